Context: an optimization exercise on an open-source flow, tuned for small area, a short achievable clock period and few clock cycles per item. The choices shown serve that exercise and are no tape-out recipe. RTL that was checked went through simulation tests only; none was proved equivalent to the original. The runs stand in the order in which they began. Some may have run side by side, so a run need not build on the results above it, and the first need not be the original design. Some runs may be left out. An edit can pass the tests and still lose a function that they never use. No functional check of the RTL was part of runs 2, 3, 7, 10 to 13, 17, 23, 24, 27 and 33. Power figures rest on the tool's default switching activity, not on a simulated workload.

### design.v
`timescale 1ns / 1ps
`timescale 1ns / 1ps
module mac (
    input  wire        clk,
    input  wire        rst,
    input  wire [31:0] x,
    input  wire [31:0] y,
    input  wire        start,
    output wire [31:0] z,
    output wire        busy
  );
  wire signed [7:0] a0 = x[ 7: 0], b0 = y[ 7: 0];
  wire signed [7:0] a1 = x[15: 8], b1 = y[15: 8];
  wire signed [7:0] a2 = x[23:16], b2 = y[23:16];
  wire signed [7:0] a3 = x[31:24], b3 = y[31:24];
  wire signed [15:0] p0 = a0 * b0;
  wire signed [15:0] p1 = a1 * b1;
  wire signed [15:0] p2 = a2 * b2;
  wire signed [15:0] p3 = a3 * b3;
  wire signed [17:0] dot = p0 + p1 + p2 + p3;
  reg [17:0] zr;
  always @(posedge clk)
  begin
    if (start)
      zr <= dot;
  end
  assign z    = {{14{zr[17]}}, zr};
  assign busy = 1'b0;
endmodule
### run.sh
#!/bin/bash
# synth_recipe.tcl (not shown) runs the flow's synth.tcl, then flattens the netlist and writes it again
# the make line also repeats each setting of config.mk as NAME=value (left out here)
make -C /OpenROAD-flow-scripts/flow DESIGN_CONFIG=/design/flow/config.mk WORK_HOME=/design/flow/orfs CLKGATE_MAP_FILE= SYNTH_SCRIPT=/design/flow/synth_recipe.tcl finish
### config.mk
export PLATFORM = sky130hd
export DESIGN_NAME = mac
export DESIGN_NICKNAME = mac
export VERILOG_FILES = /design/flow/design.v
export SDC_FILE = /design/flow/constraint.sdc
export NUM_CORES = 4
export LEC_CHECK = 0
export CAP_MARGIN = 20
export CORE_MARGIN = 2
export CORE_UTILIZATION = 40
export SLEW_MARGIN = 20
### constraint.sdc
create_clock -name core_clock -period 7.0 [get_ports {clk}]
set_input_delay 1.4000 -clock core_clock [delete_from_list [all_inputs] [get_ports {clk}]]
set_output_delay 1.4000 -clock core_clock [all_outputs]
set_load 0.01 [all_outputs]
==> results by group, run 1 <==
Floorplan
  • Die Wd: 174 um
  • Die area: 30400 um2
  • FP Rows: 62
  • Placeable core region: 28600 um2
  • Effective utilization at floorplan: 0.406
  • I/O pin count: 100
  • Die boundary height: 174 um

STA
  • Time the final worst path needs with I/O delays and setup: 7.22 ns
  • Max Transition Viols Final: 0
  • Final period utilization: 1.03
  • Max Clock Freq: 139 MHz
  • Measured slew at the worst slew-check pin: 0.849 ns
  • Slew headroom: 0.432
  • Setup repair after global routing missed its margin: yes
  • Hold violation total from the final report: 0
  • Final hold slack: 1.71 ns
  • Final setup violating endpoints: 7
  • Post-route worst setup slack: -0.219 ns

Yosys
  • Library cells used by synthesis: 37
  • Number of warnings printed during yosys synthesis: 1
  • Most common library cells after synthesis: 357 x sky130_fd_sc_hd__inv_1, 318 x sky130_fd_sc_hd__fa_1, 148 x sky130_fd_sc_hd__and2_1, 97 x sky130_fd_sc_hd__ha_1, 81 x sky130_fd_sc_hd__nand2_1
  • Area share of the largest cell type after synthesis: 0.548
  • Post-synthesis area per instance: 10.1 um2
  • Most used flip-flop cell after synthesis: sky130_fd_sc_hd__edfxtp_1
  • Number of flops mapped to enable cells by yosys: 18
  • Gate count after technology mapping: 1155
  • Flops & latches, synth: 18
  • Area leader, netlist: sky130_fd_sc_hd__fa_1
  • Synth Net Count: 1637
  • Part of the Yosys area used for sequential elements: 0.0465
  • Library cell with the highest instance count after synthesis: sky130_fd_sc_hd__inv_1
  • Async set or reset register ratio after synthesis: 0
  • Synth Cell Area: 11600 um2
  • Top cells by area in the synthesized netlist: sky130_fd_sc_hd__fa_1 55%, sky130_fd_sc_hd__inv_1 12%, sky130_fd_sc_hd__ha_1 10%

Finish
  • Largest registers: zr: 18 flops
  • Fraction of final layout cells sized beyond drive strength 1: 0.264
  • Inserted Diodes: 0
  • Number of flip-flops under the largest register name: 18
  • Sequential Area: 541 um2
  • Area of combinational cells with multiple inputs: 10200 um2
  • Most flops, register: zr
  • Total Nets Final: 1875
  • Fill cell total of the finished layout: 2596
  • P&R area growth vs syn: 28.1%

Clocking
  • Buffer cell driving the clock tree root: sky130_fd_sc_hd__clkbuf_16
  • Count of hold-fix buffers inserted at cts: 0
  • Max clock buf depth: 2
  • Inserted Clock Buffers: 3
  • Clock slew seen by the registers of the worst setup and hold paths: 0.06 ns
  • Max H-tree Level: 1
  • Clock sink count: 18
  • TritonCTS clock tree: yes

Detailed routing
  • Antenna-violating nets left: 0
  • Total length of routed met3 wires: 809 um
  • Overall routed net length: 26000 um
  • Length of routed met2 wiring: 13900 um
  • Total vias in the final route: 7920
  • Average wire per cell in the routed design: 14.6 um
  • Post-detailed-route via-to-cell ratio: 4.46
  • DRC Markers: 0
  • Number of DRC violations after detailed-routing iteration 0: 289
  • Routed met1 length: 11300 um
  • DRT Pass-1 Iters: 4
  • Highest routing layer actually used: met4

GRT
  • Global-route usage over all layers: 0.182
  • Largest net degree at the start of global routing: 19
  • First-pass GRT wire length: 44000 um
  • Number of antenna violations at the first check in global routing: 0
  • Vias in the first global route: 8836
  • GR Overflow Total: 0

Critical path
  • Critical Path Source Type: input port
  • Critical path arrival: 7.20 ns
  • CP required: 6.98 ns
  • Critical Setup Path Class: in -> reg
  • Largest fanout of any net on the critical path: 4
  • Capturing element type of the critical path: flop

Flow run
  • # Max-Cap Violations: 0

Outcome
  • Status: complete, but fails checks
  • Layout violations: negative setup slack

Placed design
  • HPWL after DPL: 23700 um
  • Worst setup slack before clock tree synthesis: -1.06 ns
  • Input/output buffers: 97
  • GPL Wtd Cong: 0.825

Worst hold path
  • Path category of the worst min-delay check: in -> reg
==> per-layer routing <==
metal	up-vias	track usage
met1	4033	0.253
met2	123	0.331
met5	-	0
met3	6	0.00941
met4	0	0.00945
li1	3758	-
==> through the flow <==
stage / setup TNS [ns] / cells / utilization / cell area, um2
finish: -0.976 / 1776 / 0.520 / 14900
global route: -2.48 / 1776 / 0.520 / 14900
CTS: -1.43 / 1772 / 0.511 / 14600
detailed placement: -10.94 / 1745 / 0.488 / 14000
global placement: -10.42 / 1745 / 0.488 / 14000
floorplan: -0.0484 / 1155 / - / 11600
==> kinds of logic after synthesis <==
logic type,Yosys count,synth area share
compound gates,40,0.0223
xor+xnor,27,0.0222
fa+ha+maj,415,0.653
buf+inv,375,0.126
flops,18,0.0465
mux,2,0.00183
other cells,1,0.000323
simple gates,277,0.128
==> path summary, 6_finish.rpt <==
path                  startpoint  cells after the start                to  slack, ns
worst max-delay path       y[20]                     21  zr[16]$_DFFE_PP_      -0.22
worst min-delay path        y[0]                      3   zr[0]$_DFFE_PP_       1.71
==> placed cells by master (no fill, tap or decap), types with 3 or more instances in the layout <==
master                            instances
sky130_fd_sc_hd__nor2_2                   4
sky130_fd_sc_hd__ha_1                    81
sky130_fd_sc_hd__inv_1                  319
sky130_fd_sc_hd__nand2b_1                 7
sky130_fd_sc_hd__buf_4                  118
sky130_fd_sc_hd__nor2_1                  10
sky130_fd_sc_hd__buf_12                   9
sky130_fd_sc_hd__and2_1                 114
sky130_fd_sc_hd__nand2_1                 69
sky130_fd_sc_hd__clkbuf_16                3
sky130_fd_sc_hd__o21ai_1                  4
sky130_fd_sc_hd__nand2_2                  8
sky130_fd_sc_hd__edfxtp_1                18
sky130_fd_sc_hd__ha_4                    14
sky130_fd_sc_hd__clkdlybuf4s50_1         33
sky130_fd_sc_hd__xor2_1                   5
sky130_fd_sc_hd__and2_4                  34
sky130_fd_sc_hd__inv_2                   38
sky130_fd_sc_hd__a21oi_2                  6
sky130_fd_sc_hd__o21ai_0                  5
sky130_fd_sc_hd__clkbuf_4                 5
sky130_fd_sc_hd__fa_2                    11
sky130_fd_sc_hd__nand2b_4                 6
sky130_fd_sc_hd__clkdlybuf4s15_2          3
sky130_fd_sc_hd__buf_6                   55
sky130_fd_sc_hd__xnor2_1                 19
sky130_fd_sc_hd__buf_2                   22
sky130_fd_sc_hd__a21o_1                   6
sky130_fd_sc_hd__nand2_4                  4
sky130_fd_sc_hd__fa_1                   307
sky130_fd_sc_hd__nor2b_1                  7
==> layout make-up <==
class	count	area share
inverter	357	0.0901
timing repair buffer	251	0.152
sequential	18	0.0363
multi-input combinational	762	0.684
tap	384	0.0323
clock inverter	1	0.000252
clock buffer	3	0.00505
==> critical path, stage by stage <==
cell	delay (ns)
sky130_fd_sc_hd__buf_4	0.13
sky130_fd_sc_hd__buf_4	0.15
sky130_fd_sc_hd__and2_4	0.14
sky130_fd_sc_hd__fa_1	0.53
sky130_fd_sc_hd__inv_1	0.05
sky130_fd_sc_hd__fa_1	0.47
sky130_fd_sc_hd__inv_1	0.05
sky130_fd_sc_hd__fa_1	0.50
sky130_fd_sc_hd__fa_1	0.53
sky130_fd_sc_hd__fa_1	0.62
sky130_fd_sc_hd__fa_1	0.45
sky130_fd_sc_hd__fa_1	0.53
sky130_fd_sc_hd__inv_2	0.04
sky130_fd_sc_hd__fa_1	0.54
sky130_fd_sc_hd__inv_2	0.06
sky130_fd_sc_hd__ha_4	0.27
sky130_fd_sc_hd__and3_4	0.19
sky130_fd_sc_hd__a32oi_4	0.12
sky130_fd_sc_hd__buf_6	0.14
sky130_fd_sc_hd__o2111ai_2	0.15
sky130_fd_sc_hd__nand4_1	0.12
==> what timing repair did <==
action	4_1_cts	5_1_grt
pin swaps	164	84
endpoints found under the setup margin	12	10
resized for setup	436	98
cloned	0	0
hold endpoints to repair	0	0
setup buffers	24	6
Testbench counts, summed over its fixed seeds: cycles 512, items 512.
Power of run 1 is left out: the tool's default activity adds up to more than one toggle a clock period on the data nets, which glitch-free logic cannot reach.
==> run 2: changes to the inputs <==
==> design.v (replaced) <==
`timescale 1ns / 1ps
`timescale 1ns / 1ps
module mac (
    input  wire        clk,
    input  wire        rst,
    input  wire [31:0] x,
    input  wire [31:0] y,
    input  wire        start,
    output wire [31:0] z,
    output wire        busy
  );
  wire pp1 = x[0] & y[0];
  wire pp2 = x[0] & y[1];
  wire pp3 = x[0] & y[2];
  wire pp4 = x[0] & y[3];
  wire pp5 = x[0] & y[4];
  wire pp6 = x[0] & y[5];
  wire pp7 = x[0] & y[6];
  wire pp8 = ~(x[0] & y[7]);
  wire pp9 = x[1] & y[0];
  wire pp10 = x[1] & y[1];
  wire pp11 = x[1] & y[2];
  wire pp12 = x[1] & y[3];
  wire pp13 = x[1] & y[4];
  wire pp14 = x[1] & y[5];
  wire pp15 = x[1] & y[6];
  wire pp16 = ~(x[1] & y[7]);
  wire pp17 = x[2] & y[0];
  wire pp18 = x[2] & y[1];
  wire pp19 = x[2] & y[2];
  wire pp20 = x[2] & y[3];
  wire pp21 = x[2] & y[4];
  wire pp22 = x[2] & y[5];
  wire pp23 = x[2] & y[6];
  wire pp24 = ~(x[2] & y[7]);
  wire pp25 = x[3] & y[0];
  wire pp26 = x[3] & y[1];
  wire pp27 = x[3] & y[2];
  wire pp28 = x[3] & y[3];
  wire pp29 = x[3] & y[4];
  wire pp30 = x[3] & y[5];
  wire pp31 = x[3] & y[6];
  wire pp32 = ~(x[3] & y[7]);
  wire pp33 = x[4] & y[0];
  wire pp34 = x[4] & y[1];
  wire pp35 = x[4] & y[2];
  wire pp36 = x[4] & y[3];
  wire pp37 = x[4] & y[4];
  wire pp38 = x[4] & y[5];
  wire pp39 = x[4] & y[6];
  wire pp40 = ~(x[4] & y[7]);
  wire pp41 = x[5] & y[0];
  wire pp42 = x[5] & y[1];
  wire pp43 = x[5] & y[2];
  wire pp44 = x[5] & y[3];
  wire pp45 = x[5] & y[4];
  wire pp46 = x[5] & y[5];
  wire pp47 = x[5] & y[6];
  wire pp48 = ~(x[5] & y[7]);
  wire pp49 = x[6] & y[0];
  wire pp50 = x[6] & y[1];
  wire pp51 = x[6] & y[2];
  wire pp52 = x[6] & y[3];
  wire pp53 = x[6] & y[4];
  wire pp54 = x[6] & y[5];
  wire pp55 = x[6] & y[6];
  wire pp56 = ~(x[6] & y[7]);
  wire pp57 = ~(x[7] & y[0]);
  wire pp58 = ~(x[7] & y[1]);
  wire pp59 = ~(x[7] & y[2]);
  wire pp60 = ~(x[7] & y[3]);
  wire pp61 = ~(x[7] & y[4]);
  wire pp62 = ~(x[7] & y[5]);
  wire pp63 = ~(x[7] & y[6]);
  wire pp64 = x[7] & y[7];
  wire pp65 = x[8] & y[8];
  wire pp66 = x[8] & y[9];
  wire pp67 = x[8] & y[10];
  wire pp68 = x[8] & y[11];
  wire pp69 = x[8] & y[12];
  wire pp70 = x[8] & y[13];
  wire pp71 = x[8] & y[14];
  wire pp72 = ~(x[8] & y[15]);
  wire pp73 = x[9] & y[8];
  wire pp74 = x[9] & y[9];
  wire pp75 = x[9] & y[10];
  wire pp76 = x[9] & y[11];
  wire pp77 = x[9] & y[12];
  wire pp78 = x[9] & y[13];
  wire pp79 = x[9] & y[14];
  wire pp80 = ~(x[9] & y[15]);
  wire pp81 = x[10] & y[8];
  wire pp82 = x[10] & y[9];
  wire pp83 = x[10] & y[10];
  wire pp84 = x[10] & y[11];
  wire pp85 = x[10] & y[12];
  wire pp86 = x[10] & y[13];
  wire pp87 = x[10] & y[14];
  wire pp88 = ~(x[10] & y[15]);
  wire pp89 = x[11] & y[8];
  wire pp90 = x[11] & y[9];
  wire pp91 = x[11] & y[10];
  wire pp92 = x[11] & y[11];
  wire pp93 = x[11] & y[12];
  wire pp94 = x[11] & y[13];
  wire pp95 = x[11] & y[14];
  wire pp96 = ~(x[11] & y[15]);
  wire pp97 = x[12] & y[8];
  wire pp98 = x[12] & y[9];
  wire pp99 = x[12] & y[10];
  wire pp100 = x[12] & y[11];
  wire pp101 = x[12] & y[12];
  wire pp102 = x[12] & y[13];
  wire pp103 = x[12] & y[14];
  wire pp104 = ~(x[12] & y[15]);
  wire pp105 = x[13] & y[8];
  wire pp106 = x[13] & y[9];
  wire pp107 = x[13] & y[10];
  wire pp108 = x[13] & y[11];
  wire pp109 = x[13] & y[12];
  wire pp110 = x[13] & y[13];
  wire pp111 = x[13] & y[14];
  wire pp112 = ~(x[13] & y[15]);
  wire pp113 = x[14] & y[8];
  wire pp114 = x[14] & y[9];
  wire pp115 = x[14] & y[10];
  wire pp116 = x[14] & y[11];
  wire pp117 = x[14] & y[12];
  wire pp118 = x[14] & y[13];
  wire pp119 = x[14] & y[14];
  wire pp120 = ~(x[14] & y[15]);
  wire pp121 = ~(x[15] & y[8]);
  wire pp122 = ~(x[15] & y[9]);
  wire pp123 = ~(x[15] & y[10]);
  wire pp124 = ~(x[15] & y[11]);
  wire pp125 = ~(x[15] & y[12]);
  wire pp126 = ~(x[15] & y[13]);
  wire pp127 = ~(x[15] & y[14]);
  wire pp128 = x[15] & y[15];
  wire pp129 = x[16] & y[16];
  wire pp130 = x[16] & y[17];
  wire pp131 = x[16] & y[18];
  wire pp132 = x[16] & y[19];
  wire pp133 = x[16] & y[20];
  wire pp134 = x[16] & y[21];
  wire pp135 = x[16] & y[22];
  wire pp136 = ~(x[16] & y[23]);
  wire pp137 = x[17] & y[16];
  wire pp138 = x[17] & y[17];
  wire pp139 = x[17] & y[18];
  wire pp140 = x[17] & y[19];
  wire pp141 = x[17] & y[20];
  wire pp142 = x[17] & y[21];
  wire pp143 = x[17] & y[22];
  wire pp144 = ~(x[17] & y[23]);
  wire pp145 = x[18] & y[16];
  wire pp146 = x[18] & y[17];
  wire pp147 = x[18] & y[18];
  wire pp148 = x[18] & y[19];
  wire pp149 = x[18] & y[20];
  wire pp150 = x[18] & y[21];
  wire pp151 = x[18] & y[22];
  wire pp152 = ~(x[18] & y[23]);
  wire pp153 = x[19] & y[16];
  wire pp154 = x[19] & y[17];
  wire pp155 = x[19] & y[18];
  wire pp156 = x[19] & y[19];
  wire pp157 = x[19] & y[20];
  wire pp158 = x[19] & y[21];
  wire pp159 = x[19] & y[22];
  wire pp160 = ~(x[19] & y[23]);
  wire pp161 = x[20] & y[16];
  wire pp162 = x[20] & y[17];
  wire pp163 = x[20] & y[18];
  wire pp164 = x[20] & y[19];
  wire pp165 = x[20] & y[20];
  wire pp166 = x[20] & y[21];
  wire pp167 = x[20] & y[22];
  wire pp168 = ~(x[20] & y[23]);
  wire pp169 = x[21] & y[16];
  wire pp170 = x[21] & y[17];
  wire pp171 = x[21] & y[18];
  wire pp172 = x[21] & y[19];
  wire pp173 = x[21] & y[20];
  wire pp174 = x[21] & y[21];
  wire pp175 = x[21] & y[22];
  wire pp176 = ~(x[21] & y[23]);
  wire pp177 = x[22] & y[16];
  wire pp178 = x[22] & y[17];
  wire pp179 = x[22] & y[18];
  wire pp180 = x[22] & y[19];
  wire pp181 = x[22] & y[20];
  wire pp182 = x[22] & y[21];
  wire pp183 = x[22] & y[22];
  wire pp184 = ~(x[22] & y[23]);
  wire pp185 = ~(x[23] & y[16]);
  wire pp186 = ~(x[23] & y[17]);
  wire pp187 = ~(x[23] & y[18]);
  wire pp188 = ~(x[23] & y[19]);
  wire pp189 = ~(x[23] & y[20]);
  wire pp190 = ~(x[23] & y[21]);
  wire pp191 = ~(x[23] & y[22]);
  wire pp192 = x[23] & y[23];
  wire pp193 = x[24] & y[24];
  wire pp194 = x[24] & y[25];
  wire pp195 = x[24] & y[26];
  wire pp196 = x[24] & y[27];
  wire pp197 = x[24] & y[28];
  wire pp198 = x[24] & y[29];
  wire pp199 = x[24] & y[30];
  wire pp200 = ~(x[24] & y[31]);
  wire pp201 = x[25] & y[24];
  wire pp202 = x[25] & y[25];
  wire pp203 = x[25] & y[26];
  wire pp204 = x[25] & y[27];
  wire pp205 = x[25] & y[28];
  wire pp206 = x[25] & y[29];
  wire pp207 = x[25] & y[30];
  wire pp208 = ~(x[25] & y[31]);
  wire pp209 = x[26] & y[24];
  wire pp210 = x[26] & y[25];
  wire pp211 = x[26] & y[26];
  wire pp212 = x[26] & y[27];
  wire pp213 = x[26] & y[28];
  wire pp214 = x[26] & y[29];
  wire pp215 = x[26] & y[30];
  wire pp216 = ~(x[26] & y[31]);
  wire pp217 = x[27] & y[24];
  wire pp218 = x[27] & y[25];
  wire pp219 = x[27] & y[26];
  wire pp220 = x[27] & y[27];
  wire pp221 = x[27] & y[28];
  wire pp222 = x[27] & y[29];
  wire pp223 = x[27] & y[30];
  wire pp224 = ~(x[27] & y[31]);
  wire pp225 = x[28] & y[24];
  wire pp226 = x[28] & y[25];
  wire pp227 = x[28] & y[26];
  wire pp228 = x[28] & y[27];
  wire pp229 = x[28] & y[28];
  wire pp230 = x[28] & y[29];
  wire pp231 = x[28] & y[30];
  wire pp232 = ~(x[28] & y[31]);
  wire pp233 = x[29] & y[24];
  wire pp234 = x[29] & y[25];
  wire pp235 = x[29] & y[26];
  wire pp236 = x[29] & y[27];
  wire pp237 = x[29] & y[28];
  wire pp238 = x[29] & y[29];
  wire pp239 = x[29] & y[30];
  wire pp240 = ~(x[29] & y[31]);
  wire pp241 = x[30] & y[24];
  wire pp242 = x[30] & y[25];
  wire pp243 = x[30] & y[26];
  wire pp244 = x[30] & y[27];
  wire pp245 = x[30] & y[28];
  wire pp246 = x[30] & y[29];
  wire pp247 = x[30] & y[30];
  wire pp248 = ~(x[30] & y[31]);
  wire pp249 = ~(x[31] & y[24]);
  wire pp250 = ~(x[31] & y[25]);
  wire pp251 = ~(x[31] & y[26]);
  wire pp252 = ~(x[31] & y[27]);
  wire pp253 = ~(x[31] & y[28]);
  wire pp254 = ~(x[31] & y[29]);
  wire pp255 = ~(x[31] & y[30]);
  wire pp256 = x[31] & y[31];
  wire s257 = pp1 ^ pp65 ^ pp129;
  wire c258 = (pp1 & pp65) | (pp1 & pp129) | (pp65 & pp129);
  wire s259 = pp2 ^ pp9 ^ pp66;
  wire c260 = (pp2 & pp9) | (pp2 & pp66) | (pp9 & pp66);
  wire s261 = pp73 ^ pp130 ^ pp137;
  wire c262 = (pp73 & pp130) | (pp73 & pp137) | (pp130 & pp137);
  wire s263 = pp194 ^ pp201 ^ c258;
  wire c264 = (pp194 & pp201) | (pp194 & c258) | (pp201 & c258);
  wire s265 = s259 ^ s261 ^ s263;
  wire c266 = (s259 & s261) | (s259 & s263) | (s261 & s263);
  wire s267 = pp3 ^ pp10 ^ pp17;
  wire c268 = (pp3 & pp10) | (pp3 & pp17) | (pp10 & pp17);
  wire s269 = pp67 ^ pp74 ^ pp81;
  wire c270 = (pp67 & pp74) | (pp67 & pp81) | (pp74 & pp81);
  wire s271 = pp131 ^ pp138 ^ pp145;
  wire c272 = (pp131 & pp138) | (pp131 & pp145) | (pp138 & pp145);
  wire s273 = pp195 ^ pp202 ^ pp209;
  wire c274 = (pp195 & pp202) | (pp195 & pp209) | (pp202 & pp209);
  wire s275 = c260 ^ c262 ^ s267;
  wire c276 = (c260 & c262) | (c260 & s267) | (c262 & s267);
  wire s277 = s269 ^ s271 ^ s273;
  wire c278 = (s269 & s271) | (s269 & s273) | (s271 & s273);
  wire s279 = c264 ^ s275 ^ s277;
  wire c280 = (c264 & s275) | (c264 & s277) | (s275 & s277);
  wire s281 = pp4 ^ pp11 ^ pp18;
  wire c282 = (pp4 & pp11) | (pp4 & pp18) | (pp11 & pp18);
  wire s283 = pp25 ^ pp68 ^ pp75;
  wire c284 = (pp25 & pp68) | (pp25 & pp75) | (pp68 & pp75);
  wire s285 = pp82 ^ pp89 ^ pp132;
  wire c286 = (pp82 & pp89) | (pp82 & pp132) | (pp89 & pp132);
  wire s287 = pp139 ^ pp146 ^ pp153;
  wire c288 = (pp139 & pp146) | (pp139 & pp153) | (pp146 & pp153);
  wire s289 = pp196 ^ pp203 ^ pp210;
  wire c290 = (pp196 & pp203) | (pp196 & pp210) | (pp203 & pp210);
  wire s291 = pp217 ^ c268 ^ c270;
  wire c292 = (pp217 & c268) | (pp217 & c270) | (c268 & c270);
  wire s293 = c272 ^ c274 ^ s281;
  wire c294 = (c272 & c274) | (c272 & s281) | (c274 & s281);
  wire s295 = s283 ^ s285 ^ s287;
  wire c296 = (s283 & s285) | (s283 & s287) | (s285 & s287);
  wire s297 = s289 ^ c276 ^ c278;
  wire c298 = (s289 & c276) | (s289 & c278) | (c276 & c278);
  wire s299 = s291 ^ s293 ^ s295;
  wire c300 = (s291 & s293) | (s291 & s295) | (s293 & s295);
  wire s301 = c280 ^ s297 ^ s299;
  wire c302 = (c280 & s297) | (c280 & s299) | (s297 & s299);
  wire s303 = pp5 ^ pp12 ^ pp19;
  wire c304 = (pp5 & pp12) | (pp5 & pp19) | (pp12 & pp19);
  wire s305 = pp26 ^ pp33 ^ pp69;
  wire c306 = (pp26 & pp33) | (pp26 & pp69) | (pp33 & pp69);
  wire s307 = pp76 ^ pp83 ^ pp90;
  wire c308 = (pp76 & pp83) | (pp76 & pp90) | (pp83 & pp90);
  wire s309 = pp97 ^ pp133 ^ pp140;
  wire c310 = (pp97 & pp133) | (pp97 & pp140) | (pp133 & pp140);
  wire s311 = pp147 ^ pp154 ^ pp161;
  wire c312 = (pp147 & pp154) | (pp147 & pp161) | (pp154 & pp161);
  wire s313 = pp197 ^ pp204 ^ pp211;
  wire c314 = (pp197 & pp204) | (pp197 & pp211) | (pp204 & pp211);
  wire s315 = pp218 ^ pp225 ^ c282;
  wire c316 = (pp218 & pp225) | (pp218 & c282) | (pp225 & c282);
  wire s317 = c284 ^ c286 ^ c288;
  wire c318 = (c284 & c286) | (c284 & c288) | (c286 & c288);
  wire s319 = c290 ^ s303 ^ s305;
  wire c320 = (c290 & s303) | (c290 & s305) | (s303 & s305);
  wire s321 = s307 ^ s309 ^ s311;
  wire c322 = (s307 & s309) | (s307 & s311) | (s309 & s311);
  wire s323 = s313 ^ c292 ^ c294;
  wire c324 = (s313 & c292) | (s313 & c294) | (c292 & c294);
  wire s325 = c296 ^ s315 ^ s317;
  wire c326 = (c296 & s315) | (c296 & s317) | (s315 & s317);
  wire s327 = s319 ^ s321 ^ c298;
  wire c328 = (s319 & s321) | (s319 & c298) | (s321 & c298);
  wire s329 = c300 ^ s323 ^ s325;
  wire c330 = (c300 & s323) | (c300 & s325) | (s323 & s325);
  wire s331 = s327 ^ c302 ^ s329;
  wire c332 = (s327 & c302) | (s327 & s329) | (c302 & s329);
  wire s333 = pp6 ^ pp13 ^ pp20;
  wire c334 = (pp6 & pp13) | (pp6 & pp20) | (pp13 & pp20);
  wire s335 = pp27 ^ pp34 ^ pp41;
  wire c336 = (pp27 & pp34) | (pp27 & pp41) | (pp34 & pp41);
  wire s337 = pp70 ^ pp77 ^ pp84;
  wire c338 = (pp70 & pp77) | (pp70 & pp84) | (pp77 & pp84);
  wire s339 = pp91 ^ pp98 ^ pp105;
  wire c340 = (pp91 & pp98) | (pp91 & pp105) | (pp98 & pp105);
  wire s341 = pp134 ^ pp141 ^ pp148;
  wire c342 = (pp134 & pp141) | (pp134 & pp148) | (pp141 & pp148);
  wire s343 = pp155 ^ pp162 ^ pp169;
  wire c344 = (pp155 & pp162) | (pp155 & pp169) | (pp162 & pp169);
  wire s345 = pp198 ^ pp205 ^ pp212;
  wire c346 = (pp198 & pp205) | (pp198 & pp212) | (pp205 & pp212);
  wire s347 = pp219 ^ pp226 ^ pp233;
  wire c348 = (pp219 & pp226) | (pp219 & pp233) | (pp226 & pp233);
  wire s349 = c304 ^ c306 ^ c308;
  wire c350 = (c304 & c306) | (c304 & c308) | (c306 & c308);
  wire s351 = c310 ^ c312 ^ c314;
  wire c352 = (c310 & c312) | (c310 & c314) | (c312 & c314);
  wire s353 = s333 ^ s335 ^ s337;
  wire c354 = (s333 & s335) | (s333 & s337) | (s335 & s337);
  wire s355 = s339 ^ s341 ^ s343;
  wire c356 = (s339 & s341) | (s339 & s343) | (s341 & s343);
  wire s357 = s345 ^ s347 ^ c316;
  wire c358 = (s345 & s347) | (s345 & c316) | (s347 & c316);
  wire s359 = c318 ^ c320 ^ c322;
  wire c360 = (c318 & c320) | (c318 & c322) | (c320 & c322);
  wire s361 = s349 ^ s351 ^ s353;
  wire c362 = (s349 & s351) | (s349 & s353) | (s351 & s353);
  wire s363 = s355 ^ c324 ^ c326;
  wire c364 = (s355 & c324) | (s355 & c326) | (c324 & c326);
  wire s365 = s357 ^ s359 ^ s361;
  wire c366 = (s357 & s359) | (s357 & s361) | (s359 & s361);
  wire s367 = c328 ^ c330 ^ s363;
  wire c368 = (c328 & c330) | (c328 & s363) | (c330 & s363);
  wire s369 = s365 ^ c332 ^ s367;
  wire c370 = (s365 & c332) | (s365 & s367) | (c332 & s367);
  wire s371 = pp7 ^ pp14 ^ pp21;
  wire c372 = (pp7 & pp14) | (pp7 & pp21) | (pp14 & pp21);
  wire s373 = pp28 ^ pp35 ^ pp42;
  wire c374 = (pp28 & pp35) | (pp28 & pp42) | (pp35 & pp42);
  wire s375 = pp49 ^ pp71 ^ pp78;
  wire c376 = (pp49 & pp71) | (pp49 & pp78) | (pp71 & pp78);
  wire s377 = pp85 ^ pp92 ^ pp99;
  wire c378 = (pp85 & pp92) | (pp85 & pp99) | (pp92 & pp99);
  wire s379 = pp106 ^ pp113 ^ pp135;
  wire c380 = (pp106 & pp113) | (pp106 & pp135) | (pp113 & pp135);
  wire s381 = pp142 ^ pp149 ^ pp156;
  wire c382 = (pp142 & pp149) | (pp142 & pp156) | (pp149 & pp156);
  wire s383 = pp163 ^ pp170 ^ pp177;
  wire c384 = (pp163 & pp170) | (pp163 & pp177) | (pp170 & pp177);
  wire s385 = pp199 ^ pp206 ^ pp213;
  wire c386 = (pp199 & pp206) | (pp199 & pp213) | (pp206 & pp213);
  wire s387 = pp220 ^ pp227 ^ pp234;
  wire c388 = (pp220 & pp227) | (pp220 & pp234) | (pp227 & pp234);
  wire s389 = pp241 ^ c334 ^ c336;
  wire c390 = (pp241 & c334) | (pp241 & c336) | (c334 & c336);
  wire s391 = c338 ^ c340 ^ c342;
  wire c392 = (c338 & c340) | (c338 & c342) | (c340 & c342);
  wire s393 = c344 ^ c346 ^ c348;
  wire c394 = (c344 & c346) | (c344 & c348) | (c346 & c348);
  wire s395 = s371 ^ s373 ^ s375;
  wire c396 = (s371 & s373) | (s371 & s375) | (s373 & s375);
  wire s397 = s377 ^ s379 ^ s381;
  wire c398 = (s377 & s379) | (s377 & s381) | (s379 & s381);
  wire s399 = s383 ^ s385 ^ s387;
  wire c400 = (s383 & s385) | (s383 & s387) | (s385 & s387);
  wire s401 = c350 ^ c352 ^ c354;
  wire c402 = (c350 & c352) | (c350 & c354) | (c352 & c354);
  wire s403 = c356 ^ s389 ^ s391;
  wire c404 = (c356 & s389) | (c356 & s391) | (s389 & s391);
  wire s405 = s393 ^ s395 ^ s397;
  wire c406 = (s393 & s395) | (s393 & s397) | (s395 & s397);
  wire s407 = s399 ^ c358 ^ c360;
  wire c408 = (s399 & c358) | (s399 & c360) | (c358 & c360);
  wire s409 = c362 ^ s401 ^ s403;
  wire c410 = (c362 & s401) | (c362 & s403) | (s401 & s403);
  wire s411 = s405 ^ c364 ^ s407;
  wire c412 = (s405 & c364) | (s405 & s407) | (c364 & s407);
  wire s413 = c366 ^ s409 ^ c368;
  wire c414 = (c366 & s409) | (c366 & c368) | (s409 & c368);
  wire s415 = s411 ^ c370 ^ s413;
  wire c416 = (s411 & c370) | (s411 & s413) | (c370 & s413);
  wire s417 = pp8 ^ pp15 ^ pp22;
  wire c418 = (pp8 & pp15) | (pp8 & pp22) | (pp15 & pp22);
  wire s419 = pp29 ^ pp36 ^ pp43;
  wire c420 = (pp29 & pp36) | (pp29 & pp43) | (pp36 & pp43);
  wire s421 = pp50 ^ pp57 ^ pp72;
  wire c422 = (pp50 & pp57) | (pp50 & pp72) | (pp57 & pp72);
  wire s423 = pp79 ^ pp86 ^ pp93;
  wire c424 = (pp79 & pp86) | (pp79 & pp93) | (pp86 & pp93);
  wire s425 = pp100 ^ pp107 ^ pp114;
  wire c426 = (pp100 & pp107) | (pp100 & pp114) | (pp107 & pp114);
  wire s427 = pp121 ^ pp136 ^ pp143;
  wire c428 = (pp121 & pp136) | (pp121 & pp143) | (pp136 & pp143);
  wire s429 = pp150 ^ pp157 ^ pp164;
  wire c430 = (pp150 & pp157) | (pp150 & pp164) | (pp157 & pp164);
  wire s431 = pp171 ^ pp178 ^ pp185;
  wire c432 = (pp171 & pp178) | (pp171 & pp185) | (pp178 & pp185);
  wire s433 = pp200 ^ pp207 ^ pp214;
  wire c434 = (pp200 & pp207) | (pp200 & pp214) | (pp207 & pp214);
  wire s435 = pp221 ^ pp228 ^ pp235;
  wire c436 = (pp221 & pp228) | (pp221 & pp235) | (pp228 & pp235);
  wire s437 = pp242 ^ pp249 ^ c372;
  wire c438 = (pp242 & pp249) | (pp242 & c372) | (pp249 & c372);
  wire s439 = c374 ^ c376 ^ c378;
  wire c440 = (c374 & c376) | (c374 & c378) | (c376 & c378);
  wire s441 = c380 ^ c382 ^ c384;
  wire c442 = (c380 & c382) | (c380 & c384) | (c382 & c384);
  wire s443 = c386 ^ c388 ^ s417;
  wire c444 = (c386 & c388) | (c386 & s417) | (c388 & s417);
  wire s445 = s419 ^ s421 ^ s423;
  wire c446 = (s419 & s421) | (s419 & s423) | (s421 & s423);
  wire s447 = s425 ^ s427 ^ s429;
  wire c448 = (s425 & s427) | (s425 & s429) | (s427 & s429);
  wire s449 = s431 ^ s433 ^ s435;
  wire c450 = (s431 & s433) | (s431 & s435) | (s433 & s435);
  wire s451 = c390 ^ c392 ^ c394;
  wire c452 = (c390 & c392) | (c390 & c394) | (c392 & c394);
  wire s453 = c396 ^ c398 ^ c400;
  wire c454 = (c396 & c398) | (c396 & c400) | (c398 & c400);
  wire s455 = s437 ^ s439 ^ s441;
  wire c456 = (s437 & s439) | (s437 & s441) | (s439 & s441);
  wire s457 = s443 ^ s445 ^ s447;
  wire c458 = (s443 & s445) | (s443 & s447) | (s445 & s447);
  wire s459 = s449 ^ c402 ^ c404;
  wire c460 = (s449 & c402) | (s449 & c404) | (c402 & c404);
  wire s461 = s451 ^ c406 ^ s453;
  wire c462 = (s451 & c406) | (s451 & s453) | (c406 & s453);
  wire s463 = s455 ^ s457 ^ c408;
  wire c464 = (s455 & s457) | (s455 & c408) | (s457 & c408);
  wire s465 = c410 ^ s459 ^ s461;
  wire c466 = (c410 & s459) | (c410 & s461) | (s459 & s461);
  wire s467 = c412 ^ s463 ^ s465;
  wire c468 = (c412 & s463) | (c412 & s465) | (s463 & s465);
  wire s469 = c414 ^ s467 ^ c416;
  wire c470 = (c414 & s467) | (c414 & c416) | (s467 & c416);
  wire s471 = pp16 ^ pp23 ^ pp30;
  wire c472 = (pp16 & pp23) | (pp16 & pp30) | (pp23 & pp30);
  wire s473 = pp37 ^ pp44 ^ pp51;
  wire c474 = (pp37 & pp44) | (pp37 & pp51) | (pp44 & pp51);
  wire s475 = pp58 ^ pp80 ^ pp87;
  wire c476 = (pp58 & pp80) | (pp58 & pp87) | (pp80 & pp87);
  wire s477 = pp94 ^ pp101 ^ pp108;
  wire c478 = (pp94 & pp101) | (pp94 & pp108) | (pp101 & pp108);
  wire s479 = pp115 ^ pp122 ^ pp144;
  wire c480 = (pp115 & pp122) | (pp115 & pp144) | (pp122 & pp144);
  wire s481 = pp151 ^ pp158 ^ pp165;
  wire c482 = (pp151 & pp158) | (pp151 & pp165) | (pp158 & pp165);
  wire s483 = pp172 ^ pp179 ^ pp186;
  wire c484 = (pp172 & pp179) | (pp172 & pp186) | (pp179 & pp186);
  wire s485 = pp208 ^ pp215 ^ pp222;
  wire c486 = (pp208 & pp215) | (pp208 & pp222) | (pp215 & pp222);
  wire s487 = pp229 ^ pp236 ^ pp243;
  wire c488 = (pp229 & pp236) | (pp229 & pp243) | (pp236 & pp243);
  wire s489 = pp250 ^ c418 ^ c420;
  wire c490 = (pp250 & c418) | (pp250 & c420) | (c418 & c420);
  wire s491 = c422 ^ c424 ^ c426;
  wire c492 = (c422 & c424) | (c422 & c426) | (c424 & c426);
  wire s493 = c428 ^ c430 ^ c432;
  wire c494 = (c428 & c430) | (c428 & c432) | (c430 & c432);
  wire s495 = c434 ^ c436 ^ s471;
  wire c496 = (c434 & c436) | (c434 & s471) | (c436 & s471);
  wire s497 = s473 ^ s475 ^ s477;
  wire c498 = (s473 & s475) | (s473 & s477) | (s475 & s477);
  wire s499 = s479 ^ s481 ^ s483;
  wire c500 = (s479 & s481) | (s479 & s483) | (s481 & s483);
  wire s501 = s485 ^ s487 ^ c438;
  wire c502 = (s485 & s487) | (s485 & c438) | (s487 & c438);
  wire s503 = c440 ^ c442 ^ c444;
  wire c504 = (c440 & c442) | (c440 & c444) | (c442 & c444);
  wire s505 = c446 ^ c448 ^ c450;
  wire c506 = (c446 & c448) | (c446 & c450) | (c448 & c450);
  wire s507 = s489 ^ s491 ^ s493;
  wire c508 = (s489 & s491) | (s489 & s493) | (s491 & s493);
  wire s509 = s495 ^ s497 ^ s499;
  wire c510 = (s495 & s497) | (s495 & s499) | (s497 & s499);
  wire s511 = c452 ^ c454 ^ c456;
  wire c512 = (c452 & c454) | (c452 & c456) | (c454 & c456);
  wire s513 = s501 ^ c458 ^ s503;
  wire c514 = (s501 & c458) | (s501 & s503) | (c458 & s503);
  wire s515 = s505 ^ s507 ^ s509;
  wire c516 = (s505 & s507) | (s505 & s509) | (s507 & s509);
  wire s517 = c460 ^ c462 ^ s511;
  wire c518 = (c460 & c462) | (c460 & s511) | (c462 & s511);
  wire s519 = s513 ^ s515 ^ c464;
  wire c520 = (s513 & s515) | (s513 & c464) | (s515 & c464);
  wire s521 = c466 ^ s517 ^ s519;
  wire c522 = (c466 & s517) | (c466 & s519) | (s517 & s519);
  wire s523 = c468 ^ s521 ^ c470;
  wire c524 = (c468 & s521) | (c468 & c470) | (s521 & c470);
  wire s525 = pp24 ^ pp31 ^ pp38;
  wire c526 = (pp24 & pp31) | (pp24 & pp38) | (pp31 & pp38);
  wire s527 = pp45 ^ pp52 ^ pp59;
  wire c528 = (pp45 & pp52) | (pp45 & pp59) | (pp52 & pp59);
  wire s529 = pp88 ^ pp95 ^ pp102;
  wire c530 = (pp88 & pp95) | (pp88 & pp102) | (pp95 & pp102);
  wire s531 = pp109 ^ pp116 ^ pp123;
  wire c532 = (pp109 & pp116) | (pp109 & pp123) | (pp116 & pp123);
  wire s533 = pp152 ^ pp159 ^ pp166;
  wire c534 = (pp152 & pp159) | (pp152 & pp166) | (pp159 & pp166);
  wire s535 = pp173 ^ pp180 ^ pp187;
  wire c536 = (pp173 & pp180) | (pp173 & pp187) | (pp180 & pp187);
  wire s537 = pp216 ^ pp223 ^ pp230;
  wire c538 = (pp216 & pp223) | (pp216 & pp230) | (pp223 & pp230);
  wire s539 = pp237 ^ pp244 ^ pp251;
  wire c540 = (pp237 & pp244) | (pp237 & pp251) | (pp244 & pp251);
  wire s541 = c472 ^ c474 ^ c476;
  wire c542 = (c472 & c474) | (c472 & c476) | (c474 & c476);
  wire s543 = c478 ^ c480 ^ c482;
  wire c544 = (c478 & c480) | (c478 & c482) | (c480 & c482);
  wire s545 = c484 ^ c486 ^ c488;
  wire c546 = (c484 & c486) | (c484 & c488) | (c486 & c488);
  wire s547 = s525 ^ s527 ^ s529;
  wire c548 = (s525 & s527) | (s525 & s529) | (s527 & s529);
  wire s549 = s531 ^ s533 ^ s535;
  wire c550 = (s531 & s533) | (s531 & s535) | (s533 & s535);
  wire s551 = s537 ^ s539 ^ c490;
  wire c552 = (s537 & s539) | (s537 & c490) | (s539 & c490);
  wire s553 = c492 ^ c494 ^ c496;
  wire c554 = (c492 & c494) | (c492 & c496) | (c494 & c496);
  wire s555 = c498 ^ c500 ^ s541;
  wire c556 = (c498 & c500) | (c498 & s541) | (c500 & s541);
  wire s557 = s543 ^ s545 ^ s547;
  wire c558 = (s543 & s545) | (s543 & s547) | (s545 & s547);
  wire s559 = s549 ^ c502 ^ c504;
  wire c560 = (s549 & c502) | (s549 & c504) | (c502 & c504);
  wire s561 = c506 ^ c508 ^ s551;
  wire c562 = (c506 & c508) | (c506 & s551) | (c508 & s551);
  wire s563 = c510 ^ s553 ^ s555;
  wire c564 = (c510 & s553) | (c510 & s555) | (s553 & s555);
  wire s565 = s557 ^ c512 ^ c514;
  wire c566 = (s557 & c512) | (s557 & c514) | (c512 & c514);
  wire s567 = s559 ^ s561 ^ c516;
  wire c568 = (s559 & s561) | (s559 & c516) | (s561 & c516);
  wire s569 = s563 ^ c518 ^ s565;
  wire c570 = (s563 & c518) | (s563 & s565) | (c518 & s565);
  wire s571 = s567 ^ c520 ^ s569;
  wire c572 = (s567 & c520) | (s567 & s569) | (c520 & s569);
  wire s573 = c522 ^ s571 ^ c524;
  wire c574 = (c522 & s571) | (c522 & c524) | (s571 & c524);
  wire s575 = 1'b1 ^ pp32 ^ pp39;
  wire c576 = (1'b1 & pp32) | (1'b1 & pp39) | (pp32 & pp39);
  wire s577 = pp46 ^ pp53 ^ pp60;
  wire c578 = (pp46 & pp53) | (pp46 & pp60) | (pp53 & pp60);
  wire s579 = pp96 ^ pp103 ^ pp110;
  wire c580 = (pp96 & pp103) | (pp96 & pp110) | (pp103 & pp110);
  wire s581 = pp117 ^ pp124 ^ pp160;
  wire c582 = (pp117 & pp124) | (pp117 & pp160) | (pp124 & pp160);
  wire s583 = pp167 ^ pp174 ^ pp181;
  wire c584 = (pp167 & pp174) | (pp167 & pp181) | (pp174 & pp181);
  wire s585 = pp188 ^ pp224 ^ pp231;
  wire c586 = (pp188 & pp224) | (pp188 & pp231) | (pp224 & pp231);
  wire s587 = pp238 ^ pp245 ^ pp252;
  wire c588 = (pp238 & pp245) | (pp238 & pp252) | (pp245 & pp252);
  wire s589 = c526 ^ c528 ^ c530;
  wire c590 = (c526 & c528) | (c526 & c530) | (c528 & c530);
  wire s591 = c532 ^ c534 ^ c536;
  wire c592 = (c532 & c534) | (c532 & c536) | (c534 & c536);
  wire s593 = c538 ^ c540 ^ s575;
  wire c594 = (c538 & c540) | (c538 & s575) | (c540 & s575);
  wire s595 = s577 ^ s579 ^ s581;
  wire c596 = (s577 & s579) | (s577 & s581) | (s579 & s581);
  wire s597 = s583 ^ s585 ^ s587;
  wire c598 = (s583 & s585) | (s583 & s587) | (s585 & s587);
  wire s599 = c542 ^ c544 ^ c546;
  wire c600 = (c542 & c544) | (c542 & c546) | (c544 & c546);
  wire s601 = c548 ^ c550 ^ s589;
  wire c602 = (c548 & c550) | (c548 & s589) | (c550 & s589);
  wire s603 = s591 ^ s593 ^ s595;
  wire c604 = (s591 & s593) | (s591 & s595) | (s593 & s595);
  wire s605 = s597 ^ c552 ^ c554;
  wire c606 = (s597 & c552) | (s597 & c554) | (c552 & c554);
  wire s607 = c556 ^ s599 ^ c558;
  wire c608 = (c556 & s599) | (c556 & c558) | (s599 & c558);
  wire s609 = s601 ^ s603 ^ c560;
  wire c610 = (s601 & s603) | (s601 & c560) | (s603 & c560);
  wire s611 = c562 ^ c564 ^ s605;
  wire c612 = (c562 & c564) | (c562 & s605) | (c564 & s605);
  wire s613 = s607 ^ c566 ^ s609;
  wire c614 = (s607 & c566) | (s607 & s609) | (c566 & s609);
  wire s615 = c568 ^ s611 ^ c570;
  wire c616 = (c568 & s611) | (c568 & c570) | (s611 & c570);
  wire s617 = s613 ^ c572 ^ s615;
  wire c618 = (s613 & c572) | (s613 & s615) | (c572 & s615);
  wire s619 = pp40 ^ pp47 ^ pp54;
  wire c620 = (pp40 & pp47) | (pp40 & pp54) | (pp47 & pp54);
  wire s621 = pp61 ^ pp104 ^ pp111;
  wire c622 = (pp61 & pp104) | (pp61 & pp111) | (pp104 & pp111);
  wire s623 = pp118 ^ pp125 ^ pp168;
  wire c624 = (pp118 & pp125) | (pp118 & pp168) | (pp125 & pp168);
  wire s625 = pp175 ^ pp182 ^ pp189;
  wire c626 = (pp175 & pp182) | (pp175 & pp189) | (pp182 & pp189);
  wire s627 = pp232 ^ pp239 ^ pp246;
  wire c628 = (pp232 & pp239) | (pp232 & pp246) | (pp239 & pp246);
  wire s629 = pp253 ^ c576 ^ c578;
  wire c630 = (pp253 & c576) | (pp253 & c578) | (c576 & c578);
  wire s631 = c580 ^ c582 ^ c584;
  wire c632 = (c580 & c582) | (c580 & c584) | (c582 & c584);
  wire s633 = c586 ^ c588 ^ s619;
  wire c634 = (c586 & c588) | (c586 & s619) | (c588 & s619);
  wire s635 = s621 ^ s623 ^ s625;
  wire c636 = (s621 & s623) | (s621 & s625) | (s623 & s625);
  wire s637 = s627 ^ c590 ^ c592;
  wire c638 = (s627 & c590) | (s627 & c592) | (c590 & c592);
  wire s639 = c594 ^ c596 ^ c598;
  wire c640 = (c594 & c596) | (c594 & c598) | (c596 & c598);
  wire s641 = s629 ^ s631 ^ s633;
  wire c642 = (s629 & s631) | (s629 & s633) | (s631 & s633);
  wire s643 = s635 ^ c600 ^ c602;
  wire c644 = (s635 & c600) | (s635 & c602) | (c600 & c602);
  wire s645 = s637 ^ c604 ^ s639;
  wire c646 = (s637 & c604) | (s637 & s639) | (c604 & s639);
  wire s647 = s641 ^ c606 ^ c608;
  wire c648 = (s641 & c606) | (s641 & c608) | (c606 & c608);
  wire s649 = s643 ^ s645 ^ c610;
  wire c650 = (s643 & s645) | (s643 & c610) | (s645 & c610);
  wire s651 = c612 ^ s647 ^ c614;
  wire c652 = (c612 & s647) | (c612 & c614) | (s647 & c614);
  wire s653 = s649 ^ c616 ^ s651;
  wire c654 = (s649 & c616) | (s649 & s651) | (c616 & s651);
  wire s655 = pp48 ^ pp55 ^ pp62;
  wire c656 = (pp48 & pp55) | (pp48 & pp62) | (pp55 & pp62);
  wire s657 = pp112 ^ pp119 ^ pp126;
  wire c658 = (pp112 & pp119) | (pp112 & pp126) | (pp119 & pp126);
  wire s659 = pp176 ^ pp183 ^ pp190;
  wire c660 = (pp176 & pp183) | (pp176 & pp190) | (pp183 & pp190);
  wire s661 = pp240 ^ pp247 ^ pp254;
  wire c662 = (pp240 & pp247) | (pp240 & pp254) | (pp247 & pp254);
  wire s663 = c620 ^ c622 ^ c624;
  wire c664 = (c620 & c622) | (c620 & c624) | (c622 & c624);
  wire s665 = c626 ^ c628 ^ s655;
  wire c666 = (c626 & c628) | (c626 & s655) | (c628 & s655);
  wire s667 = s657 ^ s659 ^ s661;
  wire c668 = (s657 & s659) | (s657 & s661) | (s659 & s661);
  wire s669 = c630 ^ c632 ^ c634;
  wire c670 = (c630 & c632) | (c630 & c634) | (c632 & c634);
  wire s671 = c636 ^ s663 ^ s665;
  wire c672 = (c636 & s663) | (c636 & s665) | (s663 & s665);
  wire s673 = s667 ^ c638 ^ c640;
  wire c674 = (s667 & c638) | (s667 & c640) | (c638 & c640);
  wire s675 = c642 ^ s669 ^ s671;
  wire c676 = (c642 & s669) | (c642 & s671) | (s669 & s671);
  wire s677 = c644 ^ c646 ^ s673;
  wire c678 = (c644 & c646) | (c644 & s673) | (c646 & s673);
  wire s679 = s675 ^ c648 ^ s677;
  wire c680 = (s675 & c648) | (s675 & s677) | (c648 & s677);
  wire s681 = c650 ^ s679 ^ c652;
  wire c682 = (c650 & s679) | (c650 & c652) | (s679 & c652);
  wire s683 = pp56 ^ pp63 ^ pp120;
  wire c684 = (pp56 & pp63) | (pp56 & pp120) | (pp63 & pp120);
  wire s685 = pp127 ^ pp184 ^ pp191;
  wire c686 = (pp127 & pp184) | (pp127 & pp191) | (pp184 & pp191);
  wire s687 = pp248 ^ pp255 ^ c656;
  wire c688 = (pp248 & pp255) | (pp248 & c656) | (pp255 & c656);
  wire s689 = c658 ^ c660 ^ c662;
  wire c690 = (c658 & c660) | (c658 & c662) | (c660 & c662);
  wire s691 = s683 ^ s685 ^ c664;
  wire c692 = (s683 & s685) | (s683 & c664) | (s685 & c664);
  wire s693 = c666 ^ c668 ^ s687;
  wire c694 = (c666 & c668) | (c666 & s687) | (c668 & s687);
  wire s695 = s689 ^ c670 ^ s691;
  wire c696 = (s689 & c670) | (s689 & s691) | (c670 & s691);
  wire s697 = c672 ^ s693 ^ c674;
  wire c698 = (c672 & s693) | (c672 & c674) | (s693 & c674);
  wire s699 = s695 ^ c676 ^ c678;
  wire c700 = (s695 & c676) | (s695 & c678) | (c676 & c678);
  wire s701 = s697 ^ c680 ^ s699;
  wire c702 = (s697 & c680) | (s697 & s699) | (c680 & s699);
  wire s703 = pp64 ^ pp128 ^ pp192;
  wire c704 = (pp64 & pp128) | (pp64 & pp192) | (pp128 & pp192);
  wire s705 = pp256 ^ c684 ^ c686;
  wire c706 = (pp256 & c684) | (pp256 & c686) | (c684 & c686);
  wire s707 = s703 ^ c688 ^ c690;
  wire c708 = (s703 & c688) | (s703 & c690) | (c688 & c690);
  wire s709 = s705 ^ c692 ^ c694;
  wire c710 = (s705 & c692) | (s705 & c694) | (c692 & c694);
  wire s711 = s707 ^ c696 ^ s709;
  wire c712 = (s707 & c696) | (s707 & s709) | (c696 & s709);
  wire s713 = c698 ^ s711 ^ c700;
  wire c714 = (c698 & s711) | (c698 & c700) | (s711 & c700);
  wire s715 = c704 ^ c706 ^ c708;
  wire c716 = (c704 & c706) | (c704 & c708) | (c706 & c708);
  wire s717 = c710 ^ s715 ^ c712;
  wire c718 = (c710 & s715) | (c710 & c712) | (s715 & c712);
  reg  [16:0] ra;
  reg  [8:0] rb;
  always @(posedge clk)
  begin
    if (start)
    begin
      ra <= {c716, s717, c702, s701, c654, c618, s617, s573, s523, s469, s415, s369, s331, s301, c266, s265, pp193};
      rb <= {c718, c714, s713, c682, s681, s653, c574, s279, s257};
    end
  end
  wire [17:0] sum = {1'b1, ra[16], ra[15], ra[14], ra[13], ra[12], ra[11], ra[10], ra[9], ra[8], ra[7], ra[6], ra[5], ra[4], ra[3], ra[2], ra[1], ra[0]} + {1'b0, rb[8], rb[7], rb[6], rb[5], rb[4], rb[3], rb[2], 1'b0, 1'b0, 1'b0, 1'b0, 1'b0, 1'b0, 1'b0, rb[1], 1'b0, rb[0]};
  assign z    = {{14{sum[17]}}, sum};
  assign busy = 1'b0;
endmodule
==> results by group, run 2 <==
Outcome
  • Status: finished clean

Floorplan
  • FP Rows: 52 (-16%)
  • Placeable core region: 20200 um2 (-29%)
  • I/O pin count: 100 (unchanged)
  • Die Wd: 148 um (-15%)
  • Effective utilization at floorplan: 0.408 (+0.00275)
  • Die area: 21800 um2 (-28%)
  • Die boundary height: 148 um (-15%)

Critical path
  • CP required: 7.00 ns (+0.02 ns)
  • Largest fanout of any net on the critical path: 2 (-2)
  • Slowest cell on the critical path: sky130_fd_sc_hd__fa_1
  • Capturing element type of the critical path: flop
  • Critical Setup Path Class: in -> reg
  • Kind of cell adding the most delay to the critical path: adder cells
  • Critical Path Source Type: input port
  • Most common cell on crit path: sky130_fd_sc_hd__fa_1
  • Longest individual stage delay on the worst path: 0.54 ns (-0.08 ns)
  • Count of buffering cells on the critical path with inverters included: 5 (-2)
  • Critical path arrival: 6.75 ns (-0.45 ns)
  • CP cell instances: clkdlybuf4s50_1 > and2_1 > fa_1 > fa_1 > inv_1 > fa_1 > inv_1 > fa_1 > fa_1 > fa_1 > fa_1 > inv_1 > fa_1 > inv_1 > fa_1 > fa_1

Finish
  • Fill cell total of the finished layout: 1938 (-25%)
  • Area of combinational cells with multiple inputs: 6580 um2 (-35%)
  • Most flops, register: ra
  • Most frequent cells in the layout: 230 x sky130_fd_sc_hd__fa_1, 209 x sky130_fd_sc_hd__inv_1, 159 x sky130_fd_sc_hd__and2_1
  • Number of flip-flops under the largest register name: 17 (-1)
  • Total Nets Final: 1265 (-33%)
  • Sequential Area: 781 um2 (+44%)
  • Fraction of final layout cells sized beyond drive strength 1: 0.0732 (-0.191)
  • Commonest non-fill, non-tap cell in the layout: sky130_fd_sc_hd__fa_1
  • Number of standard cells in the layout, taps in and fillers out: 1226 (-31%)
  • P&R area growth vs syn: 21.0%
  • Largest registers: ra: 17 flops, rb: 9 flops
  • Inserted Diodes: 0 (unchanged)

GRT
  • First-pass GRT wire length: 35200 um (-20%)
  • Largest net degree at the start of global routing: 27 (+8)
  • Number of antenna violations at the first check in global routing: 1 (+1)
  • GR Overflow Total: 0 (unchanged)
  • Vias in the first global route: 6330 (-28%)
  • Global-route usage over all layers: 0.216 (+0.0342)

STA
  • Hold violation total from the final report: 0 (unchanged)
  • Final period utilization: 0.964 (-0.0676)
  • Measured slew at the worst slew-check pin: 0.591 ns (-0.259 ns)
  • Max Clock Freq: 148 MHz (+7.0%)
  • Final hold slack: 1.67 ns (-0.0374 ns)
  • Setup repair after global routing missed its margin: no
  • Slew headroom: 0.606 (+0.174)
  • Time the final worst path needs with I/O delays and setup: 6.75 ns (-0.473 ns)
  • Final setup violating endpoints: 0 (-7)
  • Max Transition Viols Final: 0 (unchanged)

Pwr
  • Maximum vdd ir drop: 0.296 mV
  • Power density of the placed cells: 430 nW/um2
  • Leak Pwr: 0.00464 uW

Detailed routing
  • Number of DRC violations after detailed-routing iteration 0: 280 (-3.1%)
  • DRC Markers: 0 (unchanged)
  • Overall routed net length: 21900 um (-16%)
  • Post-detailed-route via-to-cell ratio: 4.62 (+3.6%)
  • DRT Pass-1 Iters: 5 (+1)
  • Antenna-violating nets left: 0 (unchanged)
  • Average wire per cell in the routed design: 17.9 um (+22%)
  • Total vias in the final route: 5662 (-29%)

Placed design
  • Instance count after placement with tap cells included: 1222 (-30%)
  • HPWL after DPL: 20300 um (-14%)
  • GPL Wtd Cong: 0.891 (+7.9%)
  • Input/output buffers: 97 (unchanged)

Yosys
  • Library cell with the highest instance count after synthesis: sky130_fd_sc_hd__fa_1
  • Synth Cell Area: 8260 um2 (-29%)
  • Area leader, netlist: sky130_fd_sc_hd__fa_1
  • Post-synthesis area per instance: 10.2 um2 (+1.2%)
  • Flops & latches, synth: 26 (+8)
  • Gate count after technology mapping: 812 (-30%)
  • Library cells used by synthesis: 37 (unchanged)
  • Number of warnings printed during yosys synthesis: 1 (unchanged)
  • Top cells by area in the synthesized netlist: sky130_fd_sc_hd__fa_1 56%, sky130_fd_sc_hd__and2_1 12%, sky130_fd_sc_hd__inv_1 9.5%
  • Async set or reset register ratio after synthesis: 0 (unchanged)
  • Area share of the largest cell type after synthesis: 0.557 (+0.00894)
  • Most used flip-flop cell after synthesis: sky130_fd_sc_hd__edfxtp_1
  • Synth Net Count: 1120 (-32%)
  • Most common library cells after synthesis: 230 x sky130_fd_sc_hd__fa_1, 209 x sky130_fd_sc_hd__inv_1, 159 x sky130_fd_sc_hd__and2_1, 104 x sky130_fd_sc_hd__nand2_1, 26 x sky130_fd_sc_hd__edfxtp_1
  • Number of flops mapped to enable cells by yosys: 26 (+8)
  • Part of the Yosys area used for sequential elements: 0.0945 (+0.0479)

Clocking
  • Post-CTS setup buffer count: 0 (-100%)
  • Buffer cell driving the clock tree root: sky130_fd_sc_hd__clkbuf_16
  • TritonCTS clock tree: yes
  • Clock sink count: 26 (+8)
  • Inserted Clock Buffers: 3 (unchanged)
  • Max clock buf depth: 2 (unchanged)
  • Clock slew seen by the registers of the worst setup and hold paths: 0.06 ns (about the same)
  • Max H-tree Level: 1 (unchanged)
  • Count of hold-fix buffers inserted at cts: 0 (unchanged)
  • Number of resized instances in the post-cts repair step: 0 (-100%)

Flow run
  • # Max-Cap Violations: 0 (unchanged)

Worst hold path
  • Path category of the worst min-delay check: in -> reg
==> run 2: cell count changes after synthesis, sizes merged, moves of 5 or more <==
| cell | previous run | this run |
|---|---|---|
| a21o | 7 | 2 |
| inv | 357 | 209 |
| fa | 318 | 230 |
| a21oi | 9 | 4 |
| nor2b | 9 | 2 |
| o21ai | 11 | 2 |
| nand2b | 13 | 2 |
| ha | 97 | 11 |
| edfxtp | 18 | 26 |
| and2 | 148 | 159 |
| nand2 | 81 | 104 |
| xnor2 | 20 | 8 |
| nor2 | 16 | 5 |
==> run 2: final timing paths <==
path	startpoint	end	slack (ns)	cells after the start
max	x[11]	ra[9]$_DFFE_PP_	0.25	16
min	start	ra[2]$_DFFE_PP_	1.67	1
==> run 2: per-stage QoR <==
step / cell area, um2 / power, uW / util / TNS, ns / setup WS, ns
final: 10000 / 4300 / 0.494 / 0 / 0.254
after global routing: 10000 / 4970 / 0.494 / 0 / 0.0582
after CTS: 10000 / 4430 / 0.494 / 0 / 0.229
after detailed placement: 9900 / 4230 / 0.489 / -0.0493 / -0.0493
after global placement: 9900 / 4130 / 0.489 / -0.0215 / -0.0215
after floorplan: 8260 / 3000 / - / 0 / 0.666
==> run 2: area by class of cell <==
cell class	instances	share of cell area
multi-input cells	561	0.658
well taps	270	0.0338
inverters	209	0.0785
repair buffers	156	0.141
clock buffers	3	0.00751
clock inverters	1	0.00300
flip-flops and latches	26	0.0781
==> run 2: cell families (layout without fill, tap and decap cells) <==
| logic type | after synthesis | in the layout | synth area share |
|---|---|---|---|
| and+or+nand+nor | 288 | 288 | 0.188 |
| adders and majority gates | 241 | 241 | 0.574 |
| buffers and inverters | 225 | 369 | 0.109 |
| DFF | 26 | 26 | 0.0945 |
| AOI/OAI and AO/OA | 18 | 18 | 0.0201 |
| xor gates and xnor gates | 13 | 13 | 0.0138 |
| other | 1 | 1 | 0.000454 |
==> run 2: power breakdown <==
part           internal (uW)  switching [uW]
sequential               523            41.4
combinational           1660            1910
clock                    114            50.2
total                   2300            2000
==> run 2: layer usage <==
metal,up-vias,share of wire,track usage,routed length [um]
li1,2597,-,-,-
met1,2893,0.44,0.308,9640
met2,160,0.49,0.366,10700
met3,12,0.062,0.0293,1350
met4,0,0.011,0.0288,244
met5,-,0,0,0
==> run 3: changes to the inputs <==
==> design.v (replaced) <==
`timescale 1ns / 1ps
`timescale 1ns / 1ps
module mac (
    input  wire        clk,
    input  wire        rst,
    input  wire [31:0] x,
    input  wire [31:0] y,
    input  wire        start,
    output wire [31:0] z,
    output wire        busy
  );
  wire one1 = y[0] ^ 1'b0;
  wire two2 = (y[1] & ~y[0] & ~1'b0) | (~y[1] & y[0] & 1'b0);
  wire pp3 = ((one1 & x[0]) ^ y[1]);
  wire pp4 = (((one1 & x[1]) | (two2 & x[0])) ^ y[1]);
  wire pp5 = (((one1 & x[2]) | (two2 & x[1])) ^ y[1]);
  wire pp6 = (((one1 & x[3]) | (two2 & x[2])) ^ y[1]);
  wire pp7 = (((one1 & x[4]) | (two2 & x[3])) ^ y[1]);
  wire pp8 = (((one1 & x[5]) | (two2 & x[4])) ^ y[1]);
  wire pp9 = (((one1 & x[6]) | (two2 & x[5])) ^ y[1]);
  wire pp10 = (((one1 & x[7]) | (two2 & x[6])) ^ y[1]);
  wire pp11 = ~(((one1 & x[7]) | (two2 & x[7])) ^ y[1]);
  wire one12 = y[2] ^ y[1];
  wire two13 = (y[3] & ~y[2] & ~y[1]) | (~y[3] & y[2] & y[1]);
  wire pp14 = ((one12 & x[0]) ^ y[3]);
  wire pp15 = (((one12 & x[1]) | (two13 & x[0])) ^ y[3]);
  wire pp16 = (((one12 & x[2]) | (two13 & x[1])) ^ y[3]);
  wire pp17 = (((one12 & x[3]) | (two13 & x[2])) ^ y[3]);
  wire pp18 = (((one12 & x[4]) | (two13 & x[3])) ^ y[3]);
  wire pp19 = (((one12 & x[5]) | (two13 & x[4])) ^ y[3]);
  wire pp20 = (((one12 & x[6]) | (two13 & x[5])) ^ y[3]);
  wire pp21 = (((one12 & x[7]) | (two13 & x[6])) ^ y[3]);
  wire pp22 = ~(((one12 & x[7]) | (two13 & x[7])) ^ y[3]);
  wire one23 = y[4] ^ y[3];
  wire two24 = (y[5] & ~y[4] & ~y[3]) | (~y[5] & y[4] & y[3]);
  wire pp25 = ((one23 & x[0]) ^ y[5]);
  wire pp26 = (((one23 & x[1]) | (two24 & x[0])) ^ y[5]);
  wire pp27 = (((one23 & x[2]) | (two24 & x[1])) ^ y[5]);
  wire pp28 = (((one23 & x[3]) | (two24 & x[2])) ^ y[5]);
  wire pp29 = (((one23 & x[4]) | (two24 & x[3])) ^ y[5]);
  wire pp30 = (((one23 & x[5]) | (two24 & x[4])) ^ y[5]);
  wire pp31 = (((one23 & x[6]) | (two24 & x[5])) ^ y[5]);
  wire pp32 = (((one23 & x[7]) | (two24 & x[6])) ^ y[5]);
  wire pp33 = ~(((one23 & x[7]) | (two24 & x[7])) ^ y[5]);
  wire one34 = y[6] ^ y[5];
  wire two35 = (y[7] & ~y[6] & ~y[5]) | (~y[7] & y[6] & y[5]);
  wire pp36 = ((one34 & x[0]) ^ y[7]);
  wire pp37 = (((one34 & x[1]) | (two35 & x[0])) ^ y[7]);
  wire pp38 = (((one34 & x[2]) | (two35 & x[1])) ^ y[7]);
  wire pp39 = (((one34 & x[3]) | (two35 & x[2])) ^ y[7]);
  wire pp40 = (((one34 & x[4]) | (two35 & x[3])) ^ y[7]);
  wire pp41 = (((one34 & x[5]) | (two35 & x[4])) ^ y[7]);
  wire pp42 = (((one34 & x[6]) | (two35 & x[5])) ^ y[7]);
  wire pp43 = (((one34 & x[7]) | (two35 & x[6])) ^ y[7]);
  wire pp44 = ~(((one34 & x[7]) | (two35 & x[7])) ^ y[7]);
  wire one45 = y[8] ^ 1'b0;
  wire two46 = (y[9] & ~y[8] & ~1'b0) | (~y[9] & y[8] & 1'b0);
  wire pp47 = ((one45 & x[8]) ^ y[9]);
  wire pp48 = (((one45 & x[9]) | (two46 & x[8])) ^ y[9]);
  wire pp49 = (((one45 & x[10]) | (two46 & x[9])) ^ y[9]);
  wire pp50 = (((one45 & x[11]) | (two46 & x[10])) ^ y[9]);
  wire pp51 = (((one45 & x[12]) | (two46 & x[11])) ^ y[9]);
  wire pp52 = (((one45 & x[13]) | (two46 & x[12])) ^ y[9]);
  wire pp53 = (((one45 & x[14]) | (two46 & x[13])) ^ y[9]);
  wire pp54 = (((one45 & x[15]) | (two46 & x[14])) ^ y[9]);
  wire pp55 = ~(((one45 & x[15]) | (two46 & x[15])) ^ y[9]);
  wire one56 = y[10] ^ y[9];
  wire two57 = (y[11] & ~y[10] & ~y[9]) | (~y[11] & y[10] & y[9]);
  wire pp58 = ((one56 & x[8]) ^ y[11]);
  wire pp59 = (((one56 & x[9]) | (two57 & x[8])) ^ y[11]);
  wire pp60 = (((one56 & x[10]) | (two57 & x[9])) ^ y[11]);
  wire pp61 = (((one56 & x[11]) | (two57 & x[10])) ^ y[11]);
  wire pp62 = (((one56 & x[12]) | (two57 & x[11])) ^ y[11]);
  wire pp63 = (((one56 & x[13]) | (two57 & x[12])) ^ y[11]);
  wire pp64 = (((one56 & x[14]) | (two57 & x[13])) ^ y[11]);
  wire pp65 = (((one56 & x[15]) | (two57 & x[14])) ^ y[11]);
  wire pp66 = ~(((one56 & x[15]) | (two57 & x[15])) ^ y[11]);
  wire one67 = y[12] ^ y[11];
  wire two68 = (y[13] & ~y[12] & ~y[11]) | (~y[13] & y[12] & y[11]);
  wire pp69 = ((one67 & x[8]) ^ y[13]);
  wire pp70 = (((one67 & x[9]) | (two68 & x[8])) ^ y[13]);
  wire pp71 = (((one67 & x[10]) | (two68 & x[9])) ^ y[13]);
  wire pp72 = (((one67 & x[11]) | (two68 & x[10])) ^ y[13]);
  wire pp73 = (((one67 & x[12]) | (two68 & x[11])) ^ y[13]);
  wire pp74 = (((one67 & x[13]) | (two68 & x[12])) ^ y[13]);
  wire pp75 = (((one67 & x[14]) | (two68 & x[13])) ^ y[13]);
  wire pp76 = (((one67 & x[15]) | (two68 & x[14])) ^ y[13]);
  wire pp77 = ~(((one67 & x[15]) | (two68 & x[15])) ^ y[13]);
  wire one78 = y[14] ^ y[13];
  wire two79 = (y[15] & ~y[14] & ~y[13]) | (~y[15] & y[14] & y[13]);
  wire pp80 = ((one78 & x[8]) ^ y[15]);
  wire pp81 = (((one78 & x[9]) | (two79 & x[8])) ^ y[15]);
  wire pp82 = (((one78 & x[10]) | (two79 & x[9])) ^ y[15]);
  wire pp83 = (((one78 & x[11]) | (two79 & x[10])) ^ y[15]);
  wire pp84 = (((one78 & x[12]) | (two79 & x[11])) ^ y[15]);
  wire pp85 = (((one78 & x[13]) | (two79 & x[12])) ^ y[15]);
  wire pp86 = (((one78 & x[14]) | (two79 & x[13])) ^ y[15]);
  wire pp87 = (((one78 & x[15]) | (two79 & x[14])) ^ y[15]);
  wire pp88 = ~(((one78 & x[15]) | (two79 & x[15])) ^ y[15]);
  wire one89 = y[16] ^ 1'b0;
  wire two90 = (y[17] & ~y[16] & ~1'b0) | (~y[17] & y[16] & 1'b0);
  wire pp91 = ((one89 & x[16]) ^ y[17]);
  wire pp92 = (((one89 & x[17]) | (two90 & x[16])) ^ y[17]);
  wire pp93 = (((one89 & x[18]) | (two90 & x[17])) ^ y[17]);
  wire pp94 = (((one89 & x[19]) | (two90 & x[18])) ^ y[17]);
  wire pp95 = (((one89 & x[20]) | (two90 & x[19])) ^ y[17]);
  wire pp96 = (((one89 & x[21]) | (two90 & x[20])) ^ y[17]);
  wire pp97 = (((one89 & x[22]) | (two90 & x[21])) ^ y[17]);
  wire pp98 = (((one89 & x[23]) | (two90 & x[22])) ^ y[17]);
  wire pp99 = ~(((one89 & x[23]) | (two90 & x[23])) ^ y[17]);
  wire one100 = y[18] ^ y[17];
  wire two101 = (y[19] & ~y[18] & ~y[17]) | (~y[19] & y[18] & y[17]);
  wire pp102 = ((one100 & x[16]) ^ y[19]);
  wire pp103 = (((one100 & x[17]) | (two101 & x[16])) ^ y[19]);
  wire pp104 = (((one100 & x[18]) | (two101 & x[17])) ^ y[19]);
  wire pp105 = (((one100 & x[19]) | (two101 & x[18])) ^ y[19]);
  wire pp106 = (((one100 & x[20]) | (two101 & x[19])) ^ y[19]);
  wire pp107 = (((one100 & x[21]) | (two101 & x[20])) ^ y[19]);
  wire pp108 = (((one100 & x[22]) | (two101 & x[21])) ^ y[19]);
  wire pp109 = (((one100 & x[23]) | (two101 & x[22])) ^ y[19]);
  wire pp110 = ~(((one100 & x[23]) | (two101 & x[23])) ^ y[19]);
  wire one111 = y[20] ^ y[19];
  wire two112 = (y[21] & ~y[20] & ~y[19]) | (~y[21] & y[20] & y[19]);
  wire pp113 = ((one111 & x[16]) ^ y[21]);
  wire pp114 = (((one111 & x[17]) | (two112 & x[16])) ^ y[21]);
  wire pp115 = (((one111 & x[18]) | (two112 & x[17])) ^ y[21]);
  wire pp116 = (((one111 & x[19]) | (two112 & x[18])) ^ y[21]);
  wire pp117 = (((one111 & x[20]) | (two112 & x[19])) ^ y[21]);
  wire pp118 = (((one111 & x[21]) | (two112 & x[20])) ^ y[21]);
  wire pp119 = (((one111 & x[22]) | (two112 & x[21])) ^ y[21]);
  wire pp120 = (((one111 & x[23]) | (two112 & x[22])) ^ y[21]);
  wire pp121 = ~(((one111 & x[23]) | (two112 & x[23])) ^ y[21]);
  wire one122 = y[22] ^ y[21];
  wire two123 = (y[23] & ~y[22] & ~y[21]) | (~y[23] & y[22] & y[21]);
  wire pp124 = ((one122 & x[16]) ^ y[23]);
  wire pp125 = (((one122 & x[17]) | (two123 & x[16])) ^ y[23]);
  wire pp126 = (((one122 & x[18]) | (two123 & x[17])) ^ y[23]);
  wire pp127 = (((one122 & x[19]) | (two123 & x[18])) ^ y[23]);
  wire pp128 = (((one122 & x[20]) | (two123 & x[19])) ^ y[23]);
  wire pp129 = (((one122 & x[21]) | (two123 & x[20])) ^ y[23]);
  wire pp130 = (((one122 & x[22]) | (two123 & x[21])) ^ y[23]);
  wire pp131 = (((one122 & x[23]) | (two123 & x[22])) ^ y[23]);
  wire pp132 = ~(((one122 & x[23]) | (two123 & x[23])) ^ y[23]);
  wire one133 = y[24] ^ 1'b0;
  wire two134 = (y[25] & ~y[24] & ~1'b0) | (~y[25] & y[24] & 1'b0);
  wire pp135 = ((one133 & x[24]) ^ y[25]);
  wire pp136 = (((one133 & x[25]) | (two134 & x[24])) ^ y[25]);
  wire pp137 = (((one133 & x[26]) | (two134 & x[25])) ^ y[25]);
  wire pp138 = (((one133 & x[27]) | (two134 & x[26])) ^ y[25]);
  wire pp139 = (((one133 & x[28]) | (two134 & x[27])) ^ y[25]);
  wire pp140 = (((one133 & x[29]) | (two134 & x[28])) ^ y[25]);
  wire pp141 = (((one133 & x[30]) | (two134 & x[29])) ^ y[25]);
  wire pp142 = (((one133 & x[31]) | (two134 & x[30])) ^ y[25]);
  wire pp143 = ~(((one133 & x[31]) | (two134 & x[31])) ^ y[25]);
  wire one144 = y[26] ^ y[25];
  wire two145 = (y[27] & ~y[26] & ~y[25]) | (~y[27] & y[26] & y[25]);
  wire pp146 = ((one144 & x[24]) ^ y[27]);
  wire pp147 = (((one144 & x[25]) | (two145 & x[24])) ^ y[27]);
  wire pp148 = (((one144 & x[26]) | (two145 & x[25])) ^ y[27]);
  wire pp149 = (((one144 & x[27]) | (two145 & x[26])) ^ y[27]);
  wire pp150 = (((one144 & x[28]) | (two145 & x[27])) ^ y[27]);
  wire pp151 = (((one144 & x[29]) | (two145 & x[28])) ^ y[27]);
  wire pp152 = (((one144 & x[30]) | (two145 & x[29])) ^ y[27]);
  wire pp153 = (((one144 & x[31]) | (two145 & x[30])) ^ y[27]);
  wire pp154 = ~(((one144 & x[31]) | (two145 & x[31])) ^ y[27]);
  wire one155 = y[28] ^ y[27];
  wire two156 = (y[29] & ~y[28] & ~y[27]) | (~y[29] & y[28] & y[27]);
  wire pp157 = ((one155 & x[24]) ^ y[29]);
  wire pp158 = (((one155 & x[25]) | (two156 & x[24])) ^ y[29]);
  wire pp159 = (((one155 & x[26]) | (two156 & x[25])) ^ y[29]);
  wire pp160 = (((one155 & x[27]) | (two156 & x[26])) ^ y[29]);
  wire pp161 = (((one155 & x[28]) | (two156 & x[27])) ^ y[29]);
  wire pp162 = (((one155 & x[29]) | (two156 & x[28])) ^ y[29]);
  wire pp163 = (((one155 & x[30]) | (two156 & x[29])) ^ y[29]);
  wire pp164 = (((one155 & x[31]) | (two156 & x[30])) ^ y[29]);
  wire pp165 = ~(((one155 & x[31]) | (two156 & x[31])) ^ y[29]);
  wire one166 = y[30] ^ y[29];
  wire two167 = (y[31] & ~y[30] & ~y[29]) | (~y[31] & y[30] & y[29]);
  wire pp168 = ((one166 & x[24]) ^ y[31]);
  wire pp169 = (((one166 & x[25]) | (two167 & x[24])) ^ y[31]);
  wire pp170 = (((one166 & x[26]) | (two167 & x[25])) ^ y[31]);
  wire pp171 = (((one166 & x[27]) | (two167 & x[26])) ^ y[31]);
  wire pp172 = (((one166 & x[28]) | (two167 & x[27])) ^ y[31]);
  wire pp173 = (((one166 & x[29]) | (two167 & x[28])) ^ y[31]);
  wire pp174 = (((one166 & x[30]) | (two167 & x[29])) ^ y[31]);
  wire pp175 = (((one166 & x[31]) | (two167 & x[30])) ^ y[31]);
  wire pp176 = ~(((one166 & x[31]) | (two167 & x[31])) ^ y[31]);
  wire s177 = y[1] ^ y[9] ^ y[17];
  wire c178 = (y[1] & y[9]) | (y[1] & y[17]) | (y[9] & y[17]);
  wire s179 = y[25] ^ pp3 ^ pp47;
  wire c180 = (y[25] & pp3) | (y[25] & pp47) | (pp3 & pp47);
  wire s181 = pp91 ^ pp135 ^ s177;
  wire c182 = (pp91 & pp135) | (pp91 & s177) | (pp135 & s177);
  wire s183 = pp4 ^ pp48 ^ pp92;
  wire c184 = (pp4 & pp48) | (pp4 & pp92) | (pp48 & pp92);
  wire s185 = pp136 ^ c178 ^ c180;
  wire c186 = (pp136 & c178) | (pp136 & c180) | (c178 & c180);
  wire s187 = s183 ^ c182 ^ s185;
  wire c188 = (s183 & c182) | (s183 & s185) | (c182 & s185);
  wire s189 = y[3] ^ y[11] ^ y[19];
  wire c190 = (y[3] & y[11]) | (y[3] & y[19]) | (y[11] & y[19]);
  wire s191 = y[27] ^ pp5 ^ pp14;
  wire c192 = (y[27] & pp5) | (y[27] & pp14) | (pp5 & pp14);
  wire s193 = pp49 ^ pp58 ^ pp93;
  wire c194 = (pp49 & pp58) | (pp49 & pp93) | (pp58 & pp93);
  wire s195 = pp102 ^ pp137 ^ pp146;
  wire c196 = (pp102 & pp137) | (pp102 & pp146) | (pp137 & pp146);
  wire s197 = s189 ^ c184 ^ s191;
  wire c198 = (s189 & c184) | (s189 & s191) | (c184 & s191);
  wire s199 = s193 ^ s195 ^ c186;
  wire c200 = (s193 & s195) | (s193 & c186) | (s195 & c186);
  wire s201 = s197 ^ c188 ^ s199;
  wire c202 = (s197 & c188) | (s197 & s199) | (c188 & s199);
  wire s203 = pp6 ^ pp15 ^ pp50;
  wire c204 = (pp6 & pp15) | (pp6 & pp50) | (pp15 & pp50);
  wire s205 = pp59 ^ pp94 ^ pp103;
  wire c206 = (pp59 & pp94) | (pp59 & pp103) | (pp94 & pp103);
  wire s207 = pp138 ^ pp147 ^ c190;
  wire c208 = (pp138 & pp147) | (pp138 & c190) | (pp147 & c190);
  wire s209 = c192 ^ c194 ^ c196;
  wire c210 = (c192 & c194) | (c192 & c196) | (c194 & c196);
  wire s211 = s203 ^ s205 ^ s207;
  wire c212 = (s203 & s205) | (s203 & s207) | (s205 & s207);
  wire s213 = c198 ^ s209 ^ s211;
  wire c214 = (c198 & s209) | (c198 & s211) | (s209 & s211);
  wire s215 = c200 ^ s213 ^ c202;
  wire c216 = (c200 & s213) | (c200 & c202) | (s213 & c202);
  wire s217 = y[5] ^ y[13] ^ y[21];
  wire c218 = (y[5] & y[13]) | (y[5] & y[21]) | (y[13] & y[21]);
  wire s219 = y[29] ^ pp7 ^ pp16;
  wire c220 = (y[29] & pp7) | (y[29] & pp16) | (pp7 & pp16);
  wire s221 = pp25 ^ pp51 ^ pp60;
  wire c222 = (pp25 & pp51) | (pp25 & pp60) | (pp51 & pp60);
  wire s223 = pp69 ^ pp95 ^ pp104;
  wire c224 = (pp69 & pp95) | (pp69 & pp104) | (pp95 & pp104);
  wire s225 = pp113 ^ pp139 ^ pp148;
  wire c226 = (pp113 & pp139) | (pp113 & pp148) | (pp139 & pp148);
  wire s227 = pp157 ^ s217 ^ c204;
  wire c228 = (pp157 & s217) | (pp157 & c204) | (s217 & c204);
  wire s229 = c206 ^ s219 ^ s221;
  wire c230 = (c206 & s219) | (c206 & s221) | (s219 & s221);
  wire s231 = s223 ^ s225 ^ c208;
  wire c232 = (s223 & s225) | (s223 & c208) | (s225 & c208);
  wire s233 = c210 ^ s227 ^ s229;
  wire c234 = (c210 & s227) | (c210 & s229) | (s227 & s229);
  wire s235 = c212 ^ s231 ^ s233;
  wire c236 = (c212 & s231) | (c212 & s233) | (s231 & s233);
  wire s237 = c214 ^ s235 ^ c216;
  wire c238 = (c214 & s235) | (c214 & c216) | (s235 & c216);
  wire s239 = pp8 ^ pp17 ^ pp26;
  wire c240 = (pp8 & pp17) | (pp8 & pp26) | (pp17 & pp26);
  wire s241 = pp52 ^ pp61 ^ pp70;
  wire c242 = (pp52 & pp61) | (pp52 & pp70) | (pp61 & pp70);
  wire s243 = pp96 ^ pp105 ^ pp114;
  wire c244 = (pp96 & pp105) | (pp96 & pp114) | (pp105 & pp114);
  wire s245 = pp140 ^ pp149 ^ pp158;
  wire c246 = (pp140 & pp149) | (pp140 & pp158) | (pp149 & pp158);
  wire s247 = c218 ^ c220 ^ c222;
  wire c248 = (c218 & c220) | (c218 & c222) | (c220 & c222);
  wire s249 = c224 ^ c226 ^ s239;
  wire c250 = (c224 & c226) | (c224 & s239) | (c226 & s239);
  wire s251 = s241 ^ s243 ^ s245;
  wire c252 = (s241 & s243) | (s241 & s245) | (s243 & s245);
  wire s253 = c228 ^ c230 ^ s247;
  wire c254 = (c228 & c230) | (c228 & s247) | (c230 & s247);
  wire s255 = c232 ^ s249 ^ s251;
  wire c256 = (c232 & s249) | (c232 & s251) | (s249 & s251);
  wire s257 = c234 ^ s253 ^ s255;
  wire c258 = (c234 & s253) | (c234 & s255) | (s253 & s255);
  wire s259 = c236 ^ s257 ^ c238;
  wire c260 = (c236 & s257) | (c236 & c238) | (s257 & c238);
  wire s261 = y[7] ^ y[15] ^ y[23];
  wire c262 = (y[7] & y[15]) | (y[7] & y[23]) | (y[15] & y[23]);
  wire s263 = y[31] ^ pp9 ^ pp18;
  wire c264 = (y[31] & pp9) | (y[31] & pp18) | (pp9 & pp18);
  wire s265 = pp27 ^ pp36 ^ pp53;
  wire c266 = (pp27 & pp36) | (pp27 & pp53) | (pp36 & pp53);
  wire s267 = pp62 ^ pp71 ^ pp80;
  wire c268 = (pp62 & pp71) | (pp62 & pp80) | (pp71 & pp80);
  wire s269 = pp97 ^ pp106 ^ pp115;
  wire c270 = (pp97 & pp106) | (pp97 & pp115) | (pp106 & pp115);
  wire s271 = pp124 ^ pp141 ^ pp150;
  wire c272 = (pp124 & pp141) | (pp124 & pp150) | (pp141 & pp150);
  wire s273 = pp159 ^ pp168 ^ s261;
  wire c274 = (pp159 & pp168) | (pp159 & s261) | (pp168 & s261);
  wire s275 = c240 ^ c242 ^ c244;
  wire c276 = (c240 & c242) | (c240 & c244) | (c242 & c244);
  wire s277 = c246 ^ s263 ^ s265;
  wire c278 = (c246 & s263) | (c246 & s265) | (s263 & s265);
  wire s279 = s267 ^ s269 ^ s271;
  wire c280 = (s267 & s269) | (s267 & s271) | (s269 & s271);
  wire s281 = s273 ^ c248 ^ c250;
  wire c282 = (s273 & c248) | (s273 & c250) | (c248 & c250);
  wire s283 = c252 ^ s275 ^ s277;
  wire c284 = (c252 & s275) | (c252 & s277) | (s275 & s277);
  wire s285 = s279 ^ c254 ^ c256;
  wire c286 = (s279 & c254) | (s279 & c256) | (c254 & c256);
  wire s287 = s281 ^ s283 ^ c258;
  wire c288 = (s281 & s283) | (s281 & c258) | (s283 & c258);
  wire s289 = s285 ^ s287 ^ c260;
  wire c290 = (s285 & s287) | (s285 & c260) | (s287 & c260);
  wire s291 = pp10 ^ pp19 ^ pp28;
  wire c292 = (pp10 & pp19) | (pp10 & pp28) | (pp19 & pp28);
  wire s293 = pp37 ^ pp54 ^ pp63;
  wire c294 = (pp37 & pp54) | (pp37 & pp63) | (pp54 & pp63);
  wire s295 = pp72 ^ pp81 ^ pp98;
  wire c296 = (pp72 & pp81) | (pp72 & pp98) | (pp81 & pp98);
  wire s297 = pp107 ^ pp116 ^ pp125;
  wire c298 = (pp107 & pp116) | (pp107 & pp125) | (pp116 & pp125);
  wire s299 = pp142 ^ pp151 ^ pp160;
  wire c300 = (pp142 & pp151) | (pp142 & pp160) | (pp151 & pp160);
  wire s301 = pp169 ^ c262 ^ c264;
  wire c302 = (pp169 & c262) | (pp169 & c264) | (c262 & c264);
  wire s303 = c266 ^ c268 ^ c270;
  wire c304 = (c266 & c268) | (c266 & c270) | (c268 & c270);
  wire s305 = c272 ^ s291 ^ s293;
  wire c306 = (c272 & s291) | (c272 & s293) | (s291 & s293);
  wire s307 = s295 ^ s297 ^ s299;
  wire c308 = (s295 & s297) | (s295 & s299) | (s297 & s299);
  wire s309 = c274 ^ c276 ^ c278;
  wire c310 = (c274 & c276) | (c274 & c278) | (c276 & c278);
  wire s311 = c280 ^ s301 ^ s303;
  wire c312 = (c280 & s301) | (c280 & s303) | (s301 & s303);
  wire s313 = s305 ^ s307 ^ c282;
  wire c314 = (s305 & s307) | (s305 & c282) | (s307 & c282);
  wire s315 = c284 ^ s309 ^ s311;
  wire c316 = (c284 & s309) | (c284 & s311) | (s309 & s311);
  wire s317 = c286 ^ s313 ^ s315;
  wire c318 = (c286 & s313) | (c286 & s315) | (s313 & s315);
  wire s319 = c288 ^ s317 ^ c290;
  wire c320 = (c288 & s317) | (c288 & c290) | (s317 & c290);
  wire s321 = pp11 ^ pp20 ^ pp29;
  wire c322 = (pp11 & pp20) | (pp11 & pp29) | (pp20 & pp29);
  wire s323 = pp38 ^ pp55 ^ pp64;
  wire c324 = (pp38 & pp55) | (pp38 & pp64) | (pp55 & pp64);
  wire s325 = pp73 ^ pp82 ^ pp99;
  wire c326 = (pp73 & pp82) | (pp73 & pp99) | (pp82 & pp99);
  wire s327 = pp108 ^ pp117 ^ pp126;
  wire c328 = (pp108 & pp117) | (pp108 & pp126) | (pp117 & pp126);
  wire s329 = pp143 ^ pp152 ^ pp161;
  wire c330 = (pp143 & pp152) | (pp143 & pp161) | (pp152 & pp161);
  wire s331 = pp170 ^ c292 ^ c294;
  wire c332 = (pp170 & c292) | (pp170 & c294) | (c292 & c294);
  wire s333 = c296 ^ c298 ^ c300;
  wire c334 = (c296 & c298) | (c296 & c300) | (c298 & c300);
  wire s335 = s321 ^ s323 ^ s325;
  wire c336 = (s321 & s323) | (s321 & s325) | (s323 & s325);
  wire s337 = s327 ^ s329 ^ c302;
  wire c338 = (s327 & s329) | (s327 & c302) | (s329 & c302);
  wire s339 = c304 ^ c306 ^ c308;
  wire c340 = (c304 & c306) | (c304 & c308) | (c306 & c308);
  wire s341 = s331 ^ s333 ^ s335;
  wire c342 = (s331 & s333) | (s331 & s335) | (s333 & s335);
  wire s343 = c310 ^ c312 ^ s337;
  wire c344 = (c310 & c312) | (c310 & s337) | (c312 & s337);
  wire s345 = s339 ^ s341 ^ c314;
  wire c346 = (s339 & s341) | (s339 & c314) | (s341 & c314);
  wire s347 = c316 ^ s343 ^ s345;
  wire c348 = (c316 & s343) | (c316 & s345) | (s343 & s345);
  wire s349 = c318 ^ s347 ^ c320;
  wire c350 = (c318 & s347) | (c318 & c320) | (s347 & c320);
  wire s351 = pp21 ^ pp30 ^ pp39;
  wire c352 = (pp21 & pp30) | (pp21 & pp39) | (pp30 & pp39);
  wire s353 = pp65 ^ pp74 ^ pp83;
  wire c354 = (pp65 & pp74) | (pp65 & pp83) | (pp74 & pp83);
  wire s355 = pp109 ^ pp118 ^ pp127;
  wire c356 = (pp109 & pp118) | (pp109 & pp127) | (pp118 & pp127);
  wire s357 = pp153 ^ pp162 ^ pp171;
  wire c358 = (pp153 & pp162) | (pp153 & pp171) | (pp162 & pp171);
  wire s359 = c322 ^ c324 ^ c326;
  wire c360 = (c322 & c324) | (c322 & c326) | (c324 & c326);
  wire s361 = c328 ^ c330 ^ s351;
  wire c362 = (c328 & c330) | (c328 & s351) | (c330 & s351);
  wire s363 = s353 ^ s355 ^ s357;
  wire c364 = (s353 & s355) | (s353 & s357) | (s355 & s357);
  wire s365 = c332 ^ c334 ^ c336;
  wire c366 = (c332 & c334) | (c332 & c336) | (c334 & c336);
  wire s367 = s359 ^ s361 ^ s363;
  wire c368 = (s359 & s361) | (s359 & s363) | (s361 & s363);
  wire s369 = c338 ^ c340 ^ c342;
  wire c370 = (c338 & c340) | (c338 & c342) | (c340 & c342);
  wire s371 = s365 ^ s367 ^ c344;
  wire c372 = (s365 & s367) | (s365 & c344) | (s367 & c344);
  wire s373 = s369 ^ c346 ^ s371;
  wire c374 = (s369 & c346) | (s369 & s371) | (c346 & s371);
  wire s375 = c348 ^ s373 ^ c350;
  wire c376 = (c348 & s373) | (c348 & c350) | (s373 & c350);
  wire s377 = 1'b1 ^ pp22 ^ pp31;
  wire c378 = (1'b1 & pp22) | (1'b1 & pp31) | (pp22 & pp31);
  wire s379 = pp40 ^ pp66 ^ pp75;
  wire c380 = (pp40 & pp66) | (pp40 & pp75) | (pp66 & pp75);
  wire s381 = pp84 ^ pp110 ^ pp119;
  wire c382 = (pp84 & pp110) | (pp84 & pp119) | (pp110 & pp119);
  wire s383 = pp128 ^ pp154 ^ pp163;
  wire c384 = (pp128 & pp154) | (pp128 & pp163) | (pp154 & pp163);
  wire s385 = pp172 ^ c352 ^ c354;
  wire c386 = (pp172 & c352) | (pp172 & c354) | (c352 & c354);
  wire s387 = c356 ^ c358 ^ s377;
  wire c388 = (c356 & c358) | (c356 & s377) | (c358 & s377);
  wire s389 = s379 ^ s381 ^ s383;
  wire c390 = (s379 & s381) | (s379 & s383) | (s381 & s383);
  wire s391 = c360 ^ c362 ^ c364;
  wire c392 = (c360 & c362) | (c360 & c364) | (c362 & c364);
  wire s393 = s385 ^ s387 ^ s389;
  wire c394 = (s385 & s387) | (s385 & s389) | (s387 & s389);
  wire s395 = c366 ^ c368 ^ s391;
  wire c396 = (c366 & c368) | (c366 & s391) | (c368 & s391);
  wire s397 = s393 ^ c370 ^ s395;
  wire c398 = (s393 & c370) | (s393 & s395) | (c370 & s395);
  wire s399 = c372 ^ s397 ^ c374;
  wire c400 = (c372 & s397) | (c372 & c374) | (s397 & c374);
  wire s401 = 1'b1 ^ pp32 ^ pp41;
  wire c402 = (1'b1 & pp32) | (1'b1 & pp41) | (pp32 & pp41);
  wire s403 = pp76 ^ pp85 ^ pp120;
  wire c404 = (pp76 & pp85) | (pp76 & pp120) | (pp85 & pp120);
  wire s405 = pp129 ^ pp164 ^ pp173;
  wire c406 = (pp129 & pp164) | (pp129 & pp173) | (pp164 & pp173);
  wire s407 = c378 ^ c380 ^ c382;
  wire c408 = (c378 & c380) | (c378 & c382) | (c380 & c382);
  wire s409 = c384 ^ s401 ^ s403;
  wire c410 = (c384 & s401) | (c384 & s403) | (s401 & s403);
  wire s411 = s405 ^ c386 ^ c388;
  wire c412 = (s405 & c386) | (s405 & c388) | (c386 & c388);
  wire s413 = c390 ^ s407 ^ s409;
  wire c414 = (c390 & s407) | (c390 & s409) | (s407 & s409);
  wire s415 = c392 ^ c394 ^ s411;
  wire c416 = (c392 & c394) | (c392 & s411) | (c394 & s411);
  wire s417 = s413 ^ c396 ^ s415;
  wire c418 = (s413 & c396) | (s413 & s415) | (c396 & s415);
  wire s419 = c398 ^ s417 ^ c400;
  wire c420 = (c398 & s417) | (c398 & c400) | (s417 & c400);
  wire s421 = pp33 ^ pp42 ^ pp77;
  wire c422 = (pp33 & pp42) | (pp33 & pp77) | (pp42 & pp77);
  wire s423 = pp86 ^ pp121 ^ pp130;
  wire c424 = (pp86 & pp121) | (pp86 & pp130) | (pp121 & pp130);
  wire s425 = pp165 ^ pp174 ^ c402;
  wire c426 = (pp165 & pp174) | (pp165 & c402) | (pp174 & c402);
  wire s427 = c404 ^ c406 ^ s421;
  wire c428 = (c404 & c406) | (c404 & s421) | (c406 & s421);
  wire s429 = s423 ^ c408 ^ c410;
  wire c430 = (s423 & c408) | (s423 & c410) | (c408 & c410);
  wire s431 = s425 ^ s427 ^ c412;
  wire c432 = (s425 & s427) | (s425 & c412) | (s427 & c412);
  wire s433 = c414 ^ s429 ^ c416;
  wire c434 = (c414 & s429) | (c414 & c416) | (s429 & c416);
  wire s435 = s431 ^ c418 ^ s433;
  wire c436 = (s431 & c418) | (s431 & s433) | (c418 & s433);
  wire s437 = 1'b1 ^ pp43 ^ pp87;
  wire c438 = (1'b1 & pp43) | (1'b1 & pp87) | (pp43 & pp87);
  wire s439 = pp131 ^ pp175 ^ c422;
  wire c440 = (pp131 & pp175) | (pp131 & c422) | (pp175 & c422);
  wire s441 = c424 ^ s437 ^ c426;
  wire c442 = (c424 & s437) | (c424 & c426) | (s437 & c426);
  wire s443 = c428 ^ s439 ^ c430;
  wire c444 = (c428 & s439) | (c428 & c430) | (s439 & c430);
  wire s445 = s441 ^ c432 ^ s443;
  wire c446 = (s441 & c432) | (s441 & s443) | (c432 & s443);
  wire s447 = c434 ^ s445 ^ c436;
  wire c448 = (c434 & s445) | (c434 & c436) | (s445 & c436);
  wire s449 = pp44 ^ pp88 ^ pp132;
  wire c450 = (pp44 & pp88) | (pp44 & pp132) | (pp88 & pp132);
  wire s451 = pp176 ^ c438 ^ s449;
  wire c452 = (pp176 & c438) | (pp176 & s449) | (c438 & s449);
  wire s453 = c440 ^ s451 ^ c442;
  wire c454 = (c440 & s451) | (c440 & c442) | (s451 & c442);
  wire s455 = c444 ^ s453 ^ c446;
  wire c456 = (c444 & s453) | (c444 & c446) | (s453 & c446);
  wire s457 = 1'b1 ^ c450 ^ c452;
  wire c458 = (1'b1 & c450) | (1'b1 & c452) | (c450 & c452);
  wire s459 = s457 ^ c454 ^ c456;
  wire c460 = (s457 & c454) | (s457 & c456) | (c454 & c456);
  reg  [16:0] ra;
  reg  [4:0] rb;
  always @(posedge clk)
  begin
    if (start)
    begin
      ra <= {c458, s459, s455, s447, s435, s419, s399, s375, s349, s319, s289, s259, s237, s215, s201, s187, s179};
      rb <= {c460, c448, c420, c376, s181};
    end
  end
  wire [17:0] sum = {1'b1, ra[16], ra[15], ra[14], ra[13], ra[12], ra[11], ra[10], ra[9], ra[8], ra[7], ra[6], ra[5], ra[4], ra[3], ra[2], ra[1], ra[0]} + {1'b0, rb[4], 1'b0, rb[3], 1'b0, rb[2], 1'b0, rb[1], 1'b0, 1'b0, 1'b0, 1'b0, 1'b0, 1'b0, 1'b0, 1'b0, 1'b0, rb[0]};
  assign z    = {{14{sum[17]}}, sum};
  assign busy = 1'b0;
endmodule
==> results by group, run 3 <==
Yosys
  • Top cells by area in the synthesized netlist: sky130_fd_sc_hd__fa_1 29%, sky130_fd_sc_hd__edfxtp_1 7.0%, sky130_fd_sc_hd__a21oi_1 6.3%
  • Part of the Yosys area used for sequential elements: 0.0699 (-0.0245)
  • Synthesized-area fraction occupied by ao, oa, aoi and oai cells: 0.258 (+0.238)
  • Synth Net Count: 1411 (+26%)
  • Combinational family with the most area after synthesis: adder cells
  • Most common library cells after synthesis: 156 x sky130_fd_sc_hd__inv_1, 138 x sky130_fd_sc_hd__fa_1, 119 x sky130_fd_sc_hd__a21oi_1, 89 x sky130_fd_sc_hd__nand2_1, 64 x sky130_fd_sc_hd__o21ai_0
  • Area fraction in and, or, nand and nor cells after synthesis: 0.124 (-0.0645)
  • Synth Cell Area: 9450 um2 (+14%)
  • Share of the synthesized netlist area taken by xor and xnor gates: 0.0519 (+0.0381)
  • Mux cell area share after synthesis: 0.0201 (+0.0201)
  • Post-Synth Adder-Cell Area: 0.347 (-0.227)
  • Area share of the largest cell type after synthesis: 0.292 (-0.265)
  • Gate count after technology mapping: 1196 (+47%)
  • Library cell with the highest instance count after synthesis: sky130_fd_sc_hd__inv_1
  • Area leader, netlist: sky130_fd_sc_hd__fa_1
  • Library cells used by synthesis: 54 (+46%)
  • Number of flops mapped to enable cells by yosys: 22 (-15%)
  • Most used flip-flop cell after synthesis: sky130_fd_sc_hd__edfxtp_1
  • Flops & latches, synth: 22 (-15%)
  • Post-synthesis area per instance: 7.90 um2 (-22%)
  • Number of warnings printed during yosys synthesis: 1 (unchanged)
  • Async set or reset register ratio after synthesis: 0 (unchanged)

Finish
  • Fraction of final layout cells sized beyond drive strength 1: 0.160 (+0.0865)
  • Number of standard cells in the layout, taps in and fillers out: 1671 (+36%)
  • Most frequent cells in the layout: 178 x sky130_fd_sc_hd__buf_4, 156 x sky130_fd_sc_hd__inv_1, 132 x sky130_fd_sc_hd__fa_1
  • Largest registers: ra: 17 flops, rb: 5 flops
  • P&R area growth vs syn: 24.4%
  • Sequential Area: 661 um2 (-15%)
  • Total Nets Final: 1568 (+24%)
  • Commonest non-fill, non-tap cell in the layout: sky130_fd_sc_hd__buf_4
  • Final core utilization: 0.504 (+0.00968)
  • Post-route design area: 11800 um2 (+18%)
  • Area of combinational cells with multiple inputs: 7620 um2 (+16%)
  • Number of flip-flops under the largest register name: 17 (unchanged)
  • Fill cell total of the finished layout: 2249 (+16%)
  • Inserted Diodes: 0 (unchanged)
  • Most flops, register: ra

Critical path
  • Most common cell on crit path: sky130_fd_sc_hd__fa_1
  • Critical path arrival: 6.82 ns (+0.07 ns)
  • Critical Path Source Type: input port
  • Beginning of the critical path: x[1]
  • Largest fanout of any net on the critical path: 4 (+2)
  • Slowest cell on the critical path: sky130_fd_sc_hd__fa_1
  • Count of buffering cells on the critical path with inverters included: 6 (+1)
  • CP required: 7.00 ns (about the same)
  • Longest individual stage delay on the worst path: 0.53 ns (about the same)
  • Critical Setup Path Class: in -> reg
  • Capturing element type of the critical path: flop
  • Kind of cell adding the most delay to the critical path: adder cells
  • CP cell instances: clkdlybuf4s50_1 > maj3_1 > o22ai_1 > a21oi_1 > buf_4 > fa_1 > inv_1 > fa_1 > inv_1 > fa_1 > fa_2 > fa_2 > fa_2 > fa_1 > inv_1 > fa_1 > inv_1 > fa_2 > fa_1

Clocking
  • Buffer cell driving the clock tree root: sky130_fd_sc_hd__clkbuf_16
  • Post-CTS setup buffer count: 0 (unchanged)
  • Count of hold-fix buffers inserted at cts: 0 (unchanged)
  • TritonCTS clock tree: yes
  • Clock slew seen by the registers of the worst setup and hold paths: 0.05 ns (about the same)
  • Inserted Clock Buffers: 3 (unchanged)
  • Clock sink count: 22 (-15%)
  • Max H-tree Level: 1 (unchanged)
  • Max clock buf depth: 2 (unchanged)

STA
  • Slew headroom: 0.349 (-0.257)
  • Final period utilization: 0.975 (+0.0115)
  • Max Clock Freq: 146 MHz (-1.2%)
  • Final setup violating endpoints: 0 (unchanged)
  • Hold violation total from the final report: 0 (unchanged)
  • Post-route worst setup slack: 0.173 ns (-0.0806 ns)
  • Measured slew at the worst slew-check pin: 0.972 ns (+0.381 ns)
  • Max Transition Viols Final: 0 (unchanged)
  • Time the final worst path needs with I/O delays and setup: 6.83 ns (+0.0806 ns)

Floorplan
  • Die boundary height: 158 um (+6.7%)
  • FP Rows: 56 (+7.7%)
  • Placeable core region: 23300 um2 (+15%)
  • Die Wd: 158 um (+6.7%)
  • Die area: 24900 um2 (+14%)
  • I/O pin count: 100 (unchanged)
  • Effective utilization at floorplan: 0.405 (-0.00355)

Flow run
  • # Max-Cap Violations: 0 (unchanged)

Pwr
  • Total design power: 4190 uW (-2.6%)
  • Maximum vdd ir drop: 0.434 mV (+47%)
  • Power density of the placed cells: 356 nW/um2 (-17%)
  • Leak Pwr: 0.00504 uW (+8.6%)

Worst hold path
  • Number of cells on the worst hold path: 7 (+6)
  • Worst hold path endpoint: ra[0]$_DFFE_PP_
  • Critical hold path startpoint: y[1]
  • Path category of the worst min-delay check: in -> reg

GRT
  • Global-route usage over all layers: 0.231 (+0.0150)
  • Largest net degree at the start of global routing: 34 (+26%)
  • GR Overflow Total: 0 (unchanged)
  • First-pass GRT wire length: 45100 um (+28%)
  • Vias in the first global route: 8321 (+31%)
  • Number of antenna violations at the first check in global routing: 0 (-1)

Detailed routing
  • DRT Pass-1 Iters: 6 (+1)
  • Post-detailed-route via-to-cell ratio: 5.40 (+17%)
  • Total vias in the final route: 9019 (+59%)
  • DRC Markers: 0 (unchanged)
  • Overall routed net length: 28600 um (+30%)
  • Number of DRC violations after detailed-routing iteration 0: 750 (+170%)
  • Average wire per cell in the routed design: 17.1 um (-4.3%)
  • Antenna-violating nets left: 0 (unchanged)

Placed design
  • Worst setup slack before clock tree synthesis: -0.330 ns (-0.281 ns)
  • HPWL after DPL: 24000 um (+18%)
  • Instance count after placement with tap cells included: 1667 (+36%)
  • GPL Wtd Cong: 0.943 (+5.9%)
  • Input/output buffers: 97 (unchanged)
  • Total placed instance area: 11600 um2 (+17%)

Outcome
  • Status: finished clean
-- run 3: worst max path at each step --
stage          slack (ns)              end  cells after the start
3_3_place_gp        -0.27  ra[9]$_DFFE_PP_                     19
5_1_grt             -0.01  ra[9]$_DFFE_PP_                     19
4_1_cts              0.02  ra[9]$_DFFE_PP_                     19
3_5_place_dp        -0.33  ra[9]$_DFFE_PP_                     19
6_report             0.17  ra[9]$_DFFE_PP_                     19
2_1_floorplan        0.27  ra[9]$_DFFE_PP_                     19
-- run 3: what timing repair did --
action / 4_1_cts / 5_1_grt
pin swaps: 1 / 2
setup endpoints to repair: 2 / 2
gates cloned: 0 / 0
resized for setup: 10 / 15
-- run 3: tightest hold or removal path: cells and delay by family --
kind / cells / cell delay, ns
xor+xnor: 1 / 0.17
fa+ha+maj: 1 / 0.17
buf+inv: 5 / 0.53
-- run 3: per-stage QoR --
| stage | TNS, ns | hold WS [ns] |
|---|---|---|
| after detailed placement | -0.626 | 2.28 |
| after floorplan | 0 | 1.51 |
| after global placement | -0.494 | 2.27 |
| after CTS | 0 | 2.21 |
| after global routing | -0.0108 | 2.22 |
| final | 0 | 2.18 |
-- run 3: kinds of logic after synthesis --
| group | count (synthesis) |
|---|---|
| compound gates | 383 |
| buf+inv | 290 |
| simple gates | 239 |
| fa+ha+maj | 187 |
| xor+xnor | 56 |
| flops | 22 |
| mux | 18 |
| other cells | 1 |
-- run 3: cell type report --
| class | instances | area share |
|---|---|---|
| timing repair buffer | 279 | 0.201 |
| tap | 319 | 0.0340 |
| clock buffer | 3 | 0.00639 |
| sequential | 22 | 0.0562 |
| inverter | 163 | 0.0520 |
| multi-input combinational | 884 | 0.648 |
| clock inverter | 1 | 0.00255 |
-- run 3: where the power goes --
group	switching (uW)	internal, uW	total [uW]
Clock	41.6	113	155
Sequential	45.8	486	532
Combinational	1890	1610	3500
-- run 3: layer usage --
| layer | wire [um] | share of wire | up-vias | global-route usage |
|---|---|---|---|---|
| met2 | 13500 | 0.47 | 326 | 0.391 |
| met4 | 638 | 0.022 | 0 | 0.0506 |
| met3 | 1860 | 0.065 | 26 | 0.0104 |
| met1 | 12600 | 0.44 | 4280 | 0.329 |
| met5 | 0 | 0 | - | 0 |
| li1 | - | - | 4387 | - |
==> run 4: changes to the inputs <==
==> design.v (replaced) <==
`timescale 1ns / 1ps
`timescale 1ns / 1ps
module mac (
    input  wire        clk,
    input  wire        rst,
    input  wire [31:0] x,
    input  wire [31:0] y,
    input  wire        start,
    output wire [31:0] z,
    output wire        busy
  );
  wire pp1 = ~(x[0] & y[0]);
  wire pp2 = ~(x[0] & y[1]);
  wire pp3 = ~(x[0] & y[2]);
  wire pp4 = ~(x[0] & y[3]);
  wire pp5 = ~(x[0] & y[4]);
  wire pp6 = ~(x[0] & y[5]);
  wire pp7 = ~(x[0] & y[6]);
  wire pp8 = x[0] & y[7];
  wire pp9 = ~(x[1] & y[0]);
  wire pp10 = ~(x[1] & y[1]);
  wire pp11 = ~(x[1] & y[2]);
  wire pp12 = ~(x[1] & y[3]);
  wire pp13 = ~(x[1] & y[4]);
  wire pp14 = ~(x[1] & y[5]);
  wire pp15 = ~(x[1] & y[6]);
  wire pp16 = x[1] & y[7];
  wire pp17 = ~(x[2] & y[0]);
  wire pp18 = ~(x[2] & y[1]);
  wire pp19 = ~(x[2] & y[2]);
  wire pp20 = ~(x[2] & y[3]);
  wire pp21 = ~(x[2] & y[4]);
  wire pp22 = ~(x[2] & y[5]);
  wire pp23 = ~(x[2] & y[6]);
  wire pp24 = x[2] & y[7];
  wire pp25 = ~(x[3] & y[0]);
  wire pp26 = ~(x[3] & y[1]);
  wire pp27 = ~(x[3] & y[2]);
  wire pp28 = ~(x[3] & y[3]);
  wire pp29 = ~(x[3] & y[4]);
  wire pp30 = ~(x[3] & y[5]);
  wire pp31 = ~(x[3] & y[6]);
  wire pp32 = x[3] & y[7];
  wire pp33 = ~(x[4] & y[0]);
  wire pp34 = ~(x[4] & y[1]);
  wire pp35 = ~(x[4] & y[2]);
  wire pp36 = ~(x[4] & y[3]);
  wire pp37 = ~(x[4] & y[4]);
  wire pp38 = ~(x[4] & y[5]);
  wire pp39 = ~(x[4] & y[6]);
  wire pp40 = x[4] & y[7];
  wire pp41 = ~(x[5] & y[0]);
  wire pp42 = ~(x[5] & y[1]);
  wire pp43 = ~(x[5] & y[2]);
  wire pp44 = ~(x[5] & y[3]);
  wire pp45 = ~(x[5] & y[4]);
  wire pp46 = ~(x[5] & y[5]);
  wire pp47 = ~(x[5] & y[6]);
  wire pp48 = x[5] & y[7];
  wire pp49 = ~(x[6] & y[0]);
  wire pp50 = ~(x[6] & y[1]);
  wire pp51 = ~(x[6] & y[2]);
  wire pp52 = ~(x[6] & y[3]);
  wire pp53 = ~(x[6] & y[4]);
  wire pp54 = ~(x[6] & y[5]);
  wire pp55 = ~(x[6] & y[6]);
  wire pp56 = x[6] & y[7];
  wire pp57 = x[7] & y[0];
  wire pp58 = x[7] & y[1];
  wire pp59 = x[7] & y[2];
  wire pp60 = x[7] & y[3];
  wire pp61 = x[7] & y[4];
  wire pp62 = x[7] & y[5];
  wire pp63 = x[7] & y[6];
  wire pp64 = ~(x[7] & y[7]);
  wire pp65 = ~(x[8] & y[8]);
  wire pp66 = ~(x[8] & y[9]);
  wire pp67 = ~(x[8] & y[10]);
  wire pp68 = ~(x[8] & y[11]);
  wire pp69 = ~(x[8] & y[12]);
  wire pp70 = ~(x[8] & y[13]);
  wire pp71 = ~(x[8] & y[14]);
  wire pp72 = x[8] & y[15];
  wire pp73 = ~(x[9] & y[8]);
  wire pp74 = ~(x[9] & y[9]);
  wire pp75 = ~(x[9] & y[10]);
  wire pp76 = ~(x[9] & y[11]);
  wire pp77 = ~(x[9] & y[12]);
  wire pp78 = ~(x[9] & y[13]);
  wire pp79 = ~(x[9] & y[14]);
  wire pp80 = x[9] & y[15];
  wire pp81 = ~(x[10] & y[8]);
  wire pp82 = ~(x[10] & y[9]);
  wire pp83 = ~(x[10] & y[10]);
  wire pp84 = ~(x[10] & y[11]);
  wire pp85 = ~(x[10] & y[12]);
  wire pp86 = ~(x[10] & y[13]);
  wire pp87 = ~(x[10] & y[14]);
  wire pp88 = x[10] & y[15];
  wire pp89 = ~(x[11] & y[8]);
  wire pp90 = ~(x[11] & y[9]);
  wire pp91 = ~(x[11] & y[10]);
  wire pp92 = ~(x[11] & y[11]);
  wire pp93 = ~(x[11] & y[12]);
  wire pp94 = ~(x[11] & y[13]);
  wire pp95 = ~(x[11] & y[14]);
  wire pp96 = x[11] & y[15];
  wire pp97 = ~(x[12] & y[8]);
  wire pp98 = ~(x[12] & y[9]);
  wire pp99 = ~(x[12] & y[10]);
  wire pp100 = ~(x[12] & y[11]);
  wire pp101 = ~(x[12] & y[12]);
  wire pp102 = ~(x[12] & y[13]);
  wire pp103 = ~(x[12] & y[14]);
  wire pp104 = x[12] & y[15];
  wire pp105 = ~(x[13] & y[8]);
  wire pp106 = ~(x[13] & y[9]);
  wire pp107 = ~(x[13] & y[10]);
  wire pp108 = ~(x[13] & y[11]);
  wire pp109 = ~(x[13] & y[12]);
  wire pp110 = ~(x[13] & y[13]);
  wire pp111 = ~(x[13] & y[14]);
  wire pp112 = x[13] & y[15];
  wire pp113 = ~(x[14] & y[8]);
  wire pp114 = ~(x[14] & y[9]);
  wire pp115 = ~(x[14] & y[10]);
  wire pp116 = ~(x[14] & y[11]);
  wire pp117 = ~(x[14] & y[12]);
  wire pp118 = ~(x[14] & y[13]);
  wire pp119 = ~(x[14] & y[14]);
  wire pp120 = x[14] & y[15];
  wire pp121 = x[15] & y[8];
  wire pp122 = x[15] & y[9];
  wire pp123 = x[15] & y[10];
  wire pp124 = x[15] & y[11];
  wire pp125 = x[15] & y[12];
  wire pp126 = x[15] & y[13];
  wire pp127 = x[15] & y[14];
  wire pp128 = ~(x[15] & y[15]);
  wire pp129 = ~(x[16] & y[16]);
  wire pp130 = ~(x[16] & y[17]);
  wire pp131 = ~(x[16] & y[18]);
  wire pp132 = ~(x[16] & y[19]);
  wire pp133 = ~(x[16] & y[20]);
  wire pp134 = ~(x[16] & y[21]);
  wire pp135 = ~(x[16] & y[22]);
  wire pp136 = x[16] & y[23];
  wire pp137 = ~(x[17] & y[16]);
  wire pp138 = ~(x[17] & y[17]);
  wire pp139 = ~(x[17] & y[18]);
  wire pp140 = ~(x[17] & y[19]);
  wire pp141 = ~(x[17] & y[20]);
  wire pp142 = ~(x[17] & y[21]);
  wire pp143 = ~(x[17] & y[22]);
  wire pp144 = x[17] & y[23];
  wire pp145 = ~(x[18] & y[16]);
  wire pp146 = ~(x[18] & y[17]);
  wire pp147 = ~(x[18] & y[18]);
  wire pp148 = ~(x[18] & y[19]);
  wire pp149 = ~(x[18] & y[20]);
  wire pp150 = ~(x[18] & y[21]);
  wire pp151 = ~(x[18] & y[22]);
  wire pp152 = x[18] & y[23];
  wire pp153 = ~(x[19] & y[16]);
  wire pp154 = ~(x[19] & y[17]);
  wire pp155 = ~(x[19] & y[18]);
  wire pp156 = ~(x[19] & y[19]);
  wire pp157 = ~(x[19] & y[20]);
  wire pp158 = ~(x[19] & y[21]);
  wire pp159 = ~(x[19] & y[22]);
  wire pp160 = x[19] & y[23];
  wire pp161 = ~(x[20] & y[16]);
  wire pp162 = ~(x[20] & y[17]);
  wire pp163 = ~(x[20] & y[18]);
  wire pp164 = ~(x[20] & y[19]);
  wire pp165 = ~(x[20] & y[20]);
  wire pp166 = ~(x[20] & y[21]);
  wire pp167 = ~(x[20] & y[22]);
  wire pp168 = x[20] & y[23];
  wire pp169 = ~(x[21] & y[16]);
  wire pp170 = ~(x[21] & y[17]);
  wire pp171 = ~(x[21] & y[18]);
  wire pp172 = ~(x[21] & y[19]);
  wire pp173 = ~(x[21] & y[20]);
  wire pp174 = ~(x[21] & y[21]);
  wire pp175 = ~(x[21] & y[22]);
  wire pp176 = x[21] & y[23];
  wire pp177 = ~(x[22] & y[16]);
  wire pp178 = ~(x[22] & y[17]);
  wire pp179 = ~(x[22] & y[18]);
  wire pp180 = ~(x[22] & y[19]);
  wire pp181 = ~(x[22] & y[20]);
  wire pp182 = ~(x[22] & y[21]);
  wire pp183 = ~(x[22] & y[22]);
  wire pp184 = x[22] & y[23];
  wire pp185 = x[23] & y[16];
  wire pp186 = x[23] & y[17];
  wire pp187 = x[23] & y[18];
  wire pp188 = x[23] & y[19];
  wire pp189 = x[23] & y[20];
  wire pp190 = x[23] & y[21];
  wire pp191 = x[23] & y[22];
  wire pp192 = ~(x[23] & y[23]);
  wire pp193 = ~(x[24] & y[24]);
  wire pp194 = ~(x[24] & y[25]);
  wire pp195 = ~(x[24] & y[26]);
  wire pp196 = ~(x[24] & y[27]);
  wire pp197 = ~(x[24] & y[28]);
  wire pp198 = ~(x[24] & y[29]);
  wire pp199 = ~(x[24] & y[30]);
  wire pp200 = x[24] & y[31];
  wire pp201 = ~(x[25] & y[24]);
  wire pp202 = ~(x[25] & y[25]);
  wire pp203 = ~(x[25] & y[26]);
  wire pp204 = ~(x[25] & y[27]);
  wire pp205 = ~(x[25] & y[28]);
  wire pp206 = ~(x[25] & y[29]);
  wire pp207 = ~(x[25] & y[30]);
  wire pp208 = x[25] & y[31];
  wire pp209 = ~(x[26] & y[24]);
  wire pp210 = ~(x[26] & y[25]);
  wire pp211 = ~(x[26] & y[26]);
  wire pp212 = ~(x[26] & y[27]);
  wire pp213 = ~(x[26] & y[28]);
  wire pp214 = ~(x[26] & y[29]);
  wire pp215 = ~(x[26] & y[30]);
  wire pp216 = x[26] & y[31];
  wire pp217 = ~(x[27] & y[24]);
  wire pp218 = ~(x[27] & y[25]);
  wire pp219 = ~(x[27] & y[26]);
  wire pp220 = ~(x[27] & y[27]);
  wire pp221 = ~(x[27] & y[28]);
  wire pp222 = ~(x[27] & y[29]);
  wire pp223 = ~(x[27] & y[30]);
  wire pp224 = x[27] & y[31];
  wire pp225 = ~(x[28] & y[24]);
  wire pp226 = ~(x[28] & y[25]);
  wire pp227 = ~(x[28] & y[26]);
  wire pp228 = ~(x[28] & y[27]);
  wire pp229 = ~(x[28] & y[28]);
  wire pp230 = ~(x[28] & y[29]);
  wire pp231 = ~(x[28] & y[30]);
  wire pp232 = x[28] & y[31];
  wire pp233 = ~(x[29] & y[24]);
  wire pp234 = ~(x[29] & y[25]);
  wire pp235 = ~(x[29] & y[26]);
  wire pp236 = ~(x[29] & y[27]);
  wire pp237 = ~(x[29] & y[28]);
  wire pp238 = ~(x[29] & y[29]);
  wire pp239 = ~(x[29] & y[30]);
  wire pp240 = x[29] & y[31];
  wire pp241 = ~(x[30] & y[24]);
  wire pp242 = ~(x[30] & y[25]);
  wire pp243 = ~(x[30] & y[26]);
  wire pp244 = ~(x[30] & y[27]);
  wire pp245 = ~(x[30] & y[28]);
  wire pp246 = ~(x[30] & y[29]);
  wire pp247 = ~(x[30] & y[30]);
  wire pp248 = x[30] & y[31];
  wire pp249 = x[31] & y[24];
  wire pp250 = x[31] & y[25];
  wire pp251 = x[31] & y[26];
  wire pp252 = x[31] & y[27];
  wire pp253 = x[31] & y[28];
  wire pp254 = x[31] & y[29];
  wire pp255 = x[31] & y[30];
  wire pp256 = ~(x[31] & y[31]);
  wire s257 = ~(pp1 ^ pp65);
  wire c258 = pp1 | pp65;
  wire s259, c259;
  mac_fa u259 (.a(pp129), .b(pp193), .ci(s257), .s(s259), .co(c259));
  wire s260 = ~(pp2 ^ pp9);
  wire c261 = pp2 | pp9;
  wire s262, c262;
  mac_fa u262 (.a(pp66), .b(pp73), .ci(pp130), .s(s262), .co(c262));
  wire s263, c263;
  mac_fa u263 (.a(pp137), .b(pp194), .ci(pp201), .s(s263), .co(c263));
  wire s264, c264;
  mac_fa u264 (.a(c258), .b(s260), .ci(s262), .s(s264), .co(c264));
  wire s265, c265;
  mac_fa u265 (.a(s263), .b(c259), .ci(s264), .s(s265), .co(c265));
  wire s266, c266;
  mac_fa u266 (.a(pp3), .b(pp10), .ci(pp17), .s(s266), .co(c266));
  wire s267, c267;
  mac_fa u267 (.a(pp67), .b(pp74), .ci(pp81), .s(s267), .co(c267));
  wire s268, c268;
  mac_fa u268 (.a(pp131), .b(pp138), .ci(pp145), .s(s268), .co(c268));
  wire s269, c269;
  mac_fa u269 (.a(pp195), .b(pp202), .ci(pp209), .s(s269), .co(c269));
  wire s270, c270;
  mac_fa u270 (.a(c261), .b(c262), .ci(c263), .s(s270), .co(c270));
  wire s271, c271;
  mac_fa u271 (.a(s266), .b(s267), .ci(s268), .s(s271), .co(c271));
  wire s272, c272;
  mac_fa u272 (.a(s269), .b(c264), .ci(s270), .s(s272), .co(c272));
  wire s273, c273;
  mac_fa u273 (.a(s271), .b(c265), .ci(s272), .s(s273), .co(c273));
  wire s274 = ~(pp4 ^ pp11);
  wire c275 = pp4 | pp11;
  wire s276, c276;
  mac_fa u276 (.a(pp18), .b(pp25), .ci(pp68), .s(s276), .co(c276));
  wire s277, c277;
  mac_fa u277 (.a(pp75), .b(pp82), .ci(pp89), .s(s277), .co(c277));
  wire s278, c278;
  mac_fa u278 (.a(pp132), .b(pp139), .ci(pp146), .s(s278), .co(c278));
  wire s279, c279;
  mac_fa u279 (.a(pp153), .b(pp196), .ci(pp203), .s(s279), .co(c279));
  wire s280, c280;
  mac_fa u280 (.a(pp210), .b(pp217), .ci(s274), .s(s280), .co(c280));
  wire s281, c281;
  mac_fa u281 (.a(c266), .b(c267), .ci(c268), .s(s281), .co(c281));
  wire s282, c282;
  mac_fa u282 (.a(c269), .b(s276), .ci(s277), .s(s282), .co(c282));
  wire s283, c283;
  mac_fa u283 (.a(s278), .b(s279), .ci(s280), .s(s283), .co(c283));
  wire s284, c284;
  mac_fa u284 (.a(c270), .b(c271), .ci(s281), .s(s284), .co(c284));
  wire s285, c285;
  mac_fa u285 (.a(s282), .b(s283), .ci(c272), .s(s285), .co(c285));
  wire s286, c286;
  mac_fa u286 (.a(s284), .b(c273), .ci(s285), .s(s286), .co(c286));
  wire s287 = ~(pp5 ^ pp12);
  wire c288 = pp5 | pp12;
  wire s289, c289;
  mac_fa u289 (.a(pp19), .b(pp26), .ci(pp33), .s(s289), .co(c289));
  wire s290, c290;
  mac_fa u290 (.a(pp69), .b(pp76), .ci(pp83), .s(s290), .co(c290));
  wire s291, c291;
  mac_fa u291 (.a(pp90), .b(pp97), .ci(pp133), .s(s291), .co(c291));
  wire s292, c292;
  mac_fa u292 (.a(pp140), .b(pp147), .ci(pp154), .s(s292), .co(c292));
  wire s293, c293;
  mac_fa u293 (.a(pp161), .b(pp197), .ci(pp204), .s(s293), .co(c293));
  wire s294, c294;
  mac_fa u294 (.a(pp211), .b(pp218), .ci(pp225), .s(s294), .co(c294));
  wire s295, c295;
  mac_fa u295 (.a(c275), .b(s287), .ci(c276), .s(s295), .co(c295));
  wire s296, c296;
  mac_fa u296 (.a(c277), .b(c278), .ci(c279), .s(s296), .co(c296));
  wire s297, c297;
  mac_fa u297 (.a(s289), .b(s290), .ci(s291), .s(s297), .co(c297));
  wire s298, c298;
  mac_fa u298 (.a(s292), .b(s293), .ci(s294), .s(s298), .co(c298));
  wire s299, c299;
  mac_fa u299 (.a(c280), .b(c281), .ci(c282), .s(s299), .co(c299));
  wire s300, c300;
  mac_fa u300 (.a(s295), .b(s296), .ci(s297), .s(s300), .co(c300));
  wire s301, c301;
  mac_fa u301 (.a(s298), .b(c283), .ci(c284), .s(s301), .co(c301));
  wire s302, c302;
  mac_fa u302 (.a(s299), .b(s300), .ci(c285), .s(s302), .co(c302));
  wire s303, c303;
  mac_fa u303 (.a(s301), .b(c286), .ci(s302), .s(s303), .co(c303));
  wire s304 = ~(pp6 ^ pp13);
  wire c305 = pp6 | pp13;
  wire s306, c306;
  mac_fa u306 (.a(pp20), .b(pp27), .ci(pp34), .s(s306), .co(c306));
  wire s307, c307;
  mac_fa u307 (.a(pp41), .b(pp70), .ci(pp77), .s(s307), .co(c307));
  wire s308, c308;
  mac_fa u308 (.a(pp84), .b(pp91), .ci(pp98), .s(s308), .co(c308));
  wire s309, c309;
  mac_fa u309 (.a(pp105), .b(pp134), .ci(pp141), .s(s309), .co(c309));
  wire s310, c310;
  mac_fa u310 (.a(pp148), .b(pp155), .ci(pp162), .s(s310), .co(c310));
  wire s311, c311;
  mac_fa u311 (.a(pp169), .b(pp198), .ci(pp205), .s(s311), .co(c311));
  wire s312, c312;
  mac_fa u312 (.a(pp212), .b(pp219), .ci(pp226), .s(s312), .co(c312));
  wire s313, c313;
  mac_fa u313 (.a(pp233), .b(c288), .ci(s304), .s(s313), .co(c313));
  wire s314, c314;
  mac_fa u314 (.a(c289), .b(c290), .ci(c291), .s(s314), .co(c314));
  wire s315, c315;
  mac_fa u315 (.a(c292), .b(c293), .ci(c294), .s(s315), .co(c315));
  wire s316, c316;
  mac_fa u316 (.a(s306), .b(s307), .ci(s308), .s(s316), .co(c316));
  wire s317, c317;
  mac_fa u317 (.a(s309), .b(s310), .ci(s311), .s(s317), .co(c317));
  wire s318, c318;
  mac_fa u318 (.a(s312), .b(s313), .ci(c295), .s(s318), .co(c318));
  wire s319, c319;
  mac_fa u319 (.a(c296), .b(c297), .ci(c298), .s(s319), .co(c319));
  wire s320, c320;
  mac_fa u320 (.a(s314), .b(s315), .ci(s316), .s(s320), .co(c320));
  wire s321, c321;
  mac_fa u321 (.a(s317), .b(c299), .ci(c300), .s(s321), .co(c321));
  wire s322, c322;
  mac_fa u322 (.a(s318), .b(s319), .ci(s320), .s(s322), .co(c322));
  wire s323, c323;
  mac_fa u323 (.a(c301), .b(s321), .ci(s322), .s(s323), .co(c323));
  wire s324, c324;
  mac_fa u324 (.a(c302), .b(s323), .ci(c303), .s(s324), .co(c324));
  wire s325 = ~(pp7 ^ pp14);
  wire c326 = pp7 | pp14;
  wire s327, c327;
  mac_fa u327 (.a(pp21), .b(pp28), .ci(pp35), .s(s327), .co(c327));
  wire s328, c328;
  mac_fa u328 (.a(pp42), .b(pp49), .ci(pp71), .s(s328), .co(c328));
  wire s329, c329;
  mac_fa u329 (.a(pp78), .b(pp85), .ci(pp92), .s(s329), .co(c329));
  wire s330, c330;
  mac_fa u330 (.a(pp99), .b(pp106), .ci(pp113), .s(s330), .co(c330));
  wire s331, c331;
  mac_fa u331 (.a(pp135), .b(pp142), .ci(pp149), .s(s331), .co(c331));
  wire s332, c332;
  mac_fa u332 (.a(pp156), .b(pp163), .ci(pp170), .s(s332), .co(c332));
  wire s333, c333;
  mac_fa u333 (.a(pp177), .b(pp199), .ci(pp206), .s(s333), .co(c333));
  wire s334, c334;
  mac_fa u334 (.a(pp213), .b(pp220), .ci(pp227), .s(s334), .co(c334));
  wire s335, c335;
  mac_fa u335 (.a(pp234), .b(pp241), .ci(c305), .s(s335), .co(c335));
  wire s336, c336;
  mac_fa u336 (.a(s325), .b(c306), .ci(c307), .s(s336), .co(c336));
  wire s337, c337;
  mac_fa u337 (.a(c308), .b(c309), .ci(c310), .s(s337), .co(c337));
  wire s338, c338;
  mac_fa u338 (.a(c311), .b(c312), .ci(s327), .s(s338), .co(c338));
  wire s339, c339;
  mac_fa u339 (.a(s328), .b(s329), .ci(s330), .s(s339), .co(c339));
  wire s340, c340;
  mac_fa u340 (.a(s331), .b(s332), .ci(s333), .s(s340), .co(c340));
  wire s341, c341;
  mac_fa u341 (.a(s334), .b(s335), .ci(c313), .s(s341), .co(c341));
  wire s342, c342;
  mac_fa u342 (.a(c314), .b(c315), .ci(c316), .s(s342), .co(c342));
  wire s343, c343;
  mac_fa u343 (.a(c317), .b(s336), .ci(s337), .s(s343), .co(c343));
  wire s344, c344;
  mac_fa u344 (.a(s338), .b(s339), .ci(s340), .s(s344), .co(c344));
  wire s345, c345;
  mac_fa u345 (.a(s341), .b(c318), .ci(c319), .s(s345), .co(c345));
  wire s346, c346;
  mac_fa u346 (.a(c320), .b(s342), .ci(s343), .s(s346), .co(c346));
  wire s347, c347;
  mac_fa u347 (.a(s344), .b(c321), .ci(c322), .s(s347), .co(c347));
  wire s348, c348;
  mac_fa u348 (.a(s345), .b(s346), .ci(c323), .s(s348), .co(c348));
  wire s349, c349;
  mac_fa u349 (.a(s347), .b(s348), .ci(c324), .s(s349), .co(c349));
  wire s350 = ~(pp8 ^ pp15);
  wire c351 = pp8 | pp15;
  wire s352, c352;
  mac_fa u352 (.a(pp22), .b(pp29), .ci(pp36), .s(s352), .co(c352));
  wire s353, c353;
  mac_fa u353 (.a(pp43), .b(pp50), .ci(pp57), .s(s353), .co(c353));
  wire s354, c354;
  mac_fa u354 (.a(pp72), .b(pp79), .ci(pp86), .s(s354), .co(c354));
  wire s355, c355;
  mac_fa u355 (.a(pp93), .b(pp100), .ci(pp107), .s(s355), .co(c355));
  wire s356, c356;
  mac_fa u356 (.a(pp114), .b(pp121), .ci(pp136), .s(s356), .co(c356));
  wire s357, c357;
  mac_fa u357 (.a(pp143), .b(pp150), .ci(pp157), .s(s357), .co(c357));
  wire s358, c358;
  mac_fa u358 (.a(pp164), .b(pp171), .ci(pp178), .s(s358), .co(c358));
  wire s359, c359;
  mac_fa u359 (.a(pp185), .b(pp200), .ci(pp207), .s(s359), .co(c359));
  wire s360, c360;
  mac_fa u360 (.a(pp214), .b(pp221), .ci(pp228), .s(s360), .co(c360));
  wire s361, c361;
  mac_fa u361 (.a(pp235), .b(pp242), .ci(pp249), .s(s361), .co(c361));
  wire s362, c362;
  mac_fa u362 (.a(c326), .b(s350), .ci(c327), .s(s362), .co(c362));
  wire s363, c363;
  mac_fa u363 (.a(c328), .b(c329), .ci(c330), .s(s363), .co(c363));
  wire s364, c364;
  mac_fa u364 (.a(c331), .b(c332), .ci(c333), .s(s364), .co(c364));
  wire s365, c365;
  mac_fa u365 (.a(c334), .b(s352), .ci(s353), .s(s365), .co(c365));
  wire s366, c366;
  mac_fa u366 (.a(s354), .b(s355), .ci(s356), .s(s366), .co(c366));
  wire s367, c367;
  mac_fa u367 (.a(s357), .b(s358), .ci(s359), .s(s367), .co(c367));
  wire s368, c368;
  mac_fa u368 (.a(s360), .b(s361), .ci(c335), .s(s368), .co(c368));
  wire s369, c369;
  mac_fa u369 (.a(c336), .b(c337), .ci(c338), .s(s369), .co(c369));
  wire s370, c370;
  mac_fa u370 (.a(c339), .b(c340), .ci(s362), .s(s370), .co(c370));
  wire s371, c371;
  mac_fa u371 (.a(s363), .b(s364), .ci(s365), .s(s371), .co(c371));
  wire s372, c372;
  mac_fa u372 (.a(s366), .b(s367), .ci(s368), .s(s372), .co(c372));
  wire s373, c373;
  mac_fa u373 (.a(c341), .b(c342), .ci(c343), .s(s373), .co(c373));
  wire s374, c374;
  mac_fa u374 (.a(c344), .b(s369), .ci(s370), .s(s374), .co(c374));
  wire s375, c375;
  mac_fa u375 (.a(s371), .b(s372), .ci(c345), .s(s375), .co(c375));
  wire s376, c376;
  mac_fa u376 (.a(c346), .b(s373), .ci(s374), .s(s376), .co(c376));
  wire s377, c377;
  mac_fa u377 (.a(c347), .b(s375), .ci(s376), .s(s377), .co(c377));
  wire s378 = c348 ^ s377;
  wire c379 = c348 & s377;
  wire s380 = ~(pp16 ^ pp23);
  wire c381 = pp16 | pp23;
  wire s382, c382;
  mac_fa u382 (.a(pp30), .b(pp37), .ci(pp44), .s(s382), .co(c382));
  wire s383, c383;
  mac_fa u383 (.a(pp51), .b(pp58), .ci(pp80), .s(s383), .co(c383));
  wire s384, c384;
  mac_fa u384 (.a(pp87), .b(pp94), .ci(pp101), .s(s384), .co(c384));
  wire s385, c385;
  mac_fa u385 (.a(pp108), .b(pp115), .ci(pp122), .s(s385), .co(c385));
  wire s386, c386;
  mac_fa u386 (.a(pp144), .b(pp151), .ci(pp158), .s(s386), .co(c386));
  wire s387, c387;
  mac_fa u387 (.a(pp165), .b(pp172), .ci(pp179), .s(s387), .co(c387));
  wire s388, c388;
  mac_fa u388 (.a(pp186), .b(pp208), .ci(pp215), .s(s388), .co(c388));
  wire s389, c389;
  mac_fa u389 (.a(pp222), .b(pp229), .ci(pp236), .s(s389), .co(c389));
  wire s390, c390;
  mac_fa u390 (.a(pp243), .b(pp250), .ci(c351), .s(s390), .co(c390));
  wire s391, c391;
  mac_fa u391 (.a(s380), .b(c352), .ci(c353), .s(s391), .co(c391));
  wire s392, c392;
  mac_fa u392 (.a(c354), .b(c355), .ci(c356), .s(s392), .co(c392));
  wire s393, c393;
  mac_fa u393 (.a(c357), .b(c358), .ci(c359), .s(s393), .co(c393));
  wire s394, c394;
  mac_fa u394 (.a(c360), .b(c361), .ci(s382), .s(s394), .co(c394));
  wire s395, c395;
  mac_fa u395 (.a(s383), .b(s384), .ci(s385), .s(s395), .co(c395));
  wire s396, c396;
  mac_fa u396 (.a(s386), .b(s387), .ci(s388), .s(s396), .co(c396));
  wire s397, c397;
  mac_fa u397 (.a(s389), .b(s390), .ci(c362), .s(s397), .co(c397));
  wire s398, c398;
  mac_fa u398 (.a(c363), .b(c364), .ci(c365), .s(s398), .co(c398));
  wire s399, c399;
  mac_fa u399 (.a(c366), .b(c367), .ci(s391), .s(s399), .co(c399));
  wire s400, c400;
  mac_fa u400 (.a(s392), .b(s393), .ci(s394), .s(s400), .co(c400));
  wire s401, c401;
  mac_fa u401 (.a(s395), .b(s396), .ci(c368), .s(s401), .co(c401));
  wire s402, c402;
  mac_fa u402 (.a(c369), .b(c370), .ci(c371), .s(s402), .co(c402));
  wire s403, c403;
  mac_fa u403 (.a(s397), .b(s398), .ci(s399), .s(s403), .co(c403));
  wire s404, c404;
  mac_fa u404 (.a(s400), .b(c372), .ci(s401), .s(s404), .co(c404));
  wire s405, c405;
  mac_fa u405 (.a(c373), .b(c374), .ci(s402), .s(s405), .co(c405));
  wire s406, c406;
  mac_fa u406 (.a(s403), .b(s404), .ci(c375), .s(s406), .co(c406));
  wire s407, c407;
  mac_fa u407 (.a(c376), .b(s405), .ci(c377), .s(s407), .co(c407));
  wire s408, c408;
  mac_fa u408 (.a(s406), .b(c379), .ci(s407), .s(s408), .co(c408));
  wire s409 = ~(pp24 ^ pp31);
  wire c410 = pp24 | pp31;
  wire s411, c411;
  mac_fa u411 (.a(pp38), .b(pp45), .ci(pp52), .s(s411), .co(c411));
  wire s412, c412;
  mac_fa u412 (.a(pp59), .b(pp88), .ci(pp95), .s(s412), .co(c412));
  wire s413, c413;
  mac_fa u413 (.a(pp102), .b(pp109), .ci(pp116), .s(s413), .co(c413));
  wire s414, c414;
  mac_fa u414 (.a(pp123), .b(pp152), .ci(pp159), .s(s414), .co(c414));
  wire s415, c415;
  mac_fa u415 (.a(pp166), .b(pp173), .ci(pp180), .s(s415), .co(c415));
  wire s416, c416;
  mac_fa u416 (.a(pp187), .b(pp216), .ci(pp223), .s(s416), .co(c416));
  wire s417, c417;
  mac_fa u417 (.a(pp230), .b(pp237), .ci(pp244), .s(s417), .co(c417));
  wire s418, c418;
  mac_fa u418 (.a(pp251), .b(c381), .ci(s409), .s(s418), .co(c418));
  wire s419, c419;
  mac_fa u419 (.a(c382), .b(c383), .ci(c384), .s(s419), .co(c419));
  wire s420, c420;
  mac_fa u420 (.a(c385), .b(c386), .ci(c387), .s(s420), .co(c420));
  wire s421, c421;
  mac_fa u421 (.a(c388), .b(c389), .ci(s411), .s(s421), .co(c421));
  wire s422, c422;
  mac_fa u422 (.a(s412), .b(s413), .ci(s414), .s(s422), .co(c422));
  wire s423, c423;
  mac_fa u423 (.a(s415), .b(s416), .ci(s417), .s(s423), .co(c423));
  wire s424, c424;
  mac_fa u424 (.a(c390), .b(s418), .ci(c391), .s(s424), .co(c424));
  wire s425, c425;
  mac_fa u425 (.a(c392), .b(c393), .ci(c394), .s(s425), .co(c425));
  wire s426, c426;
  mac_fa u426 (.a(c395), .b(c396), .ci(s419), .s(s426), .co(c426));
  wire s427, c427;
  mac_fa u427 (.a(s420), .b(s421), .ci(s422), .s(s427), .co(c427));
  wire s428, c428;
  mac_fa u428 (.a(s423), .b(c397), .ci(c398), .s(s428), .co(c428));
  wire s429, c429;
  mac_fa u429 (.a(c399), .b(c400), .ci(s424), .s(s429), .co(c429));
  wire s430, c430;
  mac_fa u430 (.a(s425), .b(s426), .ci(s427), .s(s430), .co(c430));
  wire s431, c431;
  mac_fa u431 (.a(c401), .b(c402), .ci(c403), .s(s431), .co(c431));
  wire s432, c432;
  mac_fa u432 (.a(s428), .b(s429), .ci(s430), .s(s432), .co(c432));
  wire s433, c433;
  mac_fa u433 (.a(c404), .b(c405), .ci(s431), .s(s433), .co(c433));
  wire s434, c434;
  mac_fa u434 (.a(s432), .b(c406), .ci(s433), .s(s434), .co(c434));
  wire s435 = c407 ^ s434;
  wire c436 = c407 & s434;
  wire s437, c437;
  mac_fa u437 (.a(pp32), .b(pp39), .ci(pp46), .s(s437), .co(c437));
  wire s438, c438;
  mac_fa u438 (.a(pp53), .b(pp60), .ci(pp96), .s(s438), .co(c438));
  wire s439, c439;
  mac_fa u439 (.a(pp103), .b(pp110), .ci(pp117), .s(s439), .co(c439));
  wire s440, c440;
  mac_fa u440 (.a(pp124), .b(pp160), .ci(pp167), .s(s440), .co(c440));
  wire s441, c441;
  mac_fa u441 (.a(pp174), .b(pp181), .ci(pp188), .s(s441), .co(c441));
  wire s442, c442;
  mac_fa u442 (.a(pp224), .b(pp231), .ci(pp238), .s(s442), .co(c442));
  wire s443, c443;
  mac_fa u443 (.a(pp245), .b(pp252), .ci(c410), .s(s443), .co(c443));
  wire s444, c444;
  mac_fa u444 (.a(c411), .b(c412), .ci(c413), .s(s444), .co(c444));
  wire s445, c445;
  mac_fa u445 (.a(c414), .b(c415), .ci(c416), .s(s445), .co(c445));
  wire s446, c446;
  mac_fa u446 (.a(c417), .b(s437), .ci(s438), .s(s446), .co(c446));
  wire s447, c447;
  mac_fa u447 (.a(s439), .b(s440), .ci(s441), .s(s447), .co(c447));
  wire s448, c448;
  mac_fa u448 (.a(s442), .b(s443), .ci(c418), .s(s448), .co(c448));
  wire s449, c449;
  mac_fa u449 (.a(c419), .b(c420), .ci(c421), .s(s449), .co(c449));
  wire s450, c450;
  mac_fa u450 (.a(c422), .b(c423), .ci(s444), .s(s450), .co(c450));
  wire s451, c451;
  mac_fa u451 (.a(s445), .b(s446), .ci(s447), .s(s451), .co(c451));
  wire s452, c452;
  mac_fa u452 (.a(s448), .b(c424), .ci(c425), .s(s452), .co(c452));
  wire s453, c453;
  mac_fa u453 (.a(c426), .b(c427), .ci(s449), .s(s453), .co(c453));
  wire s454, c454;
  mac_fa u454 (.a(s450), .b(s451), .ci(c428), .s(s454), .co(c454));
  wire s455, c455;
  mac_fa u455 (.a(c429), .b(c430), .ci(s452), .s(s455), .co(c455));
  wire s456, c456;
  mac_fa u456 (.a(s453), .b(c431), .ci(c432), .s(s456), .co(c456));
  wire s457, c457;
  mac_fa u457 (.a(s454), .b(s455), .ci(c433), .s(s457), .co(c457));
  wire s458, c458;
  mac_fa u458 (.a(s456), .b(c434), .ci(s457), .s(s458), .co(c458));
  wire s459, c459;
  mac_fa u459 (.a(pp40), .b(pp47), .ci(pp54), .s(s459), .co(c459));
  wire s460, c460;
  mac_fa u460 (.a(pp61), .b(pp104), .ci(pp111), .s(s460), .co(c460));
  wire s461, c461;
  mac_fa u461 (.a(pp118), .b(pp125), .ci(pp168), .s(s461), .co(c461));
  wire s462, c462;
  mac_fa u462 (.a(pp175), .b(pp182), .ci(pp189), .s(s462), .co(c462));
  wire s463, c463;
  mac_fa u463 (.a(pp232), .b(pp239), .ci(pp246), .s(s463), .co(c463));
  wire s464, c464;
  mac_fa u464 (.a(pp253), .b(c437), .ci(c438), .s(s464), .co(c464));
  wire s465, c465;
  mac_fa u465 (.a(c439), .b(c440), .ci(c441), .s(s465), .co(c465));
  wire s466, c466;
  mac_fa u466 (.a(c442), .b(s459), .ci(s460), .s(s466), .co(c466));
  wire s467, c467;
  mac_fa u467 (.a(s461), .b(s462), .ci(s463), .s(s467), .co(c467));
  wire s468, c468;
  mac_fa u468 (.a(c443), .b(c444), .ci(c445), .s(s468), .co(c468));
  wire s469, c469;
  mac_fa u469 (.a(c446), .b(c447), .ci(s464), .s(s469), .co(c469));
  wire s470, c470;
  mac_fa u470 (.a(s465), .b(s466), .ci(s467), .s(s470), .co(c470));
  wire s471, c471;
  mac_fa u471 (.a(c448), .b(c449), .ci(c450), .s(s471), .co(c471));
  wire s472, c472;
  mac_fa u472 (.a(c451), .b(s468), .ci(s469), .s(s472), .co(c472));
  wire s473, c473;
  mac_fa u473 (.a(s470), .b(c452), .ci(c453), .s(s473), .co(c473));
  wire s474, c474;
  mac_fa u474 (.a(s471), .b(s472), .ci(c454), .s(s474), .co(c474));
  wire s475, c475;
  mac_fa u475 (.a(c455), .b(s473), .ci(c456), .s(s475), .co(c475));
  wire s476, c476;
  mac_fa u476 (.a(s474), .b(c457), .ci(s475), .s(s476), .co(c476));
  wire s477, c477;
  mac_fa u477 (.a(pp48), .b(pp55), .ci(pp62), .s(s477), .co(c477));
  wire s478, c478;
  mac_fa u478 (.a(pp112), .b(pp119), .ci(pp126), .s(s478), .co(c478));
  wire s479, c479;
  mac_fa u479 (.a(pp176), .b(pp183), .ci(pp190), .s(s479), .co(c479));
  wire s480, c480;
  mac_fa u480 (.a(pp240), .b(pp247), .ci(pp254), .s(s480), .co(c480));
  wire s481, c481;
  mac_fa u481 (.a(c459), .b(c460), .ci(c461), .s(s481), .co(c481));
  wire s482, c482;
  mac_fa u482 (.a(c462), .b(c463), .ci(s477), .s(s482), .co(c482));
  wire s483, c483;
  mac_fa u483 (.a(s478), .b(s479), .ci(s480), .s(s483), .co(c483));
  wire s484, c484;
  mac_fa u484 (.a(c464), .b(c465), .ci(c466), .s(s484), .co(c484));
  wire s485, c485;
  mac_fa u485 (.a(c467), .b(s481), .ci(s482), .s(s485), .co(c485));
  wire s486, c486;
  mac_fa u486 (.a(s483), .b(c468), .ci(c469), .s(s486), .co(c486));
  wire s487, c487;
  mac_fa u487 (.a(c470), .b(s484), .ci(s485), .s(s487), .co(c487));
  wire s488, c488;
  mac_fa u488 (.a(c471), .b(c472), .ci(s486), .s(s488), .co(c488));
  wire s489, c489;
  mac_fa u489 (.a(s487), .b(c473), .ci(s488), .s(s489), .co(c489));
  wire s490, c490;
  mac_fa u490 (.a(c474), .b(s489), .ci(c475), .s(s490), .co(c490));
  wire s491, c491;
  mac_fa u491 (.a(pp56), .b(pp63), .ci(pp120), .s(s491), .co(c491));
  wire s492, c492;
  mac_fa u492 (.a(pp127), .b(pp184), .ci(pp191), .s(s492), .co(c492));
  wire s493, c493;
  mac_fa u493 (.a(pp248), .b(pp255), .ci(c477), .s(s493), .co(c493));
  wire s494, c494;
  mac_fa u494 (.a(c478), .b(c479), .ci(c480), .s(s494), .co(c494));
  wire s495, c495;
  mac_fa u495 (.a(s491), .b(s492), .ci(c481), .s(s495), .co(c495));
  wire s496, c496;
  mac_fa u496 (.a(c482), .b(c483), .ci(s493), .s(s496), .co(c496));
  wire s497, c497;
  mac_fa u497 (.a(s494), .b(c484), .ci(c485), .s(s497), .co(c497));
  wire s498, c498;
  mac_fa u498 (.a(s495), .b(s496), .ci(c486), .s(s498), .co(c498));
  wire s499, c499;
  mac_fa u499 (.a(c487), .b(s497), .ci(c488), .s(s499), .co(c499));
  wire s500, c500;
  mac_fa u500 (.a(s498), .b(c489), .ci(s499), .s(s500), .co(c500));
  wire s501, c501;
  mac_fa u501 (.a(pp64), .b(pp128), .ci(pp192), .s(s501), .co(c501));
  wire s502, c502;
  mac_fa u502 (.a(pp256), .b(c491), .ci(c492), .s(s502), .co(c502));
  wire s503, c503;
  mac_fa u503 (.a(s501), .b(c493), .ci(c494), .s(s503), .co(c503));
  wire s504, c504;
  mac_fa u504 (.a(s502), .b(c495), .ci(c496), .s(s504), .co(c504));
  wire s505, c505;
  mac_fa u505 (.a(s503), .b(c497), .ci(s504), .s(s505), .co(c505));
  wire s506, c506;
  mac_fa u506 (.a(c498), .b(s505), .ci(c499), .s(s506), .co(c506));
  wire s507, c507;
  mac_fa u507 (.a(c501), .b(c502), .ci(c503), .s(s507), .co(c507));
  wire s508, c508;
  mac_fa u508 (.a(c504), .b(s507), .ci(c505), .s(s508), .co(c508));
  reg  [16:0] ra;
  reg  [8:0] rb;
  always @(posedge clk)
  begin
    if (start)
    begin
      ra <= {c507, s508, c500, s500, c476, c458, c436, s435, s408, s378, s349, s324, s303, s286, s273, s265, s259};
      rb <= {c508, c506, s506, c490, s490, s476, s458, c408, c349};
    end
  end
  wire [17:0] va = {1'b1, ra[16], ra[15], ra[14], ra[13], ra[12], ra[11], ra[10], ra[9], ra[8], ra[7], ra[6], ra[5], ra[4], ra[3], ra[2], ra[1], ra[0]};
  wire [17:0] vb = {1'b0, rb[8], rb[7], rb[6], rb[5], rb[4], rb[3], rb[2], rb[1], 1'b0, rb[0], 1'b0, 1'b0, 1'b0, 1'b0, 1'b0, 1'b0, 1'b0};
  wire [17:0] sum = ~(va + vb);
  assign z    = {{14{sum[17]}}, sum};
  assign busy = 1'b0;
endmodule
module mac_fa (
    input  wire a,
    input  wire b,
    input  wire ci,
    output wire s,
    output wire co
  );
  assign s  = a ^ b ^ ci;
  assign co = (a & b) | (a & ci) | (b & ci);
endmodule
--- a/config.mk
+++ b/config.mk
@@ -9,3 +9,5 @@
 export CORE_MARGIN = 2
 export CORE_UTILIZATION = 40
 export SLEW_MARGIN = 20
+export SYNTH_HIERARCHICAL = 1
+export SYNTH_MINIMUM_KEEP_SIZE = 0
==> results by group, run 4 <==
Yosys
  • Part of the Yosys area used for sequential elements: 0.106 (+0.0359)
  • Area fraction in and, or, nand and nor cells after synthesis: 0.164 (+0.0408)
  • Number of warnings printed during yosys synthesis: 7 (+6)
  • Post-Synth Adder-Cell Area: 0.660 (+0.313)
  • Post-synthesis area per instance: 11.6 um2 (+46%)
  • Gate count after technology mapping: 638 (-47%)
  • Library cells used by synthesis: 34 (-37%)
  • Library cell with the highest instance count after synthesis: sky130_fd_sc_hd__fa_1
  • Most common library cells after synthesis: 230 x sky130_fd_sc_hd__fa_1, 189 x sky130_fd_sc_hd__nand2_1, 68 x sky130_fd_sc_hd__and2_1, 32 x sky130_fd_sc_hd__inv_1, 26 x sky130_fd_sc_hd__edfxtp_1
  • Synthesized-area fraction occupied by ao, oa, aoi and oai cells: 0.0210 (-0.237)
  • Mux cell area share after synthesis: 0 (-0.0201)
  • Most used flip-flop cell after synthesis: sky130_fd_sc_hd__edfxtp_1
  • Async set or reset register ratio after synthesis: 0 (unchanged)
  • Synth Cell Area: 7380 um2 (-22%)
  • Synth Net Count: 956 (-32%)
  • Flops & latches, synth: 26 (+18%)
  • Area leader, netlist: sky130_fd_sc_hd__fa_1
  • Combinational family with the most area after synthesis: adder cells
  • Share of the synthesized netlist area taken by xor and xnor gates: 0.00831 (-0.0436)
  • Top cells by area in the synthesized netlist: sky130_fd_sc_hd__fa_1 62%, sky130_fd_sc_hd__edfxtp_1 11%, sky130_fd_sc_hd__nand2_1 9.6%
  • Number of flops mapped to enable cells by yosys: 26 (+18%)
  • Area share of the largest cell type after synthesis: 0.624 (+0.332)

Placed design
  • GPL Wtd Cong: 0.926 (-1.8%)
  • Total placed instance area: 8470 um2 (-27%)
  • Worst setup slack before clock tree synthesis: 0.609 ns (+0.940 ns)
  • Instance count after placement with tap cells included: 934 (-44%)
  • Input/output buffers: 97 (unchanged)
  • HPWL after DPL: 17700 um (-26%)

Pwr
  • Register share of total power: 0.140 (+0.013)
  • Internal power component: 2200 uW (-0.28%)
  • Net switching share of the total power: 0.435 (-0.0374)
  • Switching Power: 1700 uW (-14%)
  • Combinational Power Share: 0.825 (-0.011)
  • Leak Pwr: 0.00312 uW (-38%)
  • Maximum vdd ir drop: 0.255 mV (-41%)
  • Power density of the placed cells: 456 nW/um2 (+28%)
  • Portion of total power attributed to the clock network: 0.035 (-0.002)

Clocking
  • Post-CTS setup buffer count: 0 (unchanged)
  • Clock slew seen by the registers of the worst setup and hold paths: 0.08 ns (+0.03 ns)
  • Inserted Clock Buffers: 3 (unchanged)
  • Count of hold-fix buffers inserted at cts: 0 (unchanged)
  • TritonCTS clock tree: yes
  • Clock sink count: 26 (+18%)
  • Max H-tree Level: 1 (unchanged)
  • Number of resized instances in the post-cts repair step: 0 (-10)
  • Buffer cell driving the clock tree root: sky130_fd_sc_hd__clkbuf_16
  • Max clock buf depth: 2 (unchanged)

GRT
  • GR Overflow Total: 0 (unchanged)
  • First-pass GRT wire length: 32700 um (-28%)
  • Largest net degree at the start of global routing: 27 (-21%)
  • Number of antenna violations at the first check in global routing: 0 (unchanged)
  • Global-route usage over all layers: 0.220 (-0.0115)
  • Vias in the first global route: 5832 (-30%)

Detailed routing
  • Overall routed net length: 20200 um (-29%)
  • DRT Pass-1 Iters: 5 (-1)
  • Total vias in the final route: 4993 (-45%)
  • Post-detailed-route via-to-cell ratio: 5.32 (-1.4%)
  • DRC Markers: 0 (unchanged)
  • Antenna-violating nets left: 0 (unchanged)
  • Average wire per cell in the routed design: 21.6 um (+26%)
  • Number of DRC violations after detailed-routing iteration 0: 311 (-59%)

Flow run
  • # Max-Cap Violations: 0 (unchanged)

STA
  • Final hold slack: 1.97 ns (-0.210 ns)
  • Max Clock Freq: 164 MHz (+12%)
  • Time the final worst path needs with I/O delays and setup: 6.09 ns (-0.734 ns)
  • Hold violation total from the final report: 0 (unchanged)
  • Slew headroom: 0.486 (+0.136)
  • Measured slew at the worst slew-check pin: 0.769 ns (-0.203 ns)
  • Final period utilization: 0.870 (-0.105)
  • Setup repair after global routing missed its margin: no
  • Final setup TNS: 0 ns (unchanged)
  • Max Transition Viols Final: 0 (unchanged)
  • Post-route worst setup slack: 0.907 ns (+0.734 ns)
  • Final setup violating endpoints: 0 (unchanged)

Floorplan
  • FP Rows: 49 (-13%)
  • Effective utilization at floorplan: 0.409 (+0.00447)
  • Die Wd: 140 um (-11%)
  • I/O pin count: 100 (unchanged)
  • Die area: 19500 um2 (-21%)
  • Die boundary height: 140 um (-11%)
  • Placeable core region: 18000 um2 (-23%)

Finish
  • Number of standard cells in the layout, taps in and fillers out: 938 (-44%)
  • Inserted Diodes: 0 (unchanged)
  • Most frequent cells in the layout: 230 x sky130_fd_sc_hd__fa_1, 189 x sky130_fd_sc_hd__nand2_1, 97 x sky130_fd_sc_hd__clkdlybuf4s50_1
  • Fraction of final layout cells sized beyond drive strength 1: 0.0155 (-0.144)
  • Number of flip-flops under the largest register name: 17 (unchanged)
  • Total Nets Final: 1028 (-34%)
  • Post-route design area: 8550 um2 (-27%)
  • Largest registers: ra: 17 flops, rb: 9 flops
  • P&R area growth vs syn: 15.9%
  • Commonest non-fill, non-tap cell in the layout: sky130_fd_sc_hd__fa_1
  • Most flops, register: ra

Outcome
  • Status: finished clean

Critical path
  • Critical path arrival: 6.11 ns (-0.71 ns)
  • Largest fanout of any net on the critical path: 8 (+4)
  • Capturing element type of the critical path: flop
  • Critical Setup Path Class: in -> reg
  • Critical Path Source Type: input port
  • CP required: 7.02 ns (+0.02 ns)

Worst hold path
  • Path category of the worst min-delay check: in -> reg
run 4: logic make-up (layout without fill, tap and decap cells):
family | Yosys count | in the layout
flops | 26 | 26
other cells | 1 | 1
fa+ha+maj | 251 | 251
compound gates | 19 | 19
buf+inv | 64 | 135
simple gates | 270 | 270
xor+xnor | 7 | 7
run 4: layer usage:
layer	global-route usage	part of all wire
met1	0.289	0.39
met2	0.387	0.53
met3	0.0275	0.045
met4	0.0595	0.031
met5	0	0
run 4: path summary, 6_finish.rpt:
| path | end | slack, ns | startpoint | cells after the start |
|---|---|---|---|---|
| worst max-delay path | ra[8]$_DFFE_PP_ | 0.91 | x[26] | 10 |
| worst min-delay path | ra[2]$_DFFE_PP_ | 1.97 | start | 2 |
run 4: power groups by stage:
stage,Clock (uW),Sequential (uW),Combinational (uW)
3_3_place_gp,0,553,3210
3_5_place_dp,0,552,3330
2_1_floorplan,0,544,2260
4_1_cts,140,549,3340
6_report,136,548,3220
5_1_grt,146,555,3680
run 4: area by class of cell:
type	instances	area, um2
clock buffer	3	75.1
clock inverter	1	3.75
fill	1658	9470
inverter	32	120
multi-input combinational	548	6300
sequential	26	781
tap	229	287
timing repair buffer	99	986
run 4: worst max-delay path, cell delays in order:
cell	delay, ns
sky130_fd_sc_hd__clkdlybuf4s50_1	0.75
sky130_fd_sc_hd__nand2_1	0.15
sky130_fd_sc_hd__fa_1	0.50
sky130_fd_sc_hd__fa_1	0.51
sky130_fd_sc_hd__fa_1	0.48
sky130_fd_sc_hd__fa_1	0.57
sky130_fd_sc_hd__fa_1	0.43
sky130_fd_sc_hd__fa_1	0.39
sky130_fd_sc_hd__fa_1	0.51
sky130_fd_sc_hd__fa_1	0.41
run 4: through the flow:
stage / util / total power (uW)
6_report: 0.475 / 3900
5_1_grt: 0.475 / 4380
4_1_cts: 0.475 / 4030
3_5_place_dp: 0.470 / 3880
3_3_place_gp: 0.470 / 3760
2_1_floorplan: - / 2800
run 4: Yosys stat by module, one instance, submodules excluded:
module  cells  times used
mac_fa      1         230
mac       408           1
Testbench counts for the RTL of run 4, summed over its fixed seeds: cycles 512, items 512.
==> run 5: changes to the inputs <==
==> flow/run.sh (new file) <==
#!/bin/bash
# Standard layout, with port buffers of a smaller cell than buffer_ports picks by default.
set -euo pipefail
export BUFFER_PORTS_ARGS="-buffer_cell sky130_fd_sc_hd__buf_2"
bash standard.sh > standard.log 2>&1
==> standard.sh (new file) <==
#!/bin/bash
# synth_recipe.tcl (not shown) runs the flow's synth.tcl, then flattens the netlist and writes it again
# the make line also repeats each setting of config.mk as NAME=value (left out here)
make -C /OpenROAD-flow-scripts/flow DESIGN_CONFIG=/design/flow/config.mk WORK_HOME=/design/flow/orfs CLKGATE_MAP_FILE= SYNTH_SCRIPT=/design/flow/synth_recipe.tcl "${@:-finish}"
removed: run.sh
==> results by group, run 5 <==
Yosys
  • Number of warnings printed during yosys synthesis: 7 (unchanged)
  • Synth Net Count: 956 (unchanged)
  • Part of the Yosys area used for sequential elements: 0.106 (unchanged)
  • Post-synthesis area per instance: 11.6 um2 (unchanged)
  • Async set or reset register ratio after synthesis: 0 (unchanged)
  • Flops & latches, synth: 26 (unchanged)
  • Most used flip-flop cell after synthesis: sky130_fd_sc_hd__edfxtp_1
  • Area leader, netlist: sky130_fd_sc_hd__fa_1
  • Combinational family with the most area after synthesis: adder cells
  • Synth Cell Area: 7380 um2 (unchanged)
  • Most common library cells after synthesis: 230 x sky130_fd_sc_hd__fa_1, 189 x sky130_fd_sc_hd__nand2_1, 68 x sky130_fd_sc_hd__and2_1, 32 x sky130_fd_sc_hd__inv_1, 26 x sky130_fd_sc_hd__edfxtp_1
  • Number of flops mapped to enable cells by yosys: 26 (unchanged)
  • Gate count after technology mapping: 638 (unchanged)
  • Library cell with the highest instance count after synthesis: sky130_fd_sc_hd__fa_1
  • Library cells used by synthesis: 34 (unchanged)
  • Area share of the largest cell type after synthesis: 0.624 (unchanged)
  • Top cells by area in the synthesized netlist: sky130_fd_sc_hd__fa_1 62%, sky130_fd_sc_hd__edfxtp_1 11%, sky130_fd_sc_hd__nand2_1 9.6%
  • Synthesized-area fraction occupied by ao, oa, aoi and oai cells: 0.0210 (unchanged)
  • Mux cell area share after synthesis: 0 (unchanged)
  • Post-Synth Adder-Cell Area: 0.660 (unchanged)
  • Share of the synthesized netlist area taken by xor and xnor gates: 0.00831 (unchanged)
  • Area fraction in and, or, nand and nor cells after synthesis: 0.164 (unchanged)

Critical path
  • Most common cell on crit path: sky130_fd_sc_hd__fa_1
  • Beginning of the critical path: y[19]
  • Critical Path Source Type: input port
  • Kind of cell adding the most delay to the critical path: adder cells
  • Count of buffering cells on the critical path with inverters included: 1 (unchanged)
  • Slowest cell on the critical path: sky130_fd_sc_hd__fa_1
  • Critical Setup Path Class: in -> reg
  • Longest individual stage delay on the worst path: 0.54 ns (-0.21 ns)
  • Capturing element type of the critical path: flop
  • Largest fanout of any net on the critical path: 8 (unchanged)
  • Critical path arrival: 5.52 ns (-0.59 ns)
  • CP required: 7.02 ns (about the same)
  • CP cell instances: buf_2 > nand2_1 > fa_1 > fa_1 > fa_1 > fa_1 > fa_1 > fa_1 > fa_1 > fa_1

Detailed routing
  • Routed met1 length: 7420 um (-6.7%)
  • Average wire per cell in the routed design: 20.9 um (-3.2%)
  • Post-detailed-route via-to-cell ratio: 5.31 (-0.17%)
  • Total length of routed met3 wires: 1170 um (+29%)
  • Length of routed met2 wiring: 9760 um (-9.4%)
  • Number of DRC violations after detailed-routing iteration 0: 317 (+1.9%)
  • DRT Pass-1 Iters: 7 (+2)
  • Antenna-violating nets left: 0 (unchanged)
  • Highest routing layer actually used: met4
  • Total vias in the final route: 4974 (-0.38%)
  • DRC Markers: 0 (unchanged)
  • Overall routed net length: 19600 um (-3.4%)

GRT
  • First-pass GRT wire length: 31500 um (-3.7%)
  • Global-route usage over all layers: 0.211 (-0.00837)
  • GR Overflow Total: 0 (unchanged)
  • Vias in the first global route: 5848 (+0.27%)
  • Number of antenna violations at the first check in global routing: 0 (unchanged)
  • Largest net degree at the start of global routing: 27 (unchanged)

Finish
  • Most flops, register: ra
  • P&R area growth vs syn: 9.50%
  • Total Nets Final: 1026 (-0.19%)
  • Fraction of final layout cells sized beyond drive strength 1: 0.151 (+0.136)
  • Inserted Diodes: 0 (unchanged)
  • Final core utilization: 0.448 (-0.0263)
  • Most frequent cells in the layout: 230 x sky130_fd_sc_hd__fa_1, 189 x sky130_fd_sc_hd__nand2_1, 97 x sky130_fd_sc_hd__buf_2
  • Number of flip-flops under the largest register name: 17 (unchanged)
  • Commonest non-fill, non-tap cell in the layout: sky130_fd_sc_hd__fa_1
  • Number of standard cells in the layout, taps in and fillers out: 936 (-0.21%)
  • Largest registers: ra: 17 flops, rb: 9 flops

Flow run
  • # Max-Cap Violations: 0 (unchanged)

STA
  • Final period utilization: 0.787 (-0.0836)
  • Hold violation total from the final report: 0 (unchanged)
  • Max Transition Viols Final: 0 (unchanged)
  • Post-route worst setup slack: 1.49 ns (+0.585 ns)
  • Final setup TNS: 0 ns (unchanged)
  • Slew headroom: 0.582 (+0.0962)
  • Setup repair after global routing missed its margin: no
  • Measured slew at the worst slew-check pin: 0.625 ns (-0.144 ns)
  • Max Clock Freq: 182 MHz (+11%)
  • Final setup violating endpoints: 0 (unchanged)
  • Time the final worst path needs with I/O delays and setup: 5.51 ns (-0.585 ns)

Clocking
  • Post-CTS setup buffer count: 0 (unchanged)
  • TritonCTS clock tree: yes
  • Number of resized instances in the post-cts repair step: 0 (unchanged)
  • Count of hold-fix buffers inserted at cts: 0 (unchanged)
  • Buffer cell driving the clock tree root: sky130_fd_sc_hd__clkbuf_16
  • Clock slew seen by the registers of the worst setup and hold paths: 0.07 ns (about the same)
  • Clock sink count: 26 (unchanged)
  • Inserted Clock Buffers: 3 (unchanged)
  • Max H-tree Level: 1 (unchanged)
  • Max clock buf depth: 2 (unchanged)

Worst hold path
  • Critical hold path startpoint: y[24]
  • Path category of the worst min-delay check: in -> reg

Floorplan
  • Die Wd: 140 um (unchanged)
  • Placeable core region: 18000 um2 (unchanged)
  • Die area: 19500 um2 (unchanged)
  • FP Rows: 49 (unchanged)
  • Effective utilization at floorplan: 0.409 (unchanged)
  • Die boundary height: 140 um (unchanged)
  • I/O pin count: 100 (unchanged)

Placed design
  • Instance count after placement with tap cells included: 932 (-0.21%)
  • GPL Wtd Cong: 0.912 (-1.5%)
  • Worst setup slack before clock tree synthesis: 1.19 ns (+0.581 ns)
  • HPWL after DPL: 17300 um (-2.2%)
  • Input/output buffers: 97 (unchanged)

Pwr
  • Power density of the placed cells: 460 nW/um2 (+0.79%)
  • Maximum vdd ir drop: 0.325 mV (+28%)
  • Total design power: 3710 uW (-4.8%)
  • Leak Pwr: 0.00314 uW (+0.66%)

Outcome
  • Status: finished clean
[run 5: cell count changes in the layout (fill, tap and decap cells not counted), sizes merged]
| cell | before | now |
|---|---|---|
| clkinv | 1 | 0 |
| bufinv | 0 | 1 |
| clkdlybuf4s50 | 97 | 0 |
| buf | 2 | 97 |
[run 5: worst paths after layout]
path | cells after the start | endpoint
hold / removal | 3 | ra[0]$_DFFE_PP_
setup / recovery | 10 | ra[8]$_DFFE_PP_
[run 5: through the flow]
step                instance area [um2]  hold slack, ns
floorplan                          7380            1.51
global placement                   7970            1.86
detailed placement                 7970            1.86
CTS                                8080            1.67
global route                       8080            1.69
finish                             8080            1.66
[run 5: per-layer routing]
layer | track usage | vias up
met5 | 0 | -
met4 | 0.112 | 0
li1 | - | 2076
met3 | 0.0313 | 61
met1 | 0.267 | 2604
met2 | 0.353 | 233
[run 5: cells by family after synthesis]
kind of cell	Yosys count
simple gates	270
xor+xnor	7
compound gates	19
buf+inv	64
flops	26
fa+ha+maj	251
other cells	1
[run 5: power by group]
part           internal, uW  switching, uW  total [uW]
combinational          1380           1610        2990
clock                   114           59.9         174
sequential              524           24.4         548
total                  2020           1690        3710
[run 5: final cells by class]
type / count / area [um2]
Fill cell: 1709 / 9950
Multi-Input combinational cell: 548 / 6300
Sequential cell: 26 / 781
Timing Repair Buffer: 97 / 485
Tap cell: 229 / 287
Inverter: 32 / 120
Clock buffer: 3 / 75.1
Clock inverter: 1 / 30.0
[run 5: Yosys stat by module, one instance, submodules excluded]
module / times used / flip-flops and latches
mac: 1 / 26
mac_fa: 230 / 0
==> run 6: changes to the inputs <==
==> flow/run.sh (replaced) <==
#!/bin/bash
# Standard layout, with port buffers of a smaller cell than buffer_ports picks by default.
set -euo pipefail
export BUFFER_PORTS_ARGS="-buffer_cell sky130_fd_sc_hd__buf_1"
bash standard.sh > standard.log 2>&1
==> results by group, run 6 <==
Pwr
  • Total design power: 3660 uW (-1.4%)
  • Leak Pwr: 0.00287 uW (-8.6%)
  • Power density of the placed cells: 459 nW/um2 (about the same)
  • Maximum vdd ir drop: 0.298 mV (-8.5%)

Finish
  • Number of flip-flops under the largest register name: 17 (unchanged)
  • P&R area growth vs syn: 8.05%
  • Fraction of final layout cells sized beyond drive strength 1: 0.0169 (-0.134)
  • Final core utilization: 0.442 (-0.00590)
  • Inserted Diodes: 0 (unchanged)
  • Total Nets Final: 1028 (+0.19%)
  • Most frequent cells in the layout: 230 x sky130_fd_sc_hd__fa_1, 189 x sky130_fd_sc_hd__nand2_1, 97 x sky130_fd_sc_hd__buf_1
  • Commonest non-fill, non-tap cell in the layout: sky130_fd_sc_hd__fa_1
  • Largest registers: ra: 17 flops, rb: 9 flops
  • Most flops, register: ra

Yosys
  • Top cells by area in the synthesized netlist: sky130_fd_sc_hd__fa_1 62%, sky130_fd_sc_hd__edfxtp_1 11%, sky130_fd_sc_hd__nand2_1 9.6%
  • Gate count after technology mapping: 638 (unchanged)
  • Area fraction in and, or, nand and nor cells after synthesis: 0.164 (unchanged)
  • Library cells used by synthesis: 34 (unchanged)
  • Synthesized-area fraction occupied by ao, oa, aoi and oai cells: 0.0210 (unchanged)
  • Share of the synthesized netlist area taken by xor and xnor gates: 0.00831 (unchanged)
  • Area share of the largest cell type after synthesis: 0.624 (unchanged)
  • Async set or reset register ratio after synthesis: 0 (unchanged)
  • Library cell with the highest instance count after synthesis: sky130_fd_sc_hd__fa_1
  • Number of warnings printed during yosys synthesis: 7 (unchanged)
  • Area leader, netlist: sky130_fd_sc_hd__fa_1
  • Flops & latches, synth: 26 (unchanged)
  • Synth Net Count: 956 (unchanged)
  • Mux cell area share after synthesis: 0 (unchanged)
  • Combinational family with the most area after synthesis: adder cells
  • Synth Cell Area: 7380 um2 (unchanged)
  • Part of the Yosys area used for sequential elements: 0.106 (unchanged)
  • Most common library cells after synthesis: 230 x sky130_fd_sc_hd__fa_1, 189 x sky130_fd_sc_hd__nand2_1, 68 x sky130_fd_sc_hd__and2_1, 32 x sky130_fd_sc_hd__inv_1, 26 x sky130_fd_sc_hd__edfxtp_1
  • Post-synthesis area per instance: 11.6 um2 (unchanged)
  • Most used flip-flop cell after synthesis: sky130_fd_sc_hd__edfxtp_1
  • Post-Synth Adder-Cell Area: 0.660 (unchanged)
  • Number of flops mapped to enable cells by yosys: 26 (unchanged)

Outcome
  • Status: finished clean

Critical path
  • Most common cell on crit path: sky130_fd_sc_hd__fa_1
  • Critical path arrival: 5.76 ns (+0.24 ns)
  • Critical Path Source Type: input port
  • Slowest cell on the critical path: sky130_fd_sc_hd__fa_1
  • CP required: 7.01 ns (about the same)
  • Critical Setup Path Class: in -> reg
  • Longest individual stage delay on the worst path: 0.58 ns (+0.04 ns)
  • Capturing element type of the critical path: flop
  • Largest fanout of any net on the critical path: 8 (unchanged)
  • CP cell instances: buf_1 > nand2_1 > fa_1 > fa_1 > fa_1 > fa_1 > fa_1 > fa_1 > fa_1 > fa_1

Floorplan
  • Die area: 19500 um2 (unchanged)
  • FP Rows: 49 (unchanged)
  • I/O pin count: 100 (unchanged)
  • Placeable core region: 18000 um2 (unchanged)
  • Effective utilization at floorplan: 0.409 (unchanged)
  • Die boundary height: 140 um (unchanged)
  • Die Wd: 140 um (unchanged)

STA
  • Final setup TNS: 0 ns (unchanged)
  • Final hold slack: 1.64 ns (-0.0221 ns)
  • Hold violation total from the final report: 0 (unchanged)
  • Max Transition Viols Final: 0 (unchanged)
  • Time the final worst path needs with I/O delays and setup: 5.75 ns (+0.243 ns)
  • Max Clock Freq: 174 MHz (-4.2%)
  • Setup repair after global routing missed its margin: no
  • Slew headroom: 0.544 (-0.0373)
  • Final period utilization: 0.821 (+0.0347)
  • Measured slew at the worst slew-check pin: 0.681 ns (+0.0557 ns)
  • Final setup violating endpoints: 0 (unchanged)

Detailed routing
  • Average wire per cell in the routed design: 20.9 um (-0.10%)
  • Total vias in the final route: 4977 (+0.060%)
  • DRT Pass-1 Iters: 4 (-3)
  • DRC Markers: 0 (unchanged)
  • Overall routed net length: 19600 um (+0.11%)
  • Antenna-violating nets left: 0 (unchanged)
  • Number of DRC violations after detailed-routing iteration 0: 334 (+5.4%)
  • Post-detailed-route via-to-cell ratio: 5.31 (-0.15%)

Clocking
  • Clock slew seen by the registers of the worst setup and hold paths: 0.07 ns (about the same)
  • Buffer cell driving the clock tree root: sky130_fd_sc_hd__clkbuf_16
  • Max H-tree Level: 1 (unchanged)
  • Count of hold-fix buffers inserted at cts: 0 (unchanged)
  • Inserted Clock Buffers: 3 (unchanged)
  • Number of resized instances in the post-cts repair step: 0 (unchanged)
  • Clock sink count: 26 (unchanged)
  • Max clock buf depth: 2 (unchanged)
  • Post-CTS setup buffer count: 0 (unchanged)
  • TritonCTS clock tree: yes

GRT
  • Largest net degree at the start of global routing: 27 (unchanged)
  • GR Overflow Total: 0 (unchanged)
  • Vias in the first global route: 5847 (-0.017%)
  • First-pass GRT wire length: 31500 um (about the same)
  • Global-route usage over all layers: 0.211 (-0.000705)
  • Number of antenna violations at the first check in global routing: 0 (unchanged)

Placed design
  • GPL Wtd Cong: 0.898 (-1.6%)
  • HPWL after DPL: 17300 um (about the same)
  • Input/output buffers: 97 (unchanged)

Worst hold path
  • Worst hold path endpoint: ra[2]$_DFFE_PP_
  • Path category of the worst min-delay check: in -> reg
  • Critical hold path startpoint: start
  • Number of cells on the worst hold path: 2 (-1)

Flow run
  • # Max-Cap Violations: 0 (unchanged)
run 6: cell counts after synthesis:
Identical to the previous run, type by type.
run 6: stage by stage:
stage          std cells  area [um2]  setup WS, ns
2_1_floorplan        638        7380          1.34
3_3_place_gp         934        7870         0.993
3_5_place_dp         934        7870         0.966
4_1_cts              938        7970          1.26
5_1_grt              938        7970          1.12
6_report             938        7970          1.25
run 6: report_power, final:
part           internal (uW)  switching, uW  total (uW)
Sequential               524           23.1         547
Clock                    114           59.8         174
Combinational           1320           1620        2940
run 6: how the worst max path moves through the flow:
stage          startpoint  slack [ns]         endpoint  cells past startpoint
3_3_place_gp        x[26]        0.99  ra[8]$_DFFE_PP_                     10
5_1_grt              x[6]        1.12  rb[3]$_DFFE_PP_                     10
2_1_floorplan        x[2]        1.34  ra[8]$_DFFE_PP_                     10
4_1_cts              x[6]        1.26  rb[3]$_DFFE_PP_                     10
6_report             x[6]        1.25  rb[3]$_DFFE_PP_                     10
3_5_place_dp         x[6]        0.97  rb[3]$_DFFE_PP_                     10
run 6: cells by family (layout without fill, tap and decap cells):
| kind of cell | Yosys count | count (layout) |
|---|---|---|
| AOI/OAI and AO/OA | 19 | 19 |
| xor gates and xnor gates | 7 | 7 |
| adders and majority gates | 251 | 251 |
| buffers and inverters | 64 | 135 |
| DFF | 26 | 26 |
| other | 1 | 1 |
| and+or+nand+nor | 270 | 270 |
run 6: metal layers:
layer	global-route usage	share of wire	up-vias
li1	-	-	2084
met1	0.277	0.39	2621
met2	0.347	0.50	220
met3	0.0303	0.055	52
met4	0.0995	0.054	0
met5	0	0	-
run 6: cell type report:
class / instances / area [um2]
clock buffer: 3 / 75.1
clock inverter: 1 / 30.0
fill: 1728 / 10100
inverter: 32 / 120
multi-input combinational: 548 / 6300
sequential: 26 / 781
tap: 229 / 287
timing repair buffer: 99 / 379
run 6: Yosys stat by module (local to each module, per instance):
module	area [um2]	cells	flops+latches
mac_fa	20.0	1	0
mac	2770	408	26
run 6: critical path, delay by kind of cell:
| family | cells | cell delay, ns |
|---|---|---|
| and+or+nand+nor | 1 | 0.16 |
| buffers and inverters | 1 | 0.40 |
| adders and majority gates | 8 | 3.78 |
==> run 7: changes to the inputs <==
--- a/design.v
+++ b/design.v
@@ -437,329 +437,323 @@
   mac_fa u347 (.a(s344), .b(c321), .ci(c322), .s(s347), .co(c347));
   wire s348, c348;
   mac_fa u348 (.a(s345), .b(s346), .ci(c323), .s(s348), .co(c348));
-  wire s349, c349;
-  mac_fa u349 (.a(s347), .b(s348), .ci(c324), .s(s349), .co(c349));
-  wire s350 = ~(pp8 ^ pp15);
-  wire c351 = pp8 | pp15;
+  wire s349 = ~(pp8 ^ pp15);
+  wire c350 = pp8 | pp15;
+  wire s351, c351;
+  mac_fa u351 (.a(pp22), .b(pp29), .ci(pp36), .s(s351), .co(c351));
   wire s352, c352;
-  mac_fa u352 (.a(pp22), .b(pp29), .ci(pp36), .s(s352), .co(c352));
+  mac_fa u352 (.a(pp43), .b(pp50), .ci(pp57), .s(s352), .co(c352));
   wire s353, c353;
-  mac_fa u353 (.a(pp43), .b(pp50), .ci(pp57), .s(s353), .co(c353));
+  mac_fa u353 (.a(pp72), .b(pp79), .ci(pp86), .s(s353), .co(c353));
   wire s354, c354;
-  mac_fa u354 (.a(pp72), .b(pp79), .ci(pp86), .s(s354), .co(c354));
+  mac_fa u354 (.a(pp93), .b(pp100), .ci(pp107), .s(s354), .co(c354));
   wire s355, c355;
-  mac_fa u355 (.a(pp93), .b(pp100), .ci(pp107), .s(s355), .co(c355));
+  mac_fa u355 (.a(pp114), .b(pp121), .ci(pp136), .s(s355), .co(c355));
   wire s356, c356;
-  mac_fa u356 (.a(pp114), .b(pp121), .ci(pp136), .s(s356), .co(c356));
+  mac_fa u356 (.a(pp143), .b(pp150), .ci(pp157), .s(s356), .co(c356));
   wire s357, c357;
-  mac_fa u357 (.a(pp143), .b(pp150), .ci(pp157), .s(s357), .co(c357));
+  mac_fa u357 (.a(pp164), .b(pp171), .ci(pp178), .s(s357), .co(c357));
   wire s358, c358;
-  mac_fa u358 (.a(pp164), .b(pp171), .ci(pp178), .s(s358), .co(c358));
+  mac_fa u358 (.a(pp185), .b(pp200), .ci(pp207), .s(s358), .co(c358));
   wire s359, c359;
-  mac_fa u359 (.a(pp185), .b(pp200), .ci(pp207), .s(s359), .co(c359));
+  mac_fa u359 (.a(pp214), .b(pp221), .ci(pp228), .s(s359), .co(c359));
   wire s360, c360;
-  mac_fa u360 (.a(pp214), .b(pp221), .ci(pp228), .s(s360), .co(c360));
+  mac_fa u360 (.a(pp235), .b(pp242), .ci(pp249), .s(s360), .co(c360));
   wire s361, c361;
-  mac_fa u361 (.a(pp235), .b(pp242), .ci(pp249), .s(s361), .co(c361));
+  mac_fa u361 (.a(c326), .b(s349), .ci(c327), .s(s361), .co(c361));
   wire s362, c362;
-  mac_fa u362 (.a(c326), .b(s350), .ci(c327), .s(s362), .co(c362));
+  mac_fa u362 (.a(c328), .b(c329), .ci(c330), .s(s362), .co(c362));
   wire s363, c363;
-  mac_fa u363 (.a(c328), .b(c329), .ci(c330), .s(s363), .co(c363));
+  mac_fa u363 (.a(c331), .b(c332), .ci(c333), .s(s363), .co(c363));
   wire s364, c364;
-  mac_fa u364 (.a(c331), .b(c332), .ci(c333), .s(s364), .co(c364));
+  mac_fa u364 (.a(c334), .b(s351), .ci(s352), .s(s364), .co(c364));
   wire s365, c365;
-  mac_fa u365 (.a(c334), .b(s352), .ci(s353), .s(s365), .co(c365));
+  mac_fa u365 (.a(s353), .b(s354), .ci(s355), .s(s365), .co(c365));
   wire s366, c366;
-  mac_fa u366 (.a(s354), .b(s355), .ci(s356), .s(s366), .co(c366));
+  mac_fa u366 (.a(s356), .b(s357), .ci(s358), .s(s366), .co(c366));
   wire s367, c367;
-  mac_fa u367 (.a(s357), .b(s358), .ci(s359), .s(s367), .co(c367));
+  mac_fa u367 (.a(s359), .b(s360), .ci(c335), .s(s367), .co(c367));
   wire s368, c368;
-  mac_fa u368 (.a(s360), .b(s361), .ci(c335), .s(s368), .co(c368));
+  mac_fa u368 (.a(c336), .b(c337), .ci(c338), .s(s368), .co(c368));
   wire s369, c369;
-  mac_fa u369 (.a(c336), .b(c337), .ci(c338), .s(s369), .co(c369));
+  mac_fa u369 (.a(c339), .b(c340), .ci(s361), .s(s369), .co(c369));
   wire s370, c370;
-  mac_fa u370 (.a(c339), .b(c340), .ci(s362), .s(s370), .co(c370));
+  mac_fa u370 (.a(s362), .b(s363), .ci(s364), .s(s370), .co(c370));
   wire s371, c371;
-  mac_fa u371 (.a(s363), .b(s364), .ci(s365), .s(s371), .co(c371));
+  mac_fa u371 (.a(s365), .b(s366), .ci(s367), .s(s371), .co(c371));
   wire s372, c372;
-  mac_fa u372 (.a(s366), .b(s367), .ci(s368), .s(s372), .co(c372));
+  mac_fa u372 (.a(c341), .b(c342), .ci(c343), .s(s372), .co(c372));
   wire s373, c373;
-  mac_fa u373 (.a(c341), .b(c342), .ci(c343), .s(s373), .co(c373));
+  mac_fa u373 (.a(c344), .b(s368), .ci(s369), .s(s373), .co(c373));
   wire s374, c374;
-  mac_fa u374 (.a(c344), .b(s369), .ci(s370), .s(s374), .co(c374));
+  mac_fa u374 (.a(s370), .b(s371), .ci(c345), .s(s374), .co(c374));
   wire s375, c375;
-  mac_fa u375 (.a(s371), .b(s372), .ci(c345), .s(s375), .co(c375));
+  mac_fa u375 (.a(c346), .b(s372), .ci(s373), .s(s375), .co(c375));
   wire s376, c376;
-  mac_fa u376 (.a(c346), .b(s373), .ci(s374), .s(s376), .co(c376));
-  wire s377, c377;
-  mac_fa u377 (.a(c347), .b(s375), .ci(s376), .s(s377), .co(c377));
-  wire s378 = c348 ^ s377;
-  wire c379 = c348 & s377;
-  wire s380 = ~(pp16 ^ pp23);
-  wire c381 = pp16 | pp23;
+  mac_fa u376 (.a(c347), .b(s374), .ci(s375), .s(s376), .co(c376));
+  wire s377 = ~(pp16 ^ pp23);
+  wire c378 = pp16 | pp23;
+  wire s379, c379;
+  mac_fa u379 (.a(pp30), .b(pp37), .ci(pp44), .s(s379), .co(c379));
+  wire s380, c380;
+  mac_fa u380 (.a(pp51), .b(pp58), .ci(pp80), .s(s380), .co(c380));
+  wire s381, c381;
+  mac_fa u381 (.a(pp87), .b(pp94), .ci(pp101), .s(s381), .co(c381));
   wire s382, c382;
-  mac_fa u382 (.a(pp30), .b(pp37), .ci(pp44), .s(s382), .co(c382));
+  mac_fa u382 (.a(pp108), .b(pp115), .ci(pp122), .s(s382), .co(c382));
   wire s383, c383;
-  mac_fa u383 (.a(pp51), .b(pp58), .ci(pp80), .s(s383), .co(c383));
+  mac_fa u383 (.a(pp144), .b(pp151), .ci(pp158), .s(s383), .co(c383));
   wire s384, c384;
-  mac_fa u384 (.a(pp87), .b(pp94), .ci(pp101), .s(s384), .co(c384));
+  mac_fa u384 (.a(pp165), .b(pp172), .ci(pp179), .s(s384), .co(c384));
   wire s385, c385;
-  mac_fa u385 (.a(pp108), .b(pp115), .ci(pp122), .s(s385), .co(c385));
+  mac_fa u385 (.a(pp186), .b(pp208), .ci(pp215), .s(s385), .co(c385));
   wire s386, c386;
-  mac_fa u386 (.a(pp144), .b(pp151), .ci(pp158), .s(s386), .co(c386));
+  mac_fa u386 (.a(pp222), .b(pp229), .ci(pp236), .s(s386), .co(c386));
   wire s387, c387;
-  mac_fa u387 (.a(pp165), .b(pp172), .ci(pp179), .s(s387), .co(c387));
+  mac_fa u387 (.a(pp243), .b(pp250), .ci(c350), .s(s387), .co(c387));
   wire s388, c388;
-  mac_fa u388 (.a(pp186), .b(pp208), .ci(pp215), .s(s388), .co(c388));
+  mac_fa u388 (.a(s377), .b(c351), .ci(c352), .s(s388), .co(c388));
   wire s389, c389;
-  mac_fa u389 (.a(pp222), .b(pp229), .ci(pp236), .s(s389), .co(c389));
+  mac_fa u389 (.a(c353), .b(c354), .ci(c355), .s(s389), .co(c389));
   wire s390, c390;
-  mac_fa u390 (.a(pp243), .b(pp250), .ci(c351), .s(s390), .co(c390));
+  mac_fa u390 (.a(c356), .b(c357), .ci(c358), .s(s390), .co(c390));
   wire s391, c391;
-  mac_fa u391 (.a(s380), .b(c352), .ci(c353), .s(s391), .co(c391));
+  mac_fa u391 (.a(c359), .b(c360), .ci(s379), .s(s391), .co(c391));
   wire s392, c392;
-  mac_fa u392 (.a(c354), .b(c355), .ci(c356), .s(s392), .co(c392));
+  mac_fa u392 (.a(s380), .b(s381), .ci(s382), .s(s392), .co(c392));
   wire s393, c393;
-  mac_fa u393 (.a(c357), .b(c358), .ci(c359), .s(s393), .co(c393));
+  mac_fa u393 (.a(s383), .b(s384), .ci(s385), .s(s393), .co(c393));
   wire s394, c394;
-  mac_fa u394 (.a(c360), .b(c361), .ci(s382), .s(s394), .co(c394));
+  mac_fa u394 (.a(s386), .b(s387), .ci(c361), .s(s394), .co(c394));
   wire s395, c395;
-  mac_fa u395 (.a(s383), .b(s384), .ci(s385), .s(s395), .co(c395));
+  mac_fa u395 (.a(c362), .b(c363), .ci(c364), .s(s395), .co(c395));
   wire s396, c396;
-  mac_fa u396 (.a(s386), .b(s387), .ci(s388), .s(s396), .co(c396));
+  mac_fa u396 (.a(c365), .b(c366), .ci(s388), .s(s396), .co(c396));
   wire s397, c397;
-  mac_fa u397 (.a(s389), .b(s390), .ci(c362), .s(s397), .co(c397));
+  mac_fa u397 (.a(s389), .b(s390), .ci(s391), .s(s397), .co(c397));
   wire s398, c398;
-  mac_fa u398 (.a(c363), .b(c364), .ci(c365), .s(s398), .co(c398));
+  mac_fa u398 (.a(s392), .b(s393), .ci(c367), .s(s398), .co(c398));
   wire s399, c399;
-  mac_fa u399 (.a(c366), .b(c367), .ci(s391), .s(s399), .co(c399));
+  mac_fa u399 (.a(c368), .b(c369), .ci(c370), .s(s399), .co(c399));
   wire s400, c400;
-  mac_fa u400 (.a(s392), .b(s393), .ci(s394), .s(s400), .co(c400));
+  mac_fa u400 (.a(s394), .b(s395), .ci(s396), .s(s400), .co(c400));
   wire s401, c401;
-  mac_fa u401 (.a(s395), .b(s396), .ci(c368), .s(s401), .co(c401));
+  mac_fa u401 (.a(s397), .b(c371), .ci(s398), .s(s401), .co(c401));
   wire s402, c402;
-  mac_fa u402 (.a(c369), .b(c370), .ci(c371), .s(s402), .co(c402));
+  mac_fa u402 (.a(c372), .b(c373), .ci(s399), .s(s402), .co(c402));
   wire s403, c403;
-  mac_fa u403 (.a(s397), .b(s398), .ci(s399), .s(s403), .co(c403));
+  mac_fa u403 (.a(s400), .b(s401), .ci(c374), .s(s403), .co(c403));
   wire s404, c404;
-  mac_fa u404 (.a(s400), .b(c372), .ci(s401), .s(s404), .co(c404));
-  wire s405, c405;
-  mac_fa u405 (.a(c373), .b(c374), .ci(s402), .s(s405), .co(c405));
-  wire s406, c406;
-  mac_fa u406 (.a(s403), .b(s404), .ci(c375), .s(s406), .co(c406));
+  mac_fa u404 (.a(c375), .b(s402), .ci(c376), .s(s404), .co(c404));
+  wire s405 = ~(pp24 ^ pp31);
+  wire c406 = pp24 | pp31;
   wire s407, c407;
-  mac_fa u407 (.a(c376), .b(s405), .ci(c377), .s(s407), .co(c407));
+  mac_fa u407 (.a(pp38), .b(pp45), .ci(pp52), .s(s407), .co(c407));
   wire s408, c408;
-  mac_fa u408 (.a(s406), .b(c379), .ci(s407), .s(s408), .co(c408));
-  wire s409 = ~(pp24 ^ pp31);
-  wire c410 = pp24 | pp31;
+  mac_fa u408 (.a(pp59), .b(pp88), .ci(pp95), .s(s408), .co(c408));
+  wire s409, c409;
+  mac_fa u409 (.a(pp102), .b(pp109), .ci(pp116), .s(s409), .co(c409));
+  wire s410, c410;
+  mac_fa u410 (.a(pp123), .b(pp152), .ci(pp159), .s(s410), .co(c410));
   wire s411, c411;
-  mac_fa u411 (.a(pp38), .b(pp45), .ci(pp52), .s(s411), .co(c411));
+  mac_fa u411 (.a(pp166), .b(pp173), .ci(pp180), .s(s411), .co(c411));
   wire s412, c412;
-  mac_fa u412 (.a(pp59), .b(pp88), .ci(pp95), .s(s412), .co(c412));
+  mac_fa u412 (.a(pp187), .b(pp216), .ci(pp223), .s(s412), .co(c412));
   wire s413, c413;
-  mac_fa u413 (.a(pp102), .b(pp109), .ci(pp116), .s(s413), .co(c413));
+  mac_fa u413 (.a(pp230), .b(pp237), .ci(pp244), .s(s413), .co(c413));
   wire s414, c414;
-  mac_fa u414 (.a(pp123), .b(pp152), .ci(pp159), .s(s414), .co(c414));
+  mac_fa u414 (.a(pp251), .b(c378), .ci(s405), .s(s414), .co(c414));
   wire s415, c415;
-  mac_fa u415 (.a(pp166), .b(pp173), .ci(pp180), .s(s415), .co(c415));
+  mac_fa u415 (.a(c379), .b(c380), .ci(c381), .s(s415), .co(c415));
   wire s416, c416;
-  mac_fa u416 (.a(pp187), .b(pp216), .ci(pp223), .s(s416), .co(c416));
+  mac_fa u416 (.a(c382), .b(c383), .ci(c384), .s(s416), .co(c416));
   wire s417, c417;
-  mac_fa u417 (.a(pp230), .b(pp237), .ci(pp244), .s(s417), .co(c417));
+  mac_fa u417 (.a(c385), .b(c386), .ci(s407), .s(s417), .co(c417));
   wire s418, c418;
-  mac_fa u418 (.a(pp251), .b(c381), .ci(s409), .s(s418), .co(c418));
+  mac_fa u418 (.a(s408), .b(s409), .ci(s410), .s(s418), .co(c418));
   wire s419, c419;
-  mac_fa u419 (.a(c382), .b(c383), .ci(c384), .s(s419), .co(c419));
+  mac_fa u419 (.a(s411), .b(s412), .ci(s413), .s(s419), .co(c419));
   wire s420, c420;
-  mac_fa u420 (.a(c385), .b(c386), .ci(c387), .s(s420), .co(c420));
+  mac_fa u420 (.a(c387), .b(s414), .ci(c388), .s(s420), .co(c420));
   wire s421, c421;
-  mac_fa u421 (.a(c388), .b(c389), .ci(s411), .s(s421), .co(c421));
+  mac_fa u421 (.a(c389), .b(c390), .ci(c391), .s(s421), .co(c421));
   wire s422, c422;
-  mac_fa u422 (.a(s412), .b(s413), .ci(s414), .s(s422), .co(c422));
+  mac_fa u422 (.a(c392), .b(c393), .ci(s415), .s(s422), .co(c422));
   wire s423, c423;
-  mac_fa u423 (.a(s415), .b(s416), .ci(s417), .s(s423), .co(c423));
+  mac_fa u423 (.a(s416), .b(s417), .ci(s418), .s(s423), .co(c423));
   wire s424, c424;
-  mac_fa u424 (.a(c390), .b(s418), .ci(c391), .s(s424), .co(c424));
+  mac_fa u424 (.a(s419), .b(c394), .ci(c395), .s(s424), .co(c424));
   wire s425, c425;
-  mac_fa u425 (.a(c392), .b(c393), .ci(c394), .s(s425), .co(c425));
+  mac_fa u425 (.a(c396), .b(c397), .ci(s420), .s(s425), .co(c425));
   wire s426, c426;
-  mac_fa u426 (.a(c395), .b(c396), .ci(s419), .s(s426), .co(c426));
+  mac_fa u426 (.a(s421), .b(s422), .ci(s423), .s(s426), .co(c426));
   wire s427, c427;
-  mac_fa u427 (.a(s420), .b(s421), .ci(s422), .s(s427), .co(c427));
+  mac_fa u427 (.a(c398), .b(c399), .ci(c400), .s(s427), .co(c427));
   wire s428, c428;
-  mac_fa u428 (.a(s423), .b(c397), .ci(c398), .s(s428), .co(c428));
+  mac_fa u428 (.a(s424), .b(s425), .ci(s426), .s(s428), .co(c428));
   wire s429, c429;
-  mac_fa u429 (.a(c399), .b(c400), .ci(s424), .s(s429), .co(c429));
+  mac_fa u429 (.a(c401), .b(c402), .ci(s427), .s(s429), .co(c429));
   wire s430, c430;
-  mac_fa u430 (.a(s425), .b(s426), .ci(s427), .s(s430), .co(c430));
+  mac_fa u430 (.a(s428), .b(c403), .ci(s429), .s(s430), .co(c430));
   wire s431, c431;
-  mac_fa u431 (.a(c401), .b(c402), .ci(c403), .s(s431), .co(c431));
+  mac_fa u431 (.a(pp32), .b(pp39), .ci(pp46), .s(s431), .co(c431));
   wire s432, c432;
-  mac_fa u432 (.a(s428), .b(s429), .ci(s430), .s(s432), .co(c432));
+  mac_fa u432 (.a(pp53), .b(pp60), .ci(pp96), .s(s432), .co(c432));
   wire s433, c433;
-  mac_fa u433 (.a(c404), .b(c405), .ci(s431), .s(s433), .co(c433));
+  mac_fa u433 (.a(pp103), .b(pp110), .ci(pp117), .s(s433), .co(c433));
   wire s434, c434;
-  mac_fa u434 (.a(s432), .b(c406), .ci(s433), .s(s434), .co(c434));
-  wire s435 = c407 ^ s434;
-  wire c436 = c407 & s434;
+  mac_fa u434 (.a(pp124), .b(pp160), .ci(pp167), .s(s434), .co(c434));
+  wire s435, c435;
+  mac_fa u435 (.a(pp174), .b(pp181), .ci(pp188), .s(s435), .co(c435));
+  wire s436, c436;
+  mac_fa u436 (.a(pp224), .b(pp231), .ci(pp238), .s(s436), .co(c436));
   wire s437, c437;
-  mac_fa u437 (.a(pp32), .b(pp39), .ci(pp46), .s(s437), .co(c437));
+  mac_fa u437 (.a(pp245), .b(pp252), .ci(c406), .s(s437), .co(c437));
   wire s438, c438;
-  mac_fa u438 (.a(pp53), .b(pp60), .ci(pp96), .s(s438), .co(c438));
+  mac_fa u438 (.a(c407), .b(c408), .ci(c409), .s(s438), .co(c438));
   wire s439, c439;
-  mac_fa u439 (.a(pp103), .b(pp110), .ci(pp117), .s(s439), .co(c439));
+  mac_fa u439 (.a(c410), .b(c411), .ci(c412), .s(s439), .co(c439));
   wire s440, c440;
-  mac_fa u440 (.a(pp124), .b(pp160), .ci(pp167), .s(s440), .co(c440));
+  mac_fa u440 (.a(c413), .b(s431), .ci(s432), .s(s440), .co(c440));
   wire s441, c441;
-  mac_fa u441 (.a(pp174), .b(pp181), .ci(pp188), .s(s441), .co(c441));
+  mac_fa u441 (.a(s433), .b(s434), .ci(s435), .s(s441), .co(c441));
   wire s442, c442;
-  mac_fa u442 (.a(pp224), .b(pp231), .ci(pp238), .s(s442), .co(c442));
+  mac_fa u442 (.a(s436), .b(s437), .ci(c414), .s(s442), .co(c442));
   wire s443, c443;
-  mac_fa u443 (.a(pp245), .b(pp252), .ci(c410), .s(s443), .co(c443));
+  mac_fa u443 (.a(c415), .b(c416), .ci(c417), .s(s443), .co(c443));
   wire s444, c444;
-  mac_fa u444 (.a(c411), .b(c412), .ci(c413), .s(s444), .co(c444));
+  mac_fa u444 (.a(c418), .b(c419), .ci(s438), .s(s444), .co(c444));
   wire s445, c445;
-  mac_fa u445 (.a(c414), .b(c415), .ci(c416), .s(s445), .co(c445));
+  mac_fa u445 (.a(s439), .b(s440), .ci(s441), .s(s445), .co(c445));
   wire s446, c446;
-  mac_fa u446 (.a(c417), .b(s437), .ci(s438), .s(s446), .co(c446));
+  mac_fa u446 (.a(s442), .b(c420), .ci(c421), .s(s446), .co(c446));
   wire s447, c447;
-  mac_fa u447 (.a(s439), .b(s440), .ci(s441), .s(s447), .co(c447));
+  mac_fa u447 (.a(c422), .b(c423), .ci(s443), .s(s447), .co(c447));
   wire s448, c448;
-  mac_fa u448 (.a(s442), .b(s443), .ci(c418), .s(s448), .co(c448));
+  mac_fa u448 (.a(s444), .b(s445), .ci(c424), .s(s448), .co(c448));
   wire s449, c449;
-  mac_fa u449 (.a(c419), .b(c420), .ci(c421), .s(s449), .co(c449));
+  mac_fa u449 (.a(c425), .b(c426), .ci(s446), .s(s449), .co(c449));
   wire s450, c450;
-  mac_fa u450 (.a(c422), .b(c423), .ci(s444), .s(s450), .co(c450));
+  mac_fa u450 (.a(s447), .b(c427), .ci(c428), .s(s450), .co(c450));
   wire s451, c451;
-  mac_fa u451 (.a(s445), .b(s446), .ci(s447), .s(s451), .co(c451));
+  mac_fa u451 (.a(s448), .b(s449), .ci(c429), .s(s451), .co(c451));
   wire s452, c452;
-  mac_fa u452 (.a(s448), .b(c424), .ci(c425), .s(s452), .co(c452));
+  mac_fa u452 (.a(pp40), .b(pp47), .ci(pp54), .s(s452), .co(c452));
   wire s453, c453;
-  mac_fa u453 (.a(c426), .b(c427), .ci(s449), .s(s453), .co(c453));
+  mac_fa u453 (.a(pp61), .b(pp104), .ci(pp111), .s(s453), .co(c453));
   wire s454, c454;
-  mac_fa u454 (.a(s450), .b(s451), .ci(c428), .s(s454), .co(c454));
+  mac_fa u454 (.a(pp118), .b(pp125), .ci(pp168), .s(s454), .co(c454));
   wire s455, c455;
-  mac_fa u455 (.a(c429), .b(c430), .ci(s452), .s(s455), .co(c455));
+  mac_fa u455 (.a(pp175), .b(pp182), .ci(pp189), .s(s455), .co(c455));
   wire s456, c456;
-  mac_fa u456 (.a(s453), .b(c431), .ci(c432), .s(s456), .co(c456));
+  mac_fa u456 (.a(pp232), .b(pp239), .ci(pp246), .s(s456), .co(c456));
   wire s457, c457;
-  mac_fa u457 (.a(s454), .b(s455), .ci(c433), .s(s457), .co(c457));
+  mac_fa u457 (.a(pp253), .b(c431), .ci(c432), .s(s457), .co(c457));
   wire s458, c458;
-  mac_fa u458 (.a(s456), .b(c434), .ci(s457), .s(s458), .co(c458));
+  mac_fa u458 (.a(c433), .b(c434), .ci(c435), .s(s458), .co(c458));
   wire s459, c459;
-  mac_fa u459 (.a(pp40), .b(pp47), .ci(pp54), .s(s459), .co(c459));
+  mac_fa u459 (.a(c436), .b(s452), .ci(s453), .s(s459), .co(c459));
   wire s460, c460;
-  mac_fa u460 (.a(pp61), .b(pp104), .ci(pp111), .s(s460), .co(c460));
+  mac_fa u460 (.a(s454), .b(s455), .ci(s456), .s(s460), .co(c460));
   wire s461, c461;
-  mac_fa u461 (.a(pp118), .b(pp125), .ci(pp168), .s(s461), .co(c461));
+  mac_fa u461 (.a(c437), .b(c438), .ci(c439), .s(s461), .co(c461));
   wire s462, c462;
-  mac_fa u462 (.a(pp175), .b(pp182), .ci(pp189), .s(s462), .co(c462));
+  mac_fa u462 (.a(c440), .b(c441), .ci(s457), .s(s462), .co(c462));
   wire s463, c463;
-  mac_fa u463 (.a(pp232), .b(pp239), .ci(pp246), .s(s463), .co(c463));
+  mac_fa u463 (.a(s458), .b(s459), .ci(s460), .s(s463), .co(c463));
   wire s464, c464;
-  mac_fa u464 (.a(pp253), .b(c437), .ci(c438), .s(s464), .co(c464));
+  mac_fa u464 (.a(c442), .b(c443), .ci(c444), .s(s464), .co(c464));
   wire s465, c465;
-  mac_fa u465 (.a(c439), .b(c440), .ci(c441), .s(s465), .co(c465));
+  mac_fa u465 (.a(c445), .b(s461), .ci(s462), .s(s465), .co(c465));
   wire s466, c466;
-  mac_fa u466 (.a(c442), .b(s459), .ci(s460), .s(s466), .co(c466));
+  mac_fa u466 (.a(s463), .b(c446), .ci(c447), .s(s466), .co(c466));
   wire s467, c467;
-  mac_fa u467 (.a(s461), .b(s462), .ci(s463), .s(s467), .co(c467));
+  mac_fa u467 (.a(s464), .b(s465), .ci(c448), .s(s467), .co(c467));
   wire s468, c468;
-  mac_fa u468 (.a(c443), .b(c444), .ci(c445), .s(s468), .co(c468));
+  mac_fa u468 (.a(c449), .b(s466), .ci(c450), .s(s468), .co(c468));
   wire s469, c469;
-  mac_fa u469 (.a(c446), .b(c447), .ci(s464), .s(s469), .co(c469));
+  mac_fa u469 (.a(pp48), .b(pp55), .ci(pp62), .s(s469), .co(c469));
   wire s470, c470;
-  mac_fa u470 (.a(s465), .b(s466), .ci(s467), .s(s470), .co(c470));
+  mac_fa u470 (.a(pp112), .b(pp119), .ci(pp126), .s(s470), .co(c470));
   wire s471, c471;
-  mac_fa u471 (.a(c448), .b(c449), .ci(c450), .s(s471), .co(c471));
+  mac_fa u471 (.a(pp176), .b(pp183), .ci(pp190), .s(s471), .co(c471));
   wire s472, c472;
-  mac_fa u472 (.a(c451), .b(s468), .ci(s469), .s(s472), .co(c472));
+  mac_fa u472 (.a(pp240), .b(pp247), .ci(pp254), .s(s472), .co(c472));
   wire s473, c473;
-  mac_fa u473 (.a(s470), .b(c452), .ci(c453), .s(s473), .co(c473));
+  mac_fa u473 (.a(c452), .b(c453), .ci(c454), .s(s473), .co(c473));
   wire s474, c474;
-  mac_fa u474 (.a(s471), .b(s472), .ci(c454), .s(s474), .co(c474));
+  mac_fa u474 (.a(c455), .b(c456), .ci(s469), .s(s474), .co(c474));
   wire s475, c475;
-  mac_fa u475 (.a(c455), .b(s473), .ci(c456), .s(s475), .co(c475));
+  mac_fa u475 (.a(s470), .b(s471), .ci(s472), .s(s475), .co(c475));
   wire s476, c476;
-  mac_fa u476 (.a(s474), .b(c457), .ci(s475), .s(s476), .co(c476));
+  mac_fa u476 (.a(c457), .b(c458), .ci(c459), .s(s476), .co(c476));
   wire s477, c477;
-  mac_fa u477 (.a(pp48), .b(pp55), .ci(pp62), .s(s477), .co(c477));
+  mac_fa u477 (.a(c460), .b(s473), .ci(s474), .s(s477), .co(c477));
   wire s478, c478;
-  mac_fa u478 (.a(pp112), .b(pp119), .ci(pp126), .s(s478), .co(c478));
+  mac_fa u478 (.a(s475), .b(c461), .ci(c462), .s(s478), .co(c478));
   wire s479, c479;
-  mac_fa u479 (.a(pp176), .b(pp183), .ci(pp190), .s(s479), .co(c479));
+  mac_fa u479 (.a(c463), .b(s476), .ci(s477), .s(s479), .co(c479));
   wire s480, c480;
-  mac_fa u480 (.a(pp240), .b(pp247), .ci(pp254), .s(s480), .co(c480));
+  mac_fa u480 (.a(c464), .b(c465), .ci(s478), .s(s480), .co(c480));
   wire s481, c481;
-  mac_fa u481 (.a(c459), .b(c460), .ci(c461), .s(s481), .co(c481));
+  mac_fa u481 (.a(s479), .b(c466), .ci(s480), .s(s481), .co(c481));
   wire s482, c482;
-  mac_fa u482 (.a(c462), .b(c463), .ci(s477), .s(s482), .co(c482));
+  mac_fa u482 (.a(pp56), .b(pp63), .ci(pp120), .s(s482), .co(c482));
   wire s483, c483;
-  mac_fa u483 (.a(s478), .b(s479), .ci(s480), .s(s483), .co(c483));
+  mac_fa u483 (.a(pp127), .b(pp184), .ci(pp191), .s(s483), .co(c483));
   wire s484, c484;
-  mac_fa u484 (.a(c464), .b(c465), .ci(c466), .s(s484), .co(c484));
+  mac_fa u484 (.a(pp248), .b(pp255), .ci(c469), .s(s484), .co(c484));
   wire s485, c485;
-  mac_fa u485 (.a(c467), .b(s481), .ci(s482), .s(s485), .co(c485));
+  mac_fa u485 (.a(c470), .b(c471), .ci(c472), .s(s485), .co(c485));
   wire s486, c486;
-  mac_fa u486 (.a(s483), .b(c468), .ci(c469), .s(s486), .co(c486));
+  mac_fa u486 (.a(s482), .b(s483), .ci(c473), .s(s486), .co(c486));
   wire s487, c487;
-  mac_fa u487 (.a(c470), .b(s484), .ci(s485), .s(s487), .co(c487));
+  mac_fa u487 (.a(c474), .b(c475), .ci(s484), .s(s487), .co(c487));
   wire s488, c488;
-  mac_fa u488 (.a(c471), .b(c472), .ci(s486), .s(s488), .co(c488));
+  mac_fa u488 (.a(s485), .b(c476), .ci(c477), .s(s488), .co(c488));
   wire s489, c489;
-  mac_fa u489 (.a(s487), .b(c473), .ci(s488), .s(s489), .co(c489));
+  mac_fa u489 (.a(s486), .b(s487), .ci(c478), .s(s489), .co(c489));
   wire s490, c490;
-  mac_fa u490 (.a(c474), .b(s489), .ci(c475), .s(s490), .co(c490));
+  mac_fa u490 (.a(c479), .b(s488), .ci(c480), .s(s490), .co(c490));
   wire s491, c491;
-  mac_fa u491 (.a(pp56), .b(pp63), .ci(pp120), .s(s491), .co(c491));
+  mac_fa u491 (.a(s489), .b(c481), .ci(s490), .s(s491), .co(c491));
   wire s492, c492;
-  mac_fa u492 (.a(pp127), .b(pp184), .ci(pp191), .s(s492), .co(c492));
+  mac_fa u492 (.a(pp64), .b(pp128), .ci(pp192), .s(s492), .co(c492));
   wire s493, c493;
-  mac_fa u493 (.a(pp248), .b(pp255), .ci(c477), .s(s493), .co(c493));
+  mac_fa u493 (.a(pp256), .b(c482), .ci(c483), .s(s493), .co(c493));
   wire s494, c494;
-  mac_fa u494 (.a(c478), .b(c479), .ci(c480), .s(s494), .co(c494));
+  mac_fa u494 (.a(s492), .b(c484), .ci(c485), .s(s494), .co(c494));
   wire s495, c495;
-  mac_fa u495 (.a(s491), .b(s492), .ci(c481), .s(s495), .co(c495));
+  mac_fa u495 (.a(s493), .b(c486), .ci(c487), .s(s495), .co(c495));
   wire s496, c496;
-  mac_fa u496 (.a(c482), .b(c483), .ci(s493), .s(s496), .co(c496));
+  mac_fa u496 (.a(s494), .b(c488), .ci(s495), .s(s496), .co(c496));
   wire s497, c497;
-  mac_fa u497 (.a(s494), .b(c484), .ci(c485), .s(s497), .co(c497));
+  mac_fa u497 (.a(c489), .b(s496), .ci(c490), .s(s497), .co(c497));
   wire s498, c498;
-  mac_fa u498 (.a(s495), .b(s496), .ci(c486), .s(s498), .co(c498));
+  mac_fa u498 (.a(c492), .b(c493), .ci(c494), .s(s498), .co(c498));
   wire s499, c499;
-  mac_fa u499 (.a(c487), .b(s497), .ci(c488), .s(s499), .co(c499));
+  mac_fa u499 (.a(c495), .b(s498), .ci(c496), .s(s499), .co(c499));
+  reg  [30:0] r;
+  always @(posedge clk)
+  begin
+    if (start)
+      r <= {c499, c498, c497, s499, s497, c491, s491, c468, s481, c467, s468, c451, s467, s451, c430, s450, s430, c404, s404, s403, s376, c348, c324, s348, s347, s324, s303, s286, s273, s265, s259};
+  end
   wire s500, c500;
-  mac_fa u500 (.a(s498), .b(c489), .ci(s499), .s(s500), .co(c500));
+  mac_fa u500 (.a(r[6]), .b(r[7]), .ci(r[8]), .s(s500), .co(c500));
   wire s501, c501;
-  mac_fa u501 (.a(pp64), .b(pp128), .ci(pp192), .s(s501), .co(c501));
-  wire s502, c502;
-  mac_fa u502 (.a(pp256), .b(c491), .ci(c492), .s(s502), .co(c502));
-  wire s503, c503;
-  mac_fa u503 (.a(s501), .b(c493), .ci(c494), .s(s503), .co(c503));
+  mac_fa u501 (.a(r[9]), .b(r[10]), .ci(c500), .s(s501), .co(c501));
+  wire s502 = r[11] ^ r[12];
+  wire c503 = r[11] & r[12];
   wire s504, c504;
-  mac_fa u504 (.a(s502), .b(c495), .ci(c496), .s(s504), .co(c504));
+  mac_fa u504 (.a(r[13]), .b(r[14]), .ci(c503), .s(s504), .co(c504));
   wire s505, c505;
-  mac_fa u505 (.a(s503), .b(c497), .ci(s504), .s(s505), .co(c505));
+  mac_fa u505 (.a(r[15]), .b(r[16]), .ci(r[17]), .s(s505), .co(c505));
   wire s506, c506;
-  mac_fa u506 (.a(c498), .b(s505), .ci(c499), .s(s506), .co(c506));
+  mac_fa u506 (.a(r[18]), .b(r[19]), .ci(r[20]), .s(s506), .co(c506));
   wire s507, c507;
-  mac_fa u507 (.a(c501), .b(c502), .ci(c503), .s(s507), .co(c507));
-  wire s508, c508;
-  mac_fa u508 (.a(c504), .b(s507), .ci(c505), .s(s508), .co(c508));
-  reg  [16:0] ra;
-  reg  [8:0] rb;
-  always @(posedge clk)
-  begin
-    if (start)
-    begin
-      ra <= {c507, s508, c500, s500, c476, c458, c436, s435, s408, s378, s349, s324, s303, s286, s273, s265, s259};
-      rb <= {c508, c506, s506, c490, s490, s476, s458, c408, c349};
-    end
-  end
-  wire [17:0] va = {1'b1, ra[16], ra[15], ra[14], ra[13], ra[12], ra[11], ra[10], ra[9], ra[8], ra[7], ra[6], ra[5], ra[4], ra[3], ra[2], ra[1], ra[0]};
-  wire [17:0] vb = {1'b0, rb[8], rb[7], rb[6], rb[5], rb[4], rb[3], rb[2], rb[1], 1'b0, rb[0], 1'b0, 1'b0, 1'b0, 1'b0, 1'b0, 1'b0, 1'b0};
-  wire [17:0] sum = ~(va + vb);
+  mac_fa u507 (.a(r[21]), .b(r[22]), .ci(r[23]), .s(s507), .co(c507));
+  wire [17:0] sum = ~({1'b1, r[29], r[27], r[25], r[24], c506, c505, s505, s504, s502, s501, s500, r[5], r[4], r[3], r[2], r[1], r[0]} + {1'b0, r[30], r[28], r[26], c507, s507, s506, c504, 1'b0, c501, 1'b0, 1'b0, 1'b0, 1'b0, 1'b0, 1'b0, 1'b0, 1'b0});
   assign z    = {{14{sum[17]}}, sum};
   assign busy = 1'b0;
 endmodule
==> flow/run.sh (replaced) <==
#!/bin/bash
# The standard layout (standard.sh), with port buffers of the given cell instead
# of the one buffer_ports picks by default.  make's output goes to standard.log;
# ORFS keeps each step's log under orfs/logs.
set -euo pipefail
export BUFFER_PORTS_ARGS="-buffer_cell sky130_fd_sc_hd__buf_2"
bash standard.sh > standard.log 2>&1
==> results by group, run 7 <==
Outcome
  • Status: finished clean

GRT
  • Global-route track usage on met1: 0.304 (+0.0267)
  • First-pass GRT wire length: 31500 um (about the same)
  • Global routing's busiest layer: met2
  • Number of antenna violations at the first check in global routing: 0 (unchanged)
  • Met2 track demand over resource in global routing: 0.342 (-0.00527)
  • Vias in the first global route: 5436 (-7.0%)
  • GR Overflow Total: 0 (unchanged)
  • Global-route usage over all layers: 0.211 (about the same)
  • GR met3 Demand/Resource: 0.0335 (+0.00322)
  • Largest net degree at the start of global routing: 32 (+19%)

Finish
  • Most flops, register: r
  • Fraction of final layout cells sized beyond drive strength 1: 0.154 (+0.137)
  • Total Nets Final: 1023 (-0.49%)
  • Number of flip-flops under the largest register name: 31 (+14)
  • Inserted Diodes: 0 (unchanged)
  • Number of standard cells in the layout, taps in and fillers out: 936 (-0.21%)
  • Most frequent cells in the layout: 231 x sky130_fd_sc_hd__fa_1, 190 x sky130_fd_sc_hd__nand2_1, 97 x sky130_fd_sc_hd__buf_2
  • Fill cell total of the finished layout: 1697 (-1.8%)
  • P&R area growth vs syn: 9.94%
  • Commonest non-fill, non-tap cell in the layout: sky130_fd_sc_hd__fa_1
  • Largest registers: r: 31 flops

Yosys
  • Area leader, netlist: sky130_fd_sc_hd__fa_1
  • Most common library cells after synthesis: 231 x sky130_fd_sc_hd__fa_1, 190 x sky130_fd_sc_hd__nand2_1, 68 x sky130_fd_sc_hd__and2_1, 31 x sky130_fd_sc_hd__edfxtp_1, 29 x sky130_fd_sc_hd__inv_1
  • Number of flops mapped to enable cells by yosys: 31 (+19%)
  • Synth Cell Area: 7450 um2 (+1.0%)
  • Part of the Yosys area used for sequential elements: 0.125 (+0.0191)
  • Area share of the largest cell type after synthesis: 0.621 (-0.00350)
  • Post-synthesis area per instance: 11.8 um2 (+1.6%)
  • Top cells by area in the synthesized netlist: sky130_fd_sc_hd__fa_1 62%, sky130_fd_sc_hd__edfxtp_1 12%, sky130_fd_sc_hd__nand2_1 9.6%
  • Number of warnings printed during yosys synthesis: 7 (unchanged)
  • Gate count after technology mapping: 634 (-0.63%)
  • Library cells used by synthesis: 25 (-26%)
  • Synth Net Count: 951 (-0.52%)
  • Flops & latches, synth: 31 (+19%)
  • Most used flip-flop cell after synthesis: sky130_fd_sc_hd__edfxtp_1
  • Library cell with the highest instance count after synthesis: sky130_fd_sc_hd__fa_1
  • Async set or reset register ratio after synthesis: 0 (unchanged)

Flow run
  • # Max-Cap Violations: 0 (unchanged)

Detailed routing
  • Overall routed net length: 19900 um (+1.4%)
  • Antenna-violating nets left: 0 (unchanged)
  • Total vias in the final route: 4937 (-0.80%)
  • Average wire per cell in the routed design: 21.2 um (+1.6%)
  • Post-detailed-route via-to-cell ratio: 5.27 (-0.59%)
  • DRC Markers: 0 (unchanged)
  • DRT Pass-1 Iters: 4 (unchanged)
  • Number of DRC violations after detailed-routing iteration 0: 325 (-2.7%)

STA
  • Slew headroom: 0.564 (+0.0196)
  • Final period utilization: 0.725 (-0.0960)
  • Max Clock Freq: 197 MHz (+13%)
  • Time the final worst path needs with I/O delays and setup: 5.08 ns (-0.672 ns)
  • Hold violation total from the final report: 0 (unchanged)
  • Max Transition Viols Final: 0 (unchanged)
  • Setup repair after global routing missed its margin: no
  • Final setup violating endpoints: 0 (unchanged)
  • Measured slew at the worst slew-check pin: 0.654 ns (-0.0268 ns)
  • Final setup TNS: 0 ns (unchanged)

Clocking
  • Inserted Clock Buffers: 5 (+2)
  • TritonCTS clock tree: yes
  • Max clock buf depth: 2 (unchanged)
  • Max H-tree Level: 2 (+1)
  • Post-CTS setup buffer count: 0 (unchanged)
  • Clock sink count: 31 (+19%)
  • Number of resized instances in the post-cts repair step: 0 (unchanged)
  • Count of hold-fix buffers inserted at cts: 0 (unchanged)
  • Clock slew seen by the registers of the worst setup and hold paths: 0.05 ns (-0.02 ns)
  • Buffer cell driving the clock tree root: sky130_fd_sc_hd__clkbuf_16

Critical path
  • CP required: 7.01 ns (about the same)
  • Critical path arrival: 5.09 ns (-0.67 ns)
  • Critical Path Source Type: input port
  • Capturing element type of the critical path: flop
  • Largest fanout of any net on the critical path: 8 (unchanged)
  • Critical Setup Path Class: in -> reg

Pwr
  • Maximum vdd ir drop: 0.164 mV (-45%)
  • Leak Pwr: 0.00315 uW (+9.9%)
  • Power density of the placed cells: 421 nW/um2 (-8.3%)
  • Total design power: 3450 uW (-5.8%)

Placed design
  • GPL Wtd Cong: 0.965 (+7.4%)
  • Instance count after placement with tap cells included: 928 (-0.64%)
  • HPWL after DPL: 17300 um (-0.39%)
  • Input/output buffers: 97 (unchanged)

Floorplan
  • Effective utilization at floorplan: 0.411 (+0.00130)
  • Die area: 19700 um2 (+0.98%)
  • FP Rows: 49 (unchanged)
  • Die boundary height: 140 um (+0.49%)
  • I/O pin count: 100 (unchanged)
  • Die Wd: 140 um (+0.49%)
  • Placeable core region: 18100 um2 (+0.68%)

Worst hold path
  • Number of cells on the worst hold path: 3 (+1)
  • Path category of the worst min-delay check: in -> reg
[run 7: cell types whose count changed in the layout (fill, tap and decap cells not counted), moves of 3 or more]
cell / change
sky130_fd_sc_hd__edfxtp_1: +5
sky130_fd_sc_hd__buf_1: -97
sky130_fd_sc_hd__inv_1: -3
sky130_fd_sc_hd__a21oi_1: +3
sky130_fd_sc_hd__buf_2: +97
[run 7: cell type report]
cell class,count,area [um2],area share
sequential,31,931,0.114
inverter,29,109,0.0133
timing repair buffer,97,485,0.0593
clock buffer,5,125,0.0153
tap,229,287,0.0350
clock inverter,3,20.0,0.00244
multi-input combinational,542,6240,0.761
[run 7: final timing paths]
| check | startpoint | end |
|---|---|---|
| setup / recovery | x[5] | r[14]$_DFFE_PP_ |
| hold / removal | y[24] | r[0]$_DFFE_PP_ |
[run 7: power by group]
group / internal, uW / switching, uW
Combinational: 1230 / 1480
Clock: 131 / 76.5
Sequential: 496 / 36.6
[run 7: Yosys stat by module (local to each module, per instance)]
module / cell area (um2) / flip-flops and latches / times used / cells inside
mac: 2830 / 31 / 1 / 403
mac_fa: 20.0 / 0 / 231 / 1
[run 7: worst max-delay path: stages]
cell and delay [ns]:
sky130_fd_sc_hd__buf_2 0.17, sky130_fd_sc_hd__nand2_1 0.10, sky130_fd_sc_hd__fa_1 0.53, sky130_fd_sc_hd__fa_1 0.58, sky130_fd_sc_hd__fa_1 0.45, sky130_fd_sc_hd__fa_1 0.45
sky130_fd_sc_hd__fa_1 0.46, sky130_fd_sc_hd__fa_1 0.54, sky130_fd_sc_hd__fa_1 0.40
[run 7: through the flow]
stage                     setup WS (ns)  hold WS [ns]  instance area, um2  utilization
after floorplan                    1.80          1.51                7450            -
after global placement             1.66          1.86                8050        0.443
after detailed placement           1.62          1.86                8050        0.443
after CTS                          1.92          1.65                8190        0.451
after global routing               1.81          1.68                8190        0.451
final                              1.92          1.66                8190        0.451
[run 7: cell families (layout without fill, tap and decap cells)]
group / count (synthesis) / count (layout) / share of synthesized area
simple gates: 269 / 269 / 0.161
fa+ha+maj: 250 / 250 / 0.652
buf+inv: 61 / 134 / 0.0383
flops: 31 / 31 / 0.125
compound gates: 16 / 16 / 0.0163
xor+xnor: 6 / 6 / 0.00705
other cells: 1 / 1 / 0.000503
[run 7: layer usage]
layer	part of all wire	routed length, um
met5	0	0
met2	0.48	9530
met4	0.012	231
met3	0.080	1590
met1	0.43	8510
==> run 8: changes to the inputs <==
--- a/design.v
+++ b/design.v
@@ -389,371 +389,371 @@
   mac_fa u322 (.a(s318), .b(s319), .ci(s320), .s(s322), .co(c322));
   wire s323, c323;
   mac_fa u323 (.a(c301), .b(s321), .ci(s322), .s(s323), .co(c323));
-  wire s324, c324;
-  mac_fa u324 (.a(c302), .b(s323), .ci(c303), .s(s324), .co(c324));
-  wire s325 = ~(pp7 ^ pp14);
-  wire c326 = pp7 | pp14;
+  wire s324 = ~(pp7 ^ pp14);
+  wire c325 = pp7 | pp14;
+  wire s326, c326;
+  mac_fa u326 (.a(pp21), .b(pp28), .ci(pp35), .s(s326), .co(c326));
   wire s327, c327;
-  mac_fa u327 (.a(pp21), .b(pp28), .ci(pp35), .s(s327), .co(c327));
+  mac_fa u327 (.a(pp42), .b(pp49), .ci(pp71), .s(s327), .co(c327));
   wire s328, c328;
-  mac_fa u328 (.a(pp42), .b(pp49), .ci(pp71), .s(s328), .co(c328));
+  mac_fa u328 (.a(pp78), .b(pp85), .ci(pp92), .s(s328), .co(c328));
   wire s329, c329;
-  mac_fa u329 (.a(pp78), .b(pp85), .ci(pp92), .s(s329), .co(c329));
+  mac_fa u329 (.a(pp99), .b(pp106), .ci(pp113), .s(s329), .co(c329));
   wire s330, c330;
-  mac_fa u330 (.a(pp99), .b(pp106), .ci(pp113), .s(s330), .co(c330));
+  mac_fa u330 (.a(pp135), .b(pp142), .ci(pp149), .s(s330), .co(c330));
   wire s331, c331;
-  mac_fa u331 (.a(pp135), .b(pp142), .ci(pp149), .s(s331), .co(c331));
+  mac_fa u331 (.a(pp156), .b(pp163), .ci(pp170), .s(s331), .co(c331));
   wire s332, c332;
-  mac_fa u332 (.a(pp156), .b(pp163), .ci(pp170), .s(s332), .co(c332));
+  mac_fa u332 (.a(pp177), .b(pp199), .ci(pp206), .s(s332), .co(c332));
   wire s333, c333;
-  mac_fa u333 (.a(pp177), .b(pp199), .ci(pp206), .s(s333), .co(c333));
+  mac_fa u333 (.a(pp213), .b(pp220), .ci(pp227), .s(s333), .co(c333));
   wire s334, c334;
-  mac_fa u334 (.a(pp213), .b(pp220), .ci(pp227), .s(s334), .co(c334));
+  mac_fa u334 (.a(pp234), .b(pp241), .ci(c305), .s(s334), .co(c334));
   wire s335, c335;
-  mac_fa u335 (.a(pp234), .b(pp241), .ci(c305), .s(s335), .co(c335));
+  mac_fa u335 (.a(s324), .b(c306), .ci(c307), .s(s335), .co(c335));
   wire s336, c336;
-  mac_fa u336 (.a(s325), .b(c306), .ci(c307), .s(s336), .co(c336));
+  mac_fa u336 (.a(c308), .b(c309), .ci(c310), .s(s336), .co(c336));
   wire s337, c337;
-  mac_fa u337 (.a(c308), .b(c309), .ci(c310), .s(s337), .co(c337));
+  mac_fa u337 (.a(c311), .b(c312), .ci(s326), .s(s337), .co(c337));
   wire s338, c338;
-  mac_fa u338 (.a(c311), .b(c312), .ci(s327), .s(s338), .co(c338));
+  mac_fa u338 (.a(s327), .b(s328), .ci(s329), .s(s338), .co(c338));
   wire s339, c339;
-  mac_fa u339 (.a(s328), .b(s329), .ci(s330), .s(s339), .co(c339));
+  mac_fa u339 (.a(s330), .b(s331), .ci(s332), .s(s339), .co(c339));
   wire s340, c340;
-  mac_fa u340 (.a(s331), .b(s332), .ci(s333), .s(s340), .co(c340));
+  mac_fa u340 (.a(s333), .b(s334), .ci(c313), .s(s340), .co(c340));
   wire s341, c341;
-  mac_fa u341 (.a(s334), .b(s335), .ci(c313), .s(s341), .co(c341));
+  mac_fa u341 (.a(c314), .b(c315), .ci(c316), .s(s341), .co(c341));
   wire s342, c342;
-  mac_fa u342 (.a(c314), .b(c315), .ci(c316), .s(s342), .co(c342));
+  mac_fa u342 (.a(c317), .b(s335), .ci(s336), .s(s342), .co(c342));
   wire s343, c343;
-  mac_fa u343 (.a(c317), .b(s336), .ci(s337), .s(s343), .co(c343));
+  mac_fa u343 (.a(s337), .b(s338), .ci(s339), .s(s343), .co(c343));
   wire s344, c344;
-  mac_fa u344 (.a(s338), .b(s339), .ci(s340), .s(s344), .co(c344));
+  mac_fa u344 (.a(s340), .b(c318), .ci(c319), .s(s344), .co(c344));
   wire s345, c345;
-  mac_fa u345 (.a(s341), .b(c318), .ci(c319), .s(s345), .co(c345));
+  mac_fa u345 (.a(c320), .b(s341), .ci(s342), .s(s345), .co(c345));
   wire s346, c346;
-  mac_fa u346 (.a(c320), .b(s342), .ci(s343), .s(s346), .co(c346));
+  mac_fa u346 (.a(s343), .b(c321), .ci(c322), .s(s346), .co(c346));
   wire s347, c347;
-  mac_fa u347 (.a(s344), .b(c321), .ci(c322), .s(s347), .co(c347));
-  wire s348, c348;
-  mac_fa u348 (.a(s345), .b(s346), .ci(c323), .s(s348), .co(c348));
-  wire s349 = ~(pp8 ^ pp15);
-  wire c350 = pp8 | pp15;
+  mac_fa u347 (.a(s344), .b(s345), .ci(c323), .s(s347), .co(c347));
+  wire s348 = ~(pp8 ^ pp15);
+  wire c349 = pp8 | pp15;
+  wire s350, c350;
+  mac_fa u350 (.a(pp22), .b(pp29), .ci(pp36), .s(s350), .co(c350));
   wire s351, c351;
-  mac_fa u351 (.a(pp22), .b(pp29), .ci(pp36), .s(s351), .co(c351));
+  mac_fa u351 (.a(pp43), .b(pp50), .ci(pp57), .s(s351), .co(c351));
   wire s352, c352;
-  mac_fa u352 (.a(pp43), .b(pp50), .ci(pp57), .s(s352), .co(c352));
+  mac_fa u352 (.a(pp72), .b(pp79), .ci(pp86), .s(s352), .co(c352));
   wire s353, c353;
-  mac_fa u353 (.a(pp72), .b(pp79), .ci(pp86), .s(s353), .co(c353));
+  mac_fa u353 (.a(pp93), .b(pp100), .ci(pp107), .s(s353), .co(c353));
   wire s354, c354;
-  mac_fa u354 (.a(pp93), .b(pp100), .ci(pp107), .s(s354), .co(c354));
+  mac_fa u354 (.a(pp114), .b(pp121), .ci(pp136), .s(s354), .co(c354));
   wire s355, c355;
-  mac_fa u355 (.a(pp114), .b(pp121), .ci(pp136), .s(s355), .co(c355));
+  mac_fa u355 (.a(pp143), .b(pp150), .ci(pp157), .s(s355), .co(c355));
   wire s356, c356;
-  mac_fa u356 (.a(pp143), .b(pp150), .ci(pp157), .s(s356), .co(c356));
+  mac_fa u356 (.a(pp164), .b(pp171), .ci(pp178), .s(s356), .co(c356));
   wire s357, c357;
-  mac_fa u357 (.a(pp164), .b(pp171), .ci(pp178), .s(s357), .co(c357));
+  mac_fa u357 (.a(pp185), .b(pp200), .ci(pp207), .s(s357), .co(c357));
   wire s358, c358;
-  mac_fa u358 (.a(pp185), .b(pp200), .ci(pp207), .s(s358), .co(c358));
+  mac_fa u358 (.a(pp214), .b(pp221), .ci(pp228), .s(s358), .co(c358));
   wire s359, c359;
-  mac_fa u359 (.a(pp214), .b(pp221), .ci(pp228), .s(s359), .co(c359));
+  mac_fa u359 (.a(pp235), .b(pp242), .ci(pp249), .s(s359), .co(c359));
   wire s360, c360;
-  mac_fa u360 (.a(pp235), .b(pp242), .ci(pp249), .s(s360), .co(c360));
+  mac_fa u360 (.a(c325), .b(s348), .ci(c326), .s(s360), .co(c360));
   wire s361, c361;
-  mac_fa u361 (.a(c326), .b(s349), .ci(c327), .s(s361), .co(c361));
+  mac_fa u361 (.a(c327), .b(c328), .ci(c329), .s(s361), .co(c361));
   wire s362, c362;
-  mac_fa u362 (.a(c328), .b(c329), .ci(c330), .s(s362), .co(c362));
+  mac_fa u362 (.a(c330), .b(c331), .ci(c332), .s(s362), .co(c362));
   wire s363, c363;
-  mac_fa u363 (.a(c331), .b(c332), .ci(c333), .s(s363), .co(c363));
+  mac_fa u363 (.a(c333), .b(s350), .ci(s351), .s(s363), .co(c363));
   wire s364, c364;
-  mac_fa u364 (.a(c334), .b(s351), .ci(s352), .s(s364), .co(c364));
+  mac_fa u364 (.a(s352), .b(s353), .ci(s354), .s(s364), .co(c364));
   wire s365, c365;
-  mac_fa u365 (.a(s353), .b(s354), .ci(s355), .s(s365), .co(c365));
+  mac_fa u365 (.a(s355), .b(s356), .ci(s357), .s(s365), .co(c365));
   wire s366, c366;
-  mac_fa u366 (.a(s356), .b(s357), .ci(s358), .s(s366), .co(c366));
+  mac_fa u366 (.a(s358), .b(s359), .ci(c334), .s(s366), .co(c366));
   wire s367, c367;
-  mac_fa u367 (.a(s359), .b(s360), .ci(c335), .s(s367), .co(c367));
+  mac_fa u367 (.a(c335), .b(c336), .ci(c337), .s(s367), .co(c367));
   wire s368, c368;
-  mac_fa u368 (.a(c336), .b(c337), .ci(c338), .s(s368), .co(c368));
+  mac_fa u368 (.a(c338), .b(c339), .ci(s360), .s(s368), .co(c368));
   wire s369, c369;
-  mac_fa u369 (.a(c339), .b(c340), .ci(s361), .s(s369), .co(c369));
+  mac_fa u369 (.a(s361), .b(s362), .ci(s363), .s(s369), .co(c369));
   wire s370, c370;
-  mac_fa u370 (.a(s362), .b(s363), .ci(s364), .s(s370), .co(c370));
+  mac_fa u370 (.a(s364), .b(s365), .ci(s366), .s(s370), .co(c370));
   wire s371, c371;
-  mac_fa u371 (.a(s365), .b(s366), .ci(s367), .s(s371), .co(c371));
+  mac_fa u371 (.a(c340), .b(c341), .ci(c342), .s(s371), .co(c371));
   wire s372, c372;
-  mac_fa u372 (.a(c341), .b(c342), .ci(c343), .s(s372), .co(c372));
+  mac_fa u372 (.a(c343), .b(s367), .ci(s368), .s(s372), .co(c372));
   wire s373, c373;
-  mac_fa u373 (.a(c344), .b(s368), .ci(s369), .s(s373), .co(c373));
+  mac_fa u373 (.a(s369), .b(s370), .ci(c344), .s(s373), .co(c373));
   wire s374, c374;
-  mac_fa u374 (.a(s370), .b(s371), .ci(c345), .s(s374), .co(c374));
+  mac_fa u374 (.a(c345), .b(s371), .ci(s372), .s(s374), .co(c374));
   wire s375, c375;
-  mac_fa u375 (.a(c346), .b(s372), .ci(s373), .s(s375), .co(c375));
-  wire s376, c376;
-  mac_fa u376 (.a(c347), .b(s374), .ci(s375), .s(s376), .co(c376));
-  wire s377 = ~(pp16 ^ pp23);
-  wire c378 = pp16 | pp23;
+  mac_fa u375 (.a(c346), .b(s373), .ci(s374), .s(s375), .co(c375));
+  wire s376 = ~(pp16 ^ pp23);
+  wire c377 = pp16 | pp23;
+  wire s378, c378;
+  mac_fa u378 (.a(pp30), .b(pp37), .ci(pp44), .s(s378), .co(c378));
   wire s379, c379;
-  mac_fa u379 (.a(pp30), .b(pp37), .ci(pp44), .s(s379), .co(c379));
+  mac_fa u379 (.a(pp51), .b(pp58), .ci(pp80), .s(s379), .co(c379));
   wire s380, c380;
-  mac_fa u380 (.a(pp51), .b(pp58), .ci(pp80), .s(s380), .co(c380));
+  mac_fa u380 (.a(pp87), .b(pp94), .ci(pp101), .s(s380), .co(c380));
   wire s381, c381;
-  mac_fa u381 (.a(pp87), .b(pp94), .ci(pp101), .s(s381), .co(c381));
+  mac_fa u381 (.a(pp108), .b(pp115), .ci(pp122), .s(s381), .co(c381));
   wire s382, c382;
-  mac_fa u382 (.a(pp108), .b(pp115), .ci(pp122), .s(s382), .co(c382));
+  mac_fa u382 (.a(pp144), .b(pp151), .ci(pp158), .s(s382), .co(c382));
   wire s383, c383;
-  mac_fa u383 (.a(pp144), .b(pp151), .ci(pp158), .s(s383), .co(c383));
+  mac_fa u383 (.a(pp165), .b(pp172), .ci(pp179), .s(s383), .co(c383));
   wire s384, c384;
-  mac_fa u384 (.a(pp165), .b(pp172), .ci(pp179), .s(s384), .co(c384));
+  mac_fa u384 (.a(pp186), .b(pp208), .ci(pp215), .s(s384), .co(c384));
   wire s385, c385;
-  mac_fa u385 (.a(pp186), .b(pp208), .ci(pp215), .s(s385), .co(c385));
+  mac_fa u385 (.a(pp222), .b(pp229), .ci(pp236), .s(s385), .co(c385));
   wire s386, c386;
-  mac_fa u386 (.a(pp222), .b(pp229), .ci(pp236), .s(s386), .co(c386));
+  mac_fa u386 (.a(pp243), .b(pp250), .ci(c349), .s(s386), .co(c386));
   wire s387, c387;
-  mac_fa u387 (.a(pp243), .b(pp250), .ci(c350), .s(s387), .co(c387));
+  mac_fa u387 (.a(s376), .b(c350), .ci(c351), .s(s387), .co(c387));
   wire s388, c388;
-  mac_fa u388 (.a(s377), .b(c351), .ci(c352), .s(s388), .co(c388));
+  mac_fa u388 (.a(c352), .b(c353), .ci(c354), .s(s388), .co(c388));
   wire s389, c389;
-  mac_fa u389 (.a(c353), .b(c354), .ci(c355), .s(s389), .co(c389));
+  mac_fa u389 (.a(c355), .b(c356), .ci(c357), .s(s389), .co(c389));
   wire s390, c390;
-  mac_fa u390 (.a(c356), .b(c357), .ci(c358), .s(s390), .co(c390));
+  mac_fa u390 (.a(c358), .b(c359), .ci(s378), .s(s390), .co(c390));
   wire s391, c391;
-  mac_fa u391 (.a(c359), .b(c360), .ci(s379), .s(s391), .co(c391));
+  mac_fa u391 (.a(s379), .b(s380), .ci(s381), .s(s391), .co(c391));
   wire s392, c392;
-  mac_fa u392 (.a(s380), .b(s381), .ci(s382), .s(s392), .co(c392));
+  mac_fa u392 (.a(s382), .b(s383), .ci(s384), .s(s392), .co(c392));
   wire s393, c393;
-  mac_fa u393 (.a(s383), .b(s384), .ci(s385), .s(s393), .co(c393));
+  mac_fa u393 (.a(s385), .b(s386), .ci(c360), .s(s393), .co(c393));
   wire s394, c394;
-  mac_fa u394 (.a(s386), .b(s387), .ci(c361), .s(s394), .co(c394));
+  mac_fa u394 (.a(c361), .b(c362), .ci(c363), .s(s394), .co(c394));
   wire s395, c395;
-  mac_fa u395 (.a(c362), .b(c363), .ci(c364), .s(s395), .co(c395));
+  mac_fa u395 (.a(c364), .b(c365), .ci(s387), .s(s395), .co(c395));
   wire s396, c396;
-  mac_fa u396 (.a(c365), .b(c366), .ci(s388), .s(s396), .co(c396));
+  mac_fa u396 (.a(s388), .b(s389), .ci(s390), .s(s396), .co(c396));
   wire s397, c397;
-  mac_fa u397 (.a(s389), .b(s390), .ci(s391), .s(s397), .co(c397));
+  mac_fa u397 (.a(s391), .b(s392), .ci(c366), .s(s397), .co(c397));
   wire s398, c398;
-  mac_fa u398 (.a(s392), .b(s393), .ci(c367), .s(s398), .co(c398));
+  mac_fa u398 (.a(c367), .b(c368), .ci(c369), .s(s398), .co(c398));
   wire s399, c399;
-  mac_fa u399 (.a(c368), .b(c369), .ci(c370), .s(s399), .co(c399));
+  mac_fa u399 (.a(s393), .b(s394), .ci(s395), .s(s399), .co(c399));
   wire s400, c400;
-  mac_fa u400 (.a(s394), .b(s395), .ci(s396), .s(s400), .co(c400));
+  mac_fa u400 (.a(s396), .b(c370), .ci(s397), .s(s400), .co(c400));
   wire s401, c401;
-  mac_fa u401 (.a(s397), .b(c371), .ci(s398), .s(s401), .co(c401));
+  mac_fa u401 (.a(c371), .b(c372), .ci(s398), .s(s401), .co(c401));
   wire s402, c402;
-  mac_fa u402 (.a(c372), .b(c373), .ci(s399), .s(s402), .co(c402));
-  wire s403, c403;
-  mac_fa u403 (.a(s400), .b(s401), .ci(c374), .s(s403), .co(c403));
-  wire s404, c404;
-  mac_fa u404 (.a(c375), .b(s402), .ci(c376), .s(s404), .co(c404));
-  wire s405 = ~(pp24 ^ pp31);
-  wire c406 = pp24 | pp31;
+  mac_fa u402 (.a(s399), .b(s400), .ci(c373), .s(s402), .co(c402));
+  wire s403 = ~(pp24 ^ pp31);
+  wire c404 = pp24 | pp31;
+  wire s405, c405;
+  mac_fa u405 (.a(pp38), .b(pp45), .ci(pp52), .s(s405), .co(c405));
+  wire s406, c406;
+  mac_fa u406 (.a(pp59), .b(pp88), .ci(pp95), .s(s406), .co(c406));
   wire s407, c407;
-  mac_fa u407 (.a(pp38), .b(pp45), .ci(pp52), .s(s407), .co(c407));
+  mac_fa u407 (.a(pp102), .b(pp109), .ci(pp116), .s(s407), .co(c407));
   wire s408, c408;
-  mac_fa u408 (.a(pp59), .b(pp88), .ci(pp95), .s(s408), .co(c408));
+  mac_fa u408 (.a(pp123), .b(pp152), .ci(pp159), .s(s408), .co(c408));
   wire s409, c409;
-  mac_fa u409 (.a(pp102), .b(pp109), .ci(pp116), .s(s409), .co(c409));
+  mac_fa u409 (.a(pp166), .b(pp173), .ci(pp180), .s(s409), .co(c409));
   wire s410, c410;
-  mac_fa u410 (.a(pp123), .b(pp152), .ci(pp159), .s(s410), .co(c410));
+  mac_fa u410 (.a(pp187), .b(pp216), .ci(pp223), .s(s410), .co(c410));
   wire s411, c411;
-  mac_fa u411 (.a(pp166), .b(pp173), .ci(pp180), .s(s411), .co(c411));
+  mac_fa u411 (.a(pp230), .b(pp237), .ci(pp244), .s(s411), .co(c411));
   wire s412, c412;
-  mac_fa u412 (.a(pp187), .b(pp216), .ci(pp223), .s(s412), .co(c412));
+  mac_fa u412 (.a(pp251), .b(c377), .ci(s403), .s(s412), .co(c412));
   wire s413, c413;
-  mac_fa u413 (.a(pp230), .b(pp237), .ci(pp244), .s(s413), .co(c413));
+  mac_fa u413 (.a(c378), .b(c379), .ci(c380), .s(s413), .co(c413));
   wire s414, c414;
-  mac_fa u414 (.a(pp251), .b(c378), .ci(s405), .s(s414), .co(c414));
+  mac_fa u414 (.a(c381), .b(c382), .ci(c383), .s(s414), .co(c414));
   wire s415, c415;
-  mac_fa u415 (.a(c379), .b(c380), .ci(c381), .s(s415), .co(c415));
+  mac_fa u415 (.a(c384), .b(c385), .ci(s405), .s(s415), .co(c415));
   wire s416, c416;
-  mac_fa u416 (.a(c382), .b(c383), .ci(c384), .s(s416), .co(c416));
+  mac_fa u416 (.a(s406), .b(s407), .ci(s408), .s(s416), .co(c416));
   wire s417, c417;
-  mac_fa u417 (.a(c385), .b(c386), .ci(s407), .s(s417), .co(c417));
+  mac_fa u417 (.a(s409), .b(s410), .ci(s411), .s(s417), .co(c417));
   wire s418, c418;
-  mac_fa u418 (.a(s408), .b(s409), .ci(s410), .s(s418), .co(c418));
+  mac_fa u418 (.a(c386), .b(s412), .ci(c387), .s(s418), .co(c418));
   wire s419, c419;
-  mac_fa u419 (.a(s411), .b(s412), .ci(s413), .s(s419), .co(c419));
+  mac_fa u419 (.a(c388), .b(c389), .ci(c390), .s(s419), .co(c419));
   wire s420, c420;
-  mac_fa u420 (.a(c387), .b(s414), .ci(c388), .s(s420), .co(c420));
+  mac_fa u420 (.a(c391), .b(c392), .ci(s413), .s(s420), .co(c420));
   wire s421, c421;
-  mac_fa u421 (.a(c389), .b(c390), .ci(c391), .s(s421), .co(c421));
+  mac_fa u421 (.a(s414), .b(s415), .ci(s416), .s(s421), .co(c421));
   wire s422, c422;
-  mac_fa u422 (.a(c392), .b(c393), .ci(s415), .s(s422), .co(c422));
+  mac_fa u422 (.a(s417), .b(c393), .ci(c394), .s(s422), .co(c422));
   wire s423, c423;
-  mac_fa u423 (.a(s416), .b(s417), .ci(s418), .s(s423), .co(c423));
+  mac_fa u423 (.a(c395), .b(c396), .ci(s418), .s(s423), .co(c423));
   wire s424, c424;
-  mac_fa u424 (.a(s419), .b(c394), .ci(c395), .s(s424), .co(c424));
+  mac_fa u424 (.a(s419), .b(s420), .ci(s421), .s(s424), .co(c424));
   wire s425, c425;
-  mac_fa u425 (.a(c396), .b(c397), .ci(s420), .s(s425), .co(c425));
+  mac_fa u425 (.a(c397), .b(c398), .ci(c399), .s(s425), .co(c425));
   wire s426, c426;
-  mac_fa u426 (.a(s421), .b(s422), .ci(s423), .s(s426), .co(c426));
+  mac_fa u426 (.a(s422), .b(s423), .ci(s424), .s(s426), .co(c426));
   wire s427, c427;
-  mac_fa u427 (.a(c398), .b(c399), .ci(c400), .s(s427), .co(c427));
+  mac_fa u427 (.a(c400), .b(c401), .ci(s425), .s(s427), .co(c427));
   wire s428, c428;
-  mac_fa u428 (.a(s424), .b(s425), .ci(s426), .s(s428), .co(c428));
+  mac_fa u428 (.a(pp32), .b(pp39), .ci(pp46), .s(s428), .co(c428));
   wire s429, c429;
-  mac_fa u429 (.a(c401), .b(c402), .ci(s427), .s(s429), .co(c429));
+  mac_fa u429 (.a(pp53), .b(pp60), .ci(pp96), .s(s429), .co(c429));
   wire s430, c430;
-  mac_fa u430 (.a(s428), .b(c403), .ci(s429), .s(s430), .co(c430));
+  mac_fa u430 (.a(pp103), .b(pp110), .ci(pp117), .s(s430), .co(c430));
   wire s431, c431;
-  mac_fa u431 (.a(pp32), .b(pp39), .ci(pp46), .s(s431), .co(c431));
+  mac_fa u431 (.a(pp124), .b(pp160), .ci(pp167), .s(s431), .co(c431));
   wire s432, c432;
-  mac_fa u432 (.a(pp53), .b(pp60), .ci(pp96), .s(s432), .co(c432));
+  mac_fa u432 (.a(pp174), .b(pp181), .ci(pp188), .s(s432), .co(c432));
   wire s433, c433;
-  mac_fa u433 (.a(pp103), .b(pp110), .ci(pp117), .s(s433), .co(c433));
+  mac_fa u433 (.a(pp224), .b(pp231), .ci(pp238), .s(s433), .co(c433));
   wire s434, c434;
-  mac_fa u434 (.a(pp124), .b(pp160), .ci(pp167), .s(s434), .co(c434));
+  mac_fa u434 (.a(pp245), .b(pp252), .ci(c404), .s(s434), .co(c434));
   wire s435, c435;
-  mac_fa u435 (.a(pp174), .b(pp181), .ci(pp188), .s(s435), .co(c435));
+  mac_fa u435 (.a(c405), .b(c406), .ci(c407), .s(s435), .co(c435));
   wire s436, c436;
-  mac_fa u436 (.a(pp224), .b(pp231), .ci(pp238), .s(s436), .co(c436));
+  mac_fa u436 (.a(c408), .b(c409), .ci(c410), .s(s436), .co(c436));
   wire s437, c437;
-  mac_fa u437 (.a(pp245), .b(pp252), .ci(c406), .s(s437), .co(c437));
+  mac_fa u437 (.a(c411), .b(s428), .ci(s429), .s(s437), .co(c437));
   wire s438, c438;
-  mac_fa u438 (.a(c407), .b(c408), .ci(c409), .s(s438), .co(c438));
+  mac_fa u438 (.a(s430), .b(s431), .ci(s432), .s(s438), .co(c438));
   wire s439, c439;
-  mac_fa u439 (.a(c410), .b(c411), .ci(c412), .s(s439), .co(c439));
+  mac_fa u439 (.a(s433), .b(s434), .ci(c412), .s(s439), .co(c439));
   wire s440, c440;
-  mac_fa u440 (.a(c413), .b(s431), .ci(s432), .s(s440), .co(c440));
+  mac_fa u440 (.a(c413), .b(c414), .ci(c415), .s(s440), .co(c440));
   wire s441, c441;
-  mac_fa u441 (.a(s433), .b(s434), .ci(s435), .s(s441), .co(c441));
+  mac_fa u441 (.a(c416), .b(c417), .ci(s435), .s(s441), .co(c441));
   wire s442, c442;
-  mac_fa u442 (.a(s436), .b(s437), .ci(c414), .s(s442), .co(c442));
+  mac_fa u442 (.a(s436), .b(s437), .ci(s438), .s(s442), .co(c442));
   wire s443, c443;
-  mac_fa u443 (.a(c415), .b(c416), .ci(c417), .s(s443), .co(c443));
+  mac_fa u443 (.a(s439), .b(c418), .ci(c419), .s(s443), .co(c443));
   wire s444, c444;
-  mac_fa u444 (.a(c418), .b(c419), .ci(s438), .s(s444), .co(c444));
+  mac_fa u444 (.a(c420), .b(c421), .ci(s440), .s(s444), .co(c444));
   wire s445, c445;
-  mac_fa u445 (.a(s439), .b(s440), .ci(s441), .s(s445), .co(c445));
+  mac_fa u445 (.a(s441), .b(s442), .ci(c422), .s(s445), .co(c445));
   wire s446, c446;
-  mac_fa u446 (.a(s442), .b(c420), .ci(c421), .s(s446), .co(c446));
+  mac_fa u446 (.a(c423), .b(c424), .ci(s443), .s(s446), .co(c446));
   wire s447, c447;
-  mac_fa u447 (.a(c422), .b(c423), .ci(s443), .s(s447), .co(c447));
+  mac_fa u447 (.a(s444), .b(c425), .ci(c426), .s(s447), .co(c447));
   wire s448, c448;
-  mac_fa u448 (.a(s444), .b(s445), .ci(c424), .s(s448), .co(c448));
+  mac_fa u448 (.a(pp40), .b(pp47), .ci(pp54), .s(s448), .co(c448));
   wire s449, c449;
-  mac_fa u449 (.a(c425), .b(c426), .ci(s446), .s(s449), .co(c449));
+  mac_fa u449 (.a(pp61), .b(pp104), .ci(pp111), .s(s449), .co(c449));
   wire s450, c450;
-  mac_fa u450 (.a(s447), .b(c427), .ci(c428), .s(s450), .co(c450));
+  mac_fa u450 (.a(pp118), .b(pp125), .ci(pp168), .s(s450), .co(c450));
   wire s451, c451;
-  mac_fa u451 (.a(s448), .b(s449), .ci(c429), .s(s451), .co(c451));
+  mac_fa u451 (.a(pp175), .b(pp182), .ci(pp189), .s(s451), .co(c451));
   wire s452, c452;
-  mac_fa u452 (.a(pp40), .b(pp47), .ci(pp54), .s(s452), .co(c452));
+  mac_fa u452 (.a(pp232), .b(pp239), .ci(pp246), .s(s452), .co(c452));
   wire s453, c453;
-  mac_fa u453 (.a(pp61), .b(pp104), .ci(pp111), .s(s453), .co(c453));
+  mac_fa u453 (.a(pp253), .b(c428), .ci(c429), .s(s453), .co(c453));
   wire s454, c454;
-  mac_fa u454 (.a(pp118), .b(pp125), .ci(pp168), .s(s454), .co(c454));
+  mac_fa u454 (.a(c430), .b(c431), .ci(c432), .s(s454), .co(c454));
   wire s455, c455;
-  mac_fa u455 (.a(pp175), .b(pp182), .ci(pp189), .s(s455), .co(c455));
+  mac_fa u455 (.a(c433), .b(s448), .ci(s449), .s(s455), .co(c455));
   wire s456, c456;
-  mac_fa u456 (.a(pp232), .b(pp239), .ci(pp246), .s(s456), .co(c456));
+  mac_fa u456 (.a(s450), .b(s451), .ci(s452), .s(s456), .co(c456));
   wire s457, c457;
-  mac_fa u457 (.a(pp253), .b(c431), .ci(c432), .s(s457), .co(c457));
+  mac_fa u457 (.a(c434), .b(c435), .ci(c436), .s(s457), .co(c457));
   wire s458, c458;
-  mac_fa u458 (.a(c433), .b(c434), .ci(c435), .s(s458), .co(c458));
+  mac_fa u458 (.a(c437), .b(c438), .ci(s453), .s(s458), .co(c458));
   wire s459, c459;
-  mac_fa u459 (.a(c436), .b(s452), .ci(s453), .s(s459), .co(c459));
+  mac_fa u459 (.a(s454), .b(s455), .ci(s456), .s(s459), .co(c459));
   wire s460, c460;
-  mac_fa u460 (.a(s454), .b(s455), .ci(s456), .s(s460), .co(c460));
+  mac_fa u460 (.a(c439), .b(c440), .ci(c441), .s(s460), .co(c460));
   wire s461, c461;
-  mac_fa u461 (.a(c437), .b(c438), .ci(c439), .s(s461), .co(c461));
+  mac_fa u461 (.a(c442), .b(s457), .ci(s458), .s(s461), .co(c461));
   wire s462, c462;
-  mac_fa u462 (.a(c440), .b(c441), .ci(s457), .s(s462), .co(c462));
+  mac_fa u462 (.a(s459), .b(c443), .ci(c444), .s(s462), .co(c462));
   wire s463, c463;
-  mac_fa u463 (.a(s458), .b(s459), .ci(s460), .s(s463), .co(c463));
+  mac_fa u463 (.a(s460), .b(s461), .ci(c445), .s(s463), .co(c463));
   wire s464, c464;
-  mac_fa u464 (.a(c442), .b(c443), .ci(c444), .s(s464), .co(c464));
+  mac_fa u464 (.a(pp48), .b(pp55), .ci(pp62), .s(s464), .co(c464));
   wire s465, c465;
-  mac_fa u465 (.a(c445), .b(s461), .ci(s462), .s(s465), .co(c465));
+  mac_fa u465 (.a(pp112), .b(pp119), .ci(pp126), .s(s465), .co(c465));
   wire s466, c466;
-  mac_fa u466 (.a(s463), .b(c446), .ci(c447), .s(s466), .co(c466));
+  mac_fa u466 (.a(pp176), .b(pp183), .ci(pp190), .s(s466), .co(c466));
   wire s467, c467;
-  mac_fa u467 (.a(s464), .b(s465), .ci(c448), .s(s467), .co(c467));
+  mac_fa u467 (.a(pp240), .b(pp247), .ci(pp254), .s(s467), .co(c467));
   wire s468, c468;
-  mac_fa u468 (.a(c449), .b(s466), .ci(c450), .s(s468), .co(c468));
+  mac_fa u468 (.a(c448), .b(c449), .ci(c450), .s(s468), .co(c468));
   wire s469, c469;
-  mac_fa u469 (.a(pp48), .b(pp55), .ci(pp62), .s(s469), .co(c469));
+  mac_fa u469 (.a(c451), .b(c452), .ci(s464), .s(s469), .co(c469));
   wire s470, c470;
-  mac_fa u470 (.a(pp112), .b(pp119), .ci(pp126), .s(s470), .co(c470));
+  mac_fa u470 (.a(s465), .b(s466), .ci(s467), .s(s470), .co(c470));
   wire s471, c471;
-  mac_fa u471 (.a(pp176), .b(pp183), .ci(pp190), .s(s471), .co(c471));
+  mac_fa u471 (.a(c453), .b(c454), .ci(c455), .s(s471), .co(c471));
   wire s472, c472;
-  mac_fa u472 (.a(pp240), .b(pp247), .ci(pp254), .s(s472), .co(c472));
+  mac_fa u472 (.a(c456), .b(s468), .ci(s469), .s(s472), .co(c472));
   wire s473, c473;
-  mac_fa u473 (.a(c452), .b(c453), .ci(c454), .s(s473), .co(c473));
+  mac_fa u473 (.a(s470), .b(c457), .ci(c458), .s(s473), .co(c473));
   wire s474, c474;
-  mac_fa u474 (.a(c455), .b(c456), .ci(s469), .s(s474), .co(c474));
+  mac_fa u474 (.a(c459), .b(s471), .ci(s472), .s(s474), .co(c474));
   wire s475, c475;
-  mac_fa u475 (.a(s470), .b(s471), .ci(s472), .s(s475), .co(c475));
+  mac_fa u475 (.a(c460), .b(c461), .ci(s473), .s(s475), .co(c475));
   wire s476, c476;
-  mac_fa u476 (.a(c457), .b(c458), .ci(c459), .s(s476), .co(c476));
+  mac_fa u476 (.a(s474), .b(c462), .ci(s475), .s(s476), .co(c476));
   wire s477, c477;
-  mac_fa u477 (.a(c460), .b(s473), .ci(s474), .s(s477), .co(c477));
+  mac_fa u477 (.a(pp56), .b(pp63), .ci(pp120), .s(s477), .co(c477));
   wire s478, c478;
-  mac_fa u478 (.a(s475), .b(c461), .ci(c462), .s(s478), .co(c478));
+  mac_fa u478 (.a(pp127), .b(pp184), .ci(pp191), .s(s478), .co(c478));
   wire s479, c479;
-  mac_fa u479 (.a(c463), .b(s476), .ci(s477), .s(s479), .co(c479));
+  mac_fa u479 (.a(pp248), .b(pp255), .ci(c464), .s(s479), .co(c479));
   wire s480, c480;
-  mac_fa u480 (.a(c464), .b(c465), .ci(s478), .s(s480), .co(c480));
+  mac_fa u480 (.a(c465), .b(c466), .ci(c467), .s(s480), .co(c480));
   wire s481, c481;
-  mac_fa u481 (.a(s479), .b(c466), .ci(s480), .s(s481), .co(c481));
+  mac_fa u481 (.a(s477), .b(s478), .ci(c468), .s(s481), .co(c481));
   wire s482, c482;
-  mac_fa u482 (.a(pp56), .b(pp63), .ci(pp120), .s(s482), .co(c482));
+  mac_fa u482 (.a(c469), .b(c470), .ci(s479), .s(s482), .co(c482));
   wire s483, c483;
-  mac_fa u483 (.a(pp127), .b(pp184), .ci(pp191), .s(s483), .co(c483));
+  mac_fa u483 (.a(s480), .b(c471), .ci(c472), .s(s483), .co(c483));
   wire s484, c484;
-  mac_fa u484 (.a(pp248), .b(pp255), .ci(c469), .s(s484), .co(c484));
+  mac_fa u484 (.a(s481), .b(s482), .ci(c473), .s(s484), .co(c484));
   wire s485, c485;
-  mac_fa u485 (.a(c470), .b(c471), .ci(c472), .s(s485), .co(c485));
+  mac_fa u485 (.a(c474), .b(s483), .ci(c475), .s(s485), .co(c485));
   wire s486, c486;
-  mac_fa u486 (.a(s482), .b(s483), .ci(c473), .s(s486), .co(c486));
+  mac_fa u486 (.a(pp64), .b(pp128), .ci(pp192), .s(s486), .co(c486));
   wire s487, c487;
-  mac_fa u487 (.a(c474), .b(c475), .ci(s484), .s(s487), .co(c487));
+  mac_fa u487 (.a(pp256), .b(c477), .ci(c478), .s(s487), .co(c487));
   wire s488, c488;
-  mac_fa u488 (.a(s485), .b(c476), .ci(c477), .s(s488), .co(c488));
+  mac_fa u488 (.a(s486), .b(c479), .ci(c480), .s(s488), .co(c488));
   wire s489, c489;
-  mac_fa u489 (.a(s486), .b(s487), .ci(c478), .s(s489), .co(c489));
+  mac_fa u489 (.a(s487), .b(c481), .ci(c482), .s(s489), .co(c489));
   wire s490, c490;
-  mac_fa u490 (.a(c479), .b(s488), .ci(c480), .s(s490), .co(c490));
+  mac_fa u490 (.a(s488), .b(c483), .ci(s489), .s(s490), .co(c490));
   wire s491, c491;
-  mac_fa u491 (.a(s489), .b(c481), .ci(s490), .s(s491), .co(c491));
+  mac_fa u491 (.a(c486), .b(c487), .ci(c488), .s(s491), .co(c491));
   wire s492, c492;
-  mac_fa u492 (.a(pp64), .b(pp128), .ci(pp192), .s(s492), .co(c492));
+  mac_fa u492 (.a(c489), .b(s491), .ci(c490), .s(s492), .co(c492));
+  reg  [37:0] r;
+  always @(posedge clk)
+  begin
+    if (start)
+      r <= {c492, c491, s492, c485, s490, c484, s485, c476, s484, s476, c463, s463, c447, s462, c446, s447, c427, s446, s445, s427, c402, s426, s402, c375, s401, c374, s375, c347, s347, s346, c303, s323, c302, s303, s286, s273, s265, s259};
+  end
   wire s493, c493;
-  mac_fa u493 (.a(pp256), .b(c482), .ci(c483), .s(s493), .co(c493));
+  mac_fa u493 (.a(r[5]), .b(r[6]), .ci(r[7]), .s(s493), .co(c493));
   wire s494, c494;
-  mac_fa u494 (.a(s492), .b(c484), .ci(c485), .s(s494), .co(c494));
-  wire s495, c495;
-  mac_fa u495 (.a(s493), .b(c486), .ci(c487), .s(s495), .co(c495));
-  wire s496, c496;
-  mac_fa u496 (.a(s494), .b(c488), .ci(s495), .s(s496), .co(c496));
+  mac_fa u494 (.a(r[8]), .b(r[9]), .ci(c493), .s(s494), .co(c494));
+  wire s495 = r[10] ^ r[11];
+  wire c496 = r[10] & r[11];
   wire s497, c497;
-  mac_fa u497 (.a(c489), .b(s496), .ci(c490), .s(s497), .co(c497));
+  mac_fa u497 (.a(r[12]), .b(r[13]), .ci(r[14]), .s(s497), .co(c497));
   wire s498, c498;
-  mac_fa u498 (.a(c492), .b(c493), .ci(c494), .s(s498), .co(c498));
+  mac_fa u498 (.a(r[15]), .b(c496), .ci(s497), .s(s498), .co(c498));
   wire s499, c499;
-  mac_fa u499 (.a(c495), .b(s498), .ci(c496), .s(s499), .co(c499));
-  reg  [30:0] r;
-  always @(posedge clk)
-  begin
-    if (start)
-      r <= {c499, c498, c497, s499, s497, c491, s491, c468, s481, c467, s468, c451, s467, s451, c430, s450, s430, c404, s404, s403, s376, c348, c324, s348, s347, s324, s303, s286, s273, s265, s259};
-  end
-  wire s500, c500;
-  mac_fa u500 (.a(r[6]), .b(r[7]), .ci(r[8]), .s(s500), .co(c500));
-  wire s501, c501;
-  mac_fa u501 (.a(r[9]), .b(r[10]), .ci(c500), .s(s501), .co(c501));
-  wire s502 = r[11] ^ r[12];
-  wire c503 = r[11] & r[12];
+  mac_fa u499 (.a(r[16]), .b(r[17]), .ci(r[18]), .s(s499), .co(c499));
+  wire s500 = c497 ^ s499;
+  wire c501 = c497 & s499;
+  wire s502, c502;
+  mac_fa u502 (.a(r[19]), .b(r[20]), .ci(r[21]), .s(s502), .co(c502));
+  wire s503, c503;
+  mac_fa u503 (.a(r[22]), .b(c499), .ci(s502), .s(s503), .co(c503));
   wire s504, c504;
-  mac_fa u504 (.a(r[13]), .b(r[14]), .ci(c503), .s(s504), .co(c504));
+  mac_fa u504 (.a(r[23]), .b(r[24]), .ci(r[25]), .s(s504), .co(c504));
   wire s505, c505;
-  mac_fa u505 (.a(r[15]), .b(r[16]), .ci(r[17]), .s(s505), .co(c505));
+  mac_fa u505 (.a(r[26]), .b(c502), .ci(s504), .s(s505), .co(c505));
   wire s506, c506;
-  mac_fa u506 (.a(r[18]), .b(r[19]), .ci(r[20]), .s(s506), .co(c506));
+  mac_fa u506 (.a(r[27]), .b(r[28]), .ci(c504), .s(s506), .co(c506));
   wire s507, c507;
-  mac_fa u507 (.a(r[21]), .b(r[22]), .ci(r[23]), .s(s507), .co(c507));
-  wire [17:0] sum = ~({1'b1, r[29], r[27], r[25], r[24], c506, c505, s505, s504, s502, s501, s500, r[5], r[4], r[3], r[2], r[1], r[0]} + {1'b0, r[30], r[28], r[26], c507, s507, s506, c504, 1'b0, c501, 1'b0, 1'b0, 1'b0, 1'b0, 1'b0, 1'b0, 1'b0, 1'b0});
+  mac_fa u507 (.a(r[29]), .b(r[30]), .ci(r[31]), .s(s507), .co(c507));
+  wire s508, c508;
+  mac_fa u508 (.a(r[32]), .b(r[33]), .ci(r[34]), .s(s508), .co(c508));
+  wire [17:0] sum = ~({1'b1, r[36], r[35], c507, s507, c505, c503, c501, s500, s498, s495, s494, s493, r[4], r[3], r[2], r[1], r[0]} + {1'b0, r[37], c508, s508, c506, s506, s505, s503, c498, 1'b0, c494, 1'b0, 1'b0, 1'b0, 1'b0, 1'b0, 1'b0, 1'b0});
   assign z    = {{14{sum[17]}}, sum};
   assign busy = 1'b0;
 endmodule
==> results by group, run 8 <==
Placed design
  • Instance count after placement with tap cells included: 978 (+5.4%)
  • Input/output buffers: 97 (unchanged)
  • GPL Wtd Cong: 0.884 (-8.4%)
  • HPWL after DPL: 17600 um (+1.8%)
  • Total placed instance area: 8390 um2 (+4.3%)

Finish
  • Post-route design area: 8590 um2 (+4.9%)
  • Most flops, register: r
  • Most frequent cells in the layout: 230 x sky130_fd_sc_hd__fa_1, 188 x sky130_fd_sc_hd__nand2_1, 97 x sky130_fd_sc_hd__buf_2
  • Fill cell total of the finished layout: 1862 (+9.7%)
  • Commonest non-fill, non-tap cell in the layout: sky130_fd_sc_hd__fa_1
  • P&R area growth vs syn: 9.19%
  • Fraction of final layout cells sized beyond drive strength 1: 0.164 (+0.00949)
  • Largest registers: r: 38 flops
  • Inserted Diodes: 0 (unchanged)
  • Number of flip-flops under the largest register name: 38 (+23%)
  • Number of standard cells in the layout, taps in and fillers out: 986 (+5.3%)
  • Total Nets Final: 1038 (+1.5%)
  • Final core utilization: 0.443 (-0.00861)

Yosys
  • Area leader, netlist: sky130_fd_sc_hd__fa_1
  • Flops & latches, synth: 38 (+23%)
  • Library cell with the highest instance count after synthesis: sky130_fd_sc_hd__fa_1
  • Synth Cell Area: 7870 um2 (+5.6%)
  • Part of the Yosys area used for sequential elements: 0.145 (+0.0201)
  • Post-synthesis area per instance: 11.6 um2 (-0.99%)
  • Top cells by area in the synthesized netlist: sky130_fd_sc_hd__fa_1 59%, sky130_fd_sc_hd__edfxtp_1 15%, sky130_fd_sc_hd__nand2_1 9.0%
  • Number of warnings printed during yosys synthesis: 7 (unchanged)
  • Area share of the largest cell type after synthesis: 0.585 (-0.0353)
  • Most common library cells after synthesis: 230 x sky130_fd_sc_hd__fa_1, 188 x sky130_fd_sc_hd__nand2_1, 68 x sky130_fd_sc_hd__and2_1, 44 x sky130_fd_sc_hd__clkbuf_1, 38 x sky130_fd_sc_hd__edfxtp_1
  • Most used flip-flop cell after synthesis: sky130_fd_sc_hd__edfxtp_1
  • Library cells used by synthesis: 37 (+48%)
  • Async set or reset register ratio after synthesis: 0 (unchanged)
  • Synth Net Count: 994 (+4.5%)
  • Number of flops mapped to enable cells by yosys: 38 (+23%)
  • Gate count after technology mapping: 676 (+6.6%)

Floorplan
  • Die area: 20800 um2 (+5.4%)
  • Die Wd: 144 um (+2.7%)
  • Effective utilization at floorplan: 0.406 (-0.00507)
  • Placeable core region: 19400 um2 (+6.9%)
  • I/O pin count: 100 (unchanged)
  • FP Rows: 51 (+4.1%)
  • Die boundary height: 144 um (+2.7%)

Clocking
  • Number of resized instances in the post-cts repair step: 0 (unchanged)
  • Clock slew seen by the registers of the worst setup and hold paths: 0.06 ns (about the same)
  • Inserted Clock Buffers: 5 (unchanged)
  • Buffer cell driving the clock tree root: sky130_fd_sc_hd__clkbuf_16
  • TritonCTS clock tree: yes
  • Post-CTS setup buffer count: 0 (unchanged)
  • Count of hold-fix buffers inserted at cts: 0 (unchanged)
  • Max H-tree Level: 2 (unchanged)
  • Max clock buf depth: 2 (unchanged)
  • Clock sink count: 38 (+23%)

GRT
  • First-pass GRT wire length: 31700 um (+0.76%)
  • Global-route usage over all layers: 0.208 (-0.00213)
  • Number of antenna violations at the first check in global routing: 0 (unchanged)
  • Largest net degree at the start of global routing: 39 (+22%)
  • Vias in the first global route: 5494 (+1.1%)
  • GR Overflow Total: 0 (unchanged)

Critical path
  • Longest individual stage delay on the worst path: 0.56 ns (-0.02 ns)
  • Largest fanout of any net on the critical path: 15 (+7)
  • Beginning of the critical path: r[23]$_DFFE_PP_
  • Critical path arrival: 3.33 ns (-1.76 ns)
  • CP cell instances: fa_1 > fa_1 > ha_1 > nand2_2 > o21ai_2 > a2111oi_2 > nor3_2 > buf_2
  • Slowest cell on the critical path: sky130_fd_sc_hd__fa_1
  • Critical Path Source Type: flop
  • Capturing element type of the critical path: primary output
  • Most common cell on crit path: sky130_fd_sc_hd__fa_1
  • CP required: 5.60 ns (-1.41 ns)
  • Critical Setup Path Class: reg -> out

Detailed routing
  • Overall routed net length: 20200 um (+1.9%)
  • Post-detailed-route via-to-cell ratio: 5.13 (-2.7%)
  • Total vias in the final route: 5061 (+2.5%)
  • Antenna-violating nets left: 0 (unchanged)
  • Number of DRC violations after detailed-routing iteration 0: 289 (-11%)
  • DRT Pass-1 Iters: 5 (+1)
  • Average wire per cell in the routed design: 20.5 um (-3.3%)
  • DRC Markers: 0 (unchanged)

Flow run
  • # Max-Cap Violations: 0 (unchanged)

STA
  • Setup repair after global routing missed its margin: no
  • Measured slew at the worst slew-check pin: 0.847 ns (+0.194 ns)
  • Final setup violating endpoints: 0 (unchanged)
  • Max Clock Freq: 211 MHz (+7.4%)
  • Time the final worst path needs with I/O delays and setup: 4.73 ns (-0.349 ns)
  • Max Transition Viols Final: 0 (unchanged)
  • Slew headroom: 0.435 (-0.129)
  • Final setup TNS: 0 ns (unchanged)
  • Final period utilization: 0.676 (-0.0498)
  • Hold violation total from the final report: 0 (unchanged)

Outcome
  • Status: finished clean

Worst hold path
  • Critical hold path startpoint: x[24]
  • Path category of the worst min-delay check: in -> reg
==> run 8: cell type report <==
class / instances / area [um2] / area share
clock inverters: 3 / 68.8 / 0.00801
repair buffers: 97 / 485 / 0.0565
flip-flops and latches: 38 / 1140 / 0.133
multi-input cells: 547 / 6320 / 0.736
well taps: 265 / 332 / 0.0386
inverters: 31 / 116 / 0.0135
clock buffers: 5 / 125 / 0.0146
==> run 8: critical path: cells and delay by family, from the launching register on <==
| family | cells | cell delay, ns |
|---|---|---|
| fa+ha+maj | 3 | 1.40 |
| simple gates | 2 | 0.62 |
| compound gates | 2 | 0.37 |
| buf+inv | 1 | 0.24 |
| flops | 1 | 0.39 |
==> run 8: per-layer routing <==
metal / GRT usage / vias up / wire [um]
li1: - / 2137 / -
met1: 0.297 / 2708 / 8510
met2: 0.335 / 191 / 9950
met3: 0.0377 / 25 / 1390
met4: 0.0521 / 0 / 379
met5: 0 / - / 0
==> run 8: stage by stage <==
stage | setup WS [ns] | hold WS, ns
floorplan | 2.20 | 1.51
global placement | 2.04 | 1.85
detailed placement | 2.00 | 1.86
CTS | 1.81 | 1.64
global route | 1.98 | 1.67
finish | 2.27 | 1.63
==> run 8: worst paths after layout <==
kind | depth (start not counted) | to
min | 3 | r[0]$_DFFE_PP_
max | 8 | z[24]
==> run 8: logic make-up after synthesis <==
group / count (synthesis) / synth area share
adders and majority gates: 251 / 0.619
buffers and inverters: 91 / 0.0520
DFF: 38 / 0.145
AOI/OAI and AO/OA: 19 / 0.0219
other: 1 / 0.000477
xor gates and xnor gates: 7 / 0.00779
and+or+nand+nor: 269 / 0.154
==> run 8: Yosys stat by module (local to each module, per instance) <==
module	flip-flops and latches	cells inside	copies in the design	cell area [um2]
mac	38	446	1	3260
mac_fa	0	1	230	20.0
Testbench counts for the RTL of run 8, summed over its fixed seeds: cycles 512, items 512.
Power of run 8 is not shown: the default activity estimate is doubtful for this run.
==> run 9: changes to the inputs <==
--- a/config.mk
+++ b/config.mk
@@ -8,6 +8,7 @@
 export CAP_MARGIN = 20
 export CORE_MARGIN = 2
 export CORE_UTILIZATION = 40
+export SETUP_SLACK_MARGIN = 2.6
 export SLEW_MARGIN = 20
 export SYNTH_HIERARCHICAL = 1
 export SYNTH_MINIMUM_KEEP_SIZE = 0
==> results by group, run 9 <==
STA
  • Setup repair after global routing missed its margin: yes
  • Measured slew at the worst slew-check pin: 0.795 ns (-0.0521 ns)
  • Time the final worst path needs with I/O delays and setup: 4.48 ns (-0.245 ns)
  • Final hold slack: 1.65 ns (+0.0179 ns)
  • Slew headroom: 0.470 (+0.0347)
  • Max Transition Viols Final: 0 (unchanged)
  • Final period utilization: 0.641 (-0.0350)
  • Max Clock Freq: 223 MHz (+5.5%)
  • Final setup TNS: 0 ns (unchanged)
  • Final setup violating endpoints: 0 (unchanged)
  • Post-route worst setup slack: 2.52 ns (+0.245 ns)
  • Hold violation total from the final report: 0 (unchanged)

GRT
  • Number of antenna violations at the first check in global routing: 0 (unchanged)
  • Vias in the first global route: 5843 (+6.4%)
  • Global-route usage over all layers: 0.207 (-0.00120)
  • Largest net degree at the start of global routing: 39 (unchanged)
  • First-pass GRT wire length: 32000 um (+0.91%)
  • GR Overflow Total: 0 (unchanged)

Detailed routing
  • Number of DRC violations after detailed-routing iteration 0: 251 (-13%)
  • Routed met1 length: 8790 um (+3.3%)
  • Overall routed net length: 20600 um (+1.6%)
  • DRC Markers: 0 (unchanged)
  • Total length of routed met3 wires: 1280 um (-7.4%)
  • Highest routing layer actually used: met4
  • Total vias in the final route: 5052 (-0.18%)
  • Length of routed met2 wiring: 10200 um (+2.1%)
  • DRT Pass-1 Iters: 4 (-1)
  • Average wire per cell in the routed design: 20.7 um (+0.98%)
  • Post-detailed-route via-to-cell ratio: 5.09 (-0.78%)
  • Antenna-violating nets left: 0 (unchanged)

Placed design
  • Worst setup slack before clock tree synthesis: 2.06 ns (+0.0630 ns)
  • GPL Wtd Cong: 0.876 (-0.83%)
  • Input/output buffers: 97 (unchanged)
  • HPWL after DPL: 18000 um (+2.7%)

Yosys
  • Part of the Yosys area used for sequential elements: 0.145 (unchanged)
  • Most common library cells after synthesis: 230 x sky130_fd_sc_hd__fa_1, 188 x sky130_fd_sc_hd__nand2_1, 68 x sky130_fd_sc_hd__and2_1, 44 x sky130_fd_sc_hd__clkbuf_1, 38 x sky130_fd_sc_hd__edfxtp_1
  • Async set or reset register ratio after synthesis: 0 (unchanged)
  • Most used flip-flop cell after synthesis: sky130_fd_sc_hd__edfxtp_1
  • Synth Cell Area: 7870 um2 (unchanged)
  • Top cells by area in the synthesized netlist: sky130_fd_sc_hd__fa_1 59%, sky130_fd_sc_hd__edfxtp_1 15%, sky130_fd_sc_hd__nand2_1 9.0%
  • Flops & latches, synth: 38 (unchanged)
  • Number of flops mapped to enable cells by yosys: 38 (unchanged)
  • Area leader, netlist: sky130_fd_sc_hd__fa_1
  • Library cells used by synthesis: 37 (unchanged)
  • Synth Net Count: 994 (unchanged)
  • Post-synthesis area per instance: 11.6 um2 (unchanged)
  • Gate count after technology mapping: 676 (unchanged)
  • Area share of the largest cell type after synthesis: 0.585 (unchanged)
  • Number of warnings printed during yosys synthesis: 7 (unchanged)
  • Library cell with the highest instance count after synthesis: sky130_fd_sc_hd__fa_1

Clocking
  • Max H-tree Level: 2 (unchanged)
  • TritonCTS clock tree: yes
  • Inserted Clock Buffers: 5 (unchanged)
  • Buffer cell driving the clock tree root: sky130_fd_sc_hd__clkbuf_16
  • Count of hold-fix buffers inserted at cts: 0 (unchanged)
  • Max clock buf depth: 2 (unchanged)
  • Clock slew seen by the registers of the worst setup and hold paths: 0.05 ns (about the same)
  • Clock sink count: 38 (unchanged)

Finish
  • Largest registers: r: 38 flops
  • Most frequent cells in the layout: 171 x sky130_fd_sc_hd__nand2_1, 145 x sky130_fd_sc_hd__fa_1, 85 x sky130_fd_sc_hd__fa_2
  • Most flops, register: r
  • Number of flip-flops under the largest register name: 38 (unchanged)
  • Fraction of final layout cells sized beyond drive strength 1: 0.331 (+0.168)
  • Commonest non-fill, non-tap cell in the layout: sky130_fd_sc_hd__nand2_1
  • P&R area growth vs syn: 19.6%
  • Inserted Diodes: 0 (unchanged)
  • Total Nets Final: 1044 (+0.58%)

Worst hold path
  • Critical hold path startpoint: y[16]
  • Path category of the worst min-delay check: in -> reg
  • Number of cells on the worst hold path: 3 (unchanged)
  • Worst hold path endpoint: r[0]$_DFFE_PP_

Critical path
  • Capturing element type of the critical path: flop
  • Critical path arrival: 4.50 ns (+1.17 ns)
  • Critical Setup Path Class: in -> reg
  • Largest fanout of any net on the critical path: 8 (-7)
  • Critical Path Source Type: input port
  • CP required: 7.02 ns (+1.42 ns)

Floorplan
  • Placeable core region: 19400 um2 (unchanged)
  • Die boundary height: 144 um (unchanged)
  • Die Wd: 144 um (unchanged)
  • Die area: 20800 um2 (unchanged)
  • FP Rows: 51 (unchanged)
  • I/O pin count: 100 (unchanged)
  • Effective utilization at floorplan: 0.406 (unchanged)

Outcome
  • Status: finished clean

Flow run
  • # Max-Cap Violations: 0 (unchanged)
==> run 9: cell counts after synthesis <==
No cell type changed its count.
==> run 9: cell families after synthesis <==
family,after synthesis,synth area share
and+or+nand+nor,269,0.154
other,1,0.000477
DFF,38,0.145
buffers and inverters,91,0.0520
adders and majority gates,251,0.619
AOI/OAI and AO/OA,19,0.0219
xor gates and xnor gates,7,0.00779
==> run 9: final cells by class <==
cell class	instances	area, um2
inverter	31	116
multi-input combinational	547	6700
sequential	38	1140
clock inverter	3	63.8
clock buffer	5	125
timing repair buffer	103	930
tap	265	332
fill	1765	9990
==> run 9: metrics by stage <==
stage | area (um2) | instances | util
finish | 9410 | 992 | 0.485
global placement | 8570 | 978 | 0.442
floorplan | 8340 | 676 | -
global route | 9410 | 992 | 0.485
detailed placement | 8570 | 978 | 0.442
CTS | 9130 | 988 | 0.471
==> run 9: worst max path at each step <==
stage                                from         endpoint  slack (ns)
final                               y[10]  r[11]$_DFFE_PP_        2.52
after CTS                            x[1]  r[11]$_DFFE_PP_        2.52
after detailed placement            y[29]  r[11]$_DFFE_PP_        2.06
after global placement               x[4]  r[11]$_DFFE_PP_        2.08
after global routing      r[23]$_DFFE_PP_            z[20]        2.47
after floorplan                     x[21]  r[11]$_DFFE_PP_        2.33
==> run 9: repair_timing <==
item | in CTS | in global routing
pin swaps | 35 | 17
hold endpoints to repair | 0 | 0
buffers inserted | 2 | 4
setup endpoints to repair | 28 | 27
gates resized for setup | 104 | 70
gates cloned | 0 | 0
==> run 9: per-module statistics from Yosys (local to each module, per instance) <==
module,flops+latches,cells,times used,cell area (um2)
mac_fa,0,1,230,20.0
mac,38,446,1,3260
==> run 9: layer usage <==
metal  global-route usage  up-vias
met2                0.344      193
met4               0.0664        0
met5                    0        -
met3               0.0305       22
met1                0.284     2695
li1                     -     2142
==> run 9: critical path: stages <==
cell and delay [ns]:
sky130_fd_sc_hd__buf_6 0.12, sky130_fd_sc_hd__nand2_1 0.09, sky130_fd_sc_hd__fa_1 0.48, sky130_fd_sc_hd__fa_2 0.43
sky130_fd_sc_hd__fa_1 0.55, sky130_fd_sc_hd__fa_2 0.45, sky130_fd_sc_hd__fa_1 0.54, sky130_fd_sc_hd__fa_2 0.43
Power of run 9 is not shown: the default activity estimate is doubtful for this run.
--- run 10: outline of the changes from run 9 ---
design.v: 769 -> 769 lines; modules unchanged: 1
  mac: edited, 757 -> 757 lines, not shown
--- a/config.mk
+++ b/config.mk
@@ -8,7 +8,6 @@
 export CAP_MARGIN = 20
 export CORE_MARGIN = 2
 export CORE_UTILIZATION = 40
-export SETUP_SLACK_MARGIN = 2.6
 export SLEW_MARGIN = 20
 export SYNTH_HIERARCHICAL = 1
 export SYNTH_MINIMUM_KEEP_SIZE = 0
==> results by group, run 10 <==
Finish
  • Final core utilization: 0.440 (-0.0450)
  • Most frequent cells in the layout: 230 x sky130_fd_sc_hd__fa_1, 188 x sky130_fd_sc_hd__nand2_1, 97 x sky130_fd_sc_hd__buf_2
  • Fraction of final layout cells sized beyond drive strength 1: 0.159 (-0.173)
  • Inserted Diodes: 0 (unchanged)
  • Total Nets Final: 1048 (+0.38%)
  • Number of flip-flops under the largest register name: 48 (+26%)
  • Post-route design area: 8840 um2 (-6.0%)
  • Commonest non-fill, non-tap cell in the layout: sky130_fd_sc_hd__fa_1
  • P&R area growth vs syn: 8.27%
  • Most flops, register: r
  • Largest registers: r: 48 flops

GRT
  • Global-route usage over all layers: 0.195 (-0.0119)
  • Vias in the first global route: 5514 (-5.6%)
  • GR Overflow Total: 0 (unchanged)
  • First-pass GRT wire length: 31800 um (-0.67%)
  • Number of antenna violations at the first check in global routing: 0 (unchanged)
  • Largest net degree at the start of global routing: 49 (+26%)

Yosys
  • Mux cell area share after synthesis: 0 (unchanged)
  • Synthesized-area fraction occupied by ao, oa, aoi and oai cells: 0.0211 (-0.000807)
  • Synth Net Count: 1004 (+1.0%)
  • Part of the Yosys area used for sequential elements: 0.176 (+0.0314)
  • Top cells by area in the synthesized netlist: sky130_fd_sc_hd__fa_1 56%, sky130_fd_sc_hd__edfxtp_1 18%, sky130_fd_sc_hd__nand2_1 8.6%
  • Synth Cell Area: 8170 um2 (+3.8%)
  • Area leader, netlist: sky130_fd_sc_hd__fa_1
  • Post-Synth Adder-Cell Area: 0.596 (-0.0227)
  • Combinational family with the most area after synthesis: adder cells
  • Async set or reset register ratio after synthesis: 0 (unchanged)
  • Flops & latches, synth: 48 (+26%)
  • Share of the synthesized netlist area taken by xor and xnor gates: 0.00751 (-0.000286)
  • Gate count after technology mapping: 686 (+1.5%)
  • Number of flops mapped to enable cells by yosys: 48 (+26%)
  • Area share of the largest cell type after synthesis: 0.564 (-0.0215)
  • Most common library cells after synthesis: 230 x sky130_fd_sc_hd__fa_1, 188 x sky130_fd_sc_hd__nand2_1, 68 x sky130_fd_sc_hd__and2_1, 48 x sky130_fd_sc_hd__edfxtp_1, 44 x sky130_fd_sc_hd__clkbuf_1
  • Library cells used by synthesis: 37 (unchanged)
  • Area fraction in and, or, nand and nor cells after synthesis: 0.148 (-0.00567)
  • Most used flip-flop cell after synthesis: sky130_fd_sc_hd__edfxtp_1
  • Number of warnings printed during yosys synthesis: 7 (unchanged)
  • Library cell with the highest instance count after synthesis: sky130_fd_sc_hd__fa_1
  • Post-synthesis area per instance: 11.9 um2 (+2.3%)

Clocking
  • Max H-tree Level: 2 (unchanged)
  • Number of resized instances in the post-cts repair step: 0 (-100%)
  • Count of hold-fix buffers inserted at cts: 0 (unchanged)
  • Post-CTS setup buffer count: 0 (-2)
  • Buffer cell driving the clock tree root: sky130_fd_sc_hd__clkbuf_16
  • TritonCTS clock tree: yes
  • Clock sink count: 48 (+26%)
  • Max clock buf depth: 2 (unchanged)
  • Inserted Clock Buffers: 5 (unchanged)
  • Clock slew seen by the registers of the worst setup and hold paths: 0.06 ns (about the same)

STA
  • Slew headroom: 0.311 (-0.159)
  • Final setup violating endpoints: 0 (unchanged)
  • Hold violation total from the final report: 0 (unchanged)
  • Time the final worst path needs with I/O delays and setup: 5.01 ns (+0.526 ns)
  • Final hold slack: 1.64 ns (-0.0109 ns)
  • Setup repair after global routing missed its margin: no
  • Final period utilization: 0.716 (+0.0751)
  • Max Clock Freq: 200 MHz (-10%)
  • Measured slew at the worst slew-check pin: 1.03 ns (+0.238 ns)
  • Final setup TNS: 0 ns (unchanged)
  • Max Transition Viols Final: 0 (unchanged)

Worst hold path
  • Path category of the worst min-delay check: in -> reg
  • Number of cells on the worst hold path: 3 (unchanged)

Critical path
  • CP required: 5.60 ns (-1.42 ns)
  • Critical Path Source Type: flop
  • Largest fanout of any net on the critical path: 15 (+7)
  • Critical Setup Path Class: reg -> out
  • Capturing element type of the critical path: primary output
  • Critical path arrival: 3.61 ns (-0.89 ns)

Placed design
  • Input/output buffers: 97 (unchanged)
  • HPWL after DPL: 17600 um (-2.5%)
  • Total placed instance area: 8700 um2 (+1.4%)
  • GPL Wtd Cong: 0.944 (+7.7%)

Floorplan
  • Die boundary height: 147 um (+1.8%)
  • Effective utilization at floorplan: 0.406 (+0.000701)
  • Die area: 21600 um2 (+3.7%)
  • Die Wd: 147 um (+1.8%)
  • Placeable core region: 20100 um2 (+3.6%)
  • FP Rows: 52 (+2.0%)
  • I/O pin count: 100 (unchanged)

Detailed routing
  • Average wire per cell in the routed design: 20.1 um (-3.0%)
  • Post-detailed-route via-to-cell ratio: 5.03 (-1.3%)
  • Total vias in the final route: 5032 (-0.40%)
  • Overall routed net length: 20100 um (-2.1%)
  • Number of DRC violations after detailed-routing iteration 0: 259 (+3.2%)
  • Antenna-violating nets left: 0 (unchanged)
  • DRC Markers: 0 (unchanged)
  • DRT Pass-1 Iters: 5 (+1)

Outcome
  • Status: finished clean

Flow run
  • # Max-Cap Violations: 0 (unchanged)
## run 10: changes by cell type after synthesis, sizes merged
cell,previous run,this run
edfxtp,38,48
## run 10: routing by layer
layer / wire (um) / global-route usage
met1: 9070 / 0.286
met2: 9430 / 0.314
met3: 1480 / 0.0357
met4: 146 / 0.0337
met5: 0 / 0
## run 10: layout make-up
class	instances	area, um2
clock buffer	6	129
sequential	48	1440
inverter	31	116
timing repair buffer	97	485
fill	1860	11300
clock inverter	2	11.3
multi-input combinational	547	6320
tap	270	338
## run 10: per-module statistics from Yosys, one instance, submodules excluded
module | flip-flops and latches | copies in the design | cells | cell area, um2
mac | 48 | 1 | 456 | 3560
mac_fa | 0 | 230 | 1 | 20.0
## run 10: stage by stage
stage	setup WS, ns	cells
after floorplan	1.90	686
after global placement	1.96	993
after detailed placement	1.86	993
after CTS	1.54	1001
after global routing	1.70	1001
final	1.99	1001
## run 10: cell families (layout without fill, tap and decap cells)
kind of cell	count (synthesis)	in the layout
AOI/OAI and AO/OA	19	19
other	1	1
buffers and inverters	91	136
DFF	48	48
and+or+nand+nor	269	269
adders and majority gates	251	251
xor gates and xnor gates	7	7
## run 10: final timing paths
path | endpoint | from | slack, ns
worst max-delay path | z[28] | r[25]$_DFFE_PP_ | 1.99
worst min-delay path | r[0]$_DFFE_PP_ | y[24] | 1.64
## run 10: worst max-delay path: stages (launching register included)
cell	delay [ns]
sky130_fd_sc_hd__edfxtp_1	0.39
sky130_fd_sc_hd__fa_1	0.45
sky130_fd_sc_hd__fa_1	0.51
sky130_fd_sc_hd__fa_1	0.42
sky130_fd_sc_hd__ha_1	0.40
sky130_fd_sc_hd__nand2_2	0.11
sky130_fd_sc_hd__o21ai_2	0.21
sky130_fd_sc_hd__a2111oi_2	0.11
sky130_fd_sc_hd__nor3_2	0.50
sky130_fd_sc_hd__buf_2	0.24
Power of run 10 is not shown: the default activity estimate is doubtful for this run.
==> run 11: changes to the inputs <==
--- a/design.v
+++ b/design.v
@@ -711,49 +711,49 @@
   mac_fa u484 (.a(r[7]), .b(r[8]), .ci(c483), .s(s484), .co(c484));
   wire s485, c485;
   mac_fa u485 (.a(r[9]), .b(r[10]), .ci(r[11]), .s(s485), .co(c485));
-  wire s486, c486;
-  mac_fa u486 (.a(r[12]), .b(s485), .ci(c484), .s(s486), .co(c486));
-  wire s487, c487;
-  mac_fa u487 (.a(r[13]), .b(r[14]), .ci(r[15]), .s(s487), .co(c487));
-  wire s488 = c485 ^ s487;
-  wire c489 = c485 & s487;
-  wire s490, c490;
-  mac_fa u490 (.a(r[16]), .b(r[17]), .ci(r[18]), .s(s490), .co(c490));
+  wire s486 = r[12] ^ s485;
+  wire c487 = r[12] & s485;
+  wire s488, c488;
+  mac_fa u488 (.a(r[13]), .b(r[14]), .ci(r[15]), .s(s488), .co(c488));
+  wire s489 = c485 ^ s488;
+  wire c490 = c485 & s488;
   wire s491, c491;
-  mac_fa u491 (.a(r[19]), .b(r[20]), .ci(c487), .s(s491), .co(c491));
+  mac_fa u491 (.a(r[16]), .b(r[17]), .ci(r[18]), .s(s491), .co(c491));
   wire s492, c492;
-  mac_fa u492 (.a(s490), .b(c489), .ci(s491), .s(s492), .co(c492));
-  wire s493, c493;
-  mac_fa u493 (.a(r[21]), .b(r[22]), .ci(r[23]), .s(s493), .co(c493));
-  wire s494, c494;
-  mac_fa u494 (.a(r[24]), .b(c490), .ci(s493), .s(s494), .co(c494));
-  wire s495 = c491 ^ s494;
-  wire c496 = c491 & s494;
-  wire s497, c497;
-  mac_fa u497 (.a(r[25]), .b(r[26]), .ci(r[27]), .s(s497), .co(c497));
-  wire s498, c498;
-  mac_fa u498 (.a(r[28]), .b(r[29]), .ci(c493), .s(s498), .co(c498));
+  mac_fa u492 (.a(r[19]), .b(r[20]), .ci(c488), .s(s492), .co(c492));
+  wire s493 = s491 ^ c490;
+  wire c494 = s491 & c490;
+  wire s495, c495;
+  mac_fa u495 (.a(r[21]), .b(r[22]), .ci(r[23]), .s(s495), .co(c495));
+  wire s496, c496;
+  mac_fa u496 (.a(r[24]), .b(c491), .ci(s495), .s(s496), .co(c496));
+  wire s497 = c492 ^ c494;
+  wire c498 = c492 & c494;
   wire s499, c499;
-  mac_fa u499 (.a(s497), .b(c494), .ci(s498), .s(s499), .co(c499));
+  mac_fa u499 (.a(r[25]), .b(r[26]), .ci(r[27]), .s(s499), .co(c499));
   wire s500, c500;
-  mac_fa u500 (.a(r[30]), .b(r[31]), .ci(r[32]), .s(s500), .co(c500));
+  mac_fa u500 (.a(r[28]), .b(r[29]), .ci(c495), .s(s500), .co(c500));
   wire s501, c501;
-  mac_fa u501 (.a(r[33]), .b(r[34]), .ci(c497), .s(s501), .co(c501));
+  mac_fa u501 (.a(s499), .b(c496), .ci(s500), .s(s501), .co(c501));
   wire s502, c502;
-  mac_fa u502 (.a(s500), .b(c498), .ci(s501), .s(s502), .co(c502));
+  mac_fa u502 (.a(r[30]), .b(r[31]), .ci(r[32]), .s(s502), .co(c502));
   wire s503, c503;
-  mac_fa u503 (.a(r[35]), .b(r[36]), .ci(r[37]), .s(s503), .co(c503));
+  mac_fa u503 (.a(r[33]), .b(r[34]), .ci(c499), .s(s503), .co(c503));
   wire s504, c504;
-  mac_fa u504 (.a(c500), .b(s503), .ci(c501), .s(s504), .co(c504));
+  mac_fa u504 (.a(s502), .b(c500), .ci(s503), .s(s504), .co(c504));
   wire s505, c505;
-  mac_fa u505 (.a(r[38]), .b(r[39]), .ci(r[40]), .s(s505), .co(c505));
+  mac_fa u505 (.a(r[35]), .b(r[36]), .ci(r[37]), .s(s505), .co(c505));
   wire s506, c506;
-  mac_fa u506 (.a(r[41]), .b(c503), .ci(s505), .s(s506), .co(c506));
+  mac_fa u506 (.a(c502), .b(s505), .ci(c503), .s(s506), .co(c506));
   wire s507, c507;
-  mac_fa u507 (.a(r[42]), .b(r[43]), .ci(c505), .s(s507), .co(c507));
+  mac_fa u507 (.a(r[38]), .b(r[39]), .ci(r[40]), .s(s507), .co(c507));
   wire s508, c508;
-  mac_fa u508 (.a(r[44]), .b(r[45]), .ci(r[46]), .s(s508), .co(c508));
-  wire [17:0] sum = ~({1'b1, r[47], s508, c506, s506, c502, c499, c496, s495, s492, s488, s486, s484, s483, r[3], r[2], r[1], r[0]} + {1'b0, c508, c507, s507, c504, s504, s502, s499, c492, 1'b0, c486, 1'b0, 1'b0, 1'b0, 1'b0, 1'b0, 1'b0, 1'b0});
+  mac_fa u508 (.a(r[41]), .b(c505), .ci(s507), .s(s508), .co(c508));
+  wire s509, c509;
+  mac_fa u509 (.a(r[42]), .b(r[43]), .ci(c507), .s(s509), .co(c509));
+  wire s510, c510;
+  mac_fa u510 (.a(r[44]), .b(r[45]), .ci(r[46]), .s(s510), .co(c510));
+  wire [17:0] sum = ~({1'b1, r[47], s510, c508, s508, c504, c501, c498, s496, s492, c487, s486, s484, s483, r[3], r[2], r[1], r[0]} + {1'b0, c510, c509, s509, c506, s506, s504, s501, s497, s493, s489, c484, 1'b0, 1'b0, 1'b0, 1'b0, 1'b0, 1'b0});
   assign z    = {{14{sum[17]}}, sum};
   assign busy = 1'b0;
 endmodule
==> results by group, run 11 <==
Clocking
  • Post-CTS setup buffer count: 0 (unchanged)
  • Clock sink count: 48 (unchanged)
  • Inserted Clock Buffers: 5 (unchanged)
  • Buffer cell driving the clock tree root: sky130_fd_sc_hd__clkbuf_16
  • Count of hold-fix buffers inserted at cts: 0 (unchanged)
  • Max H-tree Level: 2 (unchanged)
  • Number of resized instances in the post-cts repair step: 0 (unchanged)
  • Max clock buf depth: 2 (unchanged)
  • Clock slew seen by the registers of the worst setup and hold paths: 0.06 ns (about the same)
  • TritonCTS clock tree: yes

Worst hold path
  • Path category of the worst min-delay check: in -> reg
  • Number of cells on the worst hold path: 3 (unchanged)

Detailed routing
  • Average wire per cell in the routed design: 20.5 um (+2.0%)
  • DRC Markers: 0 (unchanged)
  • Antenna-violating nets left: 0 (unchanged)
  • Number of DRC violations after detailed-routing iteration 0: 282 (+8.9%)
  • Overall routed net length: 20600 um (+2.4%)
  • DRT Pass-1 Iters: 5 (unchanged)
  • Post-detailed-route via-to-cell ratio: 5.09 (+1.2%)
  • Total vias in the final route: 5113 (+1.6%)

Critical path
  • Critical Setup Path Class: reg -> out
  • Critical path arrival: 3.66 ns (+0.05 ns)
  • Largest fanout of any net on the critical path: 15 (unchanged)
  • CP required: 5.60 ns (about the same)
  • Capturing element type of the critical path: primary output
  • Critical Path Source Type: flop

Placed design
  • HPWL after DPL: 17700 um (+0.79%)
  • Input/output buffers: 97 (unchanged)
  • GPL Wtd Cong: 0.928 (-1.7%)

GRT
  • Vias in the first global route: 5789 (+5.0%)
  • Number of antenna violations at the first check in global routing: 0 (unchanged)
  • Global-route usage over all layers: 0.202 (+0.00701)
  • First-pass GRT wire length: 32900 um (+3.3%)
  • Largest net degree at the start of global routing: 49 (unchanged)
  • GR Overflow Total: 0 (unchanged)

STA
  • Final setup TNS: 0 ns (unchanged)
  • Max Transition Viols Final: 0 (unchanged)
  • Final setup violating endpoints: 0 (unchanged)
  • Time the final worst path needs with I/O delays and setup: 5.06 ns (+0.0530 ns)
  • Setup repair after global routing missed its margin: no
  • Slew headroom: 0.335 (+0.0244)
  • Final period utilization: 0.723 (+0.00757)
  • Hold violation total from the final report: 0 (unchanged)
  • Measured slew at the worst slew-check pin: 0.997 ns (-0.0366 ns)
  • Final hold slack: 1.65 ns (+0.00685 ns)
  • Max Clock Freq: 198 MHz (-1.0%)

Floorplan
  • Die Wd: 146 um (-0.54%)
  • I/O pin count: 100 (unchanged)
  • FP Rows: 51 (-1.9%)
  • Die boundary height: 146 um (-0.54%)
  • Placeable core region: 19700 um2 (-2.2%)
  • Effective utilization at floorplan: 0.411 (+0.00473)
  • Die area: 21300 um2 (-1.1%)

Yosys
  • Async set or reset register ratio after synthesis: 0 (unchanged)
  • Most common library cells after synthesis: 229 x sky130_fd_sc_hd__fa_1, 192 x sky130_fd_sc_hd__nand2_1, 68 x sky130_fd_sc_hd__and2_1, 48 x sky130_fd_sc_hd__edfxtp_1, 29 x sky130_fd_sc_hd__inv_1
  • Synth Cell Area: 8080 um2 (-1.1%)
  • Library cells used by synthesis: 30 (-19%)
  • Post-synthesis area per instance: 12.1 um2 (+1.4%)
  • Area share of the largest cell type after synthesis: 0.568 (+0.00381)
  • Area leader, netlist: sky130_fd_sc_hd__fa_1
  • Top cells by area in the synthesized netlist: sky130_fd_sc_hd__fa_1 57%, sky130_fd_sc_hd__edfxtp_1 18%, sky130_fd_sc_hd__nand2_1 8.9%
  • Gate count after technology mapping: 669 (-2.5%)
  • Number of warnings printed during yosys synthesis: 7 (unchanged)
  • Synth Net Count: 989 (-1.5%)
  • Number of flops mapped to enable cells by yosys: 48 (unchanged)
  • Flops & latches, synth: 48 (unchanged)
  • Most used flip-flop cell after synthesis: sky130_fd_sc_hd__edfxtp_1
  • Library cell with the highest instance count after synthesis: sky130_fd_sc_hd__fa_1
  • Part of the Yosys area used for sequential elements: 0.178 (+0.00197)

Finish
  • Largest registers: r: 48 flops
  • Commonest non-fill, non-tap cell in the layout: sky130_fd_sc_hd__fa_1
  • Inserted Diodes: 0 (unchanged)
  • Most flops, register: r
  • Total Nets Final: 1059 (+1.0%)
  • Fill cell total of the finished layout: 1872 (+0.65%)
  • Fraction of final layout cells sized beyond drive strength 1: 0.147 (-0.0114)
  • P&R area growth vs syn: 9.93%
  • Number of flip-flops under the largest register name: 48 (unchanged)
  • Most frequent cells in the layout: 229 x sky130_fd_sc_hd__fa_1, 192 x sky130_fd_sc_hd__nand2_1, 97 x sky130_fd_sc_hd__buf_2

Outcome
  • Status: finished clean

Flow run
  • # Max-Cap Violations: 0 (unchanged)
==> run 11: cell types whose count changed after synthesis, sizes merged, moves of 3 or more <==
cell | before | now
a21oi | 4 | 10
clkbuf | 44 | 17
ha | 21 | 24
nand2b | 0 | 3
xor2 | 3 | 6
==> run 11: stage by stage <==
step	instances	util	cell area [um2]	worst slack, ns
final	1005	0.452	8880	1.94
after floorplan	669	-	8080	2.42
after global routing	1005	0.452	8880	1.68
after CTS	1005	0.452	8880	1.92
after global placement	997	0.443	8710	2.29
after detailed placement	997	0.443	8710	2.24
==> run 11: final cells by class <==
cell class	instances	area [um2]	area share
clock buffer	5	125	0.0141
clock inverter	3	46.3	0.00521
inverter	29	109	0.0123
multi-input combinational	558	6340	0.714
sequential	48	1440	0.162
tap	265	332	0.0373
timing repair buffer	97	485	0.0547
==> run 11: path summary, 6_finish.rpt <==
path	from	to
min	y[24]	r[0]$_DFFE_PP_
max	r[16]$_DFFE_PP_	z[26]
==> run 11: critical path, stage by stage, from the launching register on <==
cell                       delay [ns]
sky130_fd_sc_hd__edfxtp_1        0.40
sky130_fd_sc_hd__fa_1            0.47
sky130_fd_sc_hd__fa_1            0.43
sky130_fd_sc_hd__fa_1            0.47
sky130_fd_sc_hd__ha_1            0.36
sky130_fd_sc_hd__a21oi_1         0.18
sky130_fd_sc_hd__o21ai_1         0.13
sky130_fd_sc_hd__a31oi_1         0.34
sky130_fd_sc_hd__o21ai_1         0.13
sky130_fd_sc_hd__a21o_1          0.29
sky130_fd_sc_hd__buf_2           0.18
==> run 11: cell families (layout without fill, tap and decap cells) <==
family / count (synthesis) / after routing / share of synthesized area
simple gates: 270 / 270 / 0.149
fa+ha+maj: 253 / 253 / 0.605
buf+inv: 63 / 134 / 0.0366
flops: 48 / 48 / 0.178
compound gates: 25 / 25 / 0.0208
xor+xnor: 9 / 9 / 0.00976
other cells: 1 / 1 / 0.000464
==> run 11: metal layers <==
layer,GRT usage,vias to the layer above,wire length (um),share of wire
met5,0,-,0,0
met4,0.0393,0,214,0.010
met3,0.0341,17,1530,0.074
met2,0.339,196,9970,0.48
met1,0.283,2699,8880,0.43
li1,-,2201,-,-
==> run 11: Yosys stat by module, one instance, submodules excluded <==
module	area [um2]	times used
mac	3510	1
mac_fa	20.0	228
Power of run 11 is not shown: the default activity estimate is doubtful for this run.
--- run 12: outline of the changes from run 11 ---
design.v: 769 -> 895 lines; modules unchanged: 1
  mac: edited, 757 -> 858 lines, not shown
  mac_sgn: new, 9 lines, not shown
  mac_sgn0: new, 8 lines
  mac_sgn1: new, 8 lines
==> module mac_sgn0 as of run 12 <==
module mac_sgn0 (
    input  wire g,
    input  wire p,
    input  wire c,
    output wire s
  );
  assign s = ~(g | (p & c));
endmodule
==> module mac_sgn1 as of run 12 <==
module mac_sgn1 (
    input  wire g,
    input  wire p,
    input  wire c,
    output wire s
  );
  assign s = g | (p & c);
endmodule
==> results by group, run 12 <==
Outcome
  • Status: finished clean

Clocking
  • Clock slew seen by the registers of the worst setup and hold paths: 0.06 ns (about the same)
  • Number of resized instances in the post-cts repair step: 0 (unchanged)
  • Inserted Clock Buffers: 5 (unchanged)
  • Max clock buf depth: 2 (unchanged)
  • Buffer cell driving the clock tree root: sky130_fd_sc_hd__clkbuf_16
  • Count of hold-fix buffers inserted at cts: 0 (unchanged)
  • Post-CTS setup buffer count: 0 (unchanged)
  • Max H-tree Level: 2 (unchanged)
  • TritonCTS clock tree: yes
  • Clock sink count: 38 (-21%)

Floorplan
  • Die boundary height: 144 um (-1.5%)
  • I/O pin count: 100 (unchanged)
  • FP Rows: 51 (unchanged)
  • Placeable core region: 19300 um2 (-1.6%)
  • Die area: 20700 um2 (-3.0%)
  • Effective utilization at floorplan: 0.405 (-0.00622)
  • Die Wd: 144 um (-1.5%)

STA
  • Setup repair after global routing missed its margin: no
  • Slew headroom: 0.407 (+0.0712)
  • Final setup violating endpoints: 0 (unchanged)
  • Final hold slack: 1.46 ns (-0.191 ns)
  • Max Clock Freq: 202 MHz (+2.4%)
  • Final period utilization: 0.707 (-0.0167)
  • Max Transition Viols Final: 0 (unchanged)
  • Final setup TNS: 0 ns (unchanged)
  • Time the final worst path needs with I/O delays and setup: 4.95 ns (-0.117 ns)
  • Measured slew at the worst slew-check pin: 0.890 ns (-0.107 ns)
  • Post-route worst setup slack: 2.05 ns (+0.117 ns)
  • Hold violation total from the final report: 0 (unchanged)

Critical path
  • End point of the critical path: z[28]
  • Largest fanout of any net on the critical path: 5 (-10)
  • Critical Setup Path Class: reg -> out
  • Kind of cell adding the most delay to the critical path: adder cells
  • CP cell instances: fa_1 > inv_1 > ha_1 > inv_1 > fa_1 > ha_1 > and4_1 > a21oi_1 > a21boi_1 > a21oi_1 > o21bai_1 > a21o_1 > buf_2
  • Beginning of the critical path: r[13]$_DFFE_PP_
  • Count of buffering cells on the critical path with inverters included: 3 (+2)
  • Slowest cell on the critical path: sky130_fd_sc_hd__fa_1
  • CP required: 5.60 ns (about the same)
  • Capturing element type of the critical path: primary output
  • CP Depth: 13 (+3)
  • Longest individual stage delay on the worst path: 0.43 ns (-0.04 ns)
  • Critical path arrival: 3.55 ns (-0.11 ns)
  • Critical Path Source Type: flop

Yosys
  • Area share of the largest cell type after synthesis: 0.588 (+0.0208)
  • Most common library cells after synthesis: 230 x sky130_fd_sc_hd__fa_1, 205 x sky130_fd_sc_hd__nand2_1, 56 x sky130_fd_sc_hd__and2_1, 38 x sky130_fd_sc_hd__edfxtp_1, 26 x sky130_fd_sc_hd__inv_1
  • Part of the Yosys area used for sequential elements: 0.146 (-0.0326)
  • Area leader, netlist: sky130_fd_sc_hd__fa_1
  • Top cells by area in the synthesized netlist: sky130_fd_sc_hd__fa_1 59%, sky130_fd_sc_hd__edfxtp_1 15%, sky130_fd_sc_hd__nand2_1 9.8%
  • Number of warnings printed during yosys synthesis: 7 (unchanged)
  • Post-synthesis area per instance: 11.7 um2 (-2.8%)
  • Synth Net Count: 987 (-0.20%)
  • Library cell with the highest instance count after synthesis: sky130_fd_sc_hd__fa_1
  • Library cells used by synthesis: 37 (+23%)
  • Gate count after technology mapping: 667 (-0.30%)
  • Flops & latches, synth: 38 (-21%)
  • Most used flip-flop cell after synthesis: sky130_fd_sc_hd__edfxtp_1
  • Number of flops mapped to enable cells by yosys: 38 (-21%)
  • Synth Cell Area: 7830 um2 (-3.1%)
  • Async set or reset register ratio after synthesis: 0 (unchanged)

Finish
  • Fill cell total of the finished layout: 1806 (-3.5%)
  • Commonest non-fill, non-tap cell in the layout: sky130_fd_sc_hd__fa_1
  • Inserted Diodes: 0 (unchanged)
  • Largest registers: r: 38 flops
  • Number of flip-flops under the largest register name: 38 (-21%)
  • Sequential Area: 1140 um2 (-21%)
  • Most flops, register: r
  • Area of combinational cells with multiple inputs: 6400 um2 (+0.87%)
  • P&R area growth vs syn: 9.64%
  • Total Nets Final: 1053 (-0.57%)
  • Fraction of final layout cells sized beyond drive strength 1: 0.149 (+0.00161)
  • Most frequent cells in the layout: 230 x sky130_fd_sc_hd__fa_1, 205 x sky130_fd_sc_hd__nand2_1, 97 x sky130_fd_sc_hd__buf_2

GRT
  • GR Overflow Total: 0 (unchanged)
  • Largest net degree at the start of global routing: 39 (-20%)
  • Number of antenna violations at the first check in global routing: 0 (unchanged)
  • First-pass GRT wire length: 32200 um (-1.9%)
  • Global-route usage over all layers: 0.211 (+0.00812)
  • Vias in the first global route: 5781 (-0.14%)

Placed design
  • GPL Wtd Cong: 0.894 (-3.7%)
  • Worst setup slack before clock tree synthesis: 2.02 ns (-0.224 ns)
  • HPWL after DPL: 17600 um (-0.77%)
  • Input/output buffers: 97 (unchanged)

Detailed routing
  • Number of DRC violations after detailed-routing iteration 0: 284 (+0.71%)
  • Average wire per cell in the routed design: 19.9 um (-2.9%)
  • Total vias in the final route: 5092 (-0.41%)
  • DRC Markers: 0 (unchanged)
  • Post-detailed-route via-to-cell ratio: 5.11 (+0.39%)
  • DRT Pass-1 Iters: 4 (-1)
  • Overall routed net length: 19800 um (-3.6%)
  • Antenna-violating nets left: 0 (unchanged)

Flow run
  • # Max-Cap Violations: 0 (unchanged)

Worst hold path
  • Path category of the worst min-delay check: in -> reg
## run 12: stage by stage
| step | cell area [um2] | cells | util |
|---|---|---|---|
| finish | 8580 | 997 | 0.444 |
| global route | 8580 | 997 | 0.444 |
| CTS | 8580 | 997 | 0.444 |
| detailed placement | 8450 | 991 | 0.437 |
| global placement | 8450 | 991 | 0.437 |
| floorplan | 7830 | 667 | - |
## run 12: how the worst min path moves through the flow
stage                     slack [ns]  startpoint  depth (start not counted)              to
final                           1.46       x[24]                          2  r[0]$_DFFE_PP_
after global routing            1.47       x[24]                          2  r[0]$_DFFE_PP_
after CTS                       1.46       x[24]                          2  r[0]$_DFFE_PP_
after detailed placement        1.75       x[24]                          2  r[0]$_DFFE_PP_
after global placement          1.75       x[24]                          2  r[0]$_DFFE_PP_
after floorplan                 1.51       start                          0  r[0]$_DFFE_PP_
## run 12: cell families after synthesis
group	share of synthesized area
AO/OA/AOI/OAI	0.0185
XOR/XNOR	0.00895
adder cells (fa/ha/maj)	0.625
buffers and inverters	0.0369
flip-flops	0.146
multiplexers	0.00128
other	0.000479
AND/OR/NAND/NOR	0.163
## run 12: per-module statistics from Yosys, one instance, submodules excluded
module | cell area [um2] | flip-flops and latches | cells inside | copies in the design
mac | 3220 | 38 | 435 | 1
mac_fa | 20.0 | 0 | 1 | 229
mac_sgn1 | 7.51 | 0 | 1 | 3
## run 12: cell type report
cell class              count  area share
repair buffers             97      0.0566
inverters                  26      0.0114
flip-flops and latches     38       0.133
multi-input cells         565       0.745
well taps                 265      0.0386
clock inverters             1    0.000437
clock buffers               5      0.0146
## run 12: layer usage
| layer | vias to the layer above | part of all wire | global-route usage |
|---|---|---|---|
| li1 | 2178 | - | - |
| met1 | 2715 | 0.43 | 0.288 |
| met2 | 173 | 0.48 | 0.341 |
| met3 | 26 | 0.071 | 0.0470 |
| met4 | 0 | 0.020 | 0.0583 |
| met5 | - | 0 | 0 |
Power of run 12 is not shown: the default activity estimate is doubtful for this run.
## Run 13: large edit since run 12, in outline
design.v: 895 -> 895 lines; modules unchanged: 4
  mac: edited, 858 -> 858 lines, shown in part
==> module mac, changes in run 13, first 16 of 668 lines <==
@@ -376,414 +376,414 @@
   wire s312, c312;
   mac_fa u312 (.a(c292), .b(c293), .ci(s310), .s(s312), .co(c312));
   wire s313, c313;
-  mac_fa u313 (.a(s311), .b(c294), .ci(s312), .s(s313), .co(c313));
+  mac_fa u313 (.a(pp7), .b(pp14), .ci(pp21), .s(s313), .co(c313));
   wire s314, c314;
-  mac_fa u314 (.a(pp7), .b(pp14), .ci(pp21), .s(s314), .co(c314));
+  mac_fa u314 (.a(pp28), .b(pp35), .ci(pp42), .s(s314), .co(c314));
   wire s315, c315;
-  mac_fa u315 (.a(pp28), .b(pp35), .ci(pp42), .s(s315), .co(c315));
+  mac_fa u315 (.a(pp49), .b(pp71), .ci(pp78), .s(s315), .co(c315));
   wire s316, c316;
-  mac_fa u316 (.a(pp49), .b(pp71), .ci(pp78), .s(s316), .co(c316));
+  mac_fa u316 (.a(pp85), .b(pp92), .ci(pp99), .s(s316), .co(c316));
   wire s317, c317;
==> results by group, run 13 <==
Outcome
  • Status: finished clean

Yosys
  • Flops & latches, synth: 48 (+26%)
  • Area leader, netlist: sky130_fd_sc_hd__fa_1
  • Most used flip-flop cell after synthesis: sky130_fd_sc_hd__edfxtp_1
  • Area share of the largest cell type after synthesis: 0.573 (-0.0157)
  • Number of flops mapped to enable cells by yosys: 48 (+26%)
  • Synth Cell Area: 8040 um2 (+2.7%)
  • Synth Net Count: 987 (unchanged)
  • Library cells used by synthesis: 28 (-24%)
  • Most common library cells after synthesis: 230 x sky130_fd_sc_hd__fa_1, 203 x sky130_fd_sc_hd__nand2_1, 56 x sky130_fd_sc_hd__and2_1, 48 x sky130_fd_sc_hd__edfxtp_1, 32 x sky130_fd_sc_hd__inv_1
  • Async set or reset register ratio after synthesis: 0 (unchanged)
  • Post-synthesis area per instance: 12.1 um2 (+2.9%)
  • Top cells by area in the synthesized netlist: sky130_fd_sc_hd__fa_1 57%, sky130_fd_sc_hd__edfxtp_1 18%, sky130_fd_sc_hd__nand2_1 9.5%
  • Gate count after technology mapping: 666 (-0.15%)
  • Library cell with the highest instance count after synthesis: sky130_fd_sc_hd__fa_1
  • Number of warnings printed during yosys synthesis: 7 (unchanged)
  • Part of the Yosys area used for sequential elements: 0.179 (+0.0334)

Finish
  • Number of flip-flops under the largest register name: 48 (+26%)
  • Commonest non-fill, non-tap cell in the layout: sky130_fd_sc_hd__fa_1
  • Number of standard cells in the layout, taps in and fillers out: 998 (+0.10%)
  • Most flops, register: r
  • Most frequent cells in the layout: 230 x sky130_fd_sc_hd__fa_1, 203 x sky130_fd_sc_hd__nand2_1, 96 x sky130_fd_sc_hd__buf_2
  • Largest registers: r: 48 flops
  • P&R area growth vs syn: 9.94%
  • Inserted Diodes: 0 (unchanged)
  • Sequential Area: 1440 um2 (+26%)
  • Fraction of final layout cells sized beyond drive strength 1: 0.151 (+0.00253)
  • Total Nets Final: 1053 (unchanged)
  • Area of combinational cells with multiple inputs: 6290 um2 (-1.7%)
  • Fill cell total of the finished layout: 1823 (+0.94%)

Detailed routing
  • DRC Markers: 0 (unchanged)
  • Number of DRC violations after detailed-routing iteration 0: 293 (+3.2%)
  • Antenna-violating nets left: 0 (unchanged)
  • Post-detailed-route via-to-cell ratio: 4.97 (-2.7%)
  • Total vias in the final route: 4958 (-2.6%)
  • DRT Pass-1 Iters: 5 (+1)
  • Overall routed net length: 19500 um (-1.6%)
  • Average wire per cell in the routed design: 19.6 um (-1.7%)

Worst hold path
  • Path category of the worst min-delay check: in -> reg
  • Number of cells on the worst hold path: 2 (unchanged)
  • Critical hold path startpoint: x[24]
  • Worst hold path endpoint: r[0]$_DFFE_PP_

Clocking
  • TritonCTS clock tree: yes
  • Post-CTS setup buffer count: 0 (unchanged)
  • Clock slew seen by the registers of the worst setup and hold paths: 0.07 ns (about the same)
  • Buffer cell driving the clock tree root: sky130_fd_sc_hd__clkbuf_16
  • Inserted Clock Buffers: 5 (unchanged)
  • Number of resized instances in the post-cts repair step: 0 (unchanged)
  • Count of hold-fix buffers inserted at cts: 0 (unchanged)
  • Max clock buf depth: 2 (unchanged)
  • Clock sink count: 48 (+26%)
  • Max H-tree Level: 2 (unchanged)

Critical path
  • Largest fanout of any net on the critical path: 5 (unchanged)
  • Critical Path Source Type: flop
  • Critical path arrival: 3.77 ns (+0.22 ns)
  • Capturing element type of the critical path: primary output
  • CP required: 5.60 ns (about the same)
  • Critical Setup Path Class: reg -> out

GRT
  • GR Overflow Total: 0 (unchanged)
  • Number of antenna violations at the first check in global routing: 0 (unchanged)
  • Vias in the first global route: 5764 (-0.29%)
  • Global-route usage over all layers: 0.192 (-0.0181)
  • Largest net degree at the start of global routing: 49 (+26%)
  • First-pass GRT wire length: 31600 um (-2.1%)

STA
  • Post-route worst setup slack: 1.83 ns (-0.228 ns)
  • Final period utilization: 0.739 (+0.0326)
  • Max Clock Freq: 193 MHz (-4.4%)
  • Setup repair after global routing missed its margin: no
  • Hold violation total from the final report: 0 (unchanged)
  • Measured slew at the worst slew-check pin: 0.635 ns (-0.255 ns)
  • Max Transition Viols Final: 0 (unchanged)
  • Final setup TNS: 0 ns (unchanged)
  • Time the final worst path needs with I/O delays and setup: 5.17 ns (+0.228 ns)
  • Final setup violating endpoints: 0 (unchanged)
  • Slew headroom: 0.577 (+0.170)

Floorplan
  • Die area: 21300 um2 (+2.7%)
  • Die boundary height: 146 um (+1.3%)
  • Die Wd: 146 um (+1.3%)
  • FP Rows: 51 (unchanged)
  • I/O pin count: 100 (unchanged)
  • Effective utilization at floorplan: 0.410 (+0.00571)
  • Placeable core region: 19600 um2 (+1.3%)

Placed design
  • HPWL after DPL: 17400 um (-1.1%)
  • Worst setup slack before clock tree synthesis: 2.03 ns (+0.00708 ns)
  • Instance count after placement with tap cells included: 990 (-0.10%)
  • GPL Wtd Cong: 0.879 (-1.6%)
  • Input/output buffers: 97 (unchanged)

Flow run
  • # Max-Cap Violations: 0 (unchanged)
==> run 13: cell types whose count changed in the layout (fill, tap and decap cells not counted), sizes merged, moves of 2 or more <==
cell,delta
edfxtp,+10
inv,+7
nand2,-2
nor3,-5
a21oi,-3
and3,-2
==> run 13: worst max path at each step <==
stage          depth (start not counted)     to            start
6_report                              11  z[21]  r[22]$_DFFE_PP_
5_1_grt                               11  z[20]  r[22]$_DFFE_PP_
2_1_floorplan                         10  z[18]  r[26]$_DFFE_PP_
3_3_place_gp                          11  z[21]  r[22]$_DFFE_PP_
3_5_place_dp                          11  z[21]  r[22]$_DFFE_PP_
4_1_cts                               11  z[21]  r[22]$_DFFE_PP_
==> run 13: layout make-up <==
cell class | count | area share
tap | 265 | 0.0375
clock inverter | 3 | 0.00524
timing repair buffer | 97 | 0.0552
clock buffer | 5 | 0.0142
inverter | 32 | 0.0136
multi-input combinational | 548 | 0.711
sequential | 48 | 0.163
==> run 13: cell families (layout without fill, tap and decap cells) <==
group / Yosys count / in the layout / share of synthesized area
and+or+nand+nor: 269 / 269 / 0.148
xor gates and xnor gates: 8 / 8 / 0.00871
buffers and inverters: 70 / 137 / 0.0387
DFF: 48 / 48 / 0.179
other: 1 / 1 / 0.000466
muxes: 1 / 1 / 0.00124
AOI/OAI and AO/OA: 15 / 15 / 0.0135
adders and majority gates: 254 / 254 / 0.610
==> run 13: per-module statistics from Yosys (local to each module, per instance) <==
module | cell area [um2] | copies in the design | cells inside
mac | 3430 | 1 | 434
mac_fa | 20.0 | 229 | 1
mac_sgn1 | 7.51 | 3 | 1
==> run 13: critical path, cell delays in order (launching register included) <==
cell	delay (ns)
sky130_fd_sc_hd__edfxtp_1	0.39
sky130_fd_sc_hd__fa_1	0.51
sky130_fd_sc_hd__fa_1	0.45
sky130_fd_sc_hd__fa_1	0.48
sky130_fd_sc_hd__ha_1	0.34
sky130_fd_sc_hd__nand2_1	0.07
sky130_fd_sc_hd__a221oi_2	0.31
sky130_fd_sc_hd__o2111ai_1	0.26
sky130_fd_sc_hd__nand2_1	0.18
sky130_fd_sc_hd__a21o_1	0.16
sky130_fd_sc_hd__a21o_1	0.17
sky130_fd_sc_hd__buf_2	0.15
==> run 13: stage by stage <==
| stage | hold WS, ns | instance area, um2 | util |
|---|---|---|---|
| floorplan | 1.51 | 8040 | - |
| global placement | 1.74 | 8670 | 0.442 |
| detailed placement | 1.75 | 8670 | 0.442 |
| CTS | 1.44 | 8840 | 0.451 |
| global route | 1.45 | 8840 | 0.451 |
| finish | 1.45 | 8840 | 0.451 |
==> run 13: layer usage <==
| metal | global-route usage | part of all wire |
|---|---|---|
| met1 | 0.271 | 0.45 |
| met2 | 0.313 | 0.48 |
| met3 | 0.0414 | 0.069 |
| met4 | 0.0353 | 0.0066 |
| met5 | 0 | 0 |
Power of run 13 is not shown: the default activity estimate is doubtful for this run.
==> run 14: changes to the inputs <==
==> design.v: back to that of run 8 <==
--- a/config.mk
+++ b/config.mk
@@ -8,6 +8,7 @@
 export CAP_MARGIN = 20
 export CORE_MARGIN = 2
 export CORE_UTILIZATION = 40
+export SETUP_SLACK_MARGIN = 2.35
 export SLEW_MARGIN = 20
 export SYNTH_HIERARCHICAL = 1
 export SYNTH_MINIMUM_KEEP_SIZE = 0
==> results by group, run 14 <==
Outcome
  • Status: finished clean

Yosys
  • Top cells by area in the synthesized netlist: sky130_fd_sc_hd__fa_1 59%, sky130_fd_sc_hd__edfxtp_1 15%, sky130_fd_sc_hd__nand2_1 9.0%
  • Flops & latches, synth: 38 (-21%)
  • Library cells used by synthesis: 37 (+32%)
  • Number of warnings printed during yosys synthesis: 7 (unchanged)
  • Area leader, netlist: sky130_fd_sc_hd__fa_1
  • Synth Cell Area: 7870 um2 (-2.2%)
  • Most used flip-flop cell after synthesis: sky130_fd_sc_hd__edfxtp_1
  • Most common library cells after synthesis: 230 x sky130_fd_sc_hd__fa_1, 188 x sky130_fd_sc_hd__nand2_1, 68 x sky130_fd_sc_hd__and2_1, 44 x sky130_fd_sc_hd__clkbuf_1, 38 x sky130_fd_sc_hd__edfxtp_1
  • Synth Net Count: 994 (+0.71%)
  • Gate count after technology mapping: 676 (+1.5%)
  • Async set or reset register ratio after synthesis: 0 (unchanged)
  • Part of the Yosys area used for sequential elements: 0.145 (-0.0342)
  • Library cell with the highest instance count after synthesis: sky130_fd_sc_hd__fa_1
  • Area share of the largest cell type after synthesis: 0.585 (+0.0127)
  • Number of flops mapped to enable cells by yosys: 38 (-21%)
  • Post-synthesis area per instance: 11.6 um2 (-3.6%)

Finish
  • Inserted Diodes: 0 (unchanged)
  • Most frequent cells in the layout: 218 x sky130_fd_sc_hd__fa_1, 188 x sky130_fd_sc_hd__nand2_1, 76 x sky130_fd_sc_hd__buf_2
  • Number of flip-flops under the largest register name: 38 (-21%)
  • Most flops, register: r
  • Commonest non-fill, non-tap cell in the layout: sky130_fd_sc_hd__fa_1
  • Total Nets Final: 1039 (-1.3%)
  • P&R area growth vs syn: 11.1%
  • Largest registers: r: 38 flops
  • Fraction of final layout cells sized beyond drive strength 1: 0.187 (+0.0355)

Detailed routing
  • DRC Markers: 0 (unchanged)
  • Total vias in the final route: 5135 (+3.6%)
  • Average wire per cell in the routed design: 20.7 um (+6.0%)
  • Post-detailed-route via-to-cell ratio: 5.20 (+4.7%)
  • Overall routed net length: 20500 um (+4.8%)
  • Antenna-violating nets left: 0 (unchanged)
  • DRT Pass-1 Iters: 5 (unchanged)
  • Number of DRC violations after detailed-routing iteration 0: 384 (+31%)

Clocking
  • Count of hold-fix buffers inserted at cts: 0 (unchanged)
  • Max clock buf depth: 2 (unchanged)
  • Buffer cell driving the clock tree root: sky130_fd_sc_hd__clkbuf_16
  • Clock sink count: 38 (-21%)
  • Inserted Clock Buffers: 5 (unchanged)
  • TritonCTS clock tree: yes
  • Clock slew seen by the registers of the worst setup and hold paths: 0.06 ns (about the same)
  • Max H-tree Level: 2 (unchanged)

STA
  • Measured slew at the worst slew-check pin: 0.852 ns (+0.217 ns)
  • Final setup violating endpoints: 0 (unchanged)
  • Hold violation total from the final report: 0 (unchanged)
  • Setup repair after global routing missed its margin: no
  • Time the final worst path needs with I/O delays and setup: 4.57 ns (-0.601 ns)
  • Final period utilization: 0.653 (-0.0858)
  • Slew headroom: 0.432 (-0.144)
  • Final setup TNS: 0 ns (unchanged)
  • Max Clock Freq: 219 MHz (+13%)
  • Max Transition Viols Final: 0 (unchanged)

GRT
  • Largest net degree at the start of global routing: 39 (-20%)
  • Vias in the first global route: 5698 (-1.1%)
  • First-pass GRT wire length: 31700 um (+0.46%)
  • GR Overflow Total: 0 (unchanged)
  • Number of antenna violations at the first check in global routing: 0 (unchanged)
  • Global-route usage over all layers: 0.208 (+0.0157)

Critical path
  • CP required: 7.03 ns (+1.43 ns)
  • Longest individual stage delay on the worst path: 0.64 ns (+0.13 ns)
  • Slowest cell on the critical path: sky130_fd_sc_hd__fa_2
  • Most common cell on crit path: sky130_fd_sc_hd__fa_1
  • Capturing element type of the critical path: flop
  • Critical path arrival: 4.60 ns (+0.83 ns)
  • Critical Path Source Type: input port
  • Largest fanout of any net on the critical path: 8 (+3)
  • Critical Setup Path Class: in -> reg
  • CP cell instances: buf_4 > nand2_1 > fa_2 > fa_1 > fa_2 > fa_1 > fa_1 > fa_1

Floorplan
  • Die area: 20800 um2 (-2.1%)
  • Placeable core region: 19400 um2 (-0.98%)
  • Die boundary height: 144 um (-1.1%)
  • FP Rows: 51 (unchanged)
  • I/O pin count: 100 (unchanged)
  • Effective utilization at floorplan: 0.406 (-0.00491)
  • Die Wd: 144 um (-1.1%)

Flow run
  • # Max-Cap Violations: 0 (unchanged)

Placed design
  • Input/output buffers: 97 (unchanged)
  • GPL Wtd Cong: 0.912 (+3.7%)
  • HPWL after DPL: 18000 um (+3.4%)

Worst hold path
  • Path category of the worst min-delay check: in -> reg
run 14: cell count changes in the layout (fill, tap and decap cells not counted), moves of 4 or more:
cell,delta
sky130_fd_sc_hd__buf_2,-20
sky130_fd_sc_hd__and2_1,+11
sky130_fd_sc_hd__fa_1,-12
sky130_fd_sc_hd__fa_2,+12
sky130_fd_sc_hd__ha_1,-5
sky130_fd_sc_hd__a21o_1,-4
sky130_fd_sc_hd__edfxtp_1,-10
sky130_fd_sc_hd__nand2_1,-15
sky130_fd_sc_hd__clkbuf_4,+19
run 14: metrics by stage:
stage / setup WS [ns] / hold WS, ns / instance area [um2] / std cells / util
after floorplan: 2.28 / 1.51 / 7940 / 676 / -
after global placement: 2.04 / 1.86 / 8410 / 978 / 0.434
after detailed placement: 1.99 / 1.85 / 8410 / 978 / 0.434
after CTS: 2.36 / 1.65 / 8670 / 987 / 0.447
after global routing: 2.35 / 1.66 / 8740 / 987 / 0.450
final: 2.43 / 1.65 / 8740 / 987 / 0.450
run 14: area by class of cell:
cell class | count | area (um2)
clock buffer | 5 | 125
clock inverter | 3 | 68.8
fill | 1834 | 10700
inverter | 31 | 116
multi-input combinational | 547 | 6400
sequential | 38 | 1140
tap | 265 | 332
timing repair buffer | 98 | 558
run 14: kinds of logic (layout without fill, tap and decap cells):
kind of cell | count (synthesis) | count (layout) | share of synthesized area
fa+ha+maj | 251 | 251 | 0.619
buf+inv | 91 | 137 | 0.0520
simple gates | 269 | 269 | 0.154
compound gates | 19 | 19 | 0.0219
other cells | 1 | 1 | 0.000477
xor+xnor | 7 | 7 | 0.00779
flops | 38 | 38 | 0.145
run 14: path summary, 6_finish.rpt:
kind                  startpoint         endpoint  slack [ns]  depth (start not counted)
worst min-delay path       x[24]   r[0]$_DFFE_PP_        1.65                          3
worst max-delay path        x[4]  r[11]$_DFFE_PP_        2.43                          8
run 14: modules after synthesis (local to each module, per instance):
module / cells inside / times used
mac: 446 / 1
mac_fa: 1 / 230
run 14: worst max-delay path, delay by kind of cell:
family,cells,cell delay [ns]
AND/OR/NAND/NOR,1,0.10
adder cells (fa/ha/maj),6,2.95
buffers and inverters,1,0.14
run 14: what timing repair did:
action	in CTS	in global routing
buffers inserted	1	0
setup endpoints to repair	17	20
gates resized for setup	7	27
pin swaps	4	5
run 14: routing by layer:
metal  vias to the layer above  track usage  share of wire
li1                       2134            -              -
met3                        24       0.0414          0.072
met1                      2741        0.281           0.40
met4                         0       0.0603          0.022
met2                       236        0.346           0.51
met5                         -            0              0
Testbench counts for the RTL of run 14, summed over its fixed seeds: cycles 512, items 512.
Power of run 14 is not shown: the default activity estimate is doubtful for this run.
==> run 15: changes to the inputs <==
--- a/config.mk
+++ b/config.mk
@@ -8,7 +8,7 @@
 export CAP_MARGIN = 20
 export CORE_MARGIN = 2
 export CORE_UTILIZATION = 40
-export SETUP_SLACK_MARGIN = 2.35
+export SETUP_SLACK_MARGIN = 2.45
 export SLEW_MARGIN = 20
 export SYNTH_HIERARCHICAL = 1
 export SYNTH_MINIMUM_KEEP_SIZE = 0
==> results by group, run 15 <==
Outcome
  • Status: finished clean

Detailed routing
  • Post-detailed-route via-to-cell ratio: 5.23 (+0.45%)
  • Antenna-violating nets left: 0 (unchanged)
  • DRC Markers: 0 (unchanged)
  • Average wire per cell in the routed design: 21.1 um (+1.8%)
  • Overall routed net length: 20900 um (+2.1%)
  • DRT Pass-1 Iters: 5 (unchanged)
  • Number of DRC violations after detailed-routing iteration 0: 428 (+11%)
  • Total vias in the final route: 5174 (+0.76%)

Clocking
  • Clock sink count: 38 (unchanged)
  • Max clock buf depth: 2 (unchanged)
  • Clock slew seen by the registers of the worst setup and hold paths: 0.06 ns (about the same)
  • Inserted Clock Buffers: 5 (unchanged)
  • TritonCTS clock tree: yes
  • Max H-tree Level: 2 (unchanged)
  • Count of hold-fix buffers inserted at cts: 0 (unchanged)
  • Buffer cell driving the clock tree root: sky130_fd_sc_hd__clkbuf_16

Critical path
  • CP required: 7.03 ns (about the same)
  • Critical Setup Path Class: in -> reg
  • Largest fanout of any net on the critical path: 8 (unchanged)
  • Capturing element type of the critical path: flop
  • Critical path arrival: 4.53 ns (-0.07 ns)
  • Critical Path Source Type: input port

Yosys
  • Area leader, netlist: sky130_fd_sc_hd__fa_1
  • Async set or reset register ratio after synthesis: 0 (unchanged)
  • Synth Net Count: 994 (unchanged)
  • Library cell with the highest instance count after synthesis: sky130_fd_sc_hd__fa_1
  • Number of flops mapped to enable cells by yosys: 38 (unchanged)
  • Most common library cells after synthesis: 230 x sky130_fd_sc_hd__fa_1, 188 x sky130_fd_sc_hd__nand2_1, 68 x sky130_fd_sc_hd__and2_1, 44 x sky130_fd_sc_hd__clkbuf_1, 38 x sky130_fd_sc_hd__edfxtp_1
  • Synth Cell Area: 7870 um2 (unchanged)
  • Gate count after technology mapping: 676 (unchanged)
  • Area share of the largest cell type after synthesis: 0.585 (unchanged)
  • Most used flip-flop cell after synthesis: sky130_fd_sc_hd__edfxtp_1
  • Part of the Yosys area used for sequential elements: 0.145 (unchanged)
  • Top cells by area in the synthesized netlist: sky130_fd_sc_hd__fa_1 59%, sky130_fd_sc_hd__edfxtp_1 15%, sky130_fd_sc_hd__nand2_1 9.0%
  • Library cells used by synthesis: 37 (unchanged)
  • Number of warnings printed during yosys synthesis: 7 (unchanged)
  • Post-synthesis area per instance: 11.6 um2 (unchanged)
  • Flops & latches, synth: 38 (unchanged)

Finish
  • Most flops, register: r
  • Fraction of final layout cells sized beyond drive strength 1: 0.269 (+0.0820)
  • Number of flip-flops under the largest register name: 38 (unchanged)
  • Commonest non-fill, non-tap cell in the layout: sky130_fd_sc_hd__fa_1
  • Fill cell total of the finished layout: 1806 (-1.5%)
  • Final core utilization: 0.463 (+0.0128)
  • P&R area growth vs syn: 14.2%
  • Most frequent cells in the layout: 179 x sky130_fd_sc_hd__fa_1, 178 x sky130_fd_sc_hd__nand2_1, 61 x sky130_fd_sc_hd__and2_1
  • Largest registers: r: 38 flops
  • Total Nets Final: 1042 (+0.29%)
  • Inserted Diodes: 0 (unchanged)

GRT
  • Global-route usage over all layers: 0.211 (+0.00229)
  • Largest net degree at the start of global routing: 39 (unchanged)
  • GR Overflow Total: 0 (unchanged)
  • First-pass GRT wire length: 32100 um (+1.1%)
  • Number of antenna violations at the first check in global routing: 0 (unchanged)
  • Vias in the first global route: 5810 (+2.0%)

Floorplan
  • I/O pin count: 100 (unchanged)
  • Placeable core region: 19400 um2 (unchanged)
  • Die boundary height: 144 um (unchanged)
  • FP Rows: 51 (unchanged)
  • Die area: 20800 um2 (unchanged)
  • Effective utilization at floorplan: 0.406 (unchanged)
  • Die Wd: 144 um (unchanged)

Placed design
  • Worst setup slack before clock tree synthesis: 2.06 ns (+0.0709 ns)
  • HPWL after DPL: 17900 um (-0.48%)
  • GPL Wtd Cong: 0.895 (-1.8%)
  • Input/output buffers: 97 (unchanged)

STA
  • Time the final worst path needs with I/O delays and setup: 4.50 ns (-0.0698 ns)
  • Final setup violating endpoints: 0 (unchanged)
  • Final period utilization: 0.643 (-0.00997)
  • Max Clock Freq: 222 MHz (+1.5%)
  • Slew headroom: 0.430 (-0.00201)
  • Setup repair after global routing missed its margin: yes
  • Hold violation total from the final report: 0 (unchanged)
  • Final hold slack: 1.62 ns (-0.0307 ns)
  • Final setup TNS: 0 ns (unchanged)
  • Max Transition Viols Final: 0 (unchanged)
  • Measured slew at the worst slew-check pin: 0.855 ns (+0.00301 ns)
  • Post-route worst setup slack: 2.50 ns (+0.0698 ns)

Worst hold path
  • Path category of the worst min-delay check: in -> reg
  • Number of cells on the worst hold path: 3 (unchanged)

Flow run
  • # Max-Cap Violations: 0 (unchanged)
run 15: cell types whose count changed in the layout (fill, tap and decap cells not counted), sizes merged:
cell      delta
buf          +4
bufinv       -2
clkbuf       -1
clkinv       +1
clkinvlp     +1
run 15: layout make-up:
| type | count | area (um2) | area share |
|---|---|---|---|
| clock inverter | 3 | 16.3 | 0.00181 |
| sequential | 38 | 1140 | 0.127 |
| clock buffer | 5 | 125 | 0.0139 |
| multi-input combinational | 547 | 6570 | 0.731 |
| tap | 265 | 332 | 0.0369 |
| timing repair buffer | 101 | 688 | 0.0766 |
| inverter | 31 | 116 | 0.0129 |
run 15: final timing paths:
path	start	end	slack (ns)
setup / recovery	x[5]	r[35]$_DFFE_PP_	2.50
hold / removal	x[16]	r[0]$_DFFE_PP_	1.62
run 15: repair_timing:
item / in CTS / in global routing
pin swaps: 5 / 25
resized for setup: 22 / 79
buffers inserted: 2 / 2
setup endpoints to repair: 17 / 20
run 15: critical path: stages:
cell,delay [ns]
sky130_fd_sc_hd__clkbuf_4,0.16
sky130_fd_sc_hd__and2_1,0.19
sky130_fd_sc_hd__fa_1,0.61
sky130_fd_sc_hd__fa_1,0.47
sky130_fd_sc_hd__fa_1,0.43
sky130_fd_sc_hd__fa_1,0.41
sky130_fd_sc_hd__fa_1,0.42
sky130_fd_sc_hd__fa_1,0.45
run 15: logic make-up after synthesis:
kind of cell | synth area share
other cells | 0.000477
buf+inv | 0.0520
simple gates | 0.154
xor+xnor | 0.00779
flops | 0.145
fa+ha+maj | 0.619
compound gates | 0.0219
run 15: modules after synthesis, one instance, submodules excluded:
module,flops+latches,cells,cell area (um2)
mac,38,446,3260
mac_fa,0,1,20.0
run 15: layer usage:
layer	vias up	GRT usage	share of wire
li1	2140	-	-
met1	2743	0.293	0.40
met2	248	0.341	0.50
met3	43	0.0371	0.075
met4	0	0.0629	0.024
met5	-	0	0
run 15: through the flow:
stage | instances | cell area [um2]
2_1_floorplan | 676 | 8200
3_3_place_gp | 978 | 8510
3_5_place_dp | 978 | 8510
4_1_cts | 988 | 8760
5_1_grt | 990 | 8990
6_report | 990 | 8990
Power of run 15 is not shown: the default activity estimate is doubtful for this run.
==> run 16: changes to the inputs <==
--- a/design.v
+++ b/design.v
@@ -753,8 +753,110 @@
   mac_fa u507 (.a(r[29]), .b(r[30]), .ci(r[31]), .s(s507), .co(c507));
   wire s508, c508;
   mac_fa u508 (.a(r[32]), .b(r[33]), .ci(r[34]), .s(s508), .co(c508));
-  wire [17:0] sum = ~({1'b1, r[36], r[35], c507, s507, c505, c503, c501, s500, s498, s495, s494, s493, r[4], r[3], r[2], r[1], r[0]} + {1'b0, r[37], c508, s508, c506, s506, s505, s503, c498, 1'b0, c494, 1'b0, 1'b0, 1'b0, 1'b0, 1'b0, 1'b0, 1'b0});
-  assign z    = {{14{sum[17]}}, sum};
+  wire g0 = r[0] & 1'b0;
+  wire p0 = r[0] ^ 1'b0;
+  wire g1 = r[1] & 1'b0;
+  wire p1 = r[1] ^ 1'b0;
+  wire g2 = r[2] & 1'b0;
+  wire p2 = r[2] ^ 1'b0;
+  wire g3 = r[3] & 1'b0;
+  wire p3 = r[3] ^ 1'b0;
+  wire g4 = r[4] & 1'b0;
+  wire p4 = r[4] ^ 1'b0;
+  wire g5 = s493 & 1'b0;
+  wire p5 = s493 ^ 1'b0;
+  wire g6 = s494 & 1'b0;
+  wire p6 = s494 ^ 1'b0;
+  wire g7 = s495 & c494;
+  wire p7 = s495 ^ c494;
+  wire g8 = s498 & 1'b0;
+  wire p8 = s498 ^ 1'b0;
+  wire g9 = s500 & c498;
+  wire p9 = s500 ^ c498;
+  wire g10 = c501 & s503;
+  wire p10 = c501 ^ s503;
+  wire g11 = c503 & s505;
+  wire p11 = c503 ^ s505;
+  wire g12 = c505 & s506;
+  wire p12 = c505 ^ s506;
+  wire g13 = s507 & c506;
+  wire p13 = s507 ^ c506;
+  wire g14 = c507 & s508;
+  wire p14 = c507 ^ s508;
+  wire g15 = r[35] & c508;
+  wire p15 = r[35] ^ c508;
+  wire g16 = r[36] & r[37];
+  wire p16 = r[36] ^ r[37];
+  wire G1_1 = g1 | (p1 & g0);
+  wire P1_1 = p1 & p0;
+  wire G1_3 = g3 | (p3 & g2);
+  wire P1_3 = p3 & p2;
+  wire G1_5 = g5 | (p5 & g4);
+  wire P1_5 = p5 & p4;
+  wire G1_7 = g7 | (p7 & g6);
+  wire P1_7 = p7 & p6;
+  wire G1_9 = g9 | (p9 & g8);
+  wire P1_9 = p9 & p8;
+  wire G1_11 = g11 | (p11 & g10);
+  wire P1_11 = p11 & p10;
+  wire G1_13 = g13 | (p13 & g12);
+  wire P1_13 = p13 & p12;
+  wire G1_15 = g15 | (p15 & g14);
+  wire P1_15 = p15 & p14;
+  wire G2_2 = g2 | (p2 & G1_1);
+  wire P2_2 = p2 & P1_1;
+  wire G2_3 = G1_3 | (P1_3 & G1_1);
+  wire P2_3 = P1_3 & P1_1;
+  wire G2_6 = g6 | (p6 & G1_5);
+  wire P2_6 = p6 & P1_5;
+  wire G2_7 = G1_7 | (P1_7 & G1_5);
+  wire P2_7 = P1_7 & P1_5;
+  wire G2_10 = g10 | (p10 & G1_9);
+  wire P2_10 = p10 & P1_9;
+  wire G2_11 = G1_11 | (P1_11 & G1_9);
+  wire P2_11 = P1_11 & P1_9;
+  wire G2_14 = g14 | (p14 & G1_13);
+  wire P2_14 = p14 & P1_13;
+  wire G2_15 = G1_15 | (P1_15 & G1_13);
+  wire P2_15 = P1_15 & P1_13;
+  wire G4_4 = g4 | (p4 & G2_3);
+  wire P4_4 = p4 & P2_3;
+  wire G4_5 = G1_5 | (P1_5 & G2_3);
+  wire P4_5 = P1_5 & P2_3;
+  wire G4_6 = G2_6 | (P2_6 & G2_3);
+  wire P4_6 = P2_6 & P2_3;
+  wire G4_7 = G2_7 | (P2_7 & G2_3);
+  wire P4_7 = P2_7 & P2_3;
+  wire G4_12 = g12 | (p12 & G2_11);
+  wire P4_12 = p12 & P2_11;
+  wire G4_13 = G1_13 | (P1_13 & G2_11);
+  wire P4_13 = P1_13 & P2_11;
+  wire G4_14 = G2_14 | (P2_14 & G2_11);
+  wire P4_14 = P2_14 & P2_11;
+  wire G4_15 = G2_15 | (P2_15 & G2_11);
+  wire P4_15 = P2_15 & P2_11;
+  wire G8_8 = g8 | (p8 & G4_7);
+  wire P8_8 = p8 & P4_7;
+  wire G8_9 = G1_9 | (P1_9 & G4_7);
+  wire P8_9 = P1_9 & P4_7;
+  wire G8_10 = G2_10 | (P2_10 & G4_7);
+  wire P8_10 = P2_10 & P4_7;
+  wire G8_11 = G2_11 | (P2_11 & G4_7);
+  wire P8_11 = P2_11 & P4_7;
+  wire G8_12 = G4_12 | (P4_12 & G4_7);
+  wire P8_12 = P4_12 & P4_7;
+  wire G8_13 = G4_13 | (P4_13 & G4_7);
+  wire P8_13 = P4_13 & P4_7;
+  wire G8_14 = G4_14 | (P4_14 & G4_7);
+  wire P8_14 = P4_14 & P4_7;
+  wire G8_15 = G4_15 | (P4_15 & G4_7);
+  wire P8_15 = P4_15 & P4_7;
+  wire [2:0] sgn;
+  mac_sgn1 usgn0 (.g(g16), .p(p16), .c(G8_15), .s(sgn[0]));
+  mac_sgn1 usgn1 (.g(g16), .p(p16), .c(G8_15), .s(sgn[1]));
+  mac_sgn1 usgn2 (.g(g16), .p(p16), .c(G8_15), .s(sgn[2]));
+  assign z    = {sgn[2], sgn[2], sgn[2], sgn[2], sgn[2], sgn[1], sgn[1], sgn[1], sgn[1], sgn[1], sgn[0], sgn[0], sgn[0], sgn[0], sgn[0],
+                 ~(p16 ^ G8_15), ~(p15 ^ G8_14), ~(p14 ^ G8_13), ~(p13 ^ G8_12), ~(p12 ^ G8_11), ~(p11 ^ G8_10), ~(p10 ^ G8_9), ~(p9 ^ G8_8), ~(p8 ^ G4_7), ~(p7 ^ G4_6), ~(p6 ^ G4_5), ~(p5 ^ G4_4), ~(p4 ^ G2_3), ~(p3 ^ G2_2), ~(p2 ^ G1_1), ~(p1 ^ g0), ~p0};
   assign busy = 1'b0;
 endmodule
 module mac_fa (
@@ -767,3 +869,28 @@
   assign s  = a ^ b ^ ci;
   assign co = (a & b) | (a & ci) | (b & ci);
 endmodule
+module mac_sgn (
+    input  wire t,
+    input  wire g,
+    input  wire p,
+    input  wire c,
+    output wire s
+  );
+  assign s = ~(t ^ (g | (p & c)));
+endmodule
+module mac_sgn0 (
+    input  wire g,
+    input  wire p,
+    input  wire c,
+    output wire s
+  );
+  assign s = ~(g | (p & c));
+endmodule
+module mac_sgn1 (
+    input  wire g,
+    input  wire p,
+    input  wire c,
+    output wire s
+  );
+  assign s = g | (p & c);
+endmodule
--- a/config.mk
+++ b/config.mk
@@ -8,7 +8,6 @@
 export CAP_MARGIN = 20
 export CORE_MARGIN = 2
 export CORE_UTILIZATION = 40
-export SETUP_SLACK_MARGIN = 2.45
 export SLEW_MARGIN = 20
 export SYNTH_HIERARCHICAL = 1
 export SYNTH_MINIMUM_KEEP_SIZE = 0
==> results by group, run 16 <==
Outcome
  • Status: finished clean

Clocking
  • TritonCTS clock tree: yes
  • Inserted Clock Buffers: 5 (unchanged)
  • Max H-tree Level: 2 (unchanged)
  • Buffer cell driving the clock tree root: sky130_fd_sc_hd__clkbuf_16
  • Number of resized instances in the post-cts repair step: 0 (-100%)
  • Max clock buf depth: 2 (unchanged)
  • Clock slew seen by the registers of the worst setup and hold paths: 0.06 ns (about the same)
  • Post-CTS setup buffer count: 0 (-2)
  • Clock sink count: 38 (unchanged)
  • Count of hold-fix buffers inserted at cts: 0 (unchanged)

Yosys
  • Mux cell area share after synthesis: 0 (unchanged)
  • Async set or reset register ratio after synthesis: 0 (unchanged)
  • Part of the Yosys area used for sequential elements: 0.149 (+0.00354)
  • Share of the synthesized netlist area taken by xor and xnor gates: 0.0101 (+0.00231)
  • Area leader, netlist: sky130_fd_sc_hd__fa_1
  • Post-Synth Adder-Cell Area: 0.634 (+0.0151)
  • Post-synthesis area per instance: 12.1 um2 (+4.1%)
  • Area share of the largest cell type after synthesis: 0.600 (+0.0143)
  • Synth Cell Area: 7680 um2 (-2.4%)
  • Area fraction in and, or, nand and nor cells after synthesis: 0.155 (+0.00116)
  • Library cells used by synthesis: 26 (-30%)
  • Library cell with the highest instance count after synthesis: sky130_fd_sc_hd__fa_1
  • Most used flip-flop cell after synthesis: sky130_fd_sc_hd__edfxtp_1
  • Synthesized-area fraction occupied by ao, oa, aoi and oai cells: 0.0161 (-0.00582)
  • Synth Net Count: 952 (-4.2%)
  • Number of flops mapped to enable cells by yosys: 38 (unchanged)
  • Most common library cells after synthesis: 230 x sky130_fd_sc_hd__fa_1, 188 x sky130_fd_sc_hd__nand2_1, 69 x sky130_fd_sc_hd__and2_1, 38 x sky130_fd_sc_hd__edfxtp_1, 29 x sky130_fd_sc_hd__inv_1
  • Number of warnings printed during yosys synthesis: 7 (unchanged)
  • Gate count after technology mapping: 634 (-6.2%)
  • Combinational family with the most area after synthesis: adder cells
  • Top cells by area in the synthesized netlist: sky130_fd_sc_hd__fa_1 60%, sky130_fd_sc_hd__edfxtp_1 15%, sky130_fd_sc_hd__nand2_1 9.2%
  • Flops & latches, synth: 38 (unchanged)

Critical path
  • Critical Setup Path Class: in -> reg
  • CP required: 7.02 ns (about the same)
  • Largest fanout of any net on the critical path: 8 (unchanged)
  • Critical Path Source Type: input port
  • Capturing element type of the critical path: flop
  • Critical path arrival: 4.72 ns (+0.19 ns)

GRT
  • Largest net degree at the start of global routing: 39 (unchanged)
  • Vias in the first global route: 5676 (-2.3%)
  • Number of antenna violations at the first check in global routing: 0 (unchanged)
  • First-pass GRT wire length: 32600 um (+1.5%)
  • Global-route usage over all layers: 0.217 (+0.00608)
  • GR Overflow Total: 0 (unchanged)

Finish
  • Sequential Area: 1140 um2 (unchanged)
  • Most frequent cells in the layout: 230 x sky130_fd_sc_hd__fa_1, 188 x sky130_fd_sc_hd__nand2_1, 97 x sky130_fd_sc_hd__buf_2
  • Fill cell total of the finished layout: 1783 (-1.3%)
  • Area of combinational cells with multiple inputs: 6260 um2 (-4.6%)
  • Fraction of final layout cells sized beyond drive strength 1: 0.158 (-0.111)
  • P&R area growth vs syn: 9.82%
  • Final core utilization: 0.449 (-0.0138)
  • Commonest non-fill, non-tap cell in the layout: sky130_fd_sc_hd__fa_1
  • Most flops, register: r
  • Number of standard cells in the layout, taps in and fillers out: 942 (-4.8%)
  • Number of flip-flops under the largest register name: 38 (unchanged)
  • Largest registers: r: 38 flops
  • Total Nets Final: 1025 (-1.6%)
  • Inserted Diodes: 0 (unchanged)

Floorplan
  • Die Wd: 143 um (-1.2%)
  • Die boundary height: 143 um (-1.2%)
  • Die area: 20300 um2 (-2.3%)
  • I/O pin count: 100 (unchanged)
  • Effective utilization at floorplan: 0.409 (+0.00363)
  • FP Rows: 50 (-2.0%)
  • Placeable core region: 18800 um2 (-3.3%)

Detailed routing
  • Highest routing layer actually used: met4
  • Total length of routed met3 wires: 1390 um (-11%)
  • Overall routed net length: 20700 um (-0.82%)
  • Total vias in the final route: 4975 (-3.8%)
  • Length of routed met2 wiring: 10400 um (+0.42%)
  • Antenna-violating nets left: 0 (unchanged)
  • DRC Markers: 0 (unchanged)
  • DRT Pass-1 Iters: 5 (unchanged)
  • Number of DRC violations after detailed-routing iteration 0: 324 (-24%)
  • Routed met1 length: 8740 um (+3.4%)
  • Post-detailed-route via-to-cell ratio: 5.28 (+1.1%)
  • Average wire per cell in the routed design: 22.0 um (+4.2%)

Pwr
  • Power density of the placed cells: 476 nW/um2
  • Combinational Power Share: 0.802
  • Maximum vdd ir drop: 0.277 mV
  • Internal power component: 2110 uW
  • Leak Pwr: 0.00326 uW
  • Switching Power: 1910 uW
  • Portion of total power attributed to the clock network: 0.054
  • Register share of total power: 0.143
  • Net switching share of the total power: 0.475

Placed design
  • Input/output buffers: 97 (unchanged)
  • HPWL after DPL: 17900 um (about the same)
  • GPL Wtd Cong: 0.970 (+8.3%)
  • Instance count after placement with tap cells included: 934 (-4.5%)

STA
  • Final period utilization: 0.671 (+0.0273)
  • Final setup TNS: 0 ns (unchanged)
  • Final hold slack: 1.68 ns (+0.0628 ns)
  • Final setup violating endpoints: 0 (unchanged)
  • Max Transition Viols Final: 0 (unchanged)
  • Hold violation total from the final report: 0 (unchanged)
  • Measured slew at the worst slew-check pin: 0.881 ns (+0.0259 ns)
  • Setup repair after global routing missed its margin: no
  • Time the final worst path needs with I/O delays and setup: 4.70 ns (+0.191 ns)
  • Slew headroom: 0.413 (-0.0173)
  • Max Clock Freq: 213 MHz (-4.1%)

Worst hold path
  • Path category of the worst min-delay check: in -> reg

Flow run
  • # Max-Cap Violations: 0 (unchanged)
## run 16: cell count changes after synthesis, moves of 2 or more
cell                        change
sky130_fd_sc_hd__nor3_1         -2
sky130_fd_sc_hd__clkbuf_1      -26
sky130_fd_sc_hd__buf_4          -2
sky130_fd_sc_hd__a2111oi_2      -2
sky130_fd_sc_hd__nand2_2        -2
sky130_fd_sc_hd__o21ai_0        -2
sky130_fd_sc_hd__a21oi_1        -2
sky130_fd_sc_hd__a21o_1         +2
## run 16: layout make-up
type | instances | share of cell area
multi-input combinational | 536 | 0.743
sequential | 38 | 0.135
timing repair buffer | 97 | 0.0576
tap | 234 | 0.0347
clock buffer | 5 | 0.0148
inverter | 29 | 0.0129
clock inverter | 3 | 0.00193
## run 16: layer usage
| metal | up-vias | GRT usage |
|---|---|---|
| li1 | 2076 | - |
| met2 | 216 | 0.371 |
| met1 | 2668 | 0.304 |
| met3 | 15 | 0.0259 |
| met5 | - | 0 |
| met4 | 0 | 0.0380 |
## run 16: cells by family after synthesis
| logic type | Yosys count |
|---|---|
| AO/OA/AOI/OAI | 11 |
| AND/OR/NAND/NOR | 265 |
| other | 1 |
| adder cells (fa/ha/maj) | 251 |
| XOR/XNOR | 8 |
| buffers and inverters | 60 |
| flip-flops | 38 |
## run 16: per-stage QoR
| stage | worst slack, ns | area (um2) | total power [uW] |
|---|---|---|---|
| 2_1_floorplan | 2.20 | 7680 | 2880 |
| 3_3_place_gp | 2.07 | 8290 | 3760 |
| 3_5_place_dp | 2.04 | 8290 | 3850 |
| 4_1_cts | 2.34 | 8430 | 4070 |
| 5_1_grt | 2.23 | 8430 | 4450 |
| 6_report | 2.30 | 8430 | 4010 |
## run 16: path summary, 6_finish.rpt
kind	startpoint	slack (ns)	cells after the start	end
worst min-delay path	y[24]	1.68	3	r[0]$_DFFE_PP_
worst max-delay path	y[4]	2.30	8	r[11]$_DFFE_PP_
## run 16: power groups by stage
stage / Sequential, uW / Combinational (uW) / Clock (uW)
6_report: 575 / 3220 / 219
5_1_grt: 591 / 3630 / 231
4_1_cts: 578 / 3270 / 223
3_5_place_dp: 583 / 3260 / 0
3_3_place_gp: 578 / 3180 / 0
2_1_floorplan: 570 / 2310 / 0
## run 16: critical path, stage by stage
cell and delay, ns:
sky130_fd_sc_hd__buf_2 0.19, sky130_fd_sc_hd__nand2_1 0.10, sky130_fd_sc_hd__fa_1 0.60, sky130_fd_sc_hd__fa_1 0.47, sky130_fd_sc_hd__fa_1 0.47, sky130_fd_sc_hd__fa_1 0.61, sky130_fd_sc_hd__fa_1 0.45, sky130_fd_sc_hd__fa_1 0.43
## run 16: per-module statistics from Yosys, one instance, submodules excluded
module / cell area (um2) / cells inside
mac_sgn1: 7.51 / 1
mac_fa: 20.0 / 1
mac: 3050 / 401
Testbench counts for the RTL of run 16, summed over its fixed seeds: cycles 512, items 512.
--- run 17: outline of the changes from run 16 ---
design.v: 896 -> 896 lines; modules unchanged: 4
  mac: edited, 859 -> 859 lines, shown in part
==> module mac, changes in run 17, first 19 of 698 lines <==
@@ -347,410 +347,410 @@
   mac_fa u301 (.a(s298), .b(c283), .ci(c284), .s(s301), .co(c301));
   wire s302, c302;
   mac_fa u302 (.a(s299), .b(s300), .ci(c285), .s(s302), .co(c302));
-  wire s303, c303;
-  mac_fa u303 (.a(s301), .b(c286), .ci(s302), .s(s303), .co(c303));
-  wire s304 = ~(pp6 ^ pp13);
-  wire c305 = pp6 | pp13;
+  wire s303 = ~(pp6 ^ pp13);
+  wire c304 = pp6 | pp13;
+  wire s305, c305;
+  mac_fa u305 (.a(pp20), .b(pp27), .ci(pp34), .s(s305), .co(c305));
   wire s306, c306;
-  mac_fa u306 (.a(pp20), .b(pp27), .ci(pp34), .s(s306), .co(c306));
+  mac_fa u306 (.a(pp41), .b(pp70), .ci(pp77), .s(s306), .co(c306));
   wire s307, c307;
-  mac_fa u307 (.a(pp41), .b(pp70), .ci(pp77), .s(s307), .co(c307));
+  mac_fa u307 (.a(pp84), .b(pp91), .ci(pp98), .s(s307), .co(c307));
   wire s308, c308;
==> results by group, run 17 <==
Clocking
  • Buffer cell driving the clock tree root: sky130_fd_sc_hd__clkbuf_16
  • Max H-tree Level: 2 (unchanged)
  • Clock sink count: 48 (+26%)
  • Clock slew seen by the registers of the worst setup and hold paths: 0.06 ns (about the same)
  • TritonCTS clock tree: yes
  • Number of resized instances in the post-cts repair step: 0 (unchanged)
  • Inserted Clock Buffers: 5 (unchanged)
  • Max clock buf depth: 2 (unchanged)
  • Count of hold-fix buffers inserted at cts: 0 (unchanged)
  • Post-CTS setup buffer count: 0 (unchanged)

Detailed routing
  • Antenna-violating nets left: 0 (unchanged)
  • DRC Markers: 0 (unchanged)
  • Overall routed net length: 20200 um (-2.5%)
  • Post-detailed-route via-to-cell ratio: 5.12 (-3.0%)
  • Total vias in the final route: 5105 (+2.6%)
  • DRT Pass-1 Iters: 5 (unchanged)
  • Average wire per cell in the routed design: 20.3 um (-7.8%)
  • Number of DRC violations after detailed-routing iteration 0: 306 (-5.6%)

Finish
  • Fraction of final layout cells sized beyond drive strength 1: 0.146 (-0.0120)
  • Commonest non-fill, non-tap cell in the layout: sky130_fd_sc_hd__fa_1
  • Most frequent cells in the layout: 230 x sky130_fd_sc_hd__fa_1, 191 x sky130_fd_sc_hd__nand2_1, 97 x sky130_fd_sc_hd__buf_2
  • Post-route design area: 8810 um2 (+4.5%)
  • Most flops, register: r
  • P&R area growth vs syn: 10.3%
  • Total Nets Final: 1051 (+2.5%)
  • Final core utilization: 0.451 (+0.00177)
  • Inserted Diodes: 0 (unchanged)
  • Largest registers: r: 48 flops
  • Number of flip-flops under the largest register name: 48 (+26%)

Floorplan
  • Effective utilization at floorplan: 0.409 (about the same)
  • Placeable core region: 19500 um2 (+4.0%)
  • FP Rows: 51 (+2.0%)
  • Die boundary height: 145 um (+1.9%)
  • Die Wd: 145 um (+1.9%)
  • Die area: 21100 um2 (+3.9%)
  • I/O pin count: 100 (unchanged)

GRT
  • Vias in the first global route: 5858 (+3.2%)
  • First-pass GRT wire length: 32500 um (-0.17%)
  • Global-route usage over all layers: 0.198 (-0.0181)
  • Number of antenna violations at the first check in global routing: 0 (unchanged)
  • Largest net degree at the start of global routing: 49 (+26%)
  • GR Overflow Total: 0 (unchanged)

Yosys
  • Number of warnings printed during yosys synthesis: 7 (unchanged)
  • Synth Net Count: 978 (+2.7%)
  • Flops & latches, synth: 48 (+26%)
  • Most used flip-flop cell after synthesis: sky130_fd_sc_hd__edfxtp_1
  • Async set or reset register ratio after synthesis: 0 (unchanged)
  • Area leader, netlist: sky130_fd_sc_hd__fa_1
  • Gate count after technology mapping: 658 (+3.8%)
  • Part of the Yosys area used for sequential elements: 0.180 (+0.0318)
  • Synth Cell Area: 7990 um2 (+4.0%)
  • Library cells used by synthesis: 23 (-12%)
  • Area share of the largest cell type after synthesis: 0.576 (-0.0233)
  • Most common library cells after synthesis: 230 x sky130_fd_sc_hd__fa_1, 191 x sky130_fd_sc_hd__nand2_1, 68 x sky130_fd_sc_hd__and2_1, 48 x sky130_fd_sc_hd__edfxtp_1, 31 x sky130_fd_sc_hd__inv_1
  • Post-synthesis area per instance: 12.1 um2 (+0.25%)
  • Top cells by area in the synthesized netlist: sky130_fd_sc_hd__fa_1 58%, sky130_fd_sc_hd__edfxtp_1 18%, sky130_fd_sc_hd__nand2_1 9.0%
  • Number of flops mapped to enable cells by yosys: 48 (+26%)
  • Library cell with the highest instance count after synthesis: sky130_fd_sc_hd__fa_1

STA
  • Max Transition Viols Final: 0 (unchanged)
  • Final setup TNS: 0 ns (unchanged)
  • Slew headroom: 0.346 (-0.0667)
  • Final period utilization: 0.701 (+0.0303)
  • Max Clock Freq: 204 MHz (-4.3%)
  • Hold violation total from the final report: 0 (unchanged)
  • Measured slew at the worst slew-check pin: 0.981 ns (+0.100 ns)
  • Setup repair after global routing missed its margin: no
  • Final setup violating endpoints: 0 (unchanged)
  • Time the final worst path needs with I/O delays and setup: 4.91 ns (+0.212 ns)

Placed design
  • Total placed instance area: 8640 um2 (+4.2%)
  • Input/output buffers: 97 (unchanged)
  • GPL Wtd Cong: 0.897 (-7.5%)
  • HPWL after DPL: 18000 um (+0.71%)

Flow run
  • # Max-Cap Violations: 0 (unchanged)

Worst hold path
  • Path category of the worst min-delay check: in -> reg

Critical path
  • Capturing element type of the critical path: primary output
  • Largest fanout of any net on the critical path: 5 (-3)
  • Critical Setup Path Class: reg -> out
  • Critical path arrival: 3.51 ns (-1.21 ns)
  • Critical Path Source Type: flop
  • CP required: 5.60 ns (-1.42 ns)

Outcome
  • Status: finished clean
-- run 17: worst paths after layout --
kind | start | to | slack [ns] | cells after the start
setup / recovery | r[21]$_DFFE_PP_ | z[21] | 2.09 | 10
hold / removal | x[24] | r[0]$_DFFE_PP_ | 1.66 | 3
-- run 17: worst max-delay path, stage by stage (launching register included) --
cell and delay, ns:
sky130_fd_sc_hd__edfxtp_1 0.40, sky130_fd_sc_hd__fa_1 0.51, sky130_fd_sc_hd__fa_1 0.41, sky130_fd_sc_hd__fa_1 0.48
sky130_fd_sc_hd__ha_1 0.32, sky130_fd_sc_hd__o21ai_0 0.11, sky130_fd_sc_hd__a211oi_1 0.43, sky130_fd_sc_hd__o31ai_2 0.14
sky130_fd_sc_hd__nand2b_2 0.12, sky130_fd_sc_hd__a21o_1 0.18, sky130_fd_sc_hd__buf_2 0.15
-- run 17: per-module statistics from Yosys, one instance, submodules excluded --
| module | area [um2] | times used |
|---|---|---|
| mac | 3400 | 1 |
| mac_sgn1 | 7.51 | 3 |
| mac_fa | 20.0 | 228 |
-- run 17: metrics by stage --
step / std cells / hold WS, ns / worst slack (ns)
6_report: 997 / 1.66 / 2.09
5_1_grt: 997 / 1.69 / 1.83
4_1_cts: 997 / 1.65 / 2.03
3_5_place_dp: 989 / 1.85 / 2.35
3_3_place_gp: 989 / 1.85 / 2.38
2_1_floorplan: 658 / 1.51 / 2.54
-- run 17: cell type report --
| cell class | count | area, um2 |
|---|---|---|
| Fill cell | 1836 | 10700 |
| Multi-Input combinational cell | 548 | 6270 |
| Sequential cell | 48 | 1440 |
| Timing Repair Buffer | 97 | 485 |
| Tap cell | 265 | 332 |
| Clock buffer | 5 | 125 |
| Inverter | 31 | 116 |
| Clock inverter | 3 | 42.5 |
-- run 17: cells by family (layout without fill, tap and decap cells) --
family	after synthesis	after routing	synth area share
buf+inv	62	136	0.0352
other cells	1	1	0.000469
xor+xnor	6	6	0.00658
fa+ha+maj	253	253	0.612
compound gates	15	15	0.0122
flops	48	48	0.180
simple gates	273	273	0.153
-- run 17: layer usage --
layer	routed length, um	global-route usage	vias up
met3	1360	0.0279	29
li1	-	-	2156
met2	9550	0.322	205
met4	320	0.0456	0
met1	8980	0.288	2715
met5	0	0	-
Power of run 17 is not shown: the default activity estimate is doubtful for this run.
==> run 18: changes to the inputs <==
==> design.v: back to that of run 16 <==
--- a/config.mk
+++ b/config.mk
@@ -8,6 +8,7 @@
 export CAP_MARGIN = 20
 export CORE_MARGIN = 2
 export CORE_UTILIZATION = 40
+export SETUP_SLACK_MARGIN = 2.5
 export SLEW_MARGIN = 20
 export SYNTH_HIERARCHICAL = 1
 export SYNTH_MINIMUM_KEEP_SIZE = 0
==> results by group, run 18 <==
Critical path
  • Critical path arrival: 4.53 ns (+1.02 ns)
  • Beginning of the critical path: y[29]
  • Critical Setup Path Class: in -> reg
  • Capturing element type of the critical path: flop
  • End point of the critical path: r[11]$_DFFE_PP_
  • CP required: 7.03 ns (+1.43 ns)
  • CP cell instances: buf_4 > nand2_1 > fa_1 > fa_2 > fa_2 > fa_1 > fa_1 > fa_1
  • Largest fanout of any net on the critical path: 8 (+3)
  • Slowest cell on the critical path: sky130_fd_sc_hd__fa_1
  • CP Depth: 8 (-2)
  • Most common cell on crit path: sky130_fd_sc_hd__fa_1
  • Count of buffering cells on the critical path with inverters included: 1 (unchanged)
  • Critical Path Source Type: input port
  • Longest individual stage delay on the worst path: 0.57 ns (+0.06 ns)
  • Kind of cell adding the most delay to the critical path: adder cells

Finish
  • Fill cell total of the finished layout: 1720 (-6.3%)
  • Largest registers: r: 38 flops
  • Most flops, register: r
  • Post-route design area: 9040 um2 (+2.6%)
  • Most frequent cells in the layout: 179 x sky130_fd_sc_hd__fa_1, 171 x sky130_fd_sc_hd__nand2_1, 66 x sky130_fd_sc_hd__and2_1
  • Total Nets Final: 1032 (-1.8%)
  • Area of combinational cells with multiple inputs: 6550 um2 (+4.4%)
  • Sequential Area: 1140 um2 (-21%)
  • Commonest non-fill, non-tap cell in the layout: sky130_fd_sc_hd__fa_1
  • P&R area growth vs syn: 17.7%
  • Number of flip-flops under the largest register name: 38 (-21%)
  • Fraction of final layout cells sized beyond drive strength 1: 0.277 (+0.131)
  • Inserted Diodes: 0 (unchanged)

STA
  • Final setup violating endpoints: 0 (unchanged)
  • Setup repair after global routing missed its margin: yes
  • Max Clock Freq: 222 MHz (+9.0%)
  • Slew headroom: 0.415 (+0.0692)
  • Time the final worst path needs with I/O delays and setup: 4.50 ns (-0.404 ns)
  • Measured slew at the worst slew-check pin: 0.877 ns (-0.104 ns)
  • Final hold slack: 1.65 ns (-0.00700 ns)
  • Hold violation total from the final report: 0 (unchanged)
  • Final setup TNS: 0 ns (unchanged)
  • Max Transition Viols Final: 0 (unchanged)
  • Final period utilization: 0.643 (-0.0577)

Placed design
  • Input/output buffers: 97 (unchanged)
  • GPL Wtd Cong: 0.973 (+8.5%)
  • HPWL after DPL: 17800 um (-1.0%)
  • Total placed instance area: 8370 um2 (-3.2%)

Outcome
  • Status: finished clean

Yosys
  • Part of the Yosys area used for sequential elements: 0.149 (-0.0318)
  • Top cells by area in the synthesized netlist: sky130_fd_sc_hd__fa_1 60%, sky130_fd_sc_hd__edfxtp_1 15%, sky130_fd_sc_hd__nand2_1 9.2%
  • Flops & latches, synth: 38 (-21%)
  • Gate count after technology mapping: 634 (-3.6%)
  • Library cell with the highest instance count after synthesis: sky130_fd_sc_hd__fa_1
  • Async set or reset register ratio after synthesis: 0 (unchanged)
  • Synth Net Count: 952 (-2.7%)
  • Most used flip-flop cell after synthesis: sky130_fd_sc_hd__edfxtp_1
  • Area leader, netlist: sky130_fd_sc_hd__fa_1
  • Number of flops mapped to enable cells by yosys: 38 (-21%)
  • Synth Cell Area: 7680 um2 (-3.9%)
  • Number of warnings printed during yosys synthesis: 7 (unchanged)
  • Library cells used by synthesis: 26 (+13%)
  • Post-synthesis area per instance: 12.1 um2 (-0.25%)
  • Area share of the largest cell type after synthesis: 0.600 (+0.0233)
  • Most common library cells after synthesis: 230 x sky130_fd_sc_hd__fa_1, 188 x sky130_fd_sc_hd__nand2_1, 69 x sky130_fd_sc_hd__and2_1, 38 x sky130_fd_sc_hd__edfxtp_1, 29 x sky130_fd_sc_hd__inv_1

Worst hold path
  • Path category of the worst min-delay check: in -> reg

Detailed routing
  • Routed met1 length: 8450 um (-5.9%)
  • Number of DRC violations after detailed-routing iteration 0: 226 (-26%)
  • Average wire per cell in the routed design: 21.7 um (+7.0%)
  • Overall routed net length: 20600 um (+1.8%)
  • Antenna-violating nets left: 0 (unchanged)
  • Post-detailed-route via-to-cell ratio: 5.18 (+1.2%)
  • Total length of routed met3 wires: 1740 um (+28%)
  • Highest routing layer actually used: met4
  • Length of routed met2 wiring: 10000 um (+5.2%)
  • DRT Pass-1 Iters: 5 (unchanged)
  • DRC Markers: 0 (unchanged)
  • Total vias in the final route: 4919 (-3.6%)

Pwr
  • Power density of the placed cells: 495 nW/um2
  • Switching Power: 2020 uW
  • Combinational Power Share: 0.823
  • Maximum vdd ir drop: 0.292 mV
  • Leak Pwr: 0.00338 uW
  • Register share of total power: 0.129
  • Portion of total power attributed to the clock network: 0.049
  • Internal power component: 2460 uW
  • Net switching share of the total power: 0.451

Clocking
  • Clock slew seen by the registers of the worst setup and hold paths: 0.06 ns (about the same)
  • Max H-tree Level: 2 (unchanged)
  • Count of hold-fix buffers inserted at cts: 0 (unchanged)
  • Clock sink count: 38 (-21%)
  • TritonCTS clock tree: yes
  • Inserted Clock Buffers: 5 (unchanged)
  • Buffer cell driving the clock tree root: sky130_fd_sc_hd__clkbuf_16
  • Max clock buf depth: 2 (unchanged)

GRT
  • Number of antenna violations at the first check in global routing: 0 (unchanged)
  • First-pass GRT wire length: 32800 um (+0.83%)
  • Vias in the first global route: 5818 (-0.68%)
  • GR Overflow Total: 0 (unchanged)
  • Largest net degree at the start of global routing: 39 (-20%)
  • Global-route usage over all layers: 0.217 (+0.0184)

Floorplan
  • Die Wd: 143 um (-1.9%)
  • Die boundary height: 143 um (-1.9%)
  • Die area: 20300 um2 (-3.8%)
  • I/O pin count: 100 (unchanged)
  • Effective utilization at floorplan: 0.409 (about the same)
  • FP Rows: 50 (-2.0%)
  • Placeable core region: 18800 um2 (-3.9%)

Flow run
  • # Max-Cap Violations: 0 (unchanged)
## run 18: logic make-up after synthesis
logic type,Yosys count,synth area share
AO/OA/AOI/OAI,11,0.0161
XOR/XNOR,8,0.0101
adder cells (fa/ha/maj),251,0.634
buffers and inverters,60,0.0357
flip-flops,38,0.149
other,1,0.000488
AND/OR/NAND/NOR,265,0.155
## run 18: how the worst min path moves through the flow
stage                              start              to  slack, ns  cells past startpoint
final                              x[24]  r[0]$_DFFE_PP_       1.65                      3
after global routing               x[24]  r[0]$_DFFE_PP_       1.70                      3
after detailed placement  r[3]$_DFFE_PP_            z[3]       1.86                      2
after floorplan                    start  r[0]$_DFFE_PP_       1.51                      0
after global placement    r[1]$_DFFE_PP_            z[1]       1.85                      2
after CTS                          y[24]  r[0]$_DFFE_PP_       1.68                      3
## run 18: routing by layer
metal  GRT usage  vias to the layer above
li1            -                     2086
met1       0.295                     2599
met2       0.360                      207
met3      0.0444                       27
met4      0.0526                        0
met5           0                        -
## run 18: through the flow
step	instances	total power, uW	worst slack, ns	util
floorplan	634	2920	2.37	-
global placement	934	3790	2.11	0.446
detailed placement	934	3860	2.09	0.446
CTS	944	4330	2.46	0.459
global route	949	4990	2.42	0.482
finish	949	4480	2.50	0.482
## run 18: cell type report
type | instances | share of cell area
Clock buffer | 5 | 0.0138
Multi-Input combinational cell | 536 | 0.724
Inverter | 29 | 0.0120
Sequential cell | 38 | 0.126
Timing Repair Buffer | 104 | 0.0899
Tap cell | 234 | 0.0324
Clock inverter | 3 | 0.00180
## run 18: repair_timing
item | 4_1_cts | 5_1_grt
setup endpoints to repair | 25 | 30
buffers inserted | 2 | 5
pin swaps | 8 | 35
gates resized for setup | 28 | 138
## run 18: worst min-delay path, delay by kind of cell
| kind | cells | cell delay [ns] |
|---|---|---|
| AND/OR/NAND/NOR | 1 | 0.09 |
| buffers and inverters | 1 | 0.15 |
| adder cells (fa/ha/maj) | 1 | 0.18 |
## run 18: per-module statistics from Yosys, one instance, submodules excluded
module | flip-flops and latches | area (um2) | cells
mac | 38 | 3050 | 401
mac_fa | 0 | 20.0 | 1
mac_sgn1 | 0 | 7.51 | 1
## run 18: power groups by stage
stage / Clock (uW) / Sequential (uW) / Combinational, uW
global placement: 0 / 578 / 3210
global route: 233 / 589 / 4160
finish: 218 / 576 / 3690
CTS: 223 / 579 / 3520
floorplan: 0 / 570 / 2350
detailed placement: 0 / 583 / 3280
Testbench counts for the RTL of run 18, summed over its fixed seeds: cycles 512, items 512.
==> run 19: changes to the inputs <==
--- a/config.mk
+++ b/config.mk
@@ -7,8 +7,8 @@
 export LEC_CHECK = 0
 export CAP_MARGIN = 20
 export CORE_MARGIN = 2
-export CORE_UTILIZATION = 40
-export SETUP_SLACK_MARGIN = 2.5
+export CORE_UTILIZATION = 60
+export SETUP_SLACK_MARGIN = 2.35
 export SLEW_MARGIN = 20
 export SYNTH_HIERARCHICAL = 1
 export SYNTH_MINIMUM_KEEP_SIZE = 0
==> results by group, run 19 <==
STA
  • Time the final worst path needs with I/O delays and setup: 4.65 ns (+0.147 ns)
  • Final period utilization: 0.664 (+0.0210)
  • Hold violation total from the final report: 0 (unchanged)
  • Measured slew at the worst slew-check pin: 0.902 ns (+0.0247 ns)
  • Setup repair after global routing missed its margin: yes
  • Final hold slack: 1.64 ns (-0.0120 ns)
  • Slew headroom: 0.399 (-0.0165)
  • Max Transition Viols Final: 0 (unchanged)
  • Final setup TNS: 0 ns (unchanged)
  • Final setup violating endpoints: 0 (unchanged)
  • Max Clock Freq: 215 MHz (-3.2%)

Pwr
  • Power density of the placed cells: 485 nW/um2 (-2.1%)
  • Maximum vdd ir drop: 0.327 mV (+12%)
  • Total design power: 4090 uW (-8.8%)
  • Leak Pwr: 0.00326 uW (-3.5%)

GRT
  • Largest net degree at the start of global routing: 39 (unchanged)
  • Number of antenna violations at the first check in global routing: 0 (unchanged)
  • Global-route usage over all layers: 0.313 (+0.0959)
  • GR Overflow Total: 0 (unchanged)
  • Vias in the first global route: 5592 (-3.9%)
  • First-pass GRT wire length: 30400 um (-7.3%)

Yosys
  • Share of the synthesized netlist area taken by xor and xnor gates: 0.0101 (unchanged)
  • Post-Synth Adder-Cell Area: 0.634 (unchanged)
  • Area fraction in and, or, nand and nor cells after synthesis: 0.155 (unchanged)
  • Synth Net Count: 952 (unchanged)
  • Top cells by area in the synthesized netlist: sky130_fd_sc_hd__fa_1 60%, sky130_fd_sc_hd__edfxtp_1 15%, sky130_fd_sc_hd__nand2_1 9.2%
  • Library cell with the highest instance count after synthesis: sky130_fd_sc_hd__fa_1
  • Flops & latches, synth: 38 (unchanged)
  • Part of the Yosys area used for sequential elements: 0.149 (unchanged)
  • Mux cell area share after synthesis: 0 (unchanged)
  • Most used flip-flop cell after synthesis: sky130_fd_sc_hd__edfxtp_1
  • Synthesized-area fraction occupied by ao, oa, aoi and oai cells: 0.0161 (unchanged)
  • Number of flops mapped to enable cells by yosys: 38 (unchanged)
  • Combinational family with the most area after synthesis: adder cells
  • Synth Cell Area: 7680 um2 (unchanged)
  • Most common library cells after synthesis: 230 x sky130_fd_sc_hd__fa_1, 188 x sky130_fd_sc_hd__nand2_1, 69 x sky130_fd_sc_hd__and2_1, 38 x sky130_fd_sc_hd__edfxtp_1, 29 x sky130_fd_sc_hd__inv_1
  • Area share of the largest cell type after synthesis: 0.600 (unchanged)
  • Gate count after technology mapping: 634 (unchanged)
  • Post-synthesis area per instance: 12.1 um2 (unchanged)
  • Number of warnings printed during yosys synthesis: 7 (unchanged)
  • Area leader, netlist: sky130_fd_sc_hd__fa_1
  • Async set or reset register ratio after synthesis: 0 (unchanged)
  • Library cells used by synthesis: 26 (unchanged)

Detailed routing
  • DRT Pass-1 Iters: 5 (unchanged)
  • Post-detailed-route via-to-cell ratio: 5.73 (+11%)
  • Total vias in the final route: 5038 (+2.4%)
  • Antenna-violating nets left: 0 (unchanged)
  • Average wire per cell in the routed design: 22.3 um (+2.8%)
  • Overall routed net length: 19600 um (-4.8%)
  • DRC Markers: 0 (unchanged)
  • Number of DRC violations after detailed-routing iteration 0: 306 (+35%)

Worst hold path
  • Path category of the worst min-delay check: in -> reg

Floorplan
  • Die area: 13700 um2 (-32%)
  • I/O pin count: 100 (unchanged)
  • Die Wd: 117 um (-18%)
  • Placeable core region: 12600 um2 (-33%)
  • Effective utilization at floorplan: 0.611 (+0.202)
  • FP Rows: 41 (-18%)
  • Die boundary height: 117 um (-18%)

Clocking
  • TritonCTS clock tree: yes
  • Clock sink count: 38 (unchanged)
  • Number of resized instances in the post-cts repair step: 0 (-100%)
  • Count of hold-fix buffers inserted at cts: 0 (unchanged)
  • Clock slew seen by the registers of the worst setup and hold paths: 0.05 ns (about the same)
  • Max H-tree Level: 2 (unchanged)
  • Buffer cell driving the clock tree root: sky130_fd_sc_hd__clkbuf_16
  • Inserted Clock Buffers: 5 (unchanged)
  • Post-CTS setup buffer count: 0 (-2)
  • Max clock buf depth: 2 (unchanged)

Finish
  • Number of flip-flops under the largest register name: 38 (unchanged)
  • Final core utilization: 0.670 (+0.189)
  • Largest registers: r: 38 flops
  • Most frequent cells in the layout: 217 x sky130_fd_sc_hd__fa_1, 187 x sky130_fd_sc_hd__nand2_1, 88 x sky130_fd_sc_hd__buf_2
  • Inserted Diodes: 0 (unchanged)
  • Commonest non-fill, non-tap cell in the layout: sky130_fd_sc_hd__fa_1
  • Total Nets Final: 1025 (-0.68%)
  • Most flops, register: r
  • Number of standard cells in the layout, taps in and fillers out: 879 (-7.4%)
  • Fraction of final layout cells sized beyond drive strength 1: 0.181 (-0.0959)
  • P&R area growth vs syn: 9.71%

Critical path
  • Critical path arrival: 4.67 ns (+0.14 ns)
  • Critical Path Source Type: input port
  • CP required: 7.02 ns (about the same)
  • Capturing element type of the critical path: flop
  • Largest fanout of any net on the critical path: 8 (unchanged)
  • CP cell instances: buf_2 > nand2_1 > fa_1 > fa_1 > fa_2 > fa_1 > fa_1 > fa_1
  • Longest individual stage delay on the worst path: 0.63 ns (+0.06 ns)
  • Slowest cell on the critical path: sky130_fd_sc_hd__fa_1
  • Most common cell on crit path: sky130_fd_sc_hd__fa_1
  • Kind of cell adding the most delay to the critical path: adder cells
  • Count of buffering cells on the critical path with inverters included: 1 (unchanged)
  • Critical Setup Path Class: in -> reg

Placed design
  • Instance count after placement with tap cells included: 872 (-6.6%)
  • Input/output buffers: 97 (unchanged)
  • HPWL after DPL: 17100 um (-4.4%)
  • GPL Wtd Cong: 1.02 (+4.7%)

Outcome
  • Status: finished clean

Flow run
  • # Max-Cap Violations: 0 (unchanged)
==> run 19: worst paths after layout <==
check             startpoint              end  cells past startpoint
setup / recovery        x[2]  r[11]$_DFFE_PP_                      8
hold / removal         x[24]   r[0]$_DFFE_PP_                      3
==> run 19: modules after synthesis (local to each module, per instance) <==
module / flops+latches / copies in the design
mac: 38 / 1
mac_fa: 0 / 230
mac_sgn1: 0 / 3
==> run 19: area by class of cell <==
| class | count | area, um2 |
|---|---|---|
| clock inverters | 2 | 10.0 |
| flip-flops and latches | 38 | 1140 |
| fillers | 998 | 4140 |
| inverters | 29 | 109 |
| repair buffers | 97 | 508 |
| clock buffers | 5 | 125 |
| multi-input cells | 536 | 6320 |
| well taps | 172 | 215 |
==> run 19: cell families (layout without fill, tap and decap cells) <==
logic type               count (synthesis)  count (layout)
XOR/XNOR                                 8               8
adder cells (fa/ha/maj)                251             251
AND/OR/NAND/NOR                        265             265
AO/OA/AOI/OAI                           11              11
flip-flops                              38              38
other                                    1               1
buffers and inverters                   60             133
==> run 19: through the flow <==
stage | area, um2 | setup slack [ns]
after floorplan | 7710 | 2.32
after global placement | 8230 | 2.12
after detailed placement | 8230 | 2.06
after CTS | 8360 | 2.36
after global routing | 8430 | 2.32
final | 8430 | 2.35
==> run 19: where the power goes <==
part	internal [uW]	switching, uW
clock network	129	86.8
logic	1520	1770
registers	524	56.3
==> run 19: per-layer routing <==
layer,GRT usage,part of all wire
met1,0.444,0.41
met2,0.489,0.46
met3,0.0989,0.11
met4,0.0620,0.016
met5,0,0
==> run 20: changes to the inputs <==
--- a/config.mk
+++ b/config.mk
@@ -7,7 +7,7 @@
 export LEC_CHECK = 0
 export CAP_MARGIN = 20
 export CORE_MARGIN = 2
-export CORE_UTILIZATION = 60
+export CORE_UTILIZATION = 75
 export SETUP_SLACK_MARGIN = 2.35
 export SLEW_MARGIN = 20
 export SYNTH_HIERARCHICAL = 1
==> results by group, run 20 <==
Outcome
  • Status: finished clean

Floorplan
  • Placeable core region: 9860 um2 (-22%)
  • I/O pin count: 100 (unchanged)
  • Die Wd: 105 um (-10%)
  • Effective utilization at floorplan: 0.779 (+0.167)
  • Die boundary height: 105 um (-10%)
  • Die area: 11100 um2 (-19%)
  • FP Rows: 36 (-12%)

Yosys
  • Number of flops mapped to enable cells by yosys: 38 (unchanged)
  • Post-Synth Adder-Cell Area: 0.634 (unchanged)
  • Number of warnings printed during yosys synthesis: 7 (unchanged)
  • Async set or reset register ratio after synthesis: 0 (unchanged)
  • Area share of the largest cell type after synthesis: 0.600 (unchanged)
  • Area leader, netlist: sky130_fd_sc_hd__fa_1
  • Most used flip-flop cell after synthesis: sky130_fd_sc_hd__edfxtp_1
  • Share of the synthesized netlist area taken by xor and xnor gates: 0.0101 (unchanged)
  • Library cell with the highest instance count after synthesis: sky130_fd_sc_hd__fa_1
  • Gate count after technology mapping: 634 (unchanged)
  • Top cells by area in the synthesized netlist: sky130_fd_sc_hd__fa_1 60%, sky130_fd_sc_hd__edfxtp_1 15%, sky130_fd_sc_hd__nand2_1 9.2%
  • Mux cell area share after synthesis: 0 (unchanged)
  • Synthesized-area fraction occupied by ao, oa, aoi and oai cells: 0.0161 (unchanged)
  • Part of the Yosys area used for sequential elements: 0.149 (unchanged)
  • Combinational family with the most area after synthesis: adder cells
  • Most common library cells after synthesis: 230 x sky130_fd_sc_hd__fa_1, 188 x sky130_fd_sc_hd__nand2_1, 69 x sky130_fd_sc_hd__and2_1, 38 x sky130_fd_sc_hd__edfxtp_1, 29 x sky130_fd_sc_hd__inv_1
  • Post-synthesis area per instance: 12.1 um2 (unchanged)
  • Flops & latches, synth: 38 (unchanged)
  • Area fraction in and, or, nand and nor cells after synthesis: 0.155 (unchanged)
  • Synth Net Count: 952 (unchanged)
  • Synth Cell Area: 7680 um2 (unchanged)
  • Library cells used by synthesis: 26 (unchanged)

Finish
  • Number of flip-flops under the largest register name: 38 (unchanged)
  • Most flops, register: r
  • Total Nets Final: 1027 (+0.20%)
  • Inserted Diodes: 0 (unchanged)
  • Fraction of final layout cells sized beyond drive strength 1: 0.187 (+0.00628)
  • P&R area growth vs syn: 9.47%
  • Commonest non-fill, non-tap cell in the layout: sky130_fd_sc_hd__fa_1
  • Number of standard cells in the layout, taps in and fillers out: 843 (-4.1%)
  • Largest registers: r: 38 flops
  • Fill cell total of the finished layout: 527 (-47%)
  • Most frequent cells in the layout: 216 x sky130_fd_sc_hd__fa_1, 187 x sky130_fd_sc_hd__nand2_1, 88 x sky130_fd_sc_hd__buf_2

Critical path
  • CP Depth: 8 (unchanged)
  • End point of the critical path: r[11]$_DFFE_PP_
  • Longest individual stage delay on the worst path: 0.60 ns (-0.03 ns)
  • CP required: 7.02 ns (about the same)
  • CP cell instances: buf_2 > nand2_1 > fa_1 > fa_2 > fa_2 > fa_1 > fa_1 > fa_1
  • Beginning of the critical path: y[3]
  • Most common cell on crit path: sky130_fd_sc_hd__fa_1
  • Critical Path Source Type: input port
  • Count of buffering cells on the critical path with inverters included: 1 (unchanged)
  • Critical path arrival: 4.70 ns (+0.03 ns)
  • Capturing element type of the critical path: flop
  • Slowest cell on the critical path: sky130_fd_sc_hd__fa_1
  • Kind of cell adding the most delay to the critical path: adder cells
  • Critical Setup Path Class: in -> reg
  • Largest fanout of any net on the critical path: 8 (unchanged)

Detailed routing
  • Antenna-violating nets left: 0 (unchanged)
  • Total vias in the final route: 5267 (+4.5%)
  • Post-detailed-route via-to-cell ratio: 6.25 (+9.0%)
  • DRT Pass-1 Iters: 5 (unchanged)
  • Number of DRC violations after detailed-routing iteration 0: 480 (+57%)
  • Overall routed net length: 20800 um (+6.0%)
  • DRC Markers: 0 (unchanged)
  • Average wire per cell in the routed design: 24.6 um (+10%)

Flow run
  • # Max-Cap Violations: 0 (unchanged)

STA
  • Slew headroom: 0.460 (+0.0614)
  • Setup repair after global routing missed its margin: yes
  • Time the final worst path needs with I/O delays and setup: 4.67 ns (+0.0242 ns)
  • Final hold slack: 1.64 ns (-0.00311 ns)
  • Final period utilization: 0.668 (+0.00346)
  • Final setup violating endpoints: 0 (unchanged)
  • Max Transition Viols Final: 0 (unchanged)
  • Hold violation total from the final report: 0 (unchanged)
  • Max Clock Freq: 214 MHz (-0.52%)
  • Final setup TNS: 0 ns (unchanged)
  • Measured slew at the worst slew-check pin: 0.810 ns (-0.0920 ns)

GRT
  • Number of antenna violations at the first check in global routing: 0 (unchanged)
  • First-pass GRT wire length: 32400 um (+6.7%)
  • GR Overflow Total: 0 (unchanged)
  • Global-route usage over all layers: 0.406 (+0.0933)
  • Largest net degree at the start of global routing: 39 (unchanged)
  • Vias in the first global route: 6070 (+8.5%)

Placed design
  • HPWL after DPL: 17400 um (+2.1%)
  • Instance count after placement with tap cells included: 833 (-4.5%)
  • GPL Wtd Cong: 0.981 (-3.7%)
  • Input/output buffers: 97 (unchanged)

Clocking
  • Max clock buf depth: 2 (unchanged)
  • Max H-tree Level: 2 (unchanged)
  • Inserted Clock Buffers: 5 (unchanged)
  • TritonCTS clock tree: yes
  • Clock sink count: 38 (unchanged)
  • Clock slew seen by the registers of the worst setup and hold paths: 0.07 ns (+0.02 ns)
  • Buffer cell driving the clock tree root: sky130_fd_sc_hd__clkbuf_8
  • Count of hold-fix buffers inserted at cts: 0 (unchanged)

Worst hold path
  • Critical hold path startpoint: x[24]
  • Path category of the worst min-delay check: in -> reg
## run 20: cell families (layout without fill, tap and decap cells)
group           after synthesis  in the layout
other cells                   1              1
fa+ha+maj                   251            251
simple gates                265            265
flops                        38             38
xor+xnor                      8              8
compound gates               11             11
buf+inv                      60            136
## run 20: tightest hold or removal path: cells and delay by family
| kind | cells | cell delay, ns |
|---|---|---|
| simple gates | 1 | 0.09 |
| fa+ha+maj | 1 | 0.17 |
| buf+inv | 1 | 0.15 |
## run 20: final cells by class
| type | instances | area [um2] | share of cell area |
|---|---|---|---|
| Inverter | 29 | 109 | 0.0129 |
| Clock inverter | 3 | 63.8 | 0.00759 |
| Clock buffer | 5 | 68.8 | 0.00819 |
| Multi-Input combinational cell | 536 | 6330 | 0.754 |
| Tap cell | 133 | 166 | 0.0198 |
| Timing Repair Buffer | 99 | 523 | 0.0622 |
| Sequential cell | 38 | 1140 | 0.136 |
## run 20: worst min path at each step
stage                endpoint  slack, ns  cells after the start
2_1_floorplan  r[0]$_DFFE_PP_       1.51                      0
4_1_cts        r[0]$_DFFE_PP_       1.62                      3
6_report       r[0]$_DFFE_PP_       1.64                      3
3_3_place_gp             z[0]       1.85                      2
5_1_grt        r[0]$_DFFE_PP_       1.67                      3
3_5_place_dp             z[1]       1.86                      2
## run 20: modules after synthesis, one instance, submodules excluded
module / copies in the design / area (um2) / cells inside / flops+latches
mac_sgn1: 3 / 7.51 / 1 / 0
mac_fa: 230 / 20.0 / 1 / 0
mac: 1 / 3050 / 401 / 38
## run 20: per-layer routing
metal / vias to the layer above / GRT usage / share of wire
met5: - / 0 / 0
met4: 0 / 0.123 / 0.039
met3: 85 / 0.140 / 0.13
met2: 445 / 0.674 / 0.49
met1: 2661 / 0.511 / 0.34
li1: 2076 / - / -
## run 20: what timing repair did
action                     CTS  global route
setup endpoints to repair    2            18
buffers inserted             0             2
gates resized for setup      5            19
pin swaps                    0            11
## run 20: through the flow
step | worst slack, ns | util | area (um2)
2_1_floorplan | 2.32 | - | 7710
3_3_place_gp | 2.14 | 0.829 | 8180
3_5_place_dp | 2.01 | 0.829 | 8180
4_1_cts | 2.35 | 0.844 | 8320
5_1_grt | 2.28 | 0.852 | 8410
6_report | 2.33 | 0.852 | 8410
Power of run 20 is not shown: the default activity estimate is doubtful for this run.
==> run 21: changes to the inputs <==
--- a/config.mk
+++ b/config.mk
@@ -7,7 +7,7 @@
 export LEC_CHECK = 0
 export CAP_MARGIN = 20
 export CORE_MARGIN = 2
-export CORE_UTILIZATION = 75
+export CORE_UTILIZATION = 40
 export SETUP_SLACK_MARGIN = 2.35
 export SLEW_MARGIN = 20
 export SYNTH_HIERARCHICAL = 1
==> results by group, run 21 <==
Pwr
  • Net switching share of the total power: 0.468
  • Internal power component: 2210 uW
  • Portion of total power attributed to the clock network: 0.052
  • Combinational Power Share: 0.809
  • Switching Power: 1940 uW
  • Maximum vdd ir drop: 0.262 mV
  • Power density of the placed cells: 486 nW/um2
  • Leak Pwr: 0.00326 uW
  • Register share of total power: 0.139

Clocking
  • Clock sink count: 38 (unchanged)
  • TritonCTS clock tree: yes
  • Inserted Clock Buffers: 5 (unchanged)
  • Max clock buf depth: 2 (unchanged)
  • Clock slew seen by the registers of the worst setup and hold paths: 0.06 ns (about the same)
  • Buffer cell driving the clock tree root: sky130_fd_sc_hd__clkbuf_16
  • Max H-tree Level: 2 (unchanged)

Placed design
  • Input/output buffers: 97 (unchanged)
  • Total placed instance area: 8310 um2 (+1.5%)
  • Worst setup slack before clock tree synthesis: 2.04 ns (+0.0268 ns)
  • GPL Wtd Cong: 0.937 (-4.5%)
  • HPWL after DPL: 17800 um (+2.3%)

Detailed routing
  • DRT Pass-1 Iters: 5 (unchanged)
  • Total vias in the final route: 4967 (-5.7%)
  • Number of DRC violations after detailed-routing iteration 0: 289 (-40%)
  • Antenna-violating nets left: 0 (unchanged)
  • DRC Markers: 0 (unchanged)
  • Average wire per cell in the routed design: 22.0 um (-11%)
  • Overall routed net length: 20700 um (-0.13%)
  • Post-detailed-route via-to-cell ratio: 5.27 (-16%)

GRT
  • Vias in the first global route: 5749 (-5.3%)
  • Global-route usage over all layers: 0.215 (-0.191)
  • First-pass GRT wire length: 32200 um (-0.75%)
  • Number of antenna violations at the first check in global routing: 0 (unchanged)
  • Largest net degree at the start of global routing: 39 (unchanged)
  • GR Overflow Total: 0 (unchanged)

Finish
  • Most flops, register: r
  • P&R area growth vs syn: 11.3%
  • Number of flip-flops under the largest register name: 38 (unchanged)
  • Post-route design area: 8550 um2 (+1.7%)
  • Largest registers: r: 38 flops
  • Total Nets Final: 1025 (-0.19%)
  • Inserted Diodes: 0 (unchanged)
  • Commonest non-fill, non-tap cell in the layout: sky130_fd_sc_hd__fa_1
  • Most frequent cells in the layout: 216 x sky130_fd_sc_hd__fa_1, 188 x sky130_fd_sc_hd__nand2_1, 77 x sky130_fd_sc_hd__buf_2
  • Fraction of final layout cells sized beyond drive strength 1: 0.182 (-0.00512)

STA
  • Final period utilization: 0.658 (-0.00971)
  • Time the final worst path needs with I/O delays and setup: 4.61 ns (-0.0680 ns)
  • Max Transition Viols Final: 0 (unchanged)
  • Final setup violating endpoints: 0 (unchanged)
  • Final setup TNS: 0 ns (unchanged)
  • Hold violation total from the final report: 0 (unchanged)
  • Post-route worst setup slack: 2.39 ns (+0.0680 ns)
  • Slew headroom: 0.411 (-0.0488)
  • Max Clock Freq: 217 MHz (+1.5%)
  • Setup repair after global routing missed its margin: no
  • Measured slew at the worst slew-check pin: 0.883 ns (+0.0732 ns)

Yosys
  • Number of warnings printed during yosys synthesis: 7 (unchanged)
  • Flops & latches, synth: 38 (unchanged)
  • Synth Cell Area: 7680 um2 (unchanged)
  • Most used flip-flop cell after synthesis: sky130_fd_sc_hd__edfxtp_1
  • Post-synthesis area per instance: 12.1 um2 (unchanged)
  • Part of the Yosys area used for sequential elements: 0.149 (unchanged)
  • Library cells used by synthesis: 26 (unchanged)
  • Area leader, netlist: sky130_fd_sc_hd__fa_1
  • Most common library cells after synthesis: 230 x sky130_fd_sc_hd__fa_1, 188 x sky130_fd_sc_hd__nand2_1, 69 x sky130_fd_sc_hd__and2_1, 38 x sky130_fd_sc_hd__edfxtp_1, 29 x sky130_fd_sc_hd__inv_1
  • Library cell with the highest instance count after synthesis: sky130_fd_sc_hd__fa_1
  • Area share of the largest cell type after synthesis: 0.600 (unchanged)
  • Async set or reset register ratio after synthesis: 0 (unchanged)
  • Number of flops mapped to enable cells by yosys: 38 (unchanged)
  • Top cells by area in the synthesized netlist: sky130_fd_sc_hd__fa_1 60%, sky130_fd_sc_hd__edfxtp_1 15%, sky130_fd_sc_hd__nand2_1 9.2%
  • Synth Net Count: 952 (unchanged)
  • Gate count after technology mapping: 634 (unchanged)

Floorplan
  • Die area: 20300 um2 (+84%)
  • Effective utilization at floorplan: 0.409 (-0.369)
  • Die Wd: 143 um (+36%)
  • I/O pin count: 100 (unchanged)
  • Die boundary height: 143 um (+36%)
  • FP Rows: 50 (+39%)
  • Placeable core region: 18800 um2 (+90%)

Worst hold path
  • Path category of the worst min-delay check: in -> reg

Critical path
  • Largest fanout of any net on the critical path: 8 (unchanged)
  • Critical Setup Path Class: in -> reg
  • CP required: 7.02 ns (about the same)
  • Capturing element type of the critical path: flop
  • Critical path arrival: 4.63 ns (-0.07 ns)
  • Critical Path Source Type: input port

Flow run
  • # Max-Cap Violations: 0 (unchanged)

Outcome
  • Status: finished clean
## run 21: cell types whose count changed in the layout (fill, tap and decap cells not counted)
cell,change
sky130_fd_sc_hd__bufinv_16,-2
sky130_fd_sc_hd__ha_1,+1
sky130_fd_sc_hd__buf_2,-11
sky130_fd_sc_hd__clkinvlp_4,+1
sky130_fd_sc_hd__clkbuf_16,+5
sky130_fd_sc_hd__nand2_2,-1
sky130_fd_sc_hd__clkinv_2,+1
sky130_fd_sc_hd__clkbuf_8,-5
sky130_fd_sc_hd__clkbuf_4,+9
sky130_fd_sc_hd__nand2_1,+1
sky130_fd_sc_hd__ha_2,-1
## run 21: modules after synthesis (local to each module, per instance)
module / cells inside / cell area [um2] / copies in the design
mac: 401 / 3050 / 1
mac_fa: 1 / 20.0 / 230
mac_sgn1: 1 / 7.51 / 3
## run 21: cells by family after synthesis
family                   share of synthesized area
AO/OA/AOI/OAI                               0.0161
XOR/XNOR                                    0.0101
adder cells (fa/ha/maj)                      0.634
buffers and inverters                       0.0357
flip-flops                                   0.149
other                                     0.000488
AND/OR/NAND/NOR                              0.155
## run 21: power groups by stage
stage / clock network (uW) / logic [uW] / registers (uW)
finish: 218 / 3360 / 576
global route: 231 / 3790 / 591
CTS: 222 / 3300 / 579
detailed placement: 0 / 3300 / 583
global placement: 0 / 3210 / 578
floorplan: 0 / 2320 / 570
## run 21: path summary, 6_finish.rpt
| kind | depth (start not counted) | endpoint | start | slack, ns |
|---|---|---|---|---|
| max | 8 | r[11]$_DFFE_PP_ | y[11] | 2.39 |
| min | 3 | r[0]$_DFFE_PP_ | y[24] | 1.69 |
## run 21: stage by stage
stage | hold WS [ns] | utilization | power [uW] | std cells
after floorplan | 1.51 | - | 2890 | 634
after global placement | 1.86 | 0.443 | 3790 | 934
after detailed placement | 1.86 | 0.443 | 3880 | 934
after CTS | 1.68 | 0.450 | 4100 | 942
after global routing | 1.69 | 0.456 | 4610 | 942
final | 1.69 | 0.456 | 4160 | 942
## run 21: what timing repair did
action,4_1_cts,5_1_grt
buffers inserted,0,0
gates resized for setup,2,30
hold buffers,0,0
pin swaps,0,5
setup endpoints to repair,1,23
## run 21: cell type report
type	count	area, um2
well taps	234	293
multi-input cells	536	6330
flip-flops and latches	38	1140
clock buffers	5	125
fillers	1731	10200
repair buffers	97	536
inverters	29	109
clock inverters	3	16.3
## run 21: metal layers
layer	GRT usage	routed length (um)	share of wire
met2	0.376	10500	0.51
met5	0	0	0
met4	0.0578	393	0.019
met3	0.0273	1480	0.071
met1	0.285	8350	0.40
## run 21: critical path: stages
cell	delay, ns
sky130_fd_sc_hd__buf_2	0.20
sky130_fd_sc_hd__nand2_1	0.11
sky130_fd_sc_hd__fa_1	0.47
sky130_fd_sc_hd__fa_1	0.57
sky130_fd_sc_hd__fa_1	0.46
sky130_fd_sc_hd__fa_1	0.42
sky130_fd_sc_hd__fa_1	0.59
sky130_fd_sc_hd__fa_1	0.41
==> run 22: changes to the inputs <==
==> flow/run.sh (replaced) <==
#!/bin/bash
# The standard layout (standard.sh), with port buffers of the given cell instead
# of the one buffer_ports picks by default.  make's output goes to standard.log;
# ORFS keeps each step's log under orfs/logs.
set -euo pipefail
export BUFFER_PORTS_ARGS="-buffer_cell sky130_fd_sc_hd__buf_1"
bash standard.sh > standard.log 2>&1
==> results by group, run 22 <==
Yosys
  • Part of the Yosys area used for sequential elements: 0.149 (unchanged)
  • Most used flip-flop cell after synthesis: sky130_fd_sc_hd__edfxtp_1
  • Synth Cell Area: 7680 um2 (unchanged)
  • Area leader, netlist: sky130_fd_sc_hd__fa_1
  • Most common library cells after synthesis: 230 x sky130_fd_sc_hd__fa_1, 188 x sky130_fd_sc_hd__nand2_1, 69 x sky130_fd_sc_hd__and2_1, 38 x sky130_fd_sc_hd__edfxtp_1, 29 x sky130_fd_sc_hd__inv_1
  • Number of warnings printed during yosys synthesis: 7 (unchanged)
  • Flops & latches, synth: 38 (unchanged)
  • Top cells by area in the synthesized netlist: sky130_fd_sc_hd__fa_1 60%, sky130_fd_sc_hd__edfxtp_1 15%, sky130_fd_sc_hd__nand2_1 9.2%
  • Area share of the largest cell type after synthesis: 0.600 (unchanged)
  • Library cells used by synthesis: 26 (unchanged)
  • Library cell with the highest instance count after synthesis: sky130_fd_sc_hd__fa_1
  • Synth Net Count: 952 (unchanged)
  • Gate count after technology mapping: 634 (unchanged)
  • Async set or reset register ratio after synthesis: 0 (unchanged)
  • Number of flops mapped to enable cells by yosys: 38 (unchanged)
  • Post-synthesis area per instance: 12.1 um2 (unchanged)

Clocking
  • TritonCTS clock tree: yes
  • Post-CTS setup buffer count: 0 (unchanged)
  • Inserted Clock Buffers: 5 (unchanged)
  • Clock sink count: 38 (unchanged)
  • Count of hold-fix buffers inserted at cts: 0 (unchanged)
  • Max clock buf depth: 2 (unchanged)
  • Clock slew seen by the registers of the worst setup and hold paths: 0.06 ns (about the same)
  • Max H-tree Level: 2 (unchanged)
  • Buffer cell driving the clock tree root: sky130_fd_sc_hd__clkbuf_16

Placed design
  • Input/output buffers: 97 (unchanged)
  • GPL Wtd Cong: 0.956 (+2.1%)
  • Instance count after placement with tap cells included: 934 (unchanged)
  • HPWL after DPL: 18100 um (+1.8%)

Pwr
  • Maximum vdd ir drop: 0.217 mV (-17%)
  • Register share of total power: 0.143 (+0.004)
  • Portion of total power attributed to the clock network: 0.054 (+0.002)
  • Power density of the placed cells: 472 nW/um2 (-2.9%)
  • Internal power component: 2080 uW (-5.9%)
  • Combinational Power Share: 0.803 (-0.006)
  • Switching Power: 1940 uW (-0.33%)
  • Leak Pwr: 0.00321 uW (-1.5%)
  • Net switching share of the total power: 0.482 (+0.0144)

STA
  • Max Transition Viols Final: 0 (unchanged)
  • Max Clock Freq: 217 MHz (-0.12%)
  • Hold violation total from the final report: 0 (unchanged)
  • Final setup TNS: 0 ns (unchanged)
  • Final setup violating endpoints: 0 (unchanged)
  • Time the final worst path needs with I/O delays and setup: 4.61 ns (+0.00557 ns)
  • Measured slew at the worst slew-check pin: 0.979 ns (+0.0958 ns)
  • Setup repair after global routing missed its margin: yes
  • Final period utilization: 0.659 (+0.000796)
  • Slew headroom: 0.348 (-0.0639)

Floorplan
  • Placeable core region: 18800 um2 (unchanged)
  • Die boundary height: 143 um (unchanged)
  • I/O pin count: 100 (unchanged)
  • FP Rows: 50 (unchanged)
  • Effective utilization at floorplan: 0.409 (unchanged)
  • Die Wd: 143 um (unchanged)
  • Die area: 20300 um2 (unchanged)

Detailed routing
  • Average wire per cell in the routed design: 22.5 um (+2.2%)
  • Overall routed net length: 21200 um (+2.2%)
  • Antenna-violating nets left: 0 (unchanged)
  • DRT Pass-1 Iters: 5 (unchanged)
  • DRC Markers: 0 (unchanged)
  • Post-detailed-route via-to-cell ratio: 5.30 (+0.60%)
  • Total vias in the final route: 4997 (+0.60%)
  • Number of DRC violations after detailed-routing iteration 0: 287 (-0.69%)

GRT
  • Largest net degree at the start of global routing: 39 (unchanged)
  • Number of antenna violations at the first check in global routing: 0 (unchanged)
  • Global-route usage over all layers: 0.222 (+0.00728)
  • First-pass GRT wire length: 33500 um (+4.1%)
  • GR Overflow Total: 0 (unchanged)
  • Vias in the first global route: 5949 (+3.5%)

Finish
  • Inserted Diodes: 0 (unchanged)
  • Number of flip-flops under the largest register name: 38 (unchanged)
  • Most flops, register: r
  • Fraction of final layout cells sized beyond drive strength 1: 0.157 (-0.0254)
  • P&R area growth vs syn: 10.8%
  • Commonest non-fill, non-tap cell in the layout: sky130_fd_sc_hd__fa_1
  • Largest registers: r: 38 flops
  • Most frequent cells in the layout: 215 x sky130_fd_sc_hd__fa_1, 187 x sky130_fd_sc_hd__nand2_1, 69 x sky130_fd_sc_hd__and2_1
  • Fill cell total of the finished layout: 1757 (+1.5%)
  • Total Nets Final: 1025 (unchanged)
  • Number of standard cells in the layout, taps in and fillers out: 942 (unchanged)

Critical path
  • Critical Path Source Type: input port
  • Beginning of the critical path: x[5]
  • Kind of cell adding the most delay to the critical path: adder cells
  • CP cell instances: buf_2 > nand2_1 > fa_1 > fa_2 > fa_1 > fa_1 > fa_1 > fa_1
  • End point of the critical path: r[11]$_DFFE_PP_
  • Longest individual stage delay on the worst path: 0.62 ns (+0.03 ns)
  • Critical path arrival: 4.64 ns (about the same)
  • CP Depth: 8 (unchanged)
  • Count of buffering cells on the critical path with inverters included: 1 (unchanged)
  • Capturing element type of the critical path: flop
  • Slowest cell on the critical path: sky130_fd_sc_hd__fa_1
  • CP required: 7.03 ns (about the same)
  • Most common cell on crit path: sky130_fd_sc_hd__fa_1
  • Critical Setup Path Class: in -> reg
  • Largest fanout of any net on the critical path: 8 (unchanged)

Flow run
  • # Max-Cap Violations: 0 (unchanged)

Outcome
  • Status: finished clean

Worst hold path
  • Path category of the worst min-delay check: in -> reg
## run 22: cell counts after synthesis
No cell type changed its count.
## run 22: how the worst min path moves through the flow
stage,from,depth (start not counted),slack [ns],endpoint
detailed placement,r[4]$_DFFE_PP_,2,1.85,z[4]
global placement,r[0]$_DFFE_PP_,2,1.85,z[0]
global route,y[16],3,1.70,r[0]$_DFFE_PP_
CTS,x[24],3,1.65,r[0]$_DFFE_PP_
floorplan,start,0,1.51,r[0]$_DFFE_PP_
finish,x[24],3,1.66,r[0]$_DFFE_PP_
## run 22: routing by layer
metal / up-vias / track usage / routed length (um)
li1: 2079 / - / -
met1: 2670 / 0.299 / 8630
met2: 230 / 0.387 / 10700
met3: 18 / 0.0340 / 1680
met4: 0 / 0.0427 / 237
met5: - / 0 / 0
## run 22: through the flow
step           setup WS, ns  hold slack, ns  cell area [um2]   util  power (uW)
5_1_grt                2.33            1.70             8510  0.453        4500
3_5_place_dp           1.77            1.85             8190  0.436        3760
6_report               2.39            1.66             8510  0.453        4020
4_1_cts                2.35            1.65             8390  0.447        3990
2_1_floorplan          2.32            1.51             7710      -        2890
3_3_place_gp           1.79            1.85             8190  0.436        3680
## run 22: area by class of cell
cell class              count  area [um2]  area share
clock inverters             2        8.76     0.00103
well taps                 234         293      0.0344
multi-input cells         536        6320       0.743
flip-flops and latches     38        1140       0.134
repair buffers             97         507      0.0596
inverters                  29         109      0.0128
clock buffers               6         129      0.0151
## run 22: timing repair
action / CTS / global route
pin swaps: 0 / 8
setup endpoints to repair: 19 / 27
resized for setup: 54 / 56
## run 22: Yosys stat by module, one instance, submodules excluded
module	cells inside	area, um2
mac_sgn1	1	7.51
mac_fa	1	20.0
mac	401	3050
## run 22: logic make-up after synthesis
family                     after synthesis  synth area share
adders and majority gates              251             0.634
DFF                                     38             0.149
xor gates and xnor gates                 8            0.0101
buffers and inverters                   60            0.0357
and+or+nand+nor                        265             0.155
other                                    1          0.000488
AOI/OAI and AO/OA                       11            0.0161
## run 22: power groups by stage
stage          Sequential, uW  Combinational [uW]  Clock [uW]
5_1_grt                   591                3680         229
3_5_place_dp              584                3180           0
3_3_place_gp              577                3100           0
2_1_floorplan             570                2320           0
4_1_cts                   580                3190         223
6_report                  576                3230         217
==> run 23: changes to the inputs <==
==> design.v: back to that of run 17 <==
==> flow/run.sh (replaced) <==
#!/bin/bash
# The standard layout (standard.sh), with port buffers of the given cell instead
# of the one buffer_ports picks by default.  make's output goes to standard.log;
# ORFS keeps each step's log under orfs/logs.
set -euo pipefail
export BUFFER_PORTS_ARGS="-buffer_cell sky130_fd_sc_hd__buf_2"
bash standard.sh > standard.log 2>&1
--- a/config.mk
+++ b/config.mk
@@ -8,7 +8,7 @@
 export CAP_MARGIN = 20
 export CORE_MARGIN = 2
 export CORE_UTILIZATION = 40
-export SETUP_SLACK_MARGIN = 2.35
+export SETUP_SLACK_MARGIN = 2.6
 export SLEW_MARGIN = 20
 export SYNTH_HIERARCHICAL = 1
 export SYNTH_MINIMUM_KEEP_SIZE = 0
==> results by group, run 23 <==
Yosys
  • Area share of the largest cell type after synthesis: 0.576 (-0.0233)
  • Number of warnings printed during yosys synthesis: 7 (unchanged)
  • Most used flip-flop cell after synthesis: sky130_fd_sc_hd__edfxtp_1
  • Area leader, netlist: sky130_fd_sc_hd__fa_1
  • Async set or reset register ratio after synthesis: 0 (unchanged)
  • Post-synthesis area per instance: 12.1 um2 (+0.25%)
  • Flops & latches, synth: 48 (+26%)
  • Part of the Yosys area used for sequential elements: 0.180 (+0.0318)
  • Library cell with the highest instance count after synthesis: sky130_fd_sc_hd__fa_1
  • Synth Cell Area: 7990 um2 (+4.0%)
  • Library cells used by synthesis: 23 (-12%)
  • Synth Net Count: 978 (+2.7%)
  • Most common library cells after synthesis: 230 x sky130_fd_sc_hd__fa_1, 191 x sky130_fd_sc_hd__nand2_1, 68 x sky130_fd_sc_hd__and2_1, 48 x sky130_fd_sc_hd__edfxtp_1, 31 x sky130_fd_sc_hd__inv_1
  • Top cells by area in the synthesized netlist: sky130_fd_sc_hd__fa_1 58%, sky130_fd_sc_hd__edfxtp_1 18%, sky130_fd_sc_hd__nand2_1 9.0%
  • Number of flops mapped to enable cells by yosys: 48 (+26%)
  • Gate count after technology mapping: 658 (+3.8%)

GRT
  • First-pass GRT wire length: 33600 um (+0.45%)
  • Largest net degree at the start of global routing: 49 (+26%)
  • Vias in the first global route: 5911 (-0.64%)
  • GR Overflow Total: 0 (unchanged)
  • Number of antenna violations at the first check in global routing: 0 (unchanged)
  • Global-route usage over all layers: 0.209 (-0.0134)

STA
  • Measured slew at the worst slew-check pin: 1.04 ns (+0.0635 ns)
  • Setup repair after global routing missed its margin: yes
  • Max Transition Viols Final: 0 (unchanged)
  • Max Clock Freq: 211 MHz (-2.7%)
  • Slew headroom: 0.305 (-0.0423)
  • Final setup TNS: 0 ns (unchanged)
  • Final period utilization: 0.677 (+0.0181)
  • Final setup violating endpoints: 0 (unchanged)
  • Hold violation total from the final report: 0 (unchanged)
  • Time the final worst path needs with I/O delays and setup: 4.74 ns (+0.127 ns)

Floorplan
  • Die Wd: 145 um (+1.9%)
  • Effective utilization at floorplan: 0.409 (about the same)
  • Placeable core region: 19500 um2 (+4.0%)
  • Die area: 21100 um2 (+3.9%)
  • I/O pin count: 100 (unchanged)
  • Die boundary height: 145 um (+1.9%)
  • FP Rows: 51 (+2.0%)

Worst hold path
  • Critical hold path startpoint: y[24]
  • Path category of the worst min-delay check: in -> reg

Critical path
  • Critical Path Source Type: flop
  • CP cell instances: fa_2 > fa_1 > fa_1 > ha_4 > nand4_1 > a211oi_4 > o31ai_4 > nand2b_4 > a21o_1 > buf_2
  • Largest fanout of any net on the critical path: 5 (-3)
  • CP required: 5.60 ns (-1.43 ns)
  • Kind of cell adding the most delay to the critical path: adder cells
  • Critical path arrival: 3.34 ns (-1.30 ns)
  • Beginning of the critical path: r[25]$_DFFE_PP_
  • Count of buffering cells on the critical path with inverters included: 1 (unchanged)
  • Most common cell on crit path: sky130_fd_sc_hd__fa_1
  • Slowest cell on the critical path: sky130_fd_sc_hd__fa_1
  • Longest individual stage delay on the worst path: 0.50 ns (-0.12 ns)
  • Capturing element type of the critical path: primary output
  • Critical Setup Path Class: reg -> out

Clocking
  • Count of hold-fix buffers inserted at cts: 0 (unchanged)
  • Clock slew seen by the registers of the worst setup and hold paths: 0.07 ns (about the same)
  • Clock sink count: 48 (+26%)
  • Max clock buf depth: 2 (unchanged)
  • Inserted Clock Buffers: 5 (unchanged)
  • Buffer cell driving the clock tree root: sky130_fd_sc_hd__clkbuf_16
  • TritonCTS clock tree: yes
  • Max H-tree Level: 2 (unchanged)

Finish
  • Fraction of final layout cells sized beyond drive strength 1: 0.172 (+0.0149)
  • Inserted Diodes: 0 (unchanged)
  • Most frequent cells in the layout: 225 x sky130_fd_sc_hd__fa_1, 191 x sky130_fd_sc_hd__nand2_1, 97 x sky130_fd_sc_hd__buf_2
  • Most flops, register: r
  • Commonest non-fill, non-tap cell in the layout: sky130_fd_sc_hd__fa_1
  • Number of flip-flops under the largest register name: 48 (+26%)
  • Total Nets Final: 1053 (+2.7%)
  • Largest registers: r: 48 flops
  • P&R area growth vs syn: 11.9%

Detailed routing
  • Post-detailed-route via-to-cell ratio: 5.13 (-3.2%)
  • Number of DRC violations after detailed-routing iteration 0: 239 (-17%)
  • DRT Pass-1 Iters: 5 (unchanged)
  • Antenna-violating nets left: 0 (unchanged)
  • Average wire per cell in the routed design: 21.3 um (-5.6%)
  • Total vias in the final route: 5128 (+2.6%)
  • DRC Markers: 0 (unchanged)
  • Overall routed net length: 21200 um (+0.16%)

Placed design
  • GPL Wtd Cong: 0.930 (-2.7%)
  • Input/output buffers: 97 (unchanged)
  • HPWL after DPL: 18200 um (+0.30%)

Outcome
  • Status: finished clean

Flow run
  • # Max-Cap Violations: 0 (unchanged)
==> run 23: cell types whose count changed in the layout (fill, tap and decap cells not counted), sizes merged, moves of 2 or more <==
cell    change
inv         +2
o21ai       +4
buf        +42
nand2b      +4
edfxtp     +10
ha          +2
a21oi       +3
nand4       +2
xor2        -3
nand2       +3
clkbuf     -40
or3         +2
==> run 23: layout make-up <==
cell class / count / area, um2
tap: 265 / 332
sequential: 48 / 1440
clock inverter: 2 / 35.0
timing repair buffer: 99 / 500
clock buffer: 6 / 129
multi-input combinational: 548 / 6390
fill: 1815 / 10600
inverter: 31 / 116
==> run 23: through the flow <==
stage | utilization | hold slack [ns] | worst slack, ns | cell area [um2] | cells
final | 0.458 | 1.66 | 2.26 | 8940 | 999
after global routing | 0.458 | 1.67 | 2.14 | 8940 | 999
after CTS | 0.457 | 1.65 | 2.22 | 8930 | 999
after detailed placement | 0.444 | 1.86 | 2.46 | 8670 | 989
after global placement | 0.444 | 1.86 | 2.46 | 8670 | 989
after floorplan | - | 1.51 | 2.61 | 8020 | 658
==> run 23: per-module statistics from Yosys (local to each module, per instance) <==
module    area [um2]  flip-flops and latches  cells
mac             3400                      48    427
mac_fa          20.0                       0      1
mac_sgn1        7.51                       0      1
==> run 23: path summary, 6_finish.rpt <==
| check | end | slack (ns) | depth (start not counted) |
|---|---|---|---|
| worst max-delay path | z[22] | 2.26 | 10 |
| worst min-delay path | r[0]$_DFFE_PP_ | 1.66 | 3 |
==> run 23: routing by layer <==
layer | global-route usage | share of wire | up-vias
met5 | 0 | 0 | -
met4 | 0.0525 | 0.017 | 0
met3 | 0.0417 | 0.072 | 29
met2 | 0.340 | 0.47 | 233
met1 | 0.291 | 0.44 | 2710
li1 | - | - | 2156
==> run 23: cells by family after synthesis <==
kind of cell | count (synthesis) | share of synthesized area
simple gates | 273 | 0.153
flops | 48 | 0.180
compound gates | 15 | 0.0122
fa+ha+maj | 253 | 0.612
buf+inv | 62 | 0.0352
other cells | 1 | 0.000469
xor+xnor | 6 | 0.00658
==> run 23: what timing repair did <==
item / in CTS / in global routing
buffers inserted: 2 / 0
resized for setup: 13 / 3
endpoints found under the setup margin: 21 / 21
pin swaps: 5 / 7
Power of run 23 is not shown: the default activity estimate is doubtful for this run.
==> run 24: changes to the inputs <==
--- a/config.mk
+++ b/config.mk
@@ -8,7 +8,7 @@
 export CAP_MARGIN = 20
 export CORE_MARGIN = 2
 export CORE_UTILIZATION = 40
-export SETUP_SLACK_MARGIN = 2.6
+export SETUP_SLACK_MARGIN = 2.75
 export SLEW_MARGIN = 20
 export SYNTH_HIERARCHICAL = 1
 export SYNTH_MINIMUM_KEEP_SIZE = 0
==> results by group, run 24 <==
Outcome
  • Status: finished clean

STA
  • Final setup violating endpoints: 0 (unchanged)
  • Measured slew at the worst slew-check pin: 1.02 ns (-0.0215 ns)
  • Final period utilization: 0.683 (+0.00578)
  • Post-route worst setup slack: 2.22 ns (-0.0404 ns)
  • Slew headroom: 0.320 (+0.0143)
  • Max Transition Viols Final: 0 (unchanged)
  • Final setup TNS: 0 ns (unchanged)
  • Final hold slack: 1.66 ns (+0.00281 ns)
  • Setup repair after global routing missed its margin: yes
  • Time the final worst path needs with I/O delays and setup: 4.78 ns (+0.0404 ns)
  • Hold violation total from the final report: 0 (unchanged)
  • Max Clock Freq: 209 MHz (-0.85%)

Yosys
  • Combinational family with the most area after synthesis: adder cells
  • Mux cell area share after synthesis: 0 (unchanged)
  • Synthesized-area fraction occupied by ao, oa, aoi and oai cells: 0.0122 (unchanged)
  • Share of the synthesized netlist area taken by xor and xnor gates: 0.00658 (unchanged)
  • Area fraction in and, or, nand and nor cells after synthesis: 0.153 (unchanged)
  • Gate count after technology mapping: 658 (unchanged)
  • Part of the Yosys area used for sequential elements: 0.180 (unchanged)
  • Synth Cell Area: 7990 um2 (unchanged)
  • Post-synthesis area per instance: 12.1 um2 (unchanged)
  • Library cells used by synthesis: 23 (unchanged)
  • Top cells by area in the synthesized netlist: sky130_fd_sc_hd__fa_1 58%, sky130_fd_sc_hd__edfxtp_1 18%, sky130_fd_sc_hd__nand2_1 9.0%
  • Flops & latches, synth: 48 (unchanged)
  • Most used flip-flop cell after synthesis: sky130_fd_sc_hd__edfxtp_1
  • Area share of the largest cell type after synthesis: 0.576 (unchanged)
  • Number of flops mapped to enable cells by yosys: 48 (unchanged)
  • Post-Synth Adder-Cell Area: 0.612 (unchanged)
  • Synth Net Count: 978 (unchanged)
  • Number of warnings printed during yosys synthesis: 7 (unchanged)
  • Area leader, netlist: sky130_fd_sc_hd__fa_1
  • Async set or reset register ratio after synthesis: 0 (unchanged)
  • Library cell with the highest instance count after synthesis: sky130_fd_sc_hd__fa_1
  • Most common library cells after synthesis: 230 x sky130_fd_sc_hd__fa_1, 191 x sky130_fd_sc_hd__nand2_1, 68 x sky130_fd_sc_hd__and2_1, 48 x sky130_fd_sc_hd__edfxtp_1, 31 x sky130_fd_sc_hd__inv_1

Clocking
  • Count of hold-fix buffers inserted at cts: 0 (unchanged)
  • Max H-tree Level: 2 (unchanged)
  • TritonCTS clock tree: yes
  • Clock sink count: 48 (unchanged)
  • Max clock buf depth: 2 (unchanged)
  • Clock slew seen by the registers of the worst setup and hold paths: 0.06 ns (about the same)
  • Buffer cell driving the clock tree root: sky130_fd_sc_hd__clkbuf_16
  • Inserted Clock Buffers: 5 (unchanged)

Placed design
  • Input/output buffers: 97 (unchanged)
  • Worst setup slack before clock tree synthesis: 2.43 ns (-0.0333 ns)
  • GPL Wtd Cong: 0.941 (+1.1%)
  • HPWL after DPL: 18200 um (about the same)
  • Total placed instance area: 8700 um2 (+0.32%)

Critical path
  • Capturing element type of the critical path: primary output
  • Kind of cell adding the most delay to the critical path: adder cells
  • Longest individual stage delay on the worst path: 0.53 ns (+0.03 ns)
  • Largest fanout of any net on the critical path: 5 (unchanged)
  • Slowest cell on the critical path: sky130_fd_sc_hd__fa_2
  • CP cell instances: fa_2 > fa_2 > fa_1 > ha_4 > nand4_1 > a211oi_2 > o31ai_2 > nand2b_2 > a21o_1 > buf_2
  • Critical Setup Path Class: reg -> out
  • Critical path arrival: 3.38 ns (+0.04 ns)
  • Critical Path Source Type: flop
  • CP required: 5.60 ns (about the same)
  • Most common cell on crit path: sky130_fd_sc_hd__fa_2
  • Count of buffering cells on the critical path with inverters included: 1 (unchanged)

Detailed routing
  • Overall routed net length: 21200 um (about the same)
  • Length of routed met2 wiring: 10200 um (+1.1%)
  • Total length of routed met3 wires: 1440 um (-5.8%)
  • Number of DRC violations after detailed-routing iteration 0: 199 (-17%)
  • Routed met1 length: 9190 um (-0.82%)
  • DRT Pass-1 Iters: 4 (-1)
  • Total vias in the final route: 5115 (-0.25%)
  • DRC Markers: 0 (unchanged)
  • Post-detailed-route via-to-cell ratio: 5.10 (-0.65%)
  • Average wire per cell in the routed design: 21.2 um (-0.37%)
  • Highest routing layer actually used: met4
  • Antenna-violating nets left: 0 (unchanged)

Finish
  • Fill cell total of the finished layout: 1833 (+0.99%)
  • Number of flip-flops under the largest register name: 48 (unchanged)
  • Post-route design area: 9070 um2 (+1.5%)
  • Most flops, register: r
  • Largest registers: r: 48 flops
  • Inserted Diodes: 0 (unchanged)
  • Area of combinational cells with multiple inputs: 6410 um2 (+0.41%)
  • Sequential Area: 1440 um2 (unchanged)
  • Fraction of final layout cells sized beyond drive strength 1: 0.201 (+0.0289)
  • Total Nets Final: 1057 (+0.38%)
  • Most frequent cells in the layout: 213 x sky130_fd_sc_hd__fa_1, 190 x sky130_fd_sc_hd__nand2_1, 77 x sky130_fd_sc_hd__buf_2
  • Commonest non-fill, non-tap cell in the layout: sky130_fd_sc_hd__fa_1
  • P&R area growth vs syn: 13.6%

GRT
  • GR Overflow Total: 0 (unchanged)
  • Global-route usage over all layers: 0.208 (-0.00100)
  • Largest net degree at the start of global routing: 49 (unchanged)
  • Number of antenna violations at the first check in global routing: 0 (unchanged)
  • First-pass GRT wire length: 33400 um (-0.57%)
  • Vias in the first global route: 5963 (+0.88%)

Flow run
  • # Max-Cap Violations: 0 (unchanged)

Floorplan
  • Die Wd: 145 um (unchanged)
  • Effective utilization at floorplan: 0.409 (unchanged)
  • I/O pin count: 100 (unchanged)
  • FP Rows: 51 (unchanged)
  • Die area: 21100 um2 (unchanged)
  • Placeable core region: 19500 um2 (unchanged)
  • Die boundary height: 145 um (unchanged)

Worst hold path
  • Path category of the worst min-delay check: in -> reg
## run 24: cell type report
type / instances / area share
Clock buffer: 5 / 0.0138
Inverter: 31 / 0.0128
Sequential cell: 48 / 0.159
Tap cell: 265 / 0.0365
Clock inverter: 3 / 0.00248
Multi-Input combinational cell: 548 / 0.707
Timing Repair Buffer: 103 / 0.0687
## run 24: cell families after synthesis
family                     count (synthesis)
buffers and inverters                     62
xor gates and xnor gates                   6
AOI/OAI and AO/OA                         15
other                                      1
DFF                                       48
adders and majority gates                253
and+or+nand+nor                          273
## run 24: routing by layer
metal	vias to the layer above	GRT usage
met5	-	0
met1	2745	0.288
li1	2165	-
met2	171	0.341
met4	0	0.0559
met3	34	0.0382
## run 24: path summary, 6_finish.rpt
path	startpoint	to	cells after the start
max	r[25]$_DFFE_PP_	z[21]	10
min	x[16]	r[0]$_DFFE_PP_	3
## run 24: per-stage QoR
stage / utilization / instances
2_1_floorplan: - / 658
3_3_place_gp: 0.445 / 989
3_5_place_dp: 0.445 / 989
4_1_cts: 0.456 / 1000
5_1_grt: 0.465 / 1003
6_report: 0.465 / 1003
## run 24: modules after synthesis, one instance, submodules excluded
module | cells | flip-flops and latches | cell area [um2]
mac_sgn1 | 1 | 0 | 7.51
mac | 427 | 48 | 3400
mac_fa | 1 | 0 | 20.0
## run 24: timing repair
action,CTS,global route
cloned,0,0
buffers inserted,3,3
pin swaps,13,21
gates resized for setup,9,54
setup endpoints to repair,22,30
Power of run 24 is not shown: the default activity estimate is doubtful for this run.
==> run 25: changes to the inputs <==
==> design.v: back to that of run 16 <==
--- a/config.mk
+++ b/config.mk
@@ -8,7 +8,8 @@
 export CAP_MARGIN = 20
 export CORE_MARGIN = 2
 export CORE_UTILIZATION = 40
-export SETUP_SLACK_MARGIN = 2.75
+export PLACE_DENSITY = 0.85
+export SETUP_SLACK_MARGIN = 2.35
 export SLEW_MARGIN = 20
 export SYNTH_HIERARCHICAL = 1
 export SYNTH_MINIMUM_KEEP_SIZE = 0
==> results by group, run 25 <==
Outcome
  • Status: finished clean

Critical path
  • Capturing element type of the critical path: flop
  • Largest fanout of any net on the critical path: 8 (+3)
  • CP required: 7.02 ns (+1.42 ns)
  • Critical Setup Path Class: in -> reg
  • Critical Path Source Type: input port
  • Critical path arrival: 4.63 ns (+1.25 ns)

STA
  • Max Transition Viols Final: 0 (unchanged)
  • Final period utilization: 0.658 (-0.0249)
  • Time the final worst path needs with I/O delays and setup: 4.61 ns (-0.174 ns)
  • Slew headroom: 0.442 (+0.122)
  • Hold violation total from the final report: 0 (unchanged)
  • Measured slew at the worst slew-check pin: 0.837 ns (-0.184 ns)
  • Setup repair after global routing missed its margin: yes
  • Final hold slack: 1.66 ns (+0.00347 ns)
  • Final setup TNS: 0 ns (unchanged)
  • Max Clock Freq: 217 MHz (+3.8%)
  • Final setup violating endpoints: 0 (unchanged)

GRT
  • First-pass GRT wire length: 31700 um (-5.1%)
  • Vias in the first global route: 5925 (-0.64%)
  • Global-route usage over all layers: 0.207 (-0.000768)
  • Largest net degree at the start of global routing: 39 (-20%)
  • Number of antenna violations at the first check in global routing: 0 (unchanged)
  • GR Overflow Total: 0 (unchanged)

Yosys
  • Most common library cells after synthesis: 230 x sky130_fd_sc_hd__fa_1, 188 x sky130_fd_sc_hd__nand2_1, 69 x sky130_fd_sc_hd__and2_1, 38 x sky130_fd_sc_hd__edfxtp_1, 29 x sky130_fd_sc_hd__inv_1
  • Number of flops mapped to enable cells by yosys: 38 (-21%)
  • Async set or reset register ratio after synthesis: 0 (unchanged)
  • Area leader, netlist: sky130_fd_sc_hd__fa_1
  • Library cells used by synthesis: 26 (+13%)
  • Flops & latches, synth: 38 (-21%)
  • Synth Net Count: 952 (-2.7%)
  • Top cells by area in the synthesized netlist: sky130_fd_sc_hd__fa_1 60%, sky130_fd_sc_hd__edfxtp_1 15%, sky130_fd_sc_hd__nand2_1 9.2%
  • Library cell with the highest instance count after synthesis: sky130_fd_sc_hd__fa_1
  • Part of the Yosys area used for sequential elements: 0.149 (-0.0318)
  • Gate count after technology mapping: 634 (-3.6%)
  • Area share of the largest cell type after synthesis: 0.600 (+0.0233)
  • Synth Cell Area: 7680 um2 (-3.9%)
  • Number of warnings printed during yosys synthesis: 7 (unchanged)
  • Post-synthesis area per instance: 12.1 um2 (-0.25%)
  • Most used flip-flop cell after synthesis: sky130_fd_sc_hd__edfxtp_1

Clocking
  • Max clock buf depth: 2 (unchanged)
  • Inserted Clock Buffers: 5 (unchanged)
  • Max H-tree Level: 2 (unchanged)
  • Clock sink count: 38 (-21%)
  • TritonCTS clock tree: yes
  • Clock slew seen by the registers of the worst setup and hold paths: 0.06 ns (about the same)
  • Buffer cell driving the clock tree root: sky130_fd_sc_hd__clkbuf_16
  • Post-CTS setup buffer count: 0 (-3)

Pwr
  • Leak Pwr: 0.00328 uW
  • Total design power: 4190 uW
  • Power density of the placed cells: 489 nW/um2
  • Maximum vdd ir drop: 0.303 mV

Detailed routing
  • DRT Pass-1 Iters: 5 (+1)
  • Number of DRC violations after detailed-routing iteration 0: 313 (+57%)
  • Antenna-violating nets left: 0 (unchanged)
  • Overall routed net length: 19500 um (-8.3%)
  • Average wire per cell in the routed design: 20.7 um (-2.4%)
  • Total vias in the final route: 5076 (-0.76%)
  • Post-detailed-route via-to-cell ratio: 5.39 (+5.7%)
  • DRC Markers: 0 (unchanged)

Worst hold path
  • Path category of the worst min-delay check: in -> reg

Finish
  • Commonest non-fill, non-tap cell in the layout: sky130_fd_sc_hd__fa_1
  • Most frequent cells in the layout: 216 x sky130_fd_sc_hd__fa_1, 187 x sky130_fd_sc_hd__nand2_1, 80 x sky130_fd_sc_hd__buf_2
  • Number of flip-flops under the largest register name: 38 (-21%)
  • Sequential Area: 1140 um2 (-21%)
  • Area of combinational cells with multiple inputs: 6320 um2 (-1.5%)
  • Fraction of final layout cells sized beyond drive strength 1: 0.182 (-0.0183)
  • Most flops, register: r
  • Fill cell total of the finished layout: 1697 (-7.4%)
  • Post-route design area: 8580 um2 (-5.5%)
  • Total Nets Final: 1025 (-3.0%)
  • Largest registers: r: 38 flops
  • P&R area growth vs syn: 11.7%
  • Inserted Diodes: 0 (unchanged)
  • Final core utilization: 0.457 (-0.00762)

Floorplan
  • Die area: 20300 um2 (-3.8%)
  • I/O pin count: 100 (unchanged)
  • Effective utilization at floorplan: 0.409 (about the same)
  • Die boundary height: 143 um (-1.9%)
  • FP Rows: 50 (-2.0%)
  • Die Wd: 143 um (-1.9%)
  • Placeable core region: 18800 um2 (-3.9%)

Placed design
  • GPL Wtd Cong: 0.963 (+2.4%)
  • Total placed instance area: 8310 um2 (-4.5%)
  • HPWL after DPL: 17200 um (-5.8%)
  • Input/output buffers: 97 (unchanged)

Flow run
  • # Max-Cap Violations: 0 (unchanged)
[run 25: area by class of cell]
type | instances | share of cell area
multi-input combinational | 536 | 0.737
tap | 234 | 0.0341
sequential | 38 | 0.133
clock buffer | 5 | 0.0146
clock inverter | 3 | 0.00744
timing repair buffer | 97 | 0.0615
inverter | 29 | 0.0127
[run 25: logic make-up (layout without fill, tap and decap cells)]
family,Yosys count,in the layout,synth area share
and+or+nand+nor,265,265,0.155
adders and majority gates,251,251,0.634
buffers and inverters,60,134,0.0357
DFF,38,38,0.149
AOI/OAI and AO/OA,11,11,0.0161
xor gates and xnor gates,8,8,0.0101
other,1,1,0.000488
[run 25: power breakdown]
group	internal [uW]	leakage, uW	switching [uW]	total [uW]
Clock	203	0.0000915	87.1	290
Sequential	523	0.000373	53.4	577
Combinational	1510	0.00282	1820	3330
[run 25: stage by stage]
| stage | setup WS, ns | std cells |
|---|---|---|
| final | 2.39 | 942 |
| after detailed placement | 2.05 | 934 |
| after global placement | 2.11 | 934 |
| after floorplan | 2.32 | 634 |
| after global routing | 2.32 | 942 |
| after CTS | 2.37 | 942 |
[run 25: what timing repair did]
item,CTS,global route
pin swaps,0,6
hold buffers,0,0
resized for setup,1,28
endpoints found under the setup margin,1,22
[run 25: worst paths after layout]
kind / endpoint / start / cells past startpoint
max: r[18]$_DFFE_PP_ / y[5] / 8
min: r[0]$_DFFE_PP_ / y[16] / 3
[run 25: modules after synthesis (local to each module, per instance)]
module	area, um2	times used
mac	3050	1
mac_fa	20.0	230
mac_sgn1	7.51	3
[run 25: routing by layer]
layer / global-route usage / vias up / routed length (um)
met5: 0 / - / 0
met4: 0.0771 / 0 / 486
met3: 0.0448 / 46 / 1900
met2: 0.347 / 283 / 9630
met1: 0.265 / 2676 / 7450
li1: - / 2071 / -
[run 25: worst max-delay path: stages]
cell	delay (ns)
sky130_fd_sc_hd__buf_2	0.18
sky130_fd_sc_hd__nand2_1	0.11
sky130_fd_sc_hd__fa_1	0.48
sky130_fd_sc_hd__fa_1	0.66
sky130_fd_sc_hd__fa_1	0.48
sky130_fd_sc_hd__fa_1	0.40
sky130_fd_sc_hd__fa_1	0.51
sky130_fd_sc_hd__fa_1	0.40
Testbench counts for the RTL of run 25, summed over its fixed seeds: cycles 512, items 512.
==> run 26: changes to the inputs <==
--- a/config.mk
+++ b/config.mk
@@ -8,7 +8,7 @@
 export CAP_MARGIN = 20
 export CORE_MARGIN = 2
 export CORE_UTILIZATION = 40
-export PLACE_DENSITY = 0.85
+export PLACE_DENSITY = 0.95
 export SETUP_SLACK_MARGIN = 2.35
 export SLEW_MARGIN = 20
 export SYNTH_HIERARCHICAL = 1
==> results by group, run 26 <==
Outcome
  • Status: finished clean

STA
  • Max Clock Freq: 215 MHz (-0.78%)
  • Final setup TNS: 0 ns (unchanged)
  • Setup repair after global routing missed its margin: yes
  • Max Transition Viols Final: 0 (unchanged)
  • Post-route worst setup slack: 2.36 ns (-0.0363 ns)
  • Time the final worst path needs with I/O delays and setup: 4.64 ns (+0.0363 ns)
  • Slew headroom: 0.444 (+0.00200)
  • Measured slew at the worst slew-check pin: 0.834 ns (-0.00300 ns)
  • Final period utilization: 0.663 (+0.00518)
  • Hold violation total from the final report: 0 (unchanged)
  • Final setup violating endpoints: 0 (unchanged)

Placed design
  • Worst setup slack before clock tree synthesis: 2.04 ns (-0.00796 ns)
  • HPWL after DPL: 17200 um (+0.19%)
  • Input/output buffers: 97 (unchanged)
  • Total placed instance area: 8310 um2 (unchanged)
  • GPL Wtd Cong: 1.05 (+9.3%)

Yosys
  • Flops & latches, synth: 38 (unchanged)
  • Synth Cell Area: 7680 um2 (unchanged)
  • Async set or reset register ratio after synthesis: 0 (unchanged)
  • Number of warnings printed during yosys synthesis: 7 (unchanged)
  • Top cells by area in the synthesized netlist: sky130_fd_sc_hd__fa_1 60%, sky130_fd_sc_hd__edfxtp_1 15%, sky130_fd_sc_hd__nand2_1 9.2%
  • Part of the Yosys area used for sequential elements: 0.149 (unchanged)
  • Area share of the largest cell type after synthesis: 0.600 (unchanged)
  • Most used flip-flop cell after synthesis: sky130_fd_sc_hd__edfxtp_1
  • Area leader, netlist: sky130_fd_sc_hd__fa_1
  • Number of flops mapped to enable cells by yosys: 38 (unchanged)
  • Synth Net Count: 952 (unchanged)
  • Library cells used by synthesis: 26 (unchanged)
  • Gate count after technology mapping: 634 (unchanged)
  • Most common library cells after synthesis: 230 x sky130_fd_sc_hd__fa_1, 188 x sky130_fd_sc_hd__nand2_1, 69 x sky130_fd_sc_hd__and2_1, 38 x sky130_fd_sc_hd__edfxtp_1, 29 x sky130_fd_sc_hd__inv_1
  • Post-synthesis area per instance: 12.1 um2 (unchanged)
  • Library cell with the highest instance count after synthesis: sky130_fd_sc_hd__fa_1

Critical path
  • Most common cell on crit path: sky130_fd_sc_hd__fa_1
  • CP cell instances: clkbuf_4 > nand2_1 > fa_1 > fa_1 > fa_2 > fa_1 > fa_1 > fa_1
  • Critical Setup Path Class: in -> reg
  • Capturing element type of the critical path: flop
  • Slowest cell on the critical path: sky130_fd_sc_hd__fa_1
  • Longest individual stage delay on the worst path: 0.61 ns (-0.05 ns)
  • Critical path arrival: 4.66 ns (+0.03 ns)
  • Beginning of the critical path: x[2]
  • End point of the critical path: r[11]$_DFFE_PP_
  • Critical Path Source Type: input port
  • CP required: 7.02 ns (about the same)
  • Largest fanout of any net on the critical path: 8 (unchanged)

Finish
  • Number of flip-flops under the largest register name: 38 (unchanged)
  • Fraction of final layout cells sized beyond drive strength 1: 0.175 (-0.00706)
  • Most frequent cells in the layout: 217 x sky130_fd_sc_hd__fa_1, 188 x sky130_fd_sc_hd__nand2_1, 74 x sky130_fd_sc_hd__buf_2
  • Most flops, register: r
  • Total Nets Final: 1025 (unchanged)
  • Largest registers: r: 38 flops
  • Post-route design area: 8550 um2 (-0.36%)
  • P&R area growth vs syn: 11.3%
  • Commonest non-fill, non-tap cell in the layout: sky130_fd_sc_hd__fa_1
  • Fill cell total of the finished layout: 1627 (-4.1%)

Detailed routing
  • Total vias in the final route: 5306 (+4.5%)
  • DRC Markers: 0 (unchanged)
  • Number of DRC violations after detailed-routing iteration 0: 431 (+38%)
  • Overall routed net length: 20200 um (+3.9%)
  • Average wire per cell in the routed design: 21.5 um (+3.8%)
  • Antenna-violating nets left: 0 (unchanged)
  • DRT Pass-1 Iters: 9 (+4)
  • Post-detailed-route via-to-cell ratio: 5.63 (+4.4%)

GRT
  • Number of antenna violations at the first check in global routing: 0 (unchanged)
  • First-pass GRT wire length: 32100 um (+1.2%)
  • Global-route usage over all layers: 0.211 (+0.00401)
  • Vias in the first global route: 6138 (+3.6%)
  • Largest net degree at the start of global routing: 39 (unchanged)
  • GR Overflow Total: 0 (unchanged)

Floorplan
  • Die boundary height: 143 um (unchanged)
  • FP Rows: 50 (unchanged)
  • Die area: 20300 um2 (unchanged)
  • Effective utilization at floorplan: 0.409 (unchanged)
  • Die Wd: 143 um (unchanged)
  • Placeable core region: 18800 um2 (unchanged)
  • I/O pin count: 100 (unchanged)

Clocking
  • Max clock buf depth: 2 (unchanged)
  • Inserted Clock Buffers: 5 (unchanged)
  • Clock slew seen by the registers of the worst setup and hold paths: 0.06 ns (about the same)
  • Clock sink count: 38 (unchanged)
  • Buffer cell driving the clock tree root: sky130_fd_sc_hd__clkbuf_16
  • Max H-tree Level: 2 (unchanged)
  • TritonCTS clock tree: yes
  • Count of hold-fix buffers inserted at cts: 0 (unchanged)

Pwr
  • Maximum vdd ir drop: 0.352 mV (+16%)
  • Power density of the placed cells: 489 nW/um2 (about the same)
  • Total design power: 4180 uW (-0.38%)
  • Leak Pwr: 0.00327 uW (-0.30%)

Flow run
  • # Max-Cap Violations: 0 (unchanged)

Worst hold path
  • Path category of the worst min-delay check: in -> reg
==> run 26: cell counts after synthesis <==
Identical to the previous run, type by type.
==> run 26: power by group <==
group	internal, uW	switching [uW]	leakage, uW
sequential	524	57.2	0.000373
clock	168	83.7	0.0000781
combinational	1490	1850	0.00282
total	2180	1990	0.00327
==> run 26: worst min-delay path by stage <==
stage          slack, ns              to  cells past startpoint            from
3_3_place_gp        1.86            z[1]                      2  r[1]$_DFFE_PP_
6_report            1.64  r[0]$_DFFE_PP_                      3           x[24]
4_1_cts             1.62  r[0]$_DFFE_PP_                      3           x[24]
3_5_place_dp        1.86            z[4]                      2  r[4]$_DFFE_PP_
2_1_floorplan       1.51  r[0]$_DFFE_PP_                      0           start
5_1_grt             1.67  r[0]$_DFFE_PP_                      3           x[24]
==> run 26: timing repair <==
item                                    in CTS  in global routing
buffers inserted                             0                  0
gates resized for setup                      2                 29
endpoints found under the setup margin       2                  6
pin swaps                                    0                  2
==> run 26: critical path: cells and delay by family <==
| family | cells | cell delay [ns] |
|---|---|---|
| AND/OR/NAND/NOR | 1 | 0.09 |
| adder cells (fa/ha/maj) | 6 | 3.00 |
| buffers and inverters | 1 | 0.17 |
==> run 26: kinds of logic (layout without fill, tap and decap cells) <==
group,count (synthesis),in the layout,synth area share
simple gates,265,265,0.155
fa+ha+maj,251,251,0.634
buf+inv,60,134,0.0357
flops,38,38,0.149
compound gates,11,11,0.0161
xor+xnor,8,8,0.0101
other cells,1,2,0.000488
==> run 26: area by class of cell <==
class	instances	area, um2	area share
inverter	29	109	0.0127
timing repair buffer	97	543	0.0635
multi-input combinational	536	6300	0.737
sequential	38	1140	0.133
clock buffer	7	133	0.0155
clock inverter	1	30.0	0.00351
tap	234	293	0.0343
antenna	1	2.50	0.000293
==> run 26: Yosys stat by module, one instance, submodules excluded <==
module	cell area, um2	cells inside	copies in the design	flip-flops and latches
mac_fa	20.0	1	230	0
mac	3050	401	1	38
mac_sgn1	7.51	1	3	0
==> run 26: per-stage QoR <==
step	utilization	hold WS, ns	instances
after detailed placement	0.443	1.86	934
final	0.455	1.64	943
after global routing	0.455	1.67	942
after global placement	0.443	1.86	934
after floorplan	-	1.51	634
after CTS	0.451	1.62	942
==> run 26: layer usage <==
layer  vias to the layer above  global-route usage  part of all wire
met5                         -                   0                 0
met4                         0               0.105             0.045
met3                       101              0.0622              0.12
met2                       442               0.367              0.50
met1                      2688               0.237              0.34
li1                       2075                   -                 -
--- run 27: outline of the changes from run 26 ---
design.v: 896 -> 896 lines; modules unchanged: 4
  mac: edited, 859 -> 859 lines, shown in part
==> module mac, changes in run 27, first 14 of 715 lines <==
@@ -316,7 +316,7 @@
   wire s285, c285;
   mac_fa u285 (.a(s282), .b(s283), .ci(c272), .s(s285), .co(c285));
   wire s286, c286;
-  mac_fa u286 (.a(s284), .b(c273), .ci(s285), .s(s286), .co(c286));
+  mac_fa u286 (.a(s284), .b(s285), .ci(c273), .s(s286), .co(c286));
   wire s287 = ~(pp5 ^ pp12);
   wire c288 = pp5 | pp12;
   wire s289, c289;
@@ -340,417 +340,417 @@
   wire s298, c298;
   mac_fa u298 (.a(s292), .b(s293), .ci(s294), .s(s298), .co(c298));
   wire s299, c299;
-  mac_fa u299 (.a(c280), .b(c281), .ci(c282), .s(s299), .co(c299));
--- a/config.mk
+++ b/config.mk
@@ -8,7 +8,6 @@
 export CAP_MARGIN = 20
 export CORE_MARGIN = 2
 export CORE_UTILIZATION = 40
-export PLACE_DENSITY = 0.95
 export SETUP_SLACK_MARGIN = 2.35
 export SLEW_MARGIN = 20
 export SYNTH_HIERARCHICAL = 1
==> results by group, run 27 <==
STA
  • Time the final worst path needs with I/O delays and setup: 4.54 ns (-0.101 ns)
  • Final setup violating endpoints: 0 (unchanged)
  • Max Transition Viols Final: 0 (unchanged)
  • Final setup TNS: 0 ns (unchanged)
  • Setup repair after global routing missed its margin: yes
  • Final period utilization: 0.649 (-0.0144)
  • Max Clock Freq: 220 MHz (+2.2%)
  • Measured slew at the worst slew-check pin: 1.01 ns (+0.180 ns)
  • Slew headroom: 0.324 (-0.120)
  • Hold violation total from the final report: 0 (unchanged)

Finish
  • Largest registers: r: 43 flops
  • Fraction of final layout cells sized beyond drive strength 1: 0.165 (-0.0105)
  • Total Nets Final: 1048 (+2.2%)
  • Commonest non-fill, non-tap cell in the layout: sky130_fd_sc_hd__fa_1
  • Most flops, register: r
  • Most frequent cells in the layout: 226 x sky130_fd_sc_hd__fa_1, 189 x sky130_fd_sc_hd__nand2_1, 97 x sky130_fd_sc_hd__buf_2
  • P&R area growth vs syn: 12.3%
  • Inserted Diodes: 0 (-1)
  • Number of flip-flops under the largest register name: 43 (+13%)

Placed design
  • HPWL after DPL: 17800 um (+3.6%)
  • Input/output buffers: 97 (unchanged)
  • GPL Wtd Cong: 0.975 (-7.4%)

Yosys
  • Top cells by area in the synthesized netlist: sky130_fd_sc_hd__fa_1 59%, sky130_fd_sc_hd__edfxtp_1 16%, sky130_fd_sc_hd__nand2_1 9.1%
  • Synth Net Count: 972 (+2.1%)
  • Part of the Yosys area used for sequential elements: 0.165 (+0.0162)
  • Post-synthesis area per instance: 12.0 um2 (-0.80%)
  • Gate count after technology mapping: 652 (+2.8%)
  • Area share of the largest cell type after synthesis: 0.588 (-0.0119)
  • Most common library cells after synthesis: 230 x sky130_fd_sc_hd__fa_1, 189 x sky130_fd_sc_hd__nand2_1, 68 x sky130_fd_sc_hd__and2_1, 43 x sky130_fd_sc_hd__edfxtp_1, 31 x sky130_fd_sc_hd__inv_1
  • Flops & latches, synth: 43 (+13%)
  • Synth Cell Area: 7840 um2 (+2.0%)
  • Number of flops mapped to enable cells by yosys: 43 (+13%)
  • Library cell with the highest instance count after synthesis: sky130_fd_sc_hd__fa_1
  • Library cells used by synthesis: 22 (-15%)
  • Area leader, netlist: sky130_fd_sc_hd__fa_1
  • Number of warnings printed during yosys synthesis: 7 (unchanged)
  • Async set or reset register ratio after synthesis: 0 (unchanged)
  • Most used flip-flop cell after synthesis: sky130_fd_sc_hd__edfxtp_1

Detailed routing
  • Antenna-violating nets left: 0 (unchanged)
  • DRC Markers: 0 (unchanged)
  • Overall routed net length: 21100 um (+4.2%)
  • Post-detailed-route via-to-cell ratio: 5.23 (-7.1%)
  • Average wire per cell in the routed design: 21.2 um (-1.2%)
  • DRT Pass-1 Iters: 5 (-4)
  • Total vias in the final route: 5195 (-2.1%)
  • Number of DRC violations after detailed-routing iteration 0: 337 (-22%)

Floorplan
  • Effective utilization at floorplan: 0.405 (-0.00397)
  • Placeable core region: 19300 um2 (+3.0%)
  • I/O pin count: 100 (unchanged)
  • Die area: 20700 um2 (+2.0%)
  • Die boundary height: 144 um (+0.98%)
  • FP Rows: 51 (+2.0%)
  • Die Wd: 144 um (+0.98%)

Clocking
  • Clock slew seen by the registers of the worst setup and hold paths: 0.06 ns (about the same)
  • Max clock buf depth: 2 (unchanged)
  • TritonCTS clock tree: yes
  • Buffer cell driving the clock tree root: sky130_fd_sc_hd__clkbuf_16
  • Inserted Clock Buffers: 5 (unchanged)
  • Clock sink count: 43 (+13%)
  • Max H-tree Level: 2 (unchanged)

Critical path
  • Largest fanout of any net on the critical path: 6 (-2)
  • Beginning of the critical path: r[31]$_DFFE_PP_
  • Critical path arrival: 3.14 ns (-1.52 ns)
  • CP required: 5.60 ns (-1.42 ns)
  • Capturing element type of the critical path: primary output
  • Critical Path Source Type: flop
  • Critical Setup Path Class: reg -> out

GRT
  • GR Overflow Total: 0 (unchanged)
  • Vias in the first global route: 5968 (-2.8%)
  • First-pass GRT wire length: 33200 um (+3.4%)
  • Global-route usage over all layers: 0.217 (+0.00616)
  • Number of antenna violations at the first check in global routing: 1 (+1)
  • Largest net degree at the start of global routing: 44 (+13%)

Worst hold path
  • Number of cells on the worst hold path: 3 (unchanged)
  • Path category of the worst min-delay check: in -> reg
  • Worst hold path endpoint: r[0]$_DFFE_PP_
  • Critical hold path startpoint: x[24]

Flow run
  • # Max-Cap Violations: 0 (unchanged)

Outcome
  • Status: finished clean
==> run 27: logic make-up after synthesis <==
group / count (synthesis) / share of synthesized area
other cells: 1 / 0.000479
flops: 43 / 0.165
xor+xnor: 7 / 0.00783
buf+inv: 62 / 0.0359
compound gates: 15 / 0.0118
fa+ha+maj: 253 / 0.624
simple gates: 271 / 0.155
==> run 27: how the worst max path moves through the flow <==
stage / endpoint / slack, ns / cells past startpoint
after global routing: z[24] / 2.31 / 10
after detailed placement: r[36]$_DFFE_PP_ / 2.22 / 8
after global placement: r[36]$_DFFE_PP_ / 2.22 / 8
final: z[21] / 2.46 / 9
after CTS: z[23] / 2.29 / 10
after floorplan: r[36]$_DFFE_PP_ / 2.39 / 8
==> run 27: cell type report <==
class / instances / area (um2)
clock buffers: 6 / 129
clock inverters: 2 / 60.1
fillers: 1772 / 10500
inverters: 31 / 116
multi-input cells: 547 / 6360
flip-flops and latches: 43 / 1290
well taps: 265 / 332
repair buffers: 100 / 508
==> run 27: repair_timing <==
| item | in CTS | in global routing |
|---|---|---|
| hold buffers | 0 | 0 |
| hold endpoints to repair | 0 | 0 |
| buffers inserted | 2 | 1 |
| setup endpoints to repair | 17 | 18 |
| pin swaps | 5 | 4 |
| resized for setup | 9 | 9 |
==> run 27: routing by layer <==
layer  vias up  share of wire  global-route usage
met2       235           0.50               0.369
li1       2136              -                   -
met3        35          0.081              0.0393
met5         -        0.00057                   0
met4         2          0.019              0.0568
met1      2787           0.40               0.290
==> run 27: critical path: stages, from the launching register on <==
cell and delay, ns:
sky130_fd_sc_hd__edfxtp_1 0.40, sky130_fd_sc_hd__fa_1 0.45, sky130_fd_sc_hd__fa_1 0.51, sky130_fd_sc_hd__ha_2 0.31
sky130_fd_sc_hd__a21o_1 0.19, sky130_fd_sc_hd__a21o_1 0.21, sky130_fd_sc_hd__o31ai_4 0.31, sky130_fd_sc_hd__nand2b_4 0.10
sky130_fd_sc_hd__a21o_1 0.22, sky130_fd_sc_hd__buf_2 0.15
==> run 27: per-stage QoR <==
step	cell area, um2	hold WS [ns]	std cells	worst slack (ns)	utilization
after floorplan	7840	1.51	652	2.39	-
after global placement	8490	1.86	983	2.22	0.439
after detailed placement	8490	1.86	983	2.22	0.439
after CTS	8750	1.63	993	2.29	0.453
after global routing	8800	1.67	994	2.31	0.455
final	8800	1.63	994	2.46	0.455
==> run 27: per-module statistics from Yosys, one instance, submodules excluded <==
module    cells inside  times used  flip-flops and latches
mac_fa               1         228                       0
mac_sgn1             1           3                       0
mac                421           1                      43
Power of run 27 is not shown: the default activity estimate is doubtful for this run.
## Run 28: large edit since run 27, in outline
design.v: 896 -> 896 lines; modules unchanged: 4
  mac: edited, 859 -> 859 lines, shown in part
==> module mac, changes in run 28, first 19 of 695 lines <==
@@ -347,410 +347,410 @@
   mac_fa u301 (.a(s298), .b(c283), .ci(s299), .s(s301), .co(c301));
   wire s302, c302;
   mac_fa u302 (.a(c284), .b(s300), .ci(c285), .s(s302), .co(c302));
-  wire s303 = ~(pp6 ^ pp13);
-  wire c304 = pp6 | pp13;
-  wire s305, c305;
-  mac_fa u305 (.a(pp20), .b(pp27), .ci(pp34), .s(s305), .co(c305));
+  wire s303, c303;
+  mac_fa u303 (.a(s301), .b(s302), .ci(c286), .s(s303), .co(c303));
+  wire s304 = ~(pp6 ^ pp13);
+  wire c305 = pp6 | pp13;
   wire s306, c306;
-  mac_fa u306 (.a(pp41), .b(pp70), .ci(pp77), .s(s306), .co(c306));
+  mac_fa u306 (.a(pp20), .b(pp27), .ci(pp34), .s(s306), .co(c306));
   wire s307, c307;
-  mac_fa u307 (.a(pp84), .b(pp91), .ci(pp98), .s(s307), .co(c307));
+  mac_fa u307 (.a(pp41), .b(pp70), .ci(pp77), .s(s307), .co(c307));
   wire s308, c308;
==> results by group, run 28 <==
Outcome
  • Status: finished clean

Clocking
  • Buffer cell driving the clock tree root: sky130_fd_sc_hd__clkbuf_16
  • Max clock buf depth: 2 (unchanged)
  • Max H-tree Level: 2 (unchanged)
  • Clock slew seen by the registers of the worst setup and hold paths: 0.06 ns (about the same)
  • TritonCTS clock tree: yes
  • Number of resized instances in the post-cts repair step: 0 (-9)
  • Clock sink count: 38 (-12%)
  • Inserted Clock Buffers: 5 (unchanged)
  • Post-CTS setup buffer count: 0 (-2)
  • Count of hold-fix buffers inserted at cts: 0 (unchanged)

Placed design
  • Input/output buffers: 97 (unchanged)
  • Instance count after placement with tap cells included: 934 (-5.0%)
  • GPL Wtd Cong: 0.913 (-6.4%)
  • HPWL after DPL: 18000 um (+1.3%)

Finish
  • Total Nets Final: 1025 (-2.2%)
  • Largest registers: r: 38 flops
  • Inserted Diodes: 0 (unchanged)
  • Commonest non-fill, non-tap cell in the layout: sky130_fd_sc_hd__fa_1
  • Most frequent cells in the layout: 216 x sky130_fd_sc_hd__fa_1, 188 x sky130_fd_sc_hd__nand2_1, 92 x sky130_fd_sc_hd__buf_2
  • Number of flip-flops under the largest register name: 38 (-12%)
  • Fraction of final layout cells sized beyond drive strength 1: 0.181 (+0.0162)
  • Fill cell total of the finished layout: 1760 (-0.68%)
  • P&R area growth vs syn: 10.8%
  • Most flops, register: r
  • Number of standard cells in the layout, taps in and fillers out: 942 (-5.2%)

Detailed routing
  • Post-detailed-route via-to-cell ratio: 5.26 (+0.58%)
  • Antenna-violating nets left: 0 (unchanged)
  • Average wire per cell in the routed design: 22.0 um (+3.7%)
  • DRC Markers: 0 (unchanged)
  • DRT Pass-1 Iters: 4 (-1)
  • Overall routed net length: 20700 um (-1.7%)
  • Number of DRC violations after detailed-routing iteration 0: 249 (-26%)
  • Total vias in the final route: 4952 (-4.7%)

Pwr
  • Maximum vdd ir drop: 0.266 mV
  • Power density of the placed cells: 489 nW/um2
  • Leak Pwr: 0.00326 uW

Yosys
  • Top cells by area in the synthesized netlist: sky130_fd_sc_hd__fa_1 60%, sky130_fd_sc_hd__edfxtp_1 15%, sky130_fd_sc_hd__nand2_1 9.2%
  • Synth Cell Area: 7680 um2 (-2.0%)
  • Synth Net Count: 952 (-2.1%)
  • Area share of the largest cell type after synthesis: 0.600 (+0.0119)
  • Post-synthesis area per instance: 12.1 um2 (+0.80%)
  • Library cells used by synthesis: 26 (+18%)
  • Area leader, netlist: sky130_fd_sc_hd__fa_1
  • Library cell with the highest instance count after synthesis: sky130_fd_sc_hd__fa_1
  • Flops & latches, synth: 38 (-12%)
  • Most used flip-flop cell after synthesis: sky130_fd_sc_hd__edfxtp_1
  • Gate count after technology mapping: 634 (-2.8%)
  • Async set or reset register ratio after synthesis: 0 (unchanged)
  • Most common library cells after synthesis: 230 x sky130_fd_sc_hd__fa_1, 188 x sky130_fd_sc_hd__nand2_1, 69 x sky130_fd_sc_hd__and2_1, 38 x sky130_fd_sc_hd__edfxtp_1, 29 x sky130_fd_sc_hd__inv_1
  • Part of the Yosys area used for sequential elements: 0.149 (-0.0162)
  • Number of warnings printed during yosys synthesis: 7 (unchanged)
  • Number of flops mapped to enable cells by yosys: 38 (-12%)

GRT
  • GR Overflow Total: 0 (unchanged)
  • Global-route usage over all layers: 0.224 (+0.00731)
  • Vias in the first global route: 6033 (+1.1%)
  • Largest net degree at the start of global routing: 39 (-11%)
  • Number of antenna violations at the first check in global routing: 0 (-1)
  • First-pass GRT wire length: 33300 um (+0.33%)

Floorplan
  • Die boundary height: 143 um (-0.97%)
  • FP Rows: 50 (-2.0%)
  • Effective utilization at floorplan: 0.409 (+0.00397)
  • I/O pin count: 100 (unchanged)
  • Die Wd: 143 um (-0.97%)
  • Placeable core region: 18800 um2 (-2.9%)
  • Die area: 20300 um2 (-1.9%)

STA
  • Hold violation total from the final report: 0 (unchanged)
  • Max Transition Viols Final: 0 (unchanged)
  • Measured slew at the worst slew-check pin: 0.943 ns (-0.0706 ns)
  • Max Clock Freq: 217 MHz (-1.4%)
  • Final setup violating endpoints: 0 (unchanged)
  • Time the final worst path needs with I/O delays and setup: 4.60 ns (+0.0633 ns)
  • Final period utilization: 0.658 (+0.00904)
  • Slew headroom: 0.371 (+0.0471)
  • Final hold slack: 1.67 ns (+0.0394 ns)
  • Setup repair after global routing missed its margin: yes
  • Final setup TNS: 0 ns (unchanged)

Critical path
  • Beginning of the critical path: y[2]
  • Critical Setup Path Class: in -> reg
  • Critical path arrival: 4.64 ns (+1.50 ns)
  • Largest fanout of any net on the critical path: 8 (+2)
  • CP required: 7.04 ns (+1.44 ns)
  • Capturing element type of the critical path: flop
  • Critical Path Source Type: input port

Worst hold path
  • Critical hold path startpoint: x[24]
  • Path category of the worst min-delay check: in -> reg

Flow run
  • # Max-Cap Violations: 0 (unchanged)
## run 28: changes by cell type in the layout (fill, tap and decap cells not counted), moves of 5 or more
cell,before,now
sky130_fd_sc_hd__fa_1,226,216
sky130_fd_sc_hd__fa_2,4,14
sky130_fd_sc_hd__buf_2,97,92
sky130_fd_sc_hd__clkbuf_4,0,5
sky130_fd_sc_hd__edfxtp_1,43,38
## run 28: power by group
part           leakage [uW]  switching (uW)  internal [uW]
Combinational       0.00282            1810           1550
Sequential         0.000373            51.1            526
Clock             0.0000683            87.9            130
Total               0.00326            1950           2210
## run 28: modules after synthesis, one instance, submodules excluded
module	flops+latches	area, um2	times used	cells inside
mac_sgn1	0	7.51	3	1
mac_fa	0	20.0	230	1
mac	38	3050	1	401
## run 28: kinds of logic (layout without fill, tap and decap cells)
| kind of cell | count (synthesis) | in the layout | synth area share |
|---|---|---|---|
| xor+xnor | 8 | 8 | 0.0101 |
| compound gates | 11 | 11 | 0.0161 |
| fa+ha+maj | 251 | 251 | 0.634 |
| simple gates | 265 | 265 | 0.155 |
| buf+inv | 60 | 134 | 0.0357 |
| other cells | 1 | 1 | 0.000488 |
| flops | 38 | 38 | 0.149 |
## run 28: layout make-up
cell class | instances | area (um2) | share of cell area
flip-flops and latches | 38 | 1140 | 0.134
multi-input cells | 536 | 6330 | 0.744
clock buffers | 6 | 129 | 0.0151
well taps | 234 | 293 | 0.0344
clock inverters | 2 | 8.76 | 0.00103
repair buffers | 97 | 498 | 0.0585
inverters | 29 | 109 | 0.0128
## run 28: metrics by stage
stage          area (um2)  utilization  setup slack [ns]  power (uW)
4_1_cts              8450        0.450              2.37        4140
3_3_place_gp         8310        0.443              2.07        3840
2_1_floorplan        7720            -              2.35        2910
6_report             8510        0.453              2.40        4160
5_1_grt              8510        0.453              2.32        4660
3_5_place_dp         8310        0.443              2.06        3910
## run 28: final timing paths
check	slack, ns	end	cells after the start
max	2.40	r[11]$_DFFE_PP_	8
min	1.67	r[0]$_DFFE_PP_	3
## run 28: worst max-delay path: stages
cell                      delay, ns
sky130_fd_sc_hd__buf_2         0.18
sky130_fd_sc_hd__nand2_1       0.11
sky130_fd_sc_hd__fa_2          0.65
sky130_fd_sc_hd__fa_2          0.47
sky130_fd_sc_hd__fa_2          0.40
sky130_fd_sc_hd__fa_1          0.50
sky130_fd_sc_hd__fa_1          0.52
sky130_fd_sc_hd__fa_1          0.41
## run 28: metal layers
metal,routed length [um],vias to the layer above,track usage,share of wire
li1,-,2078,-,-
met1,7980,2634,0.271,0.38
met2,10500,196,0.388,0.51
met3,1490,44,0.0542,0.072
met4,706,0,0.0902,0.034
met5,0,-,0,0
Testbench counts for the RTL of run 28, summed over its fixed seeds: cycles 512, items 512.
==> run 29: changes to the inputs <==
==> flow/run.sh (replaced) <==
#!/bin/bash
# The standard layout (standard.sh), with port buffers of the given cell instead
# of the one buffer_ports picks by default.  make's output goes to standard.log;
# ORFS keeps each step's log under orfs/logs.
set -euo pipefail
export BUFFER_PORTS_ARGS="-buffer_cell sky130_fd_sc_hd__buf_1"
bash standard.sh > standard.log 2>&1
--- a/config.mk
+++ b/config.mk
@@ -8,7 +8,7 @@
 export CAP_MARGIN = 20
 export CORE_MARGIN = 2
 export CORE_UTILIZATION = 40
-export SETUP_SLACK_MARGIN = 2.35
+export SETUP_SLACK_MARGIN = 2.4
 export SLEW_MARGIN = 20
 export SYNTH_HIERARCHICAL = 1
 export SYNTH_MINIMUM_KEEP_SIZE = 0
==> results by group, run 29 <==
Outcome
  • Status: finished clean

Finish
  • Total Nets Final: 1026 (+0.098%)
  • Commonest non-fill, non-tap cell in the layout: sky130_fd_sc_hd__fa_1
  • Post-route design area: 8620 um2 (+1.3%)
  • Largest registers: r: 38 flops
  • Most flops, register: r
  • Inserted Diodes: 0 (unchanged)
  • Most frequent cells in the layout: 206 x sky130_fd_sc_hd__fa_1, 186 x sky130_fd_sc_hd__nand2_1, 68 x sky130_fd_sc_hd__and2_1
  • Number of flip-flops under the largest register name: 38 (unchanged)
  • Fraction of final layout cells sized beyond drive strength 1: 0.175 (-0.00590)
  • Number of standard cells in the layout, taps in and fillers out: 943 (+0.11%)
  • P&R area growth vs syn: 12.3%

Detailed routing
  • Total vias in the final route: 5013 (+1.2%)
  • Overall routed net length: 20600 um (-0.67%)
  • Antenna-violating nets left: 0 (unchanged)
  • DRT Pass-1 Iters: 5 (+1)
  • Average wire per cell in the routed design: 21.8 um (-0.78%)
  • Number of DRC violations after detailed-routing iteration 0: 318 (+28%)
  • Post-detailed-route via-to-cell ratio: 5.32 (+1.1%)
  • DRC Markers: 0 (unchanged)

Yosys
  • Library cells used by synthesis: 26 (unchanged)
  • Area share of the largest cell type after synthesis: 0.600 (unchanged)
  • Post-synthesis area per instance: 12.1 um2 (unchanged)
  • Flops & latches, synth: 38 (unchanged)
  • Number of flops mapped to enable cells by yosys: 38 (unchanged)
  • Synth Net Count: 952 (unchanged)
  • Most used flip-flop cell after synthesis: sky130_fd_sc_hd__edfxtp_1
  • Gate count after technology mapping: 634 (unchanged)
  • Area leader, netlist: sky130_fd_sc_hd__fa_1
  • Async set or reset register ratio after synthesis: 0 (unchanged)
  • Library cell with the highest instance count after synthesis: sky130_fd_sc_hd__fa_1
  • Most common library cells after synthesis: 230 x sky130_fd_sc_hd__fa_1, 188 x sky130_fd_sc_hd__nand2_1, 69 x sky130_fd_sc_hd__and2_1, 38 x sky130_fd_sc_hd__edfxtp_1, 29 x sky130_fd_sc_hd__inv_1
  • Synth Cell Area: 7680 um2 (unchanged)
  • Number of warnings printed during yosys synthesis: 7 (unchanged)
  • Part of the Yosys area used for sequential elements: 0.149 (unchanged)
  • Top cells by area in the synthesized netlist: sky130_fd_sc_hd__fa_1 60%, sky130_fd_sc_hd__edfxtp_1 15%, sky130_fd_sc_hd__nand2_1 9.2%

GRT
  • First-pass GRT wire length: 33000 um (-0.87%)
  • GR Overflow Total: 0 (unchanged)
  • Vias in the first global route: 5993 (-0.66%)
  • Global routing's busiest layer: met2
  • Global-route usage over all layers: 0.221 (-0.00290)
  • Largest net degree at the start of global routing: 39 (unchanged)
  • Number of antenna violations at the first check in global routing: 0 (unchanged)
  • Met2 track demand over resource in global routing: 0.381 (-0.00734)
  • Global-route track usage on met1: 0.271 (+0.000368)
  • GR met3 Demand/Resource: 0.0548 (+0.000673)

STA
  • Slew headroom: 0.319 (-0.0523)
  • Setup repair after global routing missed its margin: yes
  • Final setup violating endpoints: 0 (unchanged)
  • Max Transition Viols Final: 0 (unchanged)
  • Measured slew at the worst slew-check pin: 1.02 ns (+0.0785 ns)
  • Hold violation total from the final report: 0 (unchanged)
  • Final hold slack: 1.65 ns (-0.0206 ns)
  • Final setup TNS: 0 ns (unchanged)
  • Max Clock Freq: 220 MHz (+1.3%)
  • Time the final worst path needs with I/O delays and setup: 4.54 ns (-0.0608 ns)
  • Final period utilization: 0.649 (-0.00869)

Worst hold path
  • Path category of the worst min-delay check: in -> reg

Clocking
  • Max H-tree Level: 2 (unchanged)
  • Max clock buf depth: 2 (unchanged)
  • Buffer cell driving the clock tree root: sky130_fd_sc_hd__clkbuf_16
  • Clock slew seen by the registers of the worst setup and hold paths: 0.06 ns (about the same)
  • Inserted Clock Buffers: 5 (unchanged)
  • Clock sink count: 38 (unchanged)
  • TritonCTS clock tree: yes

Floorplan
  • Die boundary height: 143 um (unchanged)
  • Die Wd: 143 um (unchanged)
  • Die area: 20300 um2 (unchanged)
  • I/O pin count: 100 (unchanged)
  • Effective utilization at floorplan: 0.409 (unchanged)
  • FP Rows: 50 (unchanged)
  • Placeable core region: 18800 um2 (unchanged)

Critical path
  • Critical Path Source Type: input port
  • Critical Setup Path Class: in -> reg
  • CP required: 7.03 ns (about the same)
  • Capturing element type of the critical path: flop
  • Critical path arrival: 4.57 ns (-0.07 ns)
  • Largest fanout of any net on the critical path: 8 (unchanged)

Placed design
  • Instance count after placement with tap cells included: 934 (unchanged)
  • Total placed instance area: 8210 um2 (-1.2%)
  • Input/output buffers: 97 (unchanged)
  • HPWL after DPL: 17800 um (-1.3%)
  • GPL Wtd Cong: 0.920 (+0.79%)

Flow run
  • # Max-Cap Violations: 0 (unchanged)

Pwr
  • Total design power: 4140 uW (-0.53%)
  • Leak Pwr: 0.00323 uW (-1.0%)
  • Power density of the placed cells: 480 nW/um2 (-1.8%)
  • Maximum vdd ir drop: 0.296 mV (+11%)
run 29: cell types whose count changed in the layout (fill, tap and decap cells not counted), sizes merged:
| cell | delta |
|---|---|
| buf | -37 |
| clkbuf | +37 |
| clkinvlp | +1 |
run 29: per-module statistics from Yosys, one instance, submodules excluded:
module | times used | flops+latches | cells
mac_sgn1 | 3 | 0 | 1
mac_fa | 230 | 0 | 1
mac | 1 | 38 | 401
run 29: worst max-delay path: stages:
cell and delay, ns:
sky130_fd_sc_hd__clkbuf_4 0.17, sky130_fd_sc_hd__nand2_1 0.09, sky130_fd_sc_hd__fa_1 0.53, sky130_fd_sc_hd__fa_2 0.42, sky130_fd_sc_hd__fa_1 0.53, sky130_fd_sc_hd__fa_1 0.44, sky130_fd_sc_hd__fa_1 0.56, sky130_fd_sc_hd__fa_1 0.41
run 29: kinds of logic after synthesis:
family,synth area share
xor+xnor,0.0101
flops,0.149
simple gates,0.155
other cells,0.000488
fa+ha+maj,0.634
buf+inv,0.0357
compound gates,0.0161
run 29: metrics by stage:
step / utilization / setup WS [ns]
after global placement: 0.438 / 1.91
after detailed placement: 0.438 / 1.87
final: 0.459 / 2.46
after floorplan: - / 2.39
after global routing: 0.459 / 2.38
after CTS: 0.450 / 2.40
run 29: timing repair:
item / in CTS / in global routing
resized for setup: 59 / 80
hold buffers: 0 / 0
setup buffers: 1 / 0
setup endpoints to repair: 28 / 28
pin swaps: 2 / 17
run 29: final cells by class:
class                   count  area [um2]
fillers                  1750       10100
multi-input cells         536        6380
flip-flops and latches     38        1140
repair buffers             98         559
well taps                 234         293
clock buffers               5         125
inverters                  29         109
clock inverters             3        16.3
run 29: final timing paths:
kind              startpoint              end  slack (ns)  cells past startpoint
setup / recovery       y[14]  r[11]$_DFFE_PP_        2.46                      8
hold / removal         x[24]   r[0]$_DFFE_PP_        1.65                      3
run 29: routing by layer:
metal | routed length (um) | vias to the layer above
met5 | 0 | -
met4 | 719 | 0
met3 | 1570 | 43
met2 | 10400 | 214
met1 | 7870 | 2676
li1 | - | 2080
run 29: report_power, final:
group / internal, uW / leakage [uW] / switching, uW
registers: 526 / 0.000373 / 51.6
clock network: 130 / 0.0000672 / 92.7
logic: 1510 / 0.00279 / 1830
==> run 30: changes to the inputs <==
==> flow/run.sh (replaced) <==
#!/bin/bash
# The standard layout (standard.sh), with port buffers of the given cell instead
# of the one buffer_ports picks by default.  make's output goes to standard.log;
# ORFS keeps each step's log under orfs/logs.
set -euo pipefail
export BUFFER_PORTS_ARGS="-buffer_cell sky130_fd_sc_hd__buf_2"
bash standard.sh > standard.log 2>&1
--- a/config.mk
+++ b/config.mk
@@ -8,7 +8,7 @@
 export CAP_MARGIN = 20
 export CORE_MARGIN = 2
 export CORE_UTILIZATION = 40
-export SETUP_SLACK_MARGIN = 2.4
+export SETUP_SLACK_MARGIN = 2.3
 export SLEW_MARGIN = 20
 export SYNTH_HIERARCHICAL = 1
 export SYNTH_MINIMUM_KEEP_SIZE = 0
==> results by group, run 30 <==
Detailed routing
  • Antenna-violating nets left: 0 (unchanged)
  • Total vias in the final route: 5023 (+0.20%)
  • Post-detailed-route via-to-cell ratio: 5.33 (+0.31%)
  • DRT Pass-1 Iters: 5 (unchanged)
  • DRC Markers: 0 (unchanged)
  • Overall routed net length: 20600 um (about the same)
  • Average wire per cell in the routed design: 21.9 um (+0.15%)
  • Number of DRC violations after detailed-routing iteration 0: 323 (+1.6%)

Finish
  • Number of flip-flops under the largest register name: 38 (unchanged)
  • Commonest non-fill, non-tap cell in the layout: sky130_fd_sc_hd__fa_1
  • Final core utilization: 0.452 (-0.00740)
  • Sequential Area: 1140 um2 (unchanged)
  • Fraction of final layout cells sized beyond drive strength 1: 0.167 (-0.00823)
  • Fill cell total of the finished layout: 1764 (+0.80%)
  • Most flops, register: r
  • Largest registers: r: 38 flops
  • P&R area growth vs syn: 10.4%
  • Total Nets Final: 1025 (-0.097%)
  • Inserted Diodes: 0 (unchanged)
  • Number of standard cells in the layout, taps in and fillers out: 942 (-0.11%)
  • Area of combinational cells with multiple inputs: 6280 um2 (-1.5%)
  • Most frequent cells in the layout: 226 x sky130_fd_sc_hd__fa_1, 188 x sky130_fd_sc_hd__nand2_1, 86 x sky130_fd_sc_hd__buf_2

STA
  • Max Transition Viols Final: 0 (unchanged)
  • Final setup violating endpoints: 0 (unchanged)
  • Measured slew at the worst slew-check pin: 0.946 ns (-0.0755 ns)
  • Final setup TNS: 0 ns (unchanged)
  • Setup repair after global routing missed its margin: no
  • Hold violation total from the final report: 0 (unchanged)
  • Final period utilization: 0.656 (+0.00663)
  • Max Clock Freq: 218 MHz (-1.0%)
  • Slew headroom: 0.369 (+0.0503)
  • Post-route worst setup slack: 2.41 ns (-0.0464 ns)
  • Time the final worst path needs with I/O delays and setup: 4.59 ns (+0.0464 ns)

Yosys
  • Combinational family with the most area after synthesis: adder cells
  • Gate count after technology mapping: 634 (unchanged)
  • Number of flops mapped to enable cells by yosys: 38 (unchanged)
  • Async set or reset register ratio after synthesis: 0 (unchanged)
  • Area share of the largest cell type after synthesis: 0.600 (unchanged)
  • Share of the synthesized netlist area taken by xor and xnor gates: 0.0101 (unchanged)
  • Synthesized-area fraction occupied by ao, oa, aoi and oai cells: 0.0161 (unchanged)
  • Area leader, netlist: sky130_fd_sc_hd__fa_1
  • Most common library cells after synthesis: 230 x sky130_fd_sc_hd__fa_1, 188 x sky130_fd_sc_hd__nand2_1, 69 x sky130_fd_sc_hd__and2_1, 38 x sky130_fd_sc_hd__edfxtp_1, 29 x sky130_fd_sc_hd__inv_1
  • Flops & latches, synth: 38 (unchanged)
  • Library cell with the highest instance count after synthesis: sky130_fd_sc_hd__fa_1
  • Most used flip-flop cell after synthesis: sky130_fd_sc_hd__edfxtp_1
  • Synth Net Count: 952 (unchanged)
  • Library cells used by synthesis: 26 (unchanged)
  • Part of the Yosys area used for sequential elements: 0.149 (unchanged)
  • Area fraction in and, or, nand and nor cells after synthesis: 0.155 (unchanged)
  • Post-Synth Adder-Cell Area: 0.634 (unchanged)
  • Synth Cell Area: 7680 um2 (unchanged)
  • Top cells by area in the synthesized netlist: sky130_fd_sc_hd__fa_1 60%, sky130_fd_sc_hd__edfxtp_1 15%, sky130_fd_sc_hd__nand2_1 9.2%
  • Number of warnings printed during yosys synthesis: 7 (unchanged)
  • Mux cell area share after synthesis: 0 (unchanged)
  • Post-synthesis area per instance: 12.1 um2 (unchanged)

Pwr
  • Net switching share of the total power: 0.474 (-0.00292)
  • Leak Pwr: 0.00327 uW (+1.3%)
  • Switching Power: 1910 uW (-3.3%)
  • Register share of total power: 0.143 (+0.004)
  • Portion of total power attributed to the clock network: 0.055 (about the same)
  • Maximum vdd ir drop: 0.320 mV (+8.1%)
  • Combinational Power Share: 0.802 (-0.005)
  • Internal power component: 2120 uW (-2.2%)
  • Power density of the placed cells: 475 nW/um2 (-1.1%)

Outcome
  • Status: finished clean

Clocking
  • Max H-tree Level: 2 (unchanged)
  • Inserted Clock Buffers: 5 (unchanged)
  • Count of hold-fix buffers inserted at cts: 0 (unchanged)
  • Post-CTS setup buffer count: 0 (-1)
  • Clock sink count: 38 (unchanged)
  • TritonCTS clock tree: yes
  • Clock slew seen by the registers of the worst setup and hold paths: 0.06 ns (about the same)
  • Buffer cell driving the clock tree root: sky130_fd_sc_hd__clkbuf_16
  • Max clock buf depth: 2 (unchanged)

GRT
  • Number of antenna violations at the first check in global routing: 0 (unchanged)
  • First-pass GRT wire length: 33200 um (+0.71%)
  • Met2 track demand over resource in global routing: 0.373 (-0.00784)
  • Global-route usage over all layers: 0.223 (+0.00117)
  • GR Overflow Total: 0 (unchanged)
  • Vias in the first global route: 6021 (+0.47%)
  • Global routing's busiest layer: met2
  • GR met3 Demand/Resource: 0.0515 (-0.00336)
  • Largest net degree at the start of global routing: 39 (unchanged)
  • Global-route track usage on met1: 0.275 (+0.00385)

Placed design
  • Input/output buffers: 97 (unchanged)
  • Worst setup slack before clock tree synthesis: 2.00 ns (+0.134 ns)
  • GPL Wtd Cong: 0.941 (+2.3%)
  • Instance count after placement with tap cells included: 934 (unchanged)
  • HPWL after DPL: 17700 um (-0.39%)

Floorplan
  • FP Rows: 50 (unchanged)
  • Effective utilization at floorplan: 0.409 (unchanged)
  • Placeable core region: 18800 um2 (unchanged)
  • Die Wd: 143 um (unchanged)
  • Die area: 20300 um2 (unchanged)
  • Die boundary height: 143 um (unchanged)
  • I/O pin count: 100 (unchanged)

Critical path
  • Largest fanout of any net on the critical path: 8 (unchanged)
  • Critical Path Source Type: input port
  • CP required: 7.03 ns (about the same)
  • Critical Setup Path Class: in -> reg
  • Critical path arrival: 4.62 ns (+0.05 ns)
  • Capturing element type of the critical path: flop

Worst hold path
  • Path category of the worst min-delay check: in -> reg

Flow run
  • # Max-Cap Violations: 0 (unchanged)
[run 30: cell counts after synthesis]
Identical to the previous run, type by type.
[run 30: area by class of cell]
class,count,area share
inverters,29,0.0128
repair buffers,97,0.0605
clock inverters,3,0.00251
flip-flops and latches,38,0.135
multi-input cells,536,0.740
well taps,234,0.0345
clock buffers,5,0.0148
[run 30: cell families (layout without fill, tap and decap cells)]
logic type      after synthesis  after routing
simple gates                265            265
buf+inv                      60            134
fa+ha+maj                   251            251
compound gates               11             11
xor+xnor                      8              8
flops                        38             38
other cells                   1              1
[run 30: Yosys stat by module (local to each module, per instance)]
module / cells / area [um2] / flops+latches / times used
mac_fa: 1 / 20.0 / 0 / 230
mac: 401 / 3050 / 38 / 1
mac_sgn1: 1 / 7.51 / 0 / 3
[run 30: worst max-delay path, cell delays in order]
cell and delay, ns:
sky130_fd_sc_hd__buf_2 0.20, sky130_fd_sc_hd__nand2_1 0.12, sky130_fd_sc_hd__fa_1 0.46, sky130_fd_sc_hd__fa_1 0.46
sky130_fd_sc_hd__fa_1 0.46, sky130_fd_sc_hd__fa_1 0.50, sky130_fd_sc_hd__fa_1 0.59, sky130_fd_sc_hd__fa_1 0.42
[run 30: power by group through the flow]
stage / Sequential, uW / Combinational (uW) / Clock, uW
after global routing: 593 / 3690 / 242
after global placement: 580 / 3260 / 0
after floorplan: 573 / 2330 / 0
final: 576 / 3230 / 223
after CTS: 580 / 3310 / 230
after detailed placement: 584 / 3290 / 0
[run 30: final timing paths]
kind | startpoint | cells past startpoint | slack, ns | to
worst max-delay path | y[12] | 8 | 2.41 | r[11]$_DFFE_PP_
worst min-delay path | x[24] | 3 | 1.64 | r[0]$_DFFE_PP_
[run 30: repair_timing]
action / CTS / global route
gates resized for setup: 0 / 16
hold endpoints to repair: 0 / 0
setup endpoints to repair: 0 / 17
[run 30: through the flow]
| stage | hold slack, ns | power [uW] | cell area (um2) |
|---|---|---|---|
| finish | 1.64 | 4030 | 8480 |
| global route | 1.67 | 4530 | 8480 |
| CTS | 1.64 | 4120 | 8440 |
| detailed placement | 1.86 | 3880 | 8290 |
| global placement | 1.85 | 3840 | 8290 |
| floorplan | 1.51 | 2900 | 7690 |
[run 30: layer usage]
layer / routed length, um / up-vias
li1: - / 2078
met1: 7780 / 2650
met2: 10300 / 237
met3: 1590 / 58
met4: 931 / 0
met5: 0 / -
==> run 31: changes to the inputs <==
--- a/config.mk
+++ b/config.mk
@@ -8,7 +8,7 @@
 export CAP_MARGIN = 20
 export CORE_MARGIN = 2
 export CORE_UTILIZATION = 40
-export SETUP_SLACK_MARGIN = 2.3
+export SETUP_SLACK_MARGIN = 2.45
 export SLEW_MARGIN = 20
 export SYNTH_HIERARCHICAL = 1
 export SYNTH_MINIMUM_KEEP_SIZE = 0
==> results by group, run 31 <==
Detailed routing
  • Number of DRC violations after detailed-routing iteration 0: 324 (+0.31%)
  • Total vias in the final route: 5011 (-0.24%)
  • Post-detailed-route via-to-cell ratio: 5.30 (-0.66%)
  • Antenna-violating nets left: 0 (unchanged)
  • Overall routed net length: 20600 um (+0.17%)
  • Average wire per cell in the routed design: 21.8 um (-0.26%)
  • DRT Pass-1 Iters: 5 (unchanged)
  • DRC Markers: 0 (unchanged)

Finish
  • Total Nets Final: 1029 (+0.39%)
  • Area of combinational cells with multiple inputs: 6480 um2 (+3.2%)
  • Sequential Area: 1140 um2 (unchanged)
  • Commonest non-fill, non-tap cell in the layout: sky130_fd_sc_hd__fa_1
  • Largest registers: r: 38 flops
  • Number of flip-flops under the largest register name: 38 (unchanged)
  • Fill cell total of the finished layout: 1678 (-4.9%)
  • Inserted Diodes: 0 (unchanged)
  • Fraction of final layout cells sized beyond drive strength 1: 0.246 (+0.0791)
  • Most frequent cells in the layout: 191 x sky130_fd_sc_hd__fa_1, 182 x sky130_fd_sc_hd__nand2_1, 66 x sky130_fd_sc_hd__and2_1
  • P&R area growth vs syn: 15.8%
  • Most flops, register: r

Floorplan
  • Die boundary height: 143 um (unchanged)
  • I/O pin count: 100 (unchanged)
  • FP Rows: 50 (unchanged)
  • Placeable core region: 18800 um2 (unchanged)
  • Effective utilization at floorplan: 0.409 (unchanged)
  • Die Wd: 143 um (unchanged)
  • Die area: 20300 um2 (unchanged)

Placed design
  • HPWL after DPL: 17700 um (about the same)
  • Input/output buffers: 97 (unchanged)
  • GPL Wtd Cong: 0.938 (-0.36%)
  • Worst setup slack before clock tree synthesis: 2.07 ns (+0.0671 ns)

STA
  • Measured slew at the worst slew-check pin: 0.912 ns (-0.0346 ns)
  • Final period utilization: 0.642 (-0.0136)
  • Slew headroom: 0.392 (+0.0231)
  • Final setup violating endpoints: 0 (unchanged)
  • Time the final worst path needs with I/O delays and setup: 4.49 ns (-0.0952 ns)
  • Hold violation total from the final report: 0 (unchanged)
  • Post-route worst setup slack: 2.51 ns (+0.0952 ns)
  • Max Clock Freq: 222 MHz (+2.1%)
  • Setup repair after global routing missed its margin: no
  • Final setup TNS: 0 ns (unchanged)
  • Max Transition Viols Final: 0 (unchanged)

Yosys
  • Most used flip-flop cell after synthesis: sky130_fd_sc_hd__edfxtp_1
  • Post-synthesis area per instance: 12.1 um2 (unchanged)
  • Area share of the largest cell type after synthesis: 0.600 (unchanged)
  • Flops & latches, synth: 38 (unchanged)
  • Top cells by area in the synthesized netlist: sky130_fd_sc_hd__fa_1 60%, sky130_fd_sc_hd__edfxtp_1 15%, sky130_fd_sc_hd__nand2_1 9.2%
  • Post-Synth Adder-Cell Area: 0.634 (unchanged)
  • Synth Net Count: 952 (unchanged)
  • Number of flops mapped to enable cells by yosys: 38 (unchanged)
  • Area leader, netlist: sky130_fd_sc_hd__fa_1
  • Share of the synthesized netlist area taken by xor and xnor gates: 0.0101 (unchanged)
  • Synth Cell Area: 7680 um2 (unchanged)
  • Number of warnings printed during yosys synthesis: 7 (unchanged)
  • Area fraction in and, or, nand and nor cells after synthesis: 0.155 (unchanged)
  • Library cell with the highest instance count after synthesis: sky130_fd_sc_hd__fa_1
  • Mux cell area share after synthesis: 0 (unchanged)
  • Most common library cells after synthesis: 230 x sky130_fd_sc_hd__fa_1, 188 x sky130_fd_sc_hd__nand2_1, 69 x sky130_fd_sc_hd__and2_1, 38 x sky130_fd_sc_hd__edfxtp_1, 29 x sky130_fd_sc_hd__inv_1
  • Combinational family with the most area after synthesis: adder cells
  • Async set or reset register ratio after synthesis: 0 (unchanged)
  • Gate count after technology mapping: 634 (unchanged)
  • Library cells used by synthesis: 26 (unchanged)
  • Part of the Yosys area used for sequential elements: 0.149 (unchanged)
  • Synthesized-area fraction occupied by ao, oa, aoi and oai cells: 0.0161 (unchanged)

Clocking
  • Clock slew seen by the registers of the worst setup and hold paths: 0.06 ns (about the same)
  • Max clock buf depth: 2 (unchanged)
  • TritonCTS clock tree: yes
  • Max H-tree Level: 2 (unchanged)
  • Clock sink count: 38 (unchanged)
  • Count of hold-fix buffers inserted at cts: 0 (unchanged)
  • Inserted Clock Buffers: 5 (unchanged)
  • Buffer cell driving the clock tree root: sky130_fd_sc_hd__clkbuf_16

Outcome
  • Status: finished clean

Pwr
  • Maximum vdd ir drop: 0.399 mV (+25%)
  • Power density of the placed cells: 498 nW/um2 (+4.9%)
  • Leak Pwr: 0.00334 uW (+2.3%)

GRT
  • Global-route usage over all layers: 0.223 (about the same)
  • First-pass GRT wire length: 33400 um (+0.39%)
  • Vias in the first global route: 6025 (+0.066%)
  • Largest net degree at the start of global routing: 39 (unchanged)
  • Number of antenna violations at the first check in global routing: 0 (unchanged)
  • GR Overflow Total: 0 (unchanged)

Critical path
  • Largest fanout of any net on the critical path: 8 (unchanged)
  • CP cell instances: buf_4 > and2_4 > ha_4 > inv_2 > fa_2 > fa_1 > fa_1 > fa_1 > fa_1
  • Critical Setup Path Class: in -> reg
  • Critical path arrival: 4.52 ns (-0.10 ns)
  • CP required: 7.03 ns (about the same)
  • Longest individual stage delay on the worst path: 0.57 ns (-0.02 ns)
  • Slowest cell on the critical path: sky130_fd_sc_hd__fa_2
  • Critical Path Source Type: input port
  • Most common cell on crit path: sky130_fd_sc_hd__fa_1
  • Capturing element type of the critical path: flop

Worst hold path
  • Path category of the worst min-delay check: in -> reg

Flow run
  • # Max-Cap Violations: 0 (unchanged)
==> run 31: final cells by class <==
type / count / share of cell area
repair buffers: 101 / 0.0823
flip-flops and latches: 38 / 0.128
clock inverters: 3 / 0.00183
clock buffers: 5 / 0.0141
well taps: 234 / 0.0329
multi-input cells: 536 / 0.728
inverters: 29 / 0.0122
==> run 31: cell families (layout without fill, tap and decap cells) <==
logic type                 after synthesis  after routing
xor gates and xnor gates                 8              8
adders and majority gates              251            251
AOI/OAI and AO/OA                       11             11
buffers and inverters                   60            138
other                                    1              1
DFF                                     38             38
and+or+nand+nor                        265            265
==> run 31: what timing repair did <==
action,CTS,global route
resized for setup,9,128
pin swaps,3,31
endpoints found under the setup margin,16,22
setup buffers,1,3
==> run 31: per-module statistics from Yosys, one instance, submodules excluded <==
module	cells inside	times used	area, um2	flip-flops and latches
mac_fa	1	230	20.0	0
mac	401	1	3050	38
mac_sgn1	1	3	7.51	0
==> run 31: per-stage QoR <==
stage	utilization	hold WS (ns)	cells	total power, uW	area [um2]
after global placement	0.445	1.85	934	3860	8360
after floorplan	-	1.51	634	2920	7820
after detailed placement	0.445	1.85	934	3910	8360
final	0.474	1.61	946	4430	8890
after global routing	0.474	1.64	946	4930	8890
after CTS	0.455	1.65	943	4210	8530
==> run 31: metal layers <==
metal / vias to the layer above / global-route usage / routed length, um
met5: - / 0 / 0
met4: 0 / 0.0719 / 684
met3: 45 / 0.0461 / 1320
met2: 199 / 0.384 / 10500
met1: 2683 / 0.282 / 8110
li1: 2084 / - / -
==> run 31: power breakdown <==
| group | switching [uW] | leakage (uW) | total (uW) | internal, uW |
|---|---|---|---|---|
| clock network | 88.9 | 0.0000672 | 219 | 130 |
| logic | 1880 | 0.00290 | 3630 | 1760 |
| registers | 51.9 | 0.000373 | 578 | 526 |
==> run 31: path summary, 6_finish.rpt <==
| check | cells after the start | start | endpoint |
|---|---|---|---|
| setup / recovery | 9 | x[1] | r[11]$_DFFE_PP_ |
| hold / removal | 3 | x[16] | r[0]$_DFFE_PP_ |
==> run 31: worst max-delay path, delay by kind of cell <==
family                   cells  cell delay [ns]
AND/OR/NAND/NOR              1             0.16
adder cells (fa/ha/maj)      6             2.79
buffers and inverters        2             0.17
==> run 32: changes to the inputs <==
--- a/config.mk
+++ b/config.mk
@@ -8,7 +8,8 @@
 export CAP_MARGIN = 20
 export CORE_MARGIN = 2
 export CORE_UTILIZATION = 40
-export SETUP_SLACK_MARGIN = 2.45
+export GPL_ROUTABILITY_DRIVEN = 0
+export SETUP_SLACK_MARGIN = 2.3
 export SLEW_MARGIN = 20
 export SYNTH_HIERARCHICAL = 1
 export SYNTH_MINIMUM_KEEP_SIZE = 0
==> results by group, run 32 <==
Floorplan
  • Die Wd: 143 um (unchanged)
  • I/O pin count: 100 (unchanged)
  • Die area: 20300 um2 (unchanged)
  • Placeable core region: 18800 um2 (unchanged)
  • Die boundary height: 143 um (unchanged)
  • FP Rows: 50 (unchanged)
  • Effective utilization at floorplan: 0.409 (unchanged)

Yosys
  • Flops & latches, synth: 38 (unchanged)
  • Synth Net Count: 952 (unchanged)
  • Synth Cell Area: 7680 um2 (unchanged)
  • Number of warnings printed during yosys synthesis: 7 (unchanged)
  • Area leader, netlist: sky130_fd_sc_hd__fa_1
  • Most used flip-flop cell after synthesis: sky130_fd_sc_hd__edfxtp_1
  • Async set or reset register ratio after synthesis: 0 (unchanged)
  • Top cells by area in the synthesized netlist: sky130_fd_sc_hd__fa_1 60%, sky130_fd_sc_hd__edfxtp_1 15%, sky130_fd_sc_hd__nand2_1 9.2%
  • Most common library cells after synthesis: 230 x sky130_fd_sc_hd__fa_1, 188 x sky130_fd_sc_hd__nand2_1, 69 x sky130_fd_sc_hd__and2_1, 38 x sky130_fd_sc_hd__edfxtp_1, 29 x sky130_fd_sc_hd__inv_1
  • Area share of the largest cell type after synthesis: 0.600 (unchanged)
  • Part of the Yosys area used for sequential elements: 0.149 (unchanged)
  • Number of flops mapped to enable cells by yosys: 38 (unchanged)
  • Gate count after technology mapping: 634 (unchanged)
  • Library cells used by synthesis: 26 (unchanged)
  • Library cell with the highest instance count after synthesis: sky130_fd_sc_hd__fa_1
  • Post-synthesis area per instance: 12.1 um2 (unchanged)

Finish
  • Area of combinational cells with multiple inputs: 6270 um2 (-3.1%)
  • Commonest non-fill, non-tap cell in the layout: sky130_fd_sc_hd__fa_1
  • Largest registers: r: 38 flops
  • Fraction of final layout cells sized beyond drive strength 1: 0.164 (-0.0822)
  • Most flops, register: r
  • Inserted Diodes: 0 (unchanged)
  • Number of flip-flops under the largest register name: 38 (unchanged)
  • Most frequent cells in the layout: 228 x sky130_fd_sc_hd__fa_1, 188 x sky130_fd_sc_hd__nand2_1, 89 x sky130_fd_sc_hd__buf_2
  • Fill cell total of the finished layout: 1777 (+5.9%)
  • Total Nets Final: 1026 (-0.29%)
  • Post-route design area: 8470 um2 (-4.8%)
  • P&R area growth vs syn: 10.3%
  • Sequential Area: 1140 um2 (unchanged)

STA
  • Final setup TNS: 0 ns (unchanged)
  • Final period utilization: 0.664 (+0.0222)
  • Slew headroom: 0.363 (-0.0289)
  • Hold violation total from the final report: 0 (unchanged)
  • Max Transition Viols Final: 0 (unchanged)
  • Measured slew at the worst slew-check pin: 0.955 ns (+0.0433 ns)
  • Time the final worst path needs with I/O delays and setup: 4.65 ns (+0.155 ns)
  • Max Clock Freq: 215 MHz (-3.3%)
  • Setup repair after global routing missed its margin: yes
  • Final setup violating endpoints: 0 (unchanged)
  • Post-route worst setup slack: 2.35 ns (-0.155 ns)

Outcome
  • Status: finished clean

GRT
  • First-pass GRT wire length: 33100 um (-0.89%)
  • Largest net degree at the start of global routing: 39 (unchanged)
  • Vias in the first global route: 6023 (-0.033%)
  • Number of antenna violations at the first check in global routing: 0 (unchanged)
  • GR Overflow Total: 0 (unchanged)
  • Global-route usage over all layers: 0.223 (about the same)

Critical path
  • CP required: 7.03 ns (about the same)
  • Count of buffering cells on the critical path with inverters included: 1 (-1)
  • Critical Path Source Type: input port
  • Slowest cell on the critical path: sky130_fd_sc_hd__fa_1
  • Largest fanout of any net on the critical path: 8 (unchanged)
  • Longest individual stage delay on the worst path: 0.55 ns (-0.02 ns)
  • Most common cell on crit path: sky130_fd_sc_hd__fa_1
  • Capturing element type of the critical path: flop
  • CP cell instances: buf_2 > nand2_1 > fa_1 > fa_1 > fa_1 > fa_1 > fa_1 > fa_1
  • Kind of cell adding the most delay to the critical path: adder cells
  • Critical Setup Path Class: in -> reg
  • Critical path arrival: 4.68 ns (+0.16 ns)

Flow run
  • # Max-Cap Violations: 0 (unchanged)

Pwr
  • Leak Pwr: 0.00327 uW (-2.2%)
  • Internal power component: 2150 uW (-11%)
  • Register share of total power: 0.142 (+0.012)
  • Net switching share of the total power: 0.474 (+0.0184)
  • Switching Power: 1930 uW (-4.3%)
  • Power density of the placed cells: 481 nW/um2 (-3.4%)
  • Portion of total power attributed to the clock network: 0.054 (+0.005)
  • Maximum vdd ir drop: 0.310 mV (-22%)
  • Combinational Power Share: 0.804 (-0.016)

Clocking
  • Clock slew seen by the registers of the worst setup and hold paths: 0.06 ns (about the same)
  • Count of hold-fix buffers inserted at cts: 0 (unchanged)
  • Inserted Clock Buffers: 5 (unchanged)
  • Max H-tree Level: 2 (unchanged)
  • Max clock buf depth: 2 (unchanged)
  • Buffer cell driving the clock tree root: sky130_fd_sc_hd__clkbuf_16
  • TritonCTS clock tree: yes
  • Clock sink count: 38 (unchanged)

Detailed routing
  • Number of DRC violations after detailed-routing iteration 0: 322 (-0.62%)
  • DRT Pass-1 Iters: 5 (unchanged)
  • Antenna-violating nets left: 0 (unchanged)
  • DRC Markers: 0 (unchanged)
  • Total vias in the final route: 5086 (+1.5%)
  • Overall routed net length: 20900 um (+1.5%)
  • Average wire per cell in the routed design: 22.2 um (+1.8%)
  • Post-detailed-route via-to-cell ratio: 5.39 (+1.8%)

Placed design
  • Worst setup slack before clock tree synthesis: 1.98 ns (-0.0888 ns)
  • HPWL after DPL: 17800 um (+0.56%)
  • Total placed instance area: 8290 um2 (-0.75%)
  • Input/output buffers: 97 (unchanged)

Worst hold path
  • Path category of the worst min-delay check: in -> reg
run 32: cell type report:
type                            instances  area share
Multi-Input combinational cell        536       0.741
Sequential cell                        38       0.135
Timing Repair Buffer                   98      0.0606
Tap cell                              234      0.0346
Clock buffer                            5      0.0148
Inverter                               29      0.0128
Clock inverter                          3     0.00192
run 32: per-stage QoR:
step,total power [uW],hold WS [ns],utilization,instances
floorplan,2900,1.51,-,634
global placement,3840,1.85,0.442,934
detailed placement,3890,1.85,0.442,934
CTS,4140,1.64,0.450,942
global route,4560,1.68,0.451,943
finish,4080,1.65,0.451,943
run 32: what timing repair did:
item | 4_1_cts | 5_1_grt
cloned | 0 | 0
buffers inserted | 0 | 1
pin swaps | 0 | 3
endpoints found under the setup margin | 1 | 6
gates resized for setup | 1 | 10
run 32: path summary, 6_finish.rpt:
kind,from,depth (start not counted),slack [ns],endpoint
setup / recovery,x[19],8,2.35,r[11]$_DFFE_PP_
hold / removal,x[24],3,1.65,r[0]$_DFFE_PP_
run 32: cells by family (layout without fill, tap and decap cells):
family / Yosys count / in the layout / share of synthesized area
xor+xnor: 8 / 8 / 0.0101
flops: 38 / 38 / 0.149
fa+ha+maj: 251 / 251 / 0.634
simple gates: 265 / 265 / 0.155
buf+inv: 60 / 135 / 0.0357
other cells: 1 / 1 / 0.000488
compound gates: 11 / 11 / 0.0161
run 32: per-module statistics from Yosys (local to each module, per instance):
module / area, um2 / flip-flops and latches
mac_sgn1: 7.51 / 0
mac: 3050 / 38
mac_fa: 20.0 / 0
run 32: power by group through the flow:
stage | Combinational [uW] | Sequential (uW) | Clock, uW
after CTS | 3340 | 581 | 225
after floorplan | 2330 | 573 | 0
after global routing | 3730 | 593 | 234
after global placement | 3260 | 580 | 0
after detailed placement | 3310 | 585 | 0
final | 3280 | 577 | 220
run 32: metal layers:
layer	share of wire	up-vias	track usage
met3	0.079	50	0.0471
met2	0.51	258	0.385
li1	-	2079	-
met5	0	-	0
met1	0.37	2699	0.273
met4	0.034	0	0.0896
==> run 33: too many edits to list; what changed since run 32 <==
design.v: 896 -> 898 lines; modules unchanged: 4
  mac: edited, 859 -> 861 lines, not shown
--- a/config.mk
+++ b/config.mk
@@ -8,8 +8,7 @@
 export CAP_MARGIN = 20
 export CORE_MARGIN = 2
 export CORE_UTILIZATION = 40
-export GPL_ROUTABILITY_DRIVEN = 0
-export SETUP_SLACK_MARGIN = 2.3
+export SETUP_SLACK_MARGIN = 2.5
 export SLEW_MARGIN = 20
 export SYNTH_HIERARCHICAL = 1
 export SYNTH_MINIMUM_KEEP_SIZE = 0
==> results by group, run 33 <==
Outcome
  • Status: finished clean

Floorplan
  • FP Rows: 51 (+2.0%)
  • Die boundary height: 144 um (+0.98%)
  • I/O pin count: 100 (unchanged)
  • Die area: 20700 um2 (+2.0%)
  • Placeable core region: 19300 um2 (+3.0%)
  • Die Wd: 144 um (+0.98%)
  • Effective utilization at floorplan: 0.405 (-0.00397)

Detailed routing
  • Post-detailed-route via-to-cell ratio: 5.20 (-3.6%)
  • Antenna-violating nets left: 0 (unchanged)
  • Number of DRC violations after detailed-routing iteration 0: 449 (+39%)
  • Total vias in the final route: 5176 (+1.8%)
  • DRT Pass-1 Iters: 5 (unchanged)
  • Overall routed net length: 20900 um (-0.27%)
  • DRC Markers: 0 (unchanged)
  • Average wire per cell in the routed design: 21.0 um (-5.6%)

GRT
  • Global-route usage over all layers: 0.219 (-0.00363)
  • Number of antenna violations at the first check in global routing: 0 (unchanged)
  • Vias in the first global route: 6118 (+1.6%)
  • Largest net degree at the start of global routing: 44 (+13%)
  • First-pass GRT wire length: 33400 um (+1.0%)
  • GR Overflow Total: 0 (unchanged)

Clocking
  • Clock sink count: 43 (+13%)
  • Clock slew seen by the registers of the worst setup and hold paths: 0.06 ns (about the same)
  • Buffer cell driving the clock tree root: sky130_fd_sc_hd__clkbuf_16
  • Max H-tree Level: 2 (unchanged)
  • Max clock buf depth: 2 (unchanged)
  • TritonCTS clock tree: yes
  • Inserted Clock Buffers: 5 (unchanged)

Yosys
  • Gate count after technology mapping: 652 (+2.8%)
  • Library cells used by synthesis: 22 (-15%)
  • Most used flip-flop cell after synthesis: sky130_fd_sc_hd__edfxtp_1
  • Library cell with the highest instance count after synthesis: sky130_fd_sc_hd__fa_1
  • Part of the Yosys area used for sequential elements: 0.165 (+0.0162)
  • Synth Net Count: 972 (+2.1%)
  • Post-synthesis area per instance: 12.0 um2 (-0.80%)
  • Synth Cell Area: 7840 um2 (+2.0%)
  • Area leader, netlist: sky130_fd_sc_hd__fa_1
  • Most common library cells after synthesis: 230 x sky130_fd_sc_hd__fa_1, 189 x sky130_fd_sc_hd__nand2_1, 68 x sky130_fd_sc_hd__and2_1, 43 x sky130_fd_sc_hd__edfxtp_1, 31 x sky130_fd_sc_hd__inv_1
  • Number of warnings printed during yosys synthesis: 7 (unchanged)
  • Area share of the largest cell type after synthesis: 0.588 (-0.0119)
  • Number of flops mapped to enable cells by yosys: 43 (+13%)
  • Top cells by area in the synthesized netlist: sky130_fd_sc_hd__fa_1 59%, sky130_fd_sc_hd__edfxtp_1 16%, sky130_fd_sc_hd__nand2_1 9.1%
  • Flops & latches, synth: 43 (+13%)
  • Async set or reset register ratio after synthesis: 0 (unchanged)

Placed design
  • HPWL after DPL: 17900 um (+0.52%)
  • GPL Wtd Cong: 0.938
  • Instance count after placement with tap cells included: 985 (+5.5%)
  • Input/output buffers: 97 (unchanged)

STA
  • Final setup violating endpoints: 0 (unchanged)
  • Max Clock Freq: 221 MHz (+2.8%)
  • Setup repair after global routing missed its margin: yes
  • Final setup TNS: 0 ns (unchanged)
  • Slew headroom: 0.346 (-0.0176)
  • Final period utilization: 0.646 (-0.0183)
  • Max Transition Viols Final: 0 (unchanged)
  • Measured slew at the worst slew-check pin: 0.981 ns (+0.0263 ns)
  • Hold violation total from the final report: 0 (unchanged)
  • Time the final worst path needs with I/O delays and setup: 4.52 ns (-0.128 ns)

Critical path
  • Capturing element type of the critical path: primary output
  • Largest fanout of any net on the critical path: 6 (-2)
  • Critical path arrival: 3.12 ns (-1.56 ns)
  • Critical Path Source Type: flop
  • CP required: 5.60 ns (-1.43 ns)
  • Critical Setup Path Class: reg -> out
  • Beginning of the critical path: r[16]$_DFFE_PP_

Worst hold path
  • Critical hold path startpoint: x[24]
  • Path category of the worst min-delay check: in -> reg

Finish
  • Inserted Diodes: 0 (unchanged)
  • Largest registers: r: 43 flops
  • P&R area growth vs syn: 12.3%
  • Commonest non-fill, non-tap cell in the layout: sky130_fd_sc_hd__fa_1
  • Fill cell total of the finished layout: 1790 (+0.73%)
  • Number of flip-flops under the largest register name: 43 (+13%)
  • Most flops, register: r
  • Most frequent cells in the layout: 220 x sky130_fd_sc_hd__fa_1, 189 x sky130_fd_sc_hd__nand2_1, 94 x sky130_fd_sc_hd__buf_2
  • Fraction of final layout cells sized beyond drive strength 1: 0.174 (+0.0101)
  • Total Nets Final: 1050 (+2.3%)
  • Number of standard cells in the layout, taps in and fillers out: 996 (+5.6%)

Flow run
  • # Max-Cap Violations: 0 (unchanged)
[run 33: kinds of logic after synthesis]
family,after synthesis,synth area share
buffers and inverters,60,0.0340
AND/OR/NAND/NOR,271,0.155
XOR/XNOR,7,0.00783
flip-flops,43,0.165
other,1,0.000479
AO/OA/AOI/OAI,17,0.0137
adder cells (fa/ha/maj),253,0.624
[run 33: Yosys stat by module (local to each module, per instance)]
module / cells inside / flops+latches / area (um2) / times used
mac: 419 / 43 / 3230 / 1
mac_fa: 1 / 0 / 20.0 / 228
mac_sgn1: 1 / 0 / 7.51 / 5
[run 33: critical path, stage by stage (launching register included)]
cell and delay, ns:
sky130_fd_sc_hd__edfxtp_1 0.40, sky130_fd_sc_hd__fa_2 0.41, sky130_fd_sc_hd__fa_2 0.35, sky130_fd_sc_hd__fa_2 0.55, sky130_fd_sc_hd__ha_4 0.21, sky130_fd_sc_hd__o21ai_4 0.08, sky130_fd_sc_hd__a211oi_4 0.08, sky130_fd_sc_hd__o31ai_4 0.30
sky130_fd_sc_hd__nand2b_4 0.12, sky130_fd_sc_hd__a21o_1 0.19, sky130_fd_sc_hd__buf_2 0.15
[run 33: layout make-up]
type | count | area [um2] | share of cell area
clock buffer | 6 | 129 | 0.0147
clock inverter | 2 | 12.5 | 0.00142
inverter | 31 | 116 | 0.0132
multi-input combinational | 549 | 6400 | 0.728
sequential | 43 | 1290 | 0.147
tap | 265 | 332 | 0.0377
timing repair buffer | 100 | 515 | 0.0586
[run 33: path summary, 6_finish.rpt]
kind	to	slack, ns	cells past startpoint
max	z[24]	2.48	10
min	r[0]$_DFFE_PP_	1.64	3
[run 33: routing by layer]
metal  wire [um]  share of wire  track usage  vias to the layer above
met3        1940          0.093       0.0483                       53
met5           0              0            0                        -
li1            -              -            -                     2146
met1        8100           0.39        0.283                     2735
met4         524          0.025       0.0681                        0
met2       10300           0.49        0.371                      242
[run 33: through the flow]
step	utilization	hold WS (ns)	worst slack, ns	cell area (um2)
after floorplan	-	1.51	2.45	7840
after global placement	0.440	1.85	2.23	8500
after detailed placement	0.440	1.86	2.24	8500
after CTS	0.453	1.64	2.35	8750
after global routing	0.455	1.67	2.34	8800
final	0.455	1.64	2.48	8800
[run 33: repair_timing]
item	4_1_cts	5_1_grt
hold buffers	0	0
resized for setup	14	15
pin swaps	14	10
buffers inserted	3	0
setup endpoints to repair	20	24
Power of run 33 is not shown: the default activity estimate is doubtful for this run.
==> run 34: changes to the inputs <==
==> design.v: back to that of run 28 <==
--- a/config.mk
+++ b/config.mk
@@ -8,7 +8,8 @@
 export CAP_MARGIN = 20
 export CORE_MARGIN = 2
 export CORE_UTILIZATION = 40
-export SETUP_SLACK_MARGIN = 2.5
+export CTS_BUF_LIST = sky130_fd_sc_hd__clkbuf_8
+export SETUP_SLACK_MARGIN = 2.3
 export SLEW_MARGIN = 20
 export SYNTH_HIERARCHICAL = 1
 export SYNTH_MINIMUM_KEEP_SIZE = 0
==> results by group, run 34 <==
Flow run
  • # Max-Cap Violations: 0 (unchanged)

STA
  • Hold violation total from the final report: 0 (unchanged)
  • Max Clock Freq: 217 MHz (-1.8%)
  • Final period utilization: 0.658 (+0.0119)
  • Final setup TNS: 0 ns (unchanged)
  • Time the final worst path needs with I/O delays and setup: 4.61 ns (+0.0833 ns)
  • Setup repair after global routing missed its margin: yes
  • Measured slew at the worst slew-check pin: 0.944 ns (-0.0374 ns)
  • Max Transition Viols Final: 0 (unchanged)
  • Post-route worst setup slack: 2.39 ns (-0.0833 ns)
  • Slew headroom: 0.371 (+0.0250)
  • Final setup violating endpoints: 0 (unchanged)

Worst hold path
  • Path category of the worst min-delay check: in -> reg

Floorplan
  • Die area: 20300 um2 (-1.9%)
  • Effective utilization at floorplan: 0.409 (+0.00397)
  • I/O pin count: 100 (unchanged)
  • Die boundary height: 143 um (-0.97%)
  • Placeable core region: 18800 um2 (-2.9%)
  • FP Rows: 50 (-2.0%)
  • Die Wd: 143 um (-0.97%)

Clocking
  • Clock sink count: 38 (-12%)
  • Post-CTS setup buffer count: 0 (-3)
  • TritonCTS clock tree: yes
  • Clock slew seen by the registers of the worst setup and hold paths: 0.08 ns (+0.02 ns)
  • Max clock buf depth: 2 (unchanged)
  • Buffer cell driving the clock tree root: sky130_fd_sc_hd__clkbuf_8
  • Max H-tree Level: 2 (unchanged)
  • Inserted Clock Buffers: 5 (unchanged)

Detailed routing
  • Number of DRC violations after detailed-routing iteration 0: 314 (-30%)
  • DRT Pass-1 Iters: 5 (unchanged)
  • Overall routed net length: 20500 um (-1.8%)
  • Post-detailed-route via-to-cell ratio: 5.30 (+2.0%)
  • DRC Markers: 0 (unchanged)
  • Antenna-violating nets left: 0 (unchanged)
  • Total vias in the final route: 4994 (-3.5%)
  • Average wire per cell in the routed design: 21.8 um (+3.9%)

Finish
  • Number of flip-flops under the largest register name: 38 (-12%)
  • Fraction of final layout cells sized beyond drive strength 1: 0.165 (-0.00848)
  • Number of standard cells in the layout, taps in and fillers out: 942 (-5.4%)
  • Commonest non-fill, non-tap cell in the layout: sky130_fd_sc_hd__fa_1
  • Sequential Area: 1140 um2 (-12%)
  • Fill cell total of the finished layout: 1768 (-1.2%)
  • Largest registers: r: 38 flops
  • Final core utilization: 0.448 (-0.00653)
  • Area of combinational cells with multiple inputs: 6280 um2 (-1.9%)
  • Most frequent cells in the layout: 228 x sky130_fd_sc_hd__fa_1, 188 x sky130_fd_sc_hd__nand2_1, 89 x sky130_fd_sc_hd__buf_2
  • Total Nets Final: 1025 (-2.4%)
  • Most flops, register: r
  • P&R area growth vs syn: 9.58%
  • Inserted Diodes: 0 (unchanged)

Critical path
  • Largest fanout of any net on the critical path: 8 (+2)
  • Critical Path Source Type: input port
  • Critical path arrival: 4.66 ns (+1.54 ns)
  • Kind of cell adding the most delay to the critical path: adder cells
  • Most common cell on crit path: sky130_fd_sc_hd__fa_1
  • End point of the critical path: r[11]$_DFFE_PP_
  • Slowest cell on the critical path: sky130_fd_sc_hd__fa_1
  • Capturing element type of the critical path: flop
  • Count of buffering cells on the critical path with inverters included: 1 (unchanged)
  • Beginning of the critical path: y[21]
  • Longest individual stage delay on the worst path: 0.59 ns (+0.04 ns)
  • CP cell instances: buf_2 > nand2_1 > fa_1 > fa_1 > fa_1 > fa_1 > fa_1 > fa_1
  • CP Depth: 8 (-2)
  • Critical Setup Path Class: in -> reg
  • CP required: 7.05 ns (+1.45 ns)

Pwr
  • Power density of the placed cells: 471 nW/um2
  • Switching Power: 1900 uW
  • Maximum vdd ir drop: 0.328 mV
  • Combinational Power Share: 0.816
  • Leak Pwr: 0.00324 uW
  • Portion of total power attributed to the clock network: 0.039
  • Internal power component: 2060 uW
  • Net switching share of the total power: 0.480
  • Register share of total power: 0.145

GRT
  • GR Overflow Total: 0 (unchanged)
  • Global-route usage over all layers: 0.222 (+0.00281)
  • Vias in the first global route: 5956 (-2.6%)
  • First-pass GRT wire length: 33300 um (-0.33%)
  • GR met3 Demand/Resource: 0.0431 (-0.00525)
  • Global-route track usage on met1: 0.279 (-0.00351)
  • Global routing's busiest layer: met2
  • Met2 track demand over resource in global routing: 0.386 (+0.0152)
  • Largest net degree at the start of global routing: 39 (-11%)
  • Number of antenna violations at the first check in global routing: 0 (unchanged)

Yosys
  • Async set or reset register ratio after synthesis: 0 (unchanged)
  • Flops & latches, synth: 38 (-12%)
  • Top cells by area in the synthesized netlist: sky130_fd_sc_hd__fa_1 60%, sky130_fd_sc_hd__edfxtp_1 15%, sky130_fd_sc_hd__nand2_1 9.2%
  • Area share of the largest cell type after synthesis: 0.600 (+0.0119)
  • Area leader, netlist: sky130_fd_sc_hd__fa_1
  • Most used flip-flop cell after synthesis: sky130_fd_sc_hd__edfxtp_1
  • Number of warnings printed during yosys synthesis: 7 (unchanged)
  • Part of the Yosys area used for sequential elements: 0.149 (-0.0162)
  • Most common library cells after synthesis: 230 x sky130_fd_sc_hd__fa_1, 188 x sky130_fd_sc_hd__nand2_1, 69 x sky130_fd_sc_hd__and2_1, 38 x sky130_fd_sc_hd__edfxtp_1, 29 x sky130_fd_sc_hd__inv_1
  • Library cell with the highest instance count after synthesis: sky130_fd_sc_hd__fa_1
  • Number of flops mapped to enable cells by yosys: 38 (-12%)
  • Gate count after technology mapping: 634 (-2.8%)
  • Synth Net Count: 952 (-2.1%)
  • Synth Cell Area: 7680 um2 (-2.0%)
  • Post-synthesis area per instance: 12.1 um2 (+0.80%)
  • Library cells used by synthesis: 26 (+18%)

Placed design
  • Instance count after placement with tap cells included: 934 (-5.2%)
  • HPWL after DPL: 17700 um (-1.0%)
  • Worst setup slack before clock tree synthesis: 2.00 ns (-0.235 ns)
  • GPL Wtd Cong: 0.941 (+0.30%)
  • Input/output buffers: 97 (unchanged)

Outcome
  • Status: finished clean
==> run 34: routing by layer <==
layer  vias to the layer above  share of wire  wire length (um)
met1                      2640           0.38              7820
met2                       227           0.51             10500
li1                       2076              -                 -
met3                        51          0.075              1540
met5                         -              0                 0
met4                         0          0.031               642
==> run 34: kinds of logic (layout without fill, tap and decap cells) <==
family	Yosys count	in the layout	share of synthesized area
and+or+nand+nor	265	265	0.155
adders and majority gates	251	251	0.634
buffers and inverters	60	134	0.0357
DFF	38	38	0.149
AOI/OAI and AO/OA	11	11	0.0161
xor gates and xnor gates	8	8	0.0101
other	1	1	0.000488
==> run 34: repair_timing <==
item / 4_1_cts / 5_1_grt
gates resized for setup: 0 / 12
hold buffers: 0 / 0
endpoints found under the setup margin: 0 / 17
==> run 34: worst min path at each step <==
| stage | start | to | slack (ns) | cells after the start |
|---|---|---|---|---|
| 2_1_floorplan | start | r[0]$_DFFE_PP_ | 1.51 | 0 |
| 3_3_place_gp | r[0]$_DFFE_PP_ | z[0] | 1.85 | 2 |
| 3_5_place_dp | r[4]$_DFFE_PP_ | z[4] | 1.86 | 2 |
| 4_1_cts | x[24] | r[0]$_DFFE_PP_ | 1.61 | 3 |
| 5_1_grt | x[24] | r[0]$_DFFE_PP_ | 1.64 | 3 |
| 6_report | x[24] | r[0]$_DFFE_PP_ | 1.62 | 3 |
==> run 34: cell type report <==
type / instances / share of cell area
multi-input cells: 536 / 0.746
flip-flops and latches: 38 / 0.136
repair buffers: 97 / 0.0601
well taps: 234 / 0.0348
inverters: 29 / 0.0129
clock buffers: 5 / 0.00818
clock inverters: 3 / 0.00253
==> run 34: power by group through the flow <==
stage | Combinational, uW | Clock, uW | Sequential [uW]
2_1_floorplan | 2330 | 0 | 573
3_3_place_gp | 3260 | 0 | 580
3_5_place_dp | 3290 | 0 | 584
4_1_cts | 3300 | 161 | 579
5_1_grt | 3690 | 171 | 592
6_report | 3230 | 155 | 576
==> run 34: per-module statistics from Yosys, one instance, submodules excluded <==
module    cells inside  times used
mac                401           1
mac_fa               1         230
mac_sgn1             1           3
==> run 34: stage by stage <==
stage                     hold WS (ns)  power, uW  cell area [um2]
after floorplan                   1.51       2900             7690
after global placement            1.85       3840             8290
after detailed placement          1.86       3880             8290
after CTS                         1.61       4040             8380
after global routing              1.64       4450             8420
final                             1.62       3960             8420
Testbench counts for the RTL of run 34, summed over its fixed seeds: cycles 512, items 512.

-- what the ideal ports hide --
No port has a modelled driver above. Below, the same layouts with a new extraction and two added sets of constraints.
Step 1 (the two cells are an assumption about what drives the block):
set clk [get_ports {clk}]
set_driving_cell -lib_cell sky130_fd_sc_hd__clkbuf_16 $clk
set_driving_cell -lib_cell sky130_fd_sc_hd__buf_2 [delete_from_list [all_inputs] $clk]
Step 2 moves the port delays by t, midway between the first and last clock arrival at a register: inputs arrive t later, outputs are due t later. That takes back most of the time a late clock gives input paths.
a / b / c = ideal / step 1 / step 2; a / b = the first two.
| run | t, ns | setup WS [ns] | slew at the worst register clock pin (ns) | cell pins on the clock port's net |
|---|---|---|---|---|
| run 1 | 0.277 | -0.219 / -0.214 / -0.491 | 0.06 / 0.06 | 1 |
| run 2 | 0.303 | 0.254 / 0.279 / -0.024 | 0.06 / 0.06 | 1 |
| run 3 | 0.282 | 0.173 / 0.184 / -0.098 | 0.05 / 0.05 | 1 |
| run 4 | 0.312 | 0.907 / 0.921 / 0.608 | 0.08 / 0.08 | 1 |
| run 5 | 0.314 | 1.492 / 1.513 / 1.199 | 0.07 / 0.07 | 1 |
| run 6 | 0.315 | 1.250 / 1.264 / 0.949 | 0.07 / 0.07 | 1 |
| run 7 | 0.309 | 1.922 / 1.934 / 1.625 | 0.05 / 0.05 | 1 |
| run 8 | 0.334 | 2.270 / 2.228 / 1.986 | 0.06 / 0.06 | 1 |
| run 9 | 0.311 | 2.516 / 2.509 / 2.198 | 0.05 / 0.05 | 1 |
| run 10 | 0.322 | 1.990 / 1.951 / 2.273 | 0.06 / 0.06 | 1 |
| run 11 | 0.322 | 1.937 / 1.899 / 2.221 | 0.06 / 0.06 | 1 |
| run 12 | 0.328 | 2.054 / 2.005 / 1.992 | 0.06 / 0.06 | 1 |
| run 13 | 0.333 | 1.825 / 1.783 / 2.116 | 0.07 / 0.07 | 1 |
| run 14 | 0.331 | 2.426 / 2.426 / 2.096 | 0.06 / 0.06 | 1 |
| run 15 | 0.331 | 2.496 / 2.493 / 2.163 | 0.06 / 0.06 | 1 |
| run 16 | 0.324 | 2.304 / 2.316 / 1.992 | 0.06 / 0.06 | 1 |
| run 17 | 0.313 | 2.092 / 2.057 / 2.370 | 0.06 / 0.06 | 1 |
| run 18 | 0.329 | 2.496 / 2.479 / 2.150 | 0.06 / 0.06 | 1 |
| run 19 | 0.323 | 2.349 / 2.368 / 2.045 | 0.06 / 0.06 | 1 |
| run 20 | 0.321 | 2.325 / 2.334 / 2.013 | 0.07 / 0.07 | 1 |
| run 21 | 0.329 | 2.393 / 2.408 / 2.079 | 0.06 / 0.06 | 1 |
| run 22 | 0.322 | 2.387 / 2.405 / 2.083 | 0.06 / 0.06 | 1 |
| run 23 | 0.319 | 2.261 / 2.223 / 2.457 | 0.07 / 0.07 | 1 |
| run 24 | 0.323 | 2.220 / 2.181 / 2.465 | 0.07 / 0.07 | 1 |
| run 25 | 0.323 | 2.394 / 2.413 / 2.090 | 0.06 / 0.06 | 1 |
| run 26 | 0.318 | 2.358 / 2.357 / 2.040 | 0.06 / 0.06 | 1 |
| run 27 | 0.330 | 2.459 / 2.417 / 2.177 | 0.06 / 0.06 | 1 |
| run 28 | 0.335 | 2.395 / 2.416 / 2.081 | 0.06 / 0.06 | 1 |
| run 29 | 0.336 | 2.456 / 2.465 / 2.129 | 0.06 / 0.06 | 1 |
| run 30 | 0.329 | 2.410 / 2.418 / 2.089 | 0.06 / 0.06 | 1 |
| run 31 | 0.331 | 2.505 / 2.508 / 2.177 | 0.06 / 0.06 | 1 |
| run 32 | 0.334 | 2.350 / 2.357 / 2.024 | 0.06 / 0.06 | 1 |
| run 33 | 0.328 | 2.478 / 2.435 / 2.278 | 0.06 / 0.06 | 1 |
| run 34 | 0.346 | 2.394 / 2.387 / 2.041 | 0.08 / 0.08 | 1 |
With both steps, setup timing fails in run 2 and run 3, where it was met with ideal ports. For run 34, which loses most, drivers alone change the setup slack by -0.007 ns; drivers and shift together by -0.353 ns.
